From an optimization exercise on the open Yosys and OpenROAD flow, aimed at small area and a short achievable clock period; shortcuts taken in it are not production practice. RTL that was checked went through simulation tests only; none was proved equivalent to the original. The runs stand in the order in which they began. Some may have run side by side, so a run need not build on the results above it, and the first need not be the original design. Some runs may be left out. An edit can pass the tests and still lose a function that they never use. No functional check of the RTL was part of runs 8, 10, 14 to 22, 27 to 29 and 32.

--- flow/design.v ---
module alu16_reg (
    input             clk,
    input      [15:0] valA,
    input      [15:0] valB,
    input      [ 3:0] aluop,
    input             shift_Dir,
    input             rotator_Dir,
    input             sub,
    output reg [ 3:0] cc,
    output reg [15:0] result
);
    reg [15:0] a_q, b_q;
    reg [ 3:0] op_q;
    reg        sd_q, rd_q, sub_q;
    wire [ 3:0] cc_d;
    wire [15:0] result_d;
    always @(posedge clk) begin
        a_q   <= valA;
        b_q   <= valB;
        op_q  <= aluop;
        sd_q  <= shift_Dir;
        rd_q  <= rotator_Dir;
        sub_q <= sub;
        cc     <= cc_d;
        result <= result_d;
    end
    ALU16 u_alu (a_q, b_q, op_q, sd_q, rd_q, sub_q, cc_d, result_d);
endmodule

module FA(a, b, c, cout, sum);
	input	a, b, c;
	output cout, sum;
	assign {cout,sum} = a + b + c;
endmodule
module HA(a, b, cout, sum);
	input	a, b;
	output	cout, sum;
	assign {cout,sum} = a + b;
endmodule
module BOOTH(data, sel);
	input[2:0]data;
	output[2:0]sel;
	reg[2:0]sel;
	always @(data) begin
		case(data)
			3'b000 : begin sel = 3'd3; end
			3'b010 : begin sel = 3'd4; end
			3'b100 : begin sel = 3'd1; end 
			3'b110 : begin sel = 3'd2; end 
			3'b001 : begin sel = 3'd4; end 
			3'b011 : begin sel = 3'd5; end 
			3'b101 : begin sel = 3'd2; end 
			3'b111 : begin sel = 3'd3; end 
		endcase
	end
endmodule
module PPGen (din, sel, dout, sign);
	input[15:0]	din;
	input[2:0]	sel;
	output[16:0]	dout;
	output	sign;
	reg[16:0]	dout;
	reg	sign;
	always @(sel or din) begin 
		casex(sel) 
			3'd1: begin dout = ~{din, 1'b0}; sign = 1'b1; end
			3'd2: begin dout = ~{din[15], din}; sign = 1'b1; end
			3'd3: begin dout = 17'b0; sign = 1'b0; end
			3'd4: begin dout = {din[15], din}; sign = 1'b0; end
			3'd5: begin dout = {din, 1'b0}; sign = 1'b0; end
			default : begin dout = 17'bX; sign = 1'bX; end
		endcase
	end
endmodule
module CSA20 (a, b, c, cout, sum);
	input[19:0]	a;
	input[19:0]	b;
	input[19:0]	c;
	output[19:0]	cout, sum;
	FA fadd19(a[19],b[19],c[19],cout[19],sum[19]);
	FA fadd18(a[18],b[18],c[18],cout[18],sum[18]);
	FA fadd17(a[17],b[17],c[17],cout[17],sum[17]);
	FA fadd16(a[16],b[16],c[16],cout[16],sum[16]);
	FA fadd15(a[15],b[15],c[15],cout[15],sum[15]);
	FA fadd14(a[14],b[14],c[14],cout[14],sum[14]);
	FA fadd13(a[13],b[13],c[13],cout[13],sum[13]);
	FA fadd12(a[12],b[12],c[12],cout[12],sum[12]);
	FA fadd11(a[11],b[11],c[11],cout[11],sum[11]);
	FA fadd10(a[10],b[10],c[10],cout[10],sum[10]);
	FA fadd9(a[9],b[9],c[9],cout[9],sum[9]);
	FA fadd8(a[8],b[8],c[8],cout[8],sum[8]);
	FA fadd7(a[7],b[7],c[7],cout[7],sum[7]);
	FA fadd6(a[6],b[6],c[6],cout[6],sum[6]);
	FA fadd5(a[5],b[5],c[5],cout[5],sum[5]);
	FA fadd4(a[4],b[4],c[4],cout[4],sum[4]);
	FA fadd3(a[3],b[3],c[3],cout[3],sum[3]);
	FA fadd2(a[2],b[2],c[2],cout[2],sum[2]);
	FA fadd1(a[1],b[1],c[1],cout[1],sum[1]);
	FA fadd0(a[0],b[0],c[0],cout[0],sum[0]);
endmodule
module CSA19_HA (a, b, cout, sum);
	input[18:0]a;
	input[18:0]b;
	output[18:0]cout, sum;
	HA hadd18(a[18],b[18],cout[18],sum[18]);
	HA hadd17(a[17],b[17],cout[17],sum[17]);
	HA hadd16(a[16],b[16],cout[16],sum[16]);
	HA hadd15(a[15],b[15],cout[15],sum[15]);
	HA hadd14(a[14],b[14],cout[14],sum[14]);
	HA hadd13(a[13],b[13],cout[13],sum[13]);
	HA hadd12(a[12],b[12],cout[12],sum[12]);
	HA hadd11(a[11],b[11],cout[11],sum[11]);
	HA hadd10(a[10],b[10],cout[10],sum[10]);
	HA hadd9(a[9],b[9],cout[9],sum[9]);
	HA hadd8(a[8],b[8],cout[8],sum[8]);
	HA hadd7(a[7],b[7],cout[7],sum[7]);
	HA hadd6(a[6],b[6],cout[6],sum[6]);
	HA hadd5(a[5],b[5],cout[5],sum[5]);
	HA hadd4(a[4],b[4],cout[4],sum[4]);
	HA hadd3(a[3],b[3],cout[3],sum[3]);
	HA hadd2(a[2],b[2],cout[2],sum[2]);
	HA hadd1(a[1],b[1],cout[1],sum[1]);
	HA hadd0(a[0],b[0],cout[0],sum[0]);
endmodule
module CPA32(x, y, cin, cout, sum);
   input [31:0] x, y;
   input cin;
   output [31:0] sum;
   output cout;
   wire [30:0] c;
   FA FA0(.a(x[0]), .b(y[0]), .c(cin), .sum(sum[0]), .cout(c[0]));
   FA FA1(.a(x[1]), .b(y[1]), .c(c[0]), .sum(sum[1]), .cout(c[1]));
   FA FA2(.a(x[2]), .b(y[2]), .c(c[1]), .sum(sum[2]), .cout(c[2]));
   FA FA3(.a(x[3]), .b(y[3]), .c(c[2]), .sum(sum[3]), .cout(c[3]));
   FA FA4(.a(x[4]), .b(y[4]), .c(c[3]), .sum(sum[4]), .cout(c[4]));
   FA FA5(.a(x[5]), .b(y[5]), .c(c[4]), .sum(sum[5]), .cout(c[5]));
   FA FA6(.a(x[6]), .b(y[6]), .c(c[5]), .sum(sum[6]), .cout(c[6]));
   FA FA7(.a(x[7]), .b(y[7]), .c(c[6]), .sum(sum[7]), .cout(c[7]));
   FA FA8(.a(x[8]), .b(y[8]), .c(c[7]), .sum(sum[8]), .cout(c[8]));
   FA FA9(.a(x[9]), .b(y[9]), .c(c[8]), .sum(sum[9]), .cout(c[9]));
   FA FA10(.a(x[10]), .b(y[10]), .c(c[9]), .sum(sum[10]), .cout(c[10]));
   FA FA11(.a(x[11]), .b(y[11]), .c(c[10]), .sum(sum[11]), .cout(c[11]));
   FA FA12(.a(x[12]), .b(y[12]), .c(c[11]), .sum(sum[12]), .cout(c[12]));
   FA FA13(.a(x[13]), .b(y[13]), .c(c[12]), .sum(sum[13]), .cout(c[13]));
   FA FA14(.a(x[14]), .b(y[14]), .c(c[13]), .sum(sum[14]), .cout(c[14]));
   FA FA15(.a(x[15]), .b(y[15]), .c(c[14]), .sum(sum[15]), .cout(c[15]));
	FA FA16(.a(x[16]), .b(y[16]), .c(c[15]), .sum(sum[16]), .cout(c[16]));
   FA FA17(.a(x[17]), .b(y[17]), .c(c[16]), .sum(sum[17]), .cout(c[17]));
   FA FA18(.a(x[18]), .b(y[18]), .c(c[17]), .sum(sum[18]), .cout(c[18]));
   FA FA19(.a(x[19]), .b(y[19]), .c(c[18]), .sum(sum[19]), .cout(c[19]));
   FA FA20(.a(x[20]), .b(y[20]), .c(c[19]), .sum(sum[20]), .cout(c[20]));
   FA FA21(.a(x[21]), .b(y[21]), .c(c[20]), .sum(sum[21]), .cout(c[21]));
   FA FA22(.a(x[22]), .b(y[22]), .c(c[21]), .sum(sum[22]), .cout(c[22]));
   FA FA23(.a(x[23]), .b(y[23]), .c(c[22]), .sum(sum[23]), .cout(c[23]));
	FA FA24(.a(x[24]), .b(y[24]), .c(c[23]), .sum(sum[24]), .cout(c[24]));
   FA FA25(.a(x[25]), .b(y[25]), .c(c[24]), .sum(sum[25]), .cout(c[25]));
   FA FA26(.a(x[26]), .b(y[26]), .c(c[25]), .sum(sum[26]), .cout(c[26]));
   FA FA27(.a(x[27]), .b(y[27]), .c(c[26]), .sum(sum[27]), .cout(c[27]));
   FA FA28(.a(x[28]), .b(y[28]), .c(c[27]), .sum(sum[28]), .cout(c[28]));
   FA FA29(.a(x[29]), .b(y[29]), .c(c[28]), .sum(sum[29]), .cout(c[29]));
   FA FA30(.a(x[30]), .b(y[30]), .c(c[29]), .sum(sum[30]), .cout(c[30]));
   FA FA31(.a(x[31]), .b(y[31]), .c(c[30]), .sum(sum[31]), .cout(cout));
endmodule
module BoothMultiplier(x, y, result, ov);
	input[15:0]x;		 
	input[15:0]y;		 
	output[15:0]result;		 
	output ov;
	wire [31:0] z;
	wire [2:0] sel0;	 
	wire [2:0] sel1;
	wire [2:0] sel2;
	wire [2:0] sel3;
	wire [2:0] sel4;
	wire [2:0] sel5;
	wire [2:0] sel6;
	wire [2:0] sel7;
	wire [16:0] psum0;  
	wire [16:0] psum1;
	wire [16:0] psum2;
	wire [16:0] psum3;
	wire [16:0] psum4;
	wire [16:0] psum5;
	wire [16:0] psum6;
	wire [16:0] psum7;
	wire [19:0] sum0;	  
	wire [19:0] sum1;
	wire [19:0] sum2;
	wire [19:0] sum3;
	wire [19:0] sum4;
	wire [19:0] sum5;
	wire [18:0] sum6;
	wire [19:0]carry0;	 
	wire [19:0]carry1;
	wire [19:0]carry2;
	wire [19:0]carry3;
	wire [19:0]carry4;
	wire [19:0]carry5;
	wire [18:0]carry6;
	wire cout; 			 
	wire sign0;	 
	wire sign1;
	wire sign2;
	wire sign3;
	wire sign4;
	wire sign5;
	wire sign6;
	wire sign7;
	BOOTH booth0(.data({y[1:0],1'b0}), .sel(sel0));
	BOOTH booth1(.data(y[3:1]), .sel(sel1));
	BOOTH booth2(.data(y[5:3]), .sel(sel2));
	BOOTH booth3(.data(y[7:5]), .sel(sel3));
	BOOTH booth4(.data(y[9:7]), .sel(sel4));
	BOOTH booth5(.data(y[11:9]), .sel(sel5));
	BOOTH booth6(.data(y[13:11]), .sel(sel6));
	BOOTH booth7(.data(y[15:13]), .sel(sel7));
	PPGen ppgen0(.din(x),.sel(sel0),.dout(psum0),.sign(sign0));
	PPGen ppgen1(.din(x),.sel(sel1),.dout(psum1),.sign(sign1));
	PPGen ppgen2(.din(x),.sel(sel2),.dout(psum2),.sign(sign2));
	PPGen ppgen3(.din(x),.sel(sel3),.dout(psum3),.sign(sign3));
	PPGen ppgen4(.din(x),.sel(sel4),.dout(psum4),.sign(sign4));
	PPGen ppgen5(.din(x),.sel(sel5),.dout(psum5),.sign(sign5));
	PPGen ppgen6(.din(x),.sel(sel6),.dout(psum6),.sign(sign6));
	PPGen ppgen7(.din(x),.sel(sel7),.dout(psum7),.sign(sign7));
	CSA20  csa0(
		.a ({3'b0,~psum0[16],psum0[16],psum0[16:2]}),
		.b ({2'b0,1'b1,~psum1[16],psum1[15:0]}),
		.c ({1'b1,~psum2[16],psum2[15:0],2'b0}),
		.cout (carry0),
		.sum (sum0));
	CSA20  csa1(
		.a ({2'b0, sum0[19:2]}),                    
		.b ({1'b0, carry0[19:2],sign2}),          
		.c ({1'b1, ~psum3[16],psum3[15:0],2'b0}), 
		.cout (carry1),
		.sum (sum1));
	CSA20  csa2(
		.a ({2'b0, sum1[19:2]}),                  
		.b ({1'b0, carry1[19:2],sign3}),          
		.c ({1'b1, ~psum4[16],psum4[15:0],2'b0}), 
		.cout (carry2),
		.sum (sum2));
	CSA20  csa3(
		.a ({2'b0, sum2[19:2]}),                  
		.b ({1'b0, carry2[19:2],sign4}),         
		.c ({1'b1, ~psum5[16],psum5[15:0],2'b0}), 
		.cout (carry3),
		.sum (sum3));
	CSA20  csa4(
		.a ({2'b0, sum3[19:2]}),                    
		.b ({1'b0, carry3[19:2],sign5}),          
		.c ({1'b1, ~psum6[16],psum6[15:0],2'b0}), 
		.cout (carry4),
		.sum (sum4));
	CSA20  csa5(
		.a ({2'b0, sum4[19:2]}),                  
		.b ({1'b0, carry4[19:2],sign6}),          
		.c ({1'b1, ~psum7[16],psum7[15:0],2'b0}), 
		.cout (carry5),
		.sum (sum5));
	CSA19_HA  csa6(
		.a ({1'b0,sum5[19:2]}),                
		.b ({carry5[19:2],sign7}),                  
		.cout (carry6),
		.sum (sum6));
	CPA32 cpa0(
		.x ({sum6[17:0],sum5[1:0],sum4[1:0],sum3[1:0],sum2[1:0],sum1[1:0],sum0[1:0],psum0[1:0]}),
		.y ({carry6[16:0],carry5[1:0],carry4[1:0],carry3[1:0],carry2[1:0],carry1[1:0],carry0[1:0],sign1,1'b0,sign0}),
		.cin (1'b0),
		.sum (z),
		.cout (cout));
	assign ov = z[16];
	assign result = z[15:0];
endmodule
module KoggeStoneAdder(x, y, cin, cout, sum);
	input [15:0] x, y; 
	input cin;  
	output cout; 
	output [15:0] sum; 
	wire [15:0] G_Z, P_Z;  
	wire [15:0] G_A, P_A;  
	wire [15:0] G_B, P_B;  
	wire [15:0] G_C, P_C;  
	wire [15:0] G_D, P_D;  
	wire [15:0] G_E, P_E;  
	wire [16:1] c;			  
	input_cell level_Z0(x[0], y[0], P_Z[0], G_Z[0]); 
	input_cell level_Z1(x[1], y[1], P_Z[1], G_Z[1]); 
	input_cell level_Z2(x[2], y[2], P_Z[2], G_Z[2]); 
	input_cell level_Z3(x[3], y[3], P_Z[3], G_Z[3]); 
	input_cell level_Z4(x[4], y[4], P_Z[4], G_Z[4]); 
	input_cell level_Z5(x[5], y[5], P_Z[5], G_Z[5]); 
	input_cell level_Z6(x[6], y[6], P_Z[6], G_Z[6]); 
	input_cell level_Z7(x[7], y[7], P_Z[7], G_Z[7]); 
	input_cell level_Z8(x[8], y[8], P_Z[8], G_Z[8]); 
	input_cell level_Z9(x[9], y[9], P_Z[9], G_Z[9]); 
	input_cell level_Z10(x[10], y[10], P_Z[10], G_Z[10]); 
	input_cell level_Z11(x[11], y[11], P_Z[11], G_Z[11]); 
	input_cell level_Z12(x[12], y[12], P_Z[12], G_Z[12]); 
	input_cell level_Z13(x[13], y[13], P_Z[13], G_Z[13]); 
	input_cell level_Z14(x[14], y[14], P_Z[14], G_Z[14]); 
	input_cell level_Z15(x[15], y[15], P_Z[15], G_Z[15]); 
	black_cell level_0A(P_Z[0], G_Z[0], 0, cin, P_A[0], G_A[0]);
	black_cell level_1A(P_Z[1], G_Z[1], P_Z[0], G_Z[0], P_A[1], G_A[1]);
	black_cell level_2A(P_Z[2], G_Z[2], P_Z[1], G_Z[1], P_A[2], G_A[2]);
	black_cell level_3A(P_Z[3], G_Z[3], P_Z[2], G_Z[2], P_A[3], G_A[3]);
	black_cell level_4A(P_Z[4], G_Z[4], P_Z[3], G_Z[3], P_A[4], G_A[4]);
	black_cell level_5A(P_Z[5], G_Z[5], P_Z[4], G_Z[4], P_A[5], G_A[5]);
	black_cell level_6A(P_Z[6], G_Z[6], P_Z[5], G_Z[5], P_A[6], G_A[6]);
	black_cell level_7A(P_Z[7], G_Z[7], P_Z[6], G_Z[6], P_A[7], G_A[7]);
	black_cell level_8A(P_Z[8], G_Z[8], P_Z[7], G_Z[7], P_A[8], G_A[8]);
	black_cell level_9A(P_Z[9], G_Z[9], P_Z[8], G_Z[8], P_A[9], G_A[9]);
	black_cell level_10A(P_Z[10], G_Z[10], P_Z[9], G_Z[9], P_A[10], G_A[10]);
	black_cell level_11A(P_Z[11], G_Z[11], P_Z[10], G_Z[10], P_A[11], G_A[11]);
	black_cell level_12A(P_Z[12], G_Z[12], P_Z[11], G_Z[11], P_A[12], G_A[12]);
	black_cell level_13A(P_Z[13], G_Z[13], P_Z[12], G_Z[12], P_A[13], G_A[13]);
	black_cell level_14A(P_Z[14], G_Z[14], P_Z[13], G_Z[13], P_A[14], G_A[14]);
	black_cell level_15A(P_Z[15], G_Z[15], P_Z[14], G_Z[14], P_A[15], G_A[15]);
	black_cell level_1B(P_A[1], G_A[1], 0, cin, P_B[1], G_B[1]);
	black_cell level_2B(P_A[2], G_A[2], P_A[0], G_A[0], P_B[2], G_B[2]);
	black_cell level_3B(P_A[3], G_A[3], P_A[1], G_A[1], P_B[3], G_B[3]);
	black_cell level_4B(P_A[4], G_A[4], P_A[2], G_A[2], P_B[4], G_B[4]);
	black_cell level_5B(P_A[5], G_A[5], P_A[3], G_A[3], P_B[5], G_B[5]);
	black_cell level_6B(P_A[6], G_A[6], P_A[4], G_A[4], P_B[6], G_B[6]);
	black_cell level_7B(P_A[7], G_A[7], P_A[5], G_A[5], P_B[7], G_B[7]);
	black_cell level_8B(P_A[8], G_A[8], P_A[6], G_A[6], P_B[8], G_B[8]);
	black_cell level_9B(P_A[9], G_A[9], P_A[7], G_A[7], P_B[9], G_B[9]);
	black_cell level_10B(P_A[10], G_A[10], P_A[8], G_A[8], P_B[10], G_B[10]);
	black_cell level_11B(P_A[11], G_A[11], P_A[9], G_A[9], P_B[11], G_B[11]);
	black_cell level_12B(P_A[12], G_A[12], P_A[10], G_A[10], P_B[12], G_B[12]);
	black_cell level_13B(P_A[13], G_A[13], P_A[11], G_A[11], P_B[13], G_B[13]);
	black_cell level_14B(P_A[14], G_A[14], P_A[12], G_A[12], P_B[14], G_B[14]);
	black_cell level_15B(P_A[15], G_A[15], P_A[13], G_A[13], P_B[15], G_B[15]);
	black_cell level_3C(P_B[3], G_B[3], 0, cin, P_C[3], G_C[3]);
	black_cell level_4C(P_B[4], G_B[4], P_A[0], G_A[0], P_C[4], G_C[4]);
	black_cell level_5C(P_B[5], G_B[5], P_B[1], G_B[1], P_C[5], G_C[5]);
	black_cell level_6C(P_B[6], G_B[6], P_B[2], G_B[2], P_C[6], G_C[6]);
	black_cell level_7C(P_B[7], G_B[7], P_B[3], G_B[3], P_C[7], G_C[7]);
	black_cell level_8C(P_B[8], G_B[8], P_B[4], G_B[4], P_C[8], G_C[8]);
	black_cell level_9C(P_B[9], G_B[9], P_B[5], G_B[5], P_C[9], G_C[9]);
	black_cell level_10C(P_B[10], G_B[10], P_B[6], G_B[6], P_C[10], G_C[10]);
	black_cell level_11C(P_B[11], G_B[11], P_B[7], G_B[7], P_C[11], G_C[11]);
	black_cell level_12C(P_B[12], G_B[12], P_B[8], G_B[8], P_C[12], G_C[12]);
	black_cell level_13C(P_B[13], G_B[13], P_B[9], G_B[9], P_C[13], G_C[13]);
	black_cell level_14C(P_B[14], G_B[14], P_B[10], G_B[10], P_C[14], G_C[14]);
	black_cell level_15C(P_B[15], G_B[15], P_B[11], G_B[11], P_C[15], G_C[15]);
	black_cell level_7D(P_C[7], G_C[7], 0, cin, P_D[7], G_D[7]);
	black_cell level_8D(P_C[8], G_C[8], P_A[0], G_A[0], P_D[8], G_D[8]);
	black_cell level_9D(P_C[9], G_C[9], P_B[1], G_B[1], P_D[9], G_D[9]);
	black_cell level_10D(P_C[10], G_C[10], P_B[2], G_B[2], P_D[10], G_D[10]);
	black_cell level_11D(P_C[11], G_C[11], P_C[3], G_C[3], P_D[11], G_D[11]);
	black_cell level_12D(P_C[12], G_C[12], P_C[4], G_C[4], P_D[12], G_D[12]);
	black_cell level_13D(P_C[13], G_C[13], P_C[5], G_C[5], P_D[13], G_D[13]);
	black_cell level_14D(P_C[14], G_C[14], P_C[6], G_C[6], P_D[14], G_D[14]);
	black_cell level_15D(P_C[15], G_C[15], P_C[7], G_C[7], P_D[15], G_D[15]);
	black_cell level_15E(P_D[15], G_D[15], 0, cin, P_E[15], G_E[15]);	
	carry_eval_cell carry_1(P_A[0],G_A[0],cin,c[1]);
	carry_eval_cell carry_2(P_B[1],G_B[1],cin,c[2]);
	carry_eval_cell carry_3(P_B[2],G_B[2],cin,c[3]);
	carry_eval_cell carry_4(P_C[3],G_C[3],cin,c[4]);
	carry_eval_cell carry_5(P_C[4],G_C[4],cin,c[5]);
	carry_eval_cell carry_6(P_C[5],G_C[5],cin,c[6]);
	carry_eval_cell carry_7(P_C[6],G_C[6],cin,c[7]);
	carry_eval_cell carry_8(P_D[7],G_D[7],cin,c[8]);
	carry_eval_cell carry_9(P_D[8],G_D[8],cin,c[9]);
	carry_eval_cell carry_10(P_D[9],G_D[9],cin,c[10]);
	carry_eval_cell carry_11(P_D[10],G_D[10],cin,c[11]);
	carry_eval_cell carry_12(P_D[11],G_D[11],cin,c[12]);
	carry_eval_cell carry_13(P_D[12],G_D[12],cin,c[13]);
	carry_eval_cell carry_14(P_D[13],G_D[13],cin,c[14]);
	carry_eval_cell carry_15(P_D[14],G_D[14],cin,c[15]);
	carry_eval_cell carry_16(P_E[15],G_E[15],cin,c[16]);
	assign sum[0] = cin ^ P_Z[0];
	assign sum[1] = c[1] ^ P_Z[1];
	assign sum[2] = c[2] ^ P_Z[2];
	assign sum[3] = c[3] ^ P_Z[3];
	assign sum[4] = c[4] ^ P_Z[4];
	assign sum[5] = c[5] ^ P_Z[5];
	assign sum[6] = c[6] ^ P_Z[6];
	assign sum[7] = c[7] ^ P_Z[7];
	assign sum[8] = c[8] ^ P_Z[8];
	assign sum[9] = c[9] ^ P_Z[9];
	assign sum[10] = c[10] ^ P_Z[10];
	assign sum[11] = c[11] ^ P_Z[11];
	assign sum[12] = c[12] ^ P_Z[12];
	assign sum[13] = c[13] ^ P_Z[13];
	assign sum[14] = c[14] ^ P_Z[14];
	assign sum[15] = c[15] ^ P_Z[15];
	assign cout = c[16];  
endmodule  
module input_cell(a,b,p,g);
	input a, b;
	output p,g;
	assign p = a ^ b;
	assign g = a & b;
endmodule
module black_cell(Pim, Gim, Pmj, Gmj, P, G);  
	input Pim, Gim, Pmj, Gmj;
	output G, P; 
	assign P = Pim & Pmj;
	assign G = Gim | (Pim & Gmj); 
endmodule
module carry_eval_cell(Pi0, Gi0, c0, ci);  
	input Pi0, Gi0, c0;
	output ci;
	assign ci = Gi0 | (Pi0 & c0);
endmodule
module Shift_16bit_Ar (shift, lr, in, ov, out);
	output[15:0]out;								 
	output ov;
	input[3:0]shift;								 
	input lr;										 
	input[15:0]in;
	wire[15:0]ta;
	wire[15:0]tb;
	wire[15:0]tc;
	wire[15:0]td;
	wire ov0, ov1, ov2, ov3;
	assign ov0 = lr ? 1'b0 : (shift[0] ? (in[15:15] ? 1'b1 : 1'b0) :1'b0);
	assign ov1 = lr ? 1'b0 : (shift[1] ? (in[15:15] ? 1'b1 : 1'b0) :1'b0);
	assign ov2 = lr ? 1'b0 : (shift[2] ? (in[15:15] ? 1'b1 : 1'b0) :1'b0);
	assign ov3 = lr ? 1'b0 : (shift[3] ? (in[15:15] ? 1'b1 : 1'b0) :1'b0);
	assign ta = shift[0] ? (lr ? {in[14:0], 1'b0} : {in[15:15], in[15:1]}) : in;  
	assign tb = shift[1] ? (lr ? {ta[13:0], 2'b0} : {in[15:15],in[15:15], ta[15:2]}) : ta;  
	assign tc = shift[2] ? (lr ? {tb[11:0], 4'b0} : {in[15:15],in[15:15],in[15:15],in[15:15], tb[15:4]}) : tb;  
	assign td = shift[3] ? (lr ? {tc[7:0], 8'b0} : {in[15:15],in[15:15],in[15:15],in[15:15],in[15:15],in[15:15],in[15:15],in[15:15], tc[15:8]}) : tc;  
	assign ov = ov0 | ov1 | ov2 | ov3;
	assign out = td;
endmodule
module Shift_16bit_Lo (shift, lr, in, ov, out);
	output[15:0]out;								 
	output ov;
	input[3:0]shift;								 
	input lr;										 
	input[15:0]in;
	wire[15:0]ta;
	wire[15:0]tb;
	wire[15:0]tc;
	wire[15:0]td;
	wire ov0, ov1, ov2, ov3;
	assign ov0 = lr ? 1'b0 : (shift[0] ? (in[15:15] ? 1'b1 : 1'b0) :1'b0);
	assign ov1 = lr ? 1'b0 : (shift[1] ? (in[15:15] ? 1'b1 : 1'b0) :1'b0);
	assign ov2 = lr ? 1'b0 : (shift[2] ? (in[15:15] ? 1'b1 : 1'b0) :1'b0);
	assign ov3 = lr ? 1'b0 : (shift[3] ? (in[15:15] ? 1'b1 : 1'b0) :1'b0);
	assign ta = shift[0] ? (lr ? {in[14:0], 1'b0} : {1'b0, in[15:1]}) : in;  
	assign tb = shift[1] ? (lr ? {ta[13:0], 2'b0} : {2'b0, ta[15:2]}) : ta;  
	assign tc = shift[2] ? (lr ? {tb[11:0], 4'b0} : {4'b0, tb[15:4]}) : tb;  
	assign td = shift[3] ? (lr ? {tc[7:0], 8'b0} : {8'b0, tc[15:8]}) : tc;  
	assign ov = ov0 | ov1 | ov2 | ov3;
	assign out = td;
endmodule
module Rotator_16bit (shift, lr, in, out);
	output[15:0]out;								 
	input[3:0]shift;								 
	input lr;										 
	input[15:0]in;
	wire[15:0]ta;
	wire[15:0]tb;
	wire[15:0]tc;
	wire[15:0]td;
	assign ta = shift[0] ? (lr ? {in[14:0], in[15]} : {in[0], in[15:1]}) : in;  
	assign tb = shift[1] ? (lr ? {ta[13:0], ta[15:14]} : {ta[1:0], ta[15:2]}) : ta;  
	assign tc = shift[2] ? (lr ? {tb[11:0], tb[15:12]} : {tb[3:0], tb[15:4]}) : tb;  
	assign td = shift[3] ? (lr ? {tc[7:0], tc[15:8]} : {tc[7:0], tc[15:8]}) : tc;  
	assign out = td;
endmodule
module ALU16 (valA, valB, aluop, shift_Dir, rotator_Dir, sub, cc, result);
	input [15:0] valA;
	input [15:0] valB;
	input [ 3:0] aluop;
	input          sub;
	input shift_Dir;
	input rotator_Dir;
	output [ 3:0] cc;
	output [15:0] result;
	wire [15:0] and16b, or16b, add_out, svalB, result;
	wire [15:0] Ar_out, Lo_out, rotator_out, Mul_out, not16b, xor16b;
	wire shift_co, add_co, mul_co;
	wire shift_ov_Lo, shift_ov_Ar;
	wire [3:0] cc;
	wire N,Z,C,V;
	assign and16b = valA & valB;																 
	assign or16b = valA | valB;																 
	assign not16b = ~valB;																		 
	assign xor16b = valA ^ valB;																 
	Shift_16bit_Ar myShifterAr (valB, shift_Dir, valA, shift_ov_Lo, Ar_out);	 
	Shift_16bit_Lo myShifterLo (valB, shift_Dir, valA, shift_ov_Ar, Lo_out);	 
	Rotator_16bit myRotator (valB, rotator_Dir, valA, rotator_out); 
	assign svalB = sub ? ~valB : valB;
	KoggeStoneAdder myAdder(valA, svalB, sub, add_co, add_out);						 
	BoothMultiplier myBooth (valA, valB, Mul_out, mul_co);							 
	assign result =
		(aluop == 4'd0) ? add_out :														 
		(aluop == 4'd1) ? add_out :														 
		(aluop == 4'd2) ? Lo_out :															 
		(aluop == 4'd3) ? Ar_out :															 
		(aluop == 4'd4) ? Lo_out :															 
		(aluop == 4'd5) ? rotator_out :													 
		(aluop == 4'd6) ? rotator_out :													 
		(aluop == 4'd7) ? Mul_out :														 
		(aluop == 4'd8) ? and16b :															 
		(aluop == 4'd9) ? or16b :															 
		(aluop == 4'd10) ? not16b :														 
		(aluop == 4'd11) ? xor16b : 16'd0;												 
	assign N = result[15];																	 
	assign Z = ~|result;																		 
	assign C =	(aluop==4'd0) ? add_co :												 
					(aluop==4'd7) ? mul_co : 1'b0;										 
	assign V =  (aluop == 4'd2 ) ? shift_ov_Lo :							 
					(aluop == 4'd4) ? shift_ov_Ar :										 
					(aluop == 4'd0 ) ? (~valA[15] & ~svalB[15] & add_out[15]) | (valA[15] & svalB[15] & ~add_out[15]) : 1'b0;  
	assign cc = {N,Z,C,V};
endmodule
--- flow/run.sh ---
#!/bin/bash
# synth_recipe.tcl (not shown) runs the flow's synth.tcl, then flattens the netlist and writes it again
# the make line also repeats each setting of config.mk as NAME=value (left out here)
make -C /OpenROAD-flow-scripts/flow DESIGN_CONFIG=/design/flow/config.mk WORK_HOME=/design/flow/orfs CLKGATE_MAP_FILE= SYNTH_SCRIPT=/design/flow/synth_recipe.tcl finish
--- flow/config.mk ---
export PLATFORM = sky130hd
export DESIGN_NAME = alu16_reg
export DESIGN_NICKNAME = alu16_reg
export VERILOG_FILES = /design/flow/design.v
export SDC_FILE = /design/flow/constraint.sdc
export NUM_CORES = 4
export LEC_CHECK = 0
export CAP_MARGIN = 20
export CORE_MARGIN = 2
export CORE_UTILIZATION = 40
export SLEW_MARGIN = 20
--- flow/constraint.sdc ---
create_clock -name core_clock -period 8.5 [get_ports {clk}]
set_input_delay 1.7000 -clock core_clock [delete_from_list [all_inputs] [get_ports {clk}]]
set_output_delay 1.7000 -clock core_clock [all_outputs]
set_load 0.01 [all_outputs]
==> results of run 1 <==
==> registers in the layout, indices dropped and copies added, names as in the netlist, 4 cells and up <==
register	cells
a_q	16
b_q	16
cc	4
result	15
op_q	4
==> worst max-delay path by stage <==
stage / start / to / slack [ps] / cells past startpoint
after floorplan: a_q[0]$_DFF_P_ / cc[2]$_DFF_P_ / 9 / 27
after detailed placement: u_alu.myBooth.ppgen0.sel[0]$_DFF_P_ / cc[2]$_DFF_P_ / 60 / 25
after CTS: u_alu.myBooth.ppgen0.sel[0]$_DFF_P_ / cc[2]$_DFF_P_ / 20 / 25
after global routing: u_alu.myBooth.ppgen0.sel[1]$_DFF_P_ / cc[2]$_DFF_P_ / 8 / 28
final: u_alu.myBooth.ppgen1.sel[1]$_DFF_P_ / cc[2]$_DFF_P_ / 350 / 25
after global placement: u_alu.myBooth.ppgen0.sel[1]$_DFF_P_ / cc[2]$_DFF_P_ / 210 / 28
==> routing by layer <==
layer	track usage, %	part of all wire, %
met5	0	0
met4	16.8	6.4
met3	4.18	7.4
met2	46.2	45
met1	38.3	41
==> cell type report <==
cell class	count	area [um2]	share of cell area, %
Multi-Input combinational cell	1265	9650	70.1
Sequential cell	82	1660	12.0
Timing Repair Buffer	139	1190	8.68
Tap cell	396	495	3.60
Inverter	124	465	3.38
Clock buffer	9	225	1.64
Clock inverter	7	81.3	0.591
==> metrics by stage <==
| stage | util, % | instances |
|---|---|---|
| CTS | 44.9 | 2022 |
| global placement | 43.9 | 2006 |
| floorplan | - | 1635 |
| global route | 45.0 | 2022 |
| detailed placement | 43.9 | 2006 |
| finish | 45.0 | 2022 |
==> worst min-delay path: stages, from the launching register on <==
cell and delay, ps:
dfxtp_1 590, nand2_1 160, o31ai_1 60
==> cells by family (layout without fill, tap and decap cells) <==
group,after synthesis,in the layout,share of synthesized area (%)
compound gates,551,551,28.5
simple gates,399,399,14.3
buf+inv,288,279,9.26
fa+ha+maj,135,135,17.0
mux,132,132,14.4
flops,82,82,13.2
xor+xnor,48,48,3.38
==> placed cells by master, fill, tap and decap left out, types with 6 or more instances in the layout <==
cell	count
and2_1	6
xnor2_1	24
ha_1	79
a31oi_1	15
a22oi_1	20
o21a_1	9
o22ai_1	85
a221oi_1	11
nand2b_1	23
fa_1	53
a211oi_1	26
dfxtp_2	8
mux4_2	34
or3_1	8
mux2_2	16
o211ai_1	11
o21ai_0	134
o21bai_1	6
clkbuf_16	9
a21o_1	6
nand2_1	148
clkinv_1	8
nor3_1	20
xor2_1	24
nor2b_1	18
buf_4	79
a21oi_1	116
nor2_1	121
o32ai_1	6
a22o_1	53
nand3_1	27
dfxtp_1	73
inv_1	115
mux2i_1	75
clkdlybuf4s50_1	59
o31ai_1	6
nor4_1	10
==> timing repair <==
item	CTS	global route
endpoints found under the hold margin	0	0
gates resized for setup	0	11
endpoints found under the setup margin	0	3
==> run_results.csv, run 1 <==
group,metric,value,unit
run_status,status,"finished clean",
floorplan,die_h,180,um
worst_setup_path,critical_path.top_delay_family,"adder cells",
route,via_count,12800,
sta,whs,832,ps
worst_hold_path,min_to,"cc[0]$_DFF_P_",
floorplan,die_width,180,um
synthesis,synthCells,1635,
route,avgRoutedWirePerCell,24.0,um
clock_tree,clock-sinks,82,
synthesis,syn_area,12400,um2
worst_setup_path,r2r_cells,25,
route,routed_wirelength,48.6,mm
sta,maxSlewViolCount,0,
sta,tightest_slew,1120,ps
synthesis,synth_top_area_cell,"dfxtp_1",
clock_tree,htreeDepth,3,
clock_tree,cts_buffers,9,
synthesis,synth_commonest_cells,"148 x nand2_1, 135 x o21ai_0, 121 x nor2_1",
floorplan,die-area,32500,um2
synthesis,yosysWarningCount,11,
synthesis,synth_seq_cells,82,
placed_design,io_buffer_count,59,
clock_tree,cts_tree,"done",
synthesis,netlist.area_leader.share,13.2,%
placed_design,place_area,13400,um2
worst_setup_path,crit_buf_inv,2,
floorplan,fp-row-count,64,
worst_hold_path,hold_depth,2,
synthesis,ys_types,69,
worst_setup_path,critPathCaptureType,"flip-flop",
global_route,first_global_vias,11900,
route,drtIter0Drc,1480,
clock_tree,worst_skew_pair.late_latency,370,ps
sta,rsz0062_at_grt,"false",
global_route,grt_max_degree,76,
clock_tree,clk_pin_slew_worst_paths,90,ps
clock_tree,clockBufferDepth,2,
worst_setup_path,max_stage_delay,540,ps
synthesis,synthMostInstantiatedCell,"nand2_1",
floorplan,core_area,30600,um2
run,max-cap-violations,0,
global_route,grt_overflow_total,0,
synthesis,synth.area.top_cells,"dfxtp_1 13%, fa_1 9.0%, ha_1 8.0%",
worst_setup_path,start_kind,"flip-flop",
final_layout,num-fill-cells,3122,
sta,setup_viol,0,
route,ant_nets,0,
synthesis,synth_edf_count,0,
placed_design,dpl.hpwl,36.1,mm
worst_setup_path,r2r-end,"cc[2]$_DFF_P_",
clock_tree,root_buffer,"clkbuf_16",
synthesis,yosys_most_used_dff,"dfxtp_1",
placed_design,gp_congestion,0.976,
sta,max_freq,123,MHz
route,drc_errors,0,
final_layout,final_area,13800,um2
worst_setup_path,timing_worst_setup_path_type,"reg -> reg",
final_layout,n_antenna_cell,0,
final_layout,fin_nets,1796,
worst_hold_path,min_path_type,"reg -> reg",
synthesis,yosysSeqAreaShare,13.2,%
sta,finalCriticalPeriod,8150,ps
worst_setup_path,worst_path_most_repeated_cell,"fa_1",
worst_hold_path,hp-start,"op_q[2]$_DFF_P_",
global_route,grt_pass1_wl,73.5,mm
global_route,antenna_found_initial,0,
route,drtPass1Iterations,6,
sta,setup_ws,350,ps
worst_setup_path,worstPathMaxFanout,13,
global_route,grt_usage,29.3,%
floorplan,initial_core_util,40.6,%
synthesis,syn_area_per_cell,7.60,um2
final_layout,area_delta_synth_final,10.9,%
sta,tns,0,ps
worst_setup_path,slowest_stage,"fa_1",
synthesis,syn_nets,1810,
floorplan,io_pins,60,
clock_tree,hold_buffers,0,
sta,final_hold_viol_count,0,
sta,worst_clock_skew,14.9,ps
clock_tree,cts_setup_buffers,0,
placed_design,dp_slack,63.1,ps
synthesis,synthArstFlopShare,0,%
worst_setup_path,crit_arrival,8440,ps
worst_setup_path,required,8790,ps
worst_setup_path,r2r_start,"u_alu.myBooth.ppgen1.sel[1]$_DFF_P_",
worst_setup_path,ff2ff_setup_slack,350,ps
sta,slew_headroom,24.0,%
route,routed_via_density,6.32,
final_layout,drive_gt1_share,10.7,%
sta,period_share,95.9,%
Power of run 1 is not shown: the default activity estimate is doubtful for this run.
==> inputs of run 2 (changes only) <==
==> flow/design.v (replaced) <==
module alu16_reg (
    input             clk,
    input      [15:0] valA,
    input      [15:0] valB,
    input      [ 3:0] aluop,
    input             shift_Dir,
    input             rotator_Dir,
    input             sub,
    output reg [ 3:0] cc,
    output reg [15:0] result
);
    reg [15:0] a_q, b_q;
    reg [ 3:0] op_q;
    reg        sd_q, rd_q, sub_q;
    wire [ 3:0] cc_d;
    wire [15:0] result_d;
    always @(posedge clk) begin
        a_q   <= valA;
        b_q   <= valB;
        op_q  <= aluop;
        sd_q  <= shift_Dir;
        rd_q  <= rotator_Dir;
        sub_q <= sub;
        cc     <= cc_d;
        result <= result_d;
    end
    ALU16 u_alu (a_q, b_q, op_q, sd_q, rd_q, sub_q, cc_d, result_d);
endmodule

module ALU16 (valA, valB, aluop, shift_Dir, rotator_Dir, sub, cc, result);
	input  [15:0] valA;
	input  [15:0] valB;
	input  [ 3:0] aluop;
	input         shift_Dir;
	input         rotator_Dir;
	input         sub;
	output [ 3:0] cc;
	output [15:0] result;
	wire [15:0] sb = valB ^ {16{sub}};
	wire [16:0] addr = {1'b0, valA} + {1'b0, sb} + {16'd0, sub};
	wire [15:0] sum = addr[15:0];
	wire        co  = addr[16];
	wire [3:0]  s     = valB[3:0];
	wire        isrot = (aluop == 4'd5) | (aluop == 4'd6);
	wire        left  = isrot ? rotator_Dir : shift_Dir;
	wire [3:0]  r     = left ? s : (4'd0 - s);
	wire [31:0] dbl   = {valA, valA} << r;
	wire [15:0] rot   = dbl[31:16];
	wire [15:0] mleft = 16'hFFFF << s;
	wire [15:0] mright = 16'hFFFF >> s;
	wire [15:0] keep  = isrot ? 16'hFFFF : (left ? mleft : mright);
	wire        fill  = (aluop == 4'd3) & ~left & valA[15];
	wire [15:0] shr   = (rot & keep) | ({16{fill}} & ~keep);
	wire signed [15:0] ma = valA;
	wire signed [15:0] mb = valB;
	wire signed [16:0] prod = ma * mb;
	reg [15:0] res;
	always @(*) begin
		case (aluop)
			4'd0, 4'd1: res = sum;
			4'd2, 4'd3, 4'd4, 4'd5, 4'd6: res = shr;
			4'd7: res = prod[15:0];
			4'd8: res = valA & valB;
			4'd9: res = valA | valB;
			4'd10: res = ~valB;
			4'd11: res = valA ^ valB;
			default: res = 16'd0;
		endcase
	end
	assign result = res;
	wire N = res[15];
	wire Z = ~|res;
	wire C = (aluop == 4'd0) ? co : (aluop == 4'd7) ? prod[16] : 1'b0;
	wire V = (aluop == 4'd0) ? ((~valA[15] & ~sb[15] & sum[15]) | (valA[15] & sb[15] & ~sum[15])) :
	         ((aluop == 4'd2) | (aluop == 4'd4)) ? (~shift_Dir & (s != 4'd0) & valA[15]) : 1'b0;
	assign cc = {N, Z, C, V};
endmodule
==> run 2 against run 1 <==
  * Synthesized area down 24%
  * Setup slack better by 1700 ps
  * Sequential share of layout area is 1.0 points lower
  * Clock skew shrank 5.5 ps
  * Via count fell by 36%
  * Core utilization is 0.34 points higher
  * Cell count fell by 27%
  * Routed wire length decreased by 36%
  * Worst hold slack better by 30 ps
  * Non-clock buffer count decreased by 69
  * Design area is 23% lower
  * First-iteration DRC count shrank 54%
  * Highest routed layer unchanged
==> run_results.csv, run 2 <==
group,metric,value,unit
placed_design,dpl.hpwl,24.4,mm
clock_tree,cts_setup_buffers,0,
worst_hold_path,hold_depth,4,
sta,rsz0062_at_grt,"false",
worst_setup_path,required,8770,ps
worst_setup_path,r2r_start,"a_q[3]$_DFF_P_",
run_status,status,"finished clean",
worst_setup_path,crit_arrival,6730,ps
floorplan,die_width,157,um
synthesis,syn_area,9390,um2
route,routed_via_density,5.51,
worst_setup_path,timing_worst_setup_path_type,"reg -> reg",
final_layout,final_common_cell,"inv_1",
floorplan,core_area,23300,um2
synthesis,synthMostInstantiatedCell,"inv_1",
synthesis,syn_nets,1373,
worst_setup_path,ff2ff_setup_slack,2050,ps
global_route,grt_overflow_total,0,
sta,maxSlewViolCount,0,
global_route,first_global_vias,8170,
global_route,grt_usage,25.9,%
synthesis,netlist.area_leader.share,20.3,%
clock_tree,root_buffer,"clkbuf_16",
worst_setup_path,startpoint,"a_q[3]$_DFF_P_",
synthesis,yosysSeqAreaShare,12.4,%
sta,slew_headroom,38.2,%
synthesis,synthArstFlopShare,0,%
route,top_layer_used,"met4",
synthesis,synth.area.top_cells,"fa_1 20%, ha_1 15%, dfxtp_1 12%",
worst_setup_path,r2r_cells,21,
route,drtPass1Iterations,5,
route,avgRoutedWirePerCell,20.9,um
synthesis,syn_area_per_cell,8.35,um2
floorplan,fp-row-count,56,
sta,max_freq,155,MHz
final_layout,final_core_util,45.4,%
route,via_count,8134,
floorplan,io_pins,60,
final_layout,drive_gt1_share,5.36,%
worst_setup_path,critPathCaptureType,"flip-flop",
route,drc_errors,0,
route,dr_wl_met3,3.00,mm
clock_tree,htreeDepth,3,
clock_tree,cts_buffers,9,
placed_design,io_buffer_count,59,
sta,setup_ws,2050,ps
clock_tree,clk_pin_slew_worst_paths,60,ps
synthesis,synth_commonest_cells,"196 x inv_1, 114 x ha_1, 110 x nand2_1",
placed_design,gp_congestion,0.947,
route,wl_met1,13.3,mm
clock_tree,clockBufferDepth,2,
synthesis,synthCells,1124,
synthesis,synth_seq_cells,58,
route,routed_wirelength,30.9,mm
final_layout,top_regs,"a_q x16, b_q x16, result x15",
worst_hold_path,hp-start,"a_q[15]$_DFF_P_",
synthesis,yosysWarningCount,2,
floorplan,die-area,24700,um2
route,wl_met2,13.5,mm
global_route,grt_max_degree,37,
sta,tightest_slew,925,ps
synthesis,synth_top_area_cell,"fa_1",
sta,finalCriticalPeriod,6450,ps
global_route,antenna_found_initial,0,
clock_tree,cts_tree,"done",
sta,setup_viol,0,
synthesis,yosys_most_used_dff,"dfxtp_1",
route,ant_nets,0,
worst_hold_path,min_path_type,"reg -> reg",
sta,final_hold_viol_count,0,
sta,tns,0,ps
floorplan,initial_core_util,40.4,%
clock_tree,clock-sinks,58,
worst_setup_path,worstPathMaxFanout,10,
sta,period_share,75.9,%
route,drtIter0Drc,682,
final_layout,area_delta_synth_final,12.4,%
floorplan,die_h,157,um
clock_tree,hold_buffers,0,
final_layout,n_antenna_cell,0,
global_route,grt_pass1_wl,47.3,mm
synthesis,ys_types,71,
sta,worst_clock_skew,9.36,ps
placed_design,dp_slack,2120,ps
clock_tree,cts_resized,0,
final_layout,fin_nets,1401,
worst_setup_path,start_kind,"flip-flop",
clock_tree,worst_skew_pair.late_latency,360,ps
synthesis,synth_edf_count,0,
sta,whs,862,ps
run,max-cap-violations,0,
final_layout,final_cell_mix,"196 x inv_1, 114 x ha_1, 110 x nand2_1",
final_layout,num-fill-cells,2370,
run 2: critical path, cell delays in order (launching register included):
cell and delay (ps):
dfxtp_1 630, clkinv_1 390, nor2_1 240, fa_1 440
inv_1 80, fa_1 400, inv_1 60, ha_1 150
fa_1 440, fa_1 540, inv_1 50, fa_1 480
inv_1 40, ha_1 210, or3_1 410, or3_1 320
o211ai_1 260, xnor2_1 130, a22oi_1 170, o211ai_1 140
or4_1 560, nor4b_2 220
run 2: final timing paths:
check,endpoint
worst max-delay path,cc[2]$_DFF_P_
worst min-delay path,cc[0]$_DFF_P_
worst max register to register,cc[2]$_DFF_P_
worst min register to register,cc[0]$_DFF_P_
run 2: final cells by class:
class | count | area, um2 | area share (%)
multi-input combinational | 811 | 7230 | 68.5
sequential | 58 | 1160 | 11.0
inverter | 202 | 758 | 7.19
timing repair buffer | 70 | 673 | 6.38
tap | 319 | 399 | 3.78
clock buffer | 12 | 256 | 2.43
clock inverter | 4 | 73.8 | 0.700
run 2: cells by family after synthesis:
group,Yosys count,share of synthesized area (%)
AOI/OAI and AO/OA,204,14.8
xor gates and xnor gates,66,6.36
adders and majority gates,209,35.5
buffers and inverters,255,10.6
DFF,58,12.4
muxes,38,6.26
and+or+nand+nor,294,14.2
run 2: per-layer routing:
metal,vias to the layer above,global-route usage (%)
met5,-,0
met4,0,10.1
met3,60,6.99
met2,392,39.8
met1,3920,34.8
li1,3762,-
run 2: through the flow:
| step | instance area, um2 | cells |
|---|---|---|
| floorplan | 9390 | 1124 |
| global route | 10600 | 1476 |
| detailed placement | 10200 | 1460 |
| global placement | 10200 | 1460 |
| CTS | 10600 | 1476 |
| finish | 10600 | 1476 |
Power of run 2 is not shown: the default activity estimate is doubtful for this run.
==> inputs of run 3 (changes only) <==
==> flow/design.v (replaced) <==
module alu16_reg (
    input             clk,
    input      [15:0] valA,
    input      [15:0] valB,
    input      [ 3:0] aluop,
    input             shift_Dir,
    input             rotator_Dir,
    input             sub,
    output reg [ 3:0] cc,
    output reg [15:0] result
);
    reg [15:0] a_q, b_q;
    reg [ 3:0] op_q;
    reg        sd_q, rd_q, sub_q;
    wire [ 3:0] cc_d;
    wire [15:0] result_d;
    always @(posedge clk) begin
        a_q   <= valA;
        b_q   <= valB;
        op_q  <= aluop;
        sd_q  <= shift_Dir;
        rd_q  <= rotator_Dir;
        sub_q <= sub;
        cc     <= cc_d;
        result <= result_d;
    end
    ALU16 u_alu (a_q, b_q, op_q, sd_q, rd_q, sub_q, cc_d, result_d);
endmodule

module ALU16 (valA, valB, aluop, shift_Dir, rotator_Dir, sub, cc, result);
	input  [15:0] valA;
	input  [15:0] valB;
	input  [ 3:0] aluop;
	input         shift_Dir;
	input         rotator_Dir;
	input         sub;
	output [ 3:0] cc;
	output [15:0] result;
	wire op_add = (aluop == 4'd0);
	wire op_ar  = (aluop[3:1] == 3'd0);           
	wire op_lsh = (aluop == 4'd2) | (aluop == 4'd4);
	wire op_ash = (aluop == 4'd3);
	wire op_rot = (aluop == 4'd5) | (aluop == 4'd6);
	wire op_sh  = op_lsh | op_ash | op_rot;
	wire op_mul = (aluop == 4'd7);
	wire op_and = (aluop == 4'd8);
	wire op_or  = (aluop == 4'd9);
	wire op_not = (aluop == 4'd10);
	wire op_xor = (aluop == 4'd11);
	wire        inv = (op_ar & sub) | op_not;
	wire [15:0] sb  = valB ^ {16{inv}};
	wire [15:0] ap  = valA ^ sb;
	wire [15:0] ag  = valA & sb;
	wire [15:0] ad_s;
	wire [16:0] ad_c;
	wire ad_g0 = ag[0] | (ap[0] & (op_ar & sub));
	wire ad_G1 = ag[1] | (ap[1] & ad_g0);
	wire ad_G2 = ag[3] | (ap[3] & ag[2]);
	wire ad_P2 = ap[3] & ap[2];
	wire ad_G3 = ag[5] | (ap[5] & ag[4]);
	wire ad_P3 = ap[5] & ap[4];
	wire ad_G4 = ag[7] | (ap[7] & ag[6]);
	wire ad_P4 = ap[7] & ap[6];
	wire ad_G5 = ag[9] | (ap[9] & ag[8]);
	wire ad_P5 = ap[9] & ap[8];
	wire ad_G6 = ag[11] | (ap[11] & ag[10]);
	wire ad_P6 = ap[11] & ap[10];
	wire ad_G7 = ag[13] | (ap[13] & ag[12]);
	wire ad_P7 = ap[13] & ap[12];
	wire ad_G8 = ag[15] | (ap[15] & ag[14]);
	wire ad_P8 = ap[15] & ap[14];
	wire ad_G9 = ag[2] | (ap[2] & ad_G1);
	wire ad_G10 = ad_G2 | (ad_P2 & ad_G1);
	wire ad_G11 = ag[6] | (ap[6] & ad_G3);
	wire ad_P11 = ap[6] & ad_P3;
	wire ad_G12 = ad_G4 | (ad_P4 & ad_G3);
	wire ad_P12 = ad_P4 & ad_P3;
	wire ad_G13 = ag[10] | (ap[10] & ad_G5);
	wire ad_P13 = ap[10] & ad_P5;
	wire ad_G14 = ad_G6 | (ad_P6 & ad_G5);
	wire ad_P14 = ad_P6 & ad_P5;
	wire ad_G15 = ag[14] | (ap[14] & ad_G7);
	wire ad_P15 = ap[14] & ad_P7;
	wire ad_G16 = ad_G8 | (ad_P8 & ad_G7);
	wire ad_P16 = ad_P8 & ad_P7;
	wire ad_G17 = ag[4] | (ap[4] & ad_G10);
	wire ad_G18 = ad_G3 | (ad_P3 & ad_G10);
	wire ad_G19 = ad_G11 | (ad_P11 & ad_G10);
	wire ad_G20 = ad_G12 | (ad_P12 & ad_G10);
	wire ad_G21 = ag[12] | (ap[12] & ad_G14);
	wire ad_P21 = ap[12] & ad_P14;
	wire ad_G22 = ad_G7 | (ad_P7 & ad_G14);
	wire ad_P22 = ad_P7 & ad_P14;
	wire ad_G23 = ad_G15 | (ad_P15 & ad_G14);
	wire ad_P23 = ad_P15 & ad_P14;
	wire ad_G24 = ad_G16 | (ad_P16 & ad_G14);
	wire ad_P24 = ad_P16 & ad_P14;
	wire ad_G25 = ag[8] | (ap[8] & ad_G20);
	wire ad_G26 = ad_G5 | (ad_P5 & ad_G20);
	wire ad_G27 = ad_G13 | (ad_P13 & ad_G20);
	wire ad_G28 = ad_G14 | (ad_P14 & ad_G20);
	wire ad_G29 = ad_G21 | (ad_P21 & ad_G20);
	wire ad_G30 = ad_G22 | (ad_P22 & ad_G20);
	wire ad_G31 = ad_G23 | (ad_P23 & ad_G20);
	wire ad_G32 = ad_G24 | (ad_P24 & ad_G20);
	assign ad_c[0] = (op_ar & sub);
	assign ad_c[1] = ad_g0;
	assign ad_c[2] = ad_G1;
	assign ad_c[3] = ad_G9;
	assign ad_c[4] = ad_G10;
	assign ad_c[5] = ad_G17;
	assign ad_c[6] = ad_G18;
	assign ad_c[7] = ad_G19;
	assign ad_c[8] = ad_G20;
	assign ad_c[9] = ad_G25;
	assign ad_c[10] = ad_G26;
	assign ad_c[11] = ad_G27;
	assign ad_c[12] = ad_G28;
	assign ad_c[13] = ad_G29;
	assign ad_c[14] = ad_G30;
	assign ad_c[15] = ad_G31;
	assign ad_c[16] = ad_G32;
	assign ad_s = ap ^ ad_c[15:0];
	wire [15:0] sum = ad_s;
	wire        co  = ad_c[16];
	wire        vad = ad_c[16] ^ ad_c[15];
	wire [3:0]  s    = valB[3:0];
	wire        left = op_rot ? rotator_Dir : shift_Dir;
	wire [3:0]  r;
	assign r[0] = s[0];
	assign r[1] = s[1] ^ (~left & s[0]);
	assign r[2] = s[2] ^ (~left & (s[1] | s[0]));
	assign r[3] = s[3] ^ (~left & (s[2] | s[1] | s[0]));
	wire [15:0] r1 = r[0] ? {valA[14:0], valA[15]}  : valA;
	wire [15:0] r2 = r[1] ? {r1[13:0], r1[15:14]}   : r1;
	wire [15:0] r3 = r[2] ? {r2[11:0], r2[15:12]}   : r2;
	wire [15:0] rot = r[3] ? {r3[7:0], r3[15:8]}    : r3;
	wire [15:0] therm;
	genvar k;
	generate for (k = 0; k < 16; k = k + 1) begin : th
		assign therm[k] = (s <= k);
	end endgenerate
	wire [15:0] keep;
	generate for (k = 0; k < 16; k = k + 1) begin : kp
		assign keep[k] = op_rot | (left ? therm[k] : therm[15-k]);
	end endgenerate
	wire        fill = op_ash & ~left & valA[15];
	wire [15:0] shr  = (rot & keep) | ({16{fill}} & ~keep);
	wire        vsh  = ~shift_Dir & (s != 4'd0) & valA[15];
	wire [16:0] ax = {valA[15], valA};
	wire [17:0] yb = {valB[15], valB, 1'b0};
	wire [7:0] one, two, ng;
	genvar j;
	generate for (j = 0; j < 8; j = j + 1) begin : enc
		assign one[j] = yb[2*j+1] ^ yb[2*j];
		assign two[j] = (yb[2*j+2] & ~yb[2*j+1] & ~yb[2*j]) | (~yb[2*j+2] & yb[2*j+1] & yb[2*j]);
		assign ng[j]  = yb[2*j+2];
	end endgenerate
	wire [16:0] pp0;
	assign pp0[0] = (one[0] & ax[0]) ^ ng[0];
	generate for (j = 1; j < 17; j = j + 1) begin : ppg0
		assign pp0[j] = ((one[0] & ax[j]) | (two[0] & ax[j-1])) ^ ng[0];
	end endgenerate
	wire [14:0] pp1;
	assign pp1[0] = (one[1] & ax[0]) ^ ng[1];
	generate for (j = 1; j < 15; j = j + 1) begin : ppg1
		assign pp1[j] = ((one[1] & ax[j]) | (two[1] & ax[j-1])) ^ ng[1];
	end endgenerate
	wire [12:0] pp2;
	assign pp2[0] = (one[2] & ax[0]) ^ ng[2];
	generate for (j = 1; j < 13; j = j + 1) begin : ppg2
		assign pp2[j] = ((one[2] & ax[j]) | (two[2] & ax[j-1])) ^ ng[2];
	end endgenerate
	wire [10:0] pp3;
	assign pp3[0] = (one[3] & ax[0]) ^ ng[3];
	generate for (j = 1; j < 11; j = j + 1) begin : ppg3
		assign pp3[j] = ((one[3] & ax[j]) | (two[3] & ax[j-1])) ^ ng[3];
	end endgenerate
	wire [8:0] pp4;
	assign pp4[0] = (one[4] & ax[0]) ^ ng[4];
	generate for (j = 1; j < 9; j = j + 1) begin : ppg4
		assign pp4[j] = ((one[4] & ax[j]) | (two[4] & ax[j-1])) ^ ng[4];
	end endgenerate
	wire [6:0] pp5;
	assign pp5[0] = (one[5] & ax[0]) ^ ng[5];
	generate for (j = 1; j < 7; j = j + 1) begin : ppg5
		assign pp5[j] = ((one[5] & ax[j]) | (two[5] & ax[j-1])) ^ ng[5];
	end endgenerate
	wire [4:0] pp6;
	assign pp6[0] = (one[6] & ax[0]) ^ ng[6];
	generate for (j = 1; j < 5; j = j + 1) begin : ppg6
		assign pp6[j] = ((one[6] & ax[j]) | (two[6] & ax[j-1])) ^ ng[6];
	end endgenerate
	wire [2:0] pp7;
	assign pp7[0] = (one[7] & ax[0]) ^ ng[7];
	generate for (j = 1; j < 3; j = j + 1) begin : ppg7
		assign pp7[j] = ((one[7] & ax[j]) | (two[7] & ax[j-1])) ^ ng[7];
	end endgenerate
	wire s1, c2;
	assign {c2, s1} = pp0[10] + pp1[8];
	wire s3, c4;
	assign {c4, s3} = pp0[11] + pp1[9];
	wire s5, c6;
	assign {c6, s5} = pp0[12] + pp1[10] + pp2[8];
	wire s7, c8;
	assign {c8, s7} = pp3[6] + pp4[4];
	wire s9, c10;
	assign {c10, s9} = pp0[13] + pp1[11] + pp2[9];
	wire s11, c12;
	assign {c12, s11} = pp3[7] + pp4[5];
	wire s13, c14;
	assign {c14, s13} = pp0[14] + pp1[12] + pp2[10];
	wire s15, c16;
	assign {c16, s15} = pp3[8] + pp4[6] + pp5[4];
	wire s17, c18;
	assign {c18, s17} = pp6[2] + pp7[0];
	wire s19, c20;
	assign {c20, s19} = pp0[15] + pp1[13] + pp2[11];
	wire s21, c22;
	assign {c22, s21} = pp3[9] + pp4[7] + pp5[5];
	wire s23, c24;
	assign {c24, s23} = pp6[3] + pp7[1];
	wire s25, c26;
	assign {c26, s25} = pp0[6] + pp1[4];
	wire s27, c28;
	assign {c28, s27} = pp0[7] + pp1[5];
	wire s29, c30;
	assign {c30, s29} = pp0[8] + pp1[6] + pp2[4];
	wire s31, c32;
	assign {c32, s31} = pp3[2] + pp4[0];
	wire s33, c34;
	assign {c34, s33} = pp0[9] + pp1[7] + pp2[5];
	wire s35, c36;
	assign {c36, s35} = pp3[3] + pp4[1];
	wire s37, c38;
	assign {c38, s37} = s1 + pp2[6] + pp3[4];
	wire s39, c40;
	assign {c40, s39} = pp4[2] + pp5[0] + ng[5];
	wire s41, c42;
	assign {c42, s41} = s3 + pp2[7] + pp3[5];
	wire s43, c44;
	assign {c44, s43} = pp4[3] + pp5[1] + c2;
	wire s45, c46;
	assign {c46, s45} = s5 + s7 + pp5[2];
	wire s47, c48;
	assign {c48, s47} = pp6[0] + ng[6] + c4;
	wire s49, c50;
	assign {c50, s49} = s9 + s11 + pp5[3];
	wire s51, c52;
	assign {c52, s51} = pp6[1] + c6 + c8;
	wire s53, c54;
	assign {c54, s53} = s13 + s15 + s17;
	wire s55, c56;
	assign {c56, s55} = ng[7] + c10 + c12;
	wire s57, c58;
	assign {c58, s57} = s19 + s21 + s23;
	wire s59, c60;
	assign {c60, s59} = c14 + c16 + c18;
	wire s61, c62;
	assign {c62, s61} = pp0[4] + pp1[2];
	wire s63, c64;
	assign {c64, s63} = pp0[5] + pp1[3];
	wire s65, c66;
	assign {c66, s65} = s25 + pp2[2] + pp3[0];
	wire s67, c68;
	assign {c68, s67} = s27 + pp2[3] + pp3[1];
	wire s69, c70;
	assign {c70, s69} = s29 + s31 + ng[4];
	wire s71, c72;
	assign {c72, s71} = s33 + s35 + c30;
	wire s73, c74;
	assign {c74, s73} = s37 + s39 + c34;
	wire s75, c76;
	assign {c76, s75} = s41 + s43 + c38;
	wire s77, c78;
	assign {c78, s77} = s45 + s47 + c42;
	wire s79, c80;
	assign {c80, s79} = s49 + s51 + c46;
	wire s81, c82;
	assign {c82, s81} = s53 + s55 + c50;
	wire s83, c84;
	assign {c84, s83} = s57 + s59 + c54;
	wire s85, c86;
	assign {c86, s85} = pp0[2] + pp1[0];
	wire s87, c88;
	assign {c88, s87} = pp0[3] + pp1[1];
	wire s89, c90;
	assign {c90, s89} = s61 + pp2[0] + ng[2];
	wire s91, c92;
	assign {c92, s91} = s63 + pp2[1] + c62;
	wire s93, c94;
	assign {c94, s93} = s65 + ng[3] + c64;
	wire s95, c96;
	assign {c96, s95} = s67 + c26 + c66;
	wire s97, c98;
	assign {c98, s97} = s69 + c28 + c68;
	wire s99, c100;
	assign {c100, s99} = s71 + c32 + c70;
	wire s101, c102;
	assign {c102, s101} = s73 + c36 + c72;
	wire s103, c104;
	assign {c104, s103} = s75 + c40 + c74;
	wire s105, c106;
	assign {c106, s105} = s77 + c44 + c76;
	wire s107, c108;
	assign {c108, s107} = s79 + c48 + c78;
	wire s109, c110;
	assign {c110, s109} = s81 + c52 + c80;
	wire s111, c112;
	assign {c112, s111} = s83 + c56 + c82;
	wire [15:0] mx = {s111, s109, s107, s105, s103, s101, s99, s97, s95, s93, s91, s89, s87, s85, pp0[1], pp0[0]};
	wire [15:0] my = {c110, c108, c106, c104, c102, c100, c98, c96, c94, c92, c90, c88, c86, ng[1], 1'b0, ng[0]};
	wire [15:0] cp_s;
	wire [16:0] cp_c;
	wire [15:0] cp_p = mx ^ my;
	wire [15:0] cp_g = mx & my;
	wire cp_G1 = cp_g[1] | (cp_p[1] & cp_g[0]);
	wire cp_G2 = cp_g[3] | (cp_p[3] & cp_g[2]);
	wire cp_P2 = cp_p[3] & cp_p[2];
	wire cp_G3 = cp_g[5] | (cp_p[5] & cp_g[4]);
	wire cp_P3 = cp_p[5] & cp_p[4];
	wire cp_G4 = cp_g[7] | (cp_p[7] & cp_g[6]);
	wire cp_P4 = cp_p[7] & cp_p[6];
	wire cp_G5 = cp_g[9] | (cp_p[9] & cp_g[8]);
	wire cp_P5 = cp_p[9] & cp_p[8];
	wire cp_G6 = cp_g[11] | (cp_p[11] & cp_g[10]);
	wire cp_P6 = cp_p[11] & cp_p[10];
	wire cp_G7 = cp_g[13] | (cp_p[13] & cp_g[12]);
	wire cp_P7 = cp_p[13] & cp_p[12];
	wire cp_G8 = cp_g[15] | (cp_p[15] & cp_g[14]);
	wire cp_P8 = cp_p[15] & cp_p[14];
	wire cp_G9 = cp_g[2] | (cp_p[2] & cp_G1);
	wire cp_G10 = cp_G2 | (cp_P2 & cp_G1);
	wire cp_G11 = cp_g[6] | (cp_p[6] & cp_G3);
	wire cp_P11 = cp_p[6] & cp_P3;
	wire cp_G12 = cp_G4 | (cp_P4 & cp_G3);
	wire cp_P12 = cp_P4 & cp_P3;
	wire cp_G13 = cp_g[10] | (cp_p[10] & cp_G5);
	wire cp_P13 = cp_p[10] & cp_P5;
	wire cp_G14 = cp_G6 | (cp_P6 & cp_G5);
	wire cp_P14 = cp_P6 & cp_P5;
	wire cp_G15 = cp_g[14] | (cp_p[14] & cp_G7);
	wire cp_P15 = cp_p[14] & cp_P7;
	wire cp_G16 = cp_G8 | (cp_P8 & cp_G7);
	wire cp_P16 = cp_P8 & cp_P7;
	wire cp_G17 = cp_g[4] | (cp_p[4] & cp_G10);
	wire cp_G18 = cp_G3 | (cp_P3 & cp_G10);
	wire cp_G19 = cp_G11 | (cp_P11 & cp_G10);
	wire cp_G20 = cp_G12 | (cp_P12 & cp_G10);
	wire cp_G21 = cp_g[12] | (cp_p[12] & cp_G14);
	wire cp_P21 = cp_p[12] & cp_P14;
	wire cp_G22 = cp_G7 | (cp_P7 & cp_G14);
	wire cp_P22 = cp_P7 & cp_P14;
	wire cp_G23 = cp_G15 | (cp_P15 & cp_G14);
	wire cp_P23 = cp_P15 & cp_P14;
	wire cp_G24 = cp_G16 | (cp_P16 & cp_G14);
	wire cp_P24 = cp_P16 & cp_P14;
	wire cp_G25 = cp_g[8] | (cp_p[8] & cp_G20);
	wire cp_G26 = cp_G5 | (cp_P5 & cp_G20);
	wire cp_G27 = cp_G13 | (cp_P13 & cp_G20);
	wire cp_G28 = cp_G14 | (cp_P14 & cp_G20);
	wire cp_G29 = cp_G21 | (cp_P21 & cp_G20);
	wire cp_G30 = cp_G22 | (cp_P22 & cp_G20);
	wire cp_G31 = cp_G23 | (cp_P23 & cp_G20);
	wire cp_G32 = cp_G24 | (cp_P24 & cp_G20);
	assign cp_c[0] = 1'b0;
	assign cp_c[1] = cp_g[0];
	assign cp_c[2] = cp_G1;
	assign cp_c[3] = cp_G9;
	assign cp_c[4] = cp_G10;
	assign cp_c[5] = cp_G17;
	assign cp_c[6] = cp_G18;
	assign cp_c[7] = cp_G19;
	assign cp_c[8] = cp_G20;
	assign cp_c[9] = cp_G25;
	assign cp_c[10] = cp_G26;
	assign cp_c[11] = cp_G27;
	assign cp_c[12] = cp_G28;
	assign cp_c[13] = cp_G29;
	assign cp_c[14] = cp_G30;
	assign cp_c[15] = cp_G31;
	assign cp_c[16] = cp_G32;
	assign cp_s = cp_p ^ cp_c[15:0];
	wire p16 = pp0[16] ^ pp1[14] ^ pp2[12] ^ pp3[10] ^ pp4[8] ^ pp5[6] ^ pp6[4] ^ pp7[2] ^ c20 ^ c22 ^ c24 ^ c58 ^ c60 ^ c84 ^ c112 ^ cp_c[16];
	wire [16:0] prod = {p16, cp_s};
	wire [15:0] res =
		({16{op_ar}}  & sum) |
		({16{op_sh}}  & shr) |
		({16{op_mul}} & prod[15:0]) |
		({16{op_and}} & ag) |
		({16{op_or}}  & (ap | ag)) |
		({16{op_xor}} & ap) |
		({16{op_not}} & sb);
	assign result = res;
	wire N = res[15];
	wire Z = ~|res;
	wire C = (op_add & co) | (op_mul & prod[16]);
	wire V = (op_add & vad) | (op_lsh & vsh);
	assign cc = {N, Z, C, V};
endmodule
--- a/flow/config.mk
+++ b/flow/config.mk
@@ -5,6 +5,7 @@
 export SDC_FILE = /design/flow/constraint.sdc
 export NUM_CORES = 4
 export LEC_CHECK = 0
+export ABC_AREA = 1
 export CAP_MARGIN = 20
 export CORE_MARGIN = 2
 export CORE_UTILIZATION = 40
==> run 3 against run 2 <==
  * Design area decreased by 12%
  * Synthesized area decreased by 12%
  * Cell count increased by 0.47%
  * Count of clock-buffer cells in the layout decreased by 1
  * Synthesized cell count increased by 4.8%
  * Largest cell class unchanged
  * Die area decreased by 12%
  * Highest routed layer unchanged
  * Sequential share of layout area increased by 1.5 points
  * Clock skew about the same
==> run_results.csv, run 3 <==
group,metric,value,unit
placed_design,io_buffer_count,59,
clock_tree,cts_resized,0,
route,routed_via_density,5.43,
placed_design,dp.cells,1468,
clock_tree,cts_setup_buffers,0,
clock_tree,worst_skew_pair.late_latency,350,ps
synthesis,synthArstFlopShare,0,%
route,drtIter0Drc,786,
global_route,grt_max_degree,42,
worst_setup_path,r2r-end,"cc[2]$_DFF_P_",
floorplan,die_h,148,um
worst_setup_path,timing_worst_setup_path_type,"reg -> reg",
synthesis,synth_commonest_cells,"200 x nand2_1, 197 x inv_1, 112 x nand3_1",
sta,finalCriticalPeriod,6390,ps
floorplan,io_pins,60,
sta,max_freq,157,MHz
final_layout,final_core_util,46.0,%
final_layout,top_regs,"a_q x16, b_q x16, result x15",
synthesis,netlist.area_leader.share,14.1,%
clock_tree,clockBufferDepth,2,
final_layout,n_antenna_cell,0,
worst_setup_path,slowest_stage,"inv_1",
worst_setup_path,r2r_start,"b_q[1]$_DFF_P_",
final_layout,drive_gt1_share,6.92,%
sta,tightest_slew,982,ps
worst_setup_path,worstPathMaxFanout,30,
worst_setup_path,worst_path_most_repeated_cell,"inv_1",
sta,period_share,75.1,%
synthesis,synth_seq_cells,58,
sta,setup_viol,0,
synthesis,synthMostInstantiatedCell,"nand2_1",
sta,rsz0062_at_grt,"false",
final_layout,multi_input_area,6030,um2
worst_setup_path,critPathCaptureType,"flip-flop",
final_layout,num-fill-cells,2122,
sta,final_hold_viol_count,0,
run_status,status,"finished clean",
synthesis,yosysSeqAreaShare,14.1,%
synthesis,yosysWarningCount,1,
sta,maxSlewViolCount,0,
final_layout,final_cell_mix,"200 x nand2_1, 197 x inv_1, 112 x nand3_1",
global_route,grt_usage,25.1,%
worst_setup_path,crit_arrival,6670,ps
route,ant_nets,0,
route,drtPass1Iterations,5,
floorplan,die_width,148,um
global_route,first_global_vias,7364,
synthesis,syn_nets,1331,
synthesis,yosys_most_used_dff,"dfxtp_1",
sta,whs,720,ps
floorplan,die-area,21800,um2
final_layout,final_common_cell,"nand2_1",
worst_setup_path,cp-endpoint,"cc[2]$_DFF_P_",
worst_setup_path,start_kind,"flip-flop",
worst_setup_path,r2r_cells,26,
route,drc_errors,0,
worst_setup_path,max_stage_delay,670,ps
clock_tree,cts_buffers,9,
route,via_count,8046,
clock_tree,htreeDepth,3,
worst_hold_path,min_path_type,"reg -> reg",
synthesis,syn_area_per_cell,6.99,um2
worst_setup_path,required,8780,ps
clock_tree,hold_buffers,0,
run,max-cap-violations,0,
clock_tree,root_buffer,"clkbuf_16",
clock_tree,clk_pin_slew_worst_paths,60,ps
final_layout,area_delta_synth_final,12.9,%
global_route,antenna_found_initial,0,
route,routed_wirelength,27.1,mm
synthesis,syn_area,8240,um2
clock_tree,clock-sinks,58,
synthesis,synthCells,1178,
final_layout,fin_nets,1362,
sta,slew_headroom,34.1,%
floorplan,core_area,20200,um2
placed_design,gp_congestion,0.984,
final_layout,register_area,1160,um2
sta,worst_clock_skew,9.23,ps
placed_design,dpl.hpwl,21.2,mm
floorplan,initial_core_util,40.7,%
worst_setup_path,startpoint,"b_q[1]$_DFF_P_",
synthesis,synth.area.top_cells,"dfxtp_1 14%, fa_1 11%, ha_1 10%",
global_route,grt_pass1_wl,42.0,mm
synthesis,synth_edf_count,0,
worst_setup_path,ff2ff_setup_slack,2110,ps
final_layout,fin_cells,1483,
floorplan,fp-row-count,52,
synthesis,synth_top_area_cell,"dfxtp_1",
global_route,grt_overflow_total,0,
sta,tns,0,ps
route,avgRoutedWirePerCell,18.3,um
clock_tree,cts_tree,"done",
synthesis,ys_types,56,
==> run 3: cell types whose count changed after synthesis, sizes merged, moves of 24 or more <==
cell / delta
o22ai: +64
ha: -48
nand2: +112
nand3: +119
nor2: -24
fa: -48
xor2: +53
==> run 3: metal layers <==
metal  GRT usage, %  wire (um)  up-vias
met5              0          0        -
met2           39.4      12100      341
met4           7.40        640        0
li1               -          -     3900
met3           3.52       2020       43
met1           36.0      12300     3762
==> run 3: cell type report <==
cell class / count / share of cell area [%]
Inverter: 208 / 8.42
Sequential cell: 58 / 12.5
Clock inverter: 4 / 0.821
Tap cell: 270 / 3.63
Multi-Input combinational cell: 863 / 64.9
Clock buffer: 11 / 2.61
Timing Repair Buffer: 69 / 7.16
==> run 3: how the worst min path moves through the flow <==
stage                    start            end  slack (ps)  depth (start not counted)
5_1_grt        a_q[15]$_DFF_P_  cc[0]$_DFF_P_         770                          2
3_3_place_gp   a_q[15]$_DFF_P_  cc[0]$_DFF_P_         710                          2
2_1_floorplan  a_q[15]$_DFF_P_  cc[0]$_DFF_P_         560                          2
4_1_cts        a_q[15]$_DFF_P_  cc[0]$_DFF_P_         730                          2
3_5_place_dp      sd_q$_DFF_P_  cc[0]$_DFF_P_         720                          3
6_report       a_q[15]$_DFF_P_  cc[0]$_DFF_P_         720                          2
==> run 3: cells by family after synthesis <==
group                    after synthesis  share of synthesized area, %
AND/OR/NAND/NOR                      445                          25.5
buffers and inverters                257                          12.7
AO/OA/AOI/OAI                        208                          15.8
adder cells (fa/ha/maj)              113                          21.4
XOR/XNOR                              96                          10.4
flip-flops                            58                          14.1
multiplexers                           1                         0.121
==> run 3: worst max-delay path: cells and delay by family (launching register included) <==
kind / cells / cell delay (ps)
compound gates: 6 / 1520
xor+xnor: 2 / 340
fa+ha+maj: 5 / 1980
buf+inv: 6 / 1170
flops: 1 / 290
simple gates: 7 / 1020
==> run 3: through the flow <==
stage | setup WS [ps] | area (um2)
4_1_cts | 2260 | 9300
3_3_place_gp | 2410 | 8980
5_1_grt | 1710 | 9300
2_1_floorplan | 2930 | 8240
6_report | 2110 | 9300
3_5_place_dp | 2290 | 8980
Power of run 3 is not shown: the default activity estimate is doubtful for this run.
==> inputs of run 4 (changes only) <==
--- a/flow/design.v
+++ b/flow/design.v
@@ -383,14 +383,16 @@
 	assign cp_s = cp_p ^ cp_c[15:0];
 	wire p16 = pp0[16] ^ pp1[14] ^ pp2[12] ^ pp3[10] ^ pp4[8] ^ pp5[6] ^ pp6[4] ^ pp7[2] ^ c20 ^ c22 ^ c24 ^ c58 ^ c60 ^ c84 ^ c112 ^ cp_c[16];
 	wire [16:0] prod = {p16, cp_s};
+	wire [3:0] tt = {op_and | op_or, op_or | op_xor | op_not, op_or | op_xor, op_not};
+	wire [15:0] lgo;
+	generate for (k = 0; k < 16; k = k + 1) begin : lu
+		assign lgo[k] = valA[k] ? (valB[k] ? tt[3] : tt[2]) : (valB[k] ? tt[1] : tt[0]);
+	end endgenerate
 	wire [15:0] res =
 		({16{op_ar}}  & sum) |
 		({16{op_sh}}  & shr) |
 		({16{op_mul}} & prod[15:0]) |
-		({16{op_and}} & ag) |
-		({16{op_or}}  & (ap | ag)) |
-		({16{op_xor}} & ap) |
-		({16{op_not}} & sb);
+		lgo;
 	assign result = res;
 	wire N = res[15];
 	wire Z = ~|res;
--- a/flow/config.mk
+++ b/flow/config.mk
@@ -9,4 +9,5 @@
 export CAP_MARGIN = 20
 export CORE_MARGIN = 2
 export CORE_UTILIZATION = 40
+export CTS_BUF_LIST = sky130_fd_sc_hd__clkbuf_4 sky130_fd_sc_hd__clkbuf_8
 export SLEW_MARGIN = 20
==> run 4 against run 3 <==
  * Still clean on timing, DRC and antenna
  * Design area is 5.3% lower
  * Synthesized cell count decreased by 2.0%
  * Global-route usage rose by 1.0 points
  * Critical path depth fell by 4
  * Sequential share of layout area rose by 0.70 points
  * First-iteration DRC count is 14% lower
  * Worst hold slack worse by 23 ps
  * Cell count shrank 1.8%
  * Synthesized area fell by 4.9%
  * Core utilization decreased by 0.41 points
  * Die area is 4.8% lower
  * Critical path type unchanged
==> run_results.csv, run 4 <==
group,metric,value,unit
synthesis,synthMostInstantiatedCell,"nand2_1",
global_route,grt_usage,26.2,%
route,wl_met2,12.1,mm
floorplan,die_width,144,um
synthesis,yosysSeqAreaShare,14.8,%
sta,period_share,73.0,%
route,top_layer_used,"met4",
synthesis,netlist.area_leader.share,14.8,%
synthesis,syn_area_per_cell,6.78,um2
synthesis,yosys_most_used_dff,"dfxtp_1",
synthesis,synthArstFlopShare,0,%
floorplan,fp-row-count,51,
synthesis,yosysWarningCount,1,
clock_tree,cts_setup_buffers,0,
sta,tightest_slew,1100,ps
clock_tree,clockBufferDepth,2,
route,avgRoutedWirePerCell,18.0,um
final_layout,area_delta_synth_final,12.4,%
clock_tree,clk_pin_slew_worst_paths,80,ps
worst_setup_path,path_cells,"buf_4 > inv_1 > ha_1 > inv_1 > o22ai_1 > xor2_1 > ha_1 > inv_1 > fa_1 > inv_1 > fa_1 > ha_1 > nand2_1 > o31ai_1 > inv_1 > fa_1 > o22ai_1 > nor3_1 > nand2_1 > nor2_1 > nand3_1 > nor3_2",
floorplan,core_area,19300,um2
clock_tree,hold_buffers,0,
synthesis,syn_area,7830,um2
worst_setup_path,start_kind,"flip-flop",
placed_design,dpl.hpwl,20.8,mm
synthesis,synth_edf_count,0,
final_layout,fin_cells,1456,
global_route,first_global_vias,7247,
worst_setup_path,worstPathMaxFanout,29,
floorplan,die_h,144,um
clock_tree,clock-sinks,58,
synthesis,synth_seq_cells,58,
sta,tns,0,ps
synthesis,synth_commonest_cells,"223 x nand2_1, 146 x inv_1, 122 x nand3_1",
clock_tree,worst_skew_pair.late_latency,390,ps
sta,finalCriticalPeriod,6210,ps
placed_design,gp_congestion,0.987,
floorplan,initial_core_util,40.5,%
synthesis,ys_types,49,
final_layout,fin_nets,1321,
worst_setup_path,required,8800,ps
worst_setup_path,critPathCaptureType,"flip-flop",
floorplan,die-area,20700,um2
global_route,antenna_found_initial,0,
sta,maxSlewViolCount,0,
final_layout,final_cell_mix,"223 x nand2_1, 146 x inv_1, 122 x nand3_1",
synthesis,synth_top_area_cell,"dfxtp_1",
synthesis,synthCells,1155,
route,ant_nets,0,
final_layout,top_regs,"a_q x16, b_q x16, result x15",
clock_tree,root_buffer,"clkbuf_8",
route,dr_wl_met3,1.70,mm
clock_tree,cts_tree,"done",
final_layout,n_antenna_cell,0,
run_status,status,"finished clean",
route,wl_met1,11.8,mm
sta,setup_viol,0,
global_route,grt_overflow_total,0,
route,routed_via_density,5.42,
clock_tree,cts_buffers,9,
placed_design,io_buffer_count,59,
clock_tree,htreeDepth,3,
worst_setup_path,max_stage_delay,760,ps
route,drc_errors,0,
final_layout,drive_gt1_share,5.12,%
final_layout,final_common_cell,"nand2_1",
floorplan,io_pins,60,
worst_setup_path,timing_worst_setup_path_type,"reg -> reg",
sta,worst_clock_skew,16.7,ps
sta,max_freq,161,MHz
route,drtPass1Iterations,6,
sta,whs,696,ps
worst_setup_path,worst_path_most_repeated_cell,"inv_1",
worst_setup_path,slowest_stage,"o31ai_1",
sta,final_hold_viol_count,0,
clock_tree,cts_resized,0,
global_route,grt_pass1_wl,40.9,mm
run,max-cap-violations,0,
sta,slew_headroom,26.2,%
placed_design,dp.cells,1440,
synthesis,synth.area.top_cells,"dfxtp_1 15%, fa_1 12%, nand2_1 11%",
route,routed_wirelength,26.2,mm
route,via_count,7886,
sta,rsz0062_at_grt,"false",
worst_setup_path,crit_buf_inv,6,
worst_setup_path,crit_arrival,6510,ps
route,drtIter0Drc,674,
global_route,grt_max_degree,35,
worst_hold_path,min_path_type,"reg -> reg",
final_layout,final_core_util,45.6,%
synthesis,syn_nets,1290,
worst_setup_path,critical_path.top_delay_family,"adder cells",
## run 4: area by class of cell
class | instances | area (um2)
clock buffer | 10 | 138
clock inverter | 6 | 88.8
fill | 2033 | 10500
inverter | 159 | 602
multi-input combinational | 891 | 5840
sequential | 58 | 1160
tap | 265 | 332
timing repair buffer | 67 | 651
## run 4: worst paths after layout
path,from,to,slack (ps),cells past startpoint
hold / removal,a_q[15]$_DFF_P_,cc[0]$_DFF_P_,700,1
setup / recovery,b_q[1]$_DFF_P_,cc[2]$_DFF_P_,2290,22
hold reg to reg,a_q[15]$_DFF_P_,cc[0]$_DFF_P_,700,1
setup reg to reg,b_q[1]$_DFF_P_,cc[2]$_DFF_P_,2290,22
## run 4: cells by family after synthesis
| kind of cell | synth area share (%) |
|---|---|
| flip-flops | 14.8 |
| AO/OA/AOI/OAI | 17.6 |
| buffers and inverters | 10.7 |
| adder cells (fa/ha/maj) | 19.7 |
| multiplexers | 0.128 |
| XOR/XNOR | 11.1 |
| AND/OR/NAND/NOR | 26.0 |
## run 4: routing by layer
layer,up-vias,GRT usage [%]
met5,-,0
met4,0,7.53
met3,39,4.23
met1,3698,36.1
met2,286,42.2
li1,3863,-
## run 4: per-stage QoR
stage / instance area, um2 / worst slack, ps
after global placement: 8580 / 2520
after global routing: 8810 / 1800
after detailed placement: 8580 / 2400
after CTS: 8810 / 2350
final: 8810 / 2290
after floorplan: 7830 / 2720
Power of run 4 is not shown: the default activity estimate is doubtful for this run.
==> inputs of run 5 (changes only) <==
--- a/flow/config.mk
+++ b/flow/config.mk
@@ -9,5 +9,5 @@
 export CAP_MARGIN = 20
 export CORE_MARGIN = 2
 export CORE_UTILIZATION = 40
-export CTS_BUF_LIST = sky130_fd_sc_hd__clkbuf_4 sky130_fd_sc_hd__clkbuf_8
+export SETUP_SLACK_MARGIN = 2.5
 export SLEW_MARGIN = 20
==> run 5 against run 4 <==
  * Synthesized cell count did not move
  * Critical path type unchanged
  * Critical path depth increased by 2
  * Worst hold slack lost 4.4 ps
  * Clock skew fell by 5.8 ps
  * Count of clock-buffer cells in the layout unchanged
  * Global-route usage decreased by 0.13 points
  * Cell count increased by 1.0%
  * Register-to-register slack better by 590 ps
  * Largest cell class unchanged
==> run_results.csv, run 5 <==
group,metric,value,unit
sta,tightest_slew,1100,ps
route,avgRoutedWirePerCell,17.9,um
final_layout,area_delta_synth_final,15.7,%
synthesis,synth_top_area_cell,"dfxtp_1",
synthesis,yosysSeqAreaShare,14.8,%
final_layout,n_antenna_cell,0,
worst_setup_path,critPathCaptureType,"flip-flop",
global_route,grt_pass1_wl,40.9,mm
sta,period_share,66.1,%
worst_hold_path,min_path_type,"reg -> reg",
worst_setup_path,timing_worst_setup_path_type,"reg -> reg",
clock_tree,clock-sinks,58,
synthesis,synthArstFlopShare,0,%
floorplan,core_area,19300,um2
route,via_count,7970,
route,routed_via_density,5.42,
floorplan,die_width,144,um
synthesis,syn_area,7830,um2
floorplan,die-area,20700,um2
synthesis,syn_nets,1290,
clock_tree,root_buffer,"clkbuf_16",
sta,final_hold_viol_count,0,
sta,slew_headroom,26.1,%
placed_design,gp_congestion,0.987,
clock_tree,clockBufferDepth,2,
clock_tree,clk_pin_slew_worst_paths,60,ps
route,drc_errors,0,
worst_setup_path,r2r_cells,24,
final_layout,drive_gt1_share,6.97,%
worst_setup_path,r2r-end,"cc[2]$_DFF_P_",
worst_setup_path,cp-endpoint,"cc[2]$_DFF_P_",
final_layout,fin_nets,1336,
final_layout,final_common_cell,"nand2_1",
synthesis,netlist.area_leader.share,14.8,%
clock_tree,hold_buffers,0,
sta,max_freq,178,MHz
synthesis,synth_edf_count,0,
floorplan,die_h,144,um
sta,worst_clock_skew,10.9,ps
final_layout,num-fill-cells,2011,
synthesis,ys_types,49,
placed_design,dpl.hpwl,20.8,mm
synthesis,synth_commonest_cells,"223 x nand2_1, 146 x inv_1, 122 x nand3_1",
synthesis,synth.area.top_cells,"dfxtp_1 15%, fa_1 12%, nand2_1 11%",
worst_setup_path,crit_arrival,5890,ps
sta,finalCriticalPeriod,5620,ps
placed_design,io_buffer_count,59,
global_route,grt_usage,26.0,%
synthesis,yosysWarningCount,1,
route,ant_nets,0,
floorplan,initial_core_util,40.5,%
clock_tree,cts_tree,"done",
route,drtIter0Drc,729,
synthesis,synth_seq_cells,58,
worst_setup_path,ff2ff_setup_slack,2880,ps
final_layout,final_cell_mix,"220 x nand2_1, 142 x inv_1, 122 x nand3_1",
global_route,grt_max_degree,35,
worst_setup_path,required,8770,ps
worst_setup_path,r2r_start,"b_q[1]$_DFF_P_",
sta,setup_viol,0,
floorplan,fp-row-count,51,
clock_tree,cts_buffers,9,
synthesis,synthCells,1155,
synthesis,syn_area_per_cell,6.78,um2
sta,tns,0,ps
run_status,status,"finished clean",
clock_tree,htreeDepth,3,
synthesis,yosys_most_used_dff,"dfxtp_1",
run,max-cap-violations,0,
global_route,first_global_vias,7255,
synthesis,synthMostInstantiatedCell,"nand2_1",
global_route,grt_overflow_total,0,
sta,rsz0062_at_grt,"false",
clock_tree,worst_skew_pair.late_latency,350,ps
final_layout,top_regs,"a_q x16, b_q x16, result x15",
global_route,antenna_found_initial,0,
route,drtPass1Iterations,7,
worst_setup_path,start_kind,"flip-flop",
floorplan,io_pins,60,
worst_setup_path,worstPathMaxFanout,30,
sta,maxSlewViolCount,0,
worst_setup_path,startpoint,"b_q[1]$_DFF_P_",
route,routed_wirelength,26.3,mm
==> run 5: cell counts after synthesis <==
Identical to the previous run, type by type.
==> run 5: area by class of cell <==
| class | count | area, um2 | share of cell area, % |
|---|---|---|---|
| well taps | 265 | 332 | 3.66 |
| multi-input cells | 891 | 5850 | 64.5 |
| clock buffers | 10 | 239 | 2.64 |
| clock inverters | 6 | 88.8 | 0.980 |
| repair buffers | 81 | 772 | 8.52 |
| inverters | 159 | 617 | 6.81 |
| flip-flops and latches | 58 | 1160 | 12.8 |
| repair inverters | 1 | 5.00 | 0.0552 |
==> run 5: kinds of logic (layout without fill, tap and decap cells) <==
group | Yosys count | in the layout | share of synthesized area (%)
AOI/OAI and AO/OA | 239 | 239 | 17.6
xor gates and xnor gates | 97 | 97 | 11.1
adders and majority gates | 95 | 95 | 19.7
buffers and inverters | 206 | 257 | 10.7
DFF | 58 | 58 | 14.8
muxes | 1 | 1 | 0.128
and+or+nand+nor | 459 | 459 | 26.0
==> run 5: per-layer routing <==
layer	part of all wire [%]	track usage [%]	up-vias	routed length, um
met5	0	0	-	0
met4	2.6	7.17	0	692
met3	7.6	4.27	44	2010
met2	46	42.0	328	12100
met1	44	36.0	3700	11500
li1	-	-	3898	-
==> run 5: what timing repair did <==
action | in CTS | in global routing
cloned | 0 | 1
resized for setup | 1 | 11
setup buffers | 0 | 14
endpoints found under the setup margin | 1 | 4
==> run 5: worst max-delay path, cell delays in order (launching register included) <==
cell	delay, ps
dfxtp_1	360
buf_12	200
clkinvlp_4	180
ha_1	380
clkinvlp_4	180
buf_4	190
o22ai_1	170
xor2_1	210
ha_1	260
inv_1	80
fa_1	420
fa_1	540
inv_1	60
fa_1	510
ha_1	370
a21oi_1	250
o21bai_1	150
a21oi_1	140
nand2_1	90
or2_2	280
nand3_1	100
nand4_1	110
nor2_1	100
nand2_1	70
nor3_2	150
==> run 5: worst min-delay path by stage <==
stage / startpoint / endpoint / slack, ps / depth (start not counted)
after floorplan: a_q[15]$_DFF_P_ / cc[0]$_DFF_P_ / 560 / 1
after global placement: a_q[15]$_DFF_P_ / cc[0]$_DFF_P_ / 680 / 1
after detailed placement: a_q[15]$_DFF_P_ / cc[0]$_DFF_P_ / 680 / 1
after CTS: a_q[15]$_DFF_P_ / cc[0]$_DFF_P_ / 690 / 1
after global routing: a_q[15]$_DFF_P_ / cc[0]$_DFF_P_ / 710 / 1
final: a_q[15]$_DFF_P_ / cc[0]$_DFF_P_ / 690 / 1
==> run 5: through the flow <==
| stage | setup slack (ps) | instance area, um2 | hold slack, ps | util [%] | std cells |
|---|---|---|---|---|---|
| after floorplan | 2720 | 7830 | 556 | - | 1155 |
| after global placement | 2520 | 8580 | 677 | 44.4 | 1440 |
| after detailed placement | 2400 | 8580 | 684 | 44.4 | 1440 |
| after CTS | 2540 | 8910 | 691 | 46.1 | 1456 |
| after global routing | 2470 | 9060 | 713 | 46.9 | 1471 |
| final | 2880 | 9060 | 692 | 46.9 | 1471 |
Power of run 5 is not shown: the default activity estimate is doubtful for this run.
==> inputs of run 6 (changes only) <==
--- a/flow/config.mk
+++ b/flow/config.mk
@@ -9,5 +9,6 @@
 export CAP_MARGIN = 20
 export CORE_MARGIN = 2
 export CORE_UTILIZATION = 40
-export SETUP_SLACK_MARGIN = 2.5
+export CTS_BUF_LIST = sky130_fd_sc_hd__clkbuf_4 sky130_fd_sc_hd__clkbuf_8
+export SETUP_SLACK_MARGIN = 4
 export SLEW_MARGIN = 20
==> run 6 against run 5 <==
  * Synthesized area unchanged
  * Cell count is 3.9% higher
  * Synthesized cell count did not move
  * Design area grew 11%
  * Still clean on timing, DRC and antenna
  * Highest routed layer unchanged
  * Routed wire length increased by 11%
  * Non-clock buffer count increased by 54
  * Critical path depth fell by 2
  * Largest cell class unchanged
==> run_results.csv, run 6 <==
group,metric,value,unit
worst_setup_path,critPathCaptureType,"flip-flop",
synthesis,synthArstFlopShare,0,%
run_status,status,"finished clean",
sta,maxSlewViolCount,0,
route,drtIter0Drc,1012,
clock_tree,clock-sinks,58,
clock_tree,cts_buffers,9,
floorplan,die_width,144,um
final_layout,final_area,10100,um2
global_route,gr-usage-met3,4.33,%
sta,tightest_slew,745,ps
final_layout,final_common_cell,"nand2_1",
worst_setup_path,max_stage_delay,560,ps
final_layout,fin_nets,1393,
clock_tree,clk_pin_slew_worst_paths,80,ps
route,drtPass1Iterations,7,
clock_tree,worst_skew_pair.late_latency,390,ps
global_route,grt_util_met1,39.0,%
final_layout,n_antenna_cell,0,
sta,period_share,56.5,%
route,via_count,8600,
synthesis,yosysSeqAreaShare,14.8,%
worst_setup_path,slowest_stage,"fa_1",
synthesis,syn_nets,1290,
sta,max_freq,208,MHz
global_route,busiest_layer,"met2",
clock_tree,hold_buffers,0,
synthesis,synthMostInstantiatedCell,"nand2_1",
worst_setup_path,timing_worst_setup_path_type,"reg -> reg",
global_route,antenna_found_initial,0,
route,ant_nets,0,
synthesis,yosys_most_used_dff,"dfxtp_1",
floorplan,core_area,19300,um2
final_layout,area_delta_synth_final,28.3,%
clock_tree,clockBufferDepth,2,
worst_setup_path,worst_path_most_repeated_cell,"fa_1",
sta,final_hold_viol_count,0,
route,drc_errors,0,
global_route,first_global_vias,8020,
global_route,grt_pass1_wl,44.4,mm
sta,worst_clock_skew,17.7,ps
route,routed_via_density,5.63,
placed_design,gp_congestion,0.978,
worst_setup_path,path_cells,"clkinvlp_4 > buf_6 > o21ai_4 > nand2_8 > o22ai_2 > xor2_2 > fa_1 > fa_1 > fa_1 > fa_1 > inv_2 > ha_4 > a21oi_4 > o21bai_4 > a21oi_2 > nand2_2 > or2_4 > nand3_4 > nand4_1 > nor2_1 > nand2_1 > nor3_2",
floorplan,initial_core_util,40.5,%
global_route,grt_overflow_total,0,
global_route,grt_max_degree,35,
floorplan,fp-row-count,51,
worst_setup_path,crit_arrival,5110,ps
final_layout,top_regs,"a_q x16, b_q x16, result x15",
final_layout,final_cell_mix,"204 x nand2_1, 132 x inv_1, 119 x nand3_1",
synthesis,synth_top_area_cell,"dfxtp_1",
synthesis,synthCells,1155,
sta,finalCriticalPeriod,4800,ps
floorplan,die-area,20700,um2
clock_tree,root_buffer,"clkbuf_8",
clock_tree,cts_tree,"done",
synthesis,synth_seq_cells,58,
placed_design,io_buffer_count,59,
route,routed_wirelength,29.2,mm
sta,rsz0062_at_grt,"true",
sta,tns,0,ps
global_route,grt_usage,28.6,%
route,avgRoutedWirePerCell,19.1,um
synthesis,synth_commonest_cells,"223 x nand2_1, 146 x inv_1, 122 x nand3_1",
synthesis,netlist.area_leader.share,14.8,%
worst_setup_path,critical_path.top_delay_family,"adder cells",
run,max-cap-violations,0,
final_layout,final_core_util,52.0,%
placed_design,place_area,8680,um2
clock_tree,htreeDepth,3,
synthesis,syn_area_per_cell,6.78,um2
synthesis,synth_edf_count,0,
final_layout,num-fill-cells,1893,
worst_setup_path,worstPathMaxFanout,7,
floorplan,die_h,144,um
synthesis,syn_area,7830,um2
sta,setup_viol,0,
worst_setup_path,start_kind,"flip-flop",
sta,whs,708,ps
sta,slew_headroom,50.3,%
global_route,gr-usage-met2,44.9,%
floorplan,io_pins,60,
synthesis,yosysWarningCount,1,
synthesis,synth.area.top_cells,"dfxtp_1 15%, fa_1 12%, nand2_1 11%",
synthesis,ys_types,49,
placed_design,dpl.hpwl,21.3,mm
final_layout,drive_gt1_share,18.7,%
worst_setup_path,crit_buf_inv,3,
worst_setup_path,required,8810,ps
worst_hold_path,min_path_type,"reg -> reg",
==> run 6: cell counts after synthesis <==
No cell type changed its count.
==> run 6: logic make-up after synthesis <==
logic type / Yosys count / share of synthesized area, %
AOI/OAI and AO/OA: 239 / 17.6
xor gates and xnor gates: 97 / 11.1
adders and majority gates: 95 / 19.7
buffers and inverters: 206 / 10.7
DFF: 58 / 14.8
muxes: 1 / 0.128
and+or+nand+nor: 459 / 26.0
==> run 6: cell type report <==
cell class / count / area (um2) / area share [%]
Multi-Input combinational cell: 893 / 6370 / 63.4
Timing Repair inverter: 2 / 12.5 / 0.124
Clock inverter: 7 / 101 / 1.01
Clock buffer: 9 / 124 / 1.23
Timing Repair Buffer: 135 / 1240 / 12.3
Sequential cell: 58 / 1200 / 11.9
Inverter: 159 / 681 / 6.77
Tap cell: 265 / 332 / 3.30
==> run 6: routing by layer <==
metal | routed length, um | up-vias
li1 | - | 4031
met1 | 12500 | 4025
met3 | 2270 | 100
met2 | 13100 | 444
met4 | 1390 | 0
met5 | 0 | -
==> run 6: through the flow <==
stage / setup slack, ps / instances
after floorplan: 3650 / 1155
after global placement: 2910 / 1439
after detailed placement: 2800 / 1439
after CTS: 3790 / 1504
after global routing: 3560 / 1528
final: 3700 / 1528
==> run 6: timing repair <==
item,CTS,global route
gates resized for setup,83,62
buffers inserted,45,23
pin swaps,18,43
hold endpoints to repair,0,0
endpoints found under the setup margin,17,12
gates cloned,4,1
==> run 6: worst paths after layout <==
| kind | from | endpoint | slack [ps] | cells past startpoint |
|---|---|---|---|---|
| hold reg to reg | a_q[15]$_DFF_P_ | cc[0]$_DFF_P_ | 710 | 1 |
| setup reg to reg | b_q[3]$_DFF_P_ | cc[2]$_DFF_P_ | 3700 | 22 |
| setup / recovery | b_q[3]$_DFF_P_ | cc[2]$_DFF_P_ | 3700 | 22 |
| hold / removal | a_q[15]$_DFF_P_ | cc[0]$_DFF_P_ | 710 | 1 |
==> run 6: worst register-to-register path: cells and delay by family, from the launching register on <==
| kind | cells | cell delay [ps] |
|---|---|---|
| AOI/OAI and AO/OA | 5 | 630 |
| xor gates and xnor gates | 1 | 170 |
| adders and majority gates | 5 | 2260 |
| buffers and inverters | 3 | 320 |
| DFF | 1 | 390 |
| and+or+nand+nor | 8 | 980 |
Power of run 6 is not shown: the default activity estimate is doubtful for this run.
==> inputs of run 7 (changes only) <==
==> flow/flow/run.sh (new file) <==
#!/bin/bash
set -euo pipefail
W=$PWD
rm -rf "$W/scripts_amap"
cp -r "$FLOW_HOME/scripts" "$W/scripts_amap"
cp "$W/flow/abc_area.script" "$W/scripts_amap/abc_area.script"
bash "$W/standard.sh" "SCRIPTS_DIR=$W/scripts_amap" synth > "$W/synth.log" 2>&1
bash "$W/standard.sh" "BUFFER_PORTS_ARGS=-buffer_cell sky130_fd_sc_hd__buf_1" finish > "$W/layout.log" 2>&1
==> flow/flow/abc_area.script (new file) <==
strash
dch
amap
topo
stime -c
buffer -c
upsize -c
dnsize -c
==> flow/standard.sh (new file) <==
#!/bin/bash
# synth_recipe.tcl (not shown) runs the flow's synth.tcl, then flattens the netlist and writes it again
# the make line also repeats each setting of config.mk as NAME=value (left out here)
make -C /OpenROAD-flow-scripts/flow DESIGN_CONFIG=/design/flow/config.mk WORK_HOME=/design/flow/orfs CLKGATE_MAP_FILE= SYNTH_SCRIPT=/design/flow/synth_recipe.tcl "${@:-finish}"
--- a/flow/config.mk
+++ b/flow/config.mk
@@ -10,5 +10,5 @@
 export CORE_MARGIN = 2
 export CORE_UTILIZATION = 40
 export CTS_BUF_LIST = sky130_fd_sc_hd__clkbuf_4 sky130_fd_sc_hd__clkbuf_8
-export SETUP_SLACK_MARGIN = 4
+export SETUP_SLACK_MARGIN = 3
 export SLEW_MARGIN = 20
removed: flow/run.sh
==> run 7 against run 6 <==
  * Still clean on timing, DRC and antenna
  * Worst hold slack lost 190 ps
  * Critical path depth is 1 lower
  * Clock skew decreased by 6.0 ps
  * First-iteration DRC count down 24%
  * Fmax down 14%
  * Synthesized cell count shrank 15%
  * Setup slack worse by 750 ps
  * Critical endpoint unchanged
==> run_results.csv, run 7 <==
group,metric,value,unit
synthesis,synth_commonest_cells,"164 x nor2_1, 121 x o22ai_1, 97 x inv_1",
global_route,grt_usage,27.3,%
sta,period_share,65.4,%
final_layout,fin_nets,1188,
sta,setup_ws,2940,ps
placed_design,dp_slack,1760,ps
route,ant_nets,0,
route,via_count,7841,
global_route,grt_pass1_wl,38.8,mm
sta,tightest_slew,1100,ps
final_layout,register_area,1200,um2
route,routed_via_density,6.11,
sta,finalCriticalPeriod,5560,ps
synthesis,syn_area_per_cell,7.25,um2
synthesis,syn_area,7080,um2
route,wl_met2,11.2,mm
floorplan,fp-row-count,48,
sta,rsz0062_at_grt,"true",
clock_tree,clk_pin_slew_worst_paths,80,ps
sta,final_hold_viol_count,0,
floorplan,io_pins,60,
placed_design,gp_congestion,0.969,
final_layout,drive_gt1_share,18.6,%
synthesis,yosysSeqAreaShare,16.4,%
synthesis,ys_types,57,
global_route,grt_max_degree,37,
route,drc_errors,0,
floorplan,die-area,18800,um2
sta,tns,0,ps
synthesis,synth_seq_cells,58,
sta,maxSlewViolCount,0,
synthesis,synth.area.top_cells,"dfxtp_1 16%, fa_1 13%, o22ai_1 11%",
worst_setup_path,slowest_stage,"fa_1",
synthesis,synthCells,977,
final_layout,final_common_cell,"nor2_1",
run_status,status,"finished clean",
synthesis,netlist.area_leader.share,16.4,%
placed_design,dpl.hpwl,18.2,mm
worst_setup_path,crit_arrival,5830,ps
clock_tree,worst_skew_pair.late_latency,390,ps
synthesis,syn_nets,1112,
worst_setup_path,critical_path.top_delay_family,"adder cells",
sta,slew_headroom,25.5,%
final_layout,area_delta_synth_final,21.5,%
clock_tree,htreeDepth,3,
sta,max_freq,180,MHz
route,routed_wirelength,25.9,mm
worst_setup_path,path_cells,"inv_8 > ha_4 > clkinvlp_4 > buf_4 > o22ai_1 > nor2_1 > a21oi_1 > fa_1 > fa_1 > fa_1 > fa_1 > inv_1 > ha_1 > a21oi_1 > nor2_1 > nor2_1 > o41ai_2 > and2_1 > o31ai_2 > nor4_4 > and4b_1",
sta,setup_viol,0,
run,max-cap-violations,0,
placed_design,io_buffer_count,59,
synthesis,synth_top_area_cell,"dfxtp_1",
route,top_layer_used,"met4",
final_layout,n_antenna_cell,0,
route,drtPass1Iterations,8,
clock_tree,root_buffer,"clkbuf_8",
final_layout,top_regs,"a_q x16, b_q x16, result x15",
worst_setup_path,worst_path_most_repeated_cell,"fa_1",
global_route,antenna_found_initial,0,
synthesis,synthMostInstantiatedCell,"nor2_1",
worst_hold_path,min_path_type,"reg -> reg",
global_route,grt_overflow_total,0,
clock_tree,cts_tree,"done",
floorplan,core_area,17300,um2
worst_setup_path,max_stage_delay,550,ps
global_route,first_global_vias,6941,
route,dr_wl_met3,2.35,mm
final_layout,multi_input_area,5560,um2
worst_setup_path,timing_worst_setup_path_type,"reg -> reg",
clock_tree,clockBufferDepth,2,
clock_tree,hold_buffers,0,
worst_setup_path,crit_buf_inv,4,
worst_setup_path,critPathCaptureType,"flip-flop",
floorplan,die_h,137,um
floorplan,die_width,137,um
final_layout,final_area,8600,um2
floorplan,initial_core_util,40.9,%
clock_tree,cts_buffers,9,
sta,worst_clock_skew,11.8,ps
final_layout,num-fill-cells,1758,
synthesis,synth_edf_count,0,
route,wl_met1,11.2,mm
synthesis,yosys_most_used_dff,"dfxtp_1",
route,drtIter0Drc,770,
final_layout,final_cell_mix,"157 x nor2_1, 110 x o22ai_1, 85 x inv_1",
worst_setup_path,required,8770,ps
worst_setup_path,start_kind,"flip-flop",
placed_design,place_area,7400,um2
worst_setup_path,worstPathMaxFanout,25,
synthesis,synthArstFlopShare,0,%
route,avgRoutedWirePerCell,20.2,um
synthesis,yosysWarningCount,1,
clock_tree,clock-sinks,58,
## run 7: through the flow
step / hold WS [ps] / utilization, % / cells
after floorplan: 440 / - / 977
after global placement: 522 / 42.8 / 1202
after detailed placement: 525 / 42.8 / 1202
after CTS: 547 / 46.1 / 1240
after global routing: 556 / 49.7 / 1283
final: 521 / 49.7 / 1283
## run 7: logic make-up after synthesis
logic type / count (synthesis) / synth area share, %
AO/OA/AOI/OAI: 380 / 36.3
AND/OR/NAND/NOR: 260 / 15.4
buffers and inverters: 182 / 9.93
adder cells (fa/ha/maj): 95 / 21.8
flip-flops: 58 / 16.4
XOR/XNOR: 2 / 0.247
## run 7: final cells by class
cell class                 count  share of cell area (%)
clock inverter                 7                    1.18
tap                          225                    3.27
inverter                     112                    5.74
timing repair buffer         130                    9.48
timing repair inverter         4                   0.305
sequential                    58                    13.9
clock buffer                   9                    1.44
multi-input combinational    738                    64.7
## run 7: worst paths after layout
kind,from,to,slack [ps],cells after the start
setup / recovery,b_q[1]$_DFF_P_,cc[2]$_DFF_P_,2940,21
setup reg to reg,b_q[1]$_DFF_P_,cc[2]$_DFF_P_,2940,21
hold / removal,sd_q$_DFF_P_,cc[0]$_DFF_P_,520,1
hold reg to reg,sd_q$_DFF_P_,cc[0]$_DFF_P_,520,1
## run 7: repair_timing
item | 4_1_cts | 5_1_grt
resized for setup | 49 | 61
endpoints found under the setup margin | 11 | 3
setup buffers | 19 | 41
gates cloned | 3 | 2
endpoints found under the hold margin | 0 | 0
pin swaps | 7 | 27
## run 7: layer usage
metal | track usage, % | vias up
li1 | - | 3734
met1 | 37.8 | 3598
met2 | 41.8 | 420
met3 | 5.11 | 89
met4 | 10.7 | 0
met5 | 0 | -
Power of run 7 is not shown: the default activity estimate is doubtful for this run.
==> inputs of run 8 (changes only) <==
--- a/flow/design.v
+++ b/flow/design.v
@@ -381,21 +381,25 @@
 	assign cp_c[15] = cp_G31;
 	assign cp_c[16] = cp_G32;
 	assign cp_s = cp_p ^ cp_c[15:0];
-	wire p16 = pp0[16] ^ pp1[14] ^ pp2[12] ^ pp3[10] ^ pp4[8] ^ pp5[6] ^ pp6[4] ^ pp7[2] ^ c20 ^ c22 ^ c24 ^ c58 ^ c60 ^ c84 ^ c112 ^ cp_c[16];
+	wire p16 = (((((((pp0[16] ^ pp1[14]) ^ (pp2[12] ^ pp3[10])) ^ ((pp4[8] ^ pp5[6]) ^ (pp6[4] ^ pp7[2]))) ^ ((c20 ^ c22) ^ c24)) ^ (c58 ^ c60)) ^ c84) ^ c112) ^ cp_c[16];
 	wire [16:0] prod = {p16, cp_s};
 	wire [3:0] tt = {op_and | op_or, op_or | op_xor | op_not, op_or | op_xor, op_not};
 	wire [15:0] lgo;
 	generate for (k = 0; k < 16; k = k + 1) begin : lu
 		assign lgo[k] = valA[k] ? (valB[k] ? tt[3] : tt[2]) : (valB[k] ? tt[1] : tt[0]);
 	end endgenerate
-	wire [15:0] res =
+	wire [15:0] res_o;
+	wire [15:0] res = res_o | ({16{op_mul}} & prod[15:0]);
+	assign res_o =
 		({16{op_ar}}  & sum) |
 		({16{op_sh}}  & shr) |
-		({16{op_mul}} & prod[15:0]) |
 		lgo;
 	assign result = res;
 	wire N = res[15];
-	wire Z = ~|res;
+	wire [15:0] zk = {cp_p[14:0] | cp_g[14:0], 1'b0};
+	wire        zmul = ~|(cp_p ^ zk);
+	wire [15:0] res_nm = res_o;
+	wire Z = ~|res_nm & (~op_mul | zmul);
 	wire C = (op_add & co) | (op_mul & prod[16]);
 	wire V = (op_add & vad) | (op_lsh & vsh);
 	assign cc = {N, Z, C, V};
==> run 8 against run 7 <==
  * Still clean
  * Core utilization grew 0.75 points
  * Synthesized cell count grew 5.2%
  * Setup slack lost 79 ps
  * Via count grew 4.9%
  * Design area grew 6.1%
  * Critical path type unchanged
  * Critical endpoint is now cc[1]$_DFF_P_
==> run_results.csv, run 8 <==
group,metric,value,unit
placed_design,io_buffer_count,59,
global_route,grt_max_degree,30,
synthesis,syn_area,7420,um2
synthesis,yosysSeqAreaShare,15.7,%
placed_design,gp_congestion,0.974,
clock_tree,cts_buffers,9,
clock_tree,hold_buffers,0,
worst_hold_path,min_path_type,"reg -> reg",
worst_setup_path,slowest_stage,"fa_1",
floorplan,die_width,140,um
synthesis,synth_commonest_cells,"129 x inv_1, 127 x o22ai_1, 121 x nor2_1",
synthesis,netlist.area_leader.share,15.7,%
placed_design,dpl.hpwl,18.9,mm
final_layout,n_antenna_cell,0,
synthesis,yosysWarningCount,1,
sta,setup_ws,2870,ps
sta,slew_headroom,24.8,%
synthesis,syn_area_per_cell,7.22,um2
floorplan,die_h,140,um
route,ant_nets,0,
route,drtIter0Drc,1134,
route,via_count,8222,
global_route,grt_usage,27.6,%
synthesis,synth.area.top_cells,"dfxtp_1 16%, fa_1 13%, o22ai_1 11%",
clock_tree,root_buffer,"clkbuf_8",
final_layout,area_delta_synth_final,23.1,%
worst_setup_path,worstPathMaxFanout,11,
synthesis,synth_edf_count,0,
worst_setup_path,crit_buf_inv,7,
floorplan,die-area,19700,um2
clock_tree,htreeDepth,3,
worst_setup_path,timing_worst_setup_path_type,"reg -> reg",
route,drc_errors,0,
final_layout,drive_gt1_share,19.1,%
run_status,status,"finished clean",
global_route,grt_pass1_wl,42.0,mm
synthesis,synthCells,1028,
route,avgRoutedWirePerCell,20.0,um
final_layout,final_core_util,50.5,%
sta,rsz0062_at_grt,"true",
floorplan,core_area,18100,um2
clock_tree,cts_tree,"done",
route,drtPass1Iterations,8,
worst_setup_path,max_stage_delay,590,ps
floorplan,io_pins,60,
sta,worst_clock_skew,21.6,ps
sta,period_share,66.3,%
worst_setup_path,required,8790,ps
sta,max_freq,177,MHz
worst_setup_path,critPathCaptureType,"flip-flop",
clock_tree,clockBufferDepth,2,
floorplan,initial_core_util,41.0,%
worst_setup_path,critical_path.top_delay_family,"adder cells",
global_route,antenna_found_initial,0,
worst_setup_path,crit_arrival,5920,ps
synthesis,synth_seq_cells,58,
sta,maxSlewViolCount,0,
synthesis,synth_top_area_cell,"dfxtp_1",
worst_setup_path,start_kind,"flip-flop",
sta,tightest_slew,1110,ps
synthesis,ys_types,54,
final_layout,top_regs,"a_q x16, b_q x16, result x15",
global_route,first_global_vias,7470,
placed_design,dp_slack,1540,ps
global_route,grt_overflow_total,0,
synthesis,yosys_most_used_dff,"dfxtp_1",
floorplan,fp-row-count,49,
final_layout,fin_nets,1265,
sta,finalCriticalPeriod,5630,ps
synthesis,syn_nets,1177,
sta,tns,0,ps
clock_tree,worst_skew_pair.late_latency,380,ps
run,max-cap-violations,0,
final_layout,final_area,9130,um2
placed_design,place_area,7840,um2
sta,final_hold_viol_count,0,
synthesis,synthMostInstantiatedCell,"inv_1",
synthesis,synthArstFlopShare,0,%
route,routed_wirelength,27.0,mm
final_layout,final_cell_mix,"117 x inv_1, 117 x o22ai_1, 114 x nor2_1",
clock_tree,clock-sinks,58,
clock_tree,clk_pin_slew_worst_paths,90,ps
route,routed_via_density,6.09,
sta,setup_viol,0,
## run 8: changes by cell type after synthesis, moves of 7 or more
cell      change
nor2_1       -43
o21ai_0      +33
inv_1        +32
nand2_1      +22
a21oi_1      -16
ha_1         +14
o221ai_1     +14
a22oi_1       -9
and2_1        -8
a222oi_1      +7
## run 8: cell type report
cell class                 count  area, um2
timing repair inverter         1       5.00
fill                        1772       8950
tap                          229        287
clock buffer                  11        145
multi-input combinational    762       5870
sequential                    58       1200
timing repair buffer         143       1010
clock inverter                 5       53.8
inverter                     141        572
## run 8: per-stage QoR
step	hold slack, ps	instances
after floorplan	482	1028
after global placement	564	1265
after detailed placement	576	1265
after CTS	593	1342
after global routing	591	1350
final	587	1350
## run 8: cells by family after synthesis
logic type,synth area share (%)
adders and majority gates,23.1
AOI/OAI and AO/OA,35.9
and+or+nand+nor,13.8
buffers and inverters,10.8
xor gates and xnor gates,0.708
DFF,15.7
## run 8: worst min-delay path, delay by kind of cell (launching register included)
| family | cells | cell delay, ps |
|---|---|---|
| flops | 1 | 380 |
| simple gates | 1 | 90 |
| compound gates | 1 | 60 |
## run 8: routing by layer
metal / global-route usage (%) / vias up / wire length, um
met4: 12.2 / 0 / 1030
li1: - / 3918 / -
met3: 6.32 / 74 / 2880
met2: 42.1 / 483 / 11700
met1: 37.5 / 3747 / 11400
met5: 0 / - / 0
## run 8: final timing paths
check	start	to	slack (ps)	cells past startpoint
worst max-delay path	b_q[1]$_DFF_P_	cc[1]$_DFF_P_	2870	28
worst min-delay path	a_q[15]$_DFF_P_	cc[0]$_DFF_P_	590	2
worst max register to register	b_q[1]$_DFF_P_	cc[1]$_DFF_P_	2870	28
worst min register to register	a_q[15]$_DFF_P_	cc[0]$_DFF_P_	590	2
## run 8: timing repair
item	4_1_cts	5_1_grt
gates resized for setup	105	23
setup endpoints to repair	8	8
pin swaps	34	21
buffers inserted	57	8
gates cloned	4	0
Power of run 8 is not shown: the default activity estimate is doubtful for this run.
==> inputs of run 9 (changes only) <==
--- a/flow/design.v
+++ b/flow/design.v
@@ -381,25 +381,21 @@
 	assign cp_c[15] = cp_G31;
 	assign cp_c[16] = cp_G32;
 	assign cp_s = cp_p ^ cp_c[15:0];
-	wire p16 = (((((((pp0[16] ^ pp1[14]) ^ (pp2[12] ^ pp3[10])) ^ ((pp4[8] ^ pp5[6]) ^ (pp6[4] ^ pp7[2]))) ^ ((c20 ^ c22) ^ c24)) ^ (c58 ^ c60)) ^ c84) ^ c112) ^ cp_c[16];
+	wire p16 = pp0[16] ^ pp1[14] ^ pp2[12] ^ pp3[10] ^ pp4[8] ^ pp5[6] ^ pp6[4] ^ pp7[2] ^ c20 ^ c22 ^ c24 ^ c58 ^ c60 ^ c84 ^ c112 ^ cp_c[16];
 	wire [16:0] prod = {p16, cp_s};
 	wire [3:0] tt = {op_and | op_or, op_or | op_xor | op_not, op_or | op_xor, op_not};
 	wire [15:0] lgo;
 	generate for (k = 0; k < 16; k = k + 1) begin : lu
 		assign lgo[k] = valA[k] ? (valB[k] ? tt[3] : tt[2]) : (valB[k] ? tt[1] : tt[0]);
 	end endgenerate
-	wire [15:0] res_o;
-	wire [15:0] res = res_o | ({16{op_mul}} & prod[15:0]);
-	assign res_o =
+	wire [15:0] res =
 		({16{op_ar}}  & sum) |
 		({16{op_sh}}  & shr) |
+		({16{op_mul}} & prod[15:0]) |
 		lgo;
 	assign result = res;
 	wire N = res[15];
-	wire [15:0] zk = {cp_p[14:0] | cp_g[14:0], 1'b0};
-	wire        zmul = ~|(cp_p ^ zk);
-	wire [15:0] res_nm = res_o;
-	wire Z = ~|res_nm & (~op_mul | zmul);
+	wire Z = ~|res;
 	wire C = (op_add & co) | (op_mul & prod[16]);
 	wire V = (op_add & vad) | (op_lsh & vsh);
 	assign cc = {N, Z, C, V};
--- a/flow/config.mk
+++ b/flow/config.mk
@@ -8,7 +8,8 @@
 export ABC_AREA = 1
 export CAP_MARGIN = 20
 export CORE_MARGIN = 2
-export CORE_UTILIZATION = 40
+export CORE_UTILIZATION = 65
 export CTS_BUF_LIST = sky130_fd_sc_hd__clkbuf_4 sky130_fd_sc_hd__clkbuf_8
+export PLACE_DENSITY = 0.75
 export SETUP_SLACK_MARGIN = 3
 export SLEW_MARGIN = 20
==> run 9 against run 8 <==
  * Via count up 5.6%
  * First-iteration DRC count up 78%
  * Design area down 8.0%
  * Routed wire length up 5.8%
  * Sequential share of layout area up 1.0 points
  * Fmax up 0.73%
  * Critical path depth down 3
  * Setup slack better by 41 ps
  * Sequential cell count unchanged
  * Register-to-register slack better by 40 ps
  * Core utilization up 28 points
  * Synthesized cell count down 5.0%
  * Highest routed layer unchanged
==> run_results.csv, run 9 <==
group,metric,value,unit
run_status,status,"finished clean",
synthesis,synth_edf_count,0,
synthesis,ys_types,57,
synthesis,synth-xor-area-share,0.247,%
route,avgRoutedWirePerCell,24.3,um
route,routed_via_density,7.37,
final_layout,drive_gt1_share,17.3,%
final_layout,final_cell_mix,"151 x nor2_1, 113 x o22ai_1, 85 x inv_1",
worst_setup_path,worstPathMaxFanout,8,
clock_tree,root_buffer,"clkbuf_8",
global_route,grt_usage,47.0,%
synthesis,synth_top_area_cell,"dfxtp_1",
run,max-cap-violations,0,
route,drc_errors,0,
clock_tree,cts_buffers,9,
worst_setup_path,timing_worst_setup_path_type,"reg -> reg",
synthesis,synth_commonest_cells,"164 x nor2_1, 121 x o22ai_1, 97 x inv_1",
synthesis,yosysSeqAreaShare,16.4,%
synthesis,synthArstFlopShare,0,%
synthesis,yosys.area_share.adder,21.8,%
global_route,first_global_vias,8137,
sta,setup_viol,0,
synthesis,syn_area_per_cell,7.25,um2
sta,tns,0,ps
clock_tree,cts_tree,"done",
final_layout,n_antenna_cell,0,
final_layout,fin_nets,1167,
route,via_count,8680,
sta,rsz0062_at_grt,"true",
clock_tree,htreeDepth,3,
global_route,grt_pass1_wl,41.5,mm
synthesis,yosysWarningCount,1,
synthesis,synthMostInstantiatedCell,"nor2_1",
route,ant_nets,0,
worst_setup_path,r2r_cells,25,
sta,worst_clock_skew,11.2,ps
sta,slew_headroom,31.9,%
floorplan,initial_core_util,65.9,%
worst_setup_path,required,8810,ps
worst_hold_path,min_path_type,"reg -> reg",
floorplan,fp-row-count,38,
global_route,antenna_found_initial,0,
worst_hold_path,hold_depth,1,
floorplan,die_h,108,um
route,drtIter0Drc,2016,
synthesis,synthCells,977,
sta,final_hold_viol_count,0,
final_layout,final_common_cell,"nor2_1",
global_route,grt_max_degree,37,
synthesis,syn_area,7080,um2
floorplan,die_width,108,um
synthesis,synth_compound_area_share,36.3,%
final_layout,area_delta_synth_final,18.7,%
sta,tightest_slew,1010,ps
worst_setup_path,start_kind,"flip-flop",
synthesis,syn_nets,1112,
synthesis,synth-simple-area-share,15.4,%
clock_tree,clockBufferDepth,2,
synthesis,synth_mux_area_share,0,%
clock_tree,worst_skew_pair.late_latency,380,ps
synthesis,synth_seq_cells,58,
synthesis,yosys_most_used_dff,"dfxtp_1",
sta,finalCriticalPeriod,5590,ps
sta,period_share,65.8,%
sta,max_freq,179,MHz
sta,maxSlewViolCount,0,
global_route,grt_overflow_total,0,
synthesis,netlist.area_leader.share,16.4,%
floorplan,core_area,10700,um2
synthesis,synth_top_family_by_area,"compound AO/OA/AOI/OAI gates",
synthesis,synth.area.top_cells,"dfxtp_1 16%, fa_1 13%, o22ai_1 11%",
floorplan,io_pins,60,
worst_setup_path,critPathCaptureType,"flip-flop",
final_layout,top_regs,"a_q x16, b_q x16, result x15",
route,routed_wirelength,28.6,mm
placed_design,gp_congestion,1.10,
clock_tree,clock-sinks,58,
route,drtPass1Iterations,10,
placed_design,io_buffer_count,59,
clock_tree,clk_pin_slew_worst_paths,80,ps
floorplan,die-area,11700,um2
worst_setup_path,crit_arrival,5900,ps
placed_design,dpl.hpwl,18.9,mm
[run 9: cell count changes after synthesis, sizes merged, moves of 15 or more]
cell	previous run	this run
a21oi	72	87
inv	137	108
nand2	66	43
nor2	123	164
o21ai	78	44
[run 9: worst paths after layout]
kind / end / slack (ps) / startpoint
setup reg to reg: cc[2]$_DFF_P_ / 2910 / b_q[0]$_DFF_P_
setup / recovery: cc[2]$_DFF_P_ / 2910 / b_q[0]$_DFF_P_
hold reg to reg: cc[0]$_DFF_P_ / 520 / sd_q$_DFF_P_
hold / removal: cc[0]$_DFF_P_ / 520 / sd_q$_DFF_P_
[run 9: layout make-up]
| cell class | count | area, um2 |
|---|---|---|
| clock buffer | 12 | 159 |
| clock inverter | 4 | 73.8 |
| fill | 740 | 2340 |
| inverter | 112 | 478 |
| multi-input combinational | 738 | 5590 |
| sequential | 58 | 1190 |
| tap | 140 | 175 |
| timing repair buffer | 111 | 732 |
| timing repair inverter | 2 | 10.0 |
[run 9: timing repair]
item,4_1_cts,5_1_grt
endpoints found under the setup margin,9,7
pin swaps,14,31
resized for setup,65,57
endpoints found under the hold margin,0,0
hold buffers,0,0
cloned,5,1
buffers inserted,23,16
[run 9: logic make-up (layout without fill, tap and decap cells)]
kind of cell / count (synthesis) / after routing
compound gates: 380 / 381
xor+xnor: 2 / 2
fa+ha+maj: 95 / 95
buf+inv: 182 / 241
flops: 58 / 58
simple gates: 260 / 260
[run 9: critical path, cell delays in order, from the launching register on]
cell and delay (ps):
dfxtp_4 360, buf_12 100, clkinvlp_4 200, buf_8 210, buf_4 150, nor2_1 170, a21oi_1 70, a22o_1 260
ha_1 320, inv_1 80, o22ai_1 270, nor2_1 110, a21oi_2 200, inv_1 70, ha_1 280, nand2_1 50
o21ai_1 220, and2_1 230, o21a_1 200, nor2_4 60, fa_2 350, xnor2_2 170, a222oi_1 560, o311ai_2 270
nor4_1 310, and4b_1 260
[run 9: per-layer routing]
metal / GRT usage [%] / share of wire [%] / vias up
li1: - / - / 3682
met5: 1.34 / 0 / -
met2: 73.0 / 43 / 863
met1: 50.9 / 33 / 3826
met3: 18.4 / 14 / 309
met4: 37.2 / 10 / 0
[run 9: through the flow]
step / instance area, um2 / util [%] / worst slack (ps) / hold WS [ps] / std cells
3_3_place_gp: 7290 / 67.8 / 2290 / 515 / 1116
2_1_floorplan: 7120 / - / 3010 / 440 / 977
6_report: 8400 / 78.2 / 2910 / 518 / 1177
5_1_grt: 8400 / 78.2 / 2830 / 523 / 1177
3_5_place_dp: 7290 / 67.8 / 2030 / 500 / 1116
4_1_cts: 8030 / 74.7 / 3020 / 516 / 1160
Power of run 9 is not shown: the default activity estimate is doubtful for this run.
==> inputs of run 10 (changes only) <==
--- a/flow/design.v
+++ b/flow/design.v
@@ -381,21 +381,25 @@
 	assign cp_c[15] = cp_G31;
 	assign cp_c[16] = cp_G32;
 	assign cp_s = cp_p ^ cp_c[15:0];
-	wire p16 = pp0[16] ^ pp1[14] ^ pp2[12] ^ pp3[10] ^ pp4[8] ^ pp5[6] ^ pp6[4] ^ pp7[2] ^ c20 ^ c22 ^ c24 ^ c58 ^ c60 ^ c84 ^ c112 ^ cp_c[16];
+	wire p16 = (((((((pp0[16] ^ pp1[14]) ^ (pp2[12] ^ pp3[10])) ^ ((pp4[8] ^ pp5[6]) ^ (pp6[4] ^ pp7[2]))) ^ ((c20 ^ c22) ^ c24)) ^ (c58 ^ c60)) ^ c84) ^ c112) ^ cp_c[16];
 	wire [16:0] prod = {p16, cp_s};
 	wire [3:0] tt = {op_and | op_or, op_or | op_xor | op_not, op_or | op_xor, op_not};
 	wire [15:0] lgo;
 	generate for (k = 0; k < 16; k = k + 1) begin : lu
 		assign lgo[k] = valA[k] ? (valB[k] ? tt[3] : tt[2]) : (valB[k] ? tt[1] : tt[0]);
 	end endgenerate
-	wire [15:0] res =
+	wire [15:0] res_o;
+	wire [15:0] res = res_o | ({16{op_mul}} & prod[15:0]);
+	assign res_o =
 		({16{op_ar}}  & sum) |
 		({16{op_sh}}  & shr) |
-		({16{op_mul}} & prod[15:0]) |
 		lgo;
 	assign result = res;
 	wire N = res[15];
-	wire Z = ~|res;
+	wire [15:0] zk = {cp_p[14:0] | cp_g[14:0], 1'b0};
+	wire        zmul = ~|(cp_p ^ zk);
+	wire [15:0] res_nm = res_o;
+	wire Z = ~|res_nm & (~op_mul | zmul);
 	wire C = (op_add & co) | (op_mul & prod[16]);
 	wire V = (op_add & vad) | (op_lsh & vsh);
 	assign cc = {N, Z, C, V};
==> flow/flow/abc_area.script (replaced) <==
strash
dch
map -D 3000
topo
stime -c
buffer -c
upsize -c
dnsize -c
--- a/flow/config.mk
+++ b/flow/config.mk
@@ -8,8 +8,7 @@
 export ABC_AREA = 1
 export CAP_MARGIN = 20
 export CORE_MARGIN = 2
-export CORE_UTILIZATION = 65
+export CORE_UTILIZATION = 40
 export CTS_BUF_LIST = sky130_fd_sc_hd__clkbuf_4 sky130_fd_sc_hd__clkbuf_8
-export PLACE_DENSITY = 0.75
-export SETUP_SLACK_MARGIN = 3
+export SETUP_SLACK_MARGIN = 2
 export SLEW_MARGIN = 20
==> run 10 against run 9 <==
  * Still clean
  * Routed wire length down 8.1%
  * Synthesized cell count rose by 11%
  * Fmax fell by 7.6%
  * Cell count increased by 18%
  * Register-to-register slack worse by 460 ps
  * Sequential cell count unchanged
  * Via count down 12%
  * Highest routed layer unchanged
==> run_results.csv, run 10 <==
group,metric,value,unit
sta,whs,629,ps
synthesis,syn_nets,1237,
placed_design,dp.cells,1364,
route,routed_via_density,5.51,
synthesis,synth_top_area_cell,"dfxtp_1",
sta,setup_viol,0,
synthesis,synthArstFlopShare,0,%
floorplan,die_width,143,um
worst_setup_path,critPathCaptureType,"flip-flop",
global_route,first_global_vias,7051,
final_layout,fin_nets,1275,
worst_setup_path,max_stage_delay,570,ps
clock_tree,clock-sinks,58,
synthesis,synth_commonest_cells,"152 x inv_1, 136 x nand2_1, 102 x nor2_1",
final_layout,multi_input_area,5760,um2
route,drtPass1Iterations,6,
floorplan,die_h,143,um
final_layout,drive_gt1_share,6.55,%
synthesis,synthCells,1088,
synthesis,yosysWarningCount,1,
synthesis,synth-xor-area-share,12.1,%
synthesis,syn_area,7750,um2
clock_tree,worst_skew_pair.late_latency,390,ps
final_layout,top_regs,"a_q x16, b_q x16, result x15",
worst_setup_path,start_kind,"flip-flop",
worst_setup_path,slowest_stage,"fa_1",
worst_setup_path,crit_arrival,6360,ps
synthesis,synthMostInstantiatedCell,"inv_1",
sta,worst_clock_skew,25.8,ps
sta,final_hold_viol_count,0,
final_layout,area_delta_synth_final,8.86,%
synthesis,ys_types,60,
floorplan,die-area,20500,um2
final_layout,register_area,1160,um2
sta,slew_headroom,29.9,%
synthesis,netlist.area_leader.share,15.0,%
route,drtIter0Drc,803,
worst_setup_path,crit_buf_inv,4,
global_route,grt_usage,26.2,%
sta,max_freq,165,MHz
clock_tree,clk_pin_slew_worst_paths,90,ps
synthesis,synth.area.top_cells,"dfxtp_1 15%, fa_1 12%, ha_1 10%",
clock_tree,clockBufferDepth,2,
worst_setup_path,worst_path_most_repeated_cell,"fa_1",
clock_tree,hold_buffers,0,
clock_tree,htreeDepth,3,
clock_tree,cts_buffers,9,
sta,period_share,71.2,%
final_layout,final_common_cell,"inv_1",
sta,maxSlewViolCount,0,
global_route,grt_max_degree,32,
synthesis,synth_edf_count,0,
route,via_count,7648,
synthesis,synth_top_family_by_area,"compound AO/OA/AOI/OAI gates",
global_route,grt_overflow_total,0,
placed_design,dpl.hpwl,20.5,mm
global_route,antenna_found_initial,0,
worst_setup_path,ff2ff_setup_slack,2450,ps
clock_tree,cts_tree,"done",
synthesis,synth-simple-area-share,15.5,%
clock_tree,root_buffer,"clkbuf_8",
run,max-cap-violations,0,
worst_setup_path,required,8810,ps
worst_setup_path,timing_worst_setup_path_type,"reg -> reg",
placed_design,io_buffer_count,59,
worst_setup_path,path_cells,"buf_4 > inv_1 > ha_1 > clkinvlp_4 > o22ai_1 > xor2_1 > fa_1 > fa_1 > fa_1 > fa_1 > inv_1 > ha_1 > xnor2_1 > a2111oi_1 > nand2_1 > nor4_1 > nand3_1 > a21oi_1 > nand4_1 > nor4_2",
final_layout,num-fill-cells,2014,
synthesis,synth_seq_cells,58,
worst_hold_path,min_path_type,"reg -> reg",
sta,tns,0,ps
global_route,grt_pass1_wl,40.3,mm
sta,rsz0062_at_grt,"false",
final_layout,final_cell_mix,"149 x inv_1, 134 x nand2_1, 102 x nor2_1",
sta,finalCriticalPeriod,6050,ps
synthesis,yosysSeqAreaShare,15.0,%
sta,tightest_slew,1050,ps
floorplan,io_pins,60,
final_layout,n_antenna_cell,0,
worst_setup_path,critical_path.top_delay_family,"adder cells",
worst_setup_path,worstPathMaxFanout,25,
route,ant_nets,0,
route,routed_wirelength,26.3,mm
synthesis,yosys.area_share.adder,22.1,%
synthesis,yosys_most_used_dff,"dfxtp_1",
final_layout,fin_cells,1389,
run_status,status,"finished clean",
floorplan,initial_core_util,41.2,%
floorplan,fp-row-count,50,
synthesis,synth_mux_area_share,0.387,%
route,drc_errors,0,
placed_design,gp_congestion,0.954,
floorplan,core_area,18800,um2
synthesis,synth_compound_area_share,24.1,%
route,avgRoutedWirePerCell,18.9,um
synthesis,syn_area_per_cell,7.12,um2
[run 10: changes by cell type after synthesis, moves of 37 or more]
cell     delta
o22ai_1    -60
inv_1      +55
xor2_1     +85
nand2_1    +93
o21ai_0    +37
nor2_1     -62
[run 10: kinds of logic (layout without fill, tap and decap cells)]
group / after synthesis / after routing
adder cells (fa/ha/maj): 109 / 109
buffers and inverters: 214 / 255
AND/OR/NAND/NOR: 287 / 287
XOR/XNOR: 104 / 104
AO/OA/AOI/OAI: 313 / 313
flip-flops: 58 / 58
multiplexers: 3 / 3
[run 10: cell type report]
class | count | area share [%]
well taps | 260 | 3.86
clock buffers | 11 | 1.79
clock inverters | 3 | 0.474
inverters | 163 | 7.47
repair buffers | 78 | 4.31
flip-flops and latches | 58 | 13.8
multi-input cells | 816 | 68.3
[run 10: repair_timing]
| item | 4_1_cts | 5_1_grt |
|---|---|---|
| endpoints found under the setup margin | 0 | 3 |
| gates resized for setup | 0 | 10 |
| buffers inserted | 0 | 11 |
[run 10: per-stage QoR]
step / worst slack, ps / util (%) / instance area [um2]
3_5_place_dp: 2100 / 43.2 / 8140
4_1_cts: 2090 / 44.2 / 8330
5_1_grt: 2060 / 44.8 / 8440
6_report: 2450 / 44.8 / 8440
2_1_floorplan: 2810 / - / 7750
3_3_place_gp: 2260 / 43.2 / 8140
[run 10: path summary, 6_finish.rpt]
| path | start | end | cells past startpoint |
|---|---|---|---|
| worst min-delay path | op_q[0]$_DFF_P_ | cc[1]$_DFF_P_ | 1 |
| worst max-delay path | b_q[1]$_DFF_P_ | cc[2]$_DFF_P_ | 20 |
| worst min register to register | op_q[0]$_DFF_P_ | cc[1]$_DFF_P_ | 1 |
| worst max register to register | b_q[1]$_DFF_P_ | cc[2]$_DFF_P_ | 20 |
[run 10: routing by layer]
layer,vias to the layer above,part of all wire [%],track usage (%)
met2,348,43,40.1
li1,3706,-,-
met5,-,0,0
met3,51,9.1,6.87
met4,0,3.0,8.34
met1,3543,45,36.0
Power of run 10 is not shown: the default activity estimate is doubtful for this run.
==> inputs of run 11 (changes only) <==
--- a/flow/design.v
+++ b/flow/design.v
@@ -381,25 +381,21 @@
 	assign cp_c[15] = cp_G31;
 	assign cp_c[16] = cp_G32;
 	assign cp_s = cp_p ^ cp_c[15:0];
-	wire p16 = (((((((pp0[16] ^ pp1[14]) ^ (pp2[12] ^ pp3[10])) ^ ((pp4[8] ^ pp5[6]) ^ (pp6[4] ^ pp7[2]))) ^ ((c20 ^ c22) ^ c24)) ^ (c58 ^ c60)) ^ c84) ^ c112) ^ cp_c[16];
+	wire p16 = pp0[16] ^ pp1[14] ^ pp2[12] ^ pp3[10] ^ pp4[8] ^ pp5[6] ^ pp6[4] ^ pp7[2] ^ c20 ^ c22 ^ c24 ^ c58 ^ c60 ^ c84 ^ c112 ^ cp_c[16];
 	wire [16:0] prod = {p16, cp_s};
 	wire [3:0] tt = {op_and | op_or, op_or | op_xor | op_not, op_or | op_xor, op_not};
 	wire [15:0] lgo;
 	generate for (k = 0; k < 16; k = k + 1) begin : lu
 		assign lgo[k] = valA[k] ? (valB[k] ? tt[3] : tt[2]) : (valB[k] ? tt[1] : tt[0]);
 	end endgenerate
-	wire [15:0] res_o;
-	wire [15:0] res = res_o | ({16{op_mul}} & prod[15:0]);
-	assign res_o =
+	wire [15:0] res =
 		({16{op_ar}}  & sum) |
 		({16{op_sh}}  & shr) |
+		({16{op_mul}} & prod[15:0]) |
 		lgo;
 	assign result = res;
 	wire N = res[15];
-	wire [15:0] zk = {cp_p[14:0] | cp_g[14:0], 1'b0};
-	wire        zmul = ~|(cp_p ^ zk);
-	wire [15:0] res_nm = res_o;
-	wire Z = ~|res_nm & (~op_mul | zmul);
+	wire Z = ~|res;
 	wire C = (op_add & co) | (op_mul & prod[16]);
 	wire V = (op_add & vad) | (op_lsh & vsh);
 	assign cc = {N, Z, C, V};
==> run 11 against run 10 <==
  * Die area decreased by 5.7%
  * Sequential cell count unchanged
  * Setup slack improved by 160 ps
  * Fmax increased by 2.7%
==> run_results.csv, run 11 <==
group,metric,value,unit
run_status,status,"finished clean",
worst_setup_path,ff2ff_setup_slack,2600,ps
sta,worst_clock_skew,12.8,ps
synthesis,netlist.area_leader.share,15.9,%
synthesis,syn_nets,1159,
worst_setup_path,max_stage_delay,480,ps
placed_design,dpl.hpwl,18.7,mm
sta,final_hold_viol_count,0,
route,drtIter0Drc,750,
sta,max_freq,170,MHz
final_layout,final_common_cell,"inv_1",
global_route,grt_usage,24.7,%
floorplan,initial_core_util,40.7,%
sta,tightest_slew,965,ps
sta,tns,0,ps
clock_tree,cts_tree,"done",
floorplan,die-area,19300,um2
clock_tree,clock-sinks,58,
worst_setup_path,slowest_stage,"clkinv_1",
synthesis,synth_edf_count,0,
final_layout,drive_gt1_share,5.00,%
final_layout,num-fill-cells,1890,
floorplan,io_pins,60,
synthesis,synth.area.top_cells,"dfxtp_1 16%, fa_1 13%, xor2_1 10%",
synthesis,yosys_most_used_dff,"dfxtp_1",
sta,maxSlewViolCount,0,
global_route,first_global_vias,6610,
final_layout,fin_nets,1191,
final_layout,final_cell_mix,"135 x inv_1, 120 x nand2_1, 98 x a21oi_1",
clock_tree,hold_buffers,0,
final_layout,fin_cells,1290,
final_layout,top_regs,"a_q x16, b_q x16, result x15",
clock_tree,htreeDepth,3,
global_route,grt_pass1_wl,37.3,mm
clock_tree,cts_buffers,9,
clock_tree,worst_skew_pair.late_latency,370,ps
clock_tree,root_buffer,"clkbuf_8",
placed_design,dp.cells,1269,
synthesis,syn_area_per_cell,7.12,um2
floorplan,die_h,139,um
worst_setup_path,r2r-end,"cc[2]$_DFF_P_",
route,drtPass1Iterations,5,
sta,slew_headroom,35.6,%
placed_design,io_buffer_count,59,
synthesis,syn_area,7290,um2
sta,period_share,69.4,%
route,via_count,7166,
route,drc_errors,0,
placed_design,gp_congestion,0.957,
synthesis,synth_top_area_cell,"dfxtp_1",
worst_setup_path,r2r_cells,26,
synthesis,ys_types,47,
global_route,grt_max_degree,33,
worst_setup_path,worstPathMaxFanout,16,
worst_setup_path,required,8800,ps
worst_setup_path,start_kind,"flip-flop",
floorplan,fp-row-count,49,
synthesis,yosysWarningCount,1,
final_layout,n_antenna_cell,0,
floorplan,core_area,17900,um2
final_layout,area_delta_synth_final,8.44,%
route,ant_nets,0,
worst_setup_path,startpoint,"op_q[1]$_DFF_P_",
worst_setup_path,r2r_start,"op_q[1]$_DFF_P_",
route,avgRoutedWirePerCell,18.6,um
global_route,grt_overflow_total,0,
clock_tree,clockBufferDepth,2,
synthesis,yosysSeqAreaShare,15.9,%
global_route,antenna_found_initial,0,
worst_setup_path,critPathCaptureType,"flip-flop",
route,routed_wirelength,24.0,mm
floorplan,die_width,139,um
worst_setup_path,cp-endpoint,"cc[2]$_DFF_P_",
run,max-cap-violations,0,
synthesis,synth_seq_cells,58,
sta,setup_viol,0,
synthesis,synthArstFlopShare,0,%
worst_hold_path,min_path_type,"reg -> reg",
worst_setup_path,timing_worst_setup_path_type,"reg -> reg",
synthesis,synthMostInstantiatedCell,"inv_1",
sta,rsz0062_at_grt,"false",
sta,finalCriticalPeriod,5900,ps
synthesis,synthCells,1024,
route,routed_via_density,5.56,
worst_hold_path,hold_depth,1,
synthesis,synth_commonest_cells,"135 x inv_1, 122 x nand2_1, 98 x a21oi_1",
worst_setup_path,crit_arrival,6190,ps
clock_tree,clk_pin_slew_worst_paths,70,ps
-- run 11: cell types whose count changed after synthesis, moves of 12 or more --
cell	previous run	this run
ha_1	62	48
nand2_1	136	122
o21ai_0	71	88
a21oi_1	86	98
nor2_1	102	86
inv_1	152	135
-- run 11: cell type report --
class	instances	area [um2]	share of cell area, %
tap	229	287	3.62
clock buffer	11	145	1.83
multi-input combinational	771	5370	67.9
inverter	144	544	6.88
sequential	58	1160	14.7
clock inverter	5	77.6	0.981
timing repair buffer	72	319	4.03
-- run 11: critical path, delay by kind of cell (launching register included) --
kind / cells / cell delay, ps
simple gates: 10 / 2120
compound gates: 7 / 1400
buf+inv: 5 / 800
fa+ha+maj: 2 / 620
xor+xnor: 2 / 500
flops: 1 / 370
-- run 11: worst min path at each step --
stage                     from       endpoint  slack (ps)
2_1_floorplan  op_q[0]$_DFF_P_  cc[1]$_DFF_P_         500
3_3_place_gp   op_q[0]$_DFF_P_  cc[1]$_DFF_P_         560
3_5_place_dp   op_q[0]$_DFF_P_  cc[1]$_DFF_P_         530
4_1_cts        op_q[0]$_DFF_P_  cc[1]$_DFF_P_         550
5_1_grt        op_q[0]$_DFF_P_  cc[1]$_DFF_P_         610
6_report       op_q[0]$_DFF_P_  cc[1]$_DFF_P_         560
-- run 11: metrics by stage --
step                hold WS, ps  cell area (um2)  util [%]  setup WS [ps]
CTS                         554             7860      43.9           2010
global placement            558             7640      42.7           2150
detailed placement          533             7640      42.7           2050
global route                608             7910      44.2           2060
finish                      559             7910      44.2           2600
floorplan                   504             7290         -           2800
-- run 11: cell families (layout without fill, tap and decap cells) --
group / Yosys count / in the layout / share of synthesized area [%]
AO/OA/AOI/OAI: 314 / 314 / 25.1
AND/OR/NAND/NOR: 258 / 258 / 14.6
buffers and inverters: 195 / 232 / 10.5
XOR/XNOR: 98 / 98 / 11.9
adder cells (fa/ha/maj): 95 / 95 / 21.1
flip-flops: 58 / 58 / 15.9
multiplexers: 6 / 6 / 0.823
-- run 11: what timing repair did --
item / in CTS / in global routing
setup endpoints to repair: 0 / 5
setup buffers: 0 / 5
gates resized for setup: 0 / 5
-- run 11: layer usage --
layer	vias up	GRT usage [%]	share of wire [%]
li1	3505	-	-
met1	3314	34.2	45
met2	314	38.8	44
met3	33	5.49	8.7
met4	0	7.07	2.1
met5	-	0	0
Power of run 11 is not shown: the default activity estimate is doubtful for this run.
==> inputs of run 12 (changes only) <==
==> flow/flow/abc_area.script (replaced) <==
strash
dch
amap
topo
stime -c
buffer -c
upsize -c
dnsize -c
==> run 12 against run 11 <==
  * Die area fell by 2.9%
  * Cell count fell by 4.9%
  * Sequential share of layout area rose by 0.31 points
  * Count of clock-buffer cells in the layout fell by 2
  * First-iteration DRC count fell by 14%
  * Synthesized area fell by 3.0%
  * Synthesized cell count fell by 4.6%
  * Sequential cell count did not move
  * Global-route usage rose by 1.6 points
  * Critical endpoint unchanged
  * Highest routed layer unchanged
==> run_results.csv, run 12 <==
group,metric,value,unit
worst_setup_path,critPathCaptureType,"flip-flop",
floorplan,io_pins,60,
worst_hold_path,hold_depth,1,
synthesis,yosys_most_used_dff,"dfxtp_1",
synthesis,synth_top_area_cell,"dfxtp_1",
floorplan,die_width,137,um
sta,slew_headroom,15.1,%
final_layout,top_regs,"a_q x16, b_q x16, result x15",
floorplan,die_h,137,um
final_layout,area_delta_synth_final,9.10,%
route,via_count,7438,
worst_hold_path,min_path_type,"reg -> reg",
synthesis,synthMostInstantiatedCell,"nor2_1",
clock_tree,root_buffer,"clkbuf_8",
sta,finalCriticalPeriod,6050,ps
route,top_layer_used,"met4",
route,drtIter0Drc,644,
global_route,grt_usage,26.3,%
synthesis,ys_types,57,
route,dr_wl_met3,1.89,mm
clock_tree,cts_tree,"done",
sta,period_share,71.2,%
worst_setup_path,crit_arrival,6360,ps
clock_tree,worst_skew_pair.late_latency,390,ps
final_layout,n_antenna_cell,0,
placed_design,io_buffer_count,59,
route,avgRoutedWirePerCell,19.9,um
sta,tns,0,ps
route,drtPass1Iterations,6,
clock_tree,clockBufferDepth,2,
global_route,antenna_found_initial,0,
synthesis,synthCells,977,
global_route,first_global_vias,6690,
synthesis,syn_area_per_cell,7.25,um2
global_route,grt_max_degree,34,
clock_tree,clock-sinks,58,
sta,tightest_slew,1260,ps
final_layout,final_cell_mix,"163 x nor2_1, 119 x o22ai_1, 96 x inv_1",
synthesis,synth_edf_count,0,
worst_setup_path,crit_buf_inv,3,
placed_design,dpl.hpwl,18.4,mm
floorplan,fp-row-count,48,
sta,max_freq,165,MHz
final_layout,drive_gt1_share,7.29,%
synthesis,syn_area,7080,um2
route,drc_errors,0,
synthesis,yosysWarningCount,1,
worst_setup_path,max_stage_delay,710,ps
run_status,status,"finished clean",
clock_tree,htreeDepth,3,
synthesis,syn_nets,1112,
route,wl_met2,10.8,mm
worst_setup_path,worst_path_most_repeated_cell,"nor2_1",
placed_design,gp_congestion,0.954,
clock_tree,hold_buffers,0,
route,routed_via_density,6.06,
worst_setup_path,worstPathMaxFanout,20,
global_route,grt_pass1_wl,37.4,mm
worst_setup_path,required,8810,ps
global_route,grt_overflow_total,0,
sta,rsz0062_at_grt,"false",
synthesis,synth_seq_cells,58,
route,wl_met1,10.8,mm
worst_setup_path,worst-path-stages,23,
worst_setup_path,path_cells,"inv_1 > a31oi_2 > o22ai_1 > nor2_1 > a21oi_1 > ha_1 > inv_1 > fa_1 > inv_1 > fa_1 > ha_1 > a21o_1 > a21oi_1 > nor2_1 > a311oi_2 > nor2_1 > nor2_1 > nor2_1 > nor2_1 > a21oi_1 > a221o_1 > nor4_1 > and4b_1",
synthesis,yosysSeqAreaShare,16.4,%
run,max-cap-violations,0,
route,routed_wirelength,24.4,mm
final_layout,final_common_cell,"nor2_1",
synthesis,synth.area.top_cells,"dfxtp_1 16%, fa_1 13%, o22ai_1 11%",
worst_setup_path,critical_path.top_delay_family,"compound AO/OA/AOI/OAI gates",
synthesis,synthArstFlopShare,0,%
floorplan,core_area,17300,um2
clock_tree,cts_buffers,9,
floorplan,die-area,18800,um2
sta,setup_viol,0,
clock_tree,clk_pin_slew_worst_paths,80,ps
worst_setup_path,start_kind,"flip-flop",
route,ant_nets,0,
sta,worst_clock_skew,22.6,ps
sta,maxSlewViolCount,0,
floorplan,initial_core_util,40.9,%
worst_setup_path,timing_worst_setup_path_type,"reg -> reg",
synthesis,synth_commonest_cells,"164 x nor2_1, 121 x o22ai_1, 97 x inv_1",
sta,final_hold_viol_count,0,
synthesis,netlist.area_leader.share,16.4,%
final_layout,fin_nets,1132,
worst_setup_path,slowest_stage,"dfxtp_1",
worst_setup_path,r2r_cells,23,
-- run 12: repair_timing --
item / 4_1_cts / 5_1_grt
setup endpoints to repair: 1 / 1
pin swaps: 0 / 1
gates cloned: 0 / 0
gates resized for setup: 1 / 15
buffers inserted: 0 / 5
-- run 12: stage by stage --
step	util [%]	hold slack [ps]	worst slack (ps)	cells	instance area, um2
floorplan	-	440	2460	977	7080
global placement	42.9	496	2240	1206	7410
detailed placement	42.9	492	1980	1206	7410
CTS	44.1	512	2020	1222	7620
global route	44.7	550	2040	1227	7720
finish	44.7	512	2450	1227	7720
-- run 12: cell type report --
cell class | count | area, um2
clock buffer | 9 | 124
clock inverter | 7 | 77.6
fill | 1799 | 9570
inverter | 112 | 429
multi-input combinational | 737 | 5280
sequential | 58 | 1160
tap | 225 | 282
timing repair buffer | 79 | 375
-- run 12: final timing paths --
path / slack, ps / end / startpoint
worst max-delay path: 2450 / cc[2]$_DFF_P_ / b_q[9]$_DFF_P_
worst min-delay path: 510 / cc[0]$_DFF_P_ / sd_q$_DFF_P_
worst max register to register: 2450 / cc[2]$_DFF_P_ / b_q[9]$_DFF_P_
worst min register to register: 510 / cc[0]$_DFF_P_ / sd_q$_DFF_P_
-- run 12: metal layers --
metal,vias to the layer above,GRT usage (%)
met4,0,10.9
met1,3407,35.7
met2,364,41.0
met5,-,0
li1,3611,-
met3,56,4.78
-- run 12: kinds of logic (layout without fill, tap and decap cells) --
family | after synthesis | count (layout) | share of synthesized area (%)
AOI/OAI and AO/OA | 380 | 380 | 36.3
xor gates and xnor gates | 2 | 2 | 0.247
and+or+nand+nor | 260 | 260 | 15.4
DFF | 58 | 58 | 16.4
adders and majority gates | 95 | 95 | 21.8
buffers and inverters | 182 | 207 | 9.93
Power of run 12 is not shown: the default activity estimate is doubtful for this run.
==> inputs of run 13 (changes only) <==
--- a/flow/config.mk
+++ b/flow/config.mk
@@ -10,5 +10,5 @@
 export CORE_MARGIN = 2
 export CORE_UTILIZATION = 40
 export CTS_BUF_LIST = sky130_fd_sc_hd__clkbuf_4 sky130_fd_sc_hd__clkbuf_8
-export SETUP_SLACK_MARGIN = 2
+export SETUP_SLACK_MARGIN = 1
 export SLEW_MARGIN = 20
==> run 13 against run 12 <==
  * Count of clock-buffer cells in the layout unchanged
  * Design area fell by 1.4%
  * Setup slack worse by 590 ps
  * Critical path depth unchanged
  * Sequential share of layout area increased by 0.22 points
  * Highest routed layer unchanged
  * First-iteration DRC count rose by 4.0%
  * Routed wire length fell by 0.71%
==> run_results.csv, run 13 <==
group,metric,value,unit
synthesis,ys_types,57,
placed_design,gp_congestion,0.954,
clock_tree,htreeDepth,3,
worst_setup_path,path_cells,"inv_2 > nor3_1 > a31oi_1 > o22ai_1 > nor2_1 > a21oi_1 > fa_1 > fa_1 > inv_1 > fa_1 > ha_1 > a21o_1 > a21oi_1 > nor2_1 > a311oi_1 > nor2_1 > nor2_1 > nor2_1 > nor2_1 > a21oi_1 > a221o_1 > nor4_1 > and4b_1",
global_route,antenna_found_initial,0,
sta,rsz0062_at_grt,"false",
synthesis,yosysSeqAreaShare,16.4,%
global_route,grt_pass1_wl,37.4,mm
floorplan,fp-row-count,48,
final_layout,top_regs,"a_q x16, b_q x16, result x15",
clock_tree,clockBufferDepth,2,
sta,tns,0,ps
worst_setup_path,critPathCaptureType,"flip-flop",
sta,maxSlewViolCount,0,
clock_tree,root_buffer,"clkbuf_8",
floorplan,die_width,137,um
final_layout,final_cell_mix,"164 x nor2_1, 121 x o22ai_1, 97 x inv_1",
worst_setup_path,worst_path_most_repeated_cell,"nor2_1",
synthesis,synth_top_area_cell,"dfxtp_1",
worst_hold_path,min_path_type,"reg -> reg",
route,routed_wirelength,24.2,mm
final_layout,fin_nets,1127,
global_route,first_global_vias,6686,
final_layout,final_common_cell,"nor2_1",
synthesis,synthCells,977,
run_status,status,"finished clean",
final_layout,num-fill-cells,1799,
clock_tree,cts_resized,0,
final_layout,area_delta_synth_final,7.55,%
synthesis,synth_edf_count,0,
worst_setup_path,required,8810,ps
worst_setup_path,crit_arrival,6950,ps
worst_setup_path,max_stage_delay,790,ps
clock_tree,hold_buffers,0,
sta,worst_clock_skew,22.8,ps
clock_tree,clk_pin_slew_worst_paths,100,ps
run,max-cap-violations,0,
floorplan,initial_core_util,40.9,%
global_route,grt_overflow_total,0,
final_layout,fin_cells,1222,
clock_tree,clock-sinks,58,
global_route,grt_usage,26.3,%
synthesis,synth_seq_cells,58,
synthesis,syn_area_per_cell,7.25,um2
clock_tree,cts_setup_buffers,0,
worst_setup_path,worstPathMaxFanout,33,
floorplan,core_area,17300,um2
route,ant_nets,0,
synthesis,yosys_most_used_dff,"dfxtp_1",
final_layout,register_area,1160,um2
worst_setup_path,crit_buf_inv,2,
placed_design,place_area,7410,um2
floorplan,io_pins,60,
synthesis,synth_commonest_cells,"164 x nor2_1, 121 x o22ai_1, 97 x inv_1",
worst_setup_path,timing_worst_setup_path_type,"reg -> reg",
synthesis,syn_area,7080,um2
final_layout,multi_input_area,5220,um2
sta,whs,513,ps
sta,final_hold_viol_count,0,
sta,slew_headroom,21.4,%
synthesis,synthMostInstantiatedCell,"nor2_1",
placed_design,dpl.hpwl,18.4,mm
synthesis,syn_nets,1112,
final_layout,final_area,7610,um2
synthesis,synthArstFlopShare,0,%
sta,setup_viol,0,
route,routed_via_density,6.01,
placed_design,io_buffer_count,59,
worst_setup_path,critical_path.top_delay_family,"compound AO/OA/AOI/OAI gates",
sta,max_freq,151,MHz
sta,period_share,78.1,%
global_route,grt_max_degree,34,
placed_design,dp.cells,1206,
final_layout,n_antenna_cell,0,
floorplan,die_h,137,um
sta,tightest_slew,1160,ps
synthesis,netlist.area_leader.share,16.4,%
synthesis,yosysWarningCount,1,
route,avgRoutedWirePerCell,19.8,um
route,via_count,7340,
worst_setup_path,slowest_stage,"a31oi_1",
clock_tree,cts_tree,"done",
worst_setup_path,start_kind,"flip-flop",
floorplan,die-area,18800,um2
route,drtPass1Iterations,5,
clock_tree,cts_buffers,9,
final_layout,drive_gt1_share,5.92,%
route,drc_errors,0,
route,drtIter0Drc,670,
synthesis,synth.area.top_cells,"dfxtp_1 16%, fa_1 13%, o22ai_1 11%",
clock_tree,worst_skew_pair.late_latency,390,ps
sta,finalCriticalPeriod,6640,ps
-- run 13: cell type report --
type	count	area share (%)
clock inverter	7	1.02
timing repair buffer	74	4.39
clock buffer	9	1.63
inverter	112	5.52
tap	225	3.70
multi-input combinational	737	68.5
sequential	58	15.3
-- run 13: routing by layer --
metal / vias up / part of all wire, % / global-route usage (%)
met5: - / 0 / 0
met4: 0 / 4.1 / 10.9
met3: 64 / 7.7 / 4.78
met2: 345 / 44 / 41.0
met1: 3332 / 45 / 35.7
li1: 3599 / - / -
-- run 13: cells by family (layout without fill, tap and decap cells) --
group	after synthesis	count (layout)	share of synthesized area, %
flip-flops	58	58	16.4
adder cells (fa/ha/maj)	95	95	21.8
buffers and inverters	182	202	9.93
XOR/XNOR	2	2	0.247
AND/OR/NAND/NOR	260	260	15.4
AO/OA/AOI/OAI	380	380	36.3
-- run 13: worst register-to-register path: stages (launching register included) --
cell	delay [ps]
dfxtp_1	430
inv_2	430
nor3_1	90
a31oi_1	790
o22ai_1	190
nor2_1	150
a21oi_1	70
fa_1	530
fa_1	540
inv_1	50
fa_1	470
ha_1	350
a21o_1	230
a21oi_1	140
nor2_1	50
a311oi_1	510
nor2_1	120
nor2_1	150
nor2_1	70
nor2_1	130
a21oi_1	100
a221o_1	350
nor4_1	370
and4b_1	230
-- run 13: final timing paths --
kind                            slack [ps]      startpoint  cells after the start             to
worst max-delay path                  1860  b_q[5]$_DFF_P_                     23  cc[2]$_DFF_P_
worst min-delay path                   510    sd_q$_DFF_P_                      1  cc[0]$_DFF_P_
worst max register to register        1860  b_q[5]$_DFF_P_                     23  cc[2]$_DFF_P_
worst min register to register         510    sd_q$_DFF_P_                      1  cc[0]$_DFF_P_
-- run 13: per-stage QoR --
step           util (%)  setup WS [ps]
6_report           44.0           1860
5_1_grt            44.0           1340
4_1_cts            44.0           1950
3_5_place_dp       42.9           1980
3_3_place_gp       42.9           2240
2_1_floorplan         -           2460
Power of run 13 is not shown: the default activity estimate is doubtful for this run.
==> inputs of run 14 (changes only) <==
--- a/flow/design.v
+++ b/flow/design.v
@@ -47,83 +47,13 @@
 	wire op_or  = (aluop == 4'd9);
 	wire op_not = (aluop == 4'd10);
 	wire op_xor = (aluop == 4'd11);
-	wire        inv = (op_ar & sub) | op_not;
+	wire        inv = op_ar & sub;
 	wire [15:0] sb  = valB ^ {16{inv}};
 	wire [15:0] ap  = valA ^ sb;
 	wire [15:0] ag  = valA & sb;
-	wire [15:0] ad_s;
-	wire [16:0] ad_c;
-	wire ad_g0 = ag[0] | (ap[0] & (op_ar & sub));
-	wire ad_G1 = ag[1] | (ap[1] & ad_g0);
-	wire ad_G2 = ag[3] | (ap[3] & ag[2]);
-	wire ad_P2 = ap[3] & ap[2];
-	wire ad_G3 = ag[5] | (ap[5] & ag[4]);
-	wire ad_P3 = ap[5] & ap[4];
-	wire ad_G4 = ag[7] | (ap[7] & ag[6]);
-	wire ad_P4 = ap[7] & ap[6];
-	wire ad_G5 = ag[9] | (ap[9] & ag[8]);
-	wire ad_P5 = ap[9] & ap[8];
-	wire ad_G6 = ag[11] | (ap[11] & ag[10]);
-	wire ad_P6 = ap[11] & ap[10];
-	wire ad_G7 = ag[13] | (ap[13] & ag[12]);
-	wire ad_P7 = ap[13] & ap[12];
-	wire ad_G8 = ag[15] | (ap[15] & ag[14]);
-	wire ad_P8 = ap[15] & ap[14];
-	wire ad_G9 = ag[2] | (ap[2] & ad_G1);
-	wire ad_G10 = ad_G2 | (ad_P2 & ad_G1);
-	wire ad_G11 = ag[6] | (ap[6] & ad_G3);
-	wire ad_P11 = ap[6] & ad_P3;
-	wire ad_G12 = ad_G4 | (ad_P4 & ad_G3);
-	wire ad_P12 = ad_P4 & ad_P3;
-	wire ad_G13 = ag[10] | (ap[10] & ad_G5);
-	wire ad_P13 = ap[10] & ad_P5;
-	wire ad_G14 = ad_G6 | (ad_P6 & ad_G5);
-	wire ad_P14 = ad_P6 & ad_P5;
-	wire ad_G15 = ag[14] | (ap[14] & ad_G7);
-	wire ad_P15 = ap[14] & ad_P7;
-	wire ad_G16 = ad_G8 | (ad_P8 & ad_G7);
-	wire ad_P16 = ad_P8 & ad_P7;
-	wire ad_G17 = ag[4] | (ap[4] & ad_G10);
-	wire ad_G18 = ad_G3 | (ad_P3 & ad_G10);
-	wire ad_G19 = ad_G11 | (ad_P11 & ad_G10);
-	wire ad_G20 = ad_G12 | (ad_P12 & ad_G10);
-	wire ad_G21 = ag[12] | (ap[12] & ad_G14);
-	wire ad_P21 = ap[12] & ad_P14;
-	wire ad_G22 = ad_G7 | (ad_P7 & ad_G14);
-	wire ad_P22 = ad_P7 & ad_P14;
-	wire ad_G23 = ad_G15 | (ad_P15 & ad_G14);
-	wire ad_P23 = ad_P15 & ad_P14;
-	wire ad_G24 = ad_G16 | (ad_P16 & ad_G14);
-	wire ad_P24 = ad_P16 & ad_P14;
-	wire ad_G25 = ag[8] | (ap[8] & ad_G20);
-	wire ad_G26 = ad_G5 | (ad_P5 & ad_G20);
-	wire ad_G27 = ad_G13 | (ad_P13 & ad_G20);
-	wire ad_G28 = ad_G14 | (ad_P14 & ad_G20);
-	wire ad_G29 = ad_G21 | (ad_P21 & ad_G20);
-	wire ad_G30 = ad_G22 | (ad_P22 & ad_G20);
-	wire ad_G31 = ad_G23 | (ad_P23 & ad_G20);
-	wire ad_G32 = ad_G24 | (ad_P24 & ad_G20);
-	assign ad_c[0] = (op_ar & sub);
-	assign ad_c[1] = ad_g0;
-	assign ad_c[2] = ad_G1;
-	assign ad_c[3] = ad_G9;
-	assign ad_c[4] = ad_G10;
-	assign ad_c[5] = ad_G17;
-	assign ad_c[6] = ad_G18;
-	assign ad_c[7] = ad_G19;
-	assign ad_c[8] = ad_G20;
-	assign ad_c[9] = ad_G25;
-	assign ad_c[10] = ad_G26;
-	assign ad_c[11] = ad_G27;
-	assign ad_c[12] = ad_G28;
-	assign ad_c[13] = ad_G29;
-	assign ad_c[14] = ad_G30;
-	assign ad_c[15] = ad_G31;
-	assign ad_c[16] = ad_G32;
-	assign ad_s = ap ^ ad_c[15:0];
-	wire [15:0] sum = ad_s;
-	wire        co  = ad_c[16];
-	wire        vad = ad_c[16] ^ ad_c[15];
+	wire [15:0] sum = cp_s;
+	wire        co  = cp_c[16];
+	wire        vad = cp_c[16] ^ cp_c[15];
 	wire [3:0]  s    = valB[3:0];
 	wire        left = op_rot ? rotator_Dir : shift_Dir;
 	wire [3:0]  r;
@@ -152,9 +82,9 @@
 	wire [7:0] one, two, ng;
 	genvar j;
 	generate for (j = 0; j < 8; j = j + 1) begin : enc
-		assign one[j] = yb[2*j+1] ^ yb[2*j];
-		assign two[j] = (yb[2*j+2] & ~yb[2*j+1] & ~yb[2*j]) | (~yb[2*j+2] & yb[2*j+1] & yb[2*j]);
-		assign ng[j]  = yb[2*j+2];
+		assign one[j] = op_mul & (yb[2*j+1] ^ yb[2*j]);
+		assign two[j] = op_mul & ((yb[2*j+2] & ~yb[2*j+1] & ~yb[2*j]) | (~yb[2*j+2] & yb[2*j+1] & yb[2*j]));
+		assign ng[j]  = op_mul & yb[2*j+2];
 	end endgenerate
 	wire [16:0] pp0;
 	assign pp0[0] = (one[0] & ax[0]) ^ ng[0];
@@ -310,11 +240,14 @@
 	assign {c112, s111} = s83 + c56 + c82;
 	wire [15:0] mx = {s111, s109, s107, s105, s103, s101, s99, s97, s95, s93, s91, s89, s87, s85, pp0[1], pp0[0]};
 	wire [15:0] my = {c110, c108, c106, c104, c102, c100, c98, c96, c94, c92, c90, c88, c86, ng[1], 1'b0, ng[0]};
+	wire [15:0] cx = mx | ({16{op_ar}} & valA);
+	wire [15:0] cy = my | ({16{op_ar}} & sb);
 	wire [15:0] cp_s;
 	wire [16:0] cp_c;
-	wire [15:0] cp_p = mx ^ my;
-	wire [15:0] cp_g = mx & my;
-	wire cp_G1 = cp_g[1] | (cp_p[1] & cp_g[0]);
+	wire [15:0] cp_p = cx ^ cy;
+	wire [15:0] cp_g = cx & cy;
+	wire cp_g0 = cp_g[0] | (cp_p[0] & (op_ar & sub));
+	wire cp_G1 = cp_g[1] | (cp_p[1] & cp_g0);
 	wire cp_G2 = cp_g[3] | (cp_p[3] & cp_g[2]);
 	wire cp_P2 = cp_p[3] & cp_p[2];
 	wire cp_G3 = cp_g[5] | (cp_p[5] & cp_g[4]);
@@ -363,8 +296,8 @@
 	wire cp_G30 = cp_G22 | (cp_P22 & cp_G20);
 	wire cp_G31 = cp_G23 | (cp_P23 & cp_G20);
 	wire cp_G32 = cp_G24 | (cp_P24 & cp_G20);
-	assign cp_c[0] = 1'b0;
-	assign cp_c[1] = cp_g[0];
+	assign cp_c[0] = (op_ar & sub);
+	assign cp_c[1] = cp_g0;
 	assign cp_c[2] = cp_G1;
 	assign cp_c[3] = cp_G9;
 	assign cp_c[4] = cp_G10;
@@ -381,7 +314,8 @@
 	assign cp_c[15] = cp_G31;
 	assign cp_c[16] = cp_G32;
 	assign cp_s = cp_p ^ cp_c[15:0];
-	wire p16 = pp0[16] ^ pp1[14] ^ pp2[12] ^ pp3[10] ^ pp4[8] ^ pp5[6] ^ pp6[4] ^ pp7[2] ^ c20 ^ c22 ^ c24 ^ c58 ^ c60 ^ c84 ^ c112 ^ cp_c[16];
+	wire [15:0] cp_s_mul = cp_s;
+	wire p16 = (((((((pp0[16] ^ pp1[14]) ^ (pp2[12] ^ pp3[10])) ^ ((pp4[8] ^ pp5[6]) ^ (pp6[4] ^ pp7[2]))) ^ ((c20 ^ c22) ^ c24)) ^ (c58 ^ c60)) ^ c84) ^ c112) ^ cp_c[16];
 	wire [16:0] prod = {p16, cp_s};
 	wire [3:0] tt = {op_and | op_or, op_or | op_xor | op_not, op_or | op_xor, op_not};
 	wire [15:0] lgo;
@@ -389,9 +323,8 @@
 		assign lgo[k] = valA[k] ? (valB[k] ? tt[3] : tt[2]) : (valB[k] ? tt[1] : tt[0]);
 	end endgenerate
 	wire [15:0] res =
-		({16{op_ar}}  & sum) |
+		({16{op_ar | op_mul}} & cp_s) |
 		({16{op_sh}}  & shr) |
-		({16{op_mul}} & prod[15:0]) |
 		lgo;
 	assign result = res;
 	wire N = res[15];
--- a/flow/config.mk
+++ b/flow/config.mk
@@ -10,5 +10,5 @@
 export CORE_MARGIN = 2
 export CORE_UTILIZATION = 40
 export CTS_BUF_LIST = sky130_fd_sc_hd__clkbuf_4 sky130_fd_sc_hd__clkbuf_8
-export SETUP_SLACK_MARGIN = 1
+export SETUP_SLACK_MARGIN = 2
 export SLEW_MARGIN = 20
==> run 14 against run 13 <==
  * Still clean on timing, DRC and antenna
  * Cell count down 4.5%
  * Worst hold slack better by 14 ps
  * Fmax rose by 7.6%
  * Clock skew is 9.8 ps lower
  * Via count is 1.5% lower
  * Global-route usage rose by 0.43 points
  * Sequential cell count did not move
  * Critical path type unchanged
  * Critical endpoint unchanged
==> run_results.csv, run 14 <==
group,metric,value,unit
run_status,status,"finished clean",
worst_setup_path,startpoint,"op_q[3]$_DFF_P_",
worst_setup_path,crit_arrival,6460,ps
sta,setup_viol,0,
worst_setup_path,r2r_start,"op_q[3]$_DFF_P_",
clock_tree,clockBufferDepth,2,
run,max-cap-violations,0,
synthesis,synthMostInstantiatedCell,"nor2_1",
global_route,grt_overflow_total,0,
final_layout,final_cell_mix,"140 x nor2_1, 126 x o22ai_1, 72 x inv_1",
synthesis,syn_area_per_cell,7.25,um2
synthesis,synth_top_area_cell,"dfxtp_1",
synthesis,syn_area,6640,um2
final_layout,final_common_cell,"nor2_1",
clock_tree,root_buffer,"clkbuf_8",
clock_tree,cts_buffers,9,
sta,tightest_slew,1030,ps
route,avgRoutedWirePerCell,20.6,um
route,ant_nets,0,
synthesis,synth_edf_count,0,
synthesis,syn_nets,1032,
sta,finalCriticalPeriod,6170,ps
worst_setup_path,timing_worst_setup_path_type,"reg -> reg",
clock_tree,clk_pin_slew_worst_paths,70,ps
global_route,grt_max_degree,33,
final_layout,num-fill-cells,1672,
sta,rsz0062_at_grt,"false",
final_layout,fin_nets,1058,
sta,worst_clock_skew,12.9,ps
synthesis,yosys_most_used_dff,"dfxtp_1",
final_layout,top_regs,"a_q x16, b_q x16, result x15",
placed_design,io_buffer_count,59,
clock_tree,cts_tree,"done",
sta,slew_headroom,31.1,%
global_route,grt_usage,26.7,%
worst_setup_path,ff2ff_setup_slack,2330,ps
synthesis,synthCells,916,
final_layout,area_delta_synth_final,11.4,%
floorplan,core_area,16400,um2
route,drc_errors,0,
floorplan,die_h,133,um
synthesis,ys_types,53,
final_layout,multi_input_area,4980,um2
worst_setup_path,critPathCaptureType,"flip-flop",
floorplan,initial_core_util,40.5,%
clock_tree,htreeDepth,3,
route,routed_wirelength,24.0,mm
floorplan,die_width,133,um
worst_hold_path,min_path_type,"reg -> reg",
worst_setup_path,worstPathMaxFanout,12,
placed_design,dp_slack,1470,ps
global_route,first_global_vias,6505,
route,drtPass1Iterations,9,
clock_tree,worst_skew_pair.late_latency,370,ps
synthesis,synthArstFlopShare,0,%
synthesis,synth_commonest_cells,"143 x nor2_1, 127 x o22ai_1, 75 x inv_1",
floorplan,io_pins,60,
route,drtIter0Drc,934,
floorplan,die-area,17600,um2
synthesis,synth.area.top_cells,"dfxtp_1 17%, fa_1 13%, o22ai_1 12%",
worst_setup_path,r2r_cells,26,
clock_tree,hold_buffers,0,
sta,max_freq,162,MHz
sta,tns,0,ps
sta,maxSlewViolCount,0,
sta,final_hold_viol_count,0,
synthesis,yosysWarningCount,1,
worst_setup_path,required,8790,ps
global_route,grt_pass1_wl,36.8,mm
route,via_count,7233,
worst_setup_path,cp-endpoint,"cc[2]$_DFF_P_",
route,routed_via_density,6.20,
final_layout,drive_gt1_share,9.61,%
synthesis,netlist.area_leader.share,17.5,%
final_layout,n_antenna_cell,0,
worst_setup_path,r2r-end,"cc[2]$_DFF_P_",
floorplan,fp-row-count,47,
placed_design,dpl.hpwl,17.2,mm
global_route,antenna_found_initial,1,
placed_design,gp_congestion,0.993,
final_layout,register_area,1170,um2
sta,setup_ws,2330,ps
clock_tree,clock-sinks,58,
worst_setup_path,start_kind,"flip-flop",
synthesis,yosysSeqAreaShare,17.5,%
synthesis,synth_seq_cells,58,
sta,period_share,72.6,%
==> run 14: cell types whose count changed in the layout (fill, tap and decap cells not counted), sizes merged, moves of 7 or more <==
cell / previous run / this run
or3: 1 / 8
a221oi: 8 / 15
o21ai: 44 / 59
inv: 110 / 80
a21oi: 87 / 72
nor2: 164 / 145
ha: 48 / 32
o21bai: 0 / 11
clkinv: 7 / 14
==> run 14: worst min-delay path by stage <==
stage / start / end / slack [ps] / cells past startpoint
5_1_grt: sd_q$_DFF_P_ / cc[0]$_DFF_P_ / 540 / 1
4_1_cts: sd_q$_DFF_P_ / cc[0]$_DFF_P_ / 530 / 1
3_3_place_gp: sd_q$_DFF_P_ / cc[0]$_DFF_P_ / 520 / 1
2_1_floorplan: a_q[6]$_DFF_P_ / result[6]$_DFF_P_ / 460 / 2
3_5_place_dp: sd_q$_DFF_P_ / cc[0]$_DFF_P_ / 520 / 1
6_report: sd_q$_DFF_P_ / cc[0]$_DFF_P_ / 530 / 1
==> run 14: repair_timing <==
item,4_1_cts,5_1_grt
setup endpoints to repair,4,4
cloned,0,2
buffers inserted,0,3
hold endpoints to repair,0,0
resized for setup,7,25
pin swaps,0,2
==> run 14: layout make-up <==
| class | count | share of cell area, % |
|---|---|---|
| clock buffers | 12 | 2.15 |
| clock inverters | 4 | 0.998 |
| inverters | 94 | 4.92 |
| multi-input cells | 700 | 67.4 |
| flip-flops and latches | 58 | 15.8 |
| well taps | 220 | 3.72 |
| repair buffers | 77 | 4.87 |
| repair inverters | 2 | 0.135 |
==> run 14: critical path: stages (launching register included) <==
cell        delay [ps]
dfxtp_1            310
inv_1               70
nand2_1            150
nor3_4             210
inv_2              160
nor2_2             300
clkinvlp_4         350
nor2_1             230
a21oi_2             60
fa_1               510
fa_1               550
inv_1               50
fa_1               460
o21bai_1           160
ha_1               350
a21o_1             220
a21oi_1            140
nor2_1              80
a311oi_4           410
nor3_1             130
nor3_2             210
inv_1               90
nor2_1              90
o31ai_1            110
nor4_2             460
nand2_1            110
nor3_2             110
==> run 14: cells by family (layout without fill, tap and decap cells) <==
family,count (synthesis),in the layout,synth area share (%)
AOI/OAI and AO/OA,378,378,38.0
xor gates and xnor gates,7,7,0.923
adders and majority gates,76,76,19.3
buffers and inverters,158,189,9.06
DFF,58,58,17.5
and+or+nand+nor,239,239,15.2
==> run 14: layer usage <==
layer / track usage (%) / vias to the layer above / wire [um]
met5: 0 / - / 0
met4: 10.5 / 0 / 870
met3: 3.45 / 64 / 2500
met2: 41.0 / 430 / 10500
met1: 38.1 / 3312 / 10100
li1: - / 3427 / -
==> run 14: metrics by stage <==
stage,instances,utilization [%],cell area [um2],hold WS [ps]
2_1_floorplan,916,-,6640,462
3_3_place_gp,1145,42.7,7000,518
3_5_place_dp,1145,42.7,7000,522
4_1_cts,1161,44.3,7260,532
5_1_grt,1167,45.1,7390,543
6_report,1167,45.1,7390,527
Power of run 14 is not shown: the default activity estimate is doubtful for this run.
==> inputs of run 15 (changes only) <==
--- a/flow/config.mk
+++ b/flow/config.mk
@@ -10,5 +10,5 @@
 export CORE_MARGIN = 2
 export CORE_UTILIZATION = 40
 export CTS_BUF_LIST = sky130_fd_sc_hd__clkbuf_4 sky130_fd_sc_hd__clkbuf_8
-export SETUP_SLACK_MARGIN = 2
+export SETUP_SLACK_MARGIN = 3
 export SLEW_MARGIN = 20
==> run 15 against run 14 <==
  * Clock skew increased by 8.9 ps
  * Synthesized cell count unchanged
  * Still clean on timing, DRC and antenna
  * Die area unchanged
==> run_results.csv, run 15 <==
group,metric,value,unit
placed_design,dpl.hpwl,17.2,mm
synthesis,synth_seq_cells,58,
clock_tree,worst_skew_pair.late_latency,370,ps
final_layout,drive_gt1_share,21.3,%
global_route,first_global_vias,6785,
run,max-cap-violations,0,
sta,worst_clock_skew,21.8,ps
synthesis,syn_area_per_cell,7.25,um2
sta,final_hold_viol_count,0,
global_route,gr-usage-met2,43.9,%
sta,slew_headroom,39.3,%
route,routed_via_density,6.22,
global_route,gr-usage-met3,6.63,%
global_route,antenna_found_initial,0,
final_layout,final_area,8220,um2
worst_setup_path,critPathCaptureType,"flip-flop",
synthesis,ys_types,53,
clock_tree,clock-sinks,58,
synthesis,synth_commonest_cells,"143 x nor2_1, 127 x o22ai_1, 75 x inv_1",
synthesis,netlist.area_leader.share,17.5,%
floorplan,fp-row-count,47,
synthesis,synth_edf_count,0,
global_route,grt_usage,27.8,%
worst_setup_path,start_kind,"flip-flop",
placed_design,gp_congestion,0.979,
sta,tns,0,ps
sta,finalCriticalPeriod,5890,ps
synthesis,synth_top_area_cell,"dfxtp_1",
sta,max_freq,170,MHz
final_layout,area_delta_synth_final,23.8,%
worst_setup_path,worstPathMaxFanout,11,
floorplan,die_h,133,um
route,drtIter0Drc,949,
synthesis,yosys_most_used_dff,"dfxtp_1",
placed_design,place_area,7060,um2
clock_tree,root_buffer,"clkbuf_8",
route,drc_errors,0,
synthesis,synthCells,916,
synthesis,synthArstFlopShare,0,%
clock_tree,clockBufferDepth,2,
synthesis,yosysSeqAreaShare,17.5,%
floorplan,io_pins,60,
placed_design,io_buffer_count,59,
worst_setup_path,crit_arrival,6190,ps
synthesis,yosysWarningCount,1,
global_route,grt_overflow_total,0,
floorplan,die_width,133,um
synthesis,synth.area.top_cells,"dfxtp_1 17%, fa_1 13%, o22ai_1 12%",
clock_tree,htreeDepth,3,
route,via_count,7606,
floorplan,die-area,17600,um2
sta,setup_viol,0,
final_layout,num-fill-cells,1606,
sta,period_share,69.3,%
global_route,busiest_layer,"met2",
clock_tree,clk_pin_slew_worst_paths,90,ps
final_layout,final_common_cell,"nor2_1",
floorplan,core_area,16400,um2
worst_hold_path,hold_depth,1,
clock_tree,cts_tree,"done",
global_route,grt_max_degree,33,
synthesis,syn_nets,1032,
global_route,grt_util_met1,36.3,%
worst_hold_path,min_path_type,"reg -> reg",
final_layout,top_regs,"a_q x16, b_q x16, result x15",
final_layout,final_cell_mix,"129 x nor2_1, 111 x o22ai_1, 67 x inv_1",
worst_setup_path,timing_worst_setup_path_type,"reg -> reg",
worst_setup_path,r2r_cells,27,
sta,rsz0062_at_grt,"true",
sta,tightest_slew,909,ps
route,ant_nets,0,
route,routed_wirelength,25.4,mm
worst_setup_path,required,8810,ps
synthesis,synthMostInstantiatedCell,"nor2_1",
final_layout,fin_nets,1114,
sta,maxSlewViolCount,0,
global_route,grt_pass1_wl,37.8,mm
clock_tree,cts_buffers,9,
synthesis,syn_area,6640,um2
route,avgRoutedWirePerCell,20.7,um
route,drtPass1Iterations,6,
run_status,status,"finished clean",
final_layout,n_antenna_cell,0,
floorplan,initial_core_util,40.5,%
## run 15: cell counts after synthesis
Identical to the previous run, type by type.
## run 15: area by class of cell
type	instances	area [um2]	area share [%]
Clock buffer	10	131	1.60
Clock inverter	6	58.8	0.715
Inverter	94	405	4.93
Multi-Input combinational cell	701	5360	65.1
Sequential cell	58	1180	14.4
Tap cell	220	275	3.35
Timing Repair Buffer	129	774	9.42
Timing Repair inverter	5	37.5	0.457
## run 15: metrics by stage
| stage | instances | hold slack [ps] | setup slack [ps] | utilization (%) |
|---|---|---|---|---|
| 6_report | 1223 | 516 | 2610 | 50.1 |
| 5_1_grt | 1223 | 587 | 2420 | 50.1 |
| 4_1_cts | 1193 | 525 | 2920 | 47.2 |
| 3_5_place_dp | 1142 | 519 | 1550 | 43.1 |
| 3_3_place_gp | 1142 | 515 | 1590 | 43.1 |
| 2_1_floorplan | 916 | 462 | 3000 | - |
## run 15: per-layer routing
metal / vias to the layer above / wire length (um)
met5: - / 0
met4: 0 / 1100
met3: 92 / 2560
met2: 464 / 11500
met1: 3504 / 10200
li1: 3546 / -
## run 15: path summary, 6_finish.rpt
| check | startpoint | end | slack, ps |
|---|---|---|---|
| min | sd_q$_DFF_P_ | cc[0]$_DFF_P_ | 520 |
| max reg2reg | b_q[2]$_DFF_P_ | cc[2]$_DFF_P_ | 2610 |
| min reg2reg | sd_q$_DFF_P_ | cc[0]$_DFF_P_ | 520 |
| max | b_q[2]$_DFF_P_ | cc[2]$_DFF_P_ | 2610 |
## run 15: timing repair
| action | CTS | global route |
|---|---|---|
| gates resized for setup | 51 | 64 |
| endpoints found under the setup margin | 11 | 7 |
| hold buffers | 0 | 0 |
| setup buffers | 30 | 28 |
| cloned | 5 | 1 |
| pin swaps | 24 | 37 |
## run 15: critical path: stages, from the launching register on
cell	delay [ps]
dfxtp_4	450
clkinv_8	100
o21ai_2	180
inv_1	150
or3_4	490
o22ai_4	150
o21ai_2	90
ha_1	280
inv_2	40
fa_1	500
fa_1	580
inv_2	40
fa_1	440
o21bai_1	170
ha_1	340
a21oi_1	130
nor2_1	70
a311oi_2	250
buf_4	190
buf_6	100
nor3_4	40
nor3_2	160
inv_1	100
nor2_2	140
o31ai_4	90
nor4_4	300
nand2_1	110
nor3_2	160
## run 15: logic make-up (layout without fill, tap and decap cells)
family | after synthesis | after routing | synth area share, %
compound gates | 378 | 378 | 38.0
buf+inv | 158 | 244 | 9.06
fa+ha+maj | 76 | 76 | 19.3
simple gates | 239 | 240 | 15.2
flops | 58 | 58 | 17.5
xor+xnor | 7 | 7 | 0.923
Power of run 15 is not shown: the default activity estimate is doubtful for this run.
==> inputs of run 16 (changes only) <==
--- a/flow/design.v
+++ b/flow/design.v
@@ -77,13 +77,13 @@
 	wire        fill = op_ash & ~left & valA[15];
 	wire [15:0] shr  = (rot & keep) | ({16{fill}} & ~keep);
 	wire        vsh  = ~shift_Dir & (s != 4'd0) & valA[15];
-	wire [16:0] ax = {valA[15], valA};
+	wire [16:0] ax = {valA[15], valA} & {17{op_mul}};
 	wire [17:0] yb = {valB[15], valB, 1'b0};
 	wire [7:0] one, two, ng;
 	genvar j;
 	generate for (j = 0; j < 8; j = j + 1) begin : enc
-		assign one[j] = op_mul & (yb[2*j+1] ^ yb[2*j]);
-		assign two[j] = op_mul & ((yb[2*j+2] & ~yb[2*j+1] & ~yb[2*j]) | (~yb[2*j+2] & yb[2*j+1] & yb[2*j]));
+		assign one[j] = yb[2*j+1] ^ yb[2*j];
+		assign two[j] = (yb[2*j+2] & ~yb[2*j+1] & ~yb[2*j]) | (~yb[2*j+2] & yb[2*j+1] & yb[2*j]);
 		assign ng[j]  = op_mul & yb[2*j+2];
 	end endgenerate
 	wire [16:0] pp0;
--- a/flow/config.mk
+++ b/flow/config.mk
@@ -10,5 +10,5 @@
 export CORE_MARGIN = 2
 export CORE_UTILIZATION = 40
 export CTS_BUF_LIST = sky130_fd_sc_hd__clkbuf_4 sky130_fd_sc_hd__clkbuf_8
-export SETUP_SLACK_MARGIN = 3
+export SETUP_SLACK_MARGIN = 2
 export SLEW_MARGIN = 20
==> run 16 against run 15 <==
  * Die area increased by 0.51%
  * Core utilization shrank 4.5 points
  * Cell count shrank 3.2%
  * Setup slack worse by 380 ps
  * Sequential share of layout area is 1.1 points higher
  * Design area down 8.7%
  * Synthesized area rose by 0.53%
  * Worst hold slack worse by 36 ps
  * Register-to-register slack got worse by 380 ps
  * Synthesized cell count grew 0.11%
  * Global-route usage shrank 0.55 points
  * Via count down 3.7%
==> run_results.csv, run 16 <==
group,metric,value,unit
global_route,antenna_found_initial,0,
route,via_count,7326,
global_route,grt_overflow_total,0,
synthesis,synthArstFlopShare,0,%
sta,setup_viol,0,
synthesis,yosys_most_used_dff,"dfxtp_1",
worst_setup_path,timing_worst_setup_path_type,"reg -> reg",
sta,maxSlewViolCount,0,
final_layout,top_regs,"a_q x16, b_q x16, result x15",
final_layout,n_antenna_cell,0,
floorplan,initial_core_util,40.5,%
placed_design,dpl.hpwl,17.9,mm
floorplan,fp-row-count,47,
synthesis,yosysSeqAreaShare,17.4,%
sta,worst_clock_skew,15.2,ps
route,drtPass1Iterations,7,
sta,rsz0062_at_grt,"false",
run_status,status,"finished clean",
sta,tns,0,ps
worst_setup_path,required,8830,ps
synthesis,netlist.area_leader.share,17.4,%
worst_setup_path,start_kind,"flip-flop",
synthesis,syn_nets,1033,
clock_tree,clk_pin_slew_worst_paths,70,ps
sta,tightest_slew,1040,ps
sta,period_share,73.8,%
synthesis,syn_area_per_cell,7.28,um2
global_route,grt_pass1_wl,37.5,mm
synthesis,yosysWarningCount,1,
route,routed_wirelength,24.4,mm
final_layout,drive_gt1_share,10.2,%
run,max-cap-violations,0,
route,drtIter0Drc,870,
global_route,grt_usage,27.2,%
clock_tree,cts_buffers,9,
placed_design,gp_congestion,1.01,
clock_tree,clock-sinks,58,
sta,final_hold_viol_count,0,
worst_setup_path,critPathCaptureType,"flip-flop",
floorplan,core_area,16500,um2
clock_tree,hold_buffers,0,
floorplan,io_pins,60,
synthesis,synthCells,917,
worst_setup_path,worstPathMaxFanout,19,
final_layout,final_common_cell,"o22ai_1",
synthesis,synth.area.top_cells,"dfxtp_1 17%, fa_1 13%, o22ai_1 11%",
final_layout,area_delta_synth_final,12.4,%
floorplan,die_h,133,um
final_layout,fin_nets,1075,
route,ant_nets,0,
clock_tree,worst_skew_pair.late_latency,390,ps
synthesis,ys_types,55,
placed_design,io_buffer_count,59,
global_route,first_global_vias,6574,
worst_setup_path,crit_arrival,6600,ps
sta,finalCriticalPeriod,6270,ps
synthesis,syn_area,6680,um2
synthesis,synth_top_area_cell,"dfxtp_1",
clock_tree,root_buffer,"clkbuf_8",
clock_tree,htreeDepth,3,
clock_tree,cts_tree,"done",
clock_tree,clockBufferDepth,2,
synthesis,synth_seq_cells,58,
worst_hold_path,min_path_type,"reg -> reg",
sta,max_freq,159,MHz
route,routed_via_density,6.19,
synthesis,synth_edf_count,0,
route,avgRoutedWirePerCell,20.6,um
floorplan,die-area,17700,um2
global_route,grt_max_degree,32,
sta,slew_headroom,30.9,%
final_layout,final_cell_mix,"120 x o22ai_1, 117 x nor2_1, 72 x inv_1",
route,drc_errors,0,
floorplan,die_width,133,um
synthesis,synthMostInstantiatedCell,"nor2_1",
synthesis,synth_commonest_cells,"121 x nor2_1, 120 x o22ai_1, 78 x inv_1",
==> run 16: cells by family after synthesis <==
logic type | after synthesis | synth area share, %
XOR/XNOR | 5 | 0.656
buffers and inverters | 155 | 9.02
AO/OA/AOI/OAI | 383 | 38.9
AND/OR/NAND/NOR | 240 | 14.9
flip-flops | 58 | 17.4
adder cells (fa/ha/maj) | 76 | 19.2
==> run 16: timing repair <==
item,CTS,global route
pin swaps,1,1
cloned,2,1
endpoints found under the setup margin,7,5
endpoints found under the hold margin,0,0
setup buffers,4,17
resized for setup,10,16
==> run 16: worst paths after layout <==
check                 startpoint             to  slack [ps]  cells after the start
hold / removal      sd_q$_DFF_P_  cc[0]$_DFF_P_         480                      1
hold reg to reg     sd_q$_DFF_P_  cc[0]$_DFF_P_         480                      1
setup reg to reg  b_q[1]$_DFF_P_  cc[2]$_DFF_P_        2230                     23
setup / recovery  b_q[1]$_DFF_P_  cc[2]$_DFF_P_        2230                     23
==> run 16: area by class of cell <==
| class | instances | area, um2 |
|---|---|---|
| timing repair inverter | 3 | 17.5 |
| multi-input combinational | 704 | 4980 |
| sequential | 58 | 1160 |
| tap | 220 | 275 |
| inverter | 89 | 365 |
| fill | 1727 | 8960 |
| timing repair buffer | 94 | 484 |
| clock inverter | 6 | 90.1 |
| clock buffer | 10 | 131 |
==> run 16: critical path, cell delays in order, from the launching register on <==
cell and delay [ps]:
dfxtp_1 310, buf_4 270, clkinvlp_4 240, ha_1 390
clkinvlp_4 220, o22ai_1 260, nor2_1 60, a21oi_1 270
ha_1 290, inv_1 80, fa_1 420, fa_1 520
o21ai_0 80, ha_1 340, and2_1 170, o21a_1 180
nor2_1 180, nor2_1 150, o21a_1 220, nor2_1 150
a21oi_1 90, a221o_1 410, nor4_1 600, and4_1 280
==> run 16: layer usage <==
layer	vias up	part of all wire [%]	track usage (%)
met3	54	10	6.39
li1	3473	-	-
met5	-	0	0
met2	430	42	40.1
met4	0	2.9	8.92
met1	3369	45	39.3
==> run 16: stage by stage <==
| stage | cell area [um2] | setup WS (ps) | hold slack, ps | instances | utilization [%] |
|---|---|---|---|---|---|
| final | 7500 | 2230 | 480 | 1184 | 45.6 |
| after global routing | 7500 | 1980 | 524 | 1184 | 45.6 |
| after floorplan | 6680 | 2730 | 439 | 917 | - |
| after CTS | 7320 | 2010 | 486 | 1166 | 44.4 |
| after detailed placement | 7020 | 1290 | 468 | 1144 | 42.6 |
| after global placement | 7020 | 1570 | 473 | 1144 | 42.6 |
Power of run 16 is not shown: the default activity estimate is doubtful for this run.
==> inputs of run 17 (changes only) <==
--- a/flow/design.v
+++ b/flow/design.v
@@ -77,13 +77,13 @@
 	wire        fill = op_ash & ~left & valA[15];
 	wire [15:0] shr  = (rot & keep) | ({16{fill}} & ~keep);
 	wire        vsh  = ~shift_Dir & (s != 4'd0) & valA[15];
-	wire [16:0] ax = {valA[15], valA} & {17{op_mul}};
+	wire [16:0] ax = {valA[15], valA};
 	wire [17:0] yb = {valB[15], valB, 1'b0};
 	wire [7:0] one, two, ng;
 	genvar j;
 	generate for (j = 0; j < 8; j = j + 1) begin : enc
-		assign one[j] = yb[2*j+1] ^ yb[2*j];
-		assign two[j] = (yb[2*j+2] & ~yb[2*j+1] & ~yb[2*j]) | (~yb[2*j+2] & yb[2*j+1] & yb[2*j]);
+		assign one[j] = op_mul & (yb[2*j+1] ^ yb[2*j]);
+		assign two[j] = op_mul & ((yb[2*j+2] & ~yb[2*j+1] & ~yb[2*j]) | (~yb[2*j+2] & yb[2*j+1] & yb[2*j]));
 		assign ng[j]  = op_mul & yb[2*j+2];
 	end endgenerate
 	wire [16:0] pp0;
--- a/flow/config.mk
+++ b/flow/config.mk
@@ -9,6 +9,6 @@
 export CAP_MARGIN = 20
 export CORE_MARGIN = 2
 export CORE_UTILIZATION = 40
-export CTS_BUF_LIST = sky130_fd_sc_hd__clkbuf_4 sky130_fd_sc_hd__clkbuf_8
+export CTS_BUF_LIST = sky130_fd_sc_hd__clkbuf_2 sky130_fd_sc_hd__clkbuf_4
 export SETUP_SLACK_MARGIN = 2
 export SLEW_MARGIN = 20
==> run 17 against run 16 <==
  * Global-route usage is 0.44 points lower
  * Sequential share of layout area grew 0.49 points
  * Core utilization is 0.94 points lower
  * Worst hold slack better by 52 ps
  * Synthesized cell count shrank 0.11%
==> run_results.csv, run 17 <==
group,metric,value,unit
route,wl_met2,10.3,mm
sta,tightest_slew,1040,ps
global_route,grt_pass1_wl,36.8,mm
synthesis,synth-xor-area-share,0.923,%
route,dr_wl_met3,2.41,mm
synthesis,synth-simple-area-share,15.2,%
floorplan,core_area,16400,um2
route,drtPass1Iterations,9,
synthesis,yosysSeqAreaShare,17.5,%
placed_design,io_buffer_count,59,
global_route,grt_usage,26.8,%
worst_setup_path,max_stage_delay,550,ps
sta,max_freq,162,MHz
route,via_count,7276,
final_layout,final_common_cell,"nor2_1",
synthesis,synth_compound_area_share,38.0,%
sta,maxSlewViolCount,0,
synthesis,synthArstFlopShare,0,%
synthesis,synth.area.top_cells,"dfxtp_1 17%, fa_1 13%, o22ai_1 12%",
worst_setup_path,crit_buf_inv,4,
sta,setup_viol,0,
synthesis,yosys_most_used_dff,"dfxtp_1",
worst_setup_path,required,8870,ps
sta,final_hold_viol_count,0,
synthesis,syn_nets,1032,
clock_tree,root_buffer,"clkbuf_4",
clock_tree,clk_pin_slew_worst_paths,110,ps
clock_tree,hold_buffers,0,
sta,tns,0,ps
sta,finalCriticalPeriod,6180,ps
synthesis,netlist.area_leader.share,17.5,%
worst_setup_path,timing_worst_setup_path_type,"reg -> reg",
synthesis,synthMostInstantiatedCell,"nor2_1",
clock_tree,clockBufferDepth,2,
final_layout,final_cell_mix,"140 x nor2_1, 126 x o22ai_1, 72 x inv_1",
run_status,status,"finished clean",
sta,slew_headroom,30.6,%
route,wl_met1,10.1,mm
synthesis,ys_types,53,
worst_setup_path,critPathCaptureType,"flip-flop",
final_layout,drive_gt1_share,9.40,%
worst_setup_path,critical_path.top_delay_family,"simple AND/OR/NAND/NOR gates",
global_route,antenna_found_initial,2,
placed_design,gp_congestion,0.993,
synthesis,yosysWarningCount,1,
floorplan,initial_core_util,40.5,%
worst_setup_path,start_kind,"flip-flop",
floorplan,fp-row-count,47,
floorplan,die_h,133,um
route,top_layer_used,"met4",
floorplan,die_width,133,um
synthesis,synth_top_area_cell,"dfxtp_1",
global_route,grt_overflow_total,0,
synthesis,synth_seq_cells,58,
synthesis,syn_area_per_cell,7.25,um2
placed_design,dpl.hpwl,17.2,mm
sta,rsz0062_at_grt,"false",
final_layout,fin_nets,1058,
route,routed_wirelength,23.9,mm
synthesis,syn_area,6640,um2
worst_setup_path,ff2ff_setup_slack,2320,ps
synthesis,synth_commonest_cells,"143 x nor2_1, 127 x o22ai_1, 75 x inv_1",
worst_setup_path,worstPathMaxFanout,13,
final_layout,top_regs,"a_q x16, b_q x16, result x15",
synthesis,synth_edf_count,0,
clock_tree,cts_buffers,9,
synthesis,synth_top_family_by_area,"compound AO/OA/AOI/OAI gates",
route,routed_via_density,6.23,
worst_setup_path,crit_arrival,6550,ps
floorplan,io_pins,60,
clock_tree,worst_skew_pair.late_latency,450,ps
sta,period_share,72.7,%
clock_tree,htreeDepth,3,
clock_tree,clock-sinks,58,
worst_setup_path,slowest_stage,"fa_1",
run,max-cap-violations,0,
route,drc_errors,0,
synthesis,yosys.area_share.adder,19.3,%
sta,worst_clock_skew,14.0,ps
worst_hold_path,min_path_type,"reg -> reg",
route,avgRoutedWirePerCell,20.4,um
global_route,first_global_vias,6524,
clock_tree,cts_tree,"done",
synthesis,synth_mux_area_share,0,%
floorplan,die-area,17600,um2
final_layout,area_delta_synth_final,10.3,%
route,ant_nets,0,
global_route,grt_max_degree,33,
route,drtIter0Drc,835,
synthesis,synthCells,916,
run 17: per-layer routing:
layer | track usage [%] | up-vias
li1 | - | 3423
met1 | 37.5 | 3364
met2 | 40.5 | 417
met3 | 4.60 | 72
met4 | 12.0 | 0
met5 | 0 | -
run 17: final cells by class:
cell class                      count  area (um2)
Clock inverter                      6        81.3
Timing Repair inverter              2        10.0
Clock buffer                       10        75.1
Sequential cell                    58        1170
Tap cell                          220         275
Antenna cell                        1        2.50
Fill cell                        1681        9080
Multi-Input combinational cell    700        4980
Inverter                           94         365
Timing Repair Buffer               77         360
run 17: kinds of logic (layout without fill, tap and decap cells):
group,count (synthesis),in the layout
other,0,1
AO/OA/AOI/OAI,378,378
XOR/XNOR,7,7
flip-flops,58,58
adder cells (fa/ha/maj),76,76
AND/OR/NAND/NOR,239,239
buffers and inverters,158,189
run 17: worst reg2reg max path, cell delays in order (launching register included):
cell and delay, ps:
dfxtp_1 320, inv_1 60, nand2_1 150, nor3_4 210, inv_2 160, or3_4 530
o22ai_2 230, nor2_1 100, a21oi_2 160, fa_1 440, fa_1 550, inv_1 60
fa_1 460, o21bai_1 160, ha_1 350, a21o_1 220, a21oi_1 140, nor2_1 80
a311oi_4 400, nor3_1 130, nor3_2 210, inv_1 90, nor2_1 90, o31ai_1 110
nor4_2 460, nand2_1 110, nor3_2 110
run 17: final timing paths:
| kind | from | end | depth (start not counted) |
|---|---|---|---|
| max | op_q[3]$_DFF_P_ | cc[2]$_DFF_P_ | 26 |
| min | sd_q$_DFF_P_ | cc[0]$_DFF_P_ | 1 |
| max reg2reg | op_q[3]$_DFF_P_ | cc[2]$_DFF_P_ | 26 |
| min reg2reg | sd_q$_DFF_P_ | cc[0]$_DFF_P_ | 1 |
run 17: through the flow:
| step | util, % | worst slack [ps] | hold WS (ps) | area, um2 | cells |
|---|---|---|---|---|---|
| global placement | 42.7 | 1490 | 518 | 7000 | 1145 |
| CTS | 43.8 | 2020 | 539 | 7190 | 1161 |
| floorplan | - | 2570 | 462 | 6640 | 916 |
| global route | 44.6 | 1960 | 549 | 7320 | 1168 |
| finish | 44.6 | 2320 | 533 | 7320 | 1168 |
| detailed placement | 42.7 | 1470 | 522 | 7000 | 1145 |
run 17: repair_timing:
item,4_1_cts,5_1_grt
pin swaps,0,3
endpoints found under the setup margin,4,4
gates cloned,0,2
resized for setup,8,25
buffers inserted,0,3
Power of run 17 is not shown: the default activity estimate is doubtful for this run.
==> inputs of run 18 (changes only) <==
==> flow/flow/abc_area.script (replaced) <==
strash
dch
map -D 3000
topo
stime -c
--- a/flow/config.mk
+++ b/flow/config.mk
@@ -9,6 +9,6 @@
 export CAP_MARGIN = 20
 export CORE_MARGIN = 2
 export CORE_UTILIZATION = 40
-export CTS_BUF_LIST = sky130_fd_sc_hd__clkbuf_2 sky130_fd_sc_hd__clkbuf_4
+export CTS_BUF_LIST = sky130_fd_sc_hd__clkbuf_4 sky130_fd_sc_hd__clkbuf_8
 export SETUP_SLACK_MARGIN = 2
 export SLEW_MARGIN = 20
==> run 18 against run 17 <==
  * Via count decreased by 1.5%
  * Still clean
  * Critical path depth decreased by 2
  * Critical endpoint unchanged
  * Core utilization increased by 2.1 points
  * Design area increased by 2.2%
  * Highest routed layer unchanged
  * Sequential share of layout area decreased by 0.45 points
  * Synthesized area decreased by 0.51%
  * Die area decreased by 0.49%
  * Sequential cell count unchanged
  * Routed wire length increased by 2.1%
  * Cell count increased by 5.7%
==> run_results.csv, run 18 <==
group,metric,value,unit
global_route,grt_max_degree,39,
floorplan,die_width,133,um
route,via_count,7169,
global_route,first_global_vias,6768,
run_status,status,"finished clean",
final_layout,drive_gt1_share,5.59,%
sta,finalCriticalPeriod,6040,ps
synthesis,netlist.area_leader.share,17.6,%
final_layout,final_common_cell,"o21ai_0",
sta,tightest_slew,982,ps
clock_tree,clock-sinks,58,
sta,final_hold_viol_count,0,
placed_design,dp.cells,1216,
synthesis,syn_area,6610,um2
sta,tns,0,ps
sta,setup_ws,2460,ps
floorplan,io_pins,60,
placed_design,dpl.hpwl,18.2,mm
worst_setup_path,crit_arrival,6360,ps
synthesis,synth_commonest_cells,"127 x o21ai_0, 124 x clkinv_1, 119 x nand2_1",
placed_design,gp_congestion,0.936,
final_layout,top_regs,"a_q x16, b_q x16, result x15",
synthesis,yosys_most_used_dff,"dfxtp_1",
synthesis,ys_types,31,
placed_design,io_buffer_count,59,
sta,slew_headroom,34.3,%
final_layout,final_cell_mix,"126 x o21ai_0, 117 x clkinv_1, 117 x nand2_1",
route,ant_nets,0,
worst_setup_path,timing_worst_setup_path_type,"reg -> reg",
worst_setup_path,start_kind,"flip-flop",
route,avgRoutedWirePerCell,19.7,um
synthesis,yosysWarningCount,1,
route,routed_wirelength,24.4,mm
floorplan,initial_core_util,41.3,%
clock_tree,cts_tree,"done",
clock_tree,htreeDepth,3,
floorplan,die-area,17600,um2
route,drc_errors,0,
clock_tree,clk_pin_slew_worst_paths,90,ps
route,routed_via_density,5.80,
worst_setup_path,critPathCaptureType,"flip-flop",
synthesis,synthCells,928,
sta,setup_viol,0,
sta,maxSlewViolCount,0,
global_route,grt_pass1_wl,38.2,mm
worst_hold_path,min_path_type,"reg -> reg",
final_layout,n_antenna_cell,0,
final_layout,area_delta_synth_final,13.2,%
synthesis,syn_area_per_cell,7.12,um2
sta,worst_clock_skew,24.6,ps
clock_tree,cts_buffers,9,
synthesis,synthArstFlopShare,0,%
global_route,antenna_found_initial,0,
final_layout,fin_cells,1235,
sta,max_freq,166,MHz
synthesis,synth.area.top_cells,"dfxtp_1 18%, fa_1 13%, o21ai_0 9.6%",
synthesis,synth_top_area_cell,"dfxtp_1",
clock_tree,worst_skew_pair.late_latency,390,ps
placed_design,dp_slack,1720,ps
global_route,grt_overflow_total,0,
synthesis,yosysSeqAreaShare,17.6,%
final_layout,fin_nets,1130,
route,drtIter0Drc,735,
sta,period_share,71.0,%
synthesis,synth_seq_cells,58,
clock_tree,root_buffer,"clkbuf_8",
route,drtPass1Iterations,6,
global_route,grt_usage,28.2,%
worst_setup_path,required,8820,ps
sta,rsz0062_at_grt,"false",
synthesis,synthMostInstantiatedCell,"o21ai_0",
floorplan,die_h,133,um
floorplan,core_area,16000,um2
floorplan,fp-row-count,46,
run,max-cap-violations,0,
worst_setup_path,worstPathMaxFanout,11,
synthesis,syn_nets,1044,
synthesis,synth_edf_count,0,
clock_tree,clockBufferDepth,2,
sta,whs,685,ps
## run 18: cell types whose count changed after synthesis, moves of 59 or more
cell and delta:
nand2_1 +73, clkinv_1 +112, inv_1 -75, nor2_1 -59
xor2_1 +63, o22ai_1 -65, o21ai_0 +71
## run 18: per-layer routing
layer	wire length, um	vias to the layer above	global-route usage, %
met1	10400	3331	37.5
met3	2030	62	5.21
met5	0	-	0
met4	877	0	11.8
met2	11100	375	45.1
li1	-	3401	-
## run 18: critical path: stages, from the launching register on
cell and delay (ps):
dfxtp_1 610, clkinvlp_4 380, nor2_1 170, buf_4 240, clkinv_1 310, xor2_1 280, fa_1 480, fa_1 550
clkinv_1 80, fa_1 470, o21bai_1 170, ha_1 340, a21oi_1 250, clkinv_1 130, nand2_1 70, a21oi_1 60
nor2_1 90, clkinv_1 60, nor2_1 250, clkinv_1 160, nand3_1 110, nand2_1 100, o21ai_0 170, o211ai_1 200
nor3b_1 230
## run 18: final timing paths
kind                         from  cells after the start                  to  slack (ps)
hold / removal    a_q[14]$_DFF_P_                      4  result[14]$_DFF_P_         690
setup reg to reg   b_q[3]$_DFF_P_                     24       cc[2]$_DFF_P_        2460
hold reg to reg   a_q[14]$_DFF_P_                      4  result[14]$_DFF_P_         690
setup / recovery   b_q[3]$_DFF_P_                     24       cc[2]$_DFF_P_        2460
## run 18: kinds of logic (layout without fill, tap and decap cells)
kind of cell               Yosys count  count (layout)  synth area share (%)
AOI/OAI and AO/OA                  337             337                  29.2
buffers and inverters              125             216                  7.16
DFF                                 58              58                  17.6
adders and majority gates           76              76                  19.4
muxes                                1               1                 0.152
xor gates and xnor gates            91              91                  12.1
and+or+nand+nor                    240             240                  14.5
## run 18: timing repair
item	CTS	global route
setup endpoints to repair	4	4
hold buffers	0	0
pin swaps	0	0
setup buffers	0	3
gates resized for setup	3	18
## run 18: final cells by class
| cell class | instances | area [um2] |
|---|---|---|
| Clock buffer | 11 | 139 |
| Clock inverter | 5 | 55.1 |
| Fill cell | 1726 | 8520 |
| Inverter | 124 | 487 |
| Multi-Input combinational cell | 745 | 5020 |
| Sequential cell | 58 | 1160 |
| Tap cell | 216 | 270 |
| Timing Repair Buffer | 76 | 349 |
## run 18: through the flow
stage / util, % / area [um2]
finish: 46.7 / 7480
global route: 46.7 / 7480
CTS: 46.2 / 7400
detailed placement: 45.0 / 7200
global placement: 45.0 / 7200
floorplan: - / 6610
Power of run 18 is not shown: the default activity estimate is doubtful for this run.
==> inputs of run 19 (changes only) <==
==> flow/flow/abc_area.script (replaced) <==
strash
dch
amap
topo
stime -c
==> run 19 against run 18 <==
  * Worst hold slack got worse by 200 ps
  * Setup slack got worse by 40 ps
  * Register-to-register slack got worse by 40 ps
  * Critical path type unchanged
  * Routed wire length decreased by 2.3%
==> run_results.csv, run 19 <==
group,metric,value,unit
route,drtIter0Drc,887,
run_status,status,"finished clean",
synthesis,yosys_most_used_dff,"dfxtp_1",
worst_setup_path,critPathCaptureType,"flip-flop",
worst_setup_path,ff2ff_setup_slack,2420,ps
sta,max_freq,165,MHz
global_route,grt_max_degree,33,
synthesis,synth.area.top_cells,"dfxtp_1 18%, fa_1 14%, o22ai_1 13%",
final_layout,final_core_util,47.1,%
synthesis,synth_top_area_cell,"dfxtp_1",
placed_design,io_buffer_count,59,
placed_design,place_area,6950,um2
clock_tree,clk_pin_slew_worst_paths,60,ps
floorplan,io_pins,60,
worst_setup_path,r2r_cells,27,
sta,period_share,71.5,%
sta,rsz0062_at_grt,"false",
clock_tree,clock-sinks,58,
worst_setup_path,worstPathMaxFanout,17,
route,drtPass1Iterations,7,
sta,maxSlewViolCount,0,
worst_setup_path,r2r-end,"cc[2]$_DFF_P_",
sta,tns,0,ps
global_route,antenna_found_initial,0,
worst_setup_path,required,8800,ps
synthesis,syn_nets,969,
synthesis,yosysSeqAreaShare,18.3,%
sta,tightest_slew,886,ps
route,routed_via_density,6.24,
global_route,grt_usage,28.4,%
synthesis,synth_seq_cells,58,
synthesis,synth_commonest_cells,"145 x nor2_1, 127 x o22ai_1, 94 x clkinv_1",
synthesis,synth_edf_count,0,
floorplan,core_area,15700,um2
worst_hold_path,hold_depth,1,
floorplan,die-area,16900,um2
worst_hold_path,hp-start,"sd_q$_DFF_P_",
final_layout,top_regs,"a_q x16, b_q x16, result x15",
clock_tree,cts_buffers,9,
route,avgRoutedWirePerCell,20.3,um
floorplan,initial_core_util,40.4,%
global_route,first_global_vias,6565,
final_layout,fin_nets,1066,
sta,finalCriticalPeriod,6080,ps
placed_design,dpl.hpwl,16.9,mm
sta,worst_clock_skew,28.1,ps
synthesis,netlist.area_leader.share,18.3,%
synthesis,ys_types,39,
synthesis,yosysWarningCount,1,
synthesis,synthArstFlopShare,0,%
sta,setup_viol,0,
clock_tree,worst_skew_pair.late_latency,400,ps
worst_hold_path,min_path_type,"reg -> reg",
clock_tree,cts_tree,"done",
final_layout,final_area,7400,um2
route,drc_errors,0,
synthesis,synthMostInstantiatedCell,"nor2_1",
final_layout,drive_gt1_share,8.18,%
global_route,grt_pass1_wl,36.1,mm
worst_setup_path,timing_worst_setup_path_type,"reg -> reg",
worst_setup_path,start_kind,"flip-flop",
final_layout,final_common_cell,"nor2_1",
clock_tree,clockBufferDepth,2,
final_layout,area_delta_synth_final,16.8,%
run,max-cap-violations,0,
route,ant_nets,0,
floorplan,die_h,130,um
final_layout,final_cell_mix,"143 x nor2_1, 124 x o22ai_1, 84 x clkinv_1",
worst_setup_path,r2r_start,"op_q[3]$_DFF_P_",
worst_setup_path,crit_arrival,6370,ps
clock_tree,htreeDepth,3,
floorplan,fp-row-count,46,
final_layout,num-fill-cells,1617,
worst_hold_path,min_to,"cc[0]$_DFF_P_",
placed_design,gp_congestion,0.983,
synthesis,syn_area,6340,um2
route,via_count,7310,
global_route,grt_overflow_total,0,
floorplan,die_width,130,um
sta,final_hold_viol_count,0,
synthesis,syn_area_per_cell,7.43,um2
sta,slew_headroom,40.9,%
synthesis,synthCells,853,
route,routed_wirelength,23.8,mm
clock_tree,root_buffer,"clkbuf_8",
==> run 19: cell count changes after synthesis, sizes merged, moves of 16 or more <==
cell	previous run	this run
nand2	119	47
o21ai	127	59
o22ai	62	127
xor2	68	5
nor2	84	145
clkinv	124	94
xnor2	23	2
nand3	23	4
o221ai	5	24
o22a	0	17
a21oi	88	72
==> run 19: cell type report <==
type	count	area [um2]	share of cell area, %
multi-input combinational	701	4950	66.9
antenna	1	2.50	0.0338
clock buffer	13	173	2.33
tap	216	270	3.65
inverter	94	377	5.09
sequential	58	1170	15.8
clock inverter	2	35.0	0.473
timing repair buffer	86	425	5.75
==> run 19: worst max path at each step <==
stage                          from             to  slack [ps]  cells after the start
detailed placement   b_q[1]$_DFF_P_  cc[0]$_DFF_P_        1300                     24
CTS                  b_q[3]$_DFF_P_  cc[0]$_DFF_P_        2020                     24
floorplan           op_q[1]$_DFF_P_  cc[2]$_DFF_P_        2150                     26
global placement     b_q[1]$_DFF_P_  cc[0]$_DFF_P_        1370                     24
global route        op_q[3]$_DFF_P_  cc[2]$_DFF_P_        2000                     27
finish              op_q[3]$_DFF_P_  cc[2]$_DFF_P_        2420                     27
==> run 19: per-stage QoR <==
stage	hold slack, ps	setup slack, ps	instances
4_1_cts	481	2020	1158
6_report	484	2420	1171
5_1_grt	509	2000	1170
3_3_place_gp	471	1370	1143
3_5_place_dp	467	1300	1143
2_1_floorplan	442	2150	853
==> run 19: kinds of logic (layout without fill, tap and decap cells) <==
kind of cell / Yosys count / after routing / synth area share, %
buffers and inverters: 95 / 195 / 5.68
flip-flops: 58 / 58 / 18.3
AND/OR/NAND/NOR: 239 / 240 / 15.6
other: 0 / 1 / 0
adder cells (fa/ha/maj): 76 / 76 / 20.2
XOR/XNOR: 7 / 7 / 0.967
AO/OA/AOI/OAI: 378 / 378 / 39.2
==> run 19: worst max-delay path, cell delays in order, from the launching register on <==
cell and delay [ps]:
dfxtp_1 300, clkinv_1 50, nand2_1 120, nor3_4 240, buf_6 180, inv_8 80, or3_4 490, o22ai_2 210
nor2_1 80, a21oi_2 140, fa_1 440, fa_1 560, clkinv_1 80, fa_1 480, o21bai_1 170, ha_1 350
a21o_1 220, a21oi_1 160, nor2_1 80, a311oi_4 410, nor3_2 100, nor3_2 260, clkinv_1 120, nor2_1 100
o31ai_1 90, nor4_1 270, nand2_1 80, nor3_1 130
==> run 19: what timing repair did <==
item	4_1_cts	5_1_grt
pin swaps	0	6
gates cloned	0	2
hold buffers	0	0
resized for setup	13	33
setup endpoints to repair	7	6
setup buffers	0	10
==> run 19: metal layers <==
metal  routed length [um]  track usage (%)  up-vias
met5                    0                0        -
met4                  931             14.4        0
met3                 2300             6.11       70
met2                10300             41.9      460
met1                10300             39.2     3306
li1                     -                -     3474
Power of run 19 is not shown: the default activity estimate is doubtful for this run.
==> inputs of run 20 (changes only) <==
--- a/flow/config.mk
+++ b/flow/config.mk
@@ -10,5 +10,5 @@
 export CORE_MARGIN = 2
 export CORE_UTILIZATION = 40
 export CTS_BUF_LIST = sky130_fd_sc_hd__clkbuf_4 sky130_fd_sc_hd__clkbuf_8
-export SETUP_SLACK_MARGIN = 2
+export SETUP_SLACK_MARGIN = 2.6
 export SLEW_MARGIN = 20
==> run 20 against run 19 <==
  * Fmax up 4.5%
  * Setup slack improved by 260 ps
  * Routed wire length rose by 6.3%
  * Critical path depth fell by 2
  * Synthesized cell count did not move
  * Sequential cell count did not move
  * Worst hold slack improved by 57 ps
  * First-iteration DRC count up 16%
  * Global-route usage increased by 1.4 points
  * Highest routed layer unchanged
==> run_results.csv, run 20 <==
group,metric,value,unit
worst_setup_path,r2r_cells,25,
sta,worst_clock_skew,8.00,ps
final_layout,num-fill-cells,1526,
floorplan,die_h,130,um
synthesis,yosys.area_share.adder,20.2,%
final_layout,n_antenna_cell,0,
sta,final_hold_viol_count,0,
clock_tree,worst_skew_pair.late_latency,370,ps
synthesis,yosys_most_used_dff,"dfxtp_1",
sta,maxSlewViolCount,0,
global_route,grt_overflow_total,0,
floorplan,core_area,15700,um2
worst_setup_path,start_kind,"flip-flop",
sta,max_freq,172,MHz
worst_setup_path,max_stage_delay,550,ps
clock_tree,clock-sinks,58,
sta,rsz0062_at_grt,"true",
placed_design,dpl.hpwl,17.5,mm
worst_setup_path,crit_buf_inv,4,
sta,finalCriticalPeriod,5820,ps
route,drc_errors,0,
final_layout,multi_input_area,5420,um2
clock_tree,hold_buffers,0,
synthesis,synth-simple-area-share,15.6,%
synthesis,synthArstFlopShare,0,%
worst_hold_path,min_path_type,"reg -> reg",
floorplan,die-area,16900,um2
worst_setup_path,critical_path.top_delay_family,"adder cells",
synthesis,synth.area.top_cells,"dfxtp_1 18%, fa_1 14%, o22ai_1 13%",
final_layout,final_area,8220,um2
synthesis,synth_compound_area_share,39.2,%
synthesis,synth_commonest_cells,"145 x nor2_1, 127 x o22ai_1, 94 x clkinv_1",
worst_setup_path,timing_worst_setup_path_type,"reg -> reg",
route,drtPass1Iterations,6,
placed_design,io_buffer_count,59,
route,routed_via_density,6.25,
clock_tree,clk_pin_slew_worst_paths,70,ps
final_layout,final_common_cell,"nor2_1",
clock_tree,root_buffer,"clkbuf_8",
synthesis,synth_edf_count,0,
placed_design,place_area,6960,um2
worst_setup_path,crit_arrival,6110,ps
synthesis,synth_seq_cells,58,
synthesis,synth_top_area_cell,"dfxtp_1",
synthesis,ys_types,39,
sta,tightest_slew,914,ps
worst_setup_path,slowest_stage,"a222oi_1",
worst_hold_path,hold_depth,1,
run_status,status,"finished clean",
final_layout,area_delta_synth_final,29.6,%
floorplan,die_width,130,um
worst_setup_path,worstPathMaxFanout,7,
synthesis,syn_nets,969,
global_route,grt_pass1_wl,38.6,mm
worst_hold_path,hp-start,"sd_q$_DFF_P_",
sta,period_share,68.4,%
route,avgRoutedWirePerCell,21.0,um
placed_design,gp_congestion,0.971,
sta,whs,541,ps
route,ant_nets,0,
route,drtIter0Drc,1026,
synthesis,netlist.area_leader.share,18.3,%
global_route,grt_usage,29.8,%
final_layout,final_core_util,52.3,%
synthesis,synthCells,853,
global_route,grt_max_degree,28,
clock_tree,clockBufferDepth,2,
sta,slew_headroom,38.7,%
clock_tree,cts_buffers,9,
route,via_count,7549,
global_route,first_global_vias,6875,
synthesis,syn_area,6340,um2
clock_tree,htreeDepth,3,
synthesis,synth-xor-area-share,0.967,%
floorplan,io_pins,60,
final_layout,drive_gt1_share,20.2,%
clock_tree,cts_tree,"done",
synthesis,yosysSeqAreaShare,18.3,%
worst_setup_path,critPathCaptureType,"flip-flop",
worst_setup_path,r2r_start,"op_q[3]$_DFF_P_",
final_layout,fin_nets,1104,
final_layout,register_area,1180,um2
sta,setup_viol,0,
synthesis,synth_top_family_by_area,"compound AO/OA/AOI/OAI gates",
worst_setup_path,ff2ff_setup_slack,2680,ps
floorplan,fp-row-count,46,
worst_setup_path,r2r-end,"cc[2]$_DFF_P_",
synthesis,yosysWarningCount,1,
sta,tns,0,ps
floorplan,initial_core_util,40.4,%
final_layout,final_cell_mix,"133 x nor2_1, 107 x o22ai_1, 71 x clkinv_1",
worst_hold_path,min_to,"cc[0]$_DFF_P_",
worst_setup_path,required,8790,ps
route,routed_wirelength,25.3,mm
global_route,antenna_found_initial,0,
run,max-cap-violations,0,
final_layout,top_regs,"a_q x16, b_q x16, result x15",
synthesis,synthMostInstantiatedCell,"nor2_1",
synthesis,syn_area_per_cell,7.43,um2
synthesis,synth_mux_area_share,0,%
run 20: per-layer routing:
metal	GRT usage (%)	vias up	routed length (um)
met3	5.37	96	2480
met2	45.5	472	11300
met1	41.0	3442	10400
li1	-	3539	-
met5	0	-	0
met4	13.5	0	1140
run 20: stage by stage:
| step | std cells | worst slack, ps |
|---|---|---|
| after floorplan | 853 | 2640 |
| after global placement | 1139 | 1430 |
| after detailed placement | 1139 | 1180 |
| after CTS | 1179 | 2600 |
| after global routing | 1208 | 2470 |
| final | 1208 | 2680 |
run 20: area by class of cell:
type	count	share of cell area, %
Multi-Input combinational cell	703	66.0
Sequential cell	58	14.4
Timing Repair Buffer	120	8.55
Inverter	94	4.90
Tap cell	216	3.29
Clock buffer	11	1.84
Clock inverter	4	0.913
Timing Repair inverter	2	0.122
run 20: worst max path at each step:
stage / startpoint / end / slack (ps) / cells past startpoint
after floorplan: op_q[0]$_DFF_P_ / cc[2]$_DFF_P_ / 2640 / 25
after global placement: op_q[0]$_DFF_P_ / cc[2]$_DFF_P_ / 1430 / 26
after detailed placement: op_q[0]$_DFF_P_ / cc[2]$_DFF_P_ / 1180 / 25
after CTS: b_q[2]$_DFF_P_ / cc[2]$_DFF_P_ / 2600 / 25
after global routing: op_q[3]$_DFF_P_ / cc[2]$_DFF_P_ / 2470 / 28
final: op_q[3]$_DFF_P_ / cc[2]$_DFF_P_ / 2680 / 25
run 20: worst register-to-register path, delay by kind of cell, from the launching register on:
family	cells	cell delay (ps)
flops	1	320
buf+inv	4	400
simple gates	9	1710
compound gates	6	1230
xor+xnor	1	160
fa+ha+maj	5	1910
run 20: timing repair:
action                                 CTS  global route
endpoints found under the hold margin    0             0
setup endpoints to repair               12             6
setup buffers                           22            27
resized for setup                       86            73
pin swaps                               28            40
gates cloned                             3             2
run 20: kinds of logic (layout without fill, tap and decap cells):
| kind of cell | after synthesis | after routing |
|---|---|---|
| DFF | 58 | 58 |
| adders and majority gates | 76 | 76 |
| buffers and inverters | 95 | 231 |
| and+or+nand+nor | 239 | 242 |
| xor gates and xnor gates | 7 | 7 |
| AOI/OAI and AO/OA | 378 | 378 |
Power of run 20 is not shown: the default activity estimate is doubtful for this run.
==> inputs of run 21 (changes only) <==
--- a/flow/design.v
+++ b/flow/design.v
@@ -322,13 +322,17 @@
 	generate for (k = 0; k < 16; k = k + 1) begin : lu
 		assign lgo[k] = valA[k] ? (valB[k] ? tt[3] : tt[2]) : (valB[k] ? tt[1] : tt[0]);
 	end endgenerate
-	wire [15:0] res =
-		({16{op_ar | op_mul}} & cp_s) |
+	wire [15:0] res_o;
+	wire        op_cp = op_ar | op_mul;
+	wire [15:0] res = res_o | ({16{op_cp}} & cp_s);
+	assign res_o =
 		({16{op_sh}}  & shr) |
 		lgo;
 	assign result = res;
 	wire N = res[15];
-	wire Z = ~|res;
+	wire [15:0] zk = {cp_p[14:0] | cp_g[14:0], op_ar & sub};
+	wire        zcp = ~|(cp_p ^ zk);
+	wire Z = ~|res_o & (~op_cp | zcp);
 	wire C = (op_add & co) | (op_mul & prod[16]);
 	wire V = (op_add & vad) | (op_lsh & vsh);
 	assign cc = {N, Z, C, V};
--- a/flow/config.mk
+++ b/flow/config.mk
@@ -10,5 +10,5 @@
 export CORE_MARGIN = 2
 export CORE_UTILIZATION = 40
 export CTS_BUF_LIST = sky130_fd_sc_hd__clkbuf_4 sky130_fd_sc_hd__clkbuf_8
-export SETUP_SLACK_MARGIN = 2.6
+export SETUP_SLACK_MARGIN = 2
 export SLEW_MARGIN = 20
==> run 21 against run 20 <==
  * Register-to-register slack got worse by 260 ps
  * Still clean on timing, DRC and antenna
  * Global-route usage fell by 1.0 points
  * Die area is 7.8% higher
  * Worst hold slack better by 99 ps
  * First-iteration DRC count is 3.6% higher
  * Fmax shrank 4.2%
  * Largest cell class unchanged
  * Clock skew increased by 21 ps
  * Cell count increased by 5.3%
==> run_results.csv, run 21 <==
group,metric,value,unit
run_status,status,"finished clean",
worst_setup_path,ff2ff_setup_slack,2430,ps
synthesis,synthArstFlopShare,0,%
clock_tree,clockBufferDepth,2,
placed_design,gp_congestion,0.967,
synthesis,ys_types,39,
final_layout,multi_input_area,5350,um2
sta,setup_ws,2430,ps
route,drtIter0Drc,1063,
worst_setup_path,start_kind,"flip-flop",
clock_tree,root_buffer,"clkbuf_8",
worst_setup_path,critPathCaptureType,"flip-flop",
sta,finalCriticalPeriod,6070,ps
synthesis,synth_edf_count,0,
clock_tree,clock-sinks,58,
worst_setup_path,worst_path_most_repeated_cell,"fa_1",
global_route,first_global_vias,7112,
global_route,grt_overflow_total,0,
final_layout,fin_nets,1179,
synthesis,netlist.area_leader.share,16.9,%
final_layout,num-fill-cells,1694,
floorplan,initial_core_util,41.2,%
route,drc_errors,0,
sta,maxSlewViolCount,0,
synthesis,synthMostInstantiatedCell,"nor2_1",
final_layout,register_area,1170,um2
worst_hold_path,hold_depth,2,
floorplan,die_width,135,um
synthesis,synth_top_family_by_area,"compound AO/OA/AOI/OAI gates",
worst_setup_path,max_stage_delay,570,ps
final_layout,n_antenna_cell,0,
worst_setup_path,slowest_stage,"fa_1",
floorplan,fp-row-count,47,
global_route,antenna_found_initial,0,
clock_tree,hold_buffers,0,
worst_setup_path,r2r_start,"op_q[1]$_DFF_P_",
worst_setup_path,required,8750,ps
floorplan,die-area,18200,um2
sta,setup_viol,0,
worst_setup_path,crit_arrival,6330,ps
worst_setup_path,r2r_cells,21,
synthesis,syn_nets,1074,
synthesis,synth-simple-area-share,15.9,%
sta,slew_headroom,23.3,%
synthesis,syn_area,6850,um2
synthesis,synth.area.top_cells,"dfxtp_1 17%, fa_1 13%, o22ai_1 9.8%",
worst_hold_path,hp-start,"a_q[15]$_DFF_P_",
route,drtPass1Iterations,5,
placed_design,dp_slack,1550,ps
final_layout,drive_gt1_share,8.37,%
placed_design,io_buffer_count,59,
route,routed_wirelength,26.2,mm
clock_tree,cts_buffers,9,
sta,tns,0,ps
floorplan,io_pins,60,
synthesis,synth-xor-area-share,0.895,%
worst_hold_path,min_to,"cc[0]$_DFF_P_",
worst_setup_path,path_cells,"nand2_1 > nor2_1 > buf_6 > clkinv_1 > buf_4 > or3_1 > o22ai_1 > nor2_1 > a21oi_1 > fa_1 > fa_1 > fa_1 > fa_1 > o21ai_0 > ha_1 > a221oi_1 > nor2_2 > a21oi_2 > clkinv_1 > o211ai_1 > o31ai_1",
synthesis,yosys_most_used_dff,"dfxtp_1",
synthesis,synth_mux_area_share,0,%
synthesis,yosys.area_share.adder,21.6,%
route,avgRoutedWirePerCell,20.6,um
synthesis,yosysSeqAreaShare,16.9,%
global_route,grt_pass1_wl,39.7,mm
route,routed_via_density,6.25,
synthesis,synthCells,942,
synthesis,synth_top_area_cell,"dfxtp_1",
floorplan,core_area,16600,um2
clock_tree,htreeDepth,3,
sta,rsz0062_at_grt,"false",
final_layout,top_regs,"a_q x16, b_q x16, result x15",
sta,max_freq,165,MHz
sta,period_share,71.5,%
synthesis,synth_seq_cells,58,
worst_setup_path,worstPathMaxFanout,14,
clock_tree,worst_skew_pair.late_latency,390,ps
sta,final_hold_viol_count,0,
global_route,grt_usage,28.8,%
route,ant_nets,0,
worst_hold_path,min_path_type,"reg -> reg",
synthesis,yosysWarningCount,1,
synthesis,synth_commonest_cells,"162 x nor2_1, 123 x clkinv_1, 107 x o22ai_1",
clock_tree,clk_pin_slew_worst_paths,70,ps
sta,tightest_slew,1140,ps
worst_setup_path,startpoint,"op_q[1]$_DFF_P_",
worst_setup_path,r2r-end,"cc[0]$_DFF_P_",
clock_tree,cts_tree,"done",
synthesis,syn_area_per_cell,7.27,um2
final_layout,final_common_cell,"nor2_1",
synthesis,synth_compound_area_share,37.8,%
sta,worst_clock_skew,29.0,ps
floorplan,die_h,135,um
placed_design,dpl.hpwl,19.5,mm
final_layout,area_delta_synth_final,16.6,%
global_route,grt_max_degree,29,
run,max-cap-violations,0,
route,via_count,7951,
final_layout,final_cell_mix,"156 x nor2_1, 116 x clkinv_1, 105 x o22ai_1",
worst_setup_path,timing_worst_setup_path_type,"reg -> reg",
## run 21: cell count changes after synthesis, sizes merged, moves of 10 or more
| cell | delta |
|---|---|
| a21oi | +18 |
| a221oi | -10 |
| clkinv | +29 |
| ha | +16 |
| nand2 | +11 |
| nor2 | +17 |
| nor3 | -11 |
| o21bai | -11 |
| o221a | -11 |
| o221ai | +19 |
| o22ai | -20 |
| or2 | +10 |
## run 21: routing by layer
metal,track usage (%),vias to the layer above,part of all wire (%)
li1,-,3745,-
met1,38.7,3634,41
met2,44.0,460,44
met3,4.99,112,9.6
met4,15.3,0,5.5
met5,0,-,0
## run 21: kinds of logic after synthesis
family,count (synthesis)
buffers and inverters,124
and+or+nand+nor,265
DFF,58
adders and majority gates,92
AOI/OAI and AO/OA,396
xor gates and xnor gates,7
## run 21: worst max path at each step
stage,end,slack (ps)
4_1_cts,cc[0]$_DFF_P_,2020
3_5_place_dp,cc[0]$_DFF_P_,1550
6_report,cc[0]$_DFF_P_,2430
2_1_floorplan,cc[0]$_DFF_P_,2040
3_3_place_gp,cc[0]$_DFF_P_,1660
5_1_grt,cc[0]$_DFF_P_,1990
## run 21: critical path: cells and delay by family (launching register included)
family | cells | cell delay, ps
AOI/OAI and AO/OA | 7 | 1470
adders and majority gates | 5 | 2470
buffers and inverters | 4 | 610
DFF | 1 | 370
and+or+nand+nor | 5 | 1000
## run 21: area by class of cell
type	count	share of cell area, %
multi-input combinational	760	66.9
sequential	58	14.6
timing repair buffer	94	6.26
inverter	123	6.06
tap	220	3.45
clock buffer	12	1.99
clock inverter	4	0.626
timing repair inverter	1	0.0940
## run 21: per-stage QoR
step / cells / utilization (%) / cell area, um2 / hold slack, ps
after floorplan: 942 / - / 6850 / 511
after global placement: 1237 / 44.9 / 7480 / 623
after detailed placement: 1237 / 44.9 / 7480 / 622
after CTS: 1253 / 46.3 / 7700 / 639
after global routing: 1272 / 48.0 / 7990 / 666
final: 1272 / 48.0 / 7990 / 640
## run 21: repair_timing
| item | 4_1_cts | 5_1_grt |
|---|---|---|
| cloned | 0 | 1 |
| buffers inserted | 0 | 18 |
| pin swaps | 0 | 3 |
| gates resized for setup | 8 | 37 |
| setup endpoints to repair | 4 | 5 |
Power of run 21 is not shown: the default activity estimate is doubtful for this run.
==> inputs of run 22 (changes only) <==
--- a/flow/design.v
+++ b/flow/design.v
@@ -79,12 +79,13 @@
 	wire        vsh  = ~shift_Dir & (s != 4'd0) & valA[15];
 	wire [16:0] ax = {valA[15], valA};
 	wire [17:0] yb = {valB[15], valB, 1'b0};
+	wire rows_on = |aluop[3:1];
 	wire [7:0] one, two, ng;
 	genvar j;
 	generate for (j = 0; j < 8; j = j + 1) begin : enc
-		assign one[j] = op_mul & (yb[2*j+1] ^ yb[2*j]);
-		assign two[j] = op_mul & ((yb[2*j+2] & ~yb[2*j+1] & ~yb[2*j]) | (~yb[2*j+2] & yb[2*j+1] & yb[2*j]));
-		assign ng[j]  = op_mul & yb[2*j+2];
+		assign one[j] = rows_on & (yb[2*j+1] ^ yb[2*j]);
+		assign two[j] = rows_on & ((yb[2*j+2] & ~yb[2*j+1] & ~yb[2*j]) | (~yb[2*j+2] & yb[2*j+1] & yb[2*j]));
+		assign ng[j]  = rows_on & yb[2*j+2];
 	end endgenerate
 	wire [16:0] pp0;
 	assign pp0[0] = (one[0] & ax[0]) ^ ng[0];
==> run 22 against run 21 <==
  * Core utilization decreased by 0.85 points
  * Synthesized area increased by 0.33%
  * Design area decreased by 1.4%
  * Sequential share of layout area increased by 0.23 points
  * Critical path depth decreased by 2
  * Non-clock buffer count decreased by 18
  * First-iteration DRC count decreased by 16%
  * Register-to-register slack got worse by 140 ps
  * Count of clock-buffer cells in the layout unchanged
  * Cell count decreased by 1.3%
  * Setup slack got worse by 140 ps
  * Sequential cell count unchanged
  * Highest routed layer unchanged
==> run_results.csv, run 22 <==
group,metric,value,unit
run_status,status,"finished clean",
synthesis,synthArstFlopShare,0,%
worst_setup_path,worstPathMaxFanout,20,
worst_setup_path,crit_buf_inv,4,
final_layout,final_common_cell,"nor2_1",
final_layout,area_delta_synth_final,14.6,%
worst_setup_path,crit_arrival,6480,ps
floorplan,fp-row-count,47,
floorplan,core_area,16700,um2
clock_tree,cts_tree,"done",
clock_tree,root_buffer,"clkbuf_8",
synthesis,synth_edf_count,0,
worst_setup_path,critical_path.top_delay_family,"adder cells",
placed_design,io_buffer_count,59,
global_route,grt_pass1_wl,39.2,mm
route,ant_nets,0,
floorplan,die_width,135,um
synthesis,syn_area,6870,um2
global_route,grt_usage,28.0,%
synthesis,syn_nets,1075,
clock_tree,clock-sinks,58,
synthesis,yosys_most_used_dff,"dfxtp_1",
route,avgRoutedWirePerCell,20.2,um
route,drtIter0Drc,893,
global_route,grt_max_degree,29,
sta,worst_clock_skew,19.5,ps
synthesis,synthCells,943,
synthesis,yosysWarningCount,1,
worst_setup_path,start_kind,"flip-flop",
clock_tree,worst_skew_pair.late_latency,370,ps
sta,slew_headroom,42.8,%
worst_hold_path,min_path_type,"reg -> reg",
final_layout,final_area,7880,um2
final_layout,drive_gt1_share,7.05,%
route,via_count,7760,
sta,tightest_slew,856,ps
run,max-cap-violations,0,
sta,period_share,73.1,%
clock_tree,clockBufferDepth,2,
worst_setup_path,timing_worst_setup_path_type,"reg -> reg",
synthesis,synth_seq_cells,58,
sta,finalCriticalPeriod,6220,ps
synthesis,ys_types,39,
worst_setup_path,max_stage_delay,780,ps
worst_setup_path,slowest_stage,"a2111oi_1",
route,drc_errors,0,
floorplan,die-area,18200,um2
synthesis,synth_commonest_cells,"156 x nor2_1, 128 x clkinv_1, 101 x o22ai_1",
sta,maxSlewViolCount,0,
route,routed_via_density,6.18,
synthesis,netlist.area_leader.share,16.9,%
sta,final_hold_viol_count,0,
route,routed_wirelength,25.3,mm
placed_design,gp_congestion,1.01,
final_layout,n_antenna_cell,0,
placed_design,place_area,7470,um2
placed_design,dpl.hpwl,18.6,mm
sta,whs,635,ps
clock_tree,htreeDepth,3,
floorplan,die_h,135,um
synthesis,yosysSeqAreaShare,16.9,%
clock_tree,hold_buffers,0,
sta,max_freq,161,MHz
clock_tree,clk_pin_slew_worst_paths,80,ps
synthesis,synth.area.top_cells,"dfxtp_1 17%, fa_1 13%, o22ai_1 9.2%",
clock_tree,cts_buffers,9,
final_layout,final_cell_mix,"153 x nor2_1, 118 x clkinv_1, 96 x o22ai_1",
route,drtPass1Iterations,6,
final_layout,fin_nets,1162,
sta,setup_viol,0,
synthesis,syn_area_per_cell,7.29,um2
synthesis,synthMostInstantiatedCell,"nor2_1",
placed_design,dp_slack,1220,ps
worst_setup_path,path_cells,"clkinv_1 > nand2_1 > nor2_4 > buf_6 > or3_4 > buf_4 > o22ai_1 > o21ai_0 > fa_1 > clkinv_1 > fa_1 > fa_1 > fa_1 > o21ai_0 > ha_1 > nor2_1 > a2111oi_1 > nand3_1 > a21oi_1",
sta,setup_ws,2280,ps
global_route,antenna_found_initial,0,
sta,rsz0062_at_grt,"true",
worst_setup_path,worst_path_most_repeated_cell,"fa_1",
sta,tns,0,ps
final_layout,top_regs,"a_q x16, b_q x16, result x15",
worst_setup_path,critPathCaptureType,"flip-flop",
floorplan,initial_core_util,41.2,%
global_route,grt_overflow_total,0,
worst_setup_path,required,8770,ps
global_route,first_global_vias,6980,
synthesis,synth_top_area_cell,"dfxtp_1",
floorplan,io_pins,60,
run 22: layout make-up:
cell class              count  area, um2
clock inverters             4       50.0
flip-flops and latches     58       1170
multi-input cells         757       5360
repair buffers             76        353
inverters                 128        512
well taps                 220        275
clock buffers              12        159
fillers                  1780       8820
run 22: final timing paths:
path / slack, ps / from / to / depth (start not counted)
worst max-delay path: 2280 / op_q[3]$_DFF_P_ / cc[2]$_DFF_P_ / 19
worst min-delay path: 630 / a_q[5]$_DFF_P_ / result[5]$_DFF_P_ / 3
worst max register to register: 2280 / op_q[3]$_DFF_P_ / cc[2]$_DFF_P_ / 19
worst min register to register: 630 / a_q[5]$_DFF_P_ / result[5]$_DFF_P_ / 3
run 22: metal layers:
layer  wire length, um  part of all wire [%]  GRT usage [%]  vias to the layer above
li1                  -                     -              -                     3713
met1             10700                    42           38.0                     3561
met2             11100                    44           42.9                      416
met3              2380                   9.4           5.26                       70
met4              1230                   4.8           13.3                        0
met5                 0                     0              0                        -
run 22: worst min-delay path, stage by stage (launching register included):
cell      delay [ps]
dfxtp_1          340
o221ai_1          80
a32oi_1          100
o21ai_0           80
run 22: timing repair:
action	CTS	global route
resized for setup	15	36
gates cloned	0	1
setup buffers	0	4
setup endpoints to repair	5	4
pin swaps	0	6
run 22: metrics by stage:
| step | cells | util, % |
|---|---|---|
| after floorplan | 943 | - |
| after global placement | 1234 | 44.7 |
| after detailed placement | 1234 | 44.7 |
| after CTS | 1250 | 46.2 |
| after global routing | 1255 | 47.2 |
| final | 1255 | 47.2 |
run 22: cells by family after synthesis:
family | synth area share [%]
AO/OA/AOI/OAI | 38.0
AND/OR/NAND/NOR | 16.0
buffers and inverters | 7.10
adder cells (fa/ha/maj) | 21.6
flip-flops | 16.9
XOR/XNOR | 0.510
Power of run 22 is not shown: the default activity estimate is doubtful for this run.
==> inputs of run 23 (changes only) <==
--- a/flow/design.v
+++ b/flow/design.v
@@ -323,17 +323,13 @@
 	generate for (k = 0; k < 16; k = k + 1) begin : lu
 		assign lgo[k] = valA[k] ? (valB[k] ? tt[3] : tt[2]) : (valB[k] ? tt[1] : tt[0]);
 	end endgenerate
-	wire [15:0] res_o;
-	wire        op_cp = op_ar | op_mul;
-	wire [15:0] res = res_o | ({16{op_cp}} & cp_s);
-	assign res_o =
+	wire [15:0] res =
+		({16{op_ar | op_mul}} & cp_s) |
 		({16{op_sh}}  & shr) |
 		lgo;
 	assign result = res;
 	wire N = res[15];
-	wire [15:0] zk = {cp_p[14:0] | cp_g[14:0], op_ar & sub};
-	wire        zcp = ~|(cp_p ^ zk);
-	wire Z = ~|res_o & (~op_cp | zcp);
+	wire Z = ~|res;
 	wire C = (op_add & co) | (op_mul & prod[16]);
 	wire V = (op_add & vad) | (op_lsh & vsh);
 	assign cc = {N, Z, C, V};
--- a/flow/config.mk
+++ b/flow/config.mk
@@ -10,5 +10,4 @@
 export CORE_MARGIN = 2
 export CORE_UTILIZATION = 40
 export CTS_BUF_LIST = sky130_fd_sc_hd__clkbuf_4 sky130_fd_sc_hd__clkbuf_8
-export SETUP_SLACK_MARGIN = 2
 export SLEW_MARGIN = 20
==> run 23 against run 22 <==
  * First-iteration DRC count decreased by 19%
  * Via count decreased by 9.4%
  * Critical path depth increased by 6
  * Critical endpoint unchanged
==> run_results.csv, run 23 <==
group,metric,value,unit
route,drc_errors,0,
clock_tree,clockBufferDepth,2,
synthesis,synthMostInstantiatedCell,"nor2_1",
worst_setup_path,worstPathMaxFanout,14,
synthesis,synth_seq_cells,58,
global_route,grt_usage,27.7,%
clock_tree,htreeDepth,3,
route,dr_wl_met3,1.72,mm
clock_tree,clock-sinks,58,
clock_tree,cts_resized,0,
synthesis,syn_nets,969,
global_route,first_global_vias,6514,
sta,whs,555,ps
final_layout,final_area,7180,um2
floorplan,die-area,16900,um2
global_route,grt_pass1_wl,35.5,mm
clock_tree,cts_buffers,9,
route,top_layer_used,"met4",
synthesis,ys_types,39,
final_layout,final_cell_mix,"143 x nor2_1, 129 x o22ai_1, 100 x clkinv_1",
synthesis,synthArstFlopShare,0,%
final_layout,fin_nets,1055,
route,avgRoutedWirePerCell,19.5,um
synthesis,yosysSeqAreaShare,18.3,%
synthesis,synth_top_area_cell,"dfxtp_1",
final_layout,register_area,1160,um2
route,drtPass1Iterations,6,
placed_design,place_area,6950,um2
clock_tree,cts_setup_buffers,0,
global_route,grt_overflow_total,0,
final_layout,area_delta_synth_final,13.2,%
worst_hold_path,min_path_type,"reg -> reg",
clock_tree,worst_skew_pair.late_latency,380,ps
clock_tree,clk_pin_slew_worst_paths,80,ps
route,ant_nets,0,
placed_design,gp_congestion,0.968,
synthesis,syn_area,6340,um2
floorplan,io_pins,60,
final_layout,multi_input_area,4800,um2
final_layout,drive_gt1_share,3.50,%
final_layout,final_core_util,45.7,%
synthesis,netlist.area_leader.share,18.3,%
sta,max_freq,136,MHz
worst_setup_path,slowest_stage,"a311oi_1",
worst_setup_path,crit_buf_inv,4,
synthesis,yosysWarningCount,1,
route,drtIter0Drc,719,
worst_setup_path,critical_path.top_delay_family,"compound AO/OA/AOI/OAI gates",
synthesis,synth_commonest_cells,"143 x nor2_1, 129 x o22ai_1, 100 x clkinv_1",
sta,tightest_slew,987,ps
run,max-cap-violations,0,
floorplan,die_h,130,um
final_layout,num-fill-cells,1583,
sta,worst_clock_skew,10.1,ps
global_route,grt_max_degree,28,
synthesis,yosys_most_used_dff,"dfxtp_1",
synthesis,synth.area.top_cells,"dfxtp_1 18%, fa_1 14%, o22ai_1 13%",
synthesis,synthCells,853,
floorplan,fp-row-count,46,
worst_setup_path,crit_arrival,7650,ps
synthesis,syn_area_per_cell,7.44,um2
sta,setup_viol,0,
worst_setup_path,worst_path_most_repeated_cell,"clkinv_1",
final_layout,final_common_cell,"nor2_1",
placed_design,dpl.hpwl,17.0,mm
synthesis,synth_edf_count,0,
run_status,status,"finished clean",
worst_setup_path,max_stage_delay,640,ps
route,routed_wirelength,22.6,mm
route,wl_met2,9.89,mm
placed_design,io_buffer_count,59,
worst_setup_path,start_kind,"flip-flop",
sta,slew_headroom,34.0,%
sta,tns,0,ps
global_route,antenna_found_initial,0,
sta,final_hold_viol_count,0,
route,routed_via_density,6.06,
final_layout,top_regs,"a_q x16, b_q x16, result x15",
sta,finalCriticalPeriod,7340,ps
worst_setup_path,required,8810,ps
sta,rsz0062_at_grt,"false",
final_layout,n_antenna_cell,0,
floorplan,core_area,15700,um2
sta,maxSlewViolCount,0,
floorplan,initial_core_util,40.4,%
clock_tree,cts_tree,"done",
worst_setup_path,critPathCaptureType,"flip-flop",
route,wl_met1,9.93,mm
clock_tree,hold_buffers,0,
worst_setup_path,timing_worst_setup_path_type,"reg -> reg",
route,via_count,7033,
sta,period_share,86.3,%
floorplan,die_width,130,um
clock_tree,root_buffer,"clkbuf_8",
## run 23: changes by cell type in the layout (fill, tap and decap cells not counted), sizes merged, moves of 14 or more
cell	before	now
clkinv	119	101
ha	48	32
or2	18	0
o22ai	101	129
o21ai	70	56
## run 23: path summary, 6_finish.rpt
kind / startpoint / to / slack [ps] / depth (start not counted)
max: b_q[1]$_DFF_P_ / cc[2]$_DFF_P_ / 1160 / 25
min reg2reg: sd_q$_DFF_P_ / cc[0]$_DFF_P_ / 560 / 1
max reg2reg: b_q[1]$_DFF_P_ / cc[2]$_DFF_P_ / 1160 / 25
min: sd_q$_DFF_P_ / cc[0]$_DFF_P_ / 560 / 1
## run 23: layer usage
metal | vias up | GRT usage (%)
met5 | - | 0
met4 | 0 | 12.6
met3 | 71 | 6.89
met2 | 305 | 42.2
met1 | 3238 | 37.0
li1 | 3419 | -
## run 23: area by class of cell
cell class	count	share of cell area [%]
Clock buffer	9	1.73
Clock inverter	7	1.41
Inverter	100	5.23
Multi-Input combinational cell	694	66.8
Sequential cell	58	16.2
Tap cell	216	3.76
Timing Repair Buffer	76	4.86
## run 23: kinds of logic (layout without fill, tap and decap cells)
kind of cell    Yosys count  after routing  synth area share (%)
compound gates          375            375                  38.9
buf+inv                 101            192                  6.04
xor+xnor                 10             10                  1.38
fa+ha+maj                76             76                  20.2
flops                    58             58                  18.3
simple gates            233            233                  15.2
## run 23: worst reg2reg max path, cell delays in order, from the launching register on
cell and delay (ps):
dfxtp_1 620, clkinv_1 440, o21ai_0 420, clkinv_1 150, or3_1 600, o22ai_1 260, nor2_1 60, a21oi_1 200
fa_1 480, fa_1 550, clkinv_1 80, fa_1 470, o21bai_1 170, ha_1 340, a21o_1 230, a21oi_1 150
nor2_1 50, a311oi_1 640, nor3_1 130, nor3_1 380, clkinv_1 160, nor2_1 110, o31ai_1 100, nor4_1 260
nand2_1 80, nor3_1 130
## run 23: metrics by stage
step	setup slack, ps	cells
floorplan	1840	853
global placement	1520	1144
detailed placement	1360	1144
CTS	1340	1160
global route	530	1160
finish	1160	1160
Power of run 23 is not shown: the default activity estimate is doubtful for this run.
==> inputs of run 24 (changes only) <==
--- a/flow/config.mk
+++ b/flow/config.mk
@@ -10,4 +10,5 @@
 export CORE_MARGIN = 2
 export CORE_UTILIZATION = 40
 export CTS_BUF_LIST = sky130_fd_sc_hd__clkbuf_4 sky130_fd_sc_hd__clkbuf_8
+export SETUP_SLACK_MARGIN = 1.5
 export SLEW_MARGIN = 20
==> run 24 against run 23 <==
  * Still clean on timing, DRC and antenna
  * First-iteration DRC count up 13%
  * Non-clock buffer count up 8
  * Via count up 0.61%
  * Global-route usage unchanged
  * Fmax up 15%
  * Synthesized cell count unchanged
==> run_results.csv, run 24 <==
group,metric,value,unit
run_status,status,"finished clean",
final_layout,final_cell_mix,"142 x nor2_1, 129 x o22ai_1, 95 x clkinv_1",
global_route,grt_pass1_wl,35.5,mm
route,avgRoutedWirePerCell,19.5,um
final_layout,area_delta_synth_final,15.1,%
clock_tree,worst_skew_pair.late_latency,380,ps
sta,worst_clock_skew,12.3,ps
final_layout,final_common_cell,"nor2_1",
synthesis,synthMostInstantiatedCell,"nor2_1",
sta,maxSlewViolCount,0,
clock_tree,clockBufferDepth,2,
synthesis,synth_seq_cells,58,
clock_tree,clk_pin_slew_worst_paths,80,ps
global_route,grt_max_degree,28,
clock_tree,htreeDepth,3,
worst_setup_path,path_cells,"clkinvlp_4 > o21ai_1 > clkinv_1 > or3_4 > o22ai_1 > a21oi_1 > ha_1 > clkinv_1 > fa_1 > fa_1 > o21ai_0 > ha_1 > and2_0 > o21a_1 > nor2_1 > fa_1 > xnor2_1 > a222oi_1 > o31ai_1 > nor4_1 > nand2_1 > nor3_1",
clock_tree,root_buffer,"clkbuf_8",
synthesis,synth_commonest_cells,"143 x nor2_1, 129 x o22ai_1, 100 x clkinv_1",
clock_tree,clock-sinks,58,
floorplan,fp-row-count,46,
floorplan,die-area,16900,um2
placed_design,io_buffer_count,59,
synthesis,synthCells,853,
floorplan,die_width,130,um
synthesis,synth_edf_count,0,
worst_setup_path,max_stage_delay,550,ps
final_layout,drive_gt1_share,5.97,%
sta,setup_viol,0,
floorplan,die_h,130,um
worst_hold_path,min_path_type,"reg -> reg",
floorplan,core_area,15700,um2
global_route,first_global_vias,6514,
route,drtPass1Iterations,6,
synthesis,yosys_most_used_dff,"dfxtp_1",
synthesis,yosysSeqAreaShare,18.3,%
synthesis,synth-xor-area-share,1.38,%
clock_tree,cts_tree,"done",
sta,tightest_slew,969,ps
sta,finalCriticalPeriod,6370,ps
worst_setup_path,ff2ff_setup_slack,2130,ps
synthesis,syn_area_per_cell,7.44,um2
synthesis,syn_area,6340,um2
route,routed_wirelength,22.8,mm
synthesis,synth_mux_area_share,0,%
synthesis,syn_nets,969,
sta,tns,0,ps
route,wl_met2,9.98,mm
route,dr_wl_met3,1.79,mm
placed_design,dpl.hpwl,17.0,mm
synthesis,synth-simple-area-share,15.2,%
global_route,grt_usage,27.7,%
route,routed_via_density,6.05,
synthesis,yosys.area_share.adder,20.2,%
route,ant_nets,0,
floorplan,io_pins,60,
route,wl_met1,9.99,mm
global_route,grt_overflow_total,0,
sta,period_share,75.0,%
placed_design,gp_congestion,0.968,
worst_setup_path,critPathCaptureType,"flip-flop",
worst_setup_path,required,8810,ps
global_route,antenna_found_initial,0,
final_layout,n_antenna_cell,0,
worst_setup_path,slowest_stage,"a222oi_1",
route,top_layer_used,"met4",
synthesis,netlist.area_leader.share,18.3,%
clock_tree,hold_buffers,0,
route,via_count,7076,
synthesis,synth_top_area_cell,"dfxtp_1",
worst_setup_path,crit_arrival,6680,ps
route,drtIter0Drc,813,
sta,slew_headroom,35.2,%
floorplan,initial_core_util,40.4,%
synthesis,yosysWarningCount,1,
synthesis,ys_types,39,
final_layout,fin_nets,1065,
worst_setup_path,worstPathMaxFanout,14,
worst_setup_path,worst_path_most_repeated_cell,"fa_1",
run,max-cap-violations,0,
synthesis,synth.area.top_cells,"dfxtp_1 18%, fa_1 14%, o22ai_1 13%",
route,drc_errors,0,
clock_tree,cts_buffers,9,
worst_setup_path,start_kind,"flip-flop",
synthesis,synthArstFlopShare,0,%
synthesis,synth_top_family_by_area,"compound AO/OA/AOI/OAI gates",
synthesis,synth_compound_area_share,38.9,%
sta,rsz0062_at_grt,"false",
worst_setup_path,timing_worst_setup_path_type,"reg -> reg",
final_layout,top_regs,"a_q x16, b_q x16, result x15",
sta,max_freq,157,MHz
sta,final_hold_viol_count,0,
-- run 24: cell counts after synthesis --
Identical to the previous run, type by type.
-- run 24: worst max-delay path, delay by kind of cell (launching register included) --
family / cells / cell delay [ps]
flops: 1 / 520
xor+xnor: 1 / 150
fa+ha+maj: 5 / 2000
compound gates: 7 / 1650
buf+inv: 3 / 500
simple gates: 6 / 1460
-- run 24: layout make-up --
class	count	area (um2)
inverter	100	394
clock inverter	7	101
timing repair buffer	84	409
sequential	58	1160
tap	216	270
timing repair inverter	2	10.0
clock buffer	9	124
fill	1573	8410
multi-input combinational	694	4830
-- run 24: timing repair --
| item | in CTS | in global routing |
|---|---|---|
| gates cloned | 0 | 2 |
| setup endpoints to repair | 3 | 6 |
| gates resized for setup | 1 | 14 |
| buffers inserted | 0 | 8 |
-- run 24: per-layer routing --
layer | GRT usage (%) | vias up
li1 | - | 3441
met1 | 37.0 | 3249
met2 | 42.2 | 315
met3 | 6.89 | 71
met4 | 12.6 | 0
met5 | 0 | -
-- run 24: through the flow --
stage	instance area, um2	hold WS, ps	std cells	utilization [%]	setup slack [ps]
2_1_floorplan	6340	444	853	-	1840
3_3_place_gp	6950	525	1144	44.3	1520
3_5_place_dp	6950	525	1144	44.3	1360
4_1_cts	7190	555	1160	45.7	1540
5_1_grt	7300	565	1170	46.5	1610
6_report	7300	548	1170	46.5	2130
-- run 24: path summary, 6_finish.rpt --
| check | startpoint | to | depth (start not counted) |
|---|---|---|---|
| hold / removal | sd_q$_DFF_P_ | cc[0]$_DFF_P_ | 1 |
| hold reg to reg | sd_q$_DFF_P_ | cc[0]$_DFF_P_ | 1 |
| setup reg to reg | b_q[1]$_DFF_P_ | cc[2]$_DFF_P_ | 22 |
| setup / recovery | b_q[1]$_DFF_P_ | cc[2]$_DFF_P_ | 22 |
-- run 24: cells by family (layout without fill, tap and decap cells) --
kind of cell             Yosys count  after routing
AO/OA/AOI/OAI                    375            375
adder cells (fa/ha/maj)           76             76
flip-flops                        58             58
XOR/XNOR                          10             10
buffers and inverters            101            202
AND/OR/NAND/NOR                  233            233
Power of run 24 is not shown: the default activity estimate is doubtful for this run.
==> inputs of run 25 (changes only) <==
--- a/flow/config.mk
+++ b/flow/config.mk
@@ -10,5 +10,5 @@
 export CORE_MARGIN = 2
 export CORE_UTILIZATION = 40
 export CTS_BUF_LIST = sky130_fd_sc_hd__clkbuf_4 sky130_fd_sc_hd__clkbuf_8
-export SETUP_SLACK_MARGIN = 1.5
+export SETUP_SLACK_MARGIN = 2
 export SLEW_MARGIN = 20
==> run 25 against run 24 <==
  * First-iteration DRC count decreased by 13%
  * Routed wire length increased by 0.61%
  * Highest routed layer unchanged
  * Synthesized cell count unchanged
==> run_results.csv, run 25 <==
group,metric,value,unit
run_status,status,"finished clean",
worst_setup_path,worst_path_most_repeated_cell,"clkinv_1",
worst_setup_path,max_stage_delay,550,ps
sta,period_share,72.4,%
final_layout,area_delta_synth_final,14.6,%
worst_setup_path,slowest_stage,"fa_1",
sta,tightest_slew,901,ps
final_layout,top_regs,"a_q x16, b_q x16, result x15",
worst_setup_path,critPathCaptureType,"flip-flop",
synthesis,netlist.area_leader.share,18.3,%
clock_tree,clk_pin_slew_worst_paths,80,ps
sta,finalCriticalPeriod,6160,ps
route,via_count,7042,
floorplan,die_h,130,um
sta,slew_headroom,39.9,%
synthesis,synth_commonest_cells,"143 x nor2_1, 129 x o22ai_1, 100 x clkinv_1",
route,routed_wirelength,22.9,mm
synthesis,synthMostInstantiatedCell,"nor2_1",
synthesis,yosys.area_share.adder,20.2,%
floorplan,initial_core_util,40.4,%
final_layout,num-fill-cells,1585,
synthesis,synth_compound_area_share,38.9,%
worst_setup_path,worstPathMaxFanout,14,
synthesis,synth-xor-area-share,1.38,%
worst_setup_path,r2r_cells,25,
synthesis,syn_nets,969,
worst_hold_path,min_path_type,"reg -> reg",
run,max-cap-violations,0,
global_route,first_global_vias,6484,
sta,tns,0,ps
synthesis,ys_types,39,
sta,final_hold_viol_count,0,
floorplan,io_pins,60,
final_layout,n_antenna_cell,0,
floorplan,fp-row-count,46,
clock_tree,clockBufferDepth,2,
worst_setup_path,timing_worst_setup_path_type,"reg -> reg",
sta,rsz0062_at_grt,"false",
synthesis,synth_top_family_by_area,"compound AO/OA/AOI/OAI gates",
synthesis,synthCells,853,
final_layout,fin_nets,1057,
sta,worst_clock_skew,10.7,ps
synthesis,synth.area.top_cells,"dfxtp_1 18%, fa_1 14%, o22ai_1 13%",
placed_design,dpl.hpwl,17.1,mm
route,drtPass1Iterations,6,
worst_setup_path,start_kind,"flip-flop",
global_route,grt_max_degree,28,
route,ant_nets,0,
global_route,grt_usage,28.2,%
global_route,grt_overflow_total,0,
clock_tree,htreeDepth,3,
synthesis,yosysWarningCount,1,
clock_tree,clock-sinks,58,
route,drtIter0Drc,705,
worst_setup_path,required,8800,ps
final_layout,fin_cells,1162,
floorplan,die-area,16900,um2
synthesis,syn_area_per_cell,7.44,um2
route,drc_errors,0,
worst_setup_path,crit_arrival,6460,ps
synthesis,yosys_most_used_dff,"dfxtp_1",
floorplan,core_area,15700,um2
route,routed_via_density,6.06,
final_layout,final_common_cell,"nor2_1",
synthesis,synth_top_area_cell,"dfxtp_1",
clock_tree,cts_buffers,9,
clock_tree,worst_skew_pair.late_latency,370,ps
sta,maxSlewViolCount,0,
sta,setup_viol,0,
placed_design,gp_congestion,0.944,
synthesis,synth_edf_count,0,
synthesis,synthArstFlopShare,0,%
final_layout,drive_gt1_share,5.60,%
synthesis,yosysSeqAreaShare,18.3,%
synthesis,synth_mux_area_share,0,%
route,avgRoutedWirePerCell,19.7,um
placed_design,dp.cells,1145,
final_layout,final_cell_mix,"142 x nor2_1, 129 x o22ai_1, 94 x clkinv_1",
worst_hold_path,hold_depth,1,
synthesis,synth-simple-area-share,15.2,%
clock_tree,root_buffer,"clkbuf_8",
placed_design,io_buffer_count,59,
clock_tree,cts_tree,"done",
sta,max_freq,162,MHz
global_route,grt_pass1_wl,36.0,mm
global_route,antenna_found_initial,0,
floorplan,die_width,130,um
synthesis,syn_area,6340,um2
synthesis,synth_seq_cells,58,
run 25: logic make-up after synthesis:
logic type | count (synthesis)
simple gates | 233
fa+ha+maj | 76
flops | 58
buf+inv | 101
xor+xnor | 10
compound gates | 375
run 25: final timing paths:
path,slack (ps),end,from
worst min register to register,550,cc[0]$_DFF_P_,sd_q$_DFF_P_
worst min-delay path,550,cc[0]$_DFF_P_,sd_q$_DFF_P_
worst max register to register,2340,cc[2]$_DFF_P_,b_q[2]$_DFF_P_
worst max-delay path,2340,cc[2]$_DFF_P_,b_q[2]$_DFF_P_
run 25: layer usage:
metal	GRT usage [%]	vias to the layer above	part of all wire [%]
met5	0	-	0
met4	12.3	0	4.4
met3	6.36	72	8.5
met2	43.6	354	44
met1	37.9	3178	43
li1	-	3438	-
run 25: cell type report:
type,count,area [um2],share of cell area (%)
multi-input cells,694,4860,66.8
flip-flops and latches,58,1170,16.0
repair buffers,77,357,4.91
clock inverters,7,101,1.39
well taps,216,270,3.72
inverters,100,388,5.34
clock buffers,9,124,1.70
repair inverters,1,5.00,0.0688
run 25: through the flow:
| step | utilization [%] | worst slack, ps | hold WS (ps) | cell area (um2) |
|---|---|---|---|---|
| 2_1_floorplan | - | 2190 | 444 | 6340 |
| 5_1_grt | 46.3 | 2000 | 565 | 7270 |
| 3_3_place_gp | 44.3 | 1610 | 519 | 6960 |
| 6_report | 46.3 | 2340 | 554 | 7270 |
| 4_1_cts | 45.8 | 2010 | 530 | 7200 |
| 3_5_place_dp | 44.3 | 1410 | 519 | 6960 |
run 25: critical path, delay by kind of cell, from the launching register on:
kind            cells  cell delay, ps
flops               1             450
fa+ha+maj           5            2200
buf+inv             5             610
simple gates        8            1440
compound gates      7            1370
run 25: what timing repair did:
item	4_1_cts	5_1_grt
cloned	0	1
setup buffers	0	0
setup endpoints to repair	7	4
gates resized for setup	8	15
hold buffers	0	0
Power of run 25 is not shown: the default activity estimate is doubtful for this run.
==> inputs of run 26 (changes only) <==
--- a/flow/config.mk
+++ b/flow/config.mk
@@ -10,5 +10,6 @@
 export CORE_MARGIN = 2
 export CORE_UTILIZATION = 40
 export CTS_BUF_LIST = sky130_fd_sc_hd__clkbuf_4 sky130_fd_sc_hd__clkbuf_8
-export SETUP_SLACK_MARGIN = 2
+export GPL_TIMING_DRIVEN = 1
+export SETUP_SLACK_MARGIN = 2.3
 export SLEW_MARGIN = 20
==> run 26 against run 25 <==
  * Non-clock buffer count increased by 8
  * Register-to-register slack improved by 250 ps
  * Design area increased by 3.1%
  * First-iteration DRC count increased by 1.8%
  * Highest routed layer unchanged
  * Critical path type unchanged
  * Sequential cell count unchanged
  * Critical path depth unchanged
  * Sequential share of layout area decreased by 0.37 points
==> run_results.csv, run 26 <==
group,metric,value,unit
route,via_count,7211,
clock_tree,hold_buffers,0,
sta,max_freq,169,MHz
final_layout,drive_gt1_share,9.53,%
placed_design,dpl.hpwl,17.3,mm
worst_hold_path,min_path_type,"reg -> reg",
synthesis,synth_edf_count,0,
worst_setup_path,start_kind,"flip-flop",
synthesis,yosys_most_used_dff,"dfxtp_1",
sta,tns,0,ps
floorplan,die_width,130,um
placed_design,gp_congestion,1.01,
synthesis,syn_nets,969,
route,ant_nets,0,
worst_setup_path,critPathCaptureType,"flip-flop",
global_route,grt_usage,28.1,%
placed_design,io_buffer_count,59,
synthesis,synth_seq_cells,58,
final_layout,final_core_util,47.7,%
clock_tree,htreeDepth,3,
route,drc_errors,0,
synthesis,synthCells,853,
synthesis,yosysSeqAreaShare,18.3,%
floorplan,die-area,16900,um2
clock_tree,cts_tree,"done",
floorplan,die_h,130,um
sta,worst_clock_skew,18.8,ps
synthesis,synth_top_area_cell,"dfxtp_1",
synthesis,netlist.area_leader.share,18.3,%
clock_tree,clockBufferDepth,2,
final_layout,final_cell_mix,"138 x nor2_1, 123 x o22ai_1, 90 x clkinv_1",
placed_design,dp_slack,1280,ps
sta,setup_ws,2590,ps
worst_setup_path,crit_arrival,6210,ps
global_route,grt_overflow_total,0,
run,max-cap-violations,0,
global_route,antenna_found_initial,0,
route,avgRoutedWirePerCell,20.3,um
final_layout,final_common_cell,"nor2_1",
floorplan,core_area,15700,um2
floorplan,io_pins,60,
synthesis,syn_area_per_cell,7.44,um2
sta,setup_viol,0,
synthesis,synth.area.top_cells,"dfxtp_1 18%, fa_1 14%, o22ai_1 13%",
final_layout,top_regs,"a_q x16, b_q x16, result x15",
clock_tree,clock-sinks,58,
worst_setup_path,timing_worst_setup_path_type,"reg -> reg",
global_route,grt_max_degree,28,
route,drtIter0Drc,718,
final_layout,fin_nets,1066,
floorplan,initial_core_util,40.4,%
synthesis,syn_area,6340,um2
route,routed_via_density,6.16,
synthesis,synth_commonest_cells,"143 x nor2_1, 129 x o22ai_1, 100 x clkinv_1",
worst_setup_path,worstPathMaxFanout,20,
final_layout,n_antenna_cell,0,
sta,maxSlewViolCount,0,
clock_tree,worst_skew_pair.late_latency,380,ps
synthesis,ys_types,39,
sta,period_share,69.5,%
sta,finalCriticalPeriod,5910,ps
sta,tightest_slew,950,ps
run_status,status,"finished clean",
final_layout,area_delta_synth_final,18.2,%
global_route,first_global_vias,6483,
synthesis,synthMostInstantiatedCell,"nor2_1",
synthesis,synthArstFlopShare,0,%
synthesis,yosysWarningCount,1,
worst_setup_path,required,8800,ps
floorplan,fp-row-count,46,
global_route,grt_pass1_wl,36.0,mm
sta,slew_headroom,36.1,%
clock_tree,root_buffer,"clkbuf_8",
clock_tree,cts_buffers,9,
route,routed_wirelength,23.8,mm
clock_tree,clk_pin_slew_worst_paths,80,ps
route,drtPass1Iterations,7,
sta,rsz0062_at_grt,"false",
sta,final_hold_viol_count,0,
-- run 26: cell counts after synthesis --
Identical to the previous run, type by type.
-- run 26: path summary, 6_finish.rpt --
check	from	to	slack (ps)	cells past startpoint
setup / recovery	op_q[2]$_DFF_P_	cc[2]$_DFF_P_	2590	25
hold / removal	a_q[3]$_DFF_P_	result[3]$_DFF_P_	580	2
setup reg to reg	op_q[2]$_DFF_P_	cc[2]$_DFF_P_	2590	25
hold reg to reg	a_q[3]$_DFF_P_	result[3]$_DFF_P_	580	2
-- run 26: per-stage QoR --
| stage | hold slack [ps] | instance area (um2) | std cells |
|---|---|---|---|
| after floorplan | 444 | 6350 | 853 |
| after global placement | 543 | 6940 | 1141 |
| after detailed placement | 559 | 6940 | 1141 |
| after CTS | 579 | 7240 | 1158 |
| after global routing | 598 | 7490 | 1171 |
| final | 580 | 7490 | 1171 |
-- run 26: cell type report --
cell class,instances,area [um2]
clock inverter,7,125
multi-input combinational,695,4970
sequential,58,1170
clock buffer,9,124
tap,216,270
inverter,100,403
timing repair inverter,1,7.51
fill,1614,8220
timing repair buffer,85,418
-- run 26: metal layers --
| layer | global-route usage [%] | wire length [um] | vias up | part of all wire, % |
|---|---|---|---|---|
| met5 | 0 | 0 | - | 0 |
| met1 | 38.3 | 10100 | 3311 | 42 |
| li1 | - | - | 3459 | - |
| met2 | 42.5 | 10500 | 376 | 44 |
| met4 | 12.1 | 849 | 0 | 3.6 |
| met3 | 6.85 | 2350 | 65 | 9.9 |
-- run 26: repair_timing --
action / in CTS / in global routing
gates cloned: 0 / 2
resized for setup: 18 / 43
hold endpoints to repair: 0 / 0
buffers inserted: 1 / 10
setup endpoints to repair: 7 / 5
pin swaps: 1 / 5
-- run 26: cell families (layout without fill, tap and decap cells) --
kind of cell / after synthesis / in the layout / synth area share (%)
AO/OA/AOI/OAI: 375 / 375 / 38.9
XOR/XNOR: 10 / 10 / 1.38
adder cells (fa/ha/maj): 76 / 76 / 20.2
buffers and inverters: 101 / 202 / 6.04
flip-flops: 58 / 58 / 18.3
AND/OR/NAND/NOR: 233 / 234 / 15.2
-- run 26: worst max-delay path, cell delays in order, from the launching register on --
cell	delay, ps
dfxtp_1	330
clkinv_1	110
nand2_2	100
nor2_2	70
buf_6	200
or3_4	440
buf_2	200
o22ai_2	130
nor2_1	90
a21oi_2	160
fa_1	460
fa_1	530
fa_1	540
fa_1	550
o21ai_0	80
ha_1	330
and2_0	190
nor2_1	110
nor2_1	70
nor3_2	250
inv_2	60
nor2_1	90
o31ai_1	120
nor4_2	390
nand2_1	90
nor3_1	130
Power of run 26 is not shown: the default activity estimate is doubtful for this run.
==> inputs of run 27 (changes only) <==
--- a/flow/design.v
+++ b/flow/design.v
@@ -77,14 +77,14 @@
 	wire        fill = op_ash & ~left & valA[15];
 	wire [15:0] shr  = (rot & keep) | ({16{fill}} & ~keep);
 	wire        vsh  = ~shift_Dir & (s != 4'd0) & valA[15];
-	wire [16:0] ax = {valA[15], valA};
-	wire [17:0] yb = {valB[15], valB, 1'b0};
 	wire rows_on = |aluop[3:1];
+	wire [16:0] ax = {valA[15], valA} & {17{rows_on}};
+	wire [17:0] yb = {valB[15], valB, 1'b0};
 	wire [7:0] one, two, ng;
 	genvar j;
 	generate for (j = 0; j < 8; j = j + 1) begin : enc
-		assign one[j] = rows_on & (yb[2*j+1] ^ yb[2*j]);
-		assign two[j] = rows_on & ((yb[2*j+2] & ~yb[2*j+1] & ~yb[2*j]) | (~yb[2*j+2] & yb[2*j+1] & yb[2*j]));
+		assign one[j] = yb[2*j+1] ^ yb[2*j];
+		assign two[j] = (yb[2*j+2] & ~yb[2*j+1] & ~yb[2*j]) | (~yb[2*j+2] & yb[2*j+1] & yb[2*j]);
 		assign ng[j]  = rows_on & yb[2*j+2];
 	end endgenerate
 	wire [16:0] pp0;
--- a/flow/config.mk
+++ b/flow/config.mk
@@ -10,6 +10,5 @@
 export CORE_MARGIN = 2
 export CORE_UTILIZATION = 40
 export CTS_BUF_LIST = sky130_fd_sc_hd__clkbuf_4 sky130_fd_sc_hd__clkbuf_8
-export GPL_TIMING_DRIVEN = 1
 export SETUP_SLACK_MARGIN = 2.3
 export SLEW_MARGIN = 20
==> run 27 against run 26 <==
  * Highest routed layer unchanged
  * Sequential share of layout area is 0.12 points lower
  * First-iteration DRC count increased by 21%
  * Synthesized area down 0.75%
  * Core utilization increased by 1.5 points
  * Critical path depth shrank 1
==> run_results.csv, run 27 <==
group,metric,value,unit
floorplan,core_area,15300,um2
sta,worst_clock_skew,21.1,ps
global_route,grt_pass1_wl,36.6,mm
worst_setup_path,worstPathMaxFanout,16,
final_layout,final_common_cell,"o22ai_1",
placed_design,gp_congestion,0.925,
clock_tree,clk_pin_slew_worst_paths,80,ps
floorplan,die-area,16800,um2
route,avgRoutedWirePerCell,21.0,um
route,drc_errors,0,
worst_setup_path,ff2ff_setup_slack,2590,ps
placed_design,dpl.hpwl,17.7,mm
final_layout,area_delta_synth_final,19.7,%
synthesis,syn_area,6290,um2
clock_tree,clock-sinks,58,
clock_tree,root_buffer,"clkbuf_8",
clock_tree,htreeDepth,3,
final_layout,final_cell_mix,"124 x o22ai_1, 110 x nor2_1, 85 x o21ai_0",
synthesis,synthCells,847,
worst_setup_path,r2r-end,"cc[2]$_DFF_P_",
clock_tree,cts_buffers,9,
final_layout,fin_nets,1067,
sta,finalCriticalPeriod,5910,ps
sta,period_share,69.5,%
synthesis,syn_area_per_cell,7.43,um2
global_route,grt_max_degree,46,
clock_tree,worst_skew_pair.late_latency,380,ps
synthesis,synth_edf_count,0,
synthesis,synthArstFlopShare,0,%
worst_setup_path,required,8810,ps
synthesis,ys_types,39,
synthesis,synth_seq_cells,58,
final_layout,drive_gt1_share,10.7,%
sta,tightest_slew,991,ps
worst_setup_path,r2r_cells,24,
floorplan,io_pins,60,
global_route,grt_usage,28.7,%
worst_setup_path,startpoint,"b_q[3]$_DFF_P_",
run_status,status,"finished clean",
synthesis,synthMostInstantiatedCell,"o22ai_1",
global_route,antenna_found_initial,0,
route,drtIter0Drc,871,
floorplan,initial_core_util,41.1,%
route,routed_via_density,6.25,
synthesis,synth.area.top_cells,"dfxtp_1 18%, fa_1 14%, o22ai_1 13%",
sta,setup_viol,0,
sta,max_freq,169,MHz
sta,maxSlewViolCount,0,
sta,tns,0,ps
sta,final_hold_viol_count,0,
global_route,first_global_vias,6443,
sta,rsz0062_at_grt,"false",
route,via_count,7284,
clock_tree,clockBufferDepth,2,
worst_hold_path,min_path_type,"reg -> reg",
final_layout,top_regs,"a_q x16, b_q x16, result x15",
floorplan,fp-row-count,45,
final_layout,num-fill-cells,1582,
synthesis,yosysSeqAreaShare,18.4,%
synthesis,netlist.area_leader.share,18.4,%
run,max-cap-violations,0,
floorplan,die_width,129,um
route,routed_wirelength,24.5,mm
floorplan,die_h,129,um
worst_setup_path,start_kind,"flip-flop",
worst_setup_path,timing_worst_setup_path_type,"reg -> reg",
worst_setup_path,crit_arrival,6210,ps
worst_setup_path,critPathCaptureType,"flip-flop",
final_layout,n_antenna_cell,0,
synthesis,yosysWarningCount,1,
placed_design,io_buffer_count,59,
route,ant_nets,0,
worst_setup_path,r2r_start,"b_q[3]$_DFF_P_",
synthesis,synth_top_area_cell,"dfxtp_1",
worst_setup_path,cp-endpoint,"cc[2]$_DFF_P_",
route,drtPass1Iterations,7,
synthesis,synth_commonest_cells,"129 x o22ai_1, 115 x nor2_1, 89 x clkinv_1",
synthesis,syn_nets,963,
final_layout,final_core_util,49.2,%
clock_tree,cts_tree,"done",
synthesis,yosys_most_used_dff,"dfxtp_1",
sta,slew_headroom,33.9,%
global_route,grt_overflow_total,0,
-- run 27: cell count changes after synthesis, sizes merged, moves of 7 or more --
cell	delta
o21ai	+31
nor2	-28
nand2	+23
clkinv	-11
a21oi	-9
o221a	-9
a31oi	+7
or3	-7
-- run 27: area by class of cell --
class / count / area [um2] / share of cell area, %
Timing Repair inverter: 3 / 25.0 / 0.332
Multi-Input combinational cell: 699 / 5010 / 66.4
Inverter: 89 / 403 / 5.35
Tap cell: 211 / 264 / 3.50
Clock buffer: 13 / 166 / 2.21
Timing Repair Buffer: 91 / 485 / 6.44
Clock inverter: 2 / 12.5 / 0.166
Sequential cell: 58 / 1170 / 15.6
-- run 27: per-layer routing --
metal	track usage (%)	wire length, um
met1	41.2	10800
met2	43.4	10400
met3	5.20	2360
met4	9.99	910
met5	0	0
-- run 27: kinds of logic after synthesis --
| family | synth area share [%] |
|---|---|
| AO/OA/AOI/OAI | 40.7 |
| XOR/XNOR | 1.11 |
| adder cells (fa/ha/maj) | 20.4 |
| buffers and inverters | 5.43 |
| flip-flops | 18.4 |
| AND/OR/NAND/NOR | 13.9 |
-- run 27: worst max-delay path, cell delays in order (launching register included) --
cell and delay, ps:
dfxtp_4 440, clkinvlp_4 150, buf_6 190, o21ai_2 130, o21ai_4 110, clkdlybuf4s15_2 280, buf_4 160, o22ai_1 140
nor2_1 70, a21oi_1 170, fa_1 470, fa_1 580, fa_1 460, fa_1 550, o21ai_0 80, ha_1 330
and2_0 200, nor2_1 120, nor2_1 80, nor3_2 260, inv_2 60, nor2_1 120, o31ai_2 100, nor4_4 350
and4_1 240
-- run 27: how the worst min path moves through the flow --
stage / start / endpoint / cells past startpoint
2_1_floorplan: a_q[15]$_DFF_P_ / cc[0]$_DFF_P_ / 2
3_3_place_gp: op_q[0]$_DFF_P_ / cc[1]$_DFF_P_ / 3
3_5_place_dp: a_q[15]$_DFF_P_ / cc[0]$_DFF_P_ / 2
4_1_cts: op_q[0]$_DFF_P_ / cc[1]$_DFF_P_ / 3
5_1_grt: a_q[14]$_DFF_P_ / result[14]$_DFF_P_ / 2
6_report: op_q[0]$_DFF_P_ / cc[1]$_DFF_P_ / 3
-- run 27: what timing repair did --
item / 4_1_cts / 5_1_grt
setup endpoints to repair: 7 / 4
pin swaps: 1 / 5
gates cloned: 0 / 4
gates resized for setup: 25 / 58
hold buffers: 0 / 0
setup buffers: 2 / 10
-- run 27: through the flow --
step,std cells,hold WS (ps),worst slack (ps),instance area [um2]
3_3_place_gp,1135,597,1400,6920
3_5_place_dp,1135,609,1220,6920
4_1_cts,1152,638,2370,7180
5_1_grt,1166,700,2310,7530
2_1_floorplan,847,503,2370,6300
6_report,1166,634,2590,7530
Power of run 27 is not shown: the default activity estimate is doubtful for this run.
==> inputs of run 28 (changes only) <==
--- a/flow/design.v
+++ b/flow/design.v
@@ -78,13 +78,13 @@
 	wire [15:0] shr  = (rot & keep) | ({16{fill}} & ~keep);
 	wire        vsh  = ~shift_Dir & (s != 4'd0) & valA[15];
 	wire rows_on = |aluop[3:1];
-	wire [16:0] ax = {valA[15], valA} & {17{rows_on}};
+	wire [16:0] ax = {valA[15], valA};
 	wire [17:0] yb = {valB[15], valB, 1'b0};
 	wire [7:0] one, two, ng;
 	genvar j;
 	generate for (j = 0; j < 8; j = j + 1) begin : enc
-		assign one[j] = yb[2*j+1] ^ yb[2*j];
-		assign two[j] = (yb[2*j+2] & ~yb[2*j+1] & ~yb[2*j]) | (~yb[2*j+2] & yb[2*j+1] & yb[2*j]);
+		assign one[j] = rows_on & (yb[2*j+1] ^ yb[2*j]);
+		assign two[j] = rows_on & ((yb[2*j+2] & ~yb[2*j+1] & ~yb[2*j]) | (~yb[2*j+2] & yb[2*j+1] & yb[2*j]));
 		assign ng[j]  = rows_on & yb[2*j+2];
 	end endgenerate
 	wire [16:0] pp0;
@@ -263,57 +263,45 @@
 	wire cp_P7 = cp_p[13] & cp_p[12];
 	wire cp_G8 = cp_g[15] | (cp_p[15] & cp_g[14]);
 	wire cp_P8 = cp_p[15] & cp_p[14];
-	wire cp_G9 = cp_g[2] | (cp_p[2] & cp_G1);
-	wire cp_G10 = cp_G2 | (cp_P2 & cp_G1);
-	wire cp_G11 = cp_g[6] | (cp_p[6] & cp_G3);
-	wire cp_P11 = cp_p[6] & cp_P3;
-	wire cp_G12 = cp_G4 | (cp_P4 & cp_G3);
-	wire cp_P12 = cp_P4 & cp_P3;
-	wire cp_G13 = cp_g[10] | (cp_p[10] & cp_G5);
-	wire cp_P13 = cp_p[10] & cp_P5;
-	wire cp_G14 = cp_G6 | (cp_P6 & cp_G5);
-	wire cp_P14 = cp_P6 & cp_P5;
-	wire cp_G15 = cp_g[14] | (cp_p[14] & cp_G7);
-	wire cp_P15 = cp_p[14] & cp_P7;
-	wire cp_G16 = cp_G8 | (cp_P8 & cp_G7);
-	wire cp_P16 = cp_P8 & cp_P7;
-	wire cp_G17 = cp_g[4] | (cp_p[4] & cp_G10);
-	wire cp_G18 = cp_G3 | (cp_P3 & cp_G10);
-	wire cp_G19 = cp_G11 | (cp_P11 & cp_G10);
-	wire cp_G20 = cp_G12 | (cp_P12 & cp_G10);
-	wire cp_G21 = cp_g[12] | (cp_p[12] & cp_G14);
-	wire cp_P21 = cp_p[12] & cp_P14;
-	wire cp_G22 = cp_G7 | (cp_P7 & cp_G14);
-	wire cp_P22 = cp_P7 & cp_P14;
-	wire cp_G23 = cp_G15 | (cp_P15 & cp_G14);
-	wire cp_P23 = cp_P15 & cp_P14;
-	wire cp_G24 = cp_G16 | (cp_P16 & cp_G14);
-	wire cp_P24 = cp_P16 & cp_P14;
-	wire cp_G25 = cp_g[8] | (cp_p[8] & cp_G20);
-	wire cp_G26 = cp_G5 | (cp_P5 & cp_G20);
-	wire cp_G27 = cp_G13 | (cp_P13 & cp_G20);
-	wire cp_G28 = cp_G14 | (cp_P14 & cp_G20);
-	wire cp_G29 = cp_G21 | (cp_P21 & cp_G20);
-	wire cp_G30 = cp_G22 | (cp_P22 & cp_G20);
-	wire cp_G31 = cp_G23 | (cp_P23 & cp_G20);
-	wire cp_G32 = cp_G24 | (cp_P24 & cp_G20);
+	wire cp_G9 = cp_G2 | (cp_P2 & cp_G1);
+	wire cp_G10 = cp_G4 | (cp_P4 & cp_G3);
+	wire cp_P10 = cp_P4 & cp_P3;
+	wire cp_G11 = cp_G6 | (cp_P6 & cp_G5);
+	wire cp_P11 = cp_P6 & cp_P5;
+	wire cp_G12 = cp_G8 | (cp_P8 & cp_G7);
+	wire cp_P12 = cp_P8 & cp_P7;
+	wire cp_G13 = cp_G10 | (cp_P10 & cp_G9);
+	wire cp_G14 = cp_G12 | (cp_P12 & cp_G11);
+	wire cp_P14 = cp_P12 & cp_P11;
+	wire cp_G15 = cp_G14 | (cp_P14 & cp_G13);
+	wire cp_G16 = cp_G11 | (cp_P11 & cp_G13);
+	wire cp_G17 = cp_G3 | (cp_P3 & cp_G9);
+	wire cp_G18 = cp_G5 | (cp_P5 & cp_G13);
+	wire cp_G19 = cp_G7 | (cp_P7 & cp_G16);
+	wire cp_G20 = cp_g[2] | (cp_p[2] & cp_G1);
+	wire cp_G21 = cp_g[4] | (cp_p[4] & cp_G9);
+	wire cp_G22 = cp_g[6] | (cp_p[6] & cp_G17);
+	wire cp_G23 = cp_g[8] | (cp_p[8] & cp_G13);
+	wire cp_G24 = cp_g[10] | (cp_p[10] & cp_G18);
+	wire cp_G25 = cp_g[12] | (cp_p[12] & cp_G16);
+	wire cp_G26 = cp_g[14] | (cp_p[14] & cp_G19);
 	assign cp_c[0] = (op_ar & sub);
 	assign cp_c[1] = cp_g0;
 	assign cp_c[2] = cp_G1;
-	assign cp_c[3] = cp_G9;
-	assign cp_c[4] = cp_G10;
-	assign cp_c[5] = cp_G17;
-	assign cp_c[6] = cp_G18;
-	assign cp_c[7] = cp_G19;
-	assign cp_c[8] = cp_G20;
-	assign cp_c[9] = cp_G25;
-	assign cp_c[10] = cp_G26;
-	assign cp_c[11] = cp_G27;
-	assign cp_c[12] = cp_G28;
-	assign cp_c[13] = cp_G29;
-	assign cp_c[14] = cp_G30;
-	assign cp_c[15] = cp_G31;
-	assign cp_c[16] = cp_G32;
+	assign cp_c[3] = cp_G20;
+	assign cp_c[4] = cp_G9;
+	assign cp_c[5] = cp_G21;
+	assign cp_c[6] = cp_G17;
+	assign cp_c[7] = cp_G22;
+	assign cp_c[8] = cp_G13;
+	assign cp_c[9] = cp_G23;
+	assign cp_c[10] = cp_G18;
+	assign cp_c[11] = cp_G24;
+	assign cp_c[12] = cp_G16;
+	assign cp_c[13] = cp_G25;
+	assign cp_c[14] = cp_G19;
+	assign cp_c[15] = cp_G26;
+	assign cp_c[16] = cp_G15;
 	assign cp_s = cp_p ^ cp_c[15:0];
 	wire [15:0] cp_s_mul = cp_s;
 	wire p16 = (((((((pp0[16] ^ pp1[14]) ^ (pp2[12] ^ pp3[10])) ^ ((pp4[8] ^ pp5[6]) ^ (pp6[4] ^ pp7[2]))) ^ ((c20 ^ c22) ^ c24)) ^ (c58 ^ c60)) ^ c84) ^ c112) ^ cp_c[16];
==> run 28 against run 27 <==
  * Register-to-register slack worse by 50 ps
  * Sequential cell count stayed put
  * Sequential share of layout area is 0.43 points lower
  * Non-clock buffer count is 4 higher
  * Clock skew is 14 ps lower
  * Count of clock-buffer cells in the layout is 1 lower
  * Worst hold slack worse by 91 ps
  * Synthesized area is 1.3% higher
==> run_results.csv, run 28 <==
group,metric,value,unit
worst_setup_path,max_stage_delay,530,ps
synthesis,yosys_most_used_dff,"dfxtp_1",
synthesis,synth_edf_count,0,
clock_tree,cts_buffers,9,
clock_tree,cts_tree,"done",
placed_design,io_buffer_count,59,
worst_setup_path,critical_path.top_delay_family,"adder cells",
route,routed_wirelength,24.0,mm
floorplan,core_area,15700,um2
synthesis,ys_types,39,
floorplan,die_width,130,um
floorplan,die-area,17000,um2
sta,setup_viol,0,
final_layout,multi_input_area,5130,um2
global_route,antenna_found_initial,0,
synthesis,syn_area,6380,um2
placed_design,dpl.hpwl,17.3,mm
synthesis,synth_top_area_cell,"dfxtp_1",
route,ant_nets,0,
sta,tns,0,ps
final_layout,num-fill-cells,1559,
synthesis,netlist.area_leader.share,18.2,%
floorplan,initial_core_util,40.6,%
synthesis,synthCells,855,
synthesis,yosysWarningCount,1,
worst_setup_path,start_kind,"flip-flop",
final_layout,final_common_cell,"nor2_1",
run,max-cap-violations,0,
worst_setup_path,slowest_stage,"fa_1",
sta,worst_clock_skew,7.05,ps
route,drc_errors,0,
sta,slew_headroom,29.3,%
global_route,grt_pass1_wl,36.4,mm
synthesis,yosysSeqAreaShare,18.2,%
worst_setup_path,crit_buf_inv,4,
worst_setup_path,worst_path_most_repeated_cell,"nor2_2",
global_route,grt_overflow_total,0,
worst_hold_path,min_path_type,"reg -> reg",
floorplan,fp-row-count,46,
final_layout,n_antenna_cell,0,
placed_design,gp_congestion,0.970,
placed_design,dp.cells,1141,
synthesis,synth.area.top_cells,"dfxtp_1 18%, fa_1 15%, o22ai_1 13%",
route,routed_via_density,6.15,
route,drtIter0Drc,725,
clock_tree,clockBufferDepth,2,
sta,period_share,70.0,%
clock_tree,htreeDepth,3,
run_status,status,"finished clean",
route,avgRoutedWirePerCell,20.3,um
sta,maxSlewViolCount,0,
synthesis,synth_commonest_cells,"139 x nor2_1, 128 x o22ai_1, 106 x clkinv_1",
final_layout,fin_nets,1080,
global_route,grt_usage,28.3,%
final_layout,area_delta_synth_final,21.5,%
route,top_layer_used,"met4",
clock_tree,worst_skew_pair.late_latency,350,ps
global_route,first_global_vias,6534,
final_layout,top_regs,"a_q x16, b_q x16, result x15",
synthesis,syn_area_per_cell,7.46,um2
clock_tree,clk_pin_slew_worst_paths,70,ps
worst_setup_path,critPathCaptureType,"flip-flop",
sta,final_hold_viol_count,0,
worst_setup_path,required,8790,ps
synthesis,syn_nets,975,
route,drtPass1Iterations,6,
floorplan,die_h,130,um
clock_tree,clock-sinks,58,
worst_setup_path,crit_arrival,6250,ps
final_layout,register_area,1170,um2
sta,tightest_slew,1060,ps
global_route,grt_max_degree,30,
sta,rsz0062_at_grt,"false",
synthesis,synthArstFlopShare,0,%
route,dr_wl_met3,1.96,mm
route,via_count,7262,
sta,max_freq,168,MHz
final_layout,final_cell_mix,"128 x nor2_1, 118 x o22ai_1, 93 x clkinv_1",
sta,finalCriticalPeriod,5950,ps
route,wl_met1,10.0,mm
floorplan,io_pins,60,
synthesis,synthMostInstantiatedCell,"nor2_1",
route,wl_met2,10.9,mm
worst_setup_path,worstPathMaxFanout,9,
clock_tree,root_buffer,"clkbuf_8",
final_layout,drive_gt1_share,12.8,%
worst_setup_path,timing_worst_setup_path_type,"reg -> reg",
final_layout,fin_cells,1180,
synthesis,synth_seq_cells,58,
[run 28: cell types whose count changed in the layout (fill, tap and decap cells not counted), moves of 8 or more]
cell	previous run	this run
a21oi_1	59	69
o21ai_0	85	57
nor2_1	110	128
nand2_1	58	50
a21oi_2	3	13
nor3_1	15	3
clkinv_1	75	93
[run 28: cell families (layout without fill, tap and decap cells)]
family	after synthesis	count (layout)	share of synthesized area [%]
AOI/OAI and AO/OA	389	389	39.8
and+or+nand+nor	216	216	13.6
adders and majority gates	80	80	21.3
DFF	58	58	18.2
xor gates and xnor gates	5	5	0.687
buffers and inverters	107	216	6.36
[run 28: layout make-up]
type / instances / share of cell area [%]
tap: 216 / 3.49
inverter: 106 / 5.80
clock inverter: 3 / 0.517
clock buffer: 12 / 1.97
multi-input combinational: 690 / 66.3
sequential: 58 / 15.1
timing repair buffer: 95 / 6.83
[run 28: per-stage QoR]
step	worst slack, ps	instance area (um2)	hold WS [ps]	utilization [%]
after global placement	1760	6980	532	44.4
after detailed placement	1450	6980	538	44.4
final	2550	7750	544	49.3
after global routing	2290	7750	581	49.3
after floorplan	2310	6390	480	-
after CTS	2320	7470	572	47.5
[run 28: path summary, 6_finish.rpt]
kind                   endpoint             from  depth (start not counted)  slack [ps]
max reg2reg       cc[2]$_DFF_P_  op_q[3]$_DFF_P_                         28        2550
max               cc[2]$_DFF_P_  op_q[3]$_DFF_P_                         28        2550
min reg2reg  result[14]$_DFF_P_  a_q[14]$_DFF_P_                          2         540
min          result[14]$_DFF_P_  a_q[14]$_DFF_P_                          2         540
[run 28: metal layers]
metal / vias up / GRT usage [%]
li1: 3465 / -
met1: 3336 / 37.9
met2: 381 / 45.4
met3: 80 / 4.22
met4: 0 / 12.6
met5: - / 0
[run 28: worst register-to-register path, delay by kind of cell, from the launching register on]
| kind | cells | cell delay, ps |
|---|---|---|
| adder cells (fa/ha/maj) | 5 | 1820 |
| AND/OR/NAND/NOR | 11 | 1640 |
| AO/OA/AOI/OAI | 8 | 1580 |
| buffers and inverters | 4 | 510 |
| flip-flops | 1 | 340 |
[run 28: timing repair]
action                                  4_1_cts  5_1_grt
gates resized for setup                      51       43
hold buffers                                  0        0
buffers inserted                             14        9
gates cloned                                  0        1
endpoints found under the setup margin        7        1
pin swaps                                    10       30
Power of run 28 is not shown: the default activity estimate is doubtful for this run.
==> inputs of run 29 (changes only) <==
--- a/flow/design.v
+++ b/flow/design.v
@@ -248,60 +248,106 @@
 	wire [15:0] cp_p = cx ^ cy;
 	wire [15:0] cp_g = cx & cy;
 	wire cp_g0 = cp_g[0] | (cp_p[0] & (op_ar & sub));
-	wire cp_G1 = cp_g[1] | (cp_p[1] & cp_g0);
-	wire cp_G2 = cp_g[3] | (cp_p[3] & cp_g[2]);
-	wire cp_P2 = cp_p[3] & cp_p[2];
-	wire cp_G3 = cp_g[5] | (cp_p[5] & cp_g[4]);
-	wire cp_P3 = cp_p[5] & cp_p[4];
-	wire cp_G4 = cp_g[7] | (cp_p[7] & cp_g[6]);
-	wire cp_P4 = cp_p[7] & cp_p[6];
-	wire cp_G5 = cp_g[9] | (cp_p[9] & cp_g[8]);
-	wire cp_P5 = cp_p[9] & cp_p[8];
-	wire cp_G6 = cp_g[11] | (cp_p[11] & cp_g[10]);
-	wire cp_P6 = cp_p[11] & cp_p[10];
-	wire cp_G7 = cp_g[13] | (cp_p[13] & cp_g[12]);
-	wire cp_P7 = cp_p[13] & cp_p[12];
-	wire cp_G8 = cp_g[15] | (cp_p[15] & cp_g[14]);
-	wire cp_P8 = cp_p[15] & cp_p[14];
-	wire cp_G9 = cp_G2 | (cp_P2 & cp_G1);
-	wire cp_G10 = cp_G4 | (cp_P4 & cp_G3);
-	wire cp_P10 = cp_P4 & cp_P3;
-	wire cp_G11 = cp_G6 | (cp_P6 & cp_G5);
-	wire cp_P11 = cp_P6 & cp_P5;
-	wire cp_G12 = cp_G8 | (cp_P8 & cp_G7);
-	wire cp_P12 = cp_P8 & cp_P7;
-	wire cp_G13 = cp_G10 | (cp_P10 & cp_G9);
-	wire cp_G14 = cp_G12 | (cp_P12 & cp_G11);
-	wire cp_P14 = cp_P12 & cp_P11;
-	wire cp_G15 = cp_G14 | (cp_P14 & cp_G13);
-	wire cp_G16 = cp_G11 | (cp_P11 & cp_G13);
-	wire cp_G17 = cp_G3 | (cp_P3 & cp_G9);
-	wire cp_G18 = cp_G5 | (cp_P5 & cp_G13);
-	wire cp_G19 = cp_G7 | (cp_P7 & cp_G16);
-	wire cp_G20 = cp_g[2] | (cp_p[2] & cp_G1);
-	wire cp_G21 = cp_g[4] | (cp_p[4] & cp_G9);
-	wire cp_G22 = cp_g[6] | (cp_p[6] & cp_G17);
-	wire cp_G23 = cp_g[8] | (cp_p[8] & cp_G13);
-	wire cp_G24 = cp_g[10] | (cp_p[10] & cp_G18);
-	wire cp_G25 = cp_g[12] | (cp_p[12] & cp_G16);
-	wire cp_G26 = cp_g[14] | (cp_p[14] & cp_G19);
+	wire cp_G1 = cp_g[15] | (cp_p[15] & cp_g[14]);
+	wire cp_P1 = cp_p[15] & cp_p[14];
+	wire cp_G2 = cp_g[14] | (cp_p[14] & cp_g[13]);
+	wire cp_P2 = cp_p[14] & cp_p[13];
+	wire cp_G3 = cp_g[13] | (cp_p[13] & cp_g[12]);
+	wire cp_P3 = cp_p[13] & cp_p[12];
+	wire cp_G4 = cp_g[12] | (cp_p[12] & cp_g[11]);
+	wire cp_P4 = cp_p[12] & cp_p[11];
+	wire cp_G5 = cp_g[11] | (cp_p[11] & cp_g[10]);
+	wire cp_P5 = cp_p[11] & cp_p[10];
+	wire cp_G6 = cp_g[10] | (cp_p[10] & cp_g[9]);
+	wire cp_P6 = cp_p[10] & cp_p[9];
+	wire cp_G7 = cp_g[9] | (cp_p[9] & cp_g[8]);
+	wire cp_P7 = cp_p[9] & cp_p[8];
+	wire cp_G8 = cp_g[8] | (cp_p[8] & cp_g[7]);
+	wire cp_P8 = cp_p[8] & cp_p[7];
+	wire cp_G9 = cp_g[7] | (cp_p[7] & cp_g[6]);
+	wire cp_P9 = cp_p[7] & cp_p[6];
+	wire cp_G10 = cp_g[6] | (cp_p[6] & cp_g[5]);
+	wire cp_P10 = cp_p[6] & cp_p[5];
+	wire cp_G11 = cp_g[5] | (cp_p[5] & cp_g[4]);
+	wire cp_P11 = cp_p[5] & cp_p[4];
+	wire cp_G12 = cp_g[4] | (cp_p[4] & cp_g[3]);
+	wire cp_P12 = cp_p[4] & cp_p[3];
+	wire cp_G13 = cp_g[3] | (cp_p[3] & cp_g[2]);
+	wire cp_P13 = cp_p[3] & cp_p[2];
+	wire cp_G14 = cp_g[2] | (cp_p[2] & cp_g[1]);
+	wire cp_P14 = cp_p[2] & cp_p[1];
+	wire cp_G15 = cp_g[1] | (cp_p[1] & cp_g0);
+	wire cp_G16 = cp_G1 | (cp_P1 & cp_G3);
+	wire cp_P16 = cp_P1 & cp_P3;
+	wire cp_G17 = cp_G2 | (cp_P2 & cp_G4);
+	wire cp_P17 = cp_P2 & cp_P4;
+	wire cp_G18 = cp_G3 | (cp_P3 & cp_G5);
+	wire cp_P18 = cp_P3 & cp_P5;
+	wire cp_G19 = cp_G4 | (cp_P4 & cp_G6);
+	wire cp_P19 = cp_P4 & cp_P6;
+	wire cp_G20 = cp_G5 | (cp_P5 & cp_G7);
+	wire cp_P20 = cp_P5 & cp_P7;
+	wire cp_G21 = cp_G6 | (cp_P6 & cp_G8);
+	wire cp_P21 = cp_P6 & cp_P8;
+	wire cp_G22 = cp_G7 | (cp_P7 & cp_G9);
+	wire cp_P22 = cp_P7 & cp_P9;
+	wire cp_G23 = cp_G8 | (cp_P8 & cp_G10);
+	wire cp_P23 = cp_P8 & cp_P10;
+	wire cp_G24 = cp_G9 | (cp_P9 & cp_G11);
+	wire cp_P24 = cp_P9 & cp_P11;
+	wire cp_G25 = cp_G10 | (cp_P10 & cp_G12);
+	wire cp_P25 = cp_P10 & cp_P12;
+	wire cp_G26 = cp_G11 | (cp_P11 & cp_G13);
+	wire cp_P26 = cp_P11 & cp_P13;
+	wire cp_G27 = cp_G12 | (cp_P12 & cp_G14);
+	wire cp_P27 = cp_P12 & cp_P14;
+	wire cp_G28 = cp_G13 | (cp_P13 & cp_G15);
+	wire cp_G29 = cp_G14 | (cp_P14 & cp_g0);
+	wire cp_G30 = cp_G16 | (cp_P16 & cp_G20);
+	wire cp_P30 = cp_P16 & cp_P20;
+	wire cp_G31 = cp_G17 | (cp_P17 & cp_G21);
+	wire cp_P31 = cp_P17 & cp_P21;
+	wire cp_G32 = cp_G18 | (cp_P18 & cp_G22);
+	wire cp_P32 = cp_P18 & cp_P22;
+	wire cp_G33 = cp_G19 | (cp_P19 & cp_G23);
+	wire cp_P33 = cp_P19 & cp_P23;
+	wire cp_G34 = cp_G20 | (cp_P20 & cp_G24);
+	wire cp_P34 = cp_P20 & cp_P24;
+	wire cp_G35 = cp_G21 | (cp_P21 & cp_G25);
+	wire cp_P35 = cp_P21 & cp_P25;
+	wire cp_G36 = cp_G22 | (cp_P22 & cp_G26);
+	wire cp_P36 = cp_P22 & cp_P26;
+	wire cp_G37 = cp_G23 | (cp_P23 & cp_G27);
+	wire cp_P37 = cp_P23 & cp_P27;
+	wire cp_G38 = cp_G24 | (cp_P24 & cp_G28);
+	wire cp_G39 = cp_G25 | (cp_P25 & cp_G29);
+	wire cp_G40 = cp_G26 | (cp_P26 & cp_G15);
+	wire cp_G41 = cp_G27 | (cp_P27 & cp_g0);
+	wire cp_G42 = cp_G30 | (cp_P30 & cp_G38);
+	wire cp_G43 = cp_G31 | (cp_P31 & cp_G39);
+	wire cp_G44 = cp_G32 | (cp_P32 & cp_G40);
+	wire cp_G45 = cp_G33 | (cp_P33 & cp_G41);
+	wire cp_G46 = cp_G34 | (cp_P34 & cp_G28);
+	wire cp_G47 = cp_G35 | (cp_P35 & cp_G29);
+	wire cp_G48 = cp_G36 | (cp_P36 & cp_G15);
+	wire cp_G49 = cp_G37 | (cp_P37 & cp_g0);
 	assign cp_c[0] = (op_ar & sub);
 	assign cp_c[1] = cp_g0;
-	assign cp_c[2] = cp_G1;
-	assign cp_c[3] = cp_G20;
-	assign cp_c[4] = cp_G9;
-	assign cp_c[5] = cp_G21;
-	assign cp_c[6] = cp_G17;
-	assign cp_c[7] = cp_G22;
-	assign cp_c[8] = cp_G13;
-	assign cp_c[9] = cp_G23;
-	assign cp_c[10] = cp_G18;
-	assign cp_c[11] = cp_G24;
-	assign cp_c[12] = cp_G16;
-	assign cp_c[13] = cp_G25;
-	assign cp_c[14] = cp_G19;
-	assign cp_c[15] = cp_G26;
-	assign cp_c[16] = cp_G15;
+	assign cp_c[2] = cp_G15;
+	assign cp_c[3] = cp_G29;
+	assign cp_c[4] = cp_G28;
+	assign cp_c[5] = cp_G41;
+	assign cp_c[6] = cp_G40;
+	assign cp_c[7] = cp_G39;
+	assign cp_c[8] = cp_G38;
+	assign cp_c[9] = cp_G49;
+	assign cp_c[10] = cp_G48;
+	assign cp_c[11] = cp_G47;
+	assign cp_c[12] = cp_G46;
+	assign cp_c[13] = cp_G45;
+	assign cp_c[14] = cp_G44;
+	assign cp_c[15] = cp_G43;
+	assign cp_c[16] = cp_G42;
 	assign cp_s = cp_p ^ cp_c[15:0];
 	wire [15:0] cp_s_mul = cp_s;
 	wire p16 = (((((((pp0[16] ^ pp1[14]) ^ (pp2[12] ^ pp3[10])) ^ ((pp4[8] ^ pp5[6]) ^ (pp6[4] ^ pp7[2]))) ^ ((c20 ^ c22) ^ c24)) ^ (c58 ^ c60)) ^ c84) ^ c112) ^ cp_c[16];
==> run 29 against run 28 <==
  * Largest cell class unchanged
  * Sequential share of layout area up 0.43 points
  * Via count down 1.1%
  * Sequential cell count unchanged
==> run_results.csv, run 29 <==
group,metric,value,unit
run_status,status,"finished clean",
worst_setup_path,r2r_cells,23,
sta,setup_viol,0,
synthesis,ys_types,41,
sta,tightest_slew,1060,ps
clock_tree,cts_tree,"done",
route,drtPass1Iterations,5,
synthesis,yosys_most_used_dff,"dfxtp_1",
final_layout,fin_nets,1063,
worst_setup_path,r2r-end,"cc[2]$_DFF_P_",
placed_design,dpl.hpwl,17.0,mm
route,top_layer_used,"met4",
sta,period_share,70.6,%
sta,max_freq,167,MHz
synthesis,yosysWarningCount,1,
floorplan,io_pins,60,
sta,final_hold_viol_count,0,
route,avgRoutedWirePerCell,20.2,um
synthesis,yosysSeqAreaShare,18.2,%
sta,tns,0,ps
route,via_count,7184,
worst_hold_path,min_to,"cc[0]$_DFF_P_",
synthesis,synthArstFlopShare,0,%
clock_tree,root_buffer,"clkbuf_8",
worst_setup_path,timing_worst_setup_path_type,"reg -> reg",
global_route,grt_overflow_total,0,
global_route,grt_max_degree,37,
route,drtIter0Drc,926,
synthesis,synth_seq_cells,58,
floorplan,initial_core_util,40.6,%
placed_design,io_buffer_count,59,
sta,finalCriticalPeriod,6000,ps
final_layout,area_delta_synth_final,17.3,%
final_layout,final_common_cell,"nor2_1",
worst_hold_path,min_path_type,"reg -> reg",
floorplan,die_width,130,um
clock_tree,clock-sinks,58,
synthesis,syn_area,6370,um2
final_layout,top_regs,"a_q x16, b_q x16, result x15",
floorplan,fp-row-count,46,
worst_setup_path,worstPathMaxFanout,13,
worst_hold_path,hp-start,"a_q[15]$_DFF_P_",
clock_tree,worst_skew_pair.late_latency,380,ps
sta,worst_clock_skew,16.6,ps
worst_hold_path,hold_depth,1,
worst_setup_path,critPathCaptureType,"flip-flop",
global_route,first_global_vias,6483,
global_route,grt_pass1_wl,36.2,mm
synthesis,synth_commonest_cells,"142 x nor2_1, 118 x o22ai_1, 100 x clkinv_1",
clock_tree,htreeDepth,3,
sta,rsz0062_at_grt,"false",
clock_tree,hold_buffers,0,
synthesis,synthCells,853,
floorplan,die-area,17000,um2
route,routed_wirelength,23.7,mm
route,wl_met1,10.3,mm
worst_setup_path,required,8820,ps
synthesis,synth_top_area_cell,"dfxtp_1",
worst_setup_path,start_kind,"flip-flop",
floorplan,core_area,15700,um2
route,drc_errors,0,
final_layout,num-fill-cells,1614,
clock_tree,cts_buffers,9,
synthesis,synth_edf_count,0,
sta,maxSlewViolCount,0,
final_layout,drive_gt1_share,8.07,%
synthesis,netlist.area_leader.share,18.2,%
worst_setup_path,r2r_start,"b_q[1]$_DFF_P_",
clock_tree,clockBufferDepth,2,
floorplan,die_h,130,um
synthesis,syn_nets,967,
clock_tree,clk_pin_slew_worst_paths,80,ps
synthesis,synth.area.top_cells,"dfxtp_1 18%, fa_1 13%, o22ai_1 12%",
sta,slew_headroom,28.8,%
worst_setup_path,crit_arrival,6320,ps
route,wl_met2,10.6,mm
synthesis,syn_area_per_cell,7.47,um2
final_layout,final_cell_mix,"140 x nor2_1, 117 x o22ai_1, 89 x clkinv_1",
global_route,grt_usage,28.3,%
worst_setup_path,ff2ff_setup_slack,2500,ps
route,routed_via_density,6.14,
run,max-cap-violations,0,
final_layout,n_antenna_cell,0,
route,ant_nets,0,
synthesis,synthMostInstantiatedCell,"nor2_1",
placed_design,gp_congestion,0.975,
final_layout,final_core_util,47.6,%
global_route,antenna_found_initial,0,
route,dr_wl_met3,1.80,mm
-- run 29: logic make-up (layout without fill, tap and decap cells) --
family / count (synthesis) / in the layout / synth area share, %
DFF: 58 / 58 / 18.2
AOI/OAI and AO/OA: 393 / 393 / 41.1
xor gates and xnor gates: 8 / 8 / 1.10
adders and majority gates: 74 / 74 / 19.4
buffers and inverters: 101 / 202 / 6.01
and+or+nand+nor: 219 / 219 / 14.2
-- run 29: critical path, stage by stage, from the launching register on --
cell,delay [ps]
dfxtp_1,340
buf_6,180
inv_4,80
o21ai_2,170
clkinv_1,100
or3_4,470
o22ai_1,180
o21ai_0,120
ha_1,290
clkinv_1,80
fa_1,500
fa_1,550
clkinv_1,80
fa_1,500
o21bai_1,170
ha_1,350
clkinvlp_4,170
o31ai_4,360
a31oi_2,170
nor2_1,110
a21oi_1,60
a221o_1,400
nor4_2,290
and4_1,210
-- run 29: per-stage QoR --
| stage | instances | cell area (um2) | setup WS [ps] | hold slack (ps) |
|---|---|---|---|---|
| floorplan | 853 | 6380 | 2320 | 488 |
| global placement | 1146 | 7010 | 1680 | 522 |
| detailed placement | 1146 | 7010 | 1470 | 525 |
| CTS | 1162 | 7300 | 2300 | 555 |
| global route | 1170 | 7480 | 2270 | 575 |
| finish | 1170 | 7480 | 2500 | 548 |
-- run 29: worst max-delay path by stage --
stage | from | end | slack [ps] | cells past startpoint
2_1_floorplan | b_q[1]$_DFF_P_ | cc[2]$_DFF_P_ | 2320 | 21
5_1_grt | b_q[1]$_DFF_P_ | cc[2]$_DFF_P_ | 2270 | 23
3_5_place_dp | b_q[3]$_DFF_P_ | cc[2]$_DFF_P_ | 1470 | 21
6_report | b_q[1]$_DFF_P_ | cc[2]$_DFF_P_ | 2500 | 23
3_3_place_gp | b_q[3]$_DFF_P_ | cc[2]$_DFF_P_ | 1680 | 21
4_1_cts | b_q[1]$_DFF_P_ | cc[2]$_DFF_P_ | 2300 | 23
-- run 29: repair_timing --
item                       4_1_cts  5_1_grt
pin swaps                        0        4
hold endpoints to repair         0        0
resized for setup               22       27
setup endpoints to repair        7        5
setup buffers                    0        8
cloned                           0        0
-- run 29: layer usage --
metal	vias up	global-route usage, %
met5	-	0
met4	0	13.6
met3	60	4.26
met2	347	44.2
met1	3290	38.4
li1	3487	-
-- run 29: area by class of cell --
cell class / count / area (um2) / share of cell area [%]
clock buffers: 9 / 124 / 1.66
multi-input cells: 694 / 4970 / 66.5
flip-flops and latches: 58 / 1160 / 15.6
inverters: 100 / 402 / 5.37
clock inverters: 7 / 101 / 1.36
well taps: 216 / 270 / 3.62
repair buffers: 86 / 444 / 5.94
Power of run 29 is not shown: the default activity estimate is doubtful for this run.
==> inputs of run 30 (changes only) <==
==> flow/design.v: back to that of run 23 <==
==> run 30 against run 29 <==
  * Still clean on timing, DRC and antenna
  * Global-route usage down 0.18 points
  * Cell count barely moved
  * Non-clock buffer count is 1 lower
  * Critical path depth rose by 2
  * Sequential cell count unchanged
  * Count of clock-buffer cells in the layout is the same
  * Clock skew up 2.3 ps
  * Fmax rose by 1.6%
==> run_results.csv, run 30 <==
group,metric,value,unit
synthesis,ys_types,39,
final_layout,num-fill-cells,1614,
sta,final_hold_viol_count,0,
worst_setup_path,r2r-end,"cc[2]$_DFF_P_",
synthesis,synthArstFlopShare,0,%
global_route,antenna_found_initial,0,
floorplan,die_width,130,um
route,via_count,7211,
final_layout,final_cell_mix,"138 x nor2_1, 123 x o22ai_1, 90 x clkinv_1",
synthesis,synth_top_area_cell,"dfxtp_1",
final_layout,final_common_cell,"nor2_1",
synthesis,synth_commonest_cells,"143 x nor2_1, 129 x o22ai_1, 100 x clkinv_1",
synthesis,synth_top_family_by_area,"compound AO/OA/AOI/OAI gates",
route,wl_met1,10.1,mm
global_route,grt_pass1_wl,36.0,mm
final_layout,top_regs,"a_q x16, b_q x16, result x15",
placed_design,io_buffer_count,59,
route,ant_nets,0,
clock_tree,worst_skew_pair.late_latency,380,ps
clock_tree,cts_buffers,9,
sta,worst_clock_skew,18.8,ps
synthesis,synth_edf_count,0,
sta,slew_headroom,36.1,%
worst_setup_path,r2r_cells,25,
route,drtIter0Drc,718,
placed_design,place_area,6940,um2
clock_tree,clk_pin_slew_worst_paths,80,ps
clock_tree,cts_tree,"done",
floorplan,die_h,130,um
sta,maxSlewViolCount,0,
global_route,grt_max_degree,28,
floorplan,io_pins,60,
synthesis,syn_area,6340,um2
synthesis,syn_nets,969,
placed_design,gp_congestion,1.01,
worst_hold_path,min_path_type,"reg -> reg",
clock_tree,root_buffer,"clkbuf_8",
final_layout,drive_gt1_share,9.53,%
sta,max_freq,169,MHz
route,avgRoutedWirePerCell,20.3,um
run,max-cap-violations,0,
worst_setup_path,cp-endpoint,"cc[2]$_DFF_P_",
sta,rsz0062_at_grt,"false",
worst_setup_path,crit_arrival,6210,ps
worst_setup_path,start_kind,"flip-flop",
clock_tree,clockBufferDepth,2,
global_route,grt_usage,28.1,%
synthesis,synthCells,853,
synthesis,yosysWarningCount,1,
route,routed_wirelength,23.8,mm
synthesis,syn_area_per_cell,7.44,um2
synthesis,netlist.area_leader.share,18.3,%
floorplan,initial_core_util,40.4,%
sta,finalCriticalPeriod,5910,ps
worst_setup_path,critPathCaptureType,"flip-flop",
route,drc_errors,0,
global_route,first_global_vias,6483,
placed_design,dpl.hpwl,17.3,mm
worst_setup_path,ff2ff_setup_slack,2590,ps
floorplan,fp-row-count,46,
final_layout,area_delta_synth_final,18.2,%
synthesis,synth_compound_area_share,38.9,%
synthesis,synth.area.top_cells,"dfxtp_1 18%, fa_1 14%, o22ai_1 13%",
worst_setup_path,required,8800,ps
worst_setup_path,timing_worst_setup_path_type,"reg -> reg",
clock_tree,hold_buffers,0,
placed_design,dp.cells,1141,
worst_setup_path,r2r_start,"op_q[2]$_DFF_P_",
synthesis,yosys.area_share.adder,20.2,%
sta,tightest_slew,950,ps
route,routed_via_density,6.16,
final_layout,fin_cells,1171,
synthesis,yosysSeqAreaShare,18.3,%
synthesis,synth_mux_area_share,0,%
synthesis,synth-simple-area-share,15.2,%
sta,setup_viol,0,
worst_setup_path,worstPathMaxFanout,20,
final_layout,fin_nets,1066,
worst_setup_path,startpoint,"op_q[2]$_DFF_P_",
global_route,grt_overflow_total,0,
run_status,status,"finished clean",
clock_tree,clock-sinks,58,
sta,period_share,69.5,%
route,wl_met2,10.5,mm
synthesis,yosys_most_used_dff,"dfxtp_1",
synthesis,synth-xor-area-share,1.38,%
route,top_layer_used,"met4",
route,drtPass1Iterations,7,
clock_tree,htreeDepth,3,
synthesis,synth_seq_cells,58,
floorplan,core_area,15700,um2
synthesis,synthMostInstantiatedCell,"nor2_1",
final_layout,n_antenna_cell,0,
final_layout,final_area,7490,um2
route,dr_wl_met3,2.35,mm
sta,tns,0,ps
floorplan,die-area,16900,um2
[run 30: how the worst min path moves through the flow]
stage	from	end	slack, ps	cells after the start
floorplan	sd_q$_DFF_P_	cc[0]$_DFF_P_	440	1
global placement	sd_q$_DFF_P_	cc[0]$_DFF_P_	540	1
detailed placement	a_q[3]$_DFF_P_	result[3]$_DFF_P_	560	2
CTS	a_q[3]$_DFF_P_	result[3]$_DFF_P_	580	2
global route	sd_q$_DFF_P_	cc[0]$_DFF_P_	600	1
finish	a_q[3]$_DFF_P_	result[3]$_DFF_P_	580	2
[run 30: cells by family (layout without fill, tap and decap cells)]
group / count (synthesis) / in the layout
compound gates: 375 / 375
simple gates: 233 / 234
buf+inv: 101 / 202
fa+ha+maj: 76 / 76
flops: 58 / 58
xor+xnor: 10 / 10
[run 30: metrics by stage]
step                      setup WS (ps)  utilization (%)  hold WS [ps]
after CTS                          2380             46.1           579
final                              2590             47.7           580
after global placement             1340             44.1           543
after floorplan                    2510                -           444
after detailed placement           1280             44.1           559
after global routing               2290             47.7           598
[run 30: critical path, stage by stage, from the launching register on]
cell and delay [ps]:
dfxtp_1 330, clkinv_1 110, nand2_2 100, nor2_2 70, buf_6 200, or3_4 440, buf_2 200, o22ai_2 130
nor2_1 90, a21oi_2 160, fa_1 460, fa_1 530, fa_1 540, fa_1 550, o21ai_0 80, ha_1 330
and2_0 190, nor2_1 110, nor2_1 70, nor3_2 250, inv_2 60, nor2_1 90, o31ai_1 120, nor4_2 390
nand2_1 90, nor3_1 130
[run 30: cell type report]
type,instances,area [um2],share of cell area [%]
Clock buffer,9,124,1.65
Clock inverter,7,125,1.67
Inverter,100,403,5.38
Multi-Input combinational cell,695,4970,66.3
Sequential cell,58,1170,15.7
Tap cell,216,270,3.61
Timing Repair Buffer,85,418,5.58
Timing Repair inverter,1,7.51,0.100
[run 30: repair_timing]
item / in CTS / in global routing
gates resized for setup: 18 / 43
pin swaps: 1 / 5
setup endpoints to repair: 7 / 5
setup buffers: 1 / 10
gates cloned: 0 / 2
[run 30: layer usage]
layer  up-vias  global-route usage (%)
met3        65                    6.85
met5         -                       0
li1       3459                       -
met2       376                    42.5
met1      3311                    38.3
met4         0                    12.1
Power of run 30 is not shown: the default activity estimate is doubtful for this run.
==> inputs of run 31 (changes only) <==
==> flow/flow/abc_area.script (replaced) <==
strash
dc2
dch -f
amap
topo
stime -c
==> run 31 against run 30 <==
  * Worst hold slack better by 81 ps
  * Core utilization up 0.49 points
  * Routed wire length up 9.2%
  * Register-to-register slack worse by 50 ps
  * First-iteration DRC count up 18%
  * Global-route usage up 2.9 points
  * Die area up 0.76%
  * Synthesized cell count up 3.3%
  * Critical path type unchanged
==> run_results.csv, run 31 <==
group,metric,value,unit
route,avgRoutedWirePerCell,21.6,um
synthesis,synth_commonest_cells,"134 x nor2_1, 112 x o22ai_1, 101 x clkinv_1",
run,max-cap-violations,0,
global_route,grt_pass1_wl,39.2,mm
sta,tightest_slew,909,ps
final_layout,top_regs,"a_q x16, b_q x16, result x15",
floorplan,io_pins,60,
sta,tns,0,ps
final_layout,final_area,7600,um2
placed_design,dp_slack,1380,ps
synthesis,synthMostInstantiatedCell,"nor2_1",
synthesis,yosysWarningCount,1,
sta,slew_headroom,38.8,%
global_route,first_global_vias,6943,
worst_setup_path,path_cells,"clkinv_8 > ha_1 > nand2_4 > o22ai_2 > nand2_1 > o21ai_0 > ha_1 > clkinv_1 > fa_1 > clkinv_1 > fa_1 > o21bai_1 > ha_1 > nor2b_1 > nor2_2 > fa_1 > o221ai_1 > or4_1 > or4_1 > or4_1 > nor3_1",
clock_tree,cts_buffers,9,
route,routed_via_density,6.22,
synthesis,syn_nets,997,
sta,rsz0062_at_grt,"true",
sta,max_freq,168,MHz
final_layout,n_antenna_cell,0,
worst_setup_path,required,8820,ps
route,drtIter0Drc,848,
worst_hold_path,min_path_type,"reg -> reg",
route,routed_wirelength,26.0,mm
worst_setup_path,crit_arrival,6280,ps
final_layout,drive_gt1_share,9.31,%
final_layout,final_cell_mix,"129 x nor2_1, 110 x o22ai_1, 89 x o21ai_0",
synthesis,synthArstFlopShare,0,%
worst_setup_path,critPathCaptureType,"flip-flop",
final_layout,area_delta_synth_final,18.9,%
synthesis,synth_edf_count,0,
sta,setup_viol,0,
synthesis,synth_seq_cells,58,
floorplan,fp-row-count,46,
floorplan,die_h,130,um
synthesis,ys_types,39,
sta,final_hold_viol_count,0,
synthesis,yosysSeqAreaShare,18.2,%
clock_tree,cts_tree,"done",
worst_setup_path,max_stage_delay,540,ps
worst_setup_path,crit_buf_inv,3,
synthesis,syn_area_per_cell,7.26,um2
route,via_count,7491,
clock_tree,clock-sinks,58,
clock_tree,worst_skew_pair.late_latency,390,ps
route,drc_errors,0,
sta,period_share,70.1,%
sta,worst_clock_skew,28.6,ps
synthesis,syn_area,6390,um2
worst_setup_path,timing_worst_setup_path_type,"reg -> reg",
floorplan,die_width,130,um
clock_tree,clockBufferDepth,2,
sta,finalCriticalPeriod,5960,ps
clock_tree,hold_buffers,0,
global_route,antenna_found_initial,0,
worst_setup_path,critical_path.top_delay_family,"adder cells",
global_route,grt_max_degree,32,
clock_tree,clk_pin_slew_worst_paths,100,ps
worst_setup_path,slowest_stage,"fa_1",
placed_design,place_area,6990,um2
route,ant_nets,0,
synthesis,synth.area.top_cells,"dfxtp_1 18%, fa_1 14%, o22ai_1 11%",
route,drtPass1Iterations,7,
placed_design,io_buffer_count,59,
floorplan,core_area,15800,um2
global_route,grt_usage,31.0,%
final_layout,fin_nets,1099,
sta,maxSlewViolCount,0,
global_route,grt_overflow_total,0,
worst_setup_path,start_kind,"flip-flop",
floorplan,die-area,17000,um2
synthesis,yosys_most_used_dff,"dfxtp_1",
placed_design,gp_congestion,0.976,
final_layout,final_common_cell,"nor2_1",
synthesis,synth_top_area_cell,"dfxtp_1",
sta,setup_ws,2540,ps
synthesis,netlist.area_leader.share,18.2,%
synthesis,synthCells,881,
run_status,status,"finished clean",
worst_setup_path,worstPathMaxFanout,29,
clock_tree,root_buffer,"clkbuf_8",
clock_tree,htreeDepth,3,
placed_design,dpl.hpwl,18.6,mm
floorplan,initial_core_util,40.5,%
run 31: timing repair:
item,in CTS,in global routing
cloned,2,1
setup endpoints to repair,7,5
gates resized for setup,28,29
buffers inserted,7,10
pin swaps,1,5
run 31: final timing paths:
kind	start	endpoint	slack (ps)	cells after the start
setup / recovery	b_q[1]$_DFF_P_	cc[2]$_DFF_P_	2540	21
hold / removal	op_q[0]$_DFF_P_	cc[1]$_DFF_P_	660	3
setup reg to reg	b_q[1]$_DFF_P_	cc[2]$_DFF_P_	2540	21
hold reg to reg	op_q[0]$_DFF_P_	cc[1]$_DFF_P_	660	3
run 31: area by class of cell:
type                       instances  area, um2
fill                            1647       8170
clock inverter                     4       72.6
clock buffer                      12        165
inverter                         101        447
multi-input combinational        723       4990
timing repair buffer              90        480
tap                              216        270
sequential                        58       1170
run 31: routing by layer:
metal / vias to the layer above / routed length, um / track usage, %
li1: 3516 / - / -
met1: 3431 / 10900 / 41.7
met2: 444 / 11200 / 46.8
met3: 100 / 2670 / 8.43
met4: 0 / 1240 / 13.7
met5: - / 0 / 0
run 31: cells by family (layout without fill, tap and decap cells):
kind of cell	count (synthesis)	in the layout	share of synthesized area, %
compound gates	401	401	40.0
simple gates	241	243	15.3
buf+inv	102	207	6.05
fa+ha+maj	76	76	20.0
flops	58	58	18.2
xor+xnor	3	3	0.411
run 31: per-stage QoR:
stage	utilization (%)	cells	hold WS, ps
2_1_floorplan	-	881	501
3_3_place_gp	44.3	1168	616
3_5_place_dp	44.3	1168	626
4_1_cts	46.8	1193	640
5_1_grt	48.2	1204	686
6_report	48.2	1204	661
run 31: worst min-delay path, cell delays in order, from the launching register on:
cell     delay, ps
dfxtp_1        350
o32ai_1        160
nand2_1         70
nand2_1         50
Power of run 31 is not shown: the default activity estimate is doubtful for this run.
==> inputs of run 32 (changes only) <==
--- a/flow/design.v
+++ b/flow/design.v
@@ -77,9 +77,9 @@
 	wire        fill = op_ash & ~left & valA[15];
 	wire [15:0] shr  = (rot & keep) | ({16{fill}} & ~keep);
 	wire        vsh  = ~shift_Dir & (s != 4'd0) & valA[15];
+	wire rows_on = |aluop[3:1];
 	wire [16:0] ax = {valA[15], valA};
 	wire [17:0] yb = {valB[15], valB, 1'b0};
-	wire rows_on = |aluop[3:1];
 	wire [7:0] one, two, ng;
 	genvar j;
 	generate for (j = 0; j < 8; j = j + 1) begin : enc
@@ -87,45 +87,57 @@
 		assign two[j] = rows_on & ((yb[2*j+2] & ~yb[2*j+1] & ~yb[2*j]) | (~yb[2*j+2] & yb[2*j+1] & yb[2*j]));
 		assign ng[j]  = rows_on & yb[2*j+2];
 	end endgenerate
+	wire [7:0] nge;
+	generate for (j = 0; j < 8; j = j + 1) begin : nge_g
+		assign nge[j] = ng[j] & ~(yb[2*j+1] & yb[2*j]);
+	end endgenerate
 	wire [16:0] pp0;
-	assign pp0[0] = (one[0] & ax[0]) ^ ng[0];
+	wire [16:0] xa0 = ax[16:0] ^ {17{nge[0]}};
+	assign pp0[0] = (one[0] & xa0[0]) | (two[0] & nge[0]);
 	generate for (j = 1; j < 17; j = j + 1) begin : ppg0
-		assign pp0[j] = ((one[0] & ax[j]) | (two[0] & ax[j-1])) ^ ng[0];
+		assign pp0[j] = (one[0] & xa0[j]) | (two[0] & xa0[j-1]);
 	end endgenerate
 	wire [14:0] pp1;
-	assign pp1[0] = (one[1] & ax[0]) ^ ng[1];
+	wire [14:0] xa1 = ax[14:0] ^ {15{nge[1]}};
+	assign pp1[0] = (one[1] & xa1[0]) | (two[1] & nge[1]);
 	generate for (j = 1; j < 15; j = j + 1) begin : ppg1
-		assign pp1[j] = ((one[1] & ax[j]) | (two[1] & ax[j-1])) ^ ng[1];
+		assign pp1[j] = (one[1] & xa1[j]) | (two[1] & xa1[j-1]);
 	end endgenerate
 	wire [12:0] pp2;
-	assign pp2[0] = (one[2] & ax[0]) ^ ng[2];
+	wire [12:0] xa2 = ax[12:0] ^ {13{nge[2]}};
+	assign pp2[0] = (one[2] & xa2[0]) | (two[2] & nge[2]);
 	generate for (j = 1; j < 13; j = j + 1) begin : ppg2
-		assign pp2[j] = ((one[2] & ax[j]) | (two[2] & ax[j-1])) ^ ng[2];
+		assign pp2[j] = (one[2] & xa2[j]) | (two[2] & xa2[j-1]);
 	end endgenerate
 	wire [10:0] pp3;
-	assign pp3[0] = (one[3] & ax[0]) ^ ng[3];
+	wire [10:0] xa3 = ax[10:0] ^ {11{nge[3]}};
+	assign pp3[0] = (one[3] & xa3[0]) | (two[3] & nge[3]);
 	generate for (j = 1; j < 11; j = j + 1) begin : ppg3
-		assign pp3[j] = ((one[3] & ax[j]) | (two[3] & ax[j-1])) ^ ng[3];
+		assign pp3[j] = (one[3] & xa3[j]) | (two[3] & xa3[j-1]);
 	end endgenerate
 	wire [8:0] pp4;
-	assign pp4[0] = (one[4] & ax[0]) ^ ng[4];
+	wire [8:0] xa4 = ax[8:0] ^ {9{nge[4]}};
+	assign pp4[0] = (one[4] & xa4[0]) | (two[4] & nge[4]);
 	generate for (j = 1; j < 9; j = j + 1) begin : ppg4
-		assign pp4[j] = ((one[4] & ax[j]) | (two[4] & ax[j-1])) ^ ng[4];
+		assign pp4[j] = (one[4] & xa4[j]) | (two[4] & xa4[j-1]);
 	end endgenerate
 	wire [6:0] pp5;
-	assign pp5[0] = (one[5] & ax[0]) ^ ng[5];
+	wire [6:0] xa5 = ax[6:0] ^ {7{nge[5]}};
+	assign pp5[0] = (one[5] & xa5[0]) | (two[5] & nge[5]);
 	generate for (j = 1; j < 7; j = j + 1) begin : ppg5
-		assign pp5[j] = ((one[5] & ax[j]) | (two[5] & ax[j-1])) ^ ng[5];
+		assign pp5[j] = (one[5] & xa5[j]) | (two[5] & xa5[j-1]);
 	end endgenerate
 	wire [4:0] pp6;
-	assign pp6[0] = (one[6] & ax[0]) ^ ng[6];
+	wire [4:0] xa6 = ax[4:0] ^ {5{nge[6]}};
+	assign pp6[0] = (one[6] & xa6[0]) | (two[6] & nge[6]);
 	generate for (j = 1; j < 5; j = j + 1) begin : ppg6
-		assign pp6[j] = ((one[6] & ax[j]) | (two[6] & ax[j-1])) ^ ng[6];
+		assign pp6[j] = (one[6] & xa6[j]) | (two[6] & xa6[j-1]);
 	end endgenerate
 	wire [2:0] pp7;
-	assign pp7[0] = (one[7] & ax[0]) ^ ng[7];
+	wire [2:0] xa7 = ax[2:0] ^ {3{nge[7]}};
+	assign pp7[0] = (one[7] & xa7[0]) | (two[7] & nge[7]);
 	generate for (j = 1; j < 3; j = j + 1) begin : ppg7
-		assign pp7[j] = ((one[7] & ax[j]) | (two[7] & ax[j-1])) ^ ng[7];
+		assign pp7[j] = (one[7] & xa7[j]) | (two[7] & xa7[j-1]);
 	end endgenerate
 	wire s1, c2;
 	assign {c2, s1} = pp0[10] + pp1[8];
@@ -166,7 +178,7 @@
 	wire s37, c38;
 	assign {c38, s37} = s1 + pp2[6] + pp3[4];
 	wire s39, c40;
-	assign {c40, s39} = pp4[2] + pp5[0] + ng[5];
+	assign {c40, s39} = pp4[2] + pp5[0] + nge[5];
 	wire s41, c42;
 	assign {c42, s41} = s3 + pp2[7] + pp3[5];
 	wire s43, c44;
@@ -174,7 +186,7 @@
 	wire s45, c46;
 	assign {c46, s45} = s5 + s7 + pp5[2];
 	wire s47, c48;
-	assign {c48, s47} = pp6[0] + ng[6] + c4;
+	assign {c48, s47} = pp6[0] + nge[6] + c4;
 	wire s49, c50;
 	assign {c50, s49} = s9 + s11 + pp5[3];
 	wire s51, c52;
@@ -182,7 +194,7 @@
 	wire s53, c54;
 	assign {c54, s53} = s13 + s15 + s17;
 	wire s55, c56;
-	assign {c56, s55} = ng[7] + c10 + c12;
+	assign {c56, s55} = nge[7] + c10 + c12;
 	wire s57, c58;
 	assign {c58, s57} = s19 + s21 + s23;
 	wire s59, c60;
@@ -196,7 +208,7 @@
 	wire s67, c68;
 	assign {c68, s67} = s27 + pp2[3] + pp3[1];
 	wire s69, c70;
-	assign {c70, s69} = s29 + s31 + ng[4];
+	assign {c70, s69} = s29 + s31 + nge[4];
 	wire s71, c72;
 	assign {c72, s71} = s33 + s35 + c30;
 	wire s73, c74;
@@ -216,11 +228,11 @@
 	wire s87, c88;
 	assign {c88, s87} = pp0[3] + pp1[1];
 	wire s89, c90;
-	assign {c90, s89} = s61 + pp2[0] + ng[2];
+	assign {c90, s89} = s61 + pp2[0] + nge[2];
 	wire s91, c92;
 	assign {c92, s91} = s63 + pp2[1] + c62;
 	wire s93, c94;
-	assign {c94, s93} = s65 + ng[3] + c64;
+	assign {c94, s93} = s65 + nge[3] + c64;
 	wire s95, c96;
 	assign {c96, s95} = s67 + c26 + c66;
 	wire s97, c98;
@@ -240,7 +252,7 @@
 	wire s111, c112;
 	assign {c112, s111} = s83 + c56 + c82;
 	wire [15:0] mx = {s111, s109, s107, s105, s103, s101, s99, s97, s95, s93, s91, s89, s87, s85, pp0[1], pp0[0]};
-	wire [15:0] my = {c110, c108, c106, c104, c102, c100, c98, c96, c94, c92, c90, c88, c86, ng[1], 1'b0, ng[0]};
+	wire [15:0] my = {c110, c108, c106, c104, c102, c100, c98, c96, c94, c92, c90, c88, c86, nge[1], 1'b0, nge[0]};
 	wire [15:0] cx = mx | ({16{op_ar}} & valA);
 	wire [15:0] cy = my | ({16{op_ar}} & sb);
 	wire [15:0] cp_s;
==> flow/flow/abc_area.script (replaced) <==
strash
dch
amap
topo
stime -c
==> run 32 against run 31 <==
  * Register-to-register slack got worse by 50 ps
  * Design area increased by 2.4%
  * Highest routed layer unchanged
  * Routed wire length increased by 1.5%
  * Core utilization increased by 1.3 points
  * Via count increased by 1.7%
  * Largest cell class unchanged
  * Synthesized cell count decreased by 11%
  * Fmax decreased by 0.85%
  * Critical path depth increased by 2
  * Sequential share of layout area decreased by 0.32 points
  * Die area decreased by 0.68%
  * Sequential cell count unchanged
==> run_results.csv, run 32 <==
group,metric,value,unit
route,drtPass1Iterations,6,
synthesis,yosysWarningCount,1,
synthesis,ys_types,38,
sta,slew_headroom,42.9,%
clock_tree,hold_buffers,0,
synthesis,yosys_most_used_dff,"dfxtp_1",
clock_tree,root_buffer,"clkbuf_8",
synthesis,synthCells,784,
worst_setup_path,timing_worst_setup_path_type,"reg -> reg",
global_route,grt_pass1_wl,38.7,mm
synthesis,syn_nets,909,
global_route,antenna_found_initial,0,
sta,final_hold_viol_count,0,
final_layout,area_delta_synth_final,22.6,%
final_layout,fin_nets,1033,
synthesis,netlist.area_leader.share,18.3,%
worst_setup_path,startpoint,"a_q[0]$_DFF_P_",
run_status,status,"finished clean",
final_layout,drive_gt1_share,14.5,%
route,drc_errors,0,
synthesis,synth.area.top_cells,"dfxtp_1 18%, o22ai_1 17%, fa_1 15%",
synthesis,syn_area,6350,um2
worst_setup_path,path_cells,"clkinvlp_4 > o22ai_1 > o22ai_1 > ha_1 > clkinv_1 > fa_1 > clkinv_1 > fa_1 > o21bai_1 > ha_1 > a21o_1 > a21oi_1 > nor2_1 > a311oi_2 > buf_4 > nor3_4 > nor3_2 > inv_2 > nor2_1 > o311ai_1 > nor4_1 > nand2_1 > nor3_2",
route,routed_wirelength,26.3,mm
worst_setup_path,worstPathMaxFanout,11,
synthesis,synth_top_area_cell,"dfxtp_1",
synthesis,synthArstFlopShare,0,%
clock_tree,cts_buffers,9,
worst_setup_path,start_kind,"flip-flop",
placed_design,gp_congestion,0.966,
synthesis,synthMostInstantiatedCell,"o22ai_1",
synthesis,yosysSeqAreaShare,18.3,%
final_layout,n_antenna_cell,0,
final_layout,num-fill-cells,1542,
clock_tree,htreeDepth,3,
sta,period_share,70.7,%
route,ant_nets,0,
sta,worst_clock_skew,8.47,ps
sta,rsz0062_at_grt,"false",
sta,tightest_slew,853,ps
floorplan,fp-row-count,46,
floorplan,die-area,16900,um2
global_route,grt_overflow_total,0,
clock_tree,clockBufferDepth,2,
worst_setup_path,crit_arrival,6300,ps
sta,setup_viol,0,
sta,max_freq,166,MHz
synthesis,synth_seq_cells,58,
global_route,first_global_vias,6858,
floorplan,io_pins,60,
placed_design,dpl.hpwl,18.9,mm
global_route,grt_usage,30.5,%
floorplan,initial_core_util,40.4,%
worst_setup_path,ff2ff_setup_slack,2490,ps
clock_tree,worst_skew_pair.late_latency,370,ps
final_layout,register_area,1170,um2
clock_tree,clk_pin_slew_worst_paths,70,ps
sta,finalCriticalPeriod,6010,ps
global_route,grt_max_degree,31,
sta,maxSlewViolCount,0,
synthesis,synth_edf_count,0,
final_layout,final_common_cell,"o22ai_1",
worst_setup_path,critPathCaptureType,"flip-flop",
clock_tree,clock-sinks,58,
route,avgRoutedWirePerCell,23.3,um
worst_setup_path,r2r-end,"cc[2]$_DFF_P_",
worst_setup_path,slowest_stage,"dfxtp_1",
final_layout,final_cell_mix,"169 x o22ai_1, 72 x clkinv_1, 65 x nor2_1",
floorplan,die_h,130,um
route,drtIter0Drc,1110,
run,max-cap-violations,0,
clock_tree,cts_tree,"done",
floorplan,core_area,15700,um2
worst_hold_path,min_path_type,"reg -> reg",
route,routed_via_density,6.75,
final_layout,top_regs,"a_q x16, b_q x16, result x15",
final_layout,multi_input_area,5000,um2
synthesis,syn_area_per_cell,8.10,um2
sta,tns,0,ps
floorplan,die_width,130,um
worst_setup_path,max_stage_delay,840,ps
worst_setup_path,required,8790,ps
synthesis,synth_commonest_cells,"177 x o22ai_1, 96 x clkinv_1, 68 x nor2_1",
worst_setup_path,r2r_start,"a_q[0]$_DFF_P_",
placed_design,io_buffer_count,59,
worst_setup_path,r2r_cells,23,
worst_setup_path,cp-endpoint,"cc[2]$_DFF_P_",
route,via_count,7616,
-- run 32: critical path: cells and delay by family (launching register included) --
| kind | cells | cell delay [ps] |
|---|---|---|
| AOI/OAI and AO/OA | 7 | 1380 |
| adders and majority gates | 4 | 1600 |
| buffers and inverters | 5 | 1010 |
| DFF | 1 | 840 |
| and+or+nand+nor | 7 | 1090 |
-- run 32: worst min path at each step --
stage	startpoint	endpoint	slack, ps	cells after the start
floorplan	a_q[15]$_DFF_P_	cc[0]$_DFF_P_	500	2
global placement	a_q[15]$_DFF_P_	cc[0]$_DFF_P_	640	2
detailed placement	a_q[15]$_DFF_P_	cc[0]$_DFF_P_	620	2
CTS	a_q[15]$_DFF_P_	cc[0]$_DFF_P_	650	2
global route	a_q[15]$_DFF_P_	cc[0]$_DFF_P_	670	2
finish	a_q[15]$_DFF_P_	cc[0]$_DFF_P_	660	2
-- run 32: timing repair --
action,CTS,global route
setup buffers,3,33
setup endpoints to repair,10,4
pin swaps,3,22
gates cloned,0,1
resized for setup,20,64
-- run 32: area by class of cell --
class	instances	share of cell area (%)
clock inverters	5	0.997
flip-flops and latches	58	15.1
clock buffers	11	1.87
multi-input cells	629	64.3
well taps	216	3.47
inverters	96	5.39
repair buffers	114	8.89
-- run 32: logic make-up after synthesis --
kind of cell | Yosys count | synth area share [%]
buffers and inverters | 97 | 5.80
AND/OR/NAND/NOR | 141 | 9.54
adder cells (fa/ha/maj) | 85 | 22.3
XOR/XNOR | 6 | 0.828
AO/OA/AOI/OAI | 397 | 43.2
flip-flops | 58 | 18.3
-- run 32: per-layer routing --
metal	wire length [um]	part of all wire, %	vias up	GRT usage [%]
met4	1410	5.3	0	16.0
met2	10900	41	580	44.1
met5	0	0	-	0
met3	3300	13	106	8.41
met1	10700	41	3530	41.6
li1	-	-	3400	-
-- run 32: stage by stage --
step | worst slack [ps] | utilization, % | instances | hold WS, ps | cell area [um2]
3_3_place_gp | 1330 | 44.5 | 1076 | 636 | 6990
3_5_place_dp | 1130 | 44.5 | 1076 | 623 | 6990
4_1_cts | 2310 | 46.4 | 1095 | 647 | 7300
2_1_floorplan | 2400 | - | 784 | 504 | 6370
5_1_grt | 2260 | 49.5 | 1129 | 666 | 7780
6_report | 2490 | 49.5 | 1129 | 662 | 7780
Power of run 32 is not shown: the default activity estimate is doubtful for this run.
==> inputs of run 33 (changes only) <==
==> flow/design.v: back to that of run 23 <==
--- a/flow/config.mk
+++ b/flow/config.mk
@@ -8,7 +8,7 @@
 export ABC_AREA = 1
 export CAP_MARGIN = 20
 export CORE_MARGIN = 2
-export CORE_UTILIZATION = 40
+export CORE_UTILIZATION = 50
 export CTS_BUF_LIST = sky130_fd_sc_hd__clkbuf_4 sky130_fd_sc_hd__clkbuf_8
 export SETUP_SLACK_MARGIN = 2.3
 export SLEW_MARGIN = 20
==> run 33 against run 32 <==
  * Via count is 2.0% lower
  * Synthesized cell count is 8.8% higher
  * Cell count is 0.18% lower
  * Count of clock-buffer cells in the layout is 2 lower
  * Design area is 4.3% lower
  * Clock skew is 4.6 ps higher
  * Die area is 19% lower
  * Core utilization is 10 points higher
  * Critical endpoint unchanged
==> run_results.csv, run 33 <==
group,metric,value,unit
run_status,status,"finished clean",
route,avgRoutedWirePerCell,22.3,um
sta,maxSlewViolCount,0,
floorplan,initial_core_util,50.7,%
clock_tree,worst_skew_pair.late_latency,370,ps
final_layout,drive_gt1_share,8.90,%
final_layout,n_antenna_cell,0,
synthesis,yosys.area_share.adder,20.2,%
synthesis,yosysSeqAreaShare,18.3,%
final_layout,fin_nets,1066,
worst_hold_path,min_to,"cc[0]$_DFF_P_",
final_layout,area_delta_synth_final,17.4,%
worst_setup_path,slowest_stage,"fa_1",
sta,max_freq,166,MHz
route,drtPass1Iterations,6,
synthesis,synth_compound_area_share,38.9,%
clock_tree,root_buffer,"clkbuf_8",
clock_tree,clk_pin_slew_worst_paths,80,ps
sta,tightest_slew,1030,ps
worst_setup_path,ff2ff_setup_slack,2480,ps
worst_hold_path,min_path_type,"reg -> reg",
synthesis,ys_types,39,
synthesis,synth_mux_area_share,0,%
synthesis,yosys_most_used_dff,"dfxtp_1",
route,drc_errors,0,
route,via_count,7461,
final_layout,final_common_cell,"nor2_1",
worst_setup_path,worst_path_most_repeated_cell,"fa_1",
synthesis,synth-simple-area-share,15.2,%
synthesis,synth.area.top_cells,"dfxtp_1 18%, fa_1 14%, o22ai_1 13%",
worst_setup_path,worstPathMaxFanout,20,
worst_hold_path,hold_depth,1,
sta,period_share,70.8,%
floorplan,fp-row-count,41,
floorplan,io_pins,60,
clock_tree,htreeDepth,3,
placed_design,gp_congestion,0.946,
synthesis,yosysWarningCount,1,
synthesis,synth_top_area_cell,"dfxtp_1",
global_route,antenna_found_initial,0,
worst_setup_path,path_cells,"clkinv_1 > nand2_1 > nor2_2 > buf_6 > or3_4 > buf_4 > o22ai_1 > a21oi_1 > ha_1 > clkinv_1 > fa_1 > fa_1 > o21ai_0 > ha_1 > and2_0 > o21a_1 > nor2_2 > fa_1 > xnor2_1 > a222oi_1 > o31ai_1 > nor4_2 > nand2_1 > nor3_1",
floorplan,core_area,12500,um2
sta,final_hold_viol_count,0,
worst_setup_path,r2r_start,"op_q[3]$_DFF_P_",
placed_design,dpl.hpwl,17.8,mm
worst_setup_path,critPathCaptureType,"flip-flop",
synthesis,synthMostInstantiatedCell,"nor2_1",
synthesis,netlist.area_leader.share,18.3,%
synthesis,synthArstFlopShare,0,%
worst_hold_path,hp-start,"sd_q$_DFF_P_",
synthesis,synth_edf_count,0,
placed_design,place_area,6900,um2
synthesis,syn_nets,969,
floorplan,die_h,117,um
sta,worst_clock_skew,13.1,ps
floorplan,die_width,117,um
route,routed_via_density,6.62,
sta,tns,0,ps
sta,setup_viol,0,
final_layout,final_area,7450,um2
run,max-cap-violations,0,
synthesis,syn_area,6340,um2
worst_setup_path,r2r_cells,24,
synthesis,synth_top_family_by_area,"compound AO/OA/AOI/OAI gates",
sta,rsz0062_at_grt,"false",
worst_setup_path,r2r-end,"cc[2]$_DFF_P_",
sta,slew_headroom,31.1,%
route,ant_nets,0,
clock_tree,cts_buffers,9,
clock_tree,clock-sinks,58,
synthesis,synth_seq_cells,58,
clock_tree,hold_buffers,0,
synthesis,synth-xor-area-share,1.38,%
route,drtIter0Drc,1004,
final_layout,top_regs,"a_q x16, b_q x16, result x15",
synthesis,synthCells,853,
worst_setup_path,max_stage_delay,520,ps
global_route,grt_overflow_total,0,
synthesis,syn_area_per_cell,7.44,um2
global_route,grt_pass1_wl,37.2,mm
final_layout,final_cell_mix,"137 x nor2_1, 123 x o22ai_1, 92 x clkinv_1",
global_route,grt_usage,36.5,%
clock_tree,cts_tree,"done",
sta,finalCriticalPeriod,6020,ps
worst_setup_path,required,8800,ps
global_route,grt_max_degree,31,
worst_setup_path,crit_arrival,6320,ps
worst_setup_path,start_kind,"flip-flop",
synthesis,synth_commonest_cells,"143 x nor2_1, 129 x o22ai_1, 100 x clkinv_1",
route,routed_wirelength,25.1,mm
clock_tree,clockBufferDepth,2,
worst_setup_path,timing_worst_setup_path_type,"reg -> reg",
floorplan,die-area,13600,um2
placed_design,io_buffer_count,59,
global_route,first_global_vias,6859,
-- run 33: area by class of cell --
class                      count  area, um2
fill                        1208       5070
tap                          172        215
multi-input combinational    695       4990
inverter                     100        398
timing repair buffer          85        433
timing repair inverter         1       7.51
sequential                    58       1170
clock inverter                 7        101
clock buffer                   9        124
-- run 33: critical path, delay by kind of cell, from the launching register on --
family,cells,cell delay (ps)
and+or+nand+nor,8,1640
adders and majority gates,5,2020
buffers and inverters,4,520
xor gates and xnor gates,1,140
DFF,1,370
AOI/OAI and AO/OA,6,1260
-- run 33: logic make-up (layout without fill, tap and decap cells) --
kind of cell | count (synthesis) | after routing
AOI/OAI and AO/OA | 375 | 375
xor gates and xnor gates | 10 | 10
adders and majority gates | 76 | 76
buffers and inverters | 101 | 202
DFF | 58 | 58
and+or+nand+nor | 233 | 234
-- run 33: through the flow --
step / cells / util, % / setup slack (ps) / hold WS (ps)
after floorplan: 853 / - / 2510 / 444
after global placement: 1099 / 55.1 / 1710 / 543
after detailed placement: 1099 / 55.1 / 1620 / 537
after CTS: 1115 / 57.3 / 2380 / 548
after global routing: 1127 / 59.5 / 2260 / 547
final: 1127 / 59.5 / 2480 / 553
-- run 33: worst max-delay path by stage --
| stage | startpoint | endpoint | cells past startpoint |
|---|---|---|---|
| floorplan | op_q[3]$_DFF_P_ | cc[2]$_DFF_P_ | 27 |
| global placement | b_q[3]$_DFF_P_ | cc[2]$_DFF_P_ | 25 |
| detailed placement | b_q[2]$_DFF_P_ | cc[2]$_DFF_P_ | 25 |
| CTS | b_q[1]$_DFF_P_ | cc[0]$_DFF_P_ | 26 |
| global route | op_q[2]$_DFF_P_ | cc[2]$_DFF_P_ | 26 |
| finish | op_q[3]$_DFF_P_ | cc[2]$_DFF_P_ | 24 |
-- run 33: timing repair --
action | in CTS | in global routing
buffers inserted | 0 | 10
gates resized for setup | 16 | 43
pin swaps | 0 | 7
cloned | 0 | 2
endpoints found under the setup margin | 7 | 6
-- run 33: per-layer routing --
metal | vias to the layer above | track usage [%] | part of all wire (%)
met1 | 3409 | 46.9 | 38
met2 | 508 | 57.2 | 45
met4 | 0 | 18.7 | 5.0
li1 | 3444 | - | -
met3 | 100 | 8.87 | 11
met5 | - | 0 | 0
Power of run 33 is not shown: the default activity estimate is doubtful for this run.
==> inputs of run 34 (changes only) <==
--- a/flow/config.mk
+++ b/flow/config.mk
@@ -6,9 +6,9 @@
 export NUM_CORES = 4
 export LEC_CHECK = 0
 export ABC_AREA = 1
-export CAP_MARGIN = 20
+export CAP_MARGIN = 0
 export CORE_MARGIN = 2
-export CORE_UTILIZATION = 50
+export CORE_UTILIZATION = 40
 export CTS_BUF_LIST = sky130_fd_sc_hd__clkbuf_4 sky130_fd_sc_hd__clkbuf_8
-export SETUP_SLACK_MARGIN = 2.3
-export SLEW_MARGIN = 20
+export SETUP_SLACK_MARGIN = 2
+export SLEW_MARGIN = 0
==> run 34 against run 33 <==
  * Register-to-register slack worse by 140 ps
  * First-iteration DRC count decreased by 30%
  * Sequential share of layout area is 0.30 points higher
  * Critical path depth is 1 higher
  * Count of clock-buffer cells in the layout is the same
==> run_results.csv, run 34 <==
group,metric,value,unit
run_status,status,"finished clean",
worst_setup_path,ff2ff_setup_slack,2340,ps
synthesis,synth_top_area_cell,"dfxtp_1",
run,max-cap-violations,0,
global_route,antenna_found_initial,0,
floorplan,die-area,16900,um2
synthesis,synth_seq_cells,58,
worst_setup_path,r2r-end,"cc[2]$_DFF_P_",
worst_setup_path,timing_worst_setup_path_type,"reg -> reg",
worst_hold_path,min_path_type,"reg -> reg",
final_layout,num-fill-cells,1585,
worst_setup_path,crit_arrival,6460,ps
final_layout,final_cell_mix,"142 x nor2_1, 129 x o22ai_1, 94 x clkinv_1",
worst_setup_path,r2r_cells,25,
sta,maxSlewViolCount,0,
route,drc_errors,0,
sta,rsz0062_at_grt,"false",
clock_tree,root_buffer,"clkbuf_8",
worst_setup_path,max_stage_delay,550,ps
floorplan,io_pins,60,
synthesis,synth_commonest_cells,"143 x nor2_1, 129 x o22ai_1, 100 x clkinv_1",
synthesis,synth_edf_count,0,
final_layout,drive_gt1_share,5.60,%
worst_hold_path,hp-start,"sd_q$_DFF_P_",
synthesis,synthMostInstantiatedCell,"nor2_1",
synthesis,netlist.area_leader.share,18.3,%
synthesis,yosys_most_used_dff,"dfxtp_1",
final_layout,final_common_cell,"nor2_1",
placed_design,io_buffer_count,59,
sta,final_hold_viol_count,0,
synthesis,synthCells,853,
worst_setup_path,slowest_stage,"fa_1",
sta,period_share,72.4,%
final_layout,fin_nets,1057,
route,routed_wirelength,22.9,mm
clock_tree,htreeDepth,3,
route,avgRoutedWirePerCell,19.7,um
sta,worst_clock_skew,10.7,ps
worst_setup_path,crit_buf_inv,5,
floorplan,die_h,130,um
sta,slew_headroom,39.9,%
sta,finalCriticalPeriod,6160,ps
worst_hold_path,hold_depth,1,
route,via_count,7042,
synthesis,syn_nets,969,
route,drtIter0Drc,705,
route,drtPass1Iterations,6,
global_route,grt_max_degree,28,
clock_tree,cts_tree,"done",
global_route,grt_usage,28.2,%
worst_setup_path,r2r_start,"b_q[2]$_DFF_P_",
synthesis,ys_types,39,
floorplan,core_area,15700,um2
final_layout,n_antenna_cell,0,
floorplan,die_width,130,um
placed_design,gp_congestion,0.944,
sta,setup_ws,2340,ps
worst_setup_path,worst_path_most_repeated_cell,"clkinv_1",
clock_tree,worst_skew_pair.late_latency,370,ps
floorplan,initial_core_util,40.4,%
synthesis,synthArstFlopShare,0,%
sta,tns,0,ps
sta,tightest_slew,901,ps
worst_setup_path,start_kind,"flip-flop",
final_layout,top_regs,"a_q x16, b_q x16, result x15",
clock_tree,clock-sinks,58,
worst_setup_path,critPathCaptureType,"flip-flop",
sta,setup_viol,0,
worst_hold_path,min_to,"cc[0]$_DFF_P_",
sta,max_freq,162,MHz
clock_tree,cts_setup_buffers,0,
floorplan,fp-row-count,46,
worst_setup_path,critical_path.top_delay_family,"adder cells",
synthesis,syn_area,6340,um2
placed_design,dp_slack,1410,ps
final_layout,area_delta_synth_final,14.6,%
synthesis,yosysWarningCount,1,
global_route,grt_overflow_total,0,
clock_tree,clk_pin_slew_worst_paths,80,ps
worst_setup_path,worstPathMaxFanout,14,
route,routed_via_density,6.06,
synthesis,syn_area_per_cell,7.44,um2
synthesis,yosysSeqAreaShare,18.3,%
global_route,first_global_vias,6484,
clock_tree,cts_buffers,9,
route,ant_nets,0,
synthesis,synth.area.top_cells,"dfxtp_1 18%, fa_1 14%, o22ai_1 13%",
clock_tree,clockBufferDepth,2,
global_route,grt_pass1_wl,36.0,mm
placed_design,dpl.hpwl,17.1,mm
worst_setup_path,required,8800,ps
## run 34: cell count changes in the layout (fill, tap and decap cells not counted), sizes merged
cell,before,now
buf,85,77
clkinv,95,98
clkinvlp,5,4
inv,6,4
or3,9,8
## run 34: cells by family after synthesis
family / after synthesis / share of synthesized area (%)
buffers and inverters: 101 / 6.04
AOI/OAI and AO/OA: 375 / 38.9
DFF: 58 / 18.3
and+or+nand+nor: 233 / 15.2
xor gates and xnor gates: 10 / 1.38
adders and majority gates: 76 / 20.2
## run 34: area by class of cell
| type | count | area, um2 | area share (%) |
|---|---|---|---|
| repair buffers | 77 | 357 | 4.91 |
| multi-input cells | 694 | 4860 | 66.8 |
| inverters | 100 | 388 | 5.34 |
| clock inverters | 7 | 101 | 1.39 |
| clock buffers | 9 | 124 | 1.70 |
| flip-flops and latches | 58 | 1170 | 16.0 |
| well taps | 216 | 270 | 3.72 |
| repair inverters | 1 | 5.00 | 0.0688 |
## run 34: worst max path at each step
stage,start,to,slack (ps),cells past startpoint
after floorplan,op_q[3]$_DFF_P_,cc[2]$_DFF_P_,2190,27
after global placement,b_q[1]$_DFF_P_,cc[2]$_DFF_P_,1610,25
after detailed placement,b_q[1]$_DFF_P_,cc[2]$_DFF_P_,1410,25
after CTS,b_q[3]$_DFF_P_,cc[2]$_DFF_P_,2010,25
after global routing,b_q[2]$_DFF_P_,cc[2]$_DFF_P_,2000,25
final,b_q[2]$_DFF_P_,cc[2]$_DFF_P_,2340,25
## run 34: per-stage QoR
stage / area, um2 / utilization (%) / hold WS [ps] / cells
finish: 7270 / 46.3 / 554 / 1162
global route: 7270 / 46.3 / 565 / 1162
CTS: 7200 / 45.8 / 530 / 1161
detailed placement: 6960 / 44.3 / 519 / 1145
global placement: 6960 / 44.3 / 519 / 1145
floorplan: 6340 / - / 444 / 853
## run 34: metal layers
metal	wire length (um)	global-route usage (%)	up-vias	part of all wire, %
met5	0	0	-	0
met4	1010	12.3	0	4.4
met3	1960	6.36	72	8.5
met2	10000	43.6	354	44
met1	9950	37.9	3178	43
li1	-	-	3438	-
## run 34: timing repair
item | in CTS | in global routing
cloned | 0 | 1
gates resized for setup | 8 | 15
setup endpoints to repair | 7 | 4
hold buffers | 0 | 0
Power of run 34 is not shown: the default activity estimate is doubtful for this run.
==> inputs of run 35 (changes only) <==
--- a/flow/config.mk
+++ b/flow/config.mk
@@ -10,5 +10,5 @@
 export CORE_MARGIN = 2
 export CORE_UTILIZATION = 40
 export CTS_BUF_LIST = sky130_fd_sc_hd__clkbuf_4 sky130_fd_sc_hd__clkbuf_8
-export SETUP_SLACK_MARGIN = 2
+export SETUP_SLACK_MARGIN = 2.3
 export SLEW_MARGIN = 0
==> run 35 against run 34 <==
  * Synthesized cell count did not move
  * Fmax up 3.8%
  * Critical endpoint unchanged
  * Worst hold slack gained 23 ps
==> run_results.csv, run 35 <==
group,metric,value,unit
synthesis,syn_area_per_cell,7.44,um2
synthesis,ys_types,39,
synthesis,yosysWarningCount,1,
worst_setup_path,required,8800,ps
global_route,grt_max_degree,28,
synthesis,synthMostInstantiatedCell,"nor2_1",
route,wl_met1,10.2,mm
final_layout,fin_nets,1065,
floorplan,io_pins,60,
worst_setup_path,worstPathMaxFanout,10,
clock_tree,htreeDepth,3,
synthesis,yosys.area_share.adder,20.2,%
clock_tree,clock-sinks,58,
route,routed_via_density,6.17,
synthesis,synthCells,853,
final_layout,n_antenna_cell,0,
worst_setup_path,critPathCaptureType,"flip-flop",
placed_design,gp_congestion,1.01,
floorplan,die_h,130,um
clock_tree,clockBufferDepth,2,
clock_tree,root_buffer,"clkbuf_8",
floorplan,initial_core_util,40.4,%
synthesis,syn_area,6340,um2
worst_setup_path,start_kind,"flip-flop",
worst_setup_path,cp-endpoint,"cc[2]$_DFF_P_",
final_layout,fin_cells,1170,
synthesis,synth_top_family_by_area,"compound AO/OA/AOI/OAI gates",
synthesis,synth_seq_cells,58,
route,ant_nets,0,
sta,slew_headroom,35.8,%
floorplan,fp-row-count,46,
route,wl_met2,10.5,mm
worst_setup_path,r2r_cells,24,
floorplan,die-area,16900,um2
final_layout,final_common_cell,"nor2_1",
final_layout,area_delta_synth_final,18.4,%
synthesis,synth_compound_area_share,38.9,%
placed_design,dp.cells,1141,
route,avgRoutedWirePerCell,20.4,um
run,max-cap-violations,0,
global_route,grt_pass1_wl,36.0,mm
route,drtIter0Drc,787,
placed_design,io_buffer_count,59,
worst_setup_path,startpoint,"b_q[5]$_DFF_P_",
sta,worst_clock_skew,18.2,ps
route,drc_errors,0,
run_status,status,"finished clean",
global_route,first_global_vias,6483,
worst_setup_path,ff2ff_setup_slack,2570,ps
sta,finalCriticalPeriod,5930,ps
synthesis,syn_nets,969,
synthesis,synth_edf_count,0,
final_layout,num-fill-cells,1610,
synthesis,synthArstFlopShare,0,%
clock_tree,cts_buffers,9,
synthesis,synth-xor-area-share,1.38,%
placed_design,dpl.hpwl,17.3,mm
sta,tightest_slew,954,ps
final_layout,drive_gt1_share,9.43,%
route,top_layer_used,"met4",
floorplan,core_area,15700,um2
route,via_count,7220,
sta,max_freq,169,MHz
route,dr_wl_met3,2.29,mm
synthesis,synth.area.top_cells,"dfxtp_1 18%, fa_1 14%, o22ai_1 13%",
floorplan,die_width,130,um
worst_setup_path,r2r-end,"cc[2]$_DFF_P_",
final_layout,final_core_util,47.8,%
clock_tree,cts_tree,"done",
synthesis,synth_top_area_cell,"dfxtp_1",
route,drtPass1Iterations,6,
final_layout,final_cell_mix,"138 x nor2_1, 123 x o22ai_1, 90 x clkinv_1",
sta,rsz0062_at_grt,"false",
global_route,grt_usage,28.1,%
sta,setup_viol,0,
worst_hold_path,min_path_type,"reg -> reg",
worst_setup_path,timing_worst_setup_path_type,"reg -> reg",
clock_tree,worst_skew_pair.late_latency,380,ps
clock_tree,clk_pin_slew_worst_paths,80,ps
synthesis,yosys_most_used_dff,"dfxtp_1",
sta,whs,577,ps
global_route,grt_overflow_total,0,
synthesis,netlist.area_leader.share,18.3,%
synthesis,synth_mux_area_share,0,%
sta,maxSlewViolCount,0,
synthesis,synth_commonest_cells,"143 x nor2_1, 129 x o22ai_1, 100 x clkinv_1",
worst_setup_path,crit_arrival,6230,ps
sta,tns,0,ps
route,routed_wirelength,23.9,mm
synthesis,synth-simple-area-share,15.2,%
global_route,antenna_found_initial,0,
sta,period_share,69.8,%
final_layout,top_regs,"a_q x16, b_q x16, result x15",
worst_setup_path,r2r_start,"b_q[5]$_DFF_P_",
sta,final_hold_viol_count,0,
synthesis,yosysSeqAreaShare,18.3,%
-- run 35: cell counts after synthesis --
No cell type changed its count.
-- run 35: cells by family after synthesis --
logic type               count (synthesis)
flip-flops                              58
XOR/XNOR                                10
buffers and inverters                  101
AND/OR/NAND/NOR                        233
adder cells (fa/ha/maj)                 76
AO/OA/AOI/OAI                          375
-- run 35: worst min-delay path by stage --
stage,endpoint,cells after the start,start
finish,result[3]$_DFF_P_,2,a_q[3]$_DFF_P_
global route,cc[0]$_DFF_P_,1,sd_q$_DFF_P_
CTS,result[3]$_DFF_P_,2,a_q[3]$_DFF_P_
detailed placement,result[3]$_DFF_P_,2,a_q[3]$_DFF_P_
global placement,cc[0]$_DFF_P_,1,sd_q$_DFF_P_
floorplan,cc[0]$_DFF_P_,1,sd_q$_DFF_P_
-- run 35: layout make-up --
cell class	count	area (um2)	share of cell area [%]
repair inverters	1	7.51	0.100
well taps	216	270	3.60
flip-flops and latches	58	1170	15.6
repair buffers	84	410	5.47
clock inverters	7	125	1.67
multi-input cells	695	4990	66.5
inverters	100	403	5.37
clock buffers	9	124	1.65
-- run 35: worst max-delay path: stages, from the launching register on --
cell,delay [ps]
dfxtp_1,500
clkinv_1,300
nor2_1,260
o221ai_2,300
o22ai_1,250
nor2_1,70
a21oi_1,240
fa_1,490
fa_1,550
clkinv_1,80
fa_1,460
o21bai_1,160
ha_1,340
a21oi_1,150
nor2_1,80
a311oi_2,230
buf_4,180
nor3_1,70
nor3_2,270
inv_2,60
nor2_1,90
o31ai_1,120
nor4_2,360
nand2_1,90
nor3_1,140
-- run 35: repair_timing --
action / in CTS / in global routing
gates cloned: 0 / 2
hold buffers: 0 / 0
gates resized for setup: 18 / 46
buffers inserted: 1 / 10
pin swaps: 1 / 5
setup endpoints to repair: 7 / 5
-- run 35: layer usage --
layer  global-route usage (%)  up-vias
met4                     12.1        0
met2                     42.5      381
met3                     6.85       74
met1                     38.3     3319
met5                        0        -
li1                         -     3446
-- run 35: metrics by stage --
| step | setup WS [ps] | cell area (um2) |
|---|---|---|
| floorplan | 2510 | 6350 |
| global placement | 1340 | 6940 |
| detailed placement | 1280 | 6940 |
| CTS | 2380 | 7240 |
| global route | 2200 | 7510 |
| finish | 2570 | 7510 |
Power of run 35 is not shown: the default activity estimate is doubtful for this run.

port drivers added, routing unchanged:
How much do the figures lean on ideal ports? The routed layouts below were timed once more, with nothing changed but the port constraints.
Step 1, drivers: a clkbuf_16 drives clk and a buf_2 each remaining input, both assumed.
Step 2 times the ports against the registers' clock, not the clock port: input delays grow and output delays shrink by t, the midpoint of the rising clock arrivals with the driver on.
Three values: no drivers, after step 1, after step 2; two values: the first two.
| run | t (ns) | setup WS [ns] | worst setup path at the end | clock arrival spread, ns | worst slew at a driven data input, ns |
|---|---|---|---|---|---|
| run 1 | 0.416 | 0.350 / 0.350 / 0.350 | register to register | 0.014 / 0.015 | 0.07 |
| run 2 | 0.401 | 2.045 / 2.045 / 2.045 | register to register | 0.010 / 0.010 | 0.04 |
| run 3 | 0.388 | 2.113 / 2.113 / 2.113 | register to register | 0.009 / 0.010 | 0.04 |
| run 4 | 0.415 | 2.294 / 2.294 / 2.294 | register to register | 0.019 / 0.020 | 0.04 |
| run 5 | 0.392 | 2.879 / 2.879 / 2.879 | register to register | 0.012 / 0.011 | 0.04 |
| run 6 | 0.418 | 3.698 / 3.698 / 3.698 | register to register | 0.018 / 0.018 | 0.05 |
| run 7 | 0.418 | 2.945 / 2.945 / 2.945 | register to register | 0.013 / 0.013 | 0.03 |
| run 8 | 0.415 | 2.865 / 2.865 / 2.865 | register to register | 0.023 / 0.023 | 0.04 |
| run 9 | 0.410 | 2.906 / 2.906 / 2.906 | register to register | 0.011 / 0.011 | 0.04 |
| run 10 | 0.413 | 2.445 / 2.445 / 2.445 | register to register | 0.026 / 0.026 | 0.03 |
| run 11 | 0.406 | 2.605 / 2.605 / 2.605 | register to register | 0.013 / 0.013 | 0.03 |
| run 12 | 0.417 | 2.450 / 2.450 / 2.450 | register to register | 0.023 / 0.022 | 0.03 |
| run 13 | 0.415 | 1.858 / 1.858 / 1.858 | register to register | 0.022 / 0.023 | 0.03 |
| run 14 | 0.400 | 2.330 / 2.330 / 2.330 | register to register | 0.013 / 0.013 | 0.04 |
| run 15 | 0.402 | 2.612 / 2.612 / 2.612 | register to register | 0.022 / 0.022 | 0.03 |
| run 16 | 0.415 | 2.229 / 2.229 / 2.229 | register to register | 0.017 / 0.018 | 0.03 |
| run 17 | 0.477 | 2.321 / 2.321 / 2.321 | register to register | 0.016 / 0.015 | 0.04 |
| run 18 | 0.419 | 2.463 / 2.463 / 2.463 | register to register | 0.025 / 0.024 | 0.04 |
| run 19 | 0.419 | 2.423 / 2.423 / 2.423 | register to register | 0.028 / 0.028 | 0.04 |
| run 20 | 0.397 | 2.684 / 2.684 / 2.684 | register to register | 0.008 / 0.008 | 0.04 |
| run 21 | 0.421 | 2.426 / 2.426 / 2.426 | register to register | 0.029 / 0.029 | 0.04 |
| run 22 | 0.401 | 2.284 / 2.284 / 2.284 | register to register | 0.019 / 0.019 | 0.03 |
| run 23 | 0.414 | 1.163 / 1.163 / 1.163 | register to register | 0.012 / 0.011 | 0.05 |
| run 24 | 0.405 | 2.127 / 2.127 / 2.127 | register to register | 0.013 / 0.013 | 0.04 |
| run 25 | 0.408 | 2.344 / 2.344 / 2.344 | register to register | 0.011 / 0.011 | 0.05 |
| run 26 | 0.410 | 2.591 / 2.591 / 2.591 | register to register | 0.018 / 0.018 | 0.05 |
| run 27 | 0.401 | 2.594 / 2.594 / 2.594 | register to register | 0.021 / 0.021 | 0.04 |
| run 28 | 0.380 | 2.547 / 2.547 / 2.547 | register to register | 0.007 / 0.008 | 0.04 |
| run 29 | 0.406 | 2.498 / 2.498 / 2.498 | register to register | 0.016 / 0.017 | 0.04 |
| run 30 | 0.410 | 2.591 / 2.591 / 2.591 | register to register | 0.018 / 0.018 | 0.05 |
| run 31 | 0.413 | 2.540 / 2.540 / 2.540 | register to register | 0.029 / 0.029 | 0.03 |
| run 32 | 0.408 | 2.489 / 2.489 / 2.489 | register to register | 0.009 / 0.009 | 0.03 |
| run 33 | 0.406 | 2.480 / 2.480 / 2.480 | register to register | 0.014 / 0.014 | 0.04 |
| run 34 | 0.408 | 2.344 / 2.344 / 2.344 | register to register | 0.011 / 0.011 | 0.05 |
| run 35 | 0.414 | 2.571 / 2.571 / 2.571 | register to register | 0.018 / 0.018 | 0.05 |
After both steps every run listed still meets setup and hold.
